Source: an optimization exercise on an open RTL-to-GDS flow (aim: small area and a short achievable clock period). Production flows keep margins and buffers that such runs may drop. At most, simulation tests tie the RTL to the original design; equivalence was not proved. Runs are listed by start time; runs that overlapped did not see each other's results, and the first one shown may already differ from the original design. The series may have gaps, and a smaller design here may also do less where the tests do not look. Only the layout flow was run in runs 5 to 12, 21, 22, 27, 31, 38 to 41, 43, 44, 47 and 48; the RTL was not checked for function there.

==> flow/design.v <==
module shifter #(
  parameter int AMOUNT = 1
) (
  input  logic [15:0] shift_in,
  output logic [15:0] shift_out
);
  assign shift_out = (shift_in << AMOUNT) | (shift_in >> (16 - AMOUNT));
endmodule
module round (
  input  logic [15:0] x_in, y_in, key_in,
  output logic [15:0] x_out, y_out
);
  logic [15:0] s1, s2, s8;
  shifter #(1) S1 (x_in, s1);
  shifter #(8) S8 (x_in, s8);
  shifter #(2) S2 (x_in, s2);
  assign x_out = (s1 & s8) ^ s2 ^ (y_in ^ key_in);
  assign y_out = x_in;
endmodule
module key_gen (
  input  logic [63:0] key_in,
  input  logic        z,
  output logic [63:0] key_out
);
  logic [15:0] k0, k1, k3, t, t1, k3r;
  assign k0 = key_in[15:0];
  assign k1 = key_in[31:16];
  assign k3 = key_in[63:48];
  shifter #(13) R3 (k3, k3r);    
  assign t = k3r ^ k1;
  shifter #(15) R1 (t, t1);      
  assign key_out = {k0 ^ t ^ t1 ^ {14'h3fff, 1'b0, z}, key_in[63:16]};
endmodule
module simon32_64 (
	input  logic clk, reset,
	input  logic in_valid,
	output logic in_ready,
	input  logic [31:0] plaintext,
	input  logic [63:0] key,
	output logic out_valid,
	output logic [31:0] ciphertext
);
	localparam logic [31:0] Z = 32'hFA2561CD;
	logic        idle, done;
	logic [2:0]  cnt;
	logic [15:0] x, y;
	logic [63:0] k;
	logic [15:0] xr [0:4];
	logic [15:0] yr [0:4];
	logic [63:0] kr [0:4];
	logic [3:0]  zc;
	always_comb begin
		for (int j = 0; j < 4; j++)
			zc[j] = Z[31 - ((4 * cnt + j) & 31)];
	end
	assign xr[0] = x;
	assign yr[0] = y;
	assign kr[0] = k;
	generate
		genvar i;
		for (i = 0; i < 4; i++) begin : rounds
			round   r (xr[i], yr[i], kr[i][15:0], xr[i+1], yr[i+1]);
			key_gen g (kr[i], zc[i], kr[i+1]);
		end
	endgenerate
	always_ff @(posedge clk) begin
		if (idle) begin
			x   <= plaintext[31:16];
			y   <= plaintext[15:0];
			k   <= key;
			cnt <= 3'd0;
		end else begin
			x   <= xr[4];
			y   <= yr[4];
			k   <= kr[4];
			cnt <= cnt + 3'd1;
		end
	end
	always_ff @(posedge clk) begin
		if (reset) begin
			idle      <= 1'b1;
			out_valid <= 1'b0;
		end else begin
			idle      <= idle ? !in_valid : (cnt == 3'd7);
			out_valid <= !idle && (cnt == 3'd7);
		end
	end
	assign in_ready   = idle;
	assign ciphertext = {x, y};
endmodule
==> flow/run.sh <==
#!/bin/bash
# synth_recipe.tcl (not shown) runs the flow's synth.tcl, then flattens the netlist and writes it again
# the make line also repeats each setting of config.mk as NAME=value (left out here)
make -C /OpenROAD-flow-scripts/flow DESIGN_CONFIG=/design/flow/config.mk WORK_HOME=/design/flow/orfs CLKGATE_MAP_FILE= SYNTH_SCRIPT=/design/flow/synth_recipe.tcl finish
==> flow/config.mk <==
export PLATFORM = sky130hd
export DESIGN_NAME = simon32_64
export DESIGN_NICKNAME = simon32_64
export VERILOG_FILES = /design/flow/design.v
export SDC_FILE = /design/flow/constraint.sdc
export NUM_CORES = 4
export LEC_CHECK = 0
export CAP_MARGIN = 20
export CORE_MARGIN = 2
export CORE_UTILIZATION = 40
export SLEW_MARGIN = 20
==> flow/constraint.sdc <==
create_clock -name core_clock -period 2.5 [get_ports {clk}]
set_input_delay 0.5000 -clock core_clock [delete_from_list [all_inputs] [get_ports {clk}]]
set_output_delay 0.5000 -clock core_clock [all_outputs]
set_load 0.01 [all_outputs]
==> impl_summary.txt, run 1 <==
----------------------------------------------------
[STA]
  Number of hold violations in the final report ... 0
  Final number of max-transition violations ... 0
  Maximum clock skew at final layout ... 0.00923 ns
  Final setup vio count ... 33
  Timing-limited maximum frequency ... 357 MHz
  Setup repair after global routing missed its margin ... true
  Share of the clock period used by the worst path ... 1.12
  Time the final worst path needs with I/O delays and setup ... 2.80 ns
  Relative slew slack ... 0.498
  Post-layout worst setup margin ... -0.303 ns
  Fin Setup TNS ... -5.09 ns
  Worst slew pin tran ... 0.752 ns

[Setup path]
  Cell breakdown of the critical path ... xor2_2 > xnor3_2 > buf_6 > buf_6 > buf_6 > xor2_2 > xnor3_2 > buf_6 > buf_6 > a21oi_4 > nor4_4 > xnor3_1 > a21oi_1
  Critical path's most frequent cell ... buf_6
  Worst R2R Path Depth ... 13
  Critical path buffer and inverter count ... 5
  Critical path endpoint ... x[5]$_DFF_P_
  Required time at the endpoint of the critical path ... 2.74 ns
  Critical Path Source ... y[4]$_DFF_P_
  Reg-to-reg critical path startpoint ... y[4]$_DFF_P_
  Capture point of the worst reg-to-reg path ... x[5]$_DFF_P_
  Crit-path leading delay family ... XOR/XNOR gates
  Type of origin of the critical path ... flip-flop
  Number of stages on the worst setup path ... 13
  Standard cell with the maximum stage delay on the critical path ... xnor3_2
  Largest stage delay on the critical path ... 0.42 ns
  Maximum net fanout on the critical path ... 3
  Worst reg2reg setup slack ... -0.30 ns
  Data arrival at the endpoint of the critical path ... 3.04 ns
  CP endpoint kind ... flip-flop
  Class of the most critical setup path ... reg2reg

[Clock tree]
  Level count of the clock H-tree ... 3
  Maximum buffer depth of the clock tree ... 2
  Root buf cell ... clkbuf_16
  Clock-pin slew on the worst setup and hold paths ... 0.08 ns
  Number of clock buffers inserted by TritonCTS ... 9
  Hold buffer count at CTS ... 0
  Sinks on the clock net ... 101
  TritonCTS clock tree ... yes
  Clock latency on the worst-skew pair ... 0.37 ns

[Placement]
  Cell area after placement ... 12500 µm²
  Port Buffer Count ... 132
  Final estimated routing congestion in global placement ... 0.973
  Dpl hpwl ... 27600 µm

[Final layout]
  Layout cell share with drive strength beyond 1 ... 0.546
  Relative area change from synthesis to final layout ... 81.5%
  Summed area of non-filler cells in the final layout ... 15200 µm²
  Final core utilization ... 0.745
  Count of nets after finishing ... 1412
  Count of antenna diodes in the layout ... 0

[Run status]
  Failing layout criteria ..... setup timing
  Outcome ... finished with violations

[Drt]
  Via density per instance ... 4.90
  Number of detailed-routing iterations run before antenna repair ... 5
  Total via count after detailed routing ... 7767
  Remaining DRCs ... 0
  Remaining antenna violation count ... 0
  Starting DRC count in detailed routing ... 390
  Avg WL per Cell ... 22.0 µm
  Routed Wire Length ... 34800 µm

[Synthesis]
  Count of distinct cell types in the synthesized netlist ... 43
  Async set-reset flop share out of synthesis ... 0
  Sequential element share of the synthesized area ... 0.241
  Cell area after synthesis ... 8390 µm²
  Top FF cell, synth ... dfxtp_1
  EDFF count, synth ... 0
  Register bit total from synthesis ... 101
  Area leader, netlist ... dfxtp_1
  Post-synth net total ... 933
  Area share of the largest cell type after synthesis ... 0.241
  Cell types occupying the most area after synthesis ... dfxtp_1, xnor2_1, xnor3_1, xor2_1, nand2_1
  Cells after Synth ... 830
  Mean instance size in the synthesized netlist ... 10.1 µm²
  Count of synthesis-stage warnings from yosys ... 7

[Global route]
  Total GRT Usage ... 0.312
  Wire length of the first global-routing pass ... 49200 µm
  Vias in the first global route ... 7977
  Largest net degree at the start of global routing ... 75
  Total global routing overflow ... 0
  Number of antenna violations at the first check in global routing ... 0

[Floorplan]
  Core area ... 20400 µm²
  Effective utilization at floorplan ... 0.411
  Top-Level Pins ... 133
  Die outline height ... 149 µm
  Area enclosed by the die boundary ... 22100 µm²
  Width of the die ... 149 µm
  Row Count ... 52

[Job]
  Number of max-cap violations ... 0

[Min path]
  Type of the tightest min-delay check ... reg2reg

----------------------------------------------------
[placed cells by master, fill, tap and decap left out, types with 9 or more instances in the layout]
cell type        count
buf_4              321
xnor2_1            143
clkdlybuf4s50_1    132
nand2_1             88
xnor2_2             61
xor2_1              58
buf_6               53
dfxtp_2             38
dfxtp_1             38
xnor3_2             36
xor2_2              31
xnor3_1             30
mux2_2              29
xnor2_4             27
dfxtp_4             25
o21ai_0             23
o21ai_1             18
and3_4              13
nor4_4              13
nor2_1              12
o31ai_1             12
clkbuf_16            9
[sequential cells by signal, summed over array words and instances, names as in the netlist]
register	cells
idle	1
y	16
out_valid	1
x	16
cnt	3
k	64
[cells by family after synthesis]
kind of cell / synth area share
buffers and inverters: 0.0225
muxes: 0.0458
xor gates and xnor gates: 0.544
AOI/OAI and AO/OA: 0.0567
and+or+nand+nor: 0.0841
DFF: 0.241
adders and majority gates: 0.00597
[area by class of cell]
cell class	count	area [µm²]
clock buffers	10	229
clock inverters	6	55.1
fillers	1420	5200
inverters	4	15.0
multi-input cells	680	7960
flip-flops and latches	101	2160
well taps	270	338
repair buffers	513	4470
[tightest hold or removal path, delay by kind of cell, from the launching register on]
kind                   cells  cell delay [ns]
buffers and inverters      1             0.11
AND/OR/NAND/NOR            1             0.03
flip-flops                 1             0.36
[worst min-delay path by stage]
stage               slack (ns)                end               from  depth (start not counted)
detailed placement        0.55  cnt[0]$_SDFF_PP0_  cnt[0]$_SDFF_PP0_                          2
global placement          0.55  cnt[0]$_SDFF_PP0_  cnt[0]$_SDFF_PP0_                          2
floorplan                 0.43  cnt[0]$_SDFF_PP0_  cnt[0]$_SDFF_PP0_                          1
CTS                       0.57  cnt[0]$_SDFF_PP0_  cnt[0]$_SDFF_PP0_                          2
finish                    0.52  cnt[0]$_SDFF_PP0_  cnt[0]$_SDFF_PP0_                          2
global route              0.55  cnt[0]$_SDFF_PP0_  cnt[0]$_SDFF_PP0_                          2
[cells in the mapped netlist (12+ instances only)]
cell / count
xnor3_1: 64
nor2_1: 12
nor4_1: 14
nand2_1: 101
mux2_2: 31
clkbuf_1: 41
xnor2_1: 227
o21ai_0: 40
and3_1: 14
o31ai_1: 13
a21oi_1: 21
xor2_1: 94
dfxtp_1: 101
[per-layer routing]
layer / up-vias / wire (µm) / track usage
li1: 3672 / - / -
met1: 3734 / 14200 / 0.382
met2: 268 / 16900 / 0.538
met3: 93 / 1540 / 0.0419
met4: 0 / 2200 / 0.159
met5: - / 0 / 0
[timing repair]
item	in CTS	in global routing
setup buffers	40	38
endpoints found under the setup margin	53	50
pin swaps	95	69
gates resized for setup	266	134
[through the flow]
step	worst slack (ns)	hold WS (ns)	cells
2_1_floorplan	-0.106	0.429	830
3_3_place_gp	-0.666	0.548	1500
3_5_place_dp	-0.696	0.553	1500
4_1_cts	-0.265	0.570	1551
5_1_grt	-0.375	0.547	1584
6_report	-0.303	0.516	1584
Power of run 1 is not shown: default switching activity piles up to over one toggle a cycle in this logic, so the estimate is an artifact.
==> inputs of run 2 (changes only) <==
--- a/flow/design.v
+++ b/flow/design.v
@@ -42,49 +42,59 @@
 );
 	localparam logic [31:0] Z = 32'hFA2561CD;
-	logic        idle, done;
-	logic [2:0]  cnt;
-	logic [15:0] x, y;
-	logic [63:0] k;
-	logic [15:0] xr [0:4];
-	logic [15:0] yr [0:4];
-	logic [63:0] kr [0:4];
-	logic [3:0]  zc;
+	logic [15:0] xa, ya, xb, yb;
+	logic [63:0] ka, kb;
+	logic [2:0]  ma, mb;
+	logic        va, free_b;
+	logic        ld;
+	logic [15:0] xab [0:2], yab [0:2], xba [0:2], yba [0:2];
+	logic [63:0] kab [0:2], kba [0:2];
+	logic [1:0]  zab, zba;
 	always_comb begin
-		for (int j = 0; j < 4; j++)
-			zc[j] = Z[31 - ((4 * cnt + j) & 31)];
+		for (int j = 0; j < 2; j++) begin
+			zab[j] = Z[31 - (4 * ma + j)];
+			zba[j] = Z[31 - (4 * mb + 2 + j)];
+		end
 	end
-	assign xr[0] = x;
-	assign yr[0] = y;
-	assign kr[0] = k;
+	assign xab[0] = xa;  assign yab[0] = ya;  assign kab[0] = ka;
+	assign xba[0] = xb;  assign yba[0] = yb;  assign kba[0] = kb;
 	generate
 		genvar i;
-		for (i = 0; i < 4; i++) begin : rounds
-			round   r (xr[i], yr[i], kr[i][15:0], xr[i+1], yr[i+1]);
-			key_gen g (kr[i], zc[i], kr[i+1]);
+		for (i = 0; i < 2; i++) begin : rounds
+			round   rab (xab[i], yab[i], kab[i][15:0], xab[i+1], yab[i+1]);
+			key_gen gab (kab[i], zab[i], kab[i+1]);
+			round   rba (xba[i], yba[i], kba[i][15:0], xba[i+1], yba[i+1]);
+			key_gen gba (kba[i], zba[i], kba[i+1]);
 		end
 	endgenerate
+	assign ld = in_valid && free_b;
 	always_ff @(posedge clk) begin
-		if (idle) begin
-			x   <= plaintext[31:16];
-			y   <= plaintext[15:0];
-			k   <= key;
-			cnt <= 3'd0;
+		xb <= xab[2];
+		yb <= yab[2];
+		kb <= kab[2];
+		mb <= ma;
+		if (ld) begin
+			xa <= plaintext[31:16];
+			ya <= plaintext[15:0];
+			ka <= key;
+			ma <= 3'd0;
 		end else begin
-			x   <= xr[4];
-			y   <= yr[4];
-			k   <= kr[4];
-			cnt <= cnt + 3'd1;
+			xa <= xba[2];
+			ya <= yba[2];
+			ka <= kba[2];
+			ma <= mb + 3'd1;
 		end
 	end
 	always_ff @(posedge clk) begin
 		if (reset) begin
-			idle      <= 1'b1;
+			va        <= 1'b0;
+			free_b    <= 1'b1;
 			out_valid <= 1'b0;
 		end else begin
-			idle      <= idle ? !in_valid : (cnt == 3'd7);
-			out_valid <= !idle && (cnt == 3'd7);
+			va        <= ld || (!free_b && mb != 3'd7);
+			free_b    <= !va;
+			out_valid <= !free_b && mb == 3'd7;
 		end
 	end
-	assign in_ready   = idle;
-	assign ciphertext = {x, y};
+	assign in_ready   = free_b;
+	assign ciphertext = {xa, ya};
 endmodule
==> run 2 against run 1 <==
Effect of this change: the run now finishes clean; critical path depth decreased by 12; synthesized cell count increased by 16%; flip-flop and latch count is 100 higher; count of clock-buffer cells in the layout up 23; cell count is 11% lower; non-clock buffer count decreased by 364; worst hold slack got worse by 0.16 ns; wire length shrank 20%; first-iteration DRC count shrank 8.7%; sequential share of layout area increased by 20 points; die area increased by 9.8%.
==> impl_summary.txt, run 2 <==
----------------------------------------------------
[Clock tree]
  Maximum buffer depth of the clock tree ... 3
  Hold buffer count at CTS ... 0
  TritonCTS clock tree ... yes
  Number of clock buffers inserted by TritonCTS ... 23
  Clock-pin slew on the worst setup and hold paths ... 0.05 ns
  Post-cts gate resize count ... 0
  Root buf cell ... clkbuf_16

[Setup path]
  Required time at the endpoint of the critical path ... 2.00 ns
  Maximum net fanout on the critical path ... 5
  Reg-to-reg critical path startpoint ... mb[0]$_DFF_P_
  Critical path buffer and inverter count ... 1
  Class of the most critical setup path ... reg2out
  Critical Path Source ... xa[10]$_DFF_P_
  Standard cell with the maximum stage delay on the critical path ... clkdlybuf4s50_1
  Critical path endpoint ... ciphertext[26]
  Type of origin of the critical path ... flip-flop
  Worst reg2reg setup slack ... 0.46 ns
  Number of stages on the worst setup path ... 1
  Data arrival at the endpoint of the critical path ... 1.72 ns

[Global route]
  Gr busiest metal ... met2
  Met2 Track Usage GR ... 0.378
  Met3 capacity usage during global routing ... 0.0311
  Number of antenna violations at the first check in global routing ... 0
  Total global routing overflow ... 0
  Total GRT Usage ... 0.230

[STA]
  Fin Setup TNS ... 0 ns
  Timing-limited maximum frequency ... 450 MHz
  Time the final worst path needs with I/O delays and setup ... 2.22 ns
  Share of the clock period used by the worst path ... 0.889
  Final setup vio count ... 0
  Worst slew pin tran ... 0.608 ns

[Final layout]
  Count of antenna diodes in the layout ... 0
  Most used cells in the layout excluding fill and tap cells ... xnor2_1, dfxtp_1, nand2_1
  Fill cells ... 2117
  Relative area change from synthesis to final layout ... 26.4%
  Most common cell after layout, fill and taps aside ... xnor2_1
  Area of the multi-input gates ... 5110 µm²
  Count of nets after finishing ... 1218
  Biggest registers after layout ... ka x64, kb x64
  Final non-filler cell total ... 1411

[Floorplan]
  Die outline height ... 156 µm
  Effective utilization at floorplan ... 0.408
  Width of the die ... 156 µm
  Top-Level Pins ... 133
  Area enclosed by the die boundary ... 24300 µm²
  Core area ... 22600 µm²
  Row Count ... 55

[Synthesis]
  Area leader, netlist ... dfxtp_1
  Most frequent cells after synthesis ... xnor2_1, dfxtp_1, nand2_1
  Area share of the largest cell type after synthesis ... 0.436
  Sequential element share of the synthesized area ... 0.436
  Count of distinct cell types in the synthesized netlist ... 22
  EDFF count, synth ... 0
  Cell types occupying the most area after synthesis ... dfxtp_1, xnor2_1, nand2_1, xor2_1, nor2_1
  Mean instance size in the synthesized netlist ... 9.61 µm²
  Async set-reset flop share out of synthesis ... 0
  Top FF cell, synth ... dfxtp_1
  Count of synthesis-stage warnings from yosys ... 13
  Register bit total from synthesis ... 201
  Post-synth net total ... 1066
  Cell area after synthesis ... 9230 µm²
  Library cell with the highest instance count after synthesis ... xnor2_1

[Drt]
  Routed Wire Length ... 27700 µm
  Starting DRC count in detailed routing ... 356
  Total via count after detailed routing ... 6506

[Job]
  Number of max-cap violations ... 0

[Placement]
  Final estimated routing congestion in global placement ... 0.913
  Inst Count DP ... 1373
  Dpl hpwl ... 22600 µm

[Min path]
  Type of the tightest min-delay check ... reg2reg

[Run status]
  Outcome ... timing/DRC/antenna clean

----------------------------------------------------
[run 2: layer usage]
layer / share of wire / wire, µm
met1: 0.46 / 12900
met2: 0.46 / 12700
met3: 0.050 / 1390
met4: 0.029 / 799
met5: 0 / 0
[run 2: cells by family after synthesis]
| group | after synthesis | synth area share |
|---|---|---|
| xor+xnor | 396 | 0.400 |
| simple gates | 285 | 0.118 |
| flops | 201 | 0.436 |
| compound gates | 46 | 0.0257 |
| buf+inv | 26 | 0.0110 |
| fa+ha+maj | 6 | 0.00813 |
| mux | 1 | 0.00108 |
[run 2: layout make-up]
type                    count  share of cell area
inverters                   4             0.00129
well taps                 285              0.0306
clock buffers              33              0.0560
repair buffers            149               0.127
flip-flops and latches    201               0.345
clock inverters             5             0.00214
multi-input cells         734               0.438
[run 2: metrics by stage]
stage	utilization	instance area, µm²	hold slack [ns]	setup slack, ns
final	0.516	11700	0.361	0.277
after global routing	0.516	11700	0.370	0.224
after CTS	0.516	11700	0.361	0.244
after detailed placement	0.486	11000	0.354	0.458
after global placement	0.486	11000	0.352	0.505
after floorplan	-	9230	0.337	0.717
[run 2: worst min-delay path by stage]
| stage | from | endpoint | slack, ns | depth (start not counted) |
|---|---|---|---|---|
| floorplan | ma[0]$_SDFF_PP0_ | mb[0]$_DFF_P_ | 0.34 | 0 |
| global placement | ka[37]$_DFF_P_ | kb[5]$_DFF_P_ | 0.35 | 0 |
| detailed placement | ka[47]$_DFF_P_ | kb[15]$_DFF_P_ | 0.35 | 0 |
| CTS | ka[40]$_DFF_P_ | kb[8]$_DFF_P_ | 0.36 | 0 |
| global route | ka[37]$_DFF_P_ | kb[5]$_DFF_P_ | 0.37 | 0 |
| finish | ka[40]$_DFF_P_ | kb[8]$_DFF_P_ | 0.36 | 0 |
Power of run 2 is left out for the same reason.
==> inputs of run 3 (changes only) <==
--- a/flow/config.mk
+++ b/flow/config.mk
@@ -8,4 +8,6 @@
 export CAP_MARGIN = 20
 export CORE_MARGIN = 2
-export CORE_UTILIZATION = 40
+export CORE_UTILIZATION = 60
+export CTS_BUF_LIST = sky130_fd_sc_hd__clkbuf_4 sky130_fd_sc_hd__clkbuf_8
+export SETUP_SLACK_MARGIN = 1.0
 export SLEW_MARGIN = 20
==> run 3 against run 2 <==
Effect of this change: the run now fails in global routing; synthesized area stayed put; synthesized cell count unchanged.
==> impl_summary.txt, run 3 <==
----------------------------------------------------
[Placement]
  Cell area after placement ... 11000 µm²
  Final estimated routing congestion in global placement ... 1.00
  Dpl hpwl ... 21000 µm
  Port Buffer Count ... 132

[Synthesis]
  Library cell with the highest instance count after synthesis ... xnor2_1
  Count of synthesis-stage warnings from yosys ... 13
  Mean instance size in the synthesized netlist ... 9.61 µm²
  Count of distinct cell types in the synthesized netlist ... 22
  Cells after Synth ... 961
  Area leader, netlist ... dfxtp_1
  Top FF cell, synth ... dfxtp_1
  Async set-reset flop share out of synthesis ... 0
  EDFF count, synth ... 0
  Cell area after synthesis ... 9230 µm²
  Post-synth net total ... 1066
  Cell types occupying the most area after synthesis ... dfxtp_1, xnor2_1, nand2_1, xor2_1, nor2_1
  Most frequent cells after synthesis ... xnor2_1, dfxtp_1, nand2_1
  Area share of the largest cell type after synthesis ... 0.436
  Sequential element share of the synthesized area ... 0.436
  Register bit total from synthesis ... 201

[Clock tree]
  Hold buffer count at CTS ... 0
  Sinks on the clock net ... 201
  Root buf cell ... clkbuf_8
  Maximum buffer depth of the clock tree ... 3
  Number of clock buffers inserted by TritonCTS ... 34
  Level count of the clock H-tree ... 2

[Floorplan]
  Row Count ... 45
  Top-Level Pins ... 133
  Effective utilization at floorplan ... 0.610
  Die outline height ... 128 µm
  Width of the die ... 128 µm

[Run status]
  Error msg ... [ERROR DPL-0038] Utilization greater than 100%, impossible to legalize
  Outcome ... stopped before the end
  Halt Stage ... global routing

[STA]
  Critical endpoint after global-route timing repair ... ka[62]$_DFF_P_/D
  Worst-path end type ... register data pin

[Global route]
  Largest net degree at the start of global routing ... 82

----------------------------------------------------
==> run 3: cell counts after synthesis <==
No cell type changed its count.
==> run 3: how the worst min path moves through the flow <==
stage | depth (start not counted) | to
2_1_floorplan | 0 | mb[0]$_DFF_P_
3_3_place_gp | 0 | mb[0]$_DFF_P_
3_5_place_dp | 0 | kb[4]$_DFF_P_
4_1_cts | 0 | kb[6]$_DFF_P_
==> run 3: cells by family after synthesis <==
group | after synthesis | synth area share
mux | 1 | 0.00108
compound gates | 46 | 0.0257
simple gates | 285 | 0.118
fa+ha+maj | 6 | 0.00813
buf+inv | 26 | 0.0110
xor+xnor | 396 | 0.400
flops | 201 | 0.436
==> run 3: what timing repair did <==
action | in CTS
cloned | 0
resized for setup | 462
setup buffers | 72
pin swaps | 112
endpoints found under the setup margin | 106
==> run 3: per-stage QoR <==
stage | worst slack [ns] | utilization | cells
after floorplan | 0.861 | - | 961
after global placement | 0.430 | 0.724 | 1267
after detailed placement | 0.403 | 0.724 | 1267
after CTS | 0.744 | 0.902 | 1400
==> inputs of run 4 (changes only) <==
--- a/flow/config.mk
+++ b/flow/config.mk
@@ -8,6 +8,5 @@
 export CAP_MARGIN = 20
 export CORE_MARGIN = 2
-export CORE_UTILIZATION = 60
-export CTS_BUF_LIST = sky130_fd_sc_hd__clkbuf_4 sky130_fd_sc_hd__clkbuf_8
+export CORE_UTILIZATION = 40
 export SETUP_SLACK_MARGIN = 1.0
 export SLEW_MARGIN = 20
==> run 4 against run 3 <==
Effect of this change: synthesized area unchanged; synthesized cell count stayed put; now clean on timing, DRC and antenna.
==> impl_summary.txt, run 4 <==
----------------------------------------------------
[Final layout]
  Biggest registers after layout ... ka x64, kb x64
  Most common cell after layout, fill and taps aside ... nand2_1
  Fill cells ... 1693
  Layout cell share with drive strength beyond 1 ... 0.461
  Relative area change from synthesis to final layout ... 64.2%
  Count of antenna diodes in the layout ... 0
  Most used cells in the layout excluding fill and tap cells ... nand2_1, xnor2_1, xnor2_2
  Count of nets after finishing ... 1337

[Clock tree]
  TritonCTS clock tree ... yes
  Clock latency on the worst-skew pair ... 0.51 ns
  Level count of the clock H-tree ... 1
  Hold buffer count at CTS ... 0
  Maximum buffer depth of the clock tree ... 3
  Number of clock buffers inserted by TritonCTS ... 22
  Clock-pin slew on the worst setup and hold paths ... 0.06 ns
  Root buf cell ... clkbuf_16
  Sinks on the clock net ... 201

[STA]
  Worst slew pin tran ... 0.543 ns
  Share of the clock period used by the worst path ... 0.709
  Final number of max-transition violations ... 0
  Time the final worst path needs with I/O delays and setup ... 1.77 ns
  Final setup vio count ... 0
  Setup repair after global routing missed its margin ... true
  Post-layout worst setup margin ... 0.728 ns
  Fin Setup TNS ... 0 ns
  Number of hold violations in the final report ... 0
  Maximum clock skew at final layout ... 0.0104 ns
  Timing-limited maximum frequency ... 564 MHz
  Relative slew slack ... 0.637

[Floorplan]
  Area enclosed by the die boundary ... 24300 µm²
  Die outline height ... 156 µm
  Top-Level Pins ... 133
  Row Count ... 55
  Effective utilization at floorplan ... 0.408
  Core area ... 22600 µm²
  Width of the die ... 156 µm

[Synthesis]
  Post-synth net total ... 1066
  Mean instance size in the synthesized netlist ... 9.61 µm²
  Count of synthesis-stage warnings from yosys ... 13
  Area leader, netlist ... dfxtp_1
  Async set-reset flop share out of synthesis ... 0
  Cells after Synth ... 961
  Cell area after synthesis ... 9230 µm²
  EDFF count, synth ... 0
  Top FF cell, synth ... dfxtp_1
  Count of distinct cell types in the synthesized netlist ... 22
  Library cell with the highest instance count after synthesis ... xnor2_1
  Cell types occupying the most area after synthesis ... dfxtp_1, xnor2_1, nand2_1, xor2_1, nor2_1
  Area share of the largest cell type after synthesis ... 0.436
  Most frequent cells after synthesis ... xnor2_1, dfxtp_1, nand2_1
  Register bit total from synthesis ... 201
  Sequential element share of the synthesized area ... 0.436

[Setup path]
  CP endpoint kind ... flip-flop
  Worst reg2reg setup slack ... 0.73 ns
  Maximum net fanout on the critical path ... 2
  Largest stage delay on the critical path ... 0.40 ns
  Type of origin of the critical path ... flip-flop
  Data arrival at the endpoint of the critical path ... 2.16 ns
  Cell breakdown of the critical path ... xnor2_4 > xnor3_2 > xnor2_2 > xor2_1 > xnor2_1 > o21ai_1
  Class of the most critical setup path ... reg2reg
  Required time at the endpoint of the critical path ... 2.89 ns
  Standard cell with the maximum stage delay on the critical path ... xnor3_2

[Placement]
  Setup slack after placement ... 0.504 ns
  Port Buffer Count ... 132
  Final estimated routing congestion in global placement ... 0.951
  Dpl hpwl ... 22600 µm

[Drt]
  Remaining DRCs ... 0
  Total via count after detailed routing ... 7181
  Routed Wire Length ... 31600 µm
  Number of detailed-routing iterations run before antenna repair ... 5
  Via density per instance ... 4.69
  Starting DRC count in detailed routing ... 380
  Remaining antenna violation count ... 0
  Avg WL per Cell ... 20.6 µm

[Global route]
  Wire length of the first global-routing pass ... 44100 µm
  Total global routing overflow ... 0
  Total GRT Usage ... 0.251
  Number of antenna violations at the first check in global routing ... 0
  Largest net degree at the start of global routing ... 45
  Vias in the first global route ... 7125

[Min path]
  Type of the tightest min-delay check ... reg2reg

[Run status]
  Outcome ... timing/DRC/antenna clean

[Job]
  Number of max-cap violations ... 0

----------------------------------------------------
## run 4: metrics by stage
step / util / area [µm²] / instances / hold slack (ns)
3_5_place_dp: 0.492 / 11100 / 1370 / 0.343
4_1_cts: 0.611 / 13800 / 1493 / 0.353
5_1_grt: 0.670 / 15200 / 1531 / 0.363
3_3_place_gp: 0.492 / 11100 / 1370 / 0.342
2_1_floorplan: - / 9400 / 961 / 0.335
6_report: 0.670 / 15200 / 1531 / 0.350
## run 4: worst paths after layout
kind                                  startpoint  cells after the start              to
worst max register to register    kb[52]$_DFF_P_                      6  ka[61]$_DFF_P_
worst min register to register  ma[0]$_SDFF_PP0_                      0   mb[0]$_DFF_P_
worst min-delay path            ma[0]$_SDFF_PP0_                      0   mb[0]$_DFF_P_
worst max-delay path              kb[52]$_DFF_P_                      6  ka[61]$_DFF_P_
## run 4: timing repair
action,4_1_cts,5_1_grt
gates resized for setup,451,203
pin swaps,108,145
endpoints found under the setup margin,107,87
setup buffers,85,38
## run 4: final cells by class
class,count,area [µm²],share of cell area
Sequential cell,201,4390,0.290
Timing Repair Buffer,269,2460,0.163
Clock buffer,35,671,0.0442
Tap cell,285,357,0.0235
Multi-Input combinational cell,734,7240,0.478
Clock inverter,3,15.0,0.000990
Inverter,4,15.0,0.000990
## run 4: layer usage
metal  vias to the layer above  wire length (µm)  global-route usage
li1                       3500                 -                   -
met1                      3399             13400               0.332
met2                       229             15200               0.405
met3                        53              1900              0.0492
met4                         0              1110              0.0957
met5                         -                 0                   0
## run 4: cells by family after synthesis
kind of cell / after synthesis / synth area share
buf+inv: 26 / 0.0110
mux: 1 / 0.00108
compound gates: 46 / 0.0257
xor+xnor: 396 / 0.400
simple gates: 285 / 0.118
flops: 201 / 0.436
fa+ha+maj: 6 / 0.00813
## run 4: worst max-delay path: cells and delay by family, from the launching register on
kind / cells / cell delay, ns
xor gates and xnor gates: 5 / 1.23
AOI/OAI and AO/OA: 1 / 0.07
DFF: 1 / 0.35
Power of run 4 is left out for the same reason.
==> inputs of run 5 (changes only) <==
==> flow/design.v (replaced) <==
module shifter #(
  parameter int AMOUNT = 1
) (
  input  logic [15:0] shift_in,
  output logic [15:0] shift_out
);
  assign shift_out = (shift_in << AMOUNT) | (shift_in >> (16 - AMOUNT));
endmodule
module round (
  input  logic [15:0] x_in, w_in, k1, k2,
  output logic [15:0] x_out, w_out
);
  logic [15:0] a1, a2, a8, x1, b1, b2, b8;
  shifter #(1) A1 (x_in, a1);
  shifter #(8) A8 (x_in, a8);
  shifter #(2) A2 (x_in, a2);
  assign x1 = (a1 & a8) ^ (a2 ^ w_in);
  shifter #(1) B1 (x1, b1);
  shifter #(8) B8 (x1, b8);
  shifter #(2) B2 (x1, b2);
  assign x_out = (b1 & b8) ^ (b2 ^ (x_in ^ k1));
  assign w_out = x1 ^ k2;
endmodule
module key_gen (
  input  logic [63:0] key_in,
  input  logic        z0, z1,
  output logic [63:0] key_out
);
  logic [15:0] k0, k1, k2, k3, k4, k5, p, q, p3, p4, k1r, k2r, k3r3, k3r4, k3r6, k3r8;
  assign k0 = key_in[15:0];
  assign k1 = key_in[31:16];
  assign k2 = key_in[47:32];
  assign k3 = key_in[63:48];
  shifter #(15) R1a (k1, k1r);       
  shifter #(15) R1b (k2, k2r);       
  shifter #(13) R3  (k3, k3r3);      
  shifter #(12) R4  (k3, k3r4);      
  shifter #(10) R6  (k3, k3r6);      
  shifter #(8)  R8  (k3, k3r8);      
  assign p  = k0 ^ k1 ^ k1r ^ {14'h3fff, 1'b0, z0};
  assign q  = k3r3 ^ k3r4;
  assign k4 = p ^ q;
  shifter #(13) P3 (p, p3);          
  shifter #(12) P4 (p, p4);          
  assign k5 = (p3 ^ p4) ^ ((k1 ^ k2 ^ k2r ^ {14'h3fff, 1'b0, z1}) ^ (k3r6 ^ k3r8));
  assign key_out = {k5, k4, k3, k2};
endmodule
module simon32_64 (
	input  logic clk, reset,
	input  logic in_valid,
	output logic in_ready,
	input  logic [31:0] plaintext,
	input  logic [63:0] key,
	output logic out_valid,
	output logic [31:0] ciphertext
);
	localparam logic [2:0] FIRST = 3'b110;
	localparam logic [2:0] LAST  = 3'b101;
	logic [15:0] xa, wa, xb, wb;
	logic [63:0] ka, kb;
	logic [2:0]  ca, cb, cb_next;
	logic [1:0]  zb;
	logic        va, free_b, ld, last_b;
	logic [15:0] xab, wab, xba, wba;
	logic [63:0] kab, kba;
	always_comb begin
		case (cb)
			3'b110:  begin zb = 2'b11; cb_next = 3'b100; end
			3'b100:  begin zb = 2'b10; cb_next = 3'b000; end
			3'b000:  begin zb = 2'b10; cb_next = 3'b010; end
			3'b010:  begin zb = 2'b01; cb_next = 3'b011; end
			3'b011:  begin zb = 2'b10; cb_next = 3'b001; end
			3'b001:  begin zb = 2'b01; cb_next = 3'b111; end
			3'b111:  begin zb = 2'b00; cb_next = 3'b101; end
			default: begin zb = 2'b01; cb_next = 3'b110; end
		endcase
	end
	assign last_b = (cb == LAST);
	round   rab (xa, wa, ka[31:16], ka[47:32], xab, wab);
	key_gen gab (ka, ca[2], ca[1], kab);
	round   rba (xb, wb, kb[31:16], kb[47:32] & {16{!last_b}}, xba, wba);
	key_gen gba (kb, zb[1], zb[0], kba);
	assign ld = in_valid && free_b;
	always_ff @(posedge clk) begin
		xb <= xab;
		wb <= wab;
		kb <= kab;
		cb <= ca;
		if (ld) begin
			xa <= plaintext[31:16];
			wa <= plaintext[15:0] ^ key[15:0];
			ka <= key;
			ca <= FIRST;
		end else begin
			xa <= xba;
			wa <= wba;
			ka <= kba;
			ca <= cb_next;
		end
	end
	always_ff @(posedge clk) begin
		if (reset) begin
			va        <= 1'b0;
			free_b    <= 1'b1;
			out_valid <= 1'b0;
		end else begin
			va        <= ld || (!free_b && !last_b);
			free_b    <= !va;
			out_valid <= !free_b && last_b;
		end
	end
	assign in_ready   = free_b;
	assign ciphertext = {xa, wa};
endmodule
--- a/flow/config.mk
+++ b/flow/config.mk
@@ -9,4 +9,4 @@
 export CORE_MARGIN = 2
 export CORE_UTILIZATION = 40
-export SETUP_SLACK_MARGIN = 1.0
+export SETUP_SLACK_MARGIN = 0.5
 export SLEW_MARGIN = 20
==> run 5 against run 4 <==
Effect of this change: still clean on timing, DRC and antenna; global-route usage decreased by 1.5 points; die area increased by 8.1%; synthesized area increased by 8.3%; critical path depth decreased by 5; first-iteration DRC count increased by 49%; sequential share of layout area increased by 3.6 points; critical path type is now reg2out; largest cell class unchanged.
==> impl_summary.txt, run 5 <==
----------------------------------------------------
[Run status]
  Outcome ... timing/DRC/antenna clean

[Clock tree]
  Hold buffer count at CTS ... 0
  Setup repair bufs after CTS ... 0
  Number of clock buffers inserted by TritonCTS ... 23
  Root buf cell ... clkbuf_16
  Clock latency on the worst-skew pair ... 0.52 ns
  Maximum buffer depth of the clock tree ... 3
  Clock-pin slew on the worst setup and hold paths ... 0.06 ns
  Sinks on the clock net ... 201
  TritonCTS clock tree ... yes
  Level count of the clock H-tree ... 1

[Setup path]
  Required time at the endpoint of the critical path ... 2.00 ns
  Class of the most critical setup path ... reg2out
  Largest stage delay on the critical path ... 0.56 ns
  Maximum net fanout on the critical path ... 5
  Critical Path Source ... xa[0]$_DFF_P_
  Number of stages on the worst setup path ... 1
  Type of origin of the critical path ... flip-flop
  Data arrival at the endpoint of the critical path ... 1.49 ns
  Standard cell with the maximum stage delay on the critical path ... clkdlybuf4s50_1
  Crit-path leading delay family ... buffers and inverters
  Critical path buffer and inverter count ... 1
  Capture point of the worst reg-to-reg path ... ka[32]$_DFF_P_
  Critical path endpoint ... ciphertext[16]
  Worst R2R Path Depth ... 7
  Worst reg2reg setup slack ... 0.61 ns
  CP endpoint kind ... primary output
  Reg-to-reg critical path startpoint ... cb[1]$_DFF_P_
  Cell breakdown of the critical path ... clkdlybuf4s50_1

[Synthesis]
  Count of distinct cell types in the synthesized netlist ... 24
  Area share of the largest cell type after synthesis ... 0.403
  Cell area after synthesis ... 10000 µm²
  Mean instance size in the synthesized netlist ... 9.39 µm²
  Top FF cell, synth ... dfxtp_1
  Sequential element share of the synthesized area ... 0.403
  Cell types occupying the most area after synthesis ... dfxtp_1, xnor2_1, xor2_1, nand2_1, nor2_1
  Library cell with the highest instance count after synthesis ... xnor2_1
  EDFF count, synth ... 0
  Register bit total from synthesis ... 201
  Area leader, netlist ... dfxtp_1
  Async set-reset flop share out of synthesis ... 0
  Most frequent cells after synthesis ... xnor2_1, dfxtp_1, nand2_1
  Post-synth net total ... 1168
  Cells after Synth ... 1065
  Count of synthesis-stage warnings from yosys ... 1

[STA]
  Maximum clock skew at final layout ... 0.0132 ns
  Setup repair after global routing missed its margin ... true
  Relative slew slack ... 0.496
  Timing-limited maximum frequency ... 503 MHz
  Final setup vio count ... 0
  Worst slew pin tran ... 0.751 ns
  Final number of max-transition violations ... 0
  Number of hold violations in the final report ... 0
  Fin Setup TNS ... 0 ns
  Time the final worst path needs with I/O delays and setup ... 1.99 ns
  Worst hold margin ... 0.327 ns
  Share of the clock period used by the worst path ... 0.795

[Floorplan]
  Top-Level Pins ... 133
  Core area ... 24500 µm²
  Die outline height ... 162 µm
  Area enclosed by the die boundary ... 26300 µm²
  Row Count ... 57
  Width of the die ... 162 µm
  Effective utilization at floorplan ... 0.409

[Min path]
  Startpoint of the lowest-slack hold path ... ca[0]$_SDFF_PP0_
  Terminating pin of the worst hold path ... cb[0]$_DFF_P_
  Hold path depth ... 0
  Type of the tightest min-delay check ... reg2reg

[Job]
  Number of max-cap violations ... 0

[Final layout]
  Layout cell share with drive strength beyond 1 ... 0.0637
  Count of nets after finishing ... 1294
  Most used cells in the layout excluding fill and tap cells ... xnor2_1, dfxtp_1, nand2_1
  Relative area change from synthesis to final layout ... 25.2%
  Fill cells ... 2327
  Final core utilization ... 0.511
  Most common cell after layout, fill and taps aside ... xnor2_1
  Biggest registers after layout ... ka x64, kb x64

[Drt]
  Remaining DRCs ... 0
  Avg WL per Cell ... 20.1 µm
  Routed Wire Length ... 30800 µm
  Remaining antenna violation count ... 0
  Starting DRC count in detailed routing ... 566
  Via density per instance ... 4.64
  Total via count after detailed routing ... 7106
  Number of detailed-routing iterations run before antenna repair ... 5

[Global route]
  Largest net degree at the start of global routing ... 59
  Total GRT Usage ... 0.236
  Vias in the first global route ... 7104
  Number of antenna violations at the first check in global routing ... 0
  Total global routing overflow ... 0
  Wire length of the first global-routing pass ... 45500 µm

[Placement]
  Final estimated routing congestion in global placement ... 0.866
  Port Buffer Count ... 132
  Dpl hpwl ... 24500 µm

----------------------------------------------------
## run 5: cell count changes in the layout (fill, tap and decap cells not counted), sizes merged, moves of 7 or more
cell	before	now
dlymetal6s2s	0	7
xor2	61	85
nor2	83	74
a21oi	13	42
clkdlybuf4s50	98	124
nand2	193	172
xnor2	328	407
buf	171	9
o21ai	31	24
## run 5: repair_timing
action / in CTS / in global routing
cloned: 0 / 0
setup endpoints to repair: 21 / 9
resized for setup: 30 / 9
## run 5: area by class of cell
class                           instances  area, µm²  share of cell area
Multi-Input combinational cell        820       5830               0.466
Sequential cell                       201       4070               0.326
Timing Repair Buffer                  141       1430               0.114
Clock buffer                           34        667              0.0533
Tap cell                              324        405              0.0324
Clock inverter                          8       93.8             0.00750
Inverter                                4       15.0             0.00120
Antenna cell                            1       2.50            0.000200
## run 5: cell families after synthesis
| logic type | count (synthesis) | synth area share |
|---|---|---|
| and+or+nand+nor | 251 | 0.0955 |
| buffers and inverters | 44 | 0.0166 |
| AOI/OAI and AO/OA | 69 | 0.0360 |
| xor gates and xnor gates | 495 | 0.443 |
| DFF | 201 | 0.403 |
| muxes | 1 | 0.00113 |
| adders and majority gates | 4 | 0.00501 |
## run 5: per-stage QoR
stage	cell area, µm²	std cells	worst slack (ns)
final	12500	1533	0.512
after global routing	12500	1532	0.482
after detailed placement	11700	1490	0.588
after global placement	11700	1490	0.642
after floorplan	10000	1065	0.730
after CTS	12500	1532	0.407
## run 5: routing by layer
layer	part of all wire	global-route usage	vias up
li1	-	-	3532
met1	0.46	0.327	3332
met2	0.46	0.386	196
met3	0.048	0.0294	46
met4	0.029	0.0672	0
met5	0	0	-
Power of run 5 is left out for the same reason.
==> inputs of run 6 (changes only) <==
--- a/flow/config.mk
+++ b/flow/config.mk
@@ -9,4 +9,3 @@
 export CORE_MARGIN = 2
 export CORE_UTILIZATION = 40
-export SETUP_SLACK_MARGIN = 0.5
 export SLEW_MARGIN = 20
==> run 6 against run 5 <==
Effect of this change: via count grew 0.37%; cell area fell by 0.61%; count of clock-buffer cells in the layout unchanged; synthesized area is the same; die area unchanged; worst hold slack barely moved; setup slack worse by 0.24 ns; global-route usage is the same; critical path type unchanged; flip-flop and latch count is the same; still clean on timing, DRC and antenna; critical endpoint is now ciphertext[22]; utilization is 0.31 points lower.
==> impl_summary.txt, run 6 <==
----------------------------------------------------
[Run status]
  Outcome ... timing/DRC/antenna clean

[Synthesis]
  Count of synthesis-stage warnings from yosys ... 1
  Cell area after synthesis ... 10000 µm²
  Cells after Synth ... 1065
  Most frequent cells after synthesis ... xnor2_1, dfxtp_1, nand2_1
  Top FF cell, synth ... dfxtp_1
  Async set-reset flop share out of synthesis ... 0
  Post-synth net total ... 1168
  Count of distinct cell types in the synthesized netlist ... 24
  Library cell with the highest instance count after synthesis ... xnor2_1
  Sequential element share of the synthesized area ... 0.403
  EDFF count, synth ... 0
  Cell types occupying the most area after synthesis ... dfxtp_1, xnor2_1, xor2_1, nand2_1, nor2_1
  Area leader, netlist ... dfxtp_1
  Area share of the largest cell type after synthesis ... 0.403
  Mean instance size in the synthesized netlist ... 9.39 µm²
  Register bit total from synthesis ... 201

[Clock tree]
  TritonCTS clock tree ... yes
  Setup repair bufs after CTS ... 0
  Maximum buffer depth of the clock tree ... 3
  Number of clock buffers inserted by TritonCTS ... 23
  Sinks on the clock net ... 201
  Post-cts gate resize count ... 0
  Root buf cell ... clkbuf_16
  Level count of the clock H-tree ... 1
  Hold buffer count at CTS ... 0
  Clock latency on the worst-skew pair ... 0.52 ns
  Clock-pin slew on the worst setup and hold paths ... 0.06 ns

[Global route]
  Global-route track usage on met1 ... 0.327
  Vias in the first global route ... 7101
  Largest net degree at the start of global routing ... 59
  Gr busiest metal ... met2
  Number of antenna violations at the first check in global routing ... 0
  Met2 Track Usage GR ... 0.386
  Met3 capacity usage during global routing ... 0.0294
  Total global routing overflow ... 0
  Wire length of the first global-routing pass ... 45500 µm
  Total GRT Usage ... 0.236

[Setup path]
  CP endpoint kind ... primary output
  Type of origin of the critical path ... flip-flop
  Class of the most critical setup path ... reg2out
  Data arrival at the endpoint of the critical path ... 1.73 ns
  Required time at the endpoint of the critical path ... 2.00 ns
  Crit-path leading delay family ... buffers and inverters
  Maximum net fanout on the critical path ... 5
  Critical path buffer and inverter count ... 1
  Worst R2R Path Depth ... 7
  Cell breakdown of the critical path ... clkdlybuf4s50_1
  Standard cell with the maximum stage delay on the critical path ... clkdlybuf4s50_1
  Number of stages on the worst setup path ... 1
  Largest stage delay on the critical path ... 0.62 ns

[Placement]
  Final estimated routing congestion in global placement ... 0.866
  Dpl hpwl ... 24500 µm
  Port Buffer Count ... 132

[STA]
  Timing-limited maximum frequency ... 449 MHz
  Time the final worst path needs with I/O delays and setup ... 2.23 ns
  Number of hold violations in the final report ... 0
  Share of the clock period used by the worst path ... 0.890
  Worst slew pin tran ... 0.753 ns
  Relative slew slack ... 0.495
  Final setup vio count ... 0
  Maximum clock skew at final layout ... 0.0121 ns
  Final number of max-transition violations ... 0
  Fin Setup TNS ... 0 ns
  Setup repair after global routing missed its margin ... false

[Drt]
  Remaining antenna violation count ... 0
  Via density per instance ... 4.65
  Remaining DRCs ... 0
  Routed Wire Length ... 30800 µm
  Avg WL per Cell ... 20.1 µm
  Starting DRC count in detailed routing ... 578
  Total via count after detailed routing ... 7132
  Number of detailed-routing iterations run before antenna repair ... 5

[Floorplan]
  Core area ... 24500 µm²
  Area enclosed by the die boundary ... 26300 µm²
  Effective utilization at floorplan ... 0.409
  Top-Level Pins ... 133
  Row Count ... 57
  Die outline height ... 162 µm
  Width of the die ... 162 µm

[Job]
  Number of max-cap violations ... 0

[Min path]
  Type of the tightest min-delay check ... reg2reg
  Hold path depth ... 0

[Final layout]
  Count of nets after finishing ... 1294
  Layout cell share with drive strength beyond 1 ... 0.0464
  Final core utilization ... 0.508
  Most common cell after layout, fill and taps aside ... xnor2_1
  Relative area change from synthesis to final layout ... 24.4%
  Biggest registers after layout ... ka x64, kb x64
  Most used cells in the layout excluding fill and tap cells ... xnor2_1, dfxtp_1, nand2_1

----------------------------------------------------
## run 6: logic make-up (layout without fill, tap and decap cells)
family | count (synthesis) | count (layout) | share of synthesized area
other | 0 | 1 | 0
AOI/OAI and AO/OA | 69 | 69 | 0.0360
buffers and inverters | 44 | 187 | 0.0166
DFF | 201 | 201 | 0.403
and+or+nand+nor | 251 | 251 | 0.0955
muxes | 1 | 1 | 0.00113
adders and majority gates | 4 | 4 | 0.00501
xor gates and xnor gates | 495 | 495 | 0.443
## run 6: metal layers
layer | routed length, µm | up-vias
met1 | 14500 | 3360
met2 | 14100 | 196
met3 | 1430 | 46
met4 | 901 | 0
li1 | - | 3530
met5 | 0 | -
## run 6: metrics by stage
| step | setup WS, ns | instance area (µm²) | hold slack [ns] | std cells |
|---|---|---|---|---|
| after global routing | 0.235 | 12400 | 0.344 | 1532 |
| after CTS | 0.234 | 12400 | 0.329 | 1532 |
| after detailed placement | 0.588 | 11700 | 0.314 | 1490 |
| final | 0.275 | 12400 | 0.327 | 1533 |
| after floorplan | 0.730 | 10000 | 0.310 | 1065 |
| after global placement | 0.642 | 11700 | 0.312 | 1490 |
## run 6: cell type report
cell class              instances  area, µm²
clock inverters                 8       93.8
flip-flops and latches        201       4020
fillers                      2339      12000
well taps                     324        405
repair buffers                141       1410
multi-input cells             820       5810
diodes                          1       2.50
inverters                       4       15.0
clock buffers                  34        667
## run 6: worst reg2reg max path, cell delays in order (launching register included)
cell,delay [ns]
dfxtp_1,0.42
inv_1,0.10
ha_1,0.32
inv_1,0.06
a221oi_2,0.33
xnor3_1,0.46
nor2_1,0.09
nor2_1,0.04
## run 6: final timing paths
check / startpoint / end / slack (ns)
worst min-delay path: ca[0]$_SDFF_PP0_ / cb[0]$_DFF_P_ / 0.33
worst max-delay path: xa[6]$_DFF_P_ / ciphertext[22] / 0.27
worst max register to register: cb[1]$_DFF_P_ / ka[32]$_DFF_P_ / 0.58
worst min register to register: ca[0]$_SDFF_PP0_ / cb[0]$_DFF_P_ / 0.33
Power of run 6 is left out for the same reason.
==> inputs of run 7 (changes only) <==
==> flow/flow/run.sh (new file) <==
#!/bin/bash
# Standard layout, with the port buffers made from plain buffers instead of
# the delay cells buffer_ports picks by default.
set -euo pipefail
export BUFFER_PORTS_ARGS="-buffer_cell sky130_fd_sc_hd__buf_2"
bash standard.sh finish > standard_finish.log 2>&1
==> flow/standard.sh (new file) <==
#!/bin/bash
# synth_recipe.tcl (not shown) runs the flow's synth.tcl, then flattens the netlist and writes it again
# the make line also repeats each setting of config.mk as NAME=value (left out here)
make -C /OpenROAD-flow-scripts/flow DESIGN_CONFIG=/design/flow/config.mk WORK_HOME=/design/flow/orfs CLKGATE_MAP_FILE= SYNTH_SCRIPT=/design/flow/synth_recipe.tcl "${@:-finish}"
--- a/flow/config.mk
+++ b/flow/config.mk
@@ -9,3 +9,4 @@
 export CORE_MARGIN = 2
 export CORE_UTILIZATION = 40
+export SETUP_SLACK_MARGIN = 0.5
 export SLEW_MARGIN = 20
removed: flow/run.sh
==> run 7 against run 6 <==
Effect of this change: still clean on timing, DRC and antenna; cell area decreased by 5.8%; synthesized cell count unchanged; cell count shrank 0.52%; critical path depth grew 6; non-clock buffer count shrank 2; flip-flop and latch count unchanged; via count shrank 0.72%; clock skew shrank 0.0011 ns; sequential share of layout area is 2.0 points higher; wire length fell by 2.5%; utilization fell by 3.0 points.
==> impl_summary.txt, run 7 <==
----------------------------------------------------
[Synthesis]
  Library cell with the highest instance count after synthesis ... xnor2_1
  Most frequent cells after synthesis ... xnor2_1, dfxtp_1, nand2_1
  Multiplexer fraction of the synthesized cell area ... 0.00113
  Compound-Gate Fraction of Synth Area ... 0.0360
  EDFF count, synth ... 0
  Register bit total from synthesis ... 201
  Count of distinct cell types in the synthesized netlist ... 24
  Cell area after synthesis ... 10000 µm²
  Area leader, netlist ... dfxtp_1
  Cell types occupying the most area after synthesis ... dfxtp_1, xnor2_1, xor2_1, nand2_1, nor2_1
  Parity-gate share of the synthesized area counting xor and xnor cells ... 0.443
  Sequential element share of the synthesized area ... 0.403
  Mean instance size in the synthesized netlist ... 9.39 µm²
  Top FF cell, synth ... dfxtp_1
  Fraction of the mapped netlist area in simple logic gates ... 0.0955
  Post-synth net total ... 1168
  Async set-reset flop share out of synthesis ... 0

[Clock tree]
  Maximum buffer depth of the clock tree ... 3
  Clock latency on the worst-skew pair ... 0.51 ns
  TritonCTS clock tree ... yes
  Level count of the clock H-tree ... 1
  Setup repair bufs after CTS ... 0
  Sinks on the clock net ... 201
  Number of clock buffers inserted by TritonCTS ... 22
  Root buf cell ... clkbuf_16
  Clock-pin slew on the worst setup and hold paths ... 0.06 ns

[Final layout]
  Relative area change from synthesis to final layout ... 17.1%
  Layout cell share with drive strength beyond 1 ... 0.151
  Combined flip-flop and latch cell area ... 4020 µm²
  Most common cell after layout, fill and taps aside ... xnor2_1
  Count of nets after finishing ... 1291
  Area of the multi-input gates ... 5830 µm²
  Biggest registers after layout ... ka x64, kb x64

[Setup path]
  Class of the most critical setup path ... reg2reg
  Reg-to-reg critical path startpoint ... cb[0]$_DFF_P_
  Capture point of the worst reg-to-reg path ... ka[61]$_DFF_P_
  CP endpoint kind ... flip-flop
  Type of origin of the critical path ... flip-flop
  Data arrival at the endpoint of the critical path ... 2.28 ns

[Min path]
  Hold path depth ... 3
  Type of the tightest min-delay check ... in2reg
  Startpoint of the lowest-slack hold path ... key[24]

[Drt]
  Remaining DRCs ... 0
  Total via count after detailed routing ... 7081
  Avg WL per Cell ... 19.7 µm
  Via density per instance ... 4.64
  Remaining antenna violation count ... 0
  Starting DRC count in detailed routing ... 425
  Routed Wire Length ... 30100 µm
  Number of detailed-routing iterations run before antenna repair ... 5

[STA]
  Worst slew pin tran ... 0.845 ns
  Timing-limited maximum frequency ... 527 MHz
  Relative slew slack ... 0.433
  Time the final worst path needs with I/O delays and setup ... 1.90 ns
  Number of hold violations in the final report ... 0
  Fin Setup TNS ... 0 ns

[Floorplan]
  Area enclosed by the die boundary ... 26300 µm²
  Top-Level Pins ... 133
  Effective utilization at floorplan ... 0.409
  Die outline height ... 162 µm
  Width of the die ... 162 µm

[Job]
  Number of max-cap violations ... 0

[Global route]
  Wire length of the first global-routing pass ... 44600 µm
  Number of antenna violations at the first check in global routing ... 0
  Total GRT Usage ... 0.231
  Total global routing overflow ... 0
  Largest net degree at the start of global routing ... 59

[Placement]
  Final estimated routing congestion in global placement ... 0.905
  Dpl hpwl ... 24100 µm
  Port Buffer Count ... 132

[Run status]
  Outcome ... timing/DRC/antenna clean

----------------------------------------------------
==> run 7: cell counts after synthesis <==
No cell type changed its count.
==> run 7: how the worst max path moves through the flow <==
stage | start | end | slack (ns)
6_report | cb[0]$_DFF_P_ | ka[61]$_DFF_P_ | 0.60
5_1_grt | cb[0]$_DFF_P_ | ka[61]$_DFF_P_ | 0.46
4_1_cts | cb[1]$_DFF_P_ | wa[9]$_DFF_P_ | 0.61
3_5_place_dp | cb[1]$_DFF_P_ | wa[9]$_DFF_P_ | 0.61
3_3_place_gp | cb[1]$_DFF_P_ | wa[9]$_DFF_P_ | 0.64
2_1_floorplan | cb[1]$_DFF_P_ | ka[32]$_DFF_P_ | 0.73
==> run 7: layer usage <==
layer	wire length (µm)	global-route usage	vias to the layer above
li1	-	-	3519
met1	14200	0.322	3341
met2	13800	0.381	184
met3	1570	0.0327	37
met4	560	0.0487	0
met5	0	0	-
==> run 7: final cells by class <==
type,instances,area share
tap,324,0.0346
multi-input combinational,820,0.497
clock inverter,5,0.00427
sequential,201,0.344
inverter,4,0.00128
clock buffer,32,0.0546
timing repair buffer,139,0.0641
==> run 7: what timing repair did <==
action | 4_1_cts | 5_1_grt
gates resized for setup | 0 | 1
hold endpoints to repair | 0 | 0
setup endpoints to repair | 0 | 1
==> run 7: metrics by stage <==
step	hold slack, ns	worst slack [ns]	cell area (µm²)	cells	util
global route	0.186	0.461	11700	1525	0.479
floorplan	0.310	0.730	10000	1065	-
CTS	0.174	0.606	11700	1525	0.478
global placement	0.313	0.640	11000	1488	0.450
finish	0.185	0.603	11700	1525	0.479
detailed placement	0.312	0.610	11000	1488	0.450
==> run 7: cell families after synthesis <==
logic type | Yosys count
adders and majority gates | 4
DFF | 201
buffers and inverters | 44
xor gates and xnor gates | 495
muxes | 1
and+or+nand+nor | 251
AOI/OAI and AO/OA | 69
==> run 7: critical path, stage by stage (launching register included) <==
cell      delay (ns)
dfxtp_1         0.39
inv_1           0.10
ha_1            0.33
nor3b_1         0.36
a221oi_4        0.08
xnor2_2         0.28
xnor2_1         0.16
a21oi_1         0.09
Power of run 7 is left out for the same reason.
==> inputs of run 8 (changes only) <==
--- a/flow/config.mk
+++ b/flow/config.mk
@@ -9,4 +9,3 @@
 export CORE_MARGIN = 2
 export CORE_UTILIZATION = 40
-export SETUP_SLACK_MARGIN = 0.5
 export SLEW_MARGIN = 20
==> run 8 against run 7 <==
Effect of this change: critical path depth stayed put; synthesized area stayed put; utilization about the same; critical endpoint is now ka[32]$_DFF_P_; count of clock-buffer cells in the layout stayed put; sequential share of layout area barely moved; highest routed layer unchanged; synthesized cell count unchanged.
==> impl_summary.txt, run 8 <==
----------------------------------------------------
[Global route]
  Vias in the first global route ... 7190
  Total global routing overflow ... 0
  Number of antenna violations at the first check in global routing ... 0
  Global-route track usage on met1 ... 0.322
  Largest net degree at the start of global routing ... 59
  Met3 capacity usage during global routing ... 0.0327
  Gr busiest metal ... met2
  Met2 Track Usage GR ... 0.381
  Wire length of the first global-routing pass ... 44600 µm
  Total GRT Usage ... 0.231

[Drt]
  Routed Wire Length ... 30000 µm
  Remaining antenna violation count ... 0
  Avg WL per Cell ... 19.7 µm
  Number of detailed-routing iterations run before antenna repair ... 4
  Starting DRC count in detailed routing ... 427
  Total via count after detailed routing ... 7074
  Via density per instance ... 4.64
  Remaining DRCs ... 0

[Synthesis]
  Area leader, netlist ... dfxtp_1
  Most frequent cells after synthesis ... xnor2_1, dfxtp_1, nand2_1
  Cell area after synthesis ... 10000 µm²
  Cells after Synth ... 1065
  Count of synthesis-stage warnings from yosys ... 1
  Count of distinct cell types in the synthesized netlist ... 24
  Top FF cell, synth ... dfxtp_1
  EDFF count, synth ... 0
  Library cell with the highest instance count after synthesis ... xnor2_1
  Area share of the largest cell type after synthesis ... 0.403
  Cell types occupying the most area after synthesis ... dfxtp_1, xnor2_1, xor2_1, nand2_1, nor2_1
  Async set-reset flop share out of synthesis ... 0
  Register bit total from synthesis ... 201
  Mean instance size in the synthesized netlist ... 9.39 µm²
  Sequential element share of the synthesized area ... 0.403
  Post-synth net total ... 1168

[STA]
  Number of hold violations in the final report ... 0
  Timing-limited maximum frequency ... 529 MHz
  Final number of max-transition violations ... 0
  Setup repair after global routing missed its margin ... false
  Worst slew pin tran ... 0.840 ns
  Relative slew slack ... 0.436
  Share of the clock period used by the worst path ... 0.756
  Final setup vio count ... 0
  Worst hold margin ... 0.186 ns
  Maximum clock skew at final layout ... 0.0101 ns
  Time the final worst path needs with I/O delays and setup ... 1.89 ns
  Fin Setup TNS ... 0 ns

[Setup path]
  Type of origin of the critical path ... flip-flop
  Cell breakdown of the critical path ... inv_1 > ha_1 > inv_1 > a221oi_2 > xnor3_1 > nor2_1 > nor2_1
  Critical path buffer and inverter count ... 2
  CP endpoint kind ... flip-flop
  Standard cell with the maximum stage delay on the critical path ... xnor3_1
  Data arrival at the endpoint of the critical path ... 2.29 ns
  Required time at the endpoint of the critical path ... 2.90 ns
  Class of the most critical setup path ... reg2reg
  Crit-path leading delay family ... XOR/XNOR gates
  Maximum net fanout on the critical path ... 4
  Largest stage delay on the critical path ... 0.45 ns

[Placement]
  Dpl hpwl ... 24100 µm
  Cell area after placement ... 11000 µm²
  Port Buffer Count ... 132
  Final estimated routing congestion in global placement ... 0.905

[Clock tree]
  Maximum buffer depth of the clock tree ... 3
  Clock latency on the worst-skew pair ... 0.51 ns
  Number of clock buffers inserted by TritonCTS ... 22
  Setup repair bufs after CTS ... 0
  Level count of the clock H-tree ... 1
  Post-cts gate resize count ... 0
  Hold buffer count at CTS ... 0
  Root buf cell ... clkbuf_16
  Clock-pin slew on the worst setup and hold paths ... 0.06 ns
  Sinks on the clock net ... 201
  TritonCTS clock tree ... yes

[Floorplan]
  Row Count ... 57
  Top-Level Pins ... 133
  Area enclosed by the die boundary ... 26300 µm²
  Core area ... 24500 µm²
  Die outline height ... 162 µm
  Effective utilization at floorplan ... 0.409
  Width of the die ... 162 µm

[Run status]
  Outcome ... timing/DRC/antenna clean

[Job]
  Number of max-cap violations ... 0

[Final layout]
  Count of nets after finishing ... 1291
  Final core utilization ... 0.478
  Fill cells ... 2376
  Summed area of non-filler cells in the final layout ... 11700 µm²
  Area of the multi-input gates ... 5810 µm²
  Combined flip-flop and latch cell area ... 4020 µm²
  Most common cell after layout, fill and taps aside ... xnor2_1
  Biggest registers after layout ... ka x64, kb x64
  Relative area change from synthesis to final layout ... 17.0%
  Count of antenna diodes in the layout ... 0
  Layout cell share with drive strength beyond 1 ... 0.151
  Most used cells in the layout excluding fill and tap cells ... xnor2_1, dfxtp_1, nand2_1

[Min path]
  Type of the tightest min-delay check ... in2reg

----------------------------------------------------
[run 8: final cells by class]
| type | count | area share |
|---|---|---|
| clock inverter | 5 | 0.00428 |
| timing repair buffer | 139 | 0.0642 |
| clock buffer | 32 | 0.0547 |
| inverter | 4 | 0.00128 |
| tap | 324 | 0.0347 |
| multi-input combinational | 820 | 0.497 |
| sequential | 201 | 0.344 |
[run 8: cell families (layout without fill, tap and decap cells)]
group,count (synthesis),count (layout),share of synthesized area
AO/OA/AOI/OAI,69,69,0.0360
XOR/XNOR,495,495,0.443
adder cells (fa/ha/maj),4,4,0.00501
buffers and inverters,44,180,0.0166
flip-flops,201,201,0.403
multiplexers,1,1,0.00113
AND/OR/NAND/NOR,251,251,0.0955
[run 8: per-stage QoR]
stage | worst slack, ns | instances
final | 0.609 | 1525
after floorplan | 0.730 | 1065
after detailed placement | 0.610 | 1488
after global placement | 0.640 | 1488
after CTS | 0.606 | 1525
after global routing | 0.489 | 1525
[run 8: path summary, 6_finish.rpt]
| kind | start | slack, ns | endpoint | depth (start not counted) |
|---|---|---|---|---|
| worst max-delay path | cb[0]$_DFF_P_ | 0.61 | ka[32]$_DFF_P_ | 7 |
| worst max register to register | cb[0]$_DFF_P_ | 0.61 | ka[32]$_DFF_P_ | 7 |
| worst min register to register | ca[0]$_SDFF_PP0_ | 0.33 | cb[0]$_DFF_P_ | 0 |
| worst min-delay path | reset | 0.19 | va$_SDFF_PP0_ | 2 |
[run 8: per-layer routing]
layer	wire [µm]	part of all wire	up-vias
met4	573	0.019	0
met5	0	0	-
met2	13800	0.46	176
li1	-	-	3518
met1	14200	0.47	3341
met3	1450	0.048	39
Power of run 8 is left out for the same reason.
==> inputs of run 9 (changes only) <==
--- a/flow/design.v
+++ b/flow/design.v
@@ -55,46 +55,54 @@
 	output logic [31:0] ciphertext
 );
-	localparam logic [2:0] FIRST = 3'b110;
-	localparam logic [2:0] LAST  = 3'b101;
+	localparam logic [2:0] A_FIRST = 3'b110;
+	localparam logic [3:0] B_LAST  = 4'b1101;
 	logic [15:0] xa, wa, xb, wb;
 	logic [63:0] ka, kb;
-	logic [2:0]  ca, cb, cb_next;
-	logic [1:0]  zb;
-	logic        va, free_b, ld, last_b;
+	logic [2:0]  ca, ca_next;
+	logic [3:0]  cb, cb_next;
+	logic        va, free_b, last_b;
 	logic [15:0] xab, wab, xba, wba;
 	logic [63:0] kab, kba;
 	always_comb begin
+		case (ca)
+			3'b110:  cb_next = 4'b1100;
+			3'b100:  cb_next = 4'b1000;
+			3'b000:  cb_next = 4'b1001;
+			3'b010:  cb_next = 4'b0100;
+			3'b011:  cb_next = 4'b1010;
+			3'b001:  cb_next = 4'b0101;
+			3'b111:  cb_next = 4'b0000;
+			default: cb_next = 4'b1101;
+		endcase
 		case (cb)
-			3'b110:  begin zb = 2'b11; cb_next = 3'b100; end
-			3'b100:  begin zb = 2'b10; cb_next = 3'b000; end
-			3'b000:  begin zb = 2'b10; cb_next = 3'b010; end
-			3'b010:  begin zb = 2'b01; cb_next = 3'b011; end
-			3'b011:  begin zb = 2'b10; cb_next = 3'b001; end
-			3'b001:  begin zb = 2'b01; cb_next = 3'b111; end
-			3'b111:  begin zb = 2'b00; cb_next = 3'b101; end
-			default: begin zb = 2'b01; cb_next = 3'b110; end
+			4'b1100: ca_next = 3'b100;
+			4'b1000: ca_next = 3'b000;
+			4'b1001: ca_next = 3'b010;
+			4'b0100: ca_next = 3'b011;
+			4'b1010: ca_next = 3'b001;
+			4'b0101: ca_next = 3'b111;
+			default: ca_next = 3'b101;
 		endcase
 	end
-	assign last_b = (cb == LAST);
+	assign last_b = (cb == B_LAST);
 	round   rab (xa, wa, ka[31:16], ka[47:32], xab, wab);
 	key_gen gab (ka, ca[2], ca[1], kab);
 	round   rba (xb, wb, kb[31:16], kb[47:32] & {16{!last_b}}, xba, wba);
-	key_gen gba (kb, zb[1], zb[0], kba);
-	assign ld = in_valid && free_b;
+	key_gen gba (kb, cb[3], cb[2], kba);
 	always_ff @(posedge clk) begin
 		xb <= xab;
 		wb <= wab;
 		kb <= kab;
-		cb <= ca;
-		if (ld) begin
+		cb <= cb_next;
+		if (free_b) begin
 			xa <= plaintext[31:16];
 			wa <= plaintext[15:0] ^ key[15:0];
 			ka <= key;
-			ca <= FIRST;
+			ca <= A_FIRST;
 		end else begin
 			xa <= xba;
 			wa <= wba;
 			ka <= kba;
-			ca <= cb_next;
+			ca <= ca_next;
 		end
 	end
@@ -105,5 +113,5 @@
 			out_valid <= 1'b0;
 		end else begin
-			va        <= ld || (!free_b && !last_b);
+			va        <= free_b ? in_valid : !last_b;
 			free_b    <= !va;
 			out_valid <= !free_b && last_b;
==> run 9 against run 8 <==
Effect of this change: global-route usage barely moved; cell area up 5.0%; cell count down 3.4%; utilization fell by 0.68 points; critical path depth decreased by 3; still clean; die area increased by 5.8%; non-clock buffer count grew 2.
==> impl_summary.txt, run 9 <==
----------------------------------------------------
[Clock tree]
  Clock latency on the worst-skew pair ... 0.51 ns
  Setup repair bufs after CTS ... 0
  Maximum buffer depth of the clock tree ... 3
  Sinks on the clock net ... 202
  Level count of the clock H-tree ... 1
  Clock-pin slew on the worst setup and hold paths ... 0.06 ns
  Hold buffer count at CTS ... 0
  Post-cts gate resize count ... 0
  Root buf cell ... clkbuf_16
  TritonCTS clock tree ... yes
  Number of clock buffers inserted by TritonCTS ... 23

[STA]
  Final setup vio count ... 0
  Worst slew pin tran ... 0.703 ns
  Share of the clock period used by the worst path ... 0.811
  Post-layout worst setup margin ... 0.473 ns
  Setup repair after global routing missed its margin ... false
  Time the final worst path needs with I/O delays and setup ... 2.03 ns
  Number of hold violations in the final report ... 0
  Final number of max-transition violations ... 0
  Timing-limited maximum frequency ... 493 MHz
  Maximum clock skew at final layout ... 0.00924 ns
  Worst hold margin ... 0.181 ns
  Relative slew slack ... 0.528
  Fin Setup TNS ... 0 ns

[Floorplan]
  Top-Level Pins ... 133
  Area enclosed by the die boundary ... 27800 µm²
  Core area ... 26100 µm²
  Row Count ... 59
  Effective utilization at floorplan ... 0.406
  Width of the die ... 167 µm
  Die outline height ... 167 µm

[Setup path]
  Worst reg2reg setup slack ... 0.47 ns
  Reg-to-reg critical path startpoint ... kb[16]$_DFF_P_
  Capture point of the worst reg-to-reg path ... ka[61]$_DFF_P_
  Type of origin of the critical path ... flip-flop
  Required time at the endpoint of the critical path ... 2.94 ns
  Maximum net fanout on the critical path ... 5
  Critical path endpoint ... ka[61]$_DFF_P_
  Class of the most critical setup path ... reg2reg
  Data arrival at the endpoint of the critical path ... 2.46 ns
  Worst R2R Path Depth ... 4
  CP endpoint kind ... flip-flop
  Critical Path Source ... kb[16]$_DFF_P_

[Min path]
  Type of the tightest min-delay check ... in2reg

[Run status]
  Outcome ... timing/DRC/antenna clean

[Synthesis]
  Mean instance size in the synthesized netlist ... 10.6 µm²
  Most frequent cells after synthesis ... xnor2_1, dfxtp_1, nand2_1
  Sequential element share of the synthesized area ... 0.382
  Post-synth net total ... 1101
  Library cell with the highest instance count after synthesis ... xnor2_1
  Area leader, netlist ... dfxtp_1
  Area share of the largest cell type after synthesis ... 0.382
  Cell types occupying the most area after synthesis ... dfxtp_1, xnor2_1, xnor3_1, xor2_1, mux2_2
  Async set-reset flop share out of synthesis ... 0
  Cells after Synth ... 997
  Cell area after synthesis ... 10600 µm²
  EDFF count, synth ... 0
  Register bit total from synthesis ... 202
  Top FF cell, synth ... dfxtp_1
  Count of distinct cell types in the synthesized netlist ... 28
  Count of synthesis-stage warnings from yosys ... 1

[Final layout]
  Count of antenna diodes in the layout ... 0
  Final non-filler cell total ... 1473
  Relative area change from synthesis to final layout ... 16.0%
  Final core utilization ... 0.471
  Biggest registers after layout ... ka x64, kb x64
  Fill cells ... 2545
  Most used cells in the layout excluding fill and tap cells ... xnor2_1, dfxtp_1, buf_2
  Layout cell share with drive strength beyond 1 ... 0.203
  Most common cell after layout, fill and taps aside ... xnor2_1
  Summed area of non-filler cells in the final layout ... 12300 µm²
  Count of nets after finishing ... 1227

[Global route]
  Total global routing overflow ... 0
  Total GRT Usage ... 0.231
  Vias in the first global route ... 7179
  Number of antenna violations at the first check in global routing ... 1
  Largest net degree at the start of global routing ... 35
  Wire length of the first global-routing pass ... 46900 µm

[Drt]
  Total via count after detailed routing ... 7089
  Starting DRC count in detailed routing ... 548
  Remaining DRCs ... 0
  Number of detailed-routing iterations run before antenna repair ... 4
  Remaining antenna violation count ... 0
  Avg WL per Cell ... 22.0 µm
  Routed Wire Length ... 32300 µm
  Via density per instance ... 4.81

[Placement]
  Cell area after placement ... 11500 µm²
  Dpl hpwl ... 26000 µm
  Port Buffer Count ... 132
  Final estimated routing congestion in global placement ... 0.868
  Inst Count DP ... 1433
  Setup slack after placement ... 0.490 ns

[Job]
  Number of max-cap violations ... 0

----------------------------------------------------
run 9: cell types whose count changed after synthesis, sizes merged, moves of 14 or more:
cell,before,now
nand2,172,81
mux2,1,48
a21oi,42,7
nor2,74,40
xnor2,407,375
xnor3,3,35
o21ai,24,46
a31oi,0,17
or3,0,16
xor2,85,71
run 9: worst min-delay path by stage:
stage / end / slack, ns / cells past startpoint / start
CTS: va$_SDFF_PP0_ / 0.17 / 2 / reset
finish: va$_SDFF_PP0_ / 0.18 / 2 / reset
detailed placement: kb[17]$_DFF_P_ / 0.36 / 0 / ka[49]$_DFF_P_
floorplan: kb[17]$_DFF_P_ / 0.35 / 0 / ka[49]$_DFF_P_
global placement: kb[17]$_DFF_P_ / 0.36 / 0 / ka[49]$_DFF_P_
global route: va$_SDFF_PP0_ / 0.18 / 2 / reset
run 9: critical path: stages, from the launching register on:
cell and delay [ns]:
dfxtp_1 0.69, xnor3_1 0.47, xnor2_2 0.24, xnor3_1 0.43, o21ai_1 0.13
run 9: cells by family (layout without fill, tap and decap cells):
group,Yosys count,after routing,synth area share
fa+ha+maj,5,5,0.00591
mux,48,48,0.0510
simple gates,145,145,0.0571
xor+xnor,481,481,0.447
compound gates,72,72,0.0366
buf+inv,44,185,0.0206
flops,202,202,0.382
run 9: per-layer routing:
layer | vias up | part of all wire | global-route usage
met3 | 51 | 0.064 | 0.0475
met1 | 3365 | 0.45 | 0.316
li1 | 3427 | - | -
met2 | 246 | 0.45 | 0.368
met5 | - | 0 | 0
met4 | 0 | 0.033 | 0.0701
run 9: cell type report:
type / instances / area, µm² / share of cell area
clock buffers: 33 / 663 / 0.0540
clock inverters: 7 / 85.1 / 0.00693
inverters: 4 / 15.0 / 0.00122
multi-input cells: 751 / 6330 / 0.515
flip-flops and latches: 202 / 4050 / 0.329
well taps: 335 / 419 / 0.0341
repair buffers: 141 / 728 / 0.0593
Power of run 9 is not shown: the default activity estimate is doubtful for this run.
==> inputs of run 10 (changes only) <==
--- a/flow/config.mk
+++ b/flow/config.mk
@@ -9,3 +9,5 @@
 export CORE_MARGIN = 2
 export CORE_UTILIZATION = 40
+export CTS_BUF_LIST = sky130_fd_sc_hd__clkbuf_4 sky130_fd_sc_hd__clkbuf_8
+export SETUP_SLACK_MARGIN = 0.3
 export SLEW_MARGIN = 20
==> run 10 against run 9 <==
Effect of this change: wire length grew 1.4%; still clean; count of clock-buffer cells in the layout grew 26; first-iteration DRC count shrank 19%; critical endpoint unchanged.
==> impl_summary.txt, run 10 <==
----------------------------------------------------
[Run status]
  Outcome ... timing/DRC/antenna clean

[STA]
  Final setup vio count ... 0
  Maximum clock skew at final layout ... 0.0112 ns
  Setup repair after global routing missed its margin ... false
  Post-layout worst setup margin ... 0.447 ns
  Timing-limited maximum frequency ... 487 MHz
  Time the final worst path needs with I/O delays and setup ... 2.05 ns
  Number of hold violations in the final report ... 0
  Final number of max-transition violations ... 0
  Fin Setup TNS ... 0 ns

[Synthesis]
  Cells after Synth ... 997
  Share of synthesized cell area in full adder, half adder and majority cells ... 0.00591
  Library cell with the highest instance count after synthesis ... xnor2_1
  Multiplexer fraction of the synthesized cell area ... 0.0510
  Cell area after synthesis ... 10600 µm²
  EDFF count, synth ... 0
  Count of distinct cell types in the synthesized netlist ... 28
  Sequential element share of the synthesized area ... 0.382
  Most frequent cells after synthesis ... xnor2_1, dfxtp_1, nand2_1
  Area share of the largest cell type after synthesis ... 0.382
  Parity-gate share of the synthesized area counting xor and xnor cells ... 0.447
  Top FF cell, synth ... dfxtp_1
  Main combinational cell family by area after synthesis ... XOR/XNOR gates
  Area leader, netlist ... dfxtp_1

[Global route]
  Total GRT Usage ... 0.235
  Wire length of the first global-routing pass ... 47300 µm
  Largest net degree at the start of global routing ... 35
  Vias in the first global route ... 7309
  Total global routing overflow ... 0
  Number of antenna violations at the first check in global routing ... 1

[Setup path]
  Critical path's most frequent cell ... xnor3_1
  CP endpoint kind ... flip-flop
  Largest stage delay on the critical path ... 0.70 ns
  Crit-path leading delay family ... XOR/XNOR gates
  Standard cell with the maximum stage delay on the critical path ... dfxtp_1
  Data arrival at the endpoint of the critical path ... 2.51 ns
  Class of the most critical setup path ... reg2reg
  Worst R2R Path Depth ... 4
  Critical path buffer and inverter count ... 0
  Number of stages on the worst setup path ... 4
  Maximum net fanout on the critical path ... 5
  Worst reg2reg setup slack ... 0.45 ns

[Floorplan]
  Width of the die ... 167 µm
  Area enclosed by the die boundary ... 27800 µm²
  Effective utilization at floorplan ... 0.406
  Core area ... 26100 µm²
  Row Count ... 59
  Die outline height ... 167 µm

[Min path]
  Type of the tightest min-delay check ... in2reg
  Startpoint of the lowest-slack hold path ... reset

[Clock tree]
  TritonCTS clock tree ... yes
  Clock latency on the worst-skew pair ... 0.53 ns
  Post-cts gate resize count ... 0
  Number of clock buffers inserted by TritonCTS ... 36
  Root buf cell ... clkbuf_8
  Sinks on the clock net ... 202
  Maximum buffer depth of the clock tree ... 3

[Drt]
  Starting DRC count in detailed routing ... 443
  Via density per instance ... 4.84
  Avg WL per Cell ... 21.9 µm
  Number of detailed-routing iterations run before antenna repair ... 5
  Total via count after detailed routing ... 7229
  Remaining DRCs ... 0

[Final layout]
  Count of nets after finishing ... 1240
  Most used cells in the layout excluding fill and tap cells ... xnor2_1, dfxtp_1, buf_2
  Layout cell share with drive strength beyond 1 ... 0.222
  Fill cells ... 2542
  Relative area change from synthesis to final layout ... 16.3%

[Placement]
  Dpl hpwl ... 26000 µm
  Port Buffer Count ... 132

[Job]
  Number of max-cap violations ... 0

----------------------------------------------------
run 10: logic make-up after synthesis:
logic type	after synthesis
DFF	202
muxes	48
xor gates and xnor gates	481
adders and majority gates	5
buffers and inverters	44
and+or+nand+nor	145
AOI/OAI and AO/OA	72
run 10: worst max path at each step:
stage | from | end | slack [ns]
finish | kb[16]$_DFF_P_ | ka[61]$_DFF_P_ | 0.45
global route | kb[16]$_DFF_P_ | ka[61]$_DFF_P_ | 0.43
CTS | kb[16]$_DFF_P_ | ka[61]$_DFF_P_ | 0.47
detailed placement | kb[16]$_DFF_P_ | ka[61]$_DFF_P_ | 0.49
global placement | kb[16]$_DFF_P_ | ka[61]$_DFF_P_ | 0.52
floorplan | kb[31]$_DFF_P_ | ka[59]$_DFF_P_ | 0.93
run 10: stage by stage:
| step | area [µm²] | util | hold slack [ns] | instances |
|---|---|---|---|---|
| after floorplan | 10600 | - | 0.349 | 997 |
| after global placement | 11500 | 0.443 | 0.361 | 1433 |
| after detailed placement | 11500 | 0.443 | 0.358 | 1433 |
| after CTS | 12300 | 0.473 | 0.137 | 1495 |
| after global routing | 12300 | 0.473 | 0.151 | 1495 |
| final | 12300 | 0.473 | 0.161 | 1495 |
run 10: per-layer routing:
layer | GRT usage | wire length [µm]
met5 | 0 | 0
met2 | 0.369 | 14700
met1 | 0.316 | 14700
met3 | 0.0513 | 2320
met4 | 0.0907 | 1090
run 10: final cells by class:
| class | instances | area [µm²] | area share |
|---|---|---|---|
| multi-input cells | 751 | 6330 | 0.514 |
| flip-flops and latches | 202 | 4050 | 0.329 |
| repair buffers | 141 | 728 | 0.0591 |
| clock buffers | 59 | 712 | 0.0578 |
| well taps | 335 | 419 | 0.0340 |
| clock inverters | 3 | 65.1 | 0.00528 |
| inverters | 4 | 15.0 | 0.00122 |
run 10: worst reg2reg max path, cell delays in order, from the launching register on:
cell     delay, ns
dfxtp_1       0.70
xnor3_1       0.48
xnor2_2       0.25
xnor3_1       0.43
o21ai_1       0.13
Power of run 10 is not shown: the default activity estimate is doubtful for this run.
==> inputs of run 11 (changes only) <==
--- a/flow/config.mk
+++ b/flow/config.mk
@@ -6,8 +6,7 @@
 export NUM_CORES = 4
 export LEC_CHECK = 0
+export ABC_CLOCK_PERIOD_IN_PS = 1200
 export CAP_MARGIN = 20
 export CORE_MARGIN = 2
 export CORE_UTILIZATION = 40
-export CTS_BUF_LIST = sky130_fd_sc_hd__clkbuf_4 sky130_fd_sc_hd__clkbuf_8
-export SETUP_SLACK_MARGIN = 0.3
 export SLEW_MARGIN = 20
==> run 11 against run 10 <==
Effect of this change: still clean on timing, DRC and antenna; sequential share of layout area up 0.077 points; synthesized cell count is the same; setup slack better by 0.026 ns; flip-flop and latch count did not move; synthesized area unchanged; clock skew shrank 0.0019 ns; critical path depth did not move; utilization decreased by 0.11 points; cell area shrank 0.23%; global-route usage down 0.39 points; highest routed layer unchanged.
==> impl_summary.txt, run 11 <==
----------------------------------------------------
[Setup path]
  Data arrival at the endpoint of the critical path ... 2.46 ns
  Maximum net fanout on the critical path ... 5
  Crit-path leading delay family ... XOR/XNOR gates
  Critical path buffer and inverter count ... 0
  Capture point of the worst reg-to-reg path ... ka[61]$_DFF_P_
  Cell breakdown of the critical path ... xnor3_1 > xnor2_2 > xnor3_1 > o21ai_1
  Standard cell with the maximum stage delay on the critical path ... dfxtp_1
  Worst R2R Path Depth ... 4
  Type of origin of the critical path ... flip-flop
  Reg-to-reg critical path startpoint ... kb[16]$_DFF_P_
  Critical path endpoint ... ka[61]$_DFF_P_
  Number of stages on the worst setup path ... 4
  Class of the most critical setup path ... reg2reg
  Worst reg2reg setup slack ... 0.47 ns

[Final layout]
  Most used cells in the layout excluding fill and tap cells ... xnor2_1, dfxtp_1, buf_2
  Count of antenna diodes in the layout ... 0
  Layout cell share with drive strength beyond 1 ... 0.203
  Biggest registers after layout ... ka x64, kb x64

[Synthesis]
  Fraction of the mapped netlist area in simple logic gates ... 0.0571
  Parity-gate share of the synthesized area counting xor and xnor cells ... 0.447
  Cells after Synth ... 997
  Top FF cell, synth ... dfxtp_1
  Register bit total from synthesis ... 202
  Async set-reset flop share out of synthesis ... 0
  Share of synthesized cell area in full adder, half adder and majority cells ... 0.00591
  Mean instance size in the synthesized netlist ... 10.6 µm²
  Area leader, netlist ... dfxtp_1
  Compound-Gate Fraction of Synth Area ... 0.0366
  Post-synth net total ... 1101
  Cell area after synthesis ... 10600 µm²

[Global route]
  Wire length of the first global-routing pass ... 46900 µm
  Number of antenna violations at the first check in global routing ... 1
  Vias in the first global route ... 7179
  Total global routing overflow ... 0

[Clock tree]
  Root buf cell ... clkbuf_16
  TritonCTS clock tree ... yes
  Setup repair bufs after CTS ... 0
  Maximum buffer depth of the clock tree ... 3
  Hold buffer count at CTS ... 0
  Sinks on the clock net ... 202
  Post-cts gate resize count ... 0
  Clock-pin slew on the worst setup and hold paths ... 0.06 ns
  Level count of the clock H-tree ... 1

[Drt]
  Routed Wire Length ... 32300 µm
  Starting DRC count in detailed routing ... 548
  Avg WL per Cell ... 22.0 µm
  Total via count after detailed routing ... 7089
  Via density per instance ... 4.81
  Remaining antenna violation count ... 0
  Remaining DRCs ... 0
  Number of detailed-routing iterations run before antenna repair ... 4

[STA]
  Timing-limited maximum frequency ... 493 MHz
  Fin Setup TNS ... 0 ns
  Time the final worst path needs with I/O delays and setup ... 2.03 ns
  Relative slew slack ... 0.528
  Number of hold violations in the final report ... 0
  Setup repair after global routing missed its margin ... false
  Final number of max-transition violations ... 0
  Worst slew pin tran ... 0.703 ns
  Final setup vio count ... 0

[Floorplan]
  Top-Level Pins ... 133
  Core area ... 26100 µm²
  Width of the die ... 167 µm
  Effective utilization at floorplan ... 0.406
  Area enclosed by the die boundary ... 27800 µm²
  Die outline height ... 167 µm

[Placement]
  Dpl hpwl ... 26000 µm
  Port Buffer Count ... 132

[Job]
  Number of max-cap violations ... 0

[Run status]
  Outcome ... timing/DRC/antenna clean

[Min path]
  Type of the tightest min-delay check ... in2reg

----------------------------------------------------
==> run 11: worst reg2reg max path: stages (launching register included) <==
cell	delay, ns
dfxtp_1	0.69
xnor3_1	0.47
xnor2_2	0.24
xnor3_1	0.43
o21ai_1	0.13
==> run 11: how the worst min path moves through the flow <==
stage	startpoint	end	slack, ns	depth (start not counted)
floorplan	ka[49]$_DFF_P_	kb[17]$_DFF_P_	0.35	0
global placement	ka[49]$_DFF_P_	kb[17]$_DFF_P_	0.36	0
detailed placement	ka[49]$_DFF_P_	kb[17]$_DFF_P_	0.36	0
CTS	reset	va$_SDFF_PP0_	0.17	2
global route	reset	va$_SDFF_PP0_	0.18	2
finish	reset	va$_SDFF_PP0_	0.18	2
==> run 11: stage by stage <==
| step | util | instance area (µm²) | worst slack, ns | hold slack [ns] | instances |
|---|---|---|---|---|---|
| 6_report | 0.471 | 12300 | 0.473 | 0.181 | 1473 |
| 5_1_grt | 0.471 | 12300 | 0.440 | 0.185 | 1473 |
| 4_1_cts | 0.471 | 12300 | 0.484 | 0.168 | 1473 |
| 3_5_place_dp | 0.443 | 11500 | 0.490 | 0.358 | 1433 |
| 3_3_place_gp | 0.443 | 11500 | 0.523 | 0.361 | 1433 |
| 2_1_floorplan | - | 10600 | 0.927 | 0.349 | 997 |
==> run 11: area by class of cell <==
cell class	instances	area, µm²
flip-flops and latches	202	4050
repair buffers	141	728
multi-input cells	751	6330
clock inverters	7	85.1
well taps	335	419
fillers	2545	13800
inverters	4	15.0
clock buffers	33	663
==> run 11: cells by family (layout without fill, tap and decap cells) <==
family	count (synthesis)	in the layout
xor gates and xnor gates	481	481
DFF	202	202
and+or+nand+nor	145	145
AOI/OAI and AO/OA	72	72
muxes	48	48
buffers and inverters	44	185
adders and majority gates	5	5
==> run 11: layer usage <==
layer  share of wire  vias to the layer above  global-route usage
met5               0                        -                   0
met4           0.033                        0              0.0701
met3           0.064                       51              0.0475
met2            0.45                      246               0.368
met1            0.45                     3365               0.316
li1                -                     3427                   -
Power of run 11 is not shown: the default activity estimate is doubtful for this run.
==> inputs of run 12 (changes only) <==
--- a/flow/config.mk
+++ b/flow/config.mk
@@ -10,3 +10,4 @@
 export CORE_MARGIN = 2
 export CORE_UTILIZATION = 40
+export SETUP_SLACK_MARGIN = 0.8
 export SLEW_MARGIN = 20
==> run 12 against run 11 <==
Effect of this change: clock skew is 0.0019 ns lower; worst hold slack worse by 0.0012 ns; first-iteration DRC count decreased by 16%; non-clock buffer count rose by 6; cell count increased by 0.41%; global-route usage grew 0.25 points; critical path depth did not move; critical endpoint unchanged; sequential share of layout area decreased by 0.12 points; die area is the same; synthesized cell count is the same; synthesized area stayed put.
==> impl_summary.txt, run 12 <==
----------------------------------------------------
[Run status]
  Outcome ... timing/DRC/antenna clean

[Synthesis]
  Cells after Synth ... 997
  Async set-reset flop share out of synthesis ... 0
  Mean instance size in the synthesized netlist ... 10.6 µm²
  Top FF cell, synth ... dfxtp_1
  Count of synthesis-stage warnings from yosys ... 1
  Area share of the largest cell type after synthesis ... 0.382
  EDFF count, synth ... 0
  Register bit total from synthesis ... 202
  Area leader, netlist ... dfxtp_1
  Most frequent cells after synthesis ... xnor2_1, dfxtp_1, nand2_1
  Post-synth net total ... 1101
  Cell types occupying the most area after synthesis ... dfxtp_1, xnor2_1, xnor3_1, xor2_1, mux2_2
  Count of distinct cell types in the synthesized netlist ... 28
  Sequential element share of the synthesized area ... 0.382
  Library cell with the highest instance count after synthesis ... xnor2_1
  Cell area after synthesis ... 10600 µm²

[Final layout]
  Summed area of non-filler cells in the final layout ... 12500 µm²
  Relative area change from synthesis to final layout ... 18.5%
  Biggest registers after layout ... ka x64, kb x64
  Layout cell share with drive strength beyond 1 ... 0.259
  Final non-filler cell total ... 1479
  Count of antenna diodes in the layout ... 0
  Combined flip-flop and latch cell area ... 4120 µm²
  Fill cells ... 2525
  Most used cells in the layout excluding fill and tap cells ... xnor2_1, dfxtp_1, buf_2
  Count of nets after finishing ... 1233
  Area of the multi-input gates ... 6470 µm²
  Most common cell after layout, fill and taps aside ... xnor2_1

[Clock tree]
  Root buf cell ... clkbuf_16
  Post-cts gate resize count ... 35
  Setup repair bufs after CTS ... 3
  TritonCTS clock tree ... yes
  Clock latency on the worst-skew pair ... 0.51 ns
  Level count of the clock H-tree ... 1
  Number of clock buffers inserted by TritonCTS ... 23
  Hold buffer count at CTS ... 0
  Sinks on the clock net ... 202
  Maximum buffer depth of the clock tree ... 3
  Clock-pin slew on the worst setup and hold paths ... 0.06 ns

[Floorplan]
  Area enclosed by the die boundary ... 27800 µm²
  Die outline height ... 167 µm
  Row Count ... 59
  Effective utilization at floorplan ... 0.406
  Top-Level Pins ... 133
  Core area ... 26100 µm²
  Width of the die ... 167 µm

[Min path]
  Type of the tightest min-delay check ... in2reg

[Global route]
  Vias in the first global route ... 7265
  Largest net degree at the start of global routing ... 35
  Number of antenna violations at the first check in global routing ... 1
  Total global routing overflow ... 0
  Wire length of the first global-routing pass ... 47400 µm
  Total GRT Usage ... 0.233

[Setup path]
  Cell breakdown of the critical path ... xnor3_1 > xnor2_2 > xnor3_1 > o21ai_1
  Largest stage delay on the critical path ... 0.46 ns
  Class of the most critical setup path ... reg2reg
  CP endpoint kind ... flip-flop
  Data arrival at the endpoint of the critical path ... 2.12 ns
  Standard cell with the maximum stage delay on the critical path ... xnor3_1
  Maximum net fanout on the critical path ... 4
  Type of origin of the critical path ... flip-flop
  Critical path's most frequent cell ... xnor3_1
  Required time at the endpoint of the critical path ... 2.94 ns

[Drt]
  Remaining antenna violation count ... 0
  Total via count after detailed routing ... 7149
  Avg WL per Cell ... 22.1 µm
  Remaining DRCs ... 0
  Via density per instance ... 4.83
  Routed Wire Length ... 32700 µm
  Starting DRC count in detailed routing ... 460
  Number of detailed-routing iterations run before antenna repair ... 4

[STA]
  Relative slew slack ... 0.539
  Number of hold violations in the final report ... 0
  Share of the clock period used by the worst path ... 0.674
  Time the final worst path needs with I/O delays and setup ... 1.68 ns
  Maximum clock skew at final layout ... 0.00737 ns
  Setup repair after global routing missed its margin ... true
  Fin Setup TNS ... 0 ns
  Final number of max-transition violations ... 0
  Worst slew pin tran ... 0.687 ns
  Timing-limited maximum frequency ... 594 MHz
  Final setup vio count ... 0

[Job]
  Number of max-cap violations ... 0

[Placement]
  Final estimated routing congestion in global placement ... 0.868
  Dpl hpwl ... 26000 µm
  Port Buffer Count ... 132
  Cell area after placement ... 11500 µm²
  Inst Count DP ... 1433

----------------------------------------------------
## run 12: changes by cell type in the layout (fill, tap and decap cells not counted), moves of 2 or more
cell / delta
dfxtp_4: +8
dfxtp_2: +33
xnor2_1: -15
buf_4: +5
xnor2_2: +15
xor2_1: -2
dfxtp_1: -41
## run 12: final timing paths
path / slack [ns] / endpoint / startpoint / cells after the start
worst min register to register: 0.36 / kb[17]$_DFF_P_ / ka[49]$_DFF_P_ / 0
worst max register to register: 0.82 / ka[61]$_DFF_P_ / kb[51]$_DFF_P_ / 4
worst max-delay path: 0.82 / ka[61]$_DFF_P_ / kb[51]$_DFF_P_ / 4
worst min-delay path: 0.18 / va$_SDFF_PP0_ / reset / 2
## run 12: layer usage
metal  global-route usage  part of all wire  wire length (µm)
met1                0.318              0.44             14400
met2                0.370              0.45             14800
met3               0.0513             0.072              2370
met4               0.0723             0.034              1110
met5                    0                 0                 0
## run 12: layout make-up
cell class / count / area share
Timing Repair Buffer: 147 / 0.0619
Multi-Input combinational cell: 751 / 0.516
Inverter: 4 / 0.00120
Clock inverter: 7 / 0.00678
Tap cell: 335 / 0.0334
Sequential cell: 202 / 0.328
Clock buffer: 33 / 0.0529
## run 12: worst max-delay path: cells and delay by family (launching register included)
kind | cells | cell delay (ns)
DFF | 1 | 0.39
xor gates and xnor gates | 3 | 1.09
AOI/OAI and AO/OA | 1 | 0.13
## run 12: cell families after synthesis
group | synth area share
multiplexers | 0.0510
XOR/XNOR | 0.447
AO/OA/AOI/OAI | 0.0366
flip-flops | 0.382
buffers and inverters | 0.0206
adder cells (fa/ha/maj) | 0.00591
AND/OR/NAND/NOR | 0.0571
## run 12: metrics by stage
step	hold WS (ns)	worst slack, ns	utilization
after floorplan	0.349	0.927	-
after global placement	0.361	0.523	0.443
after detailed placement	0.358	0.490	0.443
after CTS	0.168	0.735	0.475
after global routing	0.191	0.768	0.481
final	0.180	0.815	0.481
Power of run 12 is not shown: the default activity estimate is doubtful for this run.
==> inputs of run 13 (changes only) <==
--- a/flow/design.v
+++ b/flow/design.v
@@ -27,22 +27,27 @@
   output logic [63:0] key_out
 );
-  logic [15:0] k0, k1, k2, k3, k4, k5, p, q, p3, p4, k1r, k2r, k3r3, k3r4, k3r6, k3r8;
-  assign k0 = key_in[15:0];
+  logic [15:0] p, k1, k2, k3, k4, k5, pn, c0, c1, bc0;
+  logic [15:0] k2r1, k3r1, k3r3, k3r4, k3r6, k3r8, pr3, pr4, c0r3, c0r4;
+  assign p  = key_in[15:0];
   assign k1 = key_in[31:16];
   assign k2 = key_in[47:32];
   assign k3 = key_in[63:48];
-  shifter #(15) R1a (k1, k1r);       
-  shifter #(15) R1b (k2, k2r);       
-  shifter #(13) R3  (k3, k3r3);      
-  shifter #(12) R4  (k3, k3r4);      
-  shifter #(10) R6  (k3, k3r6);      
-  shifter #(8)  R8  (k3, k3r8);      
-  assign p  = k0 ^ k1 ^ k1r ^ {14'h3fff, 1'b0, z0};
-  assign q  = k3r3 ^ k3r4;
-  assign k4 = p ^ q;
-  shifter #(13) P3 (p, p3);          
-  shifter #(12) P4 (p, p4);          
-  assign k5 = (p3 ^ p4) ^ ((k1 ^ k2 ^ k2r ^ {14'h3fff, 1'b0, z1}) ^ (k3r6 ^ k3r8));
-  assign key_out = {k5, k4, k3, k2};
+  assign c0 = {14'h3fff, 1'b0, z0};
+  assign c1 = {14'h3fff, 1'b0, z1};
+  shifter #(15) R2a (k2, k2r1);      
+  shifter #(15) R3a (k3, k3r1);      
+  shifter #(13) R3b (k3, k3r3);      
+  shifter #(12) R3c (k3, k3r4);      
+  shifter #(10) R3d (k3, k3r6);      
+  shifter #(8)  R3e (k3, k3r8);      
+  shifter #(13) RPa (p, pr3);        
+  shifter #(12) RPb (p, pr4);        
+  shifter #(13) RCa (c0, c0r3);      
+  shifter #(12) RCb (c0, c0r4);      
+  assign bc0 = c0r3 ^ c0r4;
+  assign k4 = p ^ (k3r3 ^ k3r4) ^ c0;
+  assign k5 = (k1 ^ (k2 ^ k2r1)) ^ ((pr3 ^ pr4) ^ (k3r6 ^ k3r8)) ^ bc0 ^ c1;
+  assign pn = k2 ^ k3 ^ k3r1;
+  assign key_out = {k5, k4, k3, pn};
 endmodule
 module simon32_64 (
@@ -98,5 +103,5 @@
 			xa <= plaintext[31:16];
 			wa <= plaintext[15:0] ^ key[15:0];
-			ka <= key;
+			ka <= {key[63:16], key[15:0] ^ key[31:16] ^ {key[16], key[31:17]}};
 			ca <= A_FIRST;
 		end else begin
==> flow/flow/run.sh (replaced) <==
#!/bin/bash
# Standard layout, with the port buffers made from plain buffers instead of
# the delay cells buffer_ports picks by default, and without the slow
# three-input XOR cells.
set -euo pipefail
export BUFFER_PORTS_ARGS="-buffer_cell sky130_fd_sc_hd__buf_2"
export DONT_USE_CELLS="sky130_fd_sc_hd__xor3_1 sky130_fd_sc_hd__xor3_2 sky130_fd_sc_hd__xor3_4 sky130_fd_sc_hd__xnor3_1 sky130_fd_sc_hd__xnor3_2 sky130_fd_sc_hd__xnor3_4"
bash standard.sh finish > standard_finish.log 2>&1
--- a/flow/config.mk
+++ b/flow/config.mk
@@ -6,5 +6,4 @@
 export NUM_CORES = 4
 export LEC_CHECK = 0
-export ABC_CLOCK_PERIOD_IN_PS = 1200
 export CAP_MARGIN = 20
 export CORE_MARGIN = 2
==> run 13 against run 12 <==
Effect of this change: worst hold slack lost 0.027 ns; synthesized cell count grew 2.6%; first-iteration DRC count grew 31%; die area shrank 1.4%; register-to-register slack is essentially flat; flip-flop and latch count is the same; setup slack lost 0.019 ns; critical endpoint is now in_ready; utilization grew 0.064 points; largest cell class unchanged.
==> impl_summary.txt, run 13 <==
----------------------------------------------------
[Setup path]
  Largest stage delay on the critical path ... 0.49 ns
  Data arrival at the endpoint of the critical path ... 1.20 ns
  Critical path buffer and inverter count ... 1
  Maximum net fanout on the critical path ... 13
  Critical Path Source ... free_b$_SDFF_PP1_
  Reg-to-reg critical path startpoint ... xb[2]$_DFF_P_
  Type of origin of the critical path ... flip-flop
  Cell breakdown of the critical path ... buf_2
  Capture point of the worst reg-to-reg path ... xa[6]$_DFF_P_
  Required time at the endpoint of the critical path ... 2.00 ns
  Worst R2R Path Depth ... 4
  Class of the most critical setup path ... reg2out
  CP endpoint kind ... primary output
  Standard cell with the maximum stage delay on the critical path ... dfxtp_4
  Worst reg2reg setup slack ... 0.82 ns
  Crit-path leading delay family ... flip-flops

[Clock tree]
  Clock-pin slew on the worst setup and hold paths ... 0.06 ns
  Number of clock buffers inserted by TritonCTS ... 24
  Root buf cell ... clkbuf_16
  TritonCTS clock tree ... yes
  Sinks on the clock net ... 202
  Clock latency on the worst-skew pair ... 0.54 ns
  Level count of the clock H-tree ... 1
  Hold buffer count at CTS ... 0
  Maximum buffer depth of the clock tree ... 3

[Global route]
  Largest net degree at the start of global routing ... 79
  Vias in the first global route ... 7279
  Number of antenna violations at the first check in global routing ... 0
  Total global routing overflow ... 0
  Total GRT Usage ... 0.248
  Wire length of the first global-routing pass ... 48000 µm

[STA]
  Worst slew pin tran ... 0.793 ns
  Relative slew slack ... 0.468
  Number of hold violations in the final report ... 0
  Share of the clock period used by the worst path ... 0.682
  Timing-limited maximum frequency ... 587 MHz
  Maximum clock skew at final layout ... 0.0176 ns
  Setup repair after global routing missed its margin ... true
  Fin Setup TNS ... 0 ns
  Time the final worst path needs with I/O delays and setup ... 1.70 ns
  Final setup vio count ... 0
  Post-layout worst setup margin ... 0.796 ns
  Final number of max-transition violations ... 0

[Final layout]
  Count of antenna diodes in the layout ... 0
  Biggest registers after layout ... ka x64, kb x64
  Most used cells in the layout excluding fill and tap cells ... xnor2_1, dfxtp_1, buf_2
  Layout cell share with drive strength beyond 1 ... 0.226
  Relative area change from synthesis to final layout ... 19.4%
  Most common cell after layout, fill and taps aside ... xnor2_1
  Count of nets after finishing ... 1263
  Fill cells ... 2478

[Synthesis]
  Mean instance size in the synthesized netlist ... 10.2 µm²
  Count of distinct cell types in the synthesized netlist ... 26
  Area share of the largest cell type after synthesis ... 0.388
  Register bit total from synthesis ... 202
  Cell types occupying the most area after synthesis ... dfxtp_1, xnor2_1, xor2_1, xnor3_1, nand2_1
  Top FF cell, synth ... dfxtp_1
  Sequential element share of the synthesized area ... 0.388
  Most frequent cells after synthesis ... xnor2_1, dfxtp_1, nand2_1
  Async set-reset flop share out of synthesis ... 0
  Post-synth net total ... 1127
  Library cell with the highest instance count after synthesis ... xnor2_1
  Cells after Synth ... 1023
  Cell area after synthesis ... 10400 µm²
  EDFF count, synth ... 0
  Count of synthesis-stage warnings from yosys ... 1
  Area leader, netlist ... dfxtp_1

[Min path]
  Startpoint of the lowest-slack hold path ... key[34]
  Terminating pin of the worst hold path ... ka[34]$_DFF_P_
  Hold path depth ... 3
  Type of the tightest min-delay check ... in2reg

[Drt]
  Via density per instance ... 4.90
  Starting DRC count in detailed routing ... 601
  Number of detailed-routing iterations run before antenna repair ... 5
  Total via count after detailed routing ... 7409
  Routed Wire Length ... 33700 µm
  Remaining antenna violation count ... 0
  Remaining DRCs ... 0
  Avg WL per Cell ... 22.3 µm

[Floorplan]
  Die outline height ... 166 µm
  Row Count ... 59
  Top-Level Pins ... 133
  Area enclosed by the die boundary ... 27400 µm²
  Effective utilization at floorplan ... 0.404
  Core area ... 25800 µm²
  Width of the die ... 166 µm

[Placement]
  Final estimated routing congestion in global placement ... 0.904
  Setup slack after placement ... 0.737 ns
  Port Buffer Count ... 132
  Dpl hpwl ... 26700 µm

[Job]
  Number of max-cap violations ... 0

[Run status]
  Outcome ... timing/DRC/antenna clean

----------------------------------------------------
==> run 13: cell families after synthesis <==
kind of cell    share of synthesized area
flops                               0.388
mux                                0.0313
simple gates                       0.0743
xor+xnor                            0.444
fa+ha+maj                         0.00600
buf+inv                            0.0162
compound gates                     0.0405
==> run 13: worst max-delay path by stage <==
stage	endpoint	slack, ns	cells past startpoint
final	in_ready	0.80	1
after global routing	in_ready	0.77	1
after CTS	in_ready	0.72	1
after detailed placement	xa[6]$_DFF_P_	0.74	4
after global placement	xa[12]$_DFF_P_	0.73	4
after floorplan	ka[17]$_DFF_P_	0.90	4
==> run 13: routing by layer <==
metal,track usage,wire [µm],vias up
met5,0,0,-
met3,0.0357,2180,65
met1,0.331,14600,3526
met4,0.0944,1400,0
li1,-,-,3544
met2,0.407,15500,274
==> run 13: through the flow <==
stage               utilization  cell area, µm²  std cells  hold slack, ns
floorplan                     -           10400       1023           0.329
CTS                       0.480           12400       1508           0.146
detailed placement        0.445           11500       1464           0.362
finish                    0.482           12500       1511           0.153
global placement          0.445           11500       1464           0.358
global route              0.482           12500       1511           0.159
==> run 13: cell type report <==
class,count,area [µm²],area share
Tap cell,335,419,0.0337
Sequential cell,202,4090,0.328
Timing Repair Buffer,149,821,0.0659
Inverter,4,15.0,0.00121
Multi-Input combinational cell,778,6260,0.502
Clock buffer,35,732,0.0588
Clock inverter,8,121,0.00974
==> run 13: tightest hold or removal path: cells and delay by family <==
kind / cells / cell delay (ns)
buf+inv: 1 / 0.07
compound gates: 1 / 0.05
simple gates: 1 / 0.04
==> run 13: repair_timing <==
| action | CTS | global route |
|---|---|---|
| resized for setup | 19 | 18 |
| pin swaps | 0 | 2 |
| buffers inserted | 1 | 3 |
| endpoints found under the setup margin | 19 | 24 |
Power of run 13 is not shown: the default activity estimate is doubtful for this run.
==> inputs of run 14 (changes only) <==
==> flow/flow/run.sh (replaced) <==
#!/bin/bash
# Standard layout, with the port buffers made from plain buffers instead of
# the delay cells buffer_ports picks by default.
set -euo pipefail
export BUFFER_PORTS_ARGS="-buffer_cell sky130_fd_sc_hd__buf_2"
bash standard.sh finish > standard_finish.log 2>&1
--- a/flow/config.mk
+++ b/flow/config.mk
@@ -9,4 +9,4 @@
 export CORE_MARGIN = 2
 export CORE_UTILIZATION = 40
-export SETUP_SLACK_MARGIN = 0.8
+export SETUP_SLACK_MARGIN = 1.0
 export SLEW_MARGIN = 20
==> run 14 against run 13 <==
Effect of this change: still clean on timing, DRC and antenna; flip-flop and latch count stayed put; utilization is 4.0 points higher; global-route usage is 0.52 points higher; worst hold slack better by 0.017 ns; die area stayed put; clock skew is 0.0044 ns lower; critical path depth is 3 higher; setup slack better by 0.089 ns; synthesized area stayed put; non-clock buffer count is 54 higher; largest cell class unchanged.
==> impl_summary.txt, run 14 <==
----------------------------------------------------
[Floorplan]
  Core area ... 25800 µm²
  Top-Level Pins ... 133
  Width of the die ... 166 µm
  Die outline height ... 166 µm
  Effective utilization at floorplan ... 0.404
  Area enclosed by the die boundary ... 27400 µm²
  Row Count ... 59

[STA]
  Timing-limited maximum frequency ... 619 MHz
  Number of hold violations in the final report ... 0
  Worst hold margin ... 0.170 ns
  Worst slew pin tran ... 0.637 ns
  Post-layout worst setup margin ... 0.885 ns
  Final setup vio count ... 0
  Maximum clock skew at final layout ... 0.0132 ns
  Fin Setup TNS ... 0 ns
  Final number of max-transition violations ... 0
  Time the final worst path needs with I/O delays and setup ... 1.62 ns
  Relative slew slack ... 0.572
  Setup repair after global routing missed its margin ... true
  Share of the clock period used by the worst path ... 0.646

[Global route]
  Vias in the first global route ... 7582
  Total GRT Usage ... 0.253
  Largest net degree at the start of global routing ... 41
  Number of antenna violations at the first check in global routing ... 0
  Total global routing overflow ... 0
  Wire length of the first global-routing pass ... 49000 µm

[Drt]
  Highest Signal Layer ... met4
  Number of detailed-routing iterations run before antenna repair ... 5
  Routed met3 length ... 2830 µm
  DR WL met2 ... 15800 µm
  Remaining DRCs ... 0
  Avg WL per Cell ... 22.3 µm
  Met1 layer wirelength in the final routing ... 14500 µm
  Remaining antenna violation count ... 0
  Routed Wire Length ... 34700 µm
  Total via count after detailed routing ... 7748
  Starting DRC count in detailed routing ... 615
  Via density per instance ... 4.97

[Placement]
  Dpl hpwl ... 26500 µm
  Port Buffer Count ... 132
  Setup slack after placement ... 0.821 ns
  Inst Count DP ... 1467
  Cell area after placement ... 11500 µm²
  Final estimated routing congestion in global placement ... 0.947

[Final layout]
  Relative area change from synthesis to final layout ... 29.2%
  Count of antenna diodes in the layout ... 0
  Count of nets after finishing ... 1316
  Final core utilization ... 0.522
  Fill cells ... 2308
  Summed area of non-filler cells in the final layout ... 13500 µm²
  Most used cells in the layout excluding fill and tap cells ... xnor2_1, dfxtp_1, nand2_1
  Layout cell share with drive strength beyond 1 ... 0.333
  Biggest registers after layout ... ka x64, kb x64
  Most common cell after layout, fill and taps aside ... xnor2_1
  Final non-filler cell total ... 1559

[Setup path]
  Cell breakdown of the critical path ... xnor2_2 > xnor3_1 > or4_1 > nand3_1
  Maximum net fanout on the critical path ... 4
  CP endpoint kind ... flip-flop
  Largest stage delay on the critical path ... 0.49 ns
  Data arrival at the endpoint of the critical path ... 2.06 ns
  Required time at the endpoint of the critical path ... 2.95 ns
  Class of the most critical setup path ... reg2reg
  Standard cell with the maximum stage delay on the critical path ... or4_1
  Type of origin of the critical path ... flip-flop

[Clock tree]
  Clock-pin slew on the worst setup and hold paths ... 0.06 ns
  Hold buffer count at CTS ... 0
  TritonCTS clock tree ... yes
  Maximum buffer depth of the clock tree ... 3
  Sinks on the clock net ... 202
  Clock latency on the worst-skew pair ... 0.53 ns
  Number of clock buffers inserted by TritonCTS ... 23
  Root buf cell ... clkbuf_16
  Level count of the clock H-tree ... 1

[Synthesis]
  Count of synthesis-stage warnings from yosys ... 1
  Library cell with the highest instance count after synthesis ... xnor2_1
  Post-synth net total ... 1127
  Cell area after synthesis ... 10400 µm²
  Top FF cell, synth ... dfxtp_1
  Sequential element share of the synthesized area ... 0.388
  Cell types occupying the most area after synthesis ... dfxtp_1, xnor2_1, xor2_1, xnor3_1, nand2_1
  Most frequent cells after synthesis ... xnor2_1, dfxtp_1, nand2_1
  Async set-reset flop share out of synthesis ... 0
  Area leader, netlist ... dfxtp_1
  Count of distinct cell types in the synthesized netlist ... 26
  Mean instance size in the synthesized netlist ... 10.2 µm²
  Cells after Synth ... 1023
  Register bit total from synthesis ... 202
  EDFF count, synth ... 0
  Area share of the largest cell type after synthesis ... 0.388

[Min path]
  Type of the tightest min-delay check ... in2reg

[Job]
  Number of max-cap violations ... 0

[Run status]
  Outcome ... timing/DRC/antenna clean

----------------------------------------------------
==> run 14: cell counts after synthesis <==
No cell type changed its count.
==> run 14: routing by layer <==
layer,track usage,up-vias
met5,0,-
met4,0.107,0
met3,0.0519,78
met2,0.406,337
met1,0.332,3677
li1,-,3656
==> run 14: final timing paths <==
check / start / to / slack, ns / depth (start not counted)
setup / recovery: xb[12]$_DFF_P_ / xa[12]$_DFF_P_ / 0.88 / 4
setup reg to reg: xb[12]$_DFF_P_ / xa[12]$_DFF_P_ / 0.88 / 4
hold / removal: key[35] / ka[35]$_DFF_P_ / 0.17 / 3
hold reg to reg: va$_SDFF_PP0_ / free_b$_SDFF_PP1_ / 0.38 / 1
==> run 14: worst max-delay path: cells and delay by family (launching register included) <==
kind,cells,cell delay [ns]
flops,1,0.37
simple gates,2,0.58
xor+xnor,2,0.59
==> run 14: logic make-up (layout without fill, tap and decap cells) <==
| family | Yosys count | count (layout) | synth area share |
|---|---|---|---|
| AOI/OAI and AO/OA | 75 | 75 | 0.0405 |
| xor gates and xnor gates | 489 | 489 | 0.444 |
| adders and majority gates | 5 | 5 | 0.00600 |
| buffers and inverters | 43 | 244 | 0.0162 |
| DFF | 202 | 202 | 0.388 |
| muxes | 29 | 29 | 0.0313 |
| and+or+nand+nor | 180 | 180 | 0.0743 |
==> run 14: cell type report <==
cell class | instances | area, µm² | area share
Clock inverter | 7 | 88.8 | 0.00659
Inverter | 4 | 15.0 | 0.00111
Timing Repair Buffer | 203 | 1420 | 0.105
Sequential cell | 202 | 4250 | 0.315
Multi-Input combinational cell | 778 | 6670 | 0.495
Clock buffer | 30 | 622 | 0.0461
Tap cell | 335 | 419 | 0.0311
==> run 14: what timing repair did <==
action,CTS,global route
pin swaps,26,14
endpoints found under the setup margin,103,67
resized for setup,150,56
setup buffers,44,11
Power of run 14 is not shown: the default activity estimate is doubtful for this run.
==> inputs of run 15 (changes only) <==
--- a/flow/config.mk
+++ b/flow/config.mk
@@ -9,4 +9,4 @@
 export CORE_MARGIN = 2
 export CORE_UTILIZATION = 40
-export SETUP_SLACK_MARGIN = 1.0
+export SETUP_SLACK_MARGIN = 1.2
 export SLEW_MARGIN = 20
==> run 15 against run 14 <==
Effect of this change: synthesized cell count unchanged; utilization increased by 8.9 points; via count increased by 7.2%; sequential share of layout area decreased by 4.1 points; die area unchanged; synthesized area unchanged; register-to-register slack got worse by 0.07 ns; worst hold slack got worse by 0.019 ns; cell area increased by 17%; critical path depth unchanged.
==> impl_summary.txt, run 15 <==
----------------------------------------------------
[Min path]
  Type of the tightest min-delay check ... in2reg

[STA]
  Fin Setup TNS ... 0 ns
  Maximum clock skew at final layout ... 0.0137 ns
  Final setup vio count ... 0
  Share of the clock period used by the worst path ... 0.674
  Worst slew pin tran ... 0.565 ns
  Final number of max-transition violations ... 0
  Setup repair after global routing missed its margin ... true
  Time the final worst path needs with I/O delays and setup ... 1.69 ns
  Timing-limited maximum frequency ... 593 MHz
  Relative slew slack ... 0.621
  Number of hold violations in the final report ... 0

[Setup path]
  Type of origin of the critical path ... flip-flop
  Required time at the endpoint of the critical path ... 2.96 ns
  Cell breakdown of the critical path ... xnor2_2 > xnor3_2 > or4_1 > nand3_1
  Data arrival at the endpoint of the critical path ... 2.15 ns
  CP endpoint kind ... flip-flop
  Class of the most critical setup path ... reg2reg
  Standard cell with the maximum stage delay on the critical path ... or4_1
  Largest stage delay on the critical path ... 0.50 ns
  Maximum net fanout on the critical path ... 4

[Clock tree]
  TritonCTS clock tree ... yes
  Hold buffer count at CTS ... 0
  Number of clock buffers inserted by TritonCTS ... 24
  Level count of the clock H-tree ... 1
  Clock-pin slew on the worst setup and hold paths ... 0.06 ns
  Maximum buffer depth of the clock tree ... 3
  Root buf cell ... clkbuf_16
  Sinks on the clock net ... 202
  Clock latency on the worst-skew pair ... 0.53 ns

[Synthesis]
  Area share of the largest cell type after synthesis ... 0.388
  Count of synthesis-stage warnings from yosys ... 1
  Top FF cell, synth ... dfxtp_1
  Library cell with the highest instance count after synthesis ... xnor2_1
  Cell types occupying the most area after synthesis ... dfxtp_1, xnor2_1, xor2_1, xnor3_1, nand2_1
  Count of distinct cell types in the synthesized netlist ... 26
  Cell area after synthesis ... 10400 µm²
  Register bit total from synthesis ... 202
  EDFF count, synth ... 0
  Post-synth net total ... 1127
  Area leader, netlist ... dfxtp_1
  Most frequent cells after synthesis ... xnor2_1, dfxtp_1, nand2_1
  Sequential element share of the synthesized area ... 0.388
  Mean instance size in the synthesized netlist ... 10.2 µm²
  Async set-reset flop share out of synthesis ... 0
  Cells after Synth ... 1023

[Drt]
  Via density per instance ... 5.11
  Remaining antenna violation count ... 0
  Remaining DRCs ... 0
  Starting DRC count in detailed routing ... 604
  Avg WL per Cell ... 24.2 µm
  Total via count after detailed routing ... 8309
  Number of detailed-routing iterations run before antenna repair ... 5
  Routed Wire Length ... 39400 µm

[Final layout]
  Count of antenna diodes in the layout ... 0
  Fill cells ... 2008
  Area of the multi-input gates ... 7970 µm²
  Combined flip-flop and latch cell area ... 4320 µm²
  Layout cell share with drive strength beyond 1 ... 0.481
  Relative area change from synthesis to final layout ... 51.2%
  Most common cell after layout, fill and taps aside ... xnor2_1
  Most used cells in the layout excluding fill and tap cells ... xnor2_1, buf_2, nand2_1, dfxtp_1, xor2_1
  Count of nets after finishing ... 1377
  Biggest registers after layout ... ka x64, kb x64

[Run status]
  Outcome ... timing/DRC/antenna clean

[Floorplan]
  Width of the die ... 166 µm
  Effective utilization at floorplan ... 0.404
  Die outline height ... 166 µm
  Area enclosed by the die boundary ... 27400 µm²
  Core area ... 25800 µm²
  Row Count ... 59
  Top-Level Pins ... 133

[Global route]
  Total global routing overflow ... 0
  Largest net degree at the start of global routing ... 41
  Number of antenna violations at the first check in global routing ... 0
  Vias in the first global route ... 7844
  Total GRT Usage ... 0.270
  Wire length of the first global-routing pass ... 51800 µm

[Placement]
  Final estimated routing congestion in global placement ... 0.929
  Dpl hpwl ... 27900 µm
  Port Buffer Count ... 132

[Job]
  Number of max-cap violations ... 0

----------------------------------------------------
## run 15: cell type report
type	count	area share
clock buffers	35	0.0465
multi-input cells	778	0.505
clock inverters	9	0.00539
repair buffers	263	0.141
inverters	4	0.00174
flip-flops and latches	202	0.274
well taps	335	0.0266
## run 15: metrics by stage
step	std cells	setup slack, ns	hold WS, ns	instance area, µm²	utilization
5_1_grt	1626	0.801	0.157	15800	0.611
6_report	1626	0.814	0.152	15800	0.611
2_1_floorplan	1023	1.01	0.329	10500	-
3_5_place_dp	1468	0.763	0.374	11600	0.447
4_1_cts	1563	0.806	0.147	14000	0.541
3_3_place_gp	1468	0.750	0.359	11600	0.447
## run 15: cell families (layout without fill, tap and decap cells)
kind of cell,after synthesis,count (layout),share of synthesized area
xor+xnor,489,489,0.444
flops,202,202,0.388
simple gates,180,180,0.0743
compound gates,75,75,0.0405
buf+inv,43,311,0.0162
mux,29,29,0.0313
fa+ha+maj,5,5,0.00600
## run 15: path summary, 6_finish.rpt
kind	start	cells past startpoint	end	slack, ns
min reg2reg	va$_SDFF_PP0_	1	free_b$_SDFF_PP1_	0.39
min	reset	2	va$_SDFF_PP0_	0.15
max reg2reg	xb[6]$_DFF_P_	4	xa[6]$_DFF_P_	0.81
max	xb[6]$_DFF_P_	4	xa[6]$_DFF_P_	0.81
## run 15: metal layers
layer / part of all wire / GRT usage / up-vias
met5: 0 / 0 / -
met4: 0.038 / 0.0960 / 0
met3: 0.072 / 0.0397 / 85
met2: 0.48 / 0.442 / 357
met1: 0.41 / 0.363 / 4078
li1: - / - / 3789
## run 15: repair_timing
action | CTS | global route
endpoints found under the setup margin | 138 | 119
gates resized for setup | 249 | 230
pin swaps | 38 | 112
cloned | 1 | 3
setup buffers | 50 | 60
## run 15: critical path, delay by kind of cell (launching register included)
family | cells | cell delay [ns]
DFF | 1 | 0.41
and+or+nand+nor | 2 | 0.59
xor gates and xnor gates | 2 | 0.60
Power of run 15 is not shown: the default activity estimate is doubtful for this run.
==> inputs of run 16 (changes only) <==
--- a/flow/config.mk
+++ b/flow/config.mk
@@ -9,4 +9,4 @@
 export CORE_MARGIN = 2
 export CORE_UTILIZATION = 40
-export SETUP_SLACK_MARGIN = 1.2
+export SETUP_SLACK_MARGIN = 0.8
 export SLEW_MARGIN = 20
==> run 16 against run 15 <==
Effect of this change: still clean on timing, DRC and antenna; clock skew increased by 0.0038 ns; count of clock-buffer cells in the layout unchanged; non-clock buffer count decreased by 114; flip-flop and latch count unchanged; worst hold slack improved by 0.0016 ns; global-route usage decreased by 2.1 points; fmax decreased by 1.0%; cell count decreased by 7.1%; via count decreased by 11%; critical path depth decreased by 3; synthesized cell count unchanged; cell area decreased by 21%.
==> impl_summary.txt, run 16 <==
----------------------------------------------------
[Clock tree]
  Clock-pin slew on the worst setup and hold paths ... 0.06 ns
  Number of clock buffers inserted by TritonCTS ... 24
  Root buf cell ... clkbuf_16
  TritonCTS clock tree ... yes
  Hold buffer count at CTS ... 0
  Level count of the clock H-tree ... 1
  Sinks on the clock net ... 202

[Final layout]
  Count of nets after finishing ... 1263
  Biggest registers after layout ... ka x64, kb x64
  Most common cell after layout, fill and taps aside ... xnor2_1
  Area of the multi-input gates ... 6260 µm²
  Fill cells ... 2478
  Summed area of non-filler cells in the final layout ... 12500 µm²
  Relative area change from synthesis to final layout ... 19.4%
  Combined flip-flop and latch cell area ... 4090 µm²
  Count of antenna diodes in the layout ... 0

[STA]
  Worst hold margin ... 0.153 ns
  Timing-limited maximum frequency ... 587 MHz
  Maximum clock skew at final layout ... 0.0176 ns
  Time the final worst path needs with I/O delays and setup ... 1.70 ns
  Setup repair after global routing missed its margin ... true
  Share of the clock period used by the worst path ... 0.682
  Relative slew slack ... 0.468

[Global route]
  Vias in the first global route ... 7279
  Total global routing overflow ... 0
  Total GRT Usage ... 0.248
  Number of antenna violations at the first check in global routing ... 0
  Wire length of the first global-routing pass ... 48000 µm

[Synthesis]
  EDFF count, synth ... 0
  Area leader, netlist ... dfxtp_1
  Mean instance size in the synthesized netlist ... 10.2 µm²
  Most frequent cells after synthesis ... xnor2_1, dfxtp_1, nand2_1
  Count of synthesis-stage warnings from yosys ... 1
  Cells after Synth ... 1023
  Count of distinct cell types in the synthesized netlist ... 26
  Top FF cell, synth ... dfxtp_1
  Async set-reset flop share out of synthesis ... 0
  Sequential element share of the synthesized area ... 0.388
  Post-synth net total ... 1127
  Cell area after synthesis ... 10400 µm²

[Floorplan]
  Effective utilization at floorplan ... 0.404
  Row Count ... 59
  Area enclosed by the die boundary ... 27400 µm²
  Die outline height ... 166 µm
  Top-Level Pins ... 133

[Placement]
  Dpl hpwl ... 26700 µm
  Final estimated routing congestion in global placement ... 0.904

[Job]
  Number of max-cap violations ... 0

[Drt]
  Avg WL per Cell ... 22.3 µm
  Remaining DRCs ... 0
  Via density per instance ... 4.90
  Starting DRC count in detailed routing ... 601
  Remaining antenna violation count ... 0
  Number of detailed-routing iterations run before antenna repair ... 5

[Setup path]
  Crit-path leading delay family ... flip-flops
  Standard cell with the maximum stage delay on the critical path ... dfxtp_4
  Required time at the endpoint of the critical path ... 2.00 ns
  Worst R2R Path Depth ... 4
  Largest stage delay on the critical path ... 0.49 ns
  Data arrival at the endpoint of the critical path ... 1.20 ns
  Class of the most critical setup path ... reg2out
  Maximum net fanout on the critical path ... 13
  Reg-to-reg critical path startpoint ... xb[2]$_DFF_P_
  Worst reg2reg setup slack ... 0.82 ns
  Type of origin of the critical path ... flip-flop
  CP endpoint kind ... primary output

[Min path]
  Startpoint of the lowest-slack hold path ... key[34]
  Hold path depth ... 3
  Terminating pin of the worst hold path ... ka[34]$_DFF_P_
  Type of the tightest min-delay check ... in2reg

[Run status]
  Outcome ... timing/DRC/antenna clean

----------------------------------------------------
## run 16: changes by cell type in the layout (fill, tap and decap cells not counted), moves of 9 or more
cell,before,now
dfxtp_1,88,170
xnor2_2,69,13
nor2_1,19,28
buf_6,71,0
xnor2_4,57,1
xnor2_1,255,367
dfxtp_4,55,3
dfxtp_2,59,29
buf_4,77,14
nand2_2,16,0
buf_2,99,132
nand2_1,88,112
## run 16: kinds of logic after synthesis
kind of cell	share of synthesized area
flops	0.388
buf+inv	0.0162
compound gates	0.0405
fa+ha+maj	0.00600
simple gates	0.0743
mux	0.0313
xor+xnor	0.444
## run 16: area by class of cell
type,instances,share of cell area
tap,335,0.0337
clock inverter,8,0.00974
inverter,4,0.00121
sequential,202,0.328
clock buffer,35,0.0588
timing repair buffer,149,0.0659
multi-input combinational,778,0.502
## run 16: how the worst max path moves through the flow
stage / start / to / slack, ns
after floorplan: free_b$_SDFF_PP1_ / ka[17]$_DFF_P_ / 0.90
after global placement: xb[8]$_DFF_P_ / xa[12]$_DFF_P_ / 0.73
after detailed placement: xb[2]$_DFF_P_ / xa[6]$_DFF_P_ / 0.74
after CTS: free_b$_SDFF_PP1_ / in_ready / 0.72
after global routing: free_b$_SDFF_PP1_ / in_ready / 0.77
final: free_b$_SDFF_PP1_ / in_ready / 0.80
## run 16: per-stage QoR
| stage | setup WS (ns) | util | std cells |
|---|---|---|---|
| floorplan | 0.901 | - | 1023 |
| global placement | 0.732 | 0.445 | 1464 |
| detailed placement | 0.737 | 0.445 | 1464 |
| CTS | 0.719 | 0.480 | 1508 |
| global route | 0.768 | 0.482 | 1511 |
| finish | 0.796 | 0.482 | 1511 |
## run 16: routing by layer
metal  vias up  routed length [µm]  track usage
met5         -                   0            0
met4         0                1400       0.0944
met3        65                2180       0.0357
met2       274               15500        0.407
met1      3526               14600        0.331
li1       3544                   -            -
## run 16: what timing repair did
| item | in CTS | in global routing |
|---|---|---|
| setup buffers | 1 | 3 |
| resized for setup | 19 | 18 |
| pin swaps | 0 | 2 |
| setup endpoints to repair | 19 | 24 |
Power of run 16 is not shown: the default activity estimate is doubtful for this run.
==> inputs of run 17 (changes only) <==
--- a/flow/config.mk
+++ b/flow/config.mk
@@ -9,4 +9,6 @@
 export CORE_MARGIN = 2
 export CORE_UTILIZATION = 40
+export CTS_CLUSTER_DIAMETER = 100
+export CTS_CLUSTER_SIZE = 25
 export SETUP_SLACK_MARGIN = 0.8
 export SLEW_MARGIN = 20
==> run 17 against run 16 <==
Effect of this change: critical path type unchanged; highest routed layer unchanged; largest cell class unchanged; wire length decreased by 1.3%; setup slack improved by 0.017 ns; cell count decreased by 1.8%; critical path depth unchanged; utilization down 1.9 points.
==> impl_summary.txt, run 17 <==
----------------------------------------------------
[Run status]
  Outcome ... timing/DRC/antenna clean

[Floorplan]
  Effective utilization at floorplan ... 0.404
  Core area ... 25800 µm²
  Top-Level Pins ... 133
  Die outline height ... 166 µm
  Row Count ... 59
  Width of the die ... 166 µm
  Area enclosed by the die boundary ... 27400 µm²

[Placement]
  Dpl hpwl ... 26700 µm
  Final estimated routing congestion in global placement ... 0.904
  Port Buffer Count ... 132

[Clock tree]
  Maximum buffer depth of the clock tree ... 3
  Sinks on the clock net ... 202
  Root buf cell ... clkbuf_16
  Hold buffer count at CTS ... 0
  Clock latency on the worst-skew pair ... 0.49 ns
  Clock-pin slew on the worst setup and hold paths ... 0.11 ns
  TritonCTS clock tree ... yes
  Number of clock buffers inserted by TritonCTS ... 12
  Level count of the clock H-tree ... 1

[STA]
  Final setup vio count ... 0
  Fin Setup TNS ... 0 ns
  Setup repair after global routing missed its margin ... true
  Share of the clock period used by the worst path ... 0.675
  Number of hold violations in the final report ... 0
  Worst hold margin ... 0.198 ns
  Timing-limited maximum frequency ... 593 MHz
  Maximum clock skew at final layout ... 0.0320 ns
  Final number of max-transition violations ... 0
  Worst slew pin tran ... 0.785 ns
  Time the final worst path needs with I/O delays and setup ... 1.69 ns
  Relative slew slack ... 0.473

[Global route]
  Global-route track usage on met1 ... 0.331
  Met2 Track Usage GR ... 0.405
  Largest net degree at the start of global routing ... 79
  Met3 capacity usage during global routing ... 0.0340
  Total global routing overflow ... 0
  Wire length of the first global-routing pass ... 47300 µm
  Gr busiest metal ... met2
  Number of antenna violations at the first check in global routing ... 0
  Total GRT Usage ... 0.244
  Vias in the first global route ... 7141

[Synthesis]
  EDFF count, synth ... 0
  Count of distinct cell types in the synthesized netlist ... 26
  Cells after Synth ... 1023
  Post-synth net total ... 1127
  Cell types occupying the most area after synthesis ... dfxtp_1, xnor2_1, xor2_1, xnor3_1, nand2_1
  Cell area after synthesis ... 10400 µm²
  Library cell with the highest instance count after synthesis ... xnor2_1
  Sequential element share of the synthesized area ... 0.388
  Area share of the largest cell type after synthesis ... 0.388
  Most frequent cells after synthesis ... xnor2_1, dfxtp_1, nand2_1
  Count of synthesis-stage warnings from yosys ... 1
  Top FF cell, synth ... dfxtp_1
  Register bit total from synthesis ... 202
  Async set-reset flop share out of synthesis ... 0
  Area leader, netlist ... dfxtp_1
  Mean instance size in the synthesized netlist ... 10.2 µm²

[Final layout]
  Final core utilization ... 0.463
  Count of antenna diodes in the layout ... 0
  Most used cells in the layout excluding fill and tap cells ... xnor2_1, dfxtp_1, buf_2
  Layout cell share with drive strength beyond 1 ... 0.208
  Biggest registers after layout ... ka x64, kb x64
  Count of nets after finishing ... 1251
  Most common cell after layout, fill and taps aside ... xnor2_1
  Relative area change from synthesis to final layout ... 14.7%

[Min path]
  Type of the tightest min-delay check ... in2reg

[Drt]
  Starting DRC count in detailed routing ... 578
  Routed Wire Length ... 33300 µm
  Avg WL per Cell ... 22.4 µm
  Remaining DRCs ... 0
  Number of detailed-routing iterations run before antenna repair ... 5
  Total via count after detailed routing ... 7272
  Remaining antenna violation count ... 0
  Via density per instance ... 4.90

[Setup path]
  CP endpoint kind ... primary output
  Critical path buffer and inverter count ... 1
  Class of the most critical setup path ... reg2out
  Largest stage delay on the critical path ... 0.51 ns
  Data arrival at the endpoint of the critical path ... 1.19 ns
  Cell breakdown of the critical path ... buf_2
  Maximum net fanout on the critical path ... 13
  Standard cell with the maximum stage delay on the critical path ... dfxtp_4
  Crit-path leading delay family ... flip-flops
  Type of origin of the critical path ... flip-flop
  Required time at the endpoint of the critical path ... 2.00 ns

[Job]
  Number of max-cap violations ... 0

----------------------------------------------------
run 17: cell counts after synthesis:
No cell type changed its count.
run 17: layout make-up:
| type | instances | area, µm² |
|---|---|---|
| repair buffers | 149 | 827 |
| clock inverters | 2 | 28.8 |
| well taps | 335 | 419 |
| clock buffers | 14 | 329 |
| inverters | 4 | 15.0 |
| multi-input cells | 778 | 6260 |
| fillers | 2533 | 13900 |
| flip-flops and latches | 202 | 4090 |
run 17: worst paths after layout:
check	start	to	slack, ns	depth (start not counted)
worst max-delay path	free_b$_SDFF_PP1_	in_ready	0.81	1
worst min-delay path	reset	va$_SDFF_PP0_	0.20	2
worst max register to register	xb[9]$_DFF_P_	xa[9]$_DFF_P_	0.82	4
worst min register to register	va$_SDFF_PP0_	free_b$_SDFF_PP1_	0.38	1
run 17: per-layer routing:
layer / vias up / part of all wire
li1: 3496 / -
met1: 3492 / 0.45
met2: 246 / 0.46
met3: 38 / 0.058
met4: 0 / 0.030
met5: - / 0
run 17: logic make-up after synthesis:
| kind of cell | Yosys count | synth area share |
|---|---|---|
| AOI/OAI and AO/OA | 75 | 0.0405 |
| xor gates and xnor gates | 489 | 0.444 |
| adders and majority gates | 5 | 0.00600 |
| buffers and inverters | 43 | 0.0162 |
| DFF | 202 | 0.388 |
| muxes | 29 | 0.0313 |
| and+or+nand+nor | 180 | 0.0743 |
run 17: what timing repair did:
action                     CTS  global route
setup endpoints to repair   20            19
resized for setup           18            19
pin swaps                    0             2
buffers inserted             1             3
run 17: worst reg2reg max path, stage by stage, from the launching register on:
cell     delay [ns]
dfxtp_2        0.43
xnor2_1        0.15
xnor3_1        0.48
or4_1          0.49
nand3_1        0.07
run 17: metrics by stage:
stage          worst slack, ns  cell area (µm²)  cells
2_1_floorplan            0.901            10400   1023
3_3_place_gp             0.732            11500   1464
3_5_place_dp             0.737            11500   1464
4_1_cts                  0.748            11900   1481
5_1_grt                  0.761            12000   1484
6_report                 0.813            12000   1484
Power of run 17 is not shown: the default activity estimate is doubtful for this run.
==> inputs of run 18 (changes only) <==
--- a/flow/config.mk
+++ b/flow/config.mk
@@ -11,4 +11,4 @@
 export CTS_CLUSTER_DIAMETER = 100
 export CTS_CLUSTER_SIZE = 25
-export SETUP_SLACK_MARGIN = 0.8
+export SETUP_SLACK_MARGIN = 0.9
 export SLEW_MARGIN = 20
==> run 18 against run 17 <==
Effect of this change: critical endpoint is now xa[8]$_DFF_P_; cell count rose by 0.88%; via count rose by 1.5%; setup slack improved by 0.051 ns; synthesized cell count did not move; utilization rose by 1.6 points; global-route usage rose by 0.29 points; fmax rose by 3.1%; critical path type is now reg2reg; worst hold slack improved by 0.0058 ns.
==> impl_summary.txt, run 18 <==
----------------------------------------------------
[Run status]
  Outcome ... timing/DRC/antenna clean

[Setup path]
  Data arrival at the endpoint of the critical path ... 2.04 ns
  Worst reg2reg setup slack ... 0.86 ns
  Capture point of the worst reg-to-reg path ... xa[8]$_DFF_P_
  Worst R2R Path Depth ... 4
  Class of the most critical setup path ... reg2reg
  CP endpoint kind ... flip-flop
  Required time at the endpoint of the critical path ... 2.90 ns
  Maximum net fanout on the critical path ... 4
  Reg-to-reg critical path startpoint ... xb[4]$_DFF_P_
  Type of origin of the critical path ... flip-flop

[Floorplan]
  Width of the die ... 166 µm
  Row Count ... 59
  Core area ... 25800 µm²
  Die outline height ... 166 µm
  Top-Level Pins ... 133
  Effective utilization at floorplan ... 0.404
  Area enclosed by the die boundary ... 27400 µm²

[Final layout]
  Count of nets after finishing ... 1264
  Final non-filler cell total ... 1497
  Biggest registers after layout ... ka x64, kb x64
  Count of antenna diodes in the layout ... 0
  Most common cell after layout, fill and taps aside ... xnor2_1
  Relative area change from synthesis to final layout ... 18.6%
  Final core utilization ... 0.479
  Summed area of non-filler cells in the final layout ... 12400 µm²
  Layout cell share with drive strength beyond 1 ... 0.257
  Most used cells in the layout excluding fill and tap cells ... xnor2_1, dfxtp_1, buf_2

[Synthesis]
  Count of distinct cell types in the synthesized netlist ... 26
  Register bit total from synthesis ... 202
  Area leader, netlist ... dfxtp_1
  Library cell with the highest instance count after synthesis ... xnor2_1
  Cell types occupying the most area after synthesis ... dfxtp_1, xnor2_1, xor2_1, xnor3_1, nand2_1
  Mean instance size in the synthesized netlist ... 10.2 µm²
  Async set-reset flop share out of synthesis ... 0
  Post-synth net total ... 1127
  Cells after Synth ... 1023
  Count of synthesis-stage warnings from yosys ... 1
  Most frequent cells after synthesis ... xnor2_1, dfxtp_1, nand2_1
  EDFF count, synth ... 0
  Cell area after synthesis ... 10400 µm²
  Area share of the largest cell type after synthesis ... 0.388
  Top FF cell, synth ... dfxtp_1
  Sequential element share of the synthesized area ... 0.388

[Placement]
  Dpl hpwl ... 26700 µm
  Final estimated routing congestion in global placement ... 0.904
  Port Buffer Count ... 132
  Cell area after placement ... 11500 µm²
  Setup slack after placement ... 0.737 ns
  Inst Count DP ... 1464

[STA]
  Timing-limited maximum frequency ... 611 MHz
  Worst hold margin ... 0.203 ns
  Maximum clock skew at final layout ... 0.0300 ns
  Setup repair after global routing missed its margin ... true
  Final setup vio count ... 0
  Post-layout worst setup margin ... 0.865 ns
  Final number of max-transition violations ... 0
  Time the final worst path needs with I/O delays and setup ... 1.64 ns
  Worst slew pin tran ... 0.772 ns
  Number of hold violations in the final report ... 0
  Share of the clock period used by the worst path ... 0.654
  Relative slew slack ... 0.482
  Fin Setup TNS ... 0 ns

[Clock tree]
  Maximum buffer depth of the clock tree ... 3
  Hold buffer count at CTS ... 0
  Number of clock buffers inserted by TritonCTS ... 12
  Root buf cell ... clkbuf_16
  Sinks on the clock net ... 202
  Level count of the clock H-tree ... 1
  Clock-pin slew on the worst setup and hold paths ... 0.11 ns
  TritonCTS clock tree ... yes
  Clock latency on the worst-skew pair ... 0.49 ns

[Drt]
  Remaining DRCs ... 0
  Total via count after detailed routing ... 7380
  Routed Wire Length ... 33600 µm
  Via density per instance ... 4.93
  Remaining antenna violation count ... 0
  Avg WL per Cell ... 22.4 µm
  Number of detailed-routing iterations run before antenna repair ... 7
  Starting DRC count in detailed routing ... 599

[Global route]
  Total global routing overflow ... 0
  Vias in the first global route ... 7211
  Total GRT Usage ... 0.247
  Number of antenna violations at the first check in global routing ... 0
  Largest net degree at the start of global routing ... 79
  Wire length of the first global-routing pass ... 47800 µm

[Min path]
  Type of the tightest min-delay check ... in2reg
  Terminating pin of the worst hold path ... ka[34]$_DFF_P_
  Startpoint of the lowest-slack hold path ... key[34]
  Hold path depth ... 3

[Job]
  Number of max-cap violations ... 0

----------------------------------------------------
==> run 18: changes by cell type in the layout (fill, tap and decap cells not counted), sizes merged <==
cell | previous run | this run
clkbuf | 15 | 14
buf | 148 | 162
==> run 18: worst max-delay path by stage <==
stage / slack [ns] / to / start
floorplan: 0.90 / ka[17]$_DFF_P_ / free_b$_SDFF_PP1_
global route: 0.80 / xa[14]$_DFF_P_ / xb[4]$_DFF_P_
global placement: 0.73 / xa[12]$_DFF_P_ / xb[8]$_DFF_P_
detailed placement: 0.74 / xa[6]$_DFF_P_ / xb[2]$_DFF_P_
finish: 0.86 / xa[8]$_DFF_P_ / xb[4]$_DFF_P_
CTS: 0.82 / ciphertext[19] / xa[3]$_DFF_P_
==> run 18: kinds of logic after synthesis <==
logic type / count (synthesis) / share of synthesized area
AND/OR/NAND/NOR: 180 / 0.0743
AO/OA/AOI/OAI: 75 / 0.0405
flip-flops: 202 / 0.388
XOR/XNOR: 489 / 0.444
buffers and inverters: 43 / 0.0162
adder cells (fa/ha/maj): 5 / 0.00600
multiplexers: 29 / 0.0313
==> run 18: layout make-up <==
type	count	area, µm²
multi-input combinational	778	6480
timing repair buffer	162	926
sequential	202	4180
fill	2505	13500
clock inverter	2	28.8
tap	335	419
inverter	4	15.0
clock buffer	14	329
==> run 18: repair_timing <==
action | in CTS | in global routing
setup endpoints to repair | 47 | 35
gates resized for setup | 73 | 40
pin swaps | 13 | 11
setup buffers | 6 | 11
==> run 18: critical path, cell delays in order, from the launching register on <==
cell	delay [ns]
dfxtp_4	0.42
xnor2_4	0.13
xnor3_1	0.44
or4_1	0.47
nand3_1	0.09
==> run 18: metal layers <==
metal | global-route usage | vias to the layer above | wire length, µm
li1 | - | 3531 | -
met1 | 0.332 | 3545 | 14600
met2 | 0.410 | 260 | 15700
met3 | 0.0345 | 44 | 2170
met4 | 0.0792 | 0 | 1080
met5 | 0 | - | 0
Power of run 18 is not shown: the default activity estimate is doubtful for this run.
==> inputs of run 19 (changes only) <==
==> flow/flow/run.sh (replaced) <==
#!/bin/bash
# Standard layout (standard.sh) with two changes:
#  - the port buffers are plain buffers instead of the delay cells that
#    buffer_ports picks by default;
#  - the slow cells listed in flow/dont_use.txt are added to the platform's
#    don't-use list, so that synthesis maps the XOR-heavy logic onto faster
#    two-input gates.
set -euo pipefail
export BUFFER_PORTS_ARGS="-buffer_cell sky130_fd_sc_hd__buf_2"
plat=$(make -s -C "$FLOW_HOME" DESIGN_CONFIG="$PWD/config.mk" WORK_HOME="$PWD/orfs" \
  print-DONT_USE_CELLS 2> print_dont_use.log | sed -n 's/^DONT_USE_CELLS: //p')
extra=$(grep -v '^#' flow/dont_use.txt | tr '\n' ' ')
echo "platform: $plat" > dont_use.log
echo "added: $extra" >> dont_use.log
bash standard.sh "DONT_USE_CELLS=$plat $extra" finish > standard_finish.log 2>&1
==> flow/flow/dont_use.txt (new file) <==
# slow cells kept out of synthesis and repair
sky130_fd_sc_hd__xor3_1
sky130_fd_sc_hd__xor3_2
sky130_fd_sc_hd__xor3_4
sky130_fd_sc_hd__xnor3_1
sky130_fd_sc_hd__xnor3_2
sky130_fd_sc_hd__xnor3_4
--- a/flow/config.mk
+++ b/flow/config.mk
@@ -11,4 +11,4 @@
 export CTS_CLUSTER_DIAMETER = 100
 export CTS_CLUSTER_SIZE = 25
-export SETUP_SLACK_MARGIN = 0.9
+export SETUP_SLACK_MARGIN = 0.8
 export SLEW_MARGIN = 20
==> run 19 against run 18 <==
Effect of this change: still clean; clock skew is 0.0083 ns higher; utilization fell by 1.3 points; non-clock buffer count is 2 lower; synthesized area is 1.1% higher; synthesized cell count rose by 0.39%; critical endpoint is now ciphertext[29]; highest routed layer unchanged.
==> impl_summary.txt, run 19 <==
----------------------------------------------------
[Setup path]
  Cell breakdown of the critical path ... buf_2
  Worst R2R Path Depth ... 4
  Class of the most critical setup path ... reg2out
  Largest stage delay on the critical path ... 0.47 ns
  Type of origin of the critical path ... flip-flop
  Worst reg2reg setup slack ... 0.83 ns
  Required time at the endpoint of the critical path ... 2.00 ns
  Standard cell with the maximum stage delay on the critical path ... dfxtp_1
  Critical path endpoint ... ciphertext[29]
  Capture point of the worst reg-to-reg path ... wa[6]$_DFF_P_
  CP endpoint kind ... primary output
  Maximum net fanout on the critical path ... 5
  Critical Path Source ... xa[13]$_DFF_P_

[STA]
  Number of hold violations in the final report ... 0
  Setup repair after global routing missed its margin ... true
  Maximum clock skew at final layout ... 0.0383 ns
  Fin Setup TNS ... 0 ns
  Timing-limited maximum frequency ... 596 MHz
  Time the final worst path needs with I/O delays and setup ... 1.68 ns
  Final number of max-transition violations ... 0
  Relative slew slack ... 0.567
  Worst slew pin tran ... 0.645 ns
  Share of the clock period used by the worst path ... 0.671

[Global route]
  Number of antenna violations at the first check in global routing ... 0
  Largest net degree at the start of global routing ... 53
  Vias in the first global route ... 7074

[Synthesis]
  Count of synthesis-stage warnings from yosys ... 1
  Post-synth net total ... 1131
  Multiplexer fraction of the synthesized cell area ... 0.0317
  Share of synthesized cell area in full adder, half adder and majority cells ... 0.00593
  Cell area after synthesis ... 10600 µm²
  Area share of the largest cell type after synthesis ... 0.383
  EDFF count, synth ... 0
  Sequential element share of the synthesized area ... 0.383
  Area leader, netlist ... dfxtp_1
  Most frequent cells after synthesis ... xnor2_1, dfxtp_1, nand2_1
  Async set-reset flop share out of synthesis ... 0
  Fraction of the mapped netlist area in simple logic gates ... 0.0691
  Register bit total from synthesis ... 202
  Library cell with the highest instance count after synthesis ... xnor2_1
  Mean instance size in the synthesized netlist ... 10.3 µm²

[Drt]
  Remaining antenna violation count ... 0
  Avg WL per Cell ... 21.5 µm
  Remaining DRCs ... 0
  Number of detailed-routing iterations run before antenna repair ... 5
  Routed Wire Length ... 32200 µm
  Via density per instance ... 4.82

[Clock tree]
  Clock latency on the worst-skew pair ... 0.50 ns
  Clock-pin slew on the worst setup and hold paths ... 0.11 ns
  TritonCTS clock tree ... yes
  Root buf cell ... clkbuf_16
  Level count of the clock H-tree ... 1
  Number of clock buffers inserted by TritonCTS ... 12
  Sinks on the clock net ... 202

[Floorplan]
  Core area ... 26000 µm²
  Width of the die ... 166 µm
  Effective utilization at floorplan ... 0.406
  Area enclosed by the die boundary ... 27700 µm²
  Row Count ... 59
  Top-Level Pins ... 133

[Placement]
  Final estimated routing congestion in global placement ... 0.940
  Dpl hpwl ... 26300 µm
  Port Buffer Count ... 132

[Final layout]
  Biggest registers after layout ... ka x64, kb x64
  Count of nets after finishing ... 1265
  Relative area change from synthesis to final layout ... 14.8%
  Layout cell share with drive strength beyond 1 ... 0.218
  Most common cell after layout, fill and taps aside ... xnor2_1
  Count of antenna diodes in the layout ... 0

[Run status]
  Outcome ... timing/DRC/antenna clean

[Job]
  Number of max-cap violations ... 0

----------------------------------------------------
[run 19: stage by stage]
| step | std cells | area (µm²) | util | worst slack (ns) | hold WS (ns) |
|---|---|---|---|---|---|
| after global routing | 1498 | 12100 | 0.466 | 0.785 | 0.215 |
| final | 1498 | 12100 | 0.466 | 0.823 | 0.211 |
| after global placement | 1471 | 11600 | 0.448 | 0.759 | 0.357 |
| after detailed placement | 1471 | 11600 | 0.448 | 0.741 | 0.362 |
| after CTS | 1491 | 12000 | 0.463 | 0.722 | 0.206 |
| after floorplan | 1027 | 10600 | - | 1.03 | 0.326 |
[run 19: cells by family after synthesis]
| group | after synthesis |
|---|---|
| xor+xnor | 492 |
| flops | 202 |
| mux | 30 |
| compound gates | 74 |
| simple gates | 179 |
| fa+ha+maj | 5 |
| buf+inv | 45 |
[run 19: worst min path at each step]
stage	end	slack, ns	cells past startpoint
finish	ka[40]$_DFF_P_	0.21	3
global route	va$_SDFF_PP0_	0.22	2
CTS	va$_SDFF_PP0_	0.21	2
detailed placement	free_b$_SDFF_PP1_	0.36	1
global placement	free_b$_SDFF_PP1_	0.36	1
floorplan	kb[21]$_DFF_P_	0.33	0
[run 19: final cells by class]
| cell class | instances | area, µm² |
|---|---|---|
| Clock inverter | 3 | 30.0 |
| Fill cell | 2550 | 13900 |
| Multi-Input combinational cell | 780 | 6320 |
| Tap cell | 335 | 419 |
| Clock buffer | 13 | 325 |
| Sequential cell | 202 | 4070 |
| Inverter | 5 | 18.8 |
| Timing Repair Buffer | 160 | 935 |
[run 19: routing by layer]
layer | global-route usage | up-vias | routed length [µm]
met5 | 0 | - | 0
met4 | 0.0750 | 0 | 1110
met3 | 0.0290 | 53 | 1750
met2 | 0.374 | 230 | 14800
met1 | 0.308 | 3423 | 14600
li1 | - | 3521 | -
[run 19: what timing repair did]
action / CTS / global route
setup endpoints to repair: 13 / 12
endpoints found under the hold margin: 0 / 0
resized for setup: 10 / 7
pin swaps: 1 / 3
setup buffers: 4 / 7
Power of run 19 is not shown: the default activity estimate is doubtful for this run.
==> inputs of run 20 (changes only) <==
--- a/flow/flow/dont_use.txt
+++ b/flow/flow/dont_use.txt
@@ -6,2 +6,21 @@
 sky130_fd_sc_hd__xnor3_2
 sky130_fd_sc_hd__xnor3_4
+sky130_fd_sc_hd__or4_1
+sky130_fd_sc_hd__or4_2
+sky130_fd_sc_hd__or4_4
+sky130_fd_sc_hd__nor4_1
+sky130_fd_sc_hd__nor4_2
+sky130_fd_sc_hd__nor4_4
+sky130_fd_sc_hd__and4_1
+sky130_fd_sc_hd__and4_2
+sky130_fd_sc_hd__and4_4
+sky130_fd_sc_hd__nand4_1
+sky130_fd_sc_hd__nand4_2
+sky130_fd_sc_hd__nand4_4
+sky130_fd_sc_hd__or4b_1
+sky130_fd_sc_hd__or4bb_1
+sky130_fd_sc_hd__nor4b_1
+sky130_fd_sc_hd__nor4bb_1
+sky130_fd_sc_hd__or3_1
+sky130_fd_sc_hd__or3b_1
+sky130_fd_sc_hd__nor3_1
==> run 20 against run 19 <==
Effect of this change: largest cell class unchanged; register-to-register slack improved by 0.07 ns; fmax fell by 0.58%; global-route usage rose by 0.82 points; first-iteration DRC count fell by 15%; wire length fell by 1.6%; count of clock-buffer cells in the layout rose by 1; worst hold slack got worse by 0.015 ns; synthesized area fell by 1.8%; utilization rose by 0.49 points.
==> impl_summary.txt, run 20 <==
----------------------------------------------------
[Clock tree]
  Maximum buffer depth of the clock tree ... 3
  Root buf cell ... clkbuf_16
  Level count of the clock H-tree ... 1
  Clock latency on the worst-skew pair ... 0.49 ns
  TritonCTS clock tree ... yes
  Clock-pin slew on the worst setup and hold paths ... 0.11 ns
  Sinks on the clock net ... 202

[STA]
  Final setup vio count ... 0
  Worst hold margin ... 0.196 ns
  Setup repair after global routing missed its margin ... false
  Final number of max-transition violations ... 0
  Relative slew slack ... 0.555
  Share of the clock period used by the worst path ... 0.675
  Fin Setup TNS ... 0 ns
  Number of hold violations in the final report ... 0
  Time the final worst path needs with I/O delays and setup ... 1.69 ns
  Worst slew pin tran ... 0.662 ns

[Synthesis]
  Sequential element share of the synthesized area ... 0.390
  Multiplexer fraction of the synthesized cell area ... 0.0496
  Area leader, netlist ... dfxtp_1
  Cell area after synthesis ... 10400 µm²
  Register bit total from synthesis ... 202
  Library cell with the highest instance count after synthesis ... xnor2_1
  Main combinational cell family by area after synthesis ... XOR/XNOR gates
  Cell types occupying the most area after synthesis ... dfxtp_1, xnor2_1, xor2_1, xnor2_2, mux2_2
  Most frequent cells after synthesis ... xnor2_1, dfxtp_1, nand2_1
  Parity-gate share of the synthesized area counting xor and xnor cells ... 0.452
  Cells after Synth ... 1009
  Async set-reset flop share out of synthesis ... 0
  Mean instance size in the synthesized netlist ... 10.3 µm²
  Compound-Gate Fraction of Synth Area ... 0.0295
  Fraction of the mapped netlist area in simple logic gates ... 0.0553
  Top FF cell, synth ... dfxtp_1
  Post-synth net total ... 1113
  Count of distinct cell types in the synthesized netlist ... 22
  Count of synthesis-stage warnings from yosys ... 1

[Global route]
  Total GRT Usage ... 0.235
  Number of antenna violations at the first check in global routing ... 1
  Vias in the first global route ... 6855
  Wire length of the first global-routing pass ... 45200 µm
  Total global routing overflow ... 0

[Min path]
  Type of the tightest min-delay check ... in2reg
  Terminating pin of the worst hold path ... va$_SDFF_PP0_
  Hold path depth ... 2
  Startpoint of the lowest-slack hold path ... reset

[Floorplan]
  Core area ... 25300 µm²
  Effective utilization at floorplan ... 0.409
  Die outline height ... 165 µm
  Width of the die ... 165 µm
  Area enclosed by the die boundary ... 27200 µm²

[Run status]
  Outcome ... timing/DRC/antenna clean

[Final layout]
  Biggest registers after layout ... ka x64, kb x64
  Most used cells in the layout excluding fill and tap cells ... xnor2_1, dfxtp_1, buf_2
  Most common cell after layout, fill and taps aside ... xnor2_1
  Count of nets after finishing ... 1236
  Layout cell share with drive strength beyond 1 ... 0.228
  Fill cells ... 2363

[Setup path]
  Type of origin of the critical path ... flip-flop
  Critical Path Source ... xa[13]$_DFF_P_
  CP endpoint kind ... primary output
  Standard cell with the maximum stage delay on the critical path ... dfxtp_2
  Cell breakdown of the critical path ... buf_2
  Class of the most critical setup path ... reg2out
  Largest stage delay on the critical path ... 0.50 ns
  Critical path buffer and inverter count ... 1

[Drt]
  Via density per instance ... 4.71
  Routed Wire Length ... 31700 µm
  Remaining antenna violation count ... 0
  Avg WL per Cell ... 21.7 µm
  Remaining DRCs ... 0

[Placement]
  Port Buffer Count ... 132

----------------------------------------------------
[run 20: per-layer routing]
layer	part of all wire	GRT usage	vias to the layer above
li1	-	-	3375
met1	0.46	0.319	3284
met2	0.46	0.384	200
met3	0.056	0.0357	41
met4	0.030	0.0739	0
met5	0	0	-
[run 20: worst max-delay path by stage]
| stage | to | cells past startpoint |
|---|---|---|
| after detailed placement | xb[1]$_DFF_P_ | 4 |
| after CTS | in_ready | 1 |
| after floorplan | xa[10]$_DFF_P_ | 4 |
| after global routing | xa[7]$_DFF_P_ | 5 |
| final | ciphertext[29] | 1 |
| after global placement | xb[1]$_DFF_P_ | 4 |
[run 20: kinds of logic after synthesis]
logic type | after synthesis
mux | 46
simple gates | 147
xor+xnor | 508
buf+inv | 42
compound gates | 59
flops | 202
fa+ha+maj | 5
[run 20: through the flow]
| stage | cells | cell area, µm² | util | setup WS, ns |
|---|---|---|---|---|
| detailed placement | 1442 | 11400 | 0.449 | 0.634 |
| floorplan | 1009 | 10400 | - | 0.965 |
| global route | 1464 | 11900 | 0.471 | 0.798 |
| finish | 1464 | 11900 | 0.471 | 0.814 |
| global placement | 1442 | 11400 | 0.449 | 0.591 |
| CTS | 1460 | 11900 | 0.468 | 0.699 |
[run 20: repair_timing]
action                     in CTS  in global routing
pin swaps                       0                  1
setup buffers                   2                  4
gates resized for setup        13                 11
setup endpoints to repair      19                 25
[run 20: layout make-up]
type	instances	area [µm²]	share of cell area
multi-input combinational	765	6230	0.523
sequential	202	4060	0.341
timing repair buffer	146	835	0.0699
tap	330	413	0.0346
clock buffer	14	339	0.0284
clock inverter	2	27.5	0.00231
inverter	5	18.8	0.00157
Power of run 20 is not shown: the default activity estimate is doubtful for this run.
==> inputs of run 21 (changes only) <==
--- a/flow/design.v
+++ b/flow/design.v
@@ -27,27 +27,22 @@
   output logic [63:0] key_out
 );
-  logic [15:0] p, k1, k2, k3, k4, k5, pn, c0, c1, bc0;
-  logic [15:0] k2r1, k3r1, k3r3, k3r4, k3r6, k3r8, pr3, pr4, c0r3, c0r4;
-  assign p  = key_in[15:0];
+  logic [15:0] k0, k1, k2, k3, k4, k5, p, q, p3, p4, k1r, k2r, k3r3, k3r4, k3r6, k3r8;
+  assign k0 = key_in[15:0];
   assign k1 = key_in[31:16];
   assign k2 = key_in[47:32];
   assign k3 = key_in[63:48];
-  assign c0 = {14'h3fff, 1'b0, z0};
-  assign c1 = {14'h3fff, 1'b0, z1};
-  shifter #(15) R2a (k2, k2r1);      
-  shifter #(15) R3a (k3, k3r1);      
-  shifter #(13) R3b (k3, k3r3);      
-  shifter #(12) R3c (k3, k3r4);      
-  shifter #(10) R3d (k3, k3r6);      
-  shifter #(8)  R3e (k3, k3r8);      
-  shifter #(13) RPa (p, pr3);        
-  shifter #(12) RPb (p, pr4);        
-  shifter #(13) RCa (c0, c0r3);      
-  shifter #(12) RCb (c0, c0r4);      
-  assign bc0 = c0r3 ^ c0r4;
-  assign k4 = p ^ (k3r3 ^ k3r4) ^ c0;
-  assign k5 = (k1 ^ (k2 ^ k2r1)) ^ ((pr3 ^ pr4) ^ (k3r6 ^ k3r8)) ^ bc0 ^ c1;
-  assign pn = k2 ^ k3 ^ k3r1;
-  assign key_out = {k5, k4, k3, pn};
+  shifter #(15) R1a (k1, k1r);       
+  shifter #(15) R1b (k2, k2r);       
+  shifter #(13) R3  (k3, k3r3);      
+  shifter #(12) R4  (k3, k3r4);      
+  shifter #(10) R6  (k3, k3r6);      
+  shifter #(8)  R8  (k3, k3r8);      
+  assign p  = k0 ^ k1 ^ k1r ^ {14'h3fff, 1'b0, z0};
+  assign q  = k3r3 ^ k3r4;
+  assign k4 = p ^ q;
+  shifter #(13) P3 (p, p3);          
+  shifter #(12) P4 (p, p4);          
+  assign k5 = (p3 ^ p4) ^ ((k1 ^ k2 ^ k2r ^ {14'h3fff, 1'b0, z1}) ^ (k3r6 ^ k3r8));
+  assign key_out = {k5, k4, k3, k2};
 endmodule
 module simon32_64 (
@@ -103,5 +98,5 @@
 			xa <= plaintext[31:16];
 			wa <= plaintext[15:0] ^ key[15:0];
-			ka <= {key[63:16], key[15:0] ^ key[31:16] ^ {key[16], key[31:17]}};
+			ka <= key;
 			ca <= A_FIRST;
 		end else begin
==> run 21 against run 20 <==
Effect of this change: global-route usage grew 0.35 points; register-to-register slack lost 0.04 ns; synthesized cell count shrank 1.6%; cell area grew 1.2%; utilization grew 0.71 points; count of clock-buffer cells in the layout grew 3; wire length grew 0.53%; cell count shrank 0.61%; critical path depth is the same.
==> impl_summary.txt, run 21 <==
----------------------------------------------------
[Drt]
  Avg WL per Cell ... 21.9 µm
  Number of detailed-routing iterations run before antenna repair ... 5
  Routed Wire Length ... 31900 µm
  Total via count after detailed routing ... 6885
  Remaining DRCs ... 0
  Remaining antenna violation count ... 0
  Via density per instance ... 4.73
  Starting DRC count in detailed routing ... 438

[Clock tree]
  Clock-pin slew on the worst setup and hold paths ... 0.10 ns
  Root buf cell ... clkbuf_16
  Level count of the clock H-tree ... 1
  Maximum buffer depth of the clock tree ... 3
  Clock latency on the worst-skew pair ... 0.48 ns
  TritonCTS clock tree ... yes
  Hold buffer count at CTS ... 0
  Number of clock buffers inserted by TritonCTS ... 12
  Sinks on the clock net ... 202

[Setup path]
  Critical path endpoint ... ciphertext[22]
  Class of the most critical setup path ... reg2out
  Number of stages on the worst setup path ... 1
  Critical Path Source ... xa[6]$_DFF_P_
  Type of origin of the critical path ... flip-flop
  Reg-to-reg critical path startpoint ... kb[19]$_DFF_P_
  Standard cell with the maximum stage delay on the critical path ... dfxtp_1
  Worst R2R Path Depth ... 4
  CP endpoint kind ... primary output
  Required time at the endpoint of the critical path ... 2.00 ns
  Crit-path leading delay family ... flip-flops
  Data arrival at the endpoint of the critical path ... 1.18 ns
  Worst reg2reg setup slack ... 0.86 ns
  Cell breakdown of the critical path ... buf_2
  Critical path buffer and inverter count ... 1
  Largest stage delay on the critical path ... 0.51 ns
  Maximum net fanout on the critical path ... 5
  Capture point of the worst reg-to-reg path ... ka[48]$_DFF_P_

[Global route]
  Total GRT Usage ... 0.238
  Vias in the first global route ... 6989
  Wire length of the first global-routing pass ... 45900 µm
  Number of antenna violations at the first check in global routing ... 0
  Largest net degree at the start of global routing ... 60
  Total global routing overflow ... 0

[Synthesis]
  Library cell with the highest instance count after synthesis ... xnor2_1
  Cell types occupying the most area after synthesis ... dfxtp_1, xnor2_1, mux2_2, xor2_1, nand2_1
  Cell area after synthesis ... 10300 µm²
  Post-synth net total ... 1097
  EDFF count, synth ... 0
  Async set-reset flop share out of synthesis ... 0
  Mean instance size in the synthesized netlist ... 10.4 µm²
  Sequential element share of the synthesized area ... 0.392
  Count of distinct cell types in the synthesized netlist ... 24
  Count of synthesis-stage warnings from yosys ... 1
  Area leader, netlist ... dfxtp_1
  Most frequent cells after synthesis ... xnor2_1, dfxtp_1, nand2_1
  Register bit total from synthesis ... 202
  Cells after Synth ... 993
  Area share of the largest cell type after synthesis ... 0.392
  Top FF cell, synth ... dfxtp_1

[Min path]
  Startpoint of the lowest-slack hold path ... reset
  Type of the tightest min-delay check ... in2reg
  Terminating pin of the worst hold path ... va$_SDFF_PP0_
  Hold path depth ... 2

[Final layout]
  Biggest registers after layout ... ka x64, kb x64
  Relative area change from synthesis to final layout ... 17.0%
  Final non-filler cell total ... 1455
  Count of nets after finishing ... 1225
  Count of antenna diodes in the layout ... 0
  Most used cells in the layout excluding fill and tap cells ... xnor2_1, dfxtp_1, buf_2
  Final core utilization ... 0.478
  Layout cell share with drive strength beyond 1 ... 0.260
  Most common cell after layout, fill and taps aside ... xnor2_1

[Floorplan]
  Row Count ... 58
  Top-Level Pins ... 133
  Width of the die ... 165 µm
  Die outline height ... 165 µm
  Core area ... 25300 µm²
  Effective utilization at floorplan ... 0.409
  Area enclosed by the die boundary ... 27100 µm²

[Job]
  Number of max-cap violations ... 0

[Placement]
  Dpl hpwl ... 25300 µm
  Inst Count DP ... 1431
  Port Buffer Count ... 132
  Setup slack after placement ... 0.578 ns
  Final estimated routing congestion in global placement ... 0.921

[STA]
  Final setup vio count ... 0
  Post-layout worst setup margin ... 0.821 ns
  Final number of max-transition violations ... 0
  Worst slew pin tran ... 0.676 ns
  Share of the clock period used by the worst path ... 0.672
  Time the final worst path needs with I/O delays and setup ... 1.68 ns
  Timing-limited maximum frequency ... 596 MHz
  Maximum clock skew at final layout ... 0.0245 ns
  Number of hold violations in the final report ... 0
  Relative slew slack ... 0.546
  Setup repair after global routing missed its margin ... true
  Fin Setup TNS ... 0 ns

[Run status]
  Outcome ... timing/DRC/antenna clean

----------------------------------------------------
## run 21: cell types whose count changed after synthesis, moves of 2 or more
cell and change:
xnor2_1 +72, xor2_1 -35, xnor2_2 -30, nand2_1 -27, o21ai_0 -27, mux2_2 +25, buf_2 +6, clkbuf_1 -5
buf_1 -3, buf_6 +2, inv_1 +2, mux2i_1 +2
## run 21: layout make-up
cell class                      count  area (µm²)
Tap cell                          330         413
Inverter                            7        26.3
Multi-Input combinational cell    746        6290
Clock inverter                      1        20.0
Clock buffer                       17         360
Fill cell                        2455       13200
Sequential cell                   202        4080
Timing Repair Buffer              152         893
## run 21: kinds of logic (layout without fill, tap and decap cells)
group	count (synthesis)	after routing	synth area share
AOI/OAI and AO/OA	32	32	0.0165
xor gates and xnor gates	516	516	0.440
adders and majority gates	5	5	0.00606
buffers and inverters	45	177	0.0209
DFF	202	202	0.392
muxes	73	73	0.0790
and+or+nand+nor	120	120	0.0457
## run 21: worst reg2reg max path: cells and delay by family, from the launching register on
kind                      cells  cell delay, ns
xor gates and xnor gates      3            0.72
muxes                         1            0.27
DFF                           1            0.55
## run 21: timing repair
item,CTS,global route
buffers inserted,1,3
pin swaps,0,2
gates resized for setup,28,26
setup endpoints to repair,38,33
gates cloned,2,0
## run 21: metal layers
layer / vias up / GRT usage / routed length [µm]
li1: 3328 / - / -
met1: 3296 / 0.331 / 14400
met2: 219 / 0.394 / 14900
met3: 42 / 0.0296 / 1910
met4: 0 / 0.0593 / 649
met5: - / 0 / 0
## run 21: stage by stage
stage / hold WS [ns] / area (µm²)
after detailed placement: 0.362 / 11300
after floorplan: 0.349 / 10300
after global routing: 0.178 / 12100
after global placement: 0.354 / 11300
after CTS: 0.181 / 11900
final: 0.182 / 12100
Power of run 21 is not shown: default switching activity piles up to over one toggle a cycle in this logic, so the estimate is an artifact.
==> inputs of run 22 (changes only) <==
--- a/flow/design.v
+++ b/flow/design.v
@@ -27,22 +27,22 @@
   output logic [63:0] key_out
 );
-  logic [15:0] k0, k1, k2, k3, k4, k5, p, q, p3, p4, k1r, k2r, k3r3, k3r4, k3r6, k3r8;
-  assign k0 = key_in[15:0];
+  logic [15:0] p, k1, k2, k3, k4, k5, pn, c0, c1;
+  logic [15:0] k2r1, k3r1, k3r3, k3r4, k4r3, k4r4;
+  assign p  = key_in[15:0];
   assign k1 = key_in[31:16];
   assign k2 = key_in[47:32];
   assign k3 = key_in[63:48];
-  shifter #(15) R1a (k1, k1r);       
-  shifter #(15) R1b (k2, k2r);       
-  shifter #(13) R3  (k3, k3r3);      
-  shifter #(12) R4  (k3, k3r4);      
-  shifter #(10) R6  (k3, k3r6);      
-  shifter #(8)  R8  (k3, k3r8);      
-  assign p  = k0 ^ k1 ^ k1r ^ {14'h3fff, 1'b0, z0};
-  assign q  = k3r3 ^ k3r4;
-  assign k4 = p ^ q;
-  shifter #(13) P3 (p, p3);          
-  shifter #(12) P4 (p, p4);          
-  assign k5 = (p3 ^ p4) ^ ((k1 ^ k2 ^ k2r ^ {14'h3fff, 1'b0, z1}) ^ (k3r6 ^ k3r8));
-  assign key_out = {k5, k4, k3, k2};
+  assign c0 = {14'h3fff, 1'b0, z0};
+  assign c1 = {14'h3fff, 1'b0, z1};
+  shifter #(15) R2a (k2, k2r1);      
+  shifter #(15) R3a (k3, k3r1);      
+  shifter #(13) R3b (k3, k3r3);      
+  shifter #(12) R3c (k3, k3r4);      
+  shifter #(13) R4a (k4, k4r3);      
+  shifter #(12) R4b (k4, k4r4);      
+  assign k4 = p ^ (k3r3 ^ k3r4) ^ c0;
+  assign k5 = (k1 ^ (k2 ^ k2r1) ^ c1) ^ (k4r3 ^ k4r4);
+  assign pn = k2 ^ k3 ^ k3r1;
+  assign key_out = {k5, k4, k3, pn};
 endmodule
 module simon32_64 (
@@ -98,5 +98,5 @@
 			xa <= plaintext[31:16];
 			wa <= plaintext[15:0] ^ key[15:0];
-			ka <= key;
+			ka <= {key[63:16], key[15:0] ^ key[31:16] ^ {key[16], key[31:17]}};
 			ca <= A_FIRST;
 		end else begin
==> run 22 against run 21 <==
Effect of this change: still clean on timing, DRC and antenna; first-iteration DRC count shrank 15%; critical path depth is the same; register-to-register slack lost 0.02 ns; cell count shrank 3.2%.
==> impl_summary.txt, run 22 <==
----------------------------------------------------
[Setup path]
  Type of origin of the critical path ... flip-flop
  Worst R2R Path Depth ... 5
  Data arrival at the endpoint of the critical path ... 1.17 ns
  Largest stage delay on the critical path ... 0.49 ns
  Critical path buffer and inverter count ... 1
  Standard cell with the maximum stage delay on the critical path ... dfxtp_1
  Cell breakdown of the critical path ... buf_2
  Required time at the endpoint of the critical path ... 2.00 ns
  Class of the most critical setup path ... reg2out
  Crit-path leading delay family ... flip-flops
  CP endpoint kind ... primary output
  Maximum net fanout on the critical path ... 5

[Min path]
  Type of the tightest min-delay check ... in2reg
  Terminating pin of the worst hold path ... va$_SDFF_PP0_

[Final layout]
  Most common cell after layout, fill and taps aside ... xnor2_1
  Layout cell share with drive strength beyond 1 ... 0.280
  Biggest registers after layout ... ka x64, kb x64
  Combined flip-flop and latch cell area ... 4070 µm²
  Final non-filler cell total ... 1409
  Summed area of non-filler cells in the final layout ... 11800 µm²
  Area of the multi-input gates ... 6170 µm²
  Count of nets after finishing ... 1182

[Synthesis]
  Top FF cell, synth ... dfxtp_1
  Most frequent cells after synthesis ... xnor2_1, dfxtp_1, nand2_1
  Area share of the largest cell type after synthesis ... 0.402
  Async set-reset flop share out of synthesis ... 0
  Library cell with the highest instance count after synthesis ... xnor2_1
  Cell types occupying the most area after synthesis ... dfxtp_1, xnor2_1, xnor2_2, xor2_1, mux2_2
  Count of distinct cell types in the synthesized netlist ... 25
  Cell area after synthesis ... 10100 µm²
  Cells after Synth ... 939
  Mean instance size in the synthesized netlist ... 10.7 µm²
  Sequential element share of the synthesized area ... 0.402

[Job]
  Number of max-cap violations ... 0

[Drt]
  Avg WL per Cell ... 21.1 µm
  Number of detailed-routing iterations run before antenna repair ... 5
  Remaining antenna violation count ... 0
  Highest Signal Layer ... met4
  Met1 layer wirelength in the final routing ... 13700 µm
  Total via count after detailed routing ... 6474
  Starting DRC count in detailed routing ... 373

[Clock tree]
  Number of clock buffers inserted by TritonCTS ... 12
  TritonCTS clock tree ... yes
  Root buf cell ... clkbuf_16
  Clock-pin slew on the worst setup and hold paths ... 0.11 ns
  Maximum buffer depth of the clock tree ... 3
  Level count of the clock H-tree ... 1
  Hold buffer count at CTS ... 0
  Post-cts gate resize count ... 16

[Placement]
  Dpl hpwl ... 24500 µm
  Port Buffer Count ... 132
  Cell area after placement ... 11200 µm²
  Final estimated routing congestion in global placement ... 0.880

[Global route]
  Total global routing overflow ... 0
  Met2 Track Usage GR ... 0.379
  Gr busiest metal ... met2
  Total GRT Usage ... 0.226
  Largest net degree at the start of global routing ... 61
  Vias in the first global route ... 6441

[Floorplan]
  Top-Level Pins ... 133
  Width of the die ... 163 µm
  Row Count ... 58
  Die outline height ... 163 µm
  Area enclosed by the die boundary ... 26400 µm²

[STA]
  Maximum clock skew at final layout ... 0.0346 ns
  Timing-limited maximum frequency ... 600 MHz
  Number of hold violations in the final report ... 0
  Final number of max-transition violations ... 0
  Share of the clock period used by the worst path ... 0.667
  Final setup vio count ... 0

[Run status]
  Outcome ... timing/DRC/antenna clean

----------------------------------------------------
## run 22: cells by family (layout without fill, tap and decap cells)
logic type / count (synthesis) / count (layout) / synth area share
adder cells (fa/ha/maj): 5 / 5 / 0.00622
AO/OA/AOI/OAI: 54 / 54 / 0.0278
AND/OR/NAND/NOR: 142 / 142 / 0.0551
buffers and inverters: 27 / 167 / 0.0102
flip-flops: 202 / 202 / 0.402
multiplexers: 51 / 51 / 0.0563
XOR/XNOR: 458 / 458 / 0.443
## run 22: worst max path at each step
stage | startpoint | endpoint | slack [ns] | depth (start not counted)
global placement | xa[15]$_DFF_P_ | xb[9]$_DFF_P_ | 0.63 | 4
floorplan | free_b$_SDFF_PP1_ | ka[31]$_DFF_P_ | 1.01 | 3
detailed placement | xa[15]$_DFF_P_ | xb[9]$_DFF_P_ | 0.65 | 4
global route | ka[59]$_DFF_P_ | kb[52]$_DFF_P_ | 0.76 | 5
CTS | ka[59]$_DFF_P_ | kb[52]$_DFF_P_ | 0.80 | 5
finish | xa[11]$_DFF_P_ | ciphertext[27] | 0.83 | 1
## run 22: layout make-up
| type | count | area share |
|---|---|---|
| Multi-Input combinational cell | 710 | 0.522 |
| Sequential cell | 202 | 0.345 |
| Timing Repair Buffer | 144 | 0.0657 |
| Tap cell | 330 | 0.0350 |
| Clock buffer | 13 | 0.0275 |
| Inverter | 8 | 0.00254 |
| Clock inverter | 2 | 0.00244 |
## run 22: metrics by stage
stage / utilization / hold slack (ns) / setup WS (ns)
2_1_floorplan: - / 0.329 / 1.01
3_3_place_gp: 0.447 / 0.358 / 0.635
3_5_place_dp: 0.447 / 0.365 / 0.651
4_1_cts: 0.465 / 0.179 / 0.802
5_1_grt: 0.473 / 0.184 / 0.765
6_report: 0.473 / 0.191 / 0.832
## run 22: worst register-to-register path, cell delays in order, from the launching register on
cell and delay, ns:
dfxtp_1 0.38, xnor2_2 0.40, xnor2_2 0.18, xnor2_1 0.16, xnor2_1 0.14, mux2_2 0.26
Power of run 22 is left out for the same reason.
==> inputs of run 23 (changes only) <==
--- a/flow/design.v
+++ b/flow/design.v
@@ -27,6 +27,6 @@
   output logic [63:0] key_out
 );
-  logic [15:0] p, k1, k2, k3, k4, k5, pn, c0, c1;
-  logic [15:0] k2r1, k3r1, k3r3, k3r4, k4r3, k4r4;
+  logic [15:0] p, k1, k2, k3, k4, k5, pn, c0, c1, bc0;
+  logic [15:0] k2r1, k3r1, k3r3, k3r4, k3r6, k3r8, pr3, pr4, c0r3, c0r4;
   assign p  = key_in[15:0];
   assign k1 = key_in[31:16];
@@ -39,8 +39,13 @@
   shifter #(13) R3b (k3, k3r3);      
   shifter #(12) R3c (k3, k3r4);      
-  shifter #(13) R4a (k4, k4r3);      
-  shifter #(12) R4b (k4, k4r4);      
+  shifter #(10) R3d (k3, k3r6);      
+  shifter #(8)  R3e (k3, k3r8);      
+  shifter #(13) RPa (p, pr3);        
+  shifter #(12) RPb (p, pr4);        
+  shifter #(13) RCa (c0, c0r3);      
+  shifter #(12) RCb (c0, c0r4);      
+  assign bc0 = c0r3 ^ c0r4;
   assign k4 = p ^ (k3r3 ^ k3r4) ^ c0;
-  assign k5 = (k1 ^ (k2 ^ k2r1) ^ c1) ^ (k4r3 ^ k4r4);
+  assign k5 = (k1 ^ (k2 ^ k2r1)) ^ ((pr3 ^ pr4) ^ (k3r6 ^ k3r8)) ^ bc0 ^ c1;
   assign pn = k2 ^ k3 ^ k3r1;
   assign key_out = {k5, k4, k3, pn};
--- a/flow/flow/dont_use.txt
+++ b/flow/flow/dont_use.txt
@@ -25,2 +25,6 @@
 sky130_fd_sc_hd__or3b_1
 sky130_fd_sc_hd__nor3_1
+sky130_fd_sc_hd__mux2_1
+sky130_fd_sc_hd__mux2_2
+sky130_fd_sc_hd__mux2_4
+sky130_fd_sc_hd__mux2_8
==> run 23 against run 22 <==
Effect of this change: wire length grew 8.0%; flip-flop and latch count unchanged; synthesized cell count rose by 17%; synthesized area rose by 4.3%; critical endpoint is now ciphertext[31]; worst hold slack better by 0.013 ns; non-clock buffer count shrank 2; via count is 15% higher; utilization fell by 1.1 points.
==> impl_summary.txt, run 23 <==
----------------------------------------------------
[Run status]
  Outcome ... timing/DRC/antenna clean

[Final layout]
  Layout cell share with drive strength beyond 1 ... 0.171
  Relative area change from synthesis to final layout ... 14.0%
  Biggest registers after layout ... ka x64, kb x64
  Most used cells in the layout excluding fill and tap cells ... xnor2_1, dfxtp_1, buf_2
  Count of antenna diodes in the layout ... 0
  Count of nets after finishing ... 1315
  Most common cell after layout, fill and taps aside ... xnor2_1

[Setup path]
  Standard cell with the maximum stage delay on the critical path ... dfxtp_1
  Critical path buffer and inverter count ... 1
  Largest stage delay on the critical path ... 0.50 ns
  Crit-path leading delay family ... flip-flops
  Class of the most critical setup path ... reg2out
  CP endpoint kind ... primary output
  Type of origin of the critical path ... flip-flop
  Cell breakdown of the critical path ... buf_2
  Maximum net fanout on the critical path ... 5
  Data arrival at the endpoint of the critical path ... 1.16 ns
  Required time at the endpoint of the critical path ... 2.00 ns

[Synthesis]
  Cell area after synthesis ... 10500 µm²
  Count of synthesis-stage warnings from yosys ... 1
  Sequential element share of the synthesized area ... 0.385
  Cells after Synth ... 1098
  Post-synth net total ... 1202
  Cell types occupying the most area after synthesis ... dfxtp_1, xnor2_1, xor2_1, nand2_1, xor2_2
  Top FF cell, synth ... dfxtp_1
  Mean instance size in the synthesized netlist ... 9.56 µm²
  EDFF count, synth ... 0
  Most frequent cells after synthesis ... xnor2_1, dfxtp_1, nand2_1
  Async set-reset flop share out of synthesis ... 0
  Area share of the largest cell type after synthesis ... 0.385
  Count of distinct cell types in the synthesized netlist ... 25
  Area leader, netlist ... dfxtp_1
  Register bit total from synthesis ... 202
  Library cell with the highest instance count after synthesis ... xnor2_1

[STA]
  Number of hold violations in the final report ... 0
  Final setup vio count ... 0
  Final number of max-transition violations ... 0
  Maximum clock skew at final layout ... 0.0278 ns
  Fin Setup TNS ... 0 ns
  Setup repair after global routing missed its margin ... true
  Time the final worst path needs with I/O delays and setup ... 1.66 ns
  Timing-limited maximum frequency ... 601 MHz
  Worst slew pin tran ... 0.713 ns
  Relative slew slack ... 0.521
  Share of the clock period used by the worst path ... 0.666

[Clock tree]
  Post-cts gate resize count ... 10
  Hold buffer count at CTS ... 0
  Setup repair bufs after CTS ... 1
  Clock-pin slew on the worst setup and hold paths ... 0.09 ns
  Root buf cell ... clkbuf_16
  Number of clock buffers inserted by TritonCTS ... 12
  Level count of the clock H-tree ... 1
  Maximum buffer depth of the clock tree ... 3
  Sinks on the clock net ... 202
  TritonCTS clock tree ... yes
  Clock latency on the worst-skew pair ... 0.48 ns

[Drt]
  Routed Wire Length ... 32100 µm
  Total via count after detailed routing ... 7413
  Remaining antenna violation count ... 0
  Via density per instance ... 4.79
  Remaining DRCs ... 0
  Avg WL per Cell ... 20.8 µm
  Starting DRC count in detailed routing ... 494
  Number of detailed-routing iterations run before antenna repair ... 5

[Placement]
  Final estimated routing congestion in global placement ... 0.958
  Port Buffer Count ... 132
  Dpl hpwl ... 26700 µm

[Floorplan]
  Area enclosed by the die boundary ... 27600 µm²
  Row Count ... 59
  Width of the die ... 166 µm
  Core area ... 25900 µm²
  Die outline height ... 166 µm
  Effective utilization at floorplan ... 0.405
  Top-Level Pins ... 133

[Min path]
  Type of the tightest min-delay check ... in2reg

[Global route]
  Total global routing overflow ... 0
  Wire length of the first global-routing pass ... 46900 µm
  Vias in the first global route ... 7269
  Global-route track usage on met1 ... 0.322
  Largest net degree at the start of global routing ... 60
  Met2 Track Usage GR ... 0.380
  Gr busiest metal ... met2
  Number of antenna violations at the first check in global routing ... 1
  Total GRT Usage ... 0.230
  Met3 capacity usage during global routing ... 0.0224

[Job]
  Number of max-cap violations ... 0

----------------------------------------------------
run 23: worst register-to-register path, stage by stage, from the launching register on:
cell     delay [ns]
dfxtp_1        0.53
xor2_2         0.29
xnor2_2        0.21
nand2_1        0.11
nor3b_1        0.15
a221o_1        0.26
run 23: worst paths after layout:
| check | depth (start not counted) | slack [ns] | start | endpoint |
|---|---|---|---|---|
| setup / recovery | 1 | 0.84 | xa[15]$_DFF_P_ | ciphertext[31] |
| hold / removal | 2 | 0.20 | reset | va$_SDFF_PP0_ |
| setup reg to reg | 5 | 0.84 | xb[8]$_DFF_P_ | xa[2]$_DFF_P_ |
| hold reg to reg | 1 | 0.39 | va$_SDFF_PP0_ | free_b$_SDFF_PP1_ |
run 23: cells by family (layout without fill, tap and decap cells):
family                   after synthesis  in the layout  share of synthesized area
flip-flops                           202            202                      0.385
AO/OA/AOI/OAI                         99             99                     0.0548
adder cells (fa/ha/maj)                5              5                    0.00596
XOR/XNOR                             508            508                      0.441
AND/OR/NAND/NOR                      201            201                     0.0789
buffers and inverters                 77            192                     0.0286
multiplexers                           6              6                    0.00572
run 23: metal layers:
layer | part of all wire | wire length (µm) | vias to the layer above
met1 | 0.45 | 14600 | 3509
met2 | 0.46 | 14700 | 252
met3 | 0.058 | 1870 | 46
li1 | - | - | 3606
met5 | 0 | 0 | -
met4 | 0.031 | 984 | 0
run 23: area by class of cell:
class	count	area, µm²
Sequential cell	202	4070
Clock inverter	2	21.3
Timing Repair Buffer	142	777
Tap cell	335	419
Clock buffer	14	350
Multi-Input combinational cell	819	6210
Fill cell	2526	13900
Inverter	34	128
run 23: metrics by stage:
step | instance area (µm²) | hold slack (ns) | cells | utilization | setup WS [ns]
floorplan | 10500 | 0.329 | 1098 | - | 1.02
global placement | 11500 | 0.355 | 1528 | 0.444 | 0.709
detailed placement | 11500 | 0.366 | 1528 | 0.444 | 0.721
CTS | 11900 | 0.188 | 1545 | 0.459 | 0.793
global route | 12000 | 0.201 | 1548 | 0.462 | 0.781
finish | 12000 | 0.204 | 1548 | 0.462 | 0.835
Power of run 23 is not shown: the default activity estimate is doubtful for this run.
==> inputs of run 24 (changes only) <==
--- a/flow/flow/dont_use.txt
+++ b/flow/flow/dont_use.txt
@@ -25,6 +25,2 @@
 sky130_fd_sc_hd__or3b_1
 sky130_fd_sc_hd__nor3_1
-sky130_fd_sc_hd__mux2_1
-sky130_fd_sc_hd__mux2_2
-sky130_fd_sc_hd__mux2_4
-sky130_fd_sc_hd__mux2_8
--- a/flow/config.mk
+++ b/flow/config.mk
@@ -11,4 +11,4 @@
 export CTS_CLUSTER_DIAMETER = 100
 export CTS_CLUSTER_SIZE = 25
-export SETUP_SLACK_MARGIN = 0.8
+export SETUP_SLACK_MARGIN = 1.1
 export SLEW_MARGIN = 20
==> run 24 against run 23 <==
Effect of this change: critical path depth unchanged; clock skew fell by 0.0082 ns; highest routed layer unchanged; still clean on timing, DRC and antenna; wire length grew 9.7%.
==> impl_summary.txt, run 24 <==
----------------------------------------------------
[Clock tree]
  Clock latency on the worst-skew pair ... 0.49 ns
  Number of clock buffers inserted by TritonCTS ... 12
  Sinks on the clock net ... 202
  Level count of the clock H-tree ... 1
  TritonCTS clock tree ... yes
  Clock-pin slew on the worst setup and hold paths ... 0.10 ns

[Synthesis]
  Cell types occupying the most area after synthesis ... dfxtp_1, xnor2_1, xor2_1, xnor2_2, mux2_2
  Area share of the largest cell type after synthesis ... 0.390
  EDFF count, synth ... 0
  Area leader, netlist ... dfxtp_1
  Register bit total from synthesis ... 202
  Multiplexer fraction of the synthesized cell area ... 0.0496
  Main combinational cell family by area after synthesis ... XOR/XNOR gates
  Parity-gate share of the synthesized area counting xor and xnor cells ... 0.452
  Most frequent cells after synthesis ... xnor2_1, dfxtp_1, nand2_1
  Top FF cell, synth ... dfxtp_1
  Fraction of the mapped netlist area in simple logic gates ... 0.0553
  Cell area after synthesis ... 10400 µm²
  Compound-Gate Fraction of Synth Area ... 0.0295
  Cells after Synth ... 1009
  Async set-reset flop share out of synthesis ... 0
  Mean instance size in the synthesized netlist ... 10.3 µm²
  Sequential element share of the synthesized area ... 0.390
  Count of synthesis-stage warnings from yosys ... 1

[Global route]
  Total global routing overflow ... 0
  Largest net degree at the start of global routing ... 81
  Wire length of the first global-routing pass ... 47200 µm
  Met2 Track Usage GR ... 0.408
  Number of antenna violations at the first check in global routing ... 0
  Met3 capacity usage during global routing ... 0.0281
  Global-route track usage on met1 ... 0.331
  Gr busiest metal ... met2
  Vias in the first global route ... 7368

[Setup path]
  Type of origin of the critical path ... flip-flop
  Required time at the endpoint of the critical path ... 2.00 ns
  Cell breakdown of the critical path ... buf_6
  Maximum net fanout on the critical path ... 3
  Largest stage delay on the critical path ... 0.42 ns
  Critical path buffer and inverter count ... 1
  Standard cell with the maximum stage delay on the critical path ... dfxtp_4
  Crit-path leading delay family ... flip-flops

[STA]
  Worst slew pin tran ... 0.596 ns
  Fin Setup TNS ... 0 ns
  Maximum clock skew at final layout ... 0.0196 ns
  Time the final worst path needs with I/O delays and setup ... 1.53 ns
  Timing-limited maximum frequency ... 655 MHz
  Share of the clock period used by the worst path ... 0.611
  Relative slew slack ... 0.599

[Drt]
  Avg WL per Cell ... 22.7 µm
  Remaining DRCs ... 0
  Remaining antenna violation count ... 0
  Number of detailed-routing iterations run before antenna repair ... 7
  Starting DRC count in detailed routing ... 496
  Routed Wire Length ... 35300 µm

[Floorplan]
  Core area ... 25300 µm²
  Effective utilization at floorplan ... 0.409
  Row Count ... 58
  Die outline height ... 165 µm
  Top-Level Pins ... 133
  Width of the die ... 165 µm

[Job]
  Number of max-cap violations ... 0

[Placement]
  Port Buffer Count ... 132
  Final estimated routing congestion in global placement ... 0.912

[Run status]
  Outcome ... timing/DRC/antenna clean

[Min path]
  Type of the tightest min-delay check ... in2reg

[Final layout]
  Layout cell share with drive strength beyond 1 ... 0.434
  Biggest registers after layout ... ka x64, kb x64
  Fill cells ... 2159
  Final core utilization ... 0.555
  Relative area change from synthesis to final layout ... 35.7%
  Area of the multi-input gates ... 7260 µm²

----------------------------------------------------
==> run 24: changes by cell type in the layout (fill, tap and decap cells not counted), sizes merged, moves of 16 or more <==
cell / change
buf: +90
o21ai: -16
xor2: -27
inv: -27
nand2: -29
xnor2: +27
mux2: +43
==> run 24: cell families (layout without fill, tap and decap cells) <==
kind of cell	count (synthesis)	in the layout
AO/OA/AOI/OAI	59	59
XOR/XNOR	508	508
adder cells (fa/ha/maj)	5	5
buffers and inverters	42	255
flip-flops	202	202
multiplexers	46	46
AND/OR/NAND/NOR	147	147
==> run 24: path summary, 6_finish.rpt <==
| kind | from | slack, ns | depth (start not counted) | endpoint |
|---|---|---|---|---|
| setup / recovery | xa[12]$_DFF_P_ | 0.97 | 1 | ciphertext[28] |
| hold / removal | reset | 0.20 | 2 | va$_SDFF_PP0_ |
| setup reg to reg | xb[2]$_DFF_P_ | 0.98 | 5 | xa[5]$_DFF_P_ |
| hold reg to reg | va$_SDFF_PP0_ | 0.38 | 1 | free_b$_SDFF_PP1_ |
==> run 24: metal layers <==
layer	vias to the layer above	wire length [µm]
li1	3558	-
met1	3667	15100
met2	244	17000
met3	54	2030
met4	0	1080
met5	-	0
==> run 24: metrics by stage <==
| stage | setup WS, ns | instances | cell area, µm² |
|---|---|---|---|
| 2_1_floorplan | 1.10 | 1009 | 10400 |
| 3_3_place_gp | 0.699 | 1439 | 11300 |
| 3_5_place_dp | 0.681 | 1439 | 11300 |
| 4_1_cts | 0.975 | 1520 | 13200 |
| 5_1_grt | 0.939 | 1552 | 14100 |
| 6_report | 0.973 | 1552 | 14100 |
==> run 24: timing repair <==
action	CTS	global route
gates cloned	0	3
setup endpoints to repair	110	105
gates resized for setup	222	121
buffers inserted	65	29
pin swaps	43	51
==> run 24: layout make-up <==
class	count	area share
clock buffers	13	0.0231
clock inverters	3	0.00205
inverters	5	0.00133
multi-input cells	765	0.516
flip-flops and latches	202	0.303
well taps	330	0.0294
repair buffers	234	0.125
Power of run 24 is not shown: the default activity estimate is doubtful for this run.
==> inputs of run 25 (changes only) <==
--- a/flow/config.mk
+++ b/flow/config.mk
@@ -11,4 +11,4 @@
 export CTS_CLUSTER_DIAMETER = 100
 export CTS_CLUSTER_SIZE = 25
-export SETUP_SLACK_MARGIN = 1.1
+export SETUP_SLACK_MARGIN = 1.0
 export SLEW_MARGIN = 20
==> run 25 against run 24 <==
Effect of this change: register-to-register slack about the same; global-route usage down 0.49 points; cell count down 3.0%; wire length down 7.3%; flip-flop and latch count unchanged; fmax down 1.3%; worst hold slack better by 0.0033 ns; utilization down 4.7 points; die area unchanged; via count down 4.5%; cell area down 8.5%; critical path type unchanged.
==> impl_summary.txt, run 25 <==
----------------------------------------------------
[Drt]
  Remaining antenna violation count ... 0
  Remaining DRCs ... 0
  Number of detailed-routing iterations run before antenna repair ... 5
  Total via count after detailed routing ... 7183
  Starting DRC count in detailed routing ... 398
  Routed Wire Length ... 32700 µm
  Avg WL per Cell ... 21.7 µm
  Via density per instance ... 4.77

[STA]
  Number of hold violations in the final report ... 0
  Final number of max-transition violations ... 0
  Setup repair after global routing missed its margin ... true
  Fin Setup TNS ... 0 ns
  Maximum clock skew at final layout ... 0.0150 ns
  Timing-limited maximum frequency ... 646 MHz
  Worst hold margin ... 0.205 ns
  Relative slew slack ... 0.605
  Worst slew pin tran ... 0.589 ns
  Final setup vio count ... 0
  Share of the clock period used by the worst path ... 0.619
  Time the final worst path needs with I/O delays and setup ... 1.55 ns

[Placement]
  Final estimated routing congestion in global placement ... 0.912
  Port Buffer Count ... 132
  Cell area after placement ... 11300 µm²
  Dpl hpwl ... 25700 µm

[Synthesis]
  Area share of the largest cell type after synthesis ... 0.390
  Register bit total from synthesis ... 202
  Parity-gate share of the synthesized area counting xor and xnor cells ... 0.452
  Async set-reset flop share out of synthesis ... 0
  Fraction of the mapped netlist area in simple logic gates ... 0.0553
  Sequential element share of the synthesized area ... 0.390
  Compound-Gate Fraction of Synth Area ... 0.0295
  Count of distinct cell types in the synthesized netlist ... 22
  Main combinational cell family by area after synthesis ... XOR/XNOR gates
  Cells after Synth ... 1009
  Multiplexer fraction of the synthesized cell area ... 0.0496
  Top FF cell, synth ... dfxtp_1
  Cell area after synthesis ... 10400 µm²
  EDFF count, synth ... 0
  Post-synth net total ... 1113
  Mean instance size in the synthesized netlist ... 10.3 µm²
  Count of synthesis-stage warnings from yosys ... 1
  Cell types occupying the most area after synthesis ... dfxtp_1, xnor2_1, xor2_1, xnor2_2, mux2_2
  Share of synthesized cell area in full adder, half adder and majority cells ... 0.00604
  Library cell with the highest instance count after synthesis ... xnor2_1
  Most frequent cells after synthesis ... xnor2_1, dfxtp_1, nand2_1
  Area leader, netlist ... dfxtp_1

[Setup path]
  Required time at the endpoint of the critical path ... 2.00 ns
  CP endpoint kind ... primary output
  Critical path buffer and inverter count ... 1
  Type of origin of the critical path ... flip-flop
  Class of the most critical setup path ... reg2out
  Cell breakdown of the critical path ... buf_2
  Crit-path leading delay family ... flip-flops
  Standard cell with the maximum stage delay on the critical path ... dfxtp_4
  Data arrival at the endpoint of the critical path ... 1.05 ns
  Largest stage delay on the critical path ... 0.42 ns
  Maximum net fanout on the critical path ... 5

[Final layout]
  Most used cells in the layout excluding fill and tap cells ... xnor2_1, dfxtp_1, buf_2
  Relative area change from synthesis to final layout ... 24.2%
  Area of the multi-input gates ... 6690 µm²
  Summed area of non-filler cells in the final layout ... 12900 µm²
  Most common cell after layout, fill and taps aside ... xnor2_1
  Biggest registers after layout ... ka x64, kb x64
  Count of antenna diodes in the layout ... 0
  Combined flip-flop and latch cell area ... 4190 µm²
  Layout cell share with drive strength beyond 1 ... 0.319
  Count of nets after finishing ... 1277
  Fill cells ... 2329

[Clock tree]
  Root buf cell ... clkbuf_16
  TritonCTS clock tree ... yes
  Clock-pin slew on the worst setup and hold paths ... 0.11 ns
  Level count of the clock H-tree ... 1
  Number of clock buffers inserted by TritonCTS ... 12
  Sinks on the clock net ... 202
  Clock latency on the worst-skew pair ... 0.48 ns
  Maximum buffer depth of the clock tree ... 3

[Global route]
  Number of antenna violations at the first check in global routing ... 0
  Total GRT Usage ... 0.239
  Wire length of the first global-routing pass ... 46100 µm
  Total global routing overflow ... 0
  Largest net degree at the start of global routing ... 81
  Vias in the first global route ... 7120

[Floorplan]
  Effective utilization at floorplan ... 0.409
  Top-Level Pins ... 133
  Row Count ... 58
  Area enclosed by the die boundary ... 27200 µm²
  Die outline height ... 165 µm
  Core area ... 25300 µm²
  Width of the die ... 165 µm

[Min path]
  Type of the tightest min-delay check ... in2reg

[Job]
  Number of max-cap violations ... 0

[Run status]
  Outcome ... timing/DRC/antenna clean

----------------------------------------------------
==> run 25: cell counts after synthesis <==
No cell type changed its count.
==> run 25: cell families (layout without fill, tap and decap cells) <==
logic type,count (synthesis),count (layout)
xor+xnor,508,508
flops,202,202
simple gates,147,147
compound gates,59,59
mux,46,46
buf+inv,42,208
fa+ha+maj,5,5
==> run 25: layer usage <==
layer | track usage | vias to the layer above | part of all wire
met5 | 0 | - | 0
met4 | 0.0581 | 0 | 0.024
met3 | 0.0261 | 42 | 0.047
met2 | 0.397 | 211 | 0.47
met1 | 0.330 | 3471 | 0.46
li1 | - | 3459 | -
==> run 25: through the flow <==
stage	cells	utilization	setup WS [ns]
after floorplan	1009	-	1.10
after global placement	1439	0.448	0.699
after detailed placement	1439	0.448	0.681
after CTS	1485	0.486	0.899
after global routing	1505	0.508	0.930
final	1505	0.508	0.953
==> run 25: final timing paths <==
check                                    from                 to  slack (ns)  cells after the start
worst max-delay path            xa[0]$_DFF_P_     ciphertext[16]        0.95                      1
worst min register to register  va$_SDFF_PP0_  free_b$_SDFF_PP1_        0.38                      1
worst max register to register  xb[2]$_DFF_P_      xa[6]$_DFF_P_        0.99                      5
worst min-delay path                    reset      va$_SDFF_PP0_        0.20                      2
==> run 25: cell type report <==
| class | count | share of cell area |
|---|---|---|
| multi-input combinational | 765 | 0.520 |
| sequential | 202 | 0.326 |
| timing repair buffer | 187 | 0.0936 |
| tap | 330 | 0.0321 |
| clock buffer | 13 | 0.0253 |
| clock inverter | 3 | 0.00224 |
| inverter | 5 | 0.00146 |
==> run 25: timing repair <==
item / CTS / global route
endpoints found under the setup margin: 81 / 77
hold buffers: 0 / 0
resized for setup: 94 / 73
pin swaps: 9 / 18
buffers inserted: 30 / 20
Power of run 25 is not shown: the default activity estimate is doubtful for this run.
==> inputs of run 26 (changes only) <==
--- a/flow/flow/run.sh
+++ b/flow/flow/run.sh
@@ -7,5 +7,5 @@
 #    two-input gates.
 set -euo pipefail
-export BUFFER_PORTS_ARGS="-buffer_cell sky130_fd_sc_hd__buf_2"
+export BUFFER_PORTS_ARGS="-buffer_cell sky130_fd_sc_hd__buf_1"
 plat=$(make -s -C "$FLOW_HOME" DESIGN_CONFIG="$PWD/config.mk" WORK_HOME="$PWD/orfs" \
   print-DONT_USE_CELLS 2> print_dont_use.log | sed -n 's/^DONT_USE_CELLS: //p')
--- a/flow/config.mk
+++ b/flow/config.mk
@@ -11,4 +11,4 @@
 export CTS_CLUSTER_DIAMETER = 100
 export CTS_CLUSTER_SIZE = 25
-export SETUP_SLACK_MARGIN = 1.0
+export SETUP_SLACK_MARGIN = 0.9
 export SLEW_MARGIN = 20
==> run 26 against run 25 <==
Effect of this change: still clean on timing, DRC and antenna; fmax decreased by 4.2%; cell count decreased by 2.6%; sequential share of layout area increased by 2.0 points; flip-flop and latch count unchanged.
==> impl_summary.txt, run 26 <==
----------------------------------------------------
[Run status]
  Outcome ... timing/DRC/antenna clean

[Global route]
  Met3 capacity usage during global routing ... 0.0324
  Met2 Track Usage GR ... 0.379
  Total GRT Usage ... 0.233
  Largest net degree at the start of global routing ... 57
  Vias in the first global route ... 6841
  Number of antenna violations at the first check in global routing ... 1
  Total global routing overflow ... 0
  Gr busiest metal ... met2
  Global-route track usage on met1 ... 0.327

[Clock tree]
  Root buf cell ... clkbuf_16
  Sinks on the clock net ... 202
  Hold buffer count at CTS ... 0
  Clock latency on the worst-skew pair ... 0.48 ns
  Maximum buffer depth of the clock tree ... 3
  TritonCTS clock tree ... yes
  Clock-pin slew on the worst setup and hold paths ... 0.10 ns

[Floorplan]
  Effective utilization at floorplan ... 0.409
  Row Count ... 58
  Die outline height ... 165 µm
  Width of the die ... 165 µm
  Core area ... 25300 µm²

[Synthesis]
  Share of synthesized cell area in full adder, half adder and majority cells ... 0.00604
  Fraction of the mapped netlist area in simple logic gates ... 0.0553
  Library cell with the highest instance count after synthesis ... xnor2_1
  Async set-reset flop share out of synthesis ... 0
  Cell types occupying the most area after synthesis ... dfxtp_1, xnor2_1, xor2_1, xnor2_2, mux2_2
  Register bit total from synthesis ... 202
  Sequential element share of the synthesized area ... 0.390
  EDFF count, synth ... 0
  Count of distinct cell types in the synthesized netlist ... 22
  Compound-Gate Fraction of Synth Area ... 0.0295
  Mean instance size in the synthesized netlist ... 10.3 µm²
  Area share of the largest cell type after synthesis ... 0.390
  Top FF cell, synth ... dfxtp_1
  Post-synth net total ... 1113

[Final layout]
  Most common cell after layout, fill and taps aside ... xnor2_1
  Layout cell share with drive strength beyond 1 ... 0.134
  Final core utilization ... 0.469
  Count of antenna diodes in the layout ... 0
  Combined flip-flop and latch cell area ... 4110 µm²
  Biggest registers after layout ... ka x64, kb x64
  Most used cells in the layout excluding fill and tap cells ... xnor2_1, dfxtp_1, buf_1
  Area of the multi-input gates ... 6330 µm²
  Fill cells ... 2392

[Setup path]
  Maximum net fanout on the critical path ... 2
  Crit-path leading delay family ... flip-flops
  Largest stage delay on the critical path ... 0.45 ns
  Standard cell with the maximum stage delay on the critical path ... dfxtp_1
  Type of origin of the critical path ... flip-flop
  Data arrival at the endpoint of the critical path ... 1.12 ns
  Critical path buffer and inverter count ... 1
  Cell breakdown of the critical path ... buf_1

[STA]
  Number of hold violations in the final report ... 0
  Time the final worst path needs with I/O delays and setup ... 1.62 ns
  Worst slew pin tran ... 0.621 ns
  Setup repair after global routing missed its margin ... false
  Maximum clock skew at final layout ... 0.0206 ns
  Timing-limited maximum frequency ... 619 MHz
  Relative slew slack ... 0.583

[Drt]
  Starting DRC count in detailed routing ... 394
  Via density per instance ... 4.72
  Total via count after detailed routing ... 6919
  Number of detailed-routing iterations run before antenna repair ... 5
  Avg WL per Cell ... 21.4 µm
  Remaining DRCs ... 0
  Remaining antenna violation count ... 0

[Placement]
  Port Buffer Count ... 132
  Final estimated routing congestion in global placement ... 0.901
  Dpl hpwl ... 25500 µm

[Min path]
  Type of the tightest min-delay check ... in2reg

----------------------------------------------------
## run 26: changes by cell type in the layout (fill, tap and decap cells not counted), moves of 6 or more
cell     delta
buf_1     +126
buf_2     -118
buf_4      -40
dfxtp_1    +27
dfxtp_4    -21
xnor2_1    +19
xnor2_4    -15
buf_6      -10
dfxtp_2     -6
## run 26: final cells by class
cell class | instances | share of cell area
timing repair buffer | 147 | 0.0550
tap | 330 | 0.0347
sequential | 202 | 0.345
clock inverter | 2 | 0.00210
clock buffer | 15 | 0.0288
inverter | 5 | 0.00158
multi-input combinational | 765 | 0.532
## run 26: what timing repair did
item,4_1_cts,5_1_grt
gates cloned,0,0
pin swaps,1,3
buffers inserted,3,4
setup endpoints to repair,41,32
gates resized for setup,38,27
## run 26: kinds of logic after synthesis
logic type                 count (synthesis)
xor gates and xnor gates                 508
DFF                                      202
and+or+nand+nor                          147
AOI/OAI and AO/OA                         59
muxes                                     46
buffers and inverters                     42
adders and majority gates                  5
## run 26: metal layers
metal | up-vias | share of wire
met5 | - | 0
met2 | 201 | 0.47
met1 | 3311 | 0.46
met3 | 33 | 0.056
met4 | 0 | 0.018
li1 | 3374 | -
## run 26: worst register-to-register path, cell delays in order (launching register included)
cell	delay [ns]
dfxtp_1	0.45
xnor2_1	0.12
xnor2_1	0.49
nor2_1	0.14
xnor2_1	0.28
## run 26: path summary, 6_finish.rpt
kind	from	endpoint	slack, ns	cells after the start
max	wa[10]$_DFF_P_	ciphertext[10]	0.88	1
min	key[37]	ka[37]$_DFF_P_	0.22	3
min reg2reg	va$_SDFF_PP0_	free_b$_SDFF_PP1_	0.39	1
max reg2reg	wa[10]$_DFF_P_	xb[11]$_DFF_P_	0.91	4
## run 26: per-stage QoR
stage / cells / area [µm²] / worst slack, ns / hold slack [ns]
floorplan: 1009 / 10400 / 0.965 / 0.326
finish: 1466 / 11900 / 0.884 / 0.223
global route: 1466 / 11900 / 0.886 / 0.226
detailed placement: 1442 / 11200 / 0.669 / 0.362
CTS: 1462 / 11700 / 0.903 / 0.210
global placement: 1442 / 11200 / 0.644 / 0.362
Power of run 26 is not shown: the default activity estimate is doubtful for this run.
==> inputs of run 27 (changes only) <==
--- a/flow/design.v
+++ b/flow/design.v
@@ -27,6 +27,6 @@
   output logic [63:0] key_out
 );
-  logic [15:0] p, k1, k2, k3, k4, k5, pn, c0, c1, bc0;
-  logic [15:0] k2r1, k3r1, k3r3, k3r4, k3r6, k3r8, pr3, pr4, c0r3, c0r4;
+  logic [15:0] p, k1, k2, k3, k4, k5, pn, c0, c1;
+  logic [15:0] k2r1, k3r1, k3r3, k3r4, k4r3, k4r4;
   assign p  = key_in[15:0];
   assign k1 = key_in[31:16];
@@ -39,13 +39,8 @@
   shifter #(13) R3b (k3, k3r3);      
   shifter #(12) R3c (k3, k3r4);      
-  shifter #(10) R3d (k3, k3r6);      
-  shifter #(8)  R3e (k3, k3r8);      
-  shifter #(13) RPa (p, pr3);        
-  shifter #(12) RPb (p, pr4);        
-  shifter #(13) RCa (c0, c0r3);      
-  shifter #(12) RCb (c0, c0r4);      
-  assign bc0 = c0r3 ^ c0r4;
+  shifter #(13) R4a (k4, k4r3);      
+  shifter #(12) R4b (k4, k4r4);      
   assign k4 = p ^ (k3r3 ^ k3r4) ^ c0;
-  assign k5 = (k1 ^ (k2 ^ k2r1)) ^ ((pr3 ^ pr4) ^ (k3r6 ^ k3r8)) ^ bc0 ^ c1;
+  assign k5 = (k1 ^ (k2 ^ k2r1) ^ c1) ^ (k4r3 ^ k4r4);
   assign pn = k2 ^ k3 ^ k3r1;
   assign key_out = {k5, k4, k3, pn};
--- a/flow/flow/run.sh
+++ b/flow/flow/run.sh
@@ -7,5 +7,5 @@
 #    two-input gates.
 set -euo pipefail
-export BUFFER_PORTS_ARGS="-buffer_cell sky130_fd_sc_hd__buf_1"
+export BUFFER_PORTS_ARGS="-buffer_cell sky130_fd_sc_hd__buf_2"
 plat=$(make -s -C "$FLOW_HOME" DESIGN_CONFIG="$PWD/config.mk" WORK_HOME="$PWD/orfs" \
   print-DONT_USE_CELLS 2> print_dont_use.log | sed -n 's/^DONT_USE_CELLS: //p')
==> run 27 against run 26 <==
Effect of this change: synthesized area down 2.9%; sequential share of layout area down 0.92 points; critical path depth up 4; first-iteration DRC count up 2.0%; still clean on timing, DRC and antenna; worst hold slack worse by 0.038 ns; utilization up 2.3 points; global-route usage down 0.52 points; clock skew up 0.013 ns; register-to-register slack worse by 0.03 ns.
==> impl_summary.txt, run 27 <==
----------------------------------------------------
[Setup path]
  Critical path's most frequent cell ... xor2_1
  Required time at the endpoint of the critical path ... 2.87 ns
  Maximum net fanout on the critical path ... 3
  Standard cell with the maximum stage delay on the critical path ... dfxtp_1
  Critical path buffer and inverter count ... 0
  Class of the most critical setup path ... reg2reg
  Crit-path leading delay family ... XOR/XNOR gates
  Data arrival at the endpoint of the critical path ... 1.99 ns
  CP endpoint kind ... flip-flop
  Cell breakdown of the critical path ... xor2_1 > xnor2_2 > xor2_1 > xnor2_1 > o21ai_1
  Type of origin of the critical path ... flip-flop
  Largest stage delay on the critical path ... 0.47 ns

[Final layout]
  Most used cells in the layout excluding fill and tap cells ... xnor2_1, dfxtp_1, buf_2
  Biggest registers after layout ... ka x64, kb x64
  Layout cell share with drive strength beyond 1 ... 0.334
  Count of nets after finishing ... 1202
  Most common cell after layout, fill and taps aside ... xnor2_1
  Relative area change from synthesis to final layout ... 22.2%
  Area of the multi-input gates ... 6440 µm²
  Combined flip-flop and latch cell area ... 4140 µm²
  Fill cells ... 2337
  Final core utilization ... 0.493
  Final non-filler cell total ... 1429
  Count of antenna diodes in the layout ... 0

[Clock tree]
  Sinks on the clock net ... 202
  TritonCTS clock tree ... yes
  Maximum buffer depth of the clock tree ... 3
  Hold buffer count at CTS ... 0
  Level count of the clock H-tree ... 1
  Clock latency on the worst-skew pair ... 0.49 ns
  Root buf cell ... clkbuf_16
  Number of clock buffers inserted by TritonCTS ... 12
  Clock-pin slew on the worst setup and hold paths ... 0.10 ns

[Placement]
  Final estimated routing congestion in global placement ... 0.880
  Port Buffer Count ... 132
  Inst Count DP ... 1392
  Dpl hpwl ... 24500 µm

[STA]
  Time the final worst path needs with I/O delays and setup ... 1.62 ns
  Share of the clock period used by the worst path ... 0.649
  Setup repair after global routing missed its margin ... true
  Relative slew slack ... 0.586
  Worst hold margin ... 0.185 ns
  Number of hold violations in the final report ... 0
  Fin Setup TNS ... 0 ns
  Timing-limited maximum frequency ... 617 MHz
  Worst slew pin tran ... 0.617 ns
  Maximum clock skew at final layout ... 0.0337 ns
  Final number of max-transition violations ... 0
  Final setup vio count ... 0

[Synthesis]
  EDFF count, synth ... 0
  Area share of the largest cell type after synthesis ... 0.402
  Async set-reset flop share out of synthesis ... 0
  Library cell with the highest instance count after synthesis ... xnor2_1
  Mean instance size in the synthesized netlist ... 10.7 µm²
  Count of distinct cell types in the synthesized netlist ... 25
  Most frequent cells after synthesis ... xnor2_1, dfxtp_1, nand2_1
  Area leader, netlist ... dfxtp_1
  Register bit total from synthesis ... 202
  Cell types occupying the most area after synthesis ... dfxtp_1, xnor2_1, xnor2_2, xor2_1, mux2_2
  Cell area after synthesis ... 10100 µm²
  Count of synthesis-stage warnings from yosys ... 1
  Cells after Synth ... 939
  Top FF cell, synth ... dfxtp_1
  Sequential element share of the synthesized area ... 0.402
  Post-synth net total ... 1043

[Floorplan]
  Top-Level Pins ... 133
  Effective utilization at floorplan ... 0.403
  Core area ... 25000 µm²
  Row Count ... 58
  Die outline height ... 163 µm
  Area enclosed by the die boundary ... 26400 µm²
  Width of the die ... 163 µm

[Drt]
  Via density per instance ... 4.66
  Avg WL per Cell ... 21.2 µm
  Met1 layer wirelength in the final routing ... 13400 µm
  Starting DRC count in detailed routing ... 402
  Highest Signal Layer ... met4
  Total via count after detailed routing ... 6659
  Number of detailed-routing iterations run before antenna repair ... 4
  Remaining DRCs ... 0
  DR WL met2 ... 14500 µm
  Routed Wire Length ... 30300 µm
  Remaining antenna violation count ... 0
  Routed met3 length ... 1680 µm

[Global route]
  Vias in the first global route ... 6545
  Largest net degree at the start of global routing ... 61
  Number of antenna violations at the first check in global routing ... 0
  Total global routing overflow ... 0
  Total GRT Usage ... 0.228
  Wire length of the first global-routing pass ... 42900 µm

[Job]
  Number of max-cap violations ... 0

[Run status]
  Outcome ... timing/DRC/antenna clean

[Min path]
  Type of the tightest min-delay check ... in2reg

----------------------------------------------------
## run 27: cell count changes after synthesis, sizes merged, moves of 5 or more
cell	change
xnor2	-36
buf	-17
xor2	-14
nand2	-5
o21ai	-5
## run 27: final cells by class
cell class,instances,area share
multi-input cells,710,0.524
flip-flops and latches,202,0.336
repair buffers,164,0.0753
well taps,330,0.0336
clock buffers,13,0.0264
inverters,8,0.00244
clock inverters,2,0.00234
## run 27: cells by family after synthesis
| family | after synthesis | synth area share |
|---|---|---|
| xor+xnor | 458 | 0.443 |
| flops | 202 | 0.402 |
| simple gates | 142 | 0.0551 |
| buf+inv | 27 | 0.0102 |
| fa+ha+maj | 5 | 0.00622 |
| compound gates | 54 | 0.0278 |
| mux | 51 | 0.0563 |
## run 27: metrics by stage
stage	area, µm²	worst slack, ns
after global routing	12300	0.841
after floorplan	10100	1.01
final	12300	0.878
after CTS	11900	0.873
after global placement	11200	0.635
after detailed placement	11200	0.651
## run 27: repair_timing
item	4_1_cts	5_1_grt
pin swaps	17	18
hold endpoints to repair	0	0
setup buffers	14	8
gates resized for setup	64	54
endpoints found under the setup margin	61	35
## run 27: path summary, 6_finish.rpt
check                               startpoint           endpoint  slack, ns  depth (start not counted)
worst max-delay path            kb[51]$_DFF_P_     ka[60]$_DFF_P_       0.88                          5
worst min-delay path                     reset      va$_SDFF_PP0_       0.18                          2
worst min register to register   va$_SDFF_PP0_  free_b$_SDFF_PP1_       0.40                          1
worst max register to register  kb[51]$_DFF_P_     ka[60]$_DFF_P_       0.88                          5
## run 27: layer usage
metal  GRT usage  vias up
li1            -     3244
met1       0.313     3186
met2       0.383      193
met3      0.0242       36
met4      0.0611        0
met5           0        -
Power of run 27 is left out: the tool's default activity adds up to more than one toggle a clock period on the data nets, which glitch-free logic cannot reach.
==> inputs of run 28 (changes only) <==
--- a/flow/design.v
+++ b/flow/design.v
@@ -27,6 +27,6 @@
   output logic [63:0] key_out
 );
-  logic [15:0] p, k1, k2, k3, k4, k5, pn, c0, c1;
-  logic [15:0] k2r1, k3r1, k3r3, k3r4, k4r3, k4r4;
+  logic [15:0] p, k1, k2, k3, k4, k5, pn, c0, c1, bc0;
+  logic [15:0] k2r1, k3r1, k3r3, k3r4, k3r6, k3r8, pr3, pr4, c0r3, c0r4;
   assign p  = key_in[15:0];
   assign k1 = key_in[31:16];
@@ -39,8 +39,13 @@
   shifter #(13) R3b (k3, k3r3);      
   shifter #(12) R3c (k3, k3r4);      
-  shifter #(13) R4a (k4, k4r3);      
-  shifter #(12) R4b (k4, k4r4);      
+  shifter #(10) R3d (k3, k3r6);      
+  shifter #(8)  R3e (k3, k3r8);      
+  shifter #(13) RPa (p, pr3);        
+  shifter #(12) RPb (p, pr4);        
+  shifter #(13) RCa (c0, c0r3);      
+  shifter #(12) RCb (c0, c0r4);      
+  assign bc0 = c0r3 ^ c0r4;
   assign k4 = p ^ (k3r3 ^ k3r4) ^ c0;
-  assign k5 = (k1 ^ (k2 ^ k2r1) ^ c1) ^ (k4r3 ^ k4r4);
+  assign k5 = (k1 ^ (k2 ^ k2r1)) ^ ((pr3 ^ pr4) ^ (k3r6 ^ k3r8)) ^ bc0 ^ c1;
   assign pn = k2 ^ k3 ^ k3r1;
   assign key_out = {k5, k4, k3, pn};
==> run 28 against run 27 <==
Effect of this change: global-route usage increased by 0.80 points; cell count rose by 2.7%; worst hold slack better by 0.011 ns; flip-flop and latch count stayed put; critical path depth shrank 4; first-iteration DRC count rose by 31%; critical endpoint is now ciphertext[24].
==> impl_summary.txt, run 28 <==
----------------------------------------------------
[Run status]
  Outcome ... timing/DRC/antenna clean

[Floorplan]
  Die outline height ... 165 µm
  Top-Level Pins ... 133
  Area enclosed by the die boundary ... 27200 µm²
  Core area ... 25300 µm²
  Effective utilization at floorplan ... 0.409
  Row Count ... 58

[Final layout]
  Area of the multi-input gates ... 6330 µm²
  Most common cell after layout, fill and taps aside ... xnor2_1
  Layout cell share with drive strength beyond 1 ... 0.248
  Relative area change from synthesis to final layout ... 16.8%
  Fill cells ... 2353
  Combined flip-flop and latch cell area ... 4110 µm²

[Min path]
  Type of the tightest min-delay check ... in2reg

[Synthesis]
  Mean instance size in the synthesized netlist ... 10.3 µm²
  Area share of the largest cell type after synthesis ... 0.390
  Async set-reset flop share out of synthesis ... 0
  Sequential element share of the synthesized area ... 0.390
  Most frequent cells after synthesis ... xnor2_1, dfxtp_1, nand2_1
  Cells after Synth ... 1009
  Cell types occupying the most area after synthesis ... dfxtp_1, xnor2_1, xor2_1, xnor2_2, mux2_2
  Post-synth net total ... 1113
  Top FF cell, synth ... dfxtp_1
  EDFF count, synth ... 0
  Area leader, netlist ... dfxtp_1
  Register bit total from synthesis ... 202
  Count of distinct cell types in the synthesized netlist ... 22

[Drt]
  Number of detailed-routing iterations run before antenna repair ... 5
  Via density per instance ... 4.72
  Avg WL per Cell ... 21.7 µm
  Remaining DRCs ... 0
  Met1 layer wirelength in the final routing ... 14400 µm
  Remaining antenna violation count ... 0
  Highest Signal Layer ... met4
  DR WL met2 ... 14700 µm
  Routed met3 length ... 1880 µm

[STA]
  Fin Setup TNS ... 0 ns
  Final number of max-transition violations ... 0
  Maximum clock skew at final layout ... 0.0247 ns
  Time the final worst path needs with I/O delays and setup ... 1.57 ns
  Worst slew pin tran ... 0.665 ns
  Timing-limited maximum frequency ... 636 MHz
  Number of hold violations in the final report ... 0
  Share of the clock period used by the worst path ... 0.629
  Setup repair after global routing missed its margin ... true

[Clock tree]
  TritonCTS clock tree ... yes
  Sinks on the clock net ... 202
  Maximum buffer depth of the clock tree ... 3
  Root buf cell ... clkbuf_16
  Number of clock buffers inserted by TritonCTS ... 12

[Setup path]
  Maximum net fanout on the critical path ... 5
  Worst reg2reg setup slack ... 0.95 ns
  Class of the most critical setup path ... reg2out
  Capture point of the worst reg-to-reg path ... xa[2]$_DFF_P_
  Worst R2R Path Depth ... 5
  Reg-to-reg critical path startpoint ... xb[8]$_DFF_P_
  CP endpoint kind ... primary output
  Crit-path leading delay family ... flip-flops
  Critical path buffer and inverter count ... 1
  Number of stages on the worst setup path ... 1
  Data arrival at the endpoint of the critical path ... 1.07 ns
  Type of origin of the critical path ... flip-flop
  Critical path endpoint ... ciphertext[24]
  Cell breakdown of the critical path ... buf_2

[Global route]
  Largest net degree at the start of global routing ... 39
  Vias in the first global route ... 6890
  Number of antenna violations at the first check in global routing ... 1
  Wire length of the first global-routing pass ... 45400 µm
  Total global routing overflow ... 0

[Job]
  Number of max-cap violations ... 0

[Placement]
  Dpl hpwl ... 25800 µm

----------------------------------------------------
-- run 28: layout make-up --
| type | count | area share |
|---|---|---|
| clock inverter | 2 | 0.00227 |
| inverter | 5 | 0.00155 |
| multi-input combinational | 765 | 0.523 |
| sequential | 202 | 0.339 |
| tap | 330 | 0.0341 |
| clock buffer | 14 | 0.0280 |
| timing repair buffer | 150 | 0.0720 |
-- run 28: worst min-delay path by stage --
| stage | startpoint | end | cells past startpoint |
|---|---|---|---|
| 2_1_floorplan | ka[53]$_DFF_P_ | kb[21]$_DFF_P_ | 0 |
| 3_3_place_gp | va$_SDFF_PP0_ | free_b$_SDFF_PP1_ | 1 |
| 3_5_place_dp | va$_SDFF_PP0_ | free_b$_SDFF_PP1_ | 1 |
| 4_1_cts | reset | va$_SDFF_PP0_ | 2 |
| 5_1_grt | reset | va$_SDFF_PP0_ | 2 |
| 6_report | reset | va$_SDFF_PP0_ | 2 |
-- run 28: logic make-up after synthesis --
logic type	count (synthesis)	share of synthesized area
AO/OA/AOI/OAI	59	0.0295
XOR/XNOR	508	0.452
adder cells (fa/ha/maj)	5	0.00604
buffers and inverters	42	0.0171
flip-flops	202	0.390
multiplexers	46	0.0496
AND/OR/NAND/NOR	147	0.0553
-- run 28: per-stage QoR --
step	cell area, µm²	cells	util	hold slack, ns	worst slack, ns
after floorplan	10400	1009	-	0.326	0.965
after global placement	11400	1442	0.449	0.362	0.591
after detailed placement	11400	1442	0.449	0.370	0.634
after CTS	12000	1464	0.473	0.187	0.901
after global routing	12100	1468	0.478	0.195	0.878
final	12100	1468	0.478	0.196	0.928
-- run 28: routing by layer --
metal	track usage	up-vias
li1	-	3385
met1	0.320	3281
met2	0.386	217
met3	0.0354	41
met4	0.0739	0
met5	0	-
-- run 28: what timing repair did --
action | in CTS | in global routing
setup buffers | 6 | 4
endpoints found under the setup margin | 51 | 22
pin swaps | 0 | 4
resized for setup | 37 | 22
Power of run 28 is not shown: the default activity estimate is doubtful for this run.
==> inputs of run 29 (changes only) <==
--- a/flow/config.mk
+++ b/flow/config.mk
@@ -8,5 +8,5 @@
 export CAP_MARGIN = 20
 export CORE_MARGIN = 2
-export CORE_UTILIZATION = 40
+export CORE_UTILIZATION = 30
 export CTS_CLUSTER_DIAMETER = 100
 export CTS_CLUSTER_SIZE = 25
==> run 29 against run 28 <==
Effect of this change: sequential share of layout area down 0.33 points; non-clock buffer count down 2; first-iteration DRC count up 11%; flip-flop and latch count unchanged; cell area up 1.3%; wire length up 3.8%; register-to-register slack worse by 0.03 ns.
==> impl_summary.txt, run 29 <==
----------------------------------------------------
[Job]
  Number of max-cap violations ... 0

[Setup path]
  Crit-path leading delay family ... flip-flops
  CP endpoint kind ... primary output
  Type of origin of the critical path ... flip-flop
  Capture point of the worst reg-to-reg path ... xa[4]$_DFF_P_
  Data arrival at the endpoint of the critical path ... 1.10 ns
  Required time at the endpoint of the critical path ... 2.00 ns
  Maximum net fanout on the critical path ... 2
  Standard cell with the maximum stage delay on the critical path ... dfxtp_1
  Critical path buffer and inverter count ... 1
  Largest stage delay on the critical path ... 0.44 ns
  Reg-to-reg critical path startpoint ... xb[10]$_DFF_P_
  Worst R2R Path Depth ... 5
  Class of the most critical setup path ... reg2out
  Cell breakdown of the critical path ... buf_2
  Worst reg2reg setup slack ... 0.92 ns

[Drt]
  Routed Wire Length ... 33100 µm
  Total via count after detailed routing ... 6988
  Starting DRC count in detailed routing ... 584
  Avg WL per Cell ... 20.8 µm
  Number of detailed-routing iterations run before antenna repair ... 5
  Remaining antenna violation count ... 0
  Via density per instance ... 4.39
  Remaining DRCs ... 0

[Clock tree]
  Maximum buffer depth of the clock tree ... 3
  Sinks on the clock net ... 202
  Clock latency on the worst-skew pair ... 0.49 ns
  Level count of the clock H-tree ... 1
  Clock-pin slew on the worst setup and hold paths ... 0.10 ns
  TritonCTS clock tree ... yes
  Number of clock buffers inserted by TritonCTS ... 12
  Root buf cell ... clkbuf_16

[STA]
  Time the final worst path needs with I/O delays and setup ... 1.60 ns
  Final setup vio count ... 0
  Share of the clock period used by the worst path ... 0.640
  Timing-limited maximum frequency ... 625 MHz
  Setup repair after global routing missed its margin ... true
  Final number of max-transition violations ... 0
  Maximum clock skew at final layout ... 0.0205 ns
  Relative slew slack ... 0.527
  Worst slew pin tran ... 0.705 ns
  Fin Setup TNS ... 0 ns
  Number of hold violations in the final report ... 0

[Synthesis]
  Mean instance size in the synthesized netlist ... 10.3 µm²
  Count of distinct cell types in the synthesized netlist ... 22
  Most frequent cells after synthesis ... xnor2_1, dfxtp_1, nand2_1
  Library cell with the highest instance count after synthesis ... xnor2_1
  Post-synth net total ... 1113
  Register bit total from synthesis ... 202
  EDFF count, synth ... 0
  Cells after Synth ... 1009
  Area share of the largest cell type after synthesis ... 0.390
  Top FF cell, synth ... dfxtp_1
  Cell area after synthesis ... 10400 µm²
  Count of synthesis-stage warnings from yosys ... 1
  Sequential element share of the synthesized area ... 0.390
  Async set-reset flop share out of synthesis ... 0
  Cell types occupying the most area after synthesis ... dfxtp_1, xnor2_1, xor2_1, xnor2_2, mux2_2
  Area leader, netlist ... dfxtp_1

[Min path]
  Startpoint of the lowest-slack hold path ... reset
  Hold path depth ... 2
  Terminating pin of the worst hold path ... va$_SDFF_PP0_
  Type of the tightest min-delay check ... in2reg

[Global route]
  Total GRT Usage ... 0.183
  Wire length of the first global-routing pass ... 47600 µm
  Number of antenna violations at the first check in global routing ... 1
  Vias in the first global route ... 7109
  Largest net degree at the start of global routing ... 61
  Total global routing overflow ... 0

[Placement]
  Dpl hpwl ... 27000 µm
  Final estimated routing congestion in global placement ... 0.917
  Inst Count DP ... 1562
  Port Buffer Count ... 132

[Final layout]
  Relative area change from synthesis to final layout ... 18.3%
  Count of antenna diodes in the layout ... 0
  Area of the multi-input gates ... 6360 µm²
  Fill cells ... 3456
  Final non-filler cell total ... 1592
  Layout cell share with drive strength beyond 1 ... 0.254
  Most used cells in the layout excluding fill and tap cells ... xnor2_1, dfxtp_1, buf_2
  Count of nets after finishing ... 1238
  Most common cell after layout, fill and taps aside ... xnor2_1
  Combined flip-flop and latch cell area ... 4120 µm²
  Biggest registers after layout ... ka x64, kb x64

[Floorplan]
  Area enclosed by the die boundary ... 36100 µm²
  Row Count ... 68
  Top-Level Pins ... 133
  Die outline height ... 190 µm
  Core area ... 34300 µm²
  Width of the die ... 190 µm
  Effective utilization at floorplan ... 0.302

[Run status]
  Outcome ... timing/DRC/antenna clean

----------------------------------------------------
## run 29: worst max-delay path by stage
stage / startpoint / endpoint / slack (ns) / cells past startpoint
final: wa[7]$_DFF_P_ / ciphertext[7] / 0.90 / 1
after CTS: xa[12]$_DFF_P_ / ciphertext[28] / 0.86 / 1
after detailed placement: cb[2]$_DFF_P_ / wa[6]$_DFF_P_ / 0.51 / 5
after floorplan: free_b$_SDFF_PP1_ / xa[10]$_DFF_P_ / 0.97 / 4
after global placement: cb[2]$_DFF_P_ / wa[5]$_DFF_P_ / 0.50 / 5
after global routing: wa[7]$_DFF_P_ / ciphertext[7] / 0.90 / 1
## run 29: final cells by class
type,instances,area share
clock inverter,2,0.00204
clock buffer,15,0.0288
timing repair buffer,148,0.0668
tap,455,0.0464
inverter,5,0.00153
sequential,202,0.336
multi-input combinational,765,0.519
## run 29: per-layer routing
layer,vias to the layer above,part of all wire,global-route usage
met3,39,0.051,0.0280
met5,-,0,0
met2,187,0.46,0.298
met1,3379,0.46,0.252
met4,0,0.026,0.0468
li1,3383,-,-
## run 29: through the flow
| step | hold slack [ns] | worst slack, ns | area [µm²] | utilization |
|---|---|---|---|---|
| after global placement | 0.359 | 0.500 | 11500 | 0.335 |
| after detailed placement | 0.365 | 0.507 | 11500 | 0.335 |
| after floorplan | 0.326 | 0.965 | 10400 | - |
| after CTS | 0.171 | 0.865 | 12200 | 0.354 |
| after global routing | 0.199 | 0.896 | 12300 | 0.358 |
| final | 0.183 | 0.899 | 12300 | 0.358 |
## run 29: timing repair
item                                    4_1_cts  5_1_grt
endpoints found under the setup margin       62       29
hold buffers                                  0        0
pin swaps                                     3        4
setup buffers                                12        1
resized for setup                            47       25
## run 29: cells by family (layout without fill, tap and decap cells)
logic type,Yosys count,in the layout,synth area share
flops,202,202,0.390
fa+ha+maj,5,5,0.00604
xor+xnor,508,508,0.452
buf+inv,42,170,0.0171
compound gates,59,59,0.0295
simple gates,147,147,0.0553
mux,46,46,0.0496
Power of run 29 is not shown: the default activity estimate is doubtful for this run.
==> inputs of run 30 (changes only) <==
--- a/flow/config.mk
+++ b/flow/config.mk
@@ -8,5 +8,5 @@
 export CAP_MARGIN = 20
 export CORE_MARGIN = 2
-export CORE_UTILIZATION = 30
+export CORE_UTILIZATION = 55
 export CTS_CLUSTER_DIAMETER = 100
 export CTS_CLUSTER_SIZE = 25
==> run 30 against run 29 <==
Effect of this change: fmax grew 1.6%; first-iteration DRC count is 14% lower; cell area is 3.0% lower; global-route usage rose by 13 points; setup slack gained 0.025 ns; worst hold slack got worse by 0.010 ns; non-clock buffer count fell by 2.
==> impl_summary.txt, run 30 <==
----------------------------------------------------
[Setup path]
  CP endpoint kind ... primary output
  Reg-to-reg critical path startpoint ... xb[1]$_DFF_P_
  Cell breakdown of the critical path ... buf_2
  Critical path buffer and inverter count ... 1
  Crit-path leading delay family ... flip-flops
  Type of origin of the critical path ... flip-flop
  Data arrival at the endpoint of the critical path ... 1.08 ns
  Standard cell with the maximum stage delay on the critical path ... dfxtp_1
  Class of the most critical setup path ... reg2out
  Maximum net fanout on the critical path ... 2
  Required time at the endpoint of the critical path ... 2.00 ns
  Critical Path Source ... wa[14]$_DFF_P_
  Largest stage delay on the critical path ... 0.42 ns

[Synthesis]
  Fraction of the mapped netlist area in simple logic gates ... 0.0553
  Top FF cell, synth ... dfxtp_1
  Register bit total from synthesis ... 202
  EDFF count, synth ... 0
  Library cell with the highest instance count after synthesis ... xnor2_1
  Area share of the largest cell type after synthesis ... 0.390
  Main combinational cell family by area after synthesis ... XOR/XNOR gates
  Parity-gate share of the synthesized area counting xor and xnor cells ... 0.452
  Compound-Gate Fraction of Synth Area ... 0.0295
  Most frequent cells after synthesis ... xnor2_1, dfxtp_1, nand2_1
  Count of synthesis-stage warnings from yosys ... 1
  Multiplexer fraction of the synthesized cell area ... 0.0496
  Area leader, netlist ... dfxtp_1
  Cell types occupying the most area after synthesis ... dfxtp_1, xnor2_1, xor2_1, xnor2_2, mux2_2
  Sequential element share of the synthesized area ... 0.390
  Async set-reset flop share out of synthesis ... 0
  Count of distinct cell types in the synthesized netlist ... 22
  Cell area after synthesis ... 10400 µm²
  Post-synth net total ... 1113
  Cells after Synth ... 1009
  Mean instance size in the synthesized netlist ... 10.3 µm²
  Share of synthesized cell area in full adder, half adder and majority cells ... 0.00604

[Floorplan]
  Row Count ... 50
  Die outline height ... 141 µm
  Area enclosed by the die boundary ... 20000 µm²
  Core area ... 18600 µm²
  Width of the die ... 141 µm
  Top-Level Pins ... 133
  Effective utilization at floorplan ... 0.558

[Final layout]
  Most used cells in the layout excluding fill and tap cells ... xnor2_1, dfxtp_1, buf_2
  Relative area change from synthesis to final layout ... 14.8%
  Biggest registers after layout ... ka x64, kb x64
  Layout cell share with drive strength beyond 1 ... 0.244
  Most common cell after layout, fill and taps aside ... xnor2_1
  Count of antenna diodes in the layout ... 0
  Count of nets after finishing ... 1236
  Final core utilization ... 0.640

[Clock tree]
  Clock latency on the worst-skew pair ... 0.49 ns
  Level count of the clock H-tree ... 1
  Maximum buffer depth of the clock tree ... 3
  Hold buffer count at CTS ... 0
  Number of clock buffers inserted by TritonCTS ... 12
  Sinks on the clock net ... 202
  TritonCTS clock tree ... yes
  Root buf cell ... clkbuf_16
  Clock-pin slew on the worst setup and hold paths ... 0.10 ns

[STA]
  Post-layout worst setup margin ... 0.925 ns
  Final setup vio count ... 0
  Number of hold violations in the final report ... 0
  Time the final worst path needs with I/O delays and setup ... 1.58 ns
  Fin Setup TNS ... 0 ns
  Share of the clock period used by the worst path ... 0.630
  Maximum clock skew at final layout ... 0.0324 ns
  Timing-limited maximum frequency ... 635 MHz
  Final number of max-transition violations ... 0
  Setup repair after global routing missed its margin ... true
  Worst hold margin ... 0.173 ns
  Worst slew pin tran ... 0.693 ns
  Relative slew slack ... 0.535

[Global route]
  Number of antenna violations at the first check in global routing ... 0
  Wire length of the first global-routing pass ... 44700 µm
  Largest net degree at the start of global routing ... 84
  Total global routing overflow ... 0
  Vias in the first global route ... 6945
  Total GRT Usage ... 0.310

[Placement]
  Setup slack after placement ... 0.776 ns
  Dpl hpwl ... 24600 µm
  Final estimated routing congestion in global placement ... 0.895
  Port Buffer Count ... 132

[Drt]
  Avg WL per Cell ... 22.4 µm
  Routed Wire Length ... 30600 µm
  Remaining DRCs ... 0
  Remaining antenna violation count ... 0
  Via density per instance ... 5.11
  Starting DRC count in detailed routing ... 505
  Total via count after detailed routing ... 6986
  Number of detailed-routing iterations run before antenna repair ... 5

[Min path]
  Type of the tightest min-delay check ... in2reg
  Startpoint of the lowest-slack hold path ... reset

[Run status]
  Outcome ... timing/DRC/antenna clean

[Job]
  Number of max-cap violations ... 0

----------------------------------------------------
run 30: changes by cell type in the layout (fill, tap and decap cells not counted), sizes merged:
cell	change
bufinv	+1
buf	-2
clkbuf	-2
run 30: final cells by class:
class	instances	area, µm²
fill	1582	6680
timing repair buffer	146	778
inverter	5	18.8
clock buffer	13	304
clock inverter	3	66.3
sequential	202	4100
multi-input combinational	765	6340
tap	234	293
run 30: repair_timing:
action                     in CTS  in global routing
setup endpoints to repair      45                 22
buffers inserted                2                  5
pin swaps                       2                  7
resized for setup              37                 21
run 30: kinds of logic (layout without fill, tap and decap cells):
| logic type | Yosys count | in the layout |
|---|---|---|
| buf+inv | 42 | 167 |
| xor+xnor | 508 | 508 |
| fa+ha+maj | 5 | 5 |
| simple gates | 147 | 147 |
| mux | 46 | 46 |
| flops | 202 | 202 |
| compound gates | 59 | 59 |
run 30: worst paths after layout:
check | cells after the start | slack (ns) | end
setup / recovery | 1 | 0.92 | ciphertext[14]
hold / removal | 2 | 0.17 | va$_SDFF_PP0_
setup reg to reg | 5 | 0.93 | xa[11]$_DFF_P_
hold reg to reg | 1 | 0.39 | free_b$_SDFF_PP1_
run 30: layer usage:
| layer | vias to the layer above | GRT usage | wire (µm) |
|---|---|---|---|
| li1 | 3372 | - | - |
| met5 | - | 0 | 0 |
| met4 | 0 | 0.107 | 1120 |
| met2 | 251 | 0.495 | 13800 |
| met3 | 51 | 0.0503 | 1950 |
| met1 | 3312 | 0.426 | 13800 |
run 30: through the flow:
step / area (µm²) / cells
after floorplan: 10400 / 1009
after global placement: 11200 / 1345
after detailed placement: 11200 / 1345
after CTS: 11800 / 1363
after global routing: 11900 / 1368
final: 11900 / 1368
Power of run 30 is not shown: the default activity estimate is doubtful for this run.
==> inputs of run 31 (changes only) <==
--- a/flow/design.v
+++ b/flow/design.v
@@ -22,5 +22,7 @@
   assign w_out = x1 ^ k2;
 endmodule
-module key_gen (
+module key_gen #(
+  parameter bit CHAIN = 0
+) (
   input  logic [63:0] key_in,
   input  logic        z0, z1,
@@ -28,5 +30,5 @@
 );
   logic [15:0] p, k1, k2, k3, k4, k5, pn, c0, c1, bc0;
-  logic [15:0] k2r1, k3r1, k3r3, k3r4, k3r6, k3r8, pr3, pr4, c0r3, c0r4;
+  logic [15:0] k2r1, k3r1, k3r3, k3r4, k3r6, k3r8, pr3, pr4, c0r3, c0r4, k4r3, k4r4;
   assign p  = key_in[15:0];
   assign k1 = key_in[31:16];
@@ -47,5 +49,13 @@
   assign bc0 = c0r3 ^ c0r4;
   assign k4 = p ^ (k3r3 ^ k3r4) ^ c0;
-  assign k5 = (k1 ^ (k2 ^ k2r1)) ^ ((pr3 ^ pr4) ^ (k3r6 ^ k3r8)) ^ bc0 ^ c1;
+  shifter #(13) R4a (k4, k4r3);      
+  shifter #(12) R4b (k4, k4r4);      
+  generate
+    if (CHAIN) begin : chained
+      assign k5 = (k1 ^ (k2 ^ k2r1) ^ c1) ^ (k4r3 ^ k4r4);
+    end else begin : flat
+      assign k5 = (k1 ^ (k2 ^ k2r1)) ^ ((pr3 ^ pr4) ^ (k3r6 ^ k3r8)) ^ bc0 ^ c1;
+    end
+  endgenerate
   assign pn = k2 ^ k3 ^ k3r1;
   assign key_out = {k5, k4, k3, pn};
@@ -92,5 +102,5 @@
 	assign last_b = (cb == B_LAST);
 	round   rab (xa, wa, ka[31:16], ka[47:32], xab, wab);
-	key_gen gab (ka, ca[2], ca[1], kab);
+	key_gen #(1) gab (ka, ca[2], ca[1], kab);
 	round   rba (xb, wb, kb[31:16], kb[47:32] & {16{!last_b}}, xba, wba);
 	key_gen gba (kb, cb[3], cb[2], kba);
--- a/flow/config.mk
+++ b/flow/config.mk
@@ -8,5 +8,5 @@
 export CAP_MARGIN = 20
 export CORE_MARGIN = 2
-export CORE_UTILIZATION = 55
+export CORE_UTILIZATION = 40
 export CTS_CLUSTER_DIAMETER = 100
 export CTS_CLUSTER_SIZE = 25
==> run 31 against run 30 <==
Effect of this change: still clean on timing, DRC and antenna; global-route usage shrank 7.5 points; count of clock-buffer cells in the layout grew 2; non-clock buffer count increased by 3; first-iteration DRC count up 1.4%; cell count rose by 4.4%; via count fell by 4.3%; wire length up 2.6%; worst hold slack better by 0.0074 ns; synthesized area fell by 1.4%; utilization shrank 16 points; clock skew decreased by 0.013 ns; cell area is 2.2% higher; highest routed layer unchanged.
==> impl_summary.txt, run 31 <==
----------------------------------------------------
[Setup path]
  Required time at the endpoint of the critical path ... 2.90 ns
  Type of origin of the critical path ... flip-flop
  Largest stage delay on the critical path ... 0.39 ns
  Number of stages on the worst setup path ... 5
  Critical path buffer and inverter count ... 0
  Capture point of the worst reg-to-reg path ... kb[51]$_DFF_P_
  Reg-to-reg critical path startpoint ... ka[59]$_DFF_P_
  Standard cell with the maximum stage delay on the critical path ... dfxtp_4
  Critical path's most frequent cell ... xor2_2
  Maximum net fanout on the critical path ... 3
  Worst reg2reg setup slack ... 0.91 ns
  Critical path endpoint ... kb[51]$_DFF_P_
  Crit-path leading delay family ... XOR/XNOR gates
  Critical Path Source ... ka[59]$_DFF_P_
  Data arrival at the endpoint of the critical path ... 1.99 ns

[Floorplan]
  Die outline height ... 164 µm
  Tap cell count ... 330
  Effective utilization at floorplan ... 0.407
  Row Count ... 58
  Width of the die ... 164 µm
  Area enclosed by the die boundary ... 26800 µm²

[Clock tree]
  Root buf cell ... clkbuf_16
  Level count of the clock H-tree ... 1
  Clock latency on the worst-skew pair ... 0.48 ns
  TritonCTS clock tree ... yes
  Sinks on the clock net ... 202

[Final layout]
  Biggest registers after layout ... ka x64, kb x64
  Fraction of area in registers ... 0.340
  Final clock-cell share ... 0.0296
  Area of the multi-input gates ... 6430 µm²
  Count of nets after finishing ... 1199
  Relative area change from synthesis to final layout ... 19.0%
  #MultiIn Comb ... 725
  Inverter count of the layout excluding clock inverters ... 5
  Most common cell after layout, fill and taps aside ... xnor2_1
  Fill cells ... 2430
  Most used cells in the layout excluding fill and tap cells ... xnor2_1, dfxtp_1, buf_2
  Count of antenna diodes in the layout ... 0
  Summed area of non-filler cells in the final layout ... 12200 µm²
  Combined flip-flop and latch cell area ... 4130 µm²
  Area-dominant class ... multi-input gates

[Synthesis]
  Async set-reset flop share out of synthesis ... 0
  Library cell with the highest instance count after synthesis ... xnor2_1
  Register bit total from synthesis ... 202
  Cell area after synthesis ... 10200 µm²
  Mean instance size in the synthesized netlist ... 10.6 µm²
  Sequential element share of the synthesized area ... 0.396
  Most frequent cells after synthesis ... xnor2_1, dfxtp_1, nand2_1
  Post-synth net total ... 1070
  EDFF count, synth ... 0

[Global route]
  Total global routing overflow ... 0
  Largest net degree at the start of global routing ... 111
  Wire length of the first global-routing pass ... 44800 µm
  Vias in the first global route ... 6814

[Drt]
  Remaining antenna violation count ... 0
  Remaining DRCs ... 0
  Routed Wire Length ... 31400 µm
  Starting DRC count in detailed routing ... 512
  Via density per instance ... 4.68

[Placement]
  Port Buffer Count ... 132
  Setup slack after placement ... 0.639 ns

[Run status]
  Outcome ... timing/DRC/antenna clean

[STA]
  Maximum clock skew at final layout ... 0.0199 ns
  Post-layout worst setup margin ... 0.912 ns
  Number of hold violations in the final report ... 0
  Worst slew pin tran ... 0.606 ns
  Time the final worst path needs with I/O delays and setup ... 1.59 ns
  Fin Setup TNS ... 0 ns

[Min path]
  Hold path depth ... 2
  Type of the tightest min-delay check ... in2reg

[Job]
  Number of max-cap violations ... 0

----------------------------------------------------
[run 31: worst reg2reg max path, stage by stage, from the launching register on]
cell and delay (ns):
dfxtp_4 0.39, xnor2_4 0.28, xor2_2 0.22, xor2_2 0.27, xor2_1 0.21, xnor2_1 0.14
[run 31: repair_timing]
item / 4_1_cts / 5_1_grt
resized for setup: 57 / 45
pin swaps: 14 / 14
setup endpoints to repair: 59 / 40
buffers inserted: 6 / 6
hold buffers: 0 / 0
[run 31: worst min-delay path by stage]
stage | start | slack (ns) | end
floorplan | va$_SDFF_PP0_ | 0.36 | free_b$_SDFF_PP1_
global placement | va$_SDFF_PP0_ | 0.36 | free_b$_SDFF_PP1_
detailed placement | va$_SDFF_PP0_ | 0.37 | free_b$_SDFF_PP1_
CTS | reset | 0.18 | va$_SDFF_PP0_
global route | reset | 0.20 | va$_SDFF_PP0_
finish | reset | 0.18 | va$_SDFF_PP0_
[run 31: cell families (layout without fill, tap and decap cells)]
family / count (synthesis) / after routing / share of synthesized area
AOI/OAI and AO/OA: 59 / 59 / 0.0299
adders and majority gates: 5 / 5 / 0.00612
and+or+nand+nor: 147 / 147 / 0.0561
DFF: 202 / 202 / 0.396
xor gates and xnor gates: 468 / 468 / 0.447
buffers and inverters: 39 / 171 / 0.0147
muxes: 46 / 46 / 0.0503
[run 31: per-layer routing]
metal | routed length [µm] | track usage
met2 | 14500 | 0.386
met5 | 0 | 0
met4 | 854 | 0.0702
met3 | 1660 | 0.0316
met1 | 14400 | 0.321
[run 31: per-stage QoR]
stage / util / std cells / hold slack (ns)
4_1_cts: 0.474 / 1422 / 0.177
2_1_floorplan: - / 966 / 0.355
5_1_grt: 0.484 / 1428 / 0.198
6_report: 0.484 / 1428 / 0.181
3_3_place_gp: 0.447 / 1399 / 0.358
3_5_place_dp: 0.447 / 1399 / 0.368
Power of run 31 is not shown: the default activity estimate is doubtful for this run.
==> inputs of run 32 (changes only) <==
--- a/flow/design.v
+++ b/flow/design.v
@@ -22,7 +22,5 @@
   assign w_out = x1 ^ k2;
 endmodule
-module key_gen #(
-  parameter bit CHAIN = 0
-) (
+module key_gen (
   input  logic [63:0] key_in,
   input  logic        z0, z1,
@@ -30,5 +28,5 @@
 );
   logic [15:0] p, k1, k2, k3, k4, k5, pn, c0, c1, bc0;
-  logic [15:0] k2r1, k3r1, k3r3, k3r4, k3r6, k3r8, pr3, pr4, c0r3, c0r4, k4r3, k4r4;
+  logic [15:0] k2r1, k3r1, k3r3, k3r4, k3r6, k3r8, pr3, pr4, c0r3, c0r4;
   assign p  = key_in[15:0];
   assign k1 = key_in[31:16];
@@ -49,13 +47,5 @@
   assign bc0 = c0r3 ^ c0r4;
   assign k4 = p ^ (k3r3 ^ k3r4) ^ c0;
-  shifter #(13) R4a (k4, k4r3);      
-  shifter #(12) R4b (k4, k4r4);      
-  generate
-    if (CHAIN) begin : chained
-      assign k5 = (k1 ^ (k2 ^ k2r1) ^ c1) ^ (k4r3 ^ k4r4);
-    end else begin : flat
-      assign k5 = (k1 ^ (k2 ^ k2r1)) ^ ((pr3 ^ pr4) ^ (k3r6 ^ k3r8)) ^ bc0 ^ c1;
-    end
-  endgenerate
+  assign k5 = (k1 ^ (k2 ^ k2r1)) ^ ((pr3 ^ pr4) ^ (k3r6 ^ k3r8)) ^ bc0 ^ c1;
   assign pn = k2 ^ k3 ^ k3r1;
   assign key_out = {k5, k4, k3, pn};
@@ -102,5 +92,5 @@
 	assign last_b = (cb == B_LAST);
 	round   rab (xa, wa, ka[31:16], ka[47:32], xab, wab);
-	key_gen #(1) gab (ka, ca[2], ca[1], kab);
+	key_gen gab (ka, ca[2], ca[1], kab);
 	round   rba (xb, wb, kb[31:16], kb[47:32] & {16{!last_b}}, xba, wba);
 	key_gen gba (kb, cb[3], cb[2], kba);
--- a/flow/flow/run.sh
+++ b/flow/flow/run.sh
@@ -8,4 +8,5 @@
 set -euo pipefail
 export BUFFER_PORTS_ARGS="-buffer_cell sky130_fd_sc_hd__buf_2"
+export CTS_ARGS="-repair_clock_nets"
 plat=$(make -s -C "$FLOW_HOME" DESIGN_CONFIG="$PWD/config.mk" WORK_HOME="$PWD/orfs" \
   print-DONT_USE_CELLS 2> print_dont_use.log | sed -n 's/^DONT_USE_CELLS: //p')
==> run 32 against run 31 <==
Effect of this change: still clean; cell area is 1.2% higher; clock skew is 0.0087 ns lower; non-clock buffer count is 1 lower; wire length is 1.3% higher; synthesized area is 1.4% higher; worst hold slack better by 0.061 ns; critical path depth is 4 lower; setup slack better by 0.026 ns; fmax is 1.7% higher; utilization is 0.15 points higher; flip-flop and latch count stayed put; register-to-register slack better by 0.05 ns; critical endpoint is now ciphertext[28].
==> impl_summary.txt, run 32 <==
----------------------------------------------------
[Run status]
  Outcome ... timing/DRC/antenna clean

[Final layout]
  Count of nets after finishing ... 1243
  Most used cells in the layout excluding fill and tap cells ... xnor2_1, dfxtp_1, buf_2
  Count of antenna diodes in the layout ... 0
  Layout cell share with drive strength beyond 1 ... 0.255
  Relative area change from synthesis to final layout ... 18.7%
  Summed area of non-filler cells in the final layout ... 12300 µm²
  Most common cell after layout, fill and taps aside ... xnor2_1
  Final non-filler cell total ... 1482

[Drt]
  Number of detailed-routing iterations run before antenna repair ... 5
  Routed Wire Length ... 31800 µm
  Remaining antenna violation count ... 0
  Total via count after detailed routing ... 6967
  Via density per instance ... 4.70
  Starting DRC count in detailed routing ... 505

[Setup path]
  Maximum net fanout on the critical path ... 5
  Worst reg2reg setup slack ... 0.96 ns
  Cell breakdown of the critical path ... buf_2
  Required time at the endpoint of the critical path ... 2.00 ns
  Class of the most critical setup path ... reg2out
  Capture point of the worst reg-to-reg path ... xa[4]$_DFF_P_
  Worst R2R Path Depth ... 5
  Reg-to-reg critical path startpoint ... xb[10]$_DFF_P_
  Type of origin of the critical path ... flip-flop
  CP endpoint kind ... primary output
  Data arrival at the endpoint of the critical path ... 1.06 ns

[Global route]
  Number of antenna violations at the first check in global routing ... 2
  Total GRT Usage ... 0.240
  Largest net degree at the start of global routing ... 39
  Total global routing overflow ... 0
  Vias in the first global route ... 6941

[Placement]
  Port Buffer Count ... 132
  Final estimated routing congestion in global placement ... 0.926
  Cell area after placement ... 11400 µm²
  Setup slack after placement ... 0.634 ns

[STA]
  Relative slew slack ... 0.558
  Post-layout worst setup margin ... 0.938 ns
  Share of the clock period used by the worst path ... 0.625
  Setup repair after global routing missed its margin ... true
  Maximum clock skew at final layout ... 0.0112 ns
  Final setup vio count ... 0
  Worst slew pin tran ... 0.659 ns
  Number of hold violations in the final report ... 0

[Synthesis]
  Area leader, netlist ... dfxtp_1
  Count of synthesis-stage warnings from yosys ... 1
  Top FF cell, synth ... dfxtp_1
  Cell area after synthesis ... 10400 µm²
  Register bit total from synthesis ... 202
  Mean instance size in the synthesized netlist ... 10.3 µm²
  Post-synth net total ... 1113
  Area share of the largest cell type after synthesis ... 0.390
  Sequential element share of the synthesized area ... 0.390
  Most frequent cells after synthesis ... xnor2_1, dfxtp_1, nand2_1
  Cell types occupying the most area after synthesis ... dfxtp_1, xnor2_1, xor2_1, xnor2_2, mux2_2
  Library cell with the highest instance count after synthesis ... xnor2_1

[Min path]
  Startpoint of the lowest-slack hold path ... reset
  Terminating pin of the worst hold path ... va$_SDFF_PP0_
  Hold path depth ... 2
  Type of the tightest min-delay check ... in2reg

[Clock tree]
  Clock-pin slew on the worst setup and hold paths ... 0.07 ns
  Root buf cell ... clkbuf_16
  TritonCTS clock tree ... yes
  Maximum buffer depth of the clock tree ... 2
  Number of clock buffers inserted by TritonCTS ... 17
  Level count of the clock H-tree ... 4
  Clock latency on the worst-skew pair ... 0.44 ns

[Floorplan]
  Area enclosed by the die boundary ... 27200 µm²
  Die outline height ... 165 µm
  Width of the die ... 165 µm
  Core area ... 25300 µm²
  Effective utilization at floorplan ... 0.409

----------------------------------------------------
run 32: cell count changes after synthesis, sizes merged:
| cell | before | now |
|---|---|---|
| buf | 4 | 19 |
| xor2 | 93 | 97 |
| xnor2 | 375 | 411 |
| clkbuf | 30 | 18 |
run 32: worst max path at each step:
stage | slack, ns | startpoint | depth (start not counted) | to
2_1_floorplan | 0.97 | free_b$_SDFF_PP1_ | 4 | xa[10]$_DFF_P_
3_3_place_gp | 0.59 | xa[13]$_DFF_P_ | 4 | xb[1]$_DFF_P_
3_5_place_dp | 0.63 | xa[13]$_DFF_P_ | 4 | xb[1]$_DFF_P_
4_1_cts | 0.75 | free_b$_SDFF_PP1_ | 1 | in_ready
5_1_grt | 0.89 | xb[10]$_DFF_P_ | 5 | xa[4]$_DFF_P_
6_report | 0.94 | xa[12]$_DFF_P_ | 1 | ciphertext[28]
run 32: through the flow:
step	hold slack [ns]	util
final	0.242	0.486
after global routing	0.240	0.486
after CTS	0.227	0.480
after detailed placement	0.370	0.449
after global placement	0.362	0.449
after floorplan	0.326	-
run 32: final cells by class:
type | count | area, µm²
flip-flops and latches | 202 | 4080
repair buffers | 148 | 850
clock buffers | 18 | 429
clock inverters | 14 | 158
multi-input cells | 765 | 6350
inverters | 5 | 18.8
well taps | 330 | 413
fillers | 2332 | 13000
run 32: routing by layer:
layer	wire (µm)	track usage
met2	14800	0.393
met1	14300	0.320
met4	887	0.0810
met3	1810	0.0409
met5	0	0
run 32: kinds of logic (layout without fill, tap and decap cells):
family	after synthesis	after routing	share of synthesized area
AO/OA/AOI/OAI	59	59	0.0295
XOR/XNOR	508	508	0.452
adder cells (fa/ha/maj)	5	5	0.00604
buffers and inverters	42	185	0.0171
flip-flops	202	202	0.390
multiplexers	46	46	0.0496
AND/OR/NAND/NOR	147	147	0.0553
run 32: what timing repair did:
action                     4_1_cts  5_1_grt
buffers inserted                 3        5
setup endpoints to repair       48       22
hold buffers                     0        0
pin swaps                        0        4
resized for setup               29       22
Power of run 32 is not shown: the default activity estimate is doubtful for this run.
==> inputs of run 33 (changes only) <==
--- a/flow/flow/run.sh
+++ b/flow/flow/run.sh
@@ -8,5 +8,5 @@
 set -euo pipefail
 export BUFFER_PORTS_ARGS="-buffer_cell sky130_fd_sc_hd__buf_2"
-export CTS_ARGS="-repair_clock_nets"
+export CTS_ARGS="-repair_clock_nets -buf_list sky130_fd_sc_hd__clkbuf_8 -root_buf sky130_fd_sc_hd__clkbuf_16"
 plat=$(make -s -C "$FLOW_HOME" DESIGN_CONFIG="$PWD/config.mk" WORK_HOME="$PWD/orfs" \
   print-DONT_USE_CELLS 2> print_dont_use.log | sed -n 's/^DONT_USE_CELLS: //p')
==> run 33 against run 32 <==
Effect of this change: utilization down 0.70 points; setup slack better by 0.0092 ns; sequential share of layout area up 0.48 points; critical path type unchanged; critical endpoint is now ciphertext[27].
==> impl_summary.txt, run 33 <==
----------------------------------------------------
[STA]
  Relative slew slack ... 0.588
  Time the final worst path needs with I/O delays and setup ... 1.55 ns
  Worst slew pin tran ... 0.614 ns
  Fin Setup TNS ... 0 ns
  Maximum clock skew at final layout ... 0.0177 ns
  Setup repair after global routing missed its margin ... true
  Number of hold violations in the final report ... 0
  Share of the clock period used by the worst path ... 0.621
  Timing-limited maximum frequency ... 644 MHz
  Final number of max-transition violations ... 0
  Final setup vio count ... 0

[Clock tree]
  Clock-pin slew on the worst setup and hold paths ... 0.11 ns
  Number of clock buffers inserted by TritonCTS ... 17
  TritonCTS clock tree ... yes
  Hold buffer count at CTS ... 0
  Maximum buffer depth of the clock tree ... 2
  Clock latency on the worst-skew pair ... 0.41 ns
  Level count of the clock H-tree ... 4
  Root buf cell ... clkbuf_16
  Sinks on the clock net ... 202

[Synthesis]
  Most frequent cells after synthesis ... xnor2_1, dfxtp_1, nand2_1
  Cells after Synth ... 1009
  Cell types occupying the most area after synthesis ... dfxtp_1, xnor2_1, xor2_1, xnor2_2, mux2_2
  Post-synth net total ... 1113
  Count of synthesis-stage warnings from yosys ... 1
  Top FF cell, synth ... dfxtp_1
  EDFF count, synth ... 0
  Async set-reset flop share out of synthesis ... 0
  Register bit total from synthesis ... 202
  Area share of the largest cell type after synthesis ... 0.390
  Sequential element share of the synthesized area ... 0.390
  Mean instance size in the synthesized netlist ... 10.3 µm²
  Cell area after synthesis ... 10400 µm²
  Library cell with the highest instance count after synthesis ... xnor2_1
  Area leader, netlist ... dfxtp_1
  Count of distinct cell types in the synthesized netlist ... 22

[Setup path]
  Standard cell with the maximum stage delay on the critical path ... dfxtp_1
  Worst R2R Path Depth ... 5
  Largest stage delay on the critical path ... 0.36 ns
  Critical path buffer and inverter count ... 2
  Data arrival at the endpoint of the critical path ... 1.05 ns
  CP endpoint kind ... primary output
  Class of the most critical setup path ... reg2out
  Number of stages on the worst setup path ... 2
  Required time at the endpoint of the critical path ... 2.00 ns
  Type of origin of the critical path ... flip-flop
  Crit-path leading delay family ... flip-flops
  Cell breakdown of the critical path ... buf_6 > buf_2
  Maximum net fanout on the critical path ... 4

[Final layout]
  Biggest registers after layout ... ka x64, kb x64
  Count of nets after finishing ... 1243
  Count of antenna diodes in the layout ... 0
  Fill cells ... 2357
  Most used cells in the layout excluding fill and tap cells ... xnor2_1, dfxtp_1, buf_2
  Layout cell share with drive strength beyond 1 ... 0.256
  Relative area change from synthesis to final layout ... 17.0%
  Most common cell after layout, fill and taps aside ... xnor2_1

[Placement]
  Port Buffer Count ... 132
  Dpl hpwl ... 25800 µm
  Final estimated routing congestion in global placement ... 0.926

[Floorplan]
  Effective utilization at floorplan ... 0.409
  Width of the die ... 165 µm
  Die outline height ... 165 µm
  Top-Level Pins ... 133
  Area enclosed by the die boundary ... 27200 µm²
  Core area ... 25300 µm²
  Row Count ... 58

[Min path]
  Hold path depth ... 2
  Type of the tightest min-delay check ... in2reg

[Global route]
  Vias in the first global route ... 6929
  Wire length of the first global-routing pass ... 45400 µm
  Largest net degree at the start of global routing ... 39
  Number of antenna violations at the first check in global routing ... 1
  Total global routing overflow ... 0
  Total GRT Usage ... 0.239

[Drt]
  Remaining DRCs ... 0
  Remaining antenna violation count ... 0
  Via density per instance ... 4.69
  Routed Wire Length ... 31700 µm
  Starting DRC count in detailed routing ... 531
  Avg WL per Cell ... 21.4 µm
  Total via count after detailed routing ... 6954
  Number of detailed-routing iterations run before antenna repair ... 5

[Job]
  Number of max-cap violations ... 0

[Run status]
  Outcome ... timing/DRC/antenna clean

----------------------------------------------------
## run 33: cell counts after synthesis
No cell type changed its count.
## run 33: metrics by stage
stage | std cells | worst slack (ns) | utilization | hold WS [ns] | area (µm²)
global placement | 1442 | 0.591 | 0.449 | 0.362 | 11400
floorplan | 1009 | 0.965 | - | 0.326 | 10400
CTS | 1477 | 0.777 | 0.472 | 0.259 | 11900
detailed placement | 1442 | 0.634 | 0.449 | 0.370 | 11400
global route | 1482 | 0.883 | 0.479 | 0.266 | 12100
finish | 1482 | 0.947 | 0.479 | 0.274 | 12100
## run 33: final timing paths
| path | slack [ns] | to | start |
|---|---|---|---|
| max | 0.95 | ciphertext[27] | xa[11]$_DFF_P_ |
| max reg2reg | 0.96 | xa[4]$_DFF_P_ | xb[10]$_DFF_P_ |
| min | 0.27 | va$_SDFF_PP0_ | reset |
| min reg2reg | 0.39 | free_b$_SDFF_PP1_ | va$_SDFF_PP0_ |
## run 33: cell families (layout without fill, tap and decap cells)
kind of cell	after synthesis	count (layout)	synth area share
AO/OA/AOI/OAI	59	59	0.0295
XOR/XNOR	508	508	0.452
adder cells (fa/ha/maj)	5	5	0.00604
buffers and inverters	42	185	0.0171
flip-flops	202	202	0.390
multiplexers	46	46	0.0496
AND/OR/NAND/NOR	147	147	0.0553
## run 33: layer usage
metal	up-vias	GRT usage	share of wire
li1	3403	-	-
met1	3303	0.317	0.45
met2	209	0.388	0.46
met3	39	0.0482	0.057
met4	0	0.0822	0.029
met5	-	0	0
## run 33: what timing repair did
action / in CTS / in global routing
pin swaps: 0 / 6
endpoints found under the setup margin: 44 / 30
gates resized for setup: 23 / 28
buffers inserted: 3 / 5
## run 33: layout make-up
type / count / area, µm² / share of cell area
clock inverter: 15 / 161 / 0.0133
timing repair buffer: 148 / 850 / 0.0701
multi-input combinational: 765 / 6360 / 0.524
clock buffer: 17 / 245 / 0.0202
sequential: 202 / 4080 / 0.337
inverter: 5 / 18.8 / 0.00155
tap: 330 / 413 / 0.0340
Power of run 33 is not shown: the default activity estimate is doubtful for this run.
==> inputs of run 34 (changes only) <==
--- a/flow/design.v
+++ b/flow/design.v
@@ -66,5 +66,5 @@
 	logic [2:0]  ca, ca_next;
 	logic [3:0]  cb, cb_next;
-	logic        va, free_b, last_b;
+	logic        va, free_b, busy_b, last_b;
 	logic [15:0] xab, wab, xba, wba;
 	logic [63:0] kab, kba;
@@ -100,5 +100,5 @@
 		kb <= kab;
 		cb <= cb_next;
-		if (free_b) begin
+		if (!busy_b) begin
 			xa <= plaintext[31:16];
 			wa <= plaintext[15:0] ^ key[15:0];
@@ -116,8 +116,10 @@
 			va        <= 1'b0;
 			free_b    <= 1'b1;
+			busy_b    <= 1'b0;
 			out_valid <= 1'b0;
 		end else begin
 			va        <= free_b ? in_valid : !last_b;
 			free_b    <= !va;
+			busy_b    <= va;
 			out_valid <= !free_b && last_b;
 		end
--- a/flow/config.mk
+++ b/flow/config.mk
@@ -11,4 +11,4 @@
 export CTS_CLUSTER_DIAMETER = 100
 export CTS_CLUSTER_SIZE = 25
-export SETUP_SLACK_MARGIN = 0.9
+export SETUP_SLACK_MARGIN = 1.0
 export SLEW_MARGIN = 20
==> run 34 against run 33 <==
Effect of this change: cell count grew 2.5%; non-clock buffer count grew 10; synthesized area shrank 2.7%; worst hold slack lost 0.00070 ns; utilization grew 1.1 points; wire length grew 2.4%; flip-flop and latch count grew 1; synthesized cell count grew 2.8%; critical path type is now reg2reg.
==> impl_summary.txt, run 34 <==
----------------------------------------------------
[Final layout]
  Layout cell share with drive strength beyond 1 ... 0.251
  Most used cells in the layout excluding fill and tap cells ... xnor2_1, dfxtp_1, xor2_1
  Biggest registers after layout ... ka x64, kb x64
  Summed area of non-filler cells in the final layout ... 12200 µm²
  Final core utilization ... 0.490
  Count of nets after finishing ... 1279
  Most common cell after layout, fill and taps aside ... xnor2_1

[Setup path]
  Critical Path Source ... xb[2]$_DFF_P_
  Critical path endpoint ... xa[6]$_DFF_P_
  Critical path's most frequent cell ... xnor2_1
  Class of the most critical setup path ... reg2reg
  Reg-to-reg critical path startpoint ... xb[2]$_DFF_P_
  Worst reg2reg setup slack ... 1.01 ns
  Standard cell with the maximum stage delay on the critical path ... dfxtp_2
  Type of origin of the critical path ... flip-flop
  CP endpoint kind ... flip-flop
  Maximum net fanout on the critical path ... 4

[Synthesis]
  EDFF count, synth ... 0
  Area share of the largest cell type after synthesis ... 0.403
  Library cell with the highest instance count after synthesis ... xnor2_1
  Cell area after synthesis ... 10100 µm²
  Cells after Synth ... 1037
  Top FF cell, synth ... dfxtp_1
  Sequential element share of the synthesized area ... 0.403
  Mean instance size in the synthesized netlist ... 9.72 µm²
  Cell types occupying the most area after synthesis ... dfxtp_1, xnor2_1, xor2_1, nand2_1, a21oi_1
  Register bit total from synthesis ... 203

[Global route]
  Largest net degree at the start of global routing ... 77
  Global-route track usage on met1 ... 0.337
  Vias in the first global route ... 7259
  Number of antenna violations at the first check in global routing ... 0
  Total GRT Usage ... 0.250
  Met2 Track Usage GR ... 0.398
  Gr busiest metal ... met2
  Wire length of the first global-routing pass ... 47000 µm
  Total global routing overflow ... 0

[Drt]
  Starting DRC count in detailed routing ... 514
  Number of detailed-routing iterations run before antenna repair ... 5
  Remaining DRCs ... 0
  DR WL met2 ... 15100 µm
  Via density per instance ... 4.79
  Highest Signal Layer ... met4
  Remaining antenna violation count ... 0
  Routed Wire Length ... 32500 µm
  Met1 layer wirelength in the final routing ... 14200 µm

[STA]
  Relative slew slack ... 0.501
  Worst hold margin ... 0.273 ns
  Fin Setup TNS ... 0 ns
  Share of the clock period used by the worst path ... 0.595
  Maximum clock skew at final layout ... 0.0134 ns
  Final setup vio count ... 0
  Final number of max-transition violations ... 0

[Floorplan]
  Die outline height ... 163 µm
  Width of the die ... 163 µm
  Core area ... 25000 µm²
  Top-Level Pins ... 133
  Row Count ... 58
  Effective utilization at floorplan ... 0.404

[Clock tree]
  TritonCTS clock tree ... yes
  Maximum buffer depth of the clock tree ... 2
  Root buf cell ... clkbuf_16
  Clock latency on the worst-skew pair ... 0.41 ns
  Level count of the clock H-tree ... 4
  Post-cts gate resize count ... 78
  Number of clock buffers inserted by TritonCTS ... 17
  Hold buffer count at CTS ... 0

[Placement]
  Inst Count DP ... 1468
  Final estimated routing congestion in global placement ... 0.951
  Port Buffer Count ... 132

[Run status]
  Outcome ... timing/DRC/antenna clean

[Job]
  Number of max-cap violations ... 0

----------------------------------------------------
[run 34: cell count changes in the layout (fill, tap and decap cells not counted), moves of 11 or more]
cell / previous run / this run
mux2_2: 43 / 20
xnor2_2: 34 / 23
dfxtp_4: 2 / 17
buf_4: 10 / 21
xnor2_1: 367 / 328
o21ai_0: 53 / 20
xor2_1: 96 / 135
dfxtp_1: 176 / 162
nor2_1: 37 / 81
a21oi_1: 2 / 61
nand2_1: 101 / 83
[run 34: logic make-up (layout without fill, tap and decap cells)]
| logic type | Yosys count | after routing | share of synthesized area |
|---|---|---|---|
| AO/OA/AOI/OAI | 84 | 84 | 0.0422 |
| XOR/XNOR | 508 | 508 | 0.441 |
| adder cells (fa/ha/maj) | 5 | 5 | 0.00620 |
| buffers and inverters | 44 | 195 | 0.0179 |
| flip-flops | 203 | 203 | 0.403 |
| multiplexers | 21 | 21 | 0.0233 |
| other | 0 | 1 | 0 |
| AND/OR/NAND/NOR | 172 | 172 | 0.0661 |
[run 34: layout make-up]
| type | instances | area (µm²) |
|---|---|---|
| Inverter | 5 | 18.8 |
| Sequential cell | 203 | 4160 |
| Clock inverter | 14 | 174 |
| Multi-Input combinational cell | 790 | 6300 |
| Antenna cell | 1 | 2.50 |
| Clock buffer | 18 | 259 |
| Timing Repair Buffer | 158 | 910 |
| Fill cell | 2392 | 12700 |
| Tap cell | 330 | 413 |
[run 34: worst min-delay path by stage]
stage                         startpoint                end  slack [ns]  cells past startpoint
final                              reset  busy_b$_SDFF_PP0_        0.27                      2
after global placement     va$_SDFF_PP0_  busy_b$_SDFF_PP0_        0.44                      1
after floorplan           ka[53]$_DFF_P_     kb[21]$_DFF_P_        0.33                      0
after CTS                          reset  busy_b$_SDFF_PP0_        0.26                      2
after detailed placement  ka[62]$_DFF_P_     kb[30]$_DFF_P_        0.44                      0
after global routing               reset      va$_SDFF_PP0_        0.26                      2
[run 34: critical path: cells and delay by family (launching register included)]
| family | cells | cell delay (ns) |
|---|---|---|
| compound gates | 1 | 0.08 |
| flops | 1 | 0.41 |
| xor+xnor | 4 | 0.88 |
Power of run 34 is not shown: the default activity estimate is doubtful for this run.
==> inputs of run 35 (changes only) <==
--- a/flow/config.mk
+++ b/flow/config.mk
@@ -11,4 +11,4 @@
 export CTS_CLUSTER_DIAMETER = 100
 export CTS_CLUSTER_SIZE = 25
-export SETUP_SLACK_MARGIN = 1.0
+export SETUP_SLACK_MARGIN = 0.9
 export SLEW_MARGIN = 20
==> run 35 against run 34 <==
Effect of this change: critical path depth unchanged; register-to-register slack worse by 0.13 ns; utilization down 1.5 points; via count down 0.66%; cell area down 3.0%; critical path type unchanged.
==> impl_summary.txt, run 35 <==
----------------------------------------------------
[STA]
  Worst slew pin tran ... 0.730 ns
  Worst hold margin ... 0.270 ns
  Final number of max-transition violations ... 0
  Post-layout worst setup margin ... 0.883 ns
  Number of hold violations in the final report ... 0
  Final setup vio count ... 0
  Fin Setup TNS ... 0 ns
  Setup repair after global routing missed its margin ... true
  Timing-limited maximum frequency ... 618 MHz
  Share of the clock period used by the worst path ... 0.647
  Time the final worst path needs with I/O delays and setup ... 1.62 ns
  Maximum clock skew at final layout ... 0.0125 ns
  Relative slew slack ... 0.510

[Placement]
  Setup slack after placement ... 0.612 ns
  Final estimated routing congestion in global placement ... 0.951
  Dpl hpwl ... 26400 µm
  Port Buffer Count ... 132
  Cell area after placement ... 11100 µm²

[Run status]
  Outcome ... timing/DRC/antenna clean

[Drt]
  Remaining DRCs ... 0
  Routed Wire Length ... 32400 µm
  Remaining antenna violation count ... 0
  Number of detailed-routing iterations run before antenna repair ... 5
  Total via count after detailed routing ... 7222
  Via density per instance ... 4.80
  Starting DRC count in detailed routing ... 491
  Avg WL per Cell ... 21.5 µm

[Final layout]
  Layout cell share with drive strength beyond 1 ... 0.211
  Biggest registers after layout ... ka x64, kb x64
  Most common cell after layout, fill and taps aside ... xnor2_1
  Fill cells ... 2433
  Count of nets after finishing ... 1264
  Combined flip-flop and latch cell area ... 4100 µm²
  Area of the multi-input gates ... 6140 µm²
  Most used cells in the layout excluding fill and tap cells ... xnor2_1, dfxtp_1, xor2_1
  Relative area change from synthesis to final layout ... 17.7%
  Summed area of non-filler cells in the final layout ... 11900 µm²

[Synthesis]
  Most frequent cells after synthesis ... xnor2_1, dfxtp_1, xor2_1
  Mean instance size in the synthesized netlist ... 9.72 µm²
  Count of synthesis-stage warnings from yosys ... 1
  Sequential element share of the synthesized area ... 0.403
  Fraction of the mapped netlist area in simple logic gates ... 0.0661
  Parity-gate share of the synthesized area counting xor and xnor cells ... 0.441
  Cell area after synthesis ... 10100 µm²
  Async set-reset flop share out of synthesis ... 0
  EDFF count, synth ... 0
  Cell types occupying the most area after synthesis ... dfxtp_1, xnor2_1, xor2_1, nand2_1, a21oi_1
  Register bit total from synthesis ... 203
  Multiplexer fraction of the synthesized cell area ... 0.0233
  Compound-Gate Fraction of Synth Area ... 0.0422
  Area share of the largest cell type after synthesis ... 0.403
  Post-synth net total ... 1141
  Share of synthesized cell area in full adder, half adder and majority cells ... 0.00620
  Top FF cell, synth ... dfxtp_1
  Cells after Synth ... 1037
  Area leader, netlist ... dfxtp_1
  Main combinational cell family by area after synthesis ... XOR/XNOR gates
  Count of distinct cell types in the synthesized netlist ... 20
  Library cell with the highest instance count after synthesis ... xnor2_1

[Global route]
  Largest net degree at the start of global routing ... 77
  Wire length of the first global-routing pass ... 46900 µm
  Vias in the first global route ... 7187
  Total global routing overflow ... 0
  Number of antenna violations at the first check in global routing ... 0
  Total GRT Usage ... 0.250

[Floorplan]
  Core area ... 25000 µm²
  Row Count ... 58
  Area enclosed by the die boundary ... 26500 µm²
  Effective utilization at floorplan ... 0.404
  Die outline height ... 163 µm
  Width of the die ... 163 µm
  Top-Level Pins ... 133

[Clock tree]
  Root buf cell ... clkbuf_16
  TritonCTS clock tree ... yes
  Clock latency on the worst-skew pair ... 0.41 ns
  Clock-pin slew on the worst setup and hold paths ... 0.11 ns
  Number of clock buffers inserted by TritonCTS ... 17
  Hold buffer count at CTS ... 0
  Level count of the clock H-tree ... 4
  Maximum buffer depth of the clock tree ... 2
  Sinks on the clock net ... 203

[Setup path]
  Maximum net fanout on the critical path ... 4
  Data arrival at the endpoint of the critical path ... 1.89 ns
  Type of origin of the critical path ... flip-flop
  Required time at the endpoint of the critical path ... 2.77 ns
  CP endpoint kind ... flip-flop
  Class of the most critical setup path ... reg2reg

[Min path]
  Type of the tightest min-delay check ... in2reg

[Job]
  Number of max-cap violations ... 0

----------------------------------------------------
-- run 35: layout make-up --
cell class / count / share of cell area
flip-flops and latches: 203 / 0.345
clock inverters: 14 / 0.0147
repair buffers: 143 / 0.0647
diodes: 1 / 0.000211
well taps: 330 / 0.0348
inverters: 5 / 0.00158
clock buffers: 18 / 0.0218
multi-input cells: 790 / 0.517
-- run 35: logic make-up after synthesis --
logic type	Yosys count
compound gates	84
xor+xnor	508
fa+ha+maj	5
buf+inv	44
flops	203
mux	21
simple gates	172
-- run 35: stage by stage --
| stage | std cells | util |
|---|---|---|
| floorplan | 1037 | - |
| global placement | 1468 | 0.444 |
| global route | 1503 | 0.475 |
| detailed placement | 1468 | 0.444 |
| finish | 1504 | 0.475 |
| CTS | 1502 | 0.469 |
-- run 35: worst paths after layout --
check                 start           endpoint  slack (ns)  cells past startpoint
max           xb[8]$_DFF_P_     wa[10]$_DFF_P_        0.88                      5
min                   reset  busy_b$_SDFF_PP0_        0.27                      2
min reg2reg  ka[62]$_DFF_P_     kb[30]$_DFF_P_        0.47                      0
max reg2reg   xb[8]$_DFF_P_     wa[10]$_DFF_P_        0.88                      5
-- run 35: repair_timing --
item | 4_1_cts | 5_1_grt
pin swaps | 4 | 2
gates resized for setup | 31 | 26
setup buffers | 2 | 1
endpoints found under the setup margin | 47 | 26
-- run 35: routing by layer --
layer / track usage / part of all wire
met5: 0 / 0
met4: 0.101 / 0.037
met3: 0.0430 / 0.056
met2: 0.398 / 0.46
met1: 0.335 / 0.45
-- run 35: worst max-delay path: stages (launching register included) --
cell     delay [ns]
dfxtp_1        0.48
xor2_1         0.21
xnor2_1        0.10
buf_4          0.17
xor2_1         0.16
a21oi_1        0.36
Power of run 35 is not shown: the default activity estimate is doubtful for this run.
==> inputs of run 36 (changes only) <==
--- a/flow/config.mk
+++ b/flow/config.mk
@@ -11,4 +11,4 @@
 export CTS_CLUSTER_DIAMETER = 100
 export CTS_CLUSTER_SIZE = 25
-export SETUP_SLACK_MARGIN = 0.9
+export SETUP_SLACK_MARGIN = 0.95
 export SLEW_MARGIN = 20
==> run 36 against run 35 <==
Effect of this change: die area stayed put; cell area is 0.89% higher; first-iteration DRC count is 2.0% higher; synthesized area stayed put; wire length hardly changed; fmax is 4.6% higher; non-clock buffer count is 3 higher; worst hold slack better by 0.0054 ns; flip-flop and latch count stayed put; sequential share of layout area is 0.073 points lower; global-route usage hardly changed; setup slack better by 0.071 ns; highest routed layer unchanged.
==> impl_summary.txt, run 36 <==
----------------------------------------------------
[Clock tree]
  Root buf cell ... clkbuf_16
  Clock latency on the worst-skew pair ... 0.41 ns
  TritonCTS clock tree ... yes
  Sinks on the clock net ... 203
  Number of clock buffers inserted by TritonCTS ... 17
  Level count of the clock H-tree ... 4
  Clock-pin slew on the worst setup and hold paths ... 0.11 ns

[Synthesis]
  Post-synth net total ... 1141
  Most frequent cells after synthesis ... xnor2_1, dfxtp_1, xor2_1
  EDFF count, synth ... 0
  Library cell with the highest instance count after synthesis ... xnor2_1
  Count of synthesis-stage warnings from yosys ... 1
  Cell area after synthesis ... 10100 µm²
  Async set-reset flop share out of synthesis ... 0
  Sequential element share of the synthesized area ... 0.403
  Mean instance size in the synthesized netlist ... 9.72 µm²
  Register bit total from synthesis ... 203
  Area leader, netlist ... dfxtp_1
  Count of distinct cell types in the synthesized netlist ... 20
  Top FF cell, synth ... dfxtp_1

[Final layout]
  Biggest registers after layout ... ka x64, kb x64
  Count of nets after finishing ... 1267
  Most used cells in the layout excluding fill and tap cells ... xnor2_1, dfxtp_1, xor2_1
  Relative area change from synthesis to final layout ... 18.7%
  Layout cell share with drive strength beyond 1 ... 0.227
  Count of antenna diodes in the layout ... 0

[STA]
  Worst slew pin tran ... 0.729 ns
  Time the final worst path needs with I/O delays and setup ... 1.55 ns
  Final setup vio count ... 0
  Share of the clock period used by the worst path ... 0.618
  Timing-limited maximum frequency ... 647 MHz
  Maximum clock skew at final layout ... 0.0150 ns
  Fin Setup TNS ... 0 ns
  Relative slew slack ... 0.510

[Floorplan]
  Row Count ... 58
  Core area ... 25000 µm²
  Width of the die ... 163 µm
  Area enclosed by the die boundary ... 26500 µm²

[Placement]
  Final estimated routing congestion in global placement ... 0.951
  Port Buffer Count ... 132
  Dpl hpwl ... 26400 µm

[Global route]
  Largest net degree at the start of global routing ... 77
  Number of antenna violations at the first check in global routing ... 0
  Total global routing overflow ... 0
  Vias in the first global route ... 7220
  Wire length of the first global-routing pass ... 46900 µm

[Min path]
  Startpoint of the lowest-slack hold path ... reset
  Terminating pin of the worst hold path ... busy_b$_SDFF_PP0_
  Hold path depth ... 2

[Drt]
  Number of detailed-routing iterations run before antenna repair ... 8
  Via density per instance ... 4.81
  Remaining DRCs ... 0
  Avg WL per Cell ... 21.5 µm
  Total via count after detailed routing ... 7247
  Remaining antenna violation count ... 0
  Routed Wire Length ... 32400 µm

[Setup path]
  Worst R2R Path Depth ... 4
  CP endpoint kind ... flip-flop
  Capture point of the worst reg-to-reg path ... ka[59]$_DFF_P_
  Largest stage delay on the critical path ... 0.47 ns
  Reg-to-reg critical path startpoint ... kb[51]$_DFF_P_
  Data arrival at the endpoint of the critical path ... 1.83 ns
  Required time at the endpoint of the critical path ... 2.78 ns
  Worst reg2reg setup slack ... 0.95 ns
  Class of the most critical setup path ... reg2reg
  Type of origin of the critical path ... flip-flop
  Maximum net fanout on the critical path ... 5
  Cell breakdown of the critical path ... xnor2_1 > xor2_1 > xnor2_1 > a21oi_1
  Critical path's most frequent cell ... xnor2_1

[Run status]
  Outcome ... timing/DRC/antenna clean

[Job]
  Number of max-cap violations ... 0

----------------------------------------------------
[run 36: through the flow]
step,worst slack (ns),std cells,hold slack [ns],instance area (µm²),util
after floorplan,1.17,1037,0.326,10100,-
after global placement,0.537,1468,0.442,11100,0.444
after detailed placement,0.612,1468,0.442,11100,0.444
after CTS,0.884,1504,0.259,11800,0.473
after global routing,0.905,1506,0.259,12000,0.480
final,0.954,1506,0.276,12000,0.480
[run 36: critical path: cells and delay by family (launching register included)]
kind / cells / cell delay, ns
DFF: 1 / 0.40
AOI/OAI and AO/OA: 1 / 0.12
xor gates and xnor gates: 3 / 0.91
[run 36: worst max path at each step]
stage	startpoint	to	slack (ns)
2_1_floorplan	cb[2]$_DFF_P_	wa[12]$_DFF_P_	1.17
3_3_place_gp	xb[6]$_DFF_P_	xa[15]$_DFF_P_	0.54
3_5_place_dp	xb[6]$_DFF_P_	xa[15]$_DFF_P_	0.61
4_1_cts	xb[12]$_DFF_P_	xa[15]$_DFF_P_	0.88
5_1_grt	xb[11]$_DFF_P_	xa[15]$_DFF_P_	0.90
6_report	kb[51]$_DFF_P_	ka[59]$_DFF_P_	0.95
[run 36: what timing repair did]
item,4_1_cts,5_1_grt
hold buffers,0,0
buffers inserted,4,2
endpoints found under the setup margin,61,29
pin swaps,3,4
resized for setup,51,29
[run 36: per-layer routing]
metal	routed length, µm	part of all wire	up-vias	track usage
met4	1200	0.037	0	0.101
met2	14900	0.46	256	0.398
li1	-	-	3453	-
met5	0	0	-	0
met1	14400	0.45	3473	0.337
met3	1890	0.058	65	0.0413
[run 36: kinds of logic after synthesis]
group,Yosys count,synth area share
xor gates and xnor gates,508,0.441
muxes,21,0.0233
and+or+nand+nor,172,0.0661
AOI/OAI and AO/OA,84,0.0422
buffers and inverters,44,0.0179
adders and majority gates,5,0.00620
DFF,203,0.403
[run 36: final cells by class]
class | instances | area, µm²
clock buffers | 18 | 259
clock inverters | 14 | 174
fillers | 2419 | 13000
inverters | 5 | 18.8
multi-input cells | 790 | 6180
flip-flops and latches | 203 | 4120
well taps | 330 | 413
repair buffers | 146 | 803
Power of run 36 is not shown: the default activity estimate is doubtful for this run.
==> inputs of run 37 (changes only) <==
--- a/flow/config.mk
+++ b/flow/config.mk
@@ -11,4 +11,4 @@
 export CTS_CLUSTER_DIAMETER = 100
 export CTS_CLUSTER_SIZE = 25
-export SETUP_SLACK_MARGIN = 0.95
+export SETUP_SLACK_MARGIN = 1.05
 export SLEW_MARGIN = 20
==> run 37 against run 36 <==
Effect of this change: count of clock-buffer cells in the layout did not move; flip-flop and latch count is the same; die area unchanged.
==> impl_summary.txt, run 37 <==
----------------------------------------------------
[STA]
  Final setup vio count ... 0
  Fin Setup TNS ... 0 ns
  Number of hold violations in the final report ... 0
  Final number of max-transition violations ... 0
  Worst slew pin tran ... 0.795 ns
  Setup repair after global routing missed its margin ... true
  Time the final worst path needs with I/O delays and setup ... 1.47 ns
  Timing-limited maximum frequency ... 681 MHz
  Relative slew slack ... 0.466
  Maximum clock skew at final layout ... 0.0125 ns
  Share of the clock period used by the worst path ... 0.588

[Drt]
  Number of detailed-routing iterations run before antenna repair ... 5
  Remaining DRCs ... 0
  Total via count after detailed routing ... 7371
  Via density per instance ... 4.80
  Avg WL per Cell ... 21.5 µm
  Remaining antenna violation count ... 0
  Routed Wire Length ... 33000 µm
  Starting DRC count in detailed routing ... 538

[Clock tree]
  Sinks on the clock net ... 203
  Post-cts gate resize count ... 115
  Clock-pin slew on the worst setup and hold paths ... 0.11 ns
  Clock latency on the worst-skew pair ... 0.41 ns
  Setup repair bufs after CTS ... 24
  Level count of the clock H-tree ... 4
  Number of clock buffers inserted by TritonCTS ... 17
  Maximum buffer depth of the clock tree ... 2
  Hold buffer count at CTS ... 0
  TritonCTS clock tree ... yes
  Root buf cell ... clkbuf_16

[Final layout]
  Final core utilization ... 0.511
  Final non-filler cell total ... 1536
  Relative area change from synthesis to final layout ... 26.4%
  Summed area of non-filler cells in the final layout ... 12700 µm²
  Most common cell after layout, fill and taps aside ... xnor2_1
  Most used cells in the layout excluding fill and tap cells ... xnor2_1, dfxtp_1, xor2_1
  Count of nets after finishing ... 1297
  Count of antenna diodes in the layout ... 0
  Layout cell share with drive strength beyond 1 ... 0.293
  Biggest registers after layout ... ka x64, kb x64

[Global route]
  Vias in the first global route ... 7343
  Wire length of the first global-routing pass ... 47300 µm
  Number of antenna violations at the first check in global routing ... 0
  Total GRT Usage ... 0.251
  Total global routing overflow ... 0
  Largest net degree at the start of global routing ... 77

[Synthesis]
  Register bit total from synthesis ... 203
  Area leader, netlist ... dfxtp_1
  Most frequent cells after synthesis ... xnor2_1, dfxtp_1, xor2_1
  Top FF cell, synth ... dfxtp_1
  EDFF count, synth ... 0
  Cell area after synthesis ... 10100 µm²
  Count of distinct cell types in the synthesized netlist ... 20
  Post-synth net total ... 1141
  Async set-reset flop share out of synthesis ... 0
  Count of synthesis-stage warnings from yosys ... 1
  Mean instance size in the synthesized netlist ... 9.72 µm²
  Area share of the largest cell type after synthesis ... 0.403
  Library cell with the highest instance count after synthesis ... xnor2_1
  Cell types occupying the most area after synthesis ... dfxtp_1, xnor2_1, xor2_1, nand2_1, a21oi_1
  Sequential element share of the synthesized area ... 0.403
  Cells after Synth ... 1037

[Floorplan]
  Effective utilization at floorplan ... 0.404
  Core area ... 25000 µm²
  Die outline height ... 163 µm
  Row Count ... 58
  Top-Level Pins ... 133
  Width of the die ... 163 µm
  Area enclosed by the die boundary ... 26500 µm²

[Setup path]
  Data arrival at the endpoint of the critical path ... 1.80 ns
  Required time at the endpoint of the critical path ... 2.83 ns
  CP endpoint kind ... flip-flop
  Reg-to-reg critical path startpoint ... xa[2]$_DFF_P_
  Worst R2R Path Depth ... 5
  Capture point of the worst reg-to-reg path ... xb[6]$_DFF_P_
  Class of the most critical setup path ... reg2reg
  Worst reg2reg setup slack ... 1.03 ns
  Maximum net fanout on the critical path ... 5
  Type of origin of the critical path ... flip-flop

[Min path]
  Hold path depth ... 2
  Startpoint of the lowest-slack hold path ... reset
  Type of the tightest min-delay check ... in2reg
  Terminating pin of the worst hold path ... busy_b$_SDFF_PP0_

[Job]
  Number of max-cap violations ... 0

[Placement]
  Port Buffer Count ... 132
  Cell area after placement ... 11100 µm²
  Dpl hpwl ... 26400 µm
  Inst Count DP ... 1468
  Final estimated routing congestion in global placement ... 0.951

[Run status]
  Outcome ... timing/DRC/antenna clean

----------------------------------------------------
## run 37: cell types whose count changed in the layout (fill, tap and decap cells not counted), sizes merged
cell and change:
buf +29, clkbuf +1
## run 37: worst max path at each step
stage	startpoint	endpoint	slack [ns]	cells after the start
2_1_floorplan	cb[2]$_DFF_P_	wa[12]$_DFF_P_	1.17	6
3_3_place_gp	xb[6]$_DFF_P_	xa[15]$_DFF_P_	0.54	5
3_5_place_dp	xb[6]$_DFF_P_	xa[15]$_DFF_P_	0.61	5
4_1_cts	xb[11]$_DFF_P_	xa[15]$_DFF_P_	0.99	6
5_1_grt	xa[2]$_DFF_P_	xb[6]$_DFF_P_	1.0	5
6_report	xa[2]$_DFF_P_	xb[6]$_DFF_P_	1.03	5
## run 37: layout make-up
class | count | area, µm²
Multi-Input combinational cell | 790 | 6530
Tap cell | 330 | 413
Timing Repair Buffer | 176 | 1150
Sequential cell | 203 | 4200
Fill cell | 2335 | 12200
Clock buffer | 18 | 259
Inverter | 5 | 18.8
Clock inverter | 14 | 174
## run 37: cells by family after synthesis
group	count (synthesis)	share of synthesized area
buf+inv	44	0.0179
fa+ha+maj	5	0.00620
compound gates	84	0.0422
xor+xnor	508	0.441
simple gates	172	0.0661
flops	203	0.403
mux	21	0.0233
## run 37: critical path, cell delays in order, from the launching register on
cell	delay, ns
dfxtp_4	0.38
xnor2_1	0.37
xnor2_2	0.14
buf_4	0.18
xnor2_1	0.19
xnor2_1	0.13
## run 37: per-stage QoR
stage / hold WS (ns) / setup slack (ns)
final: 0.273 / 1.03
after global routing: 0.259 / 0.997
after CTS: 0.259 / 0.990
after detailed placement: 0.442 / 0.612
after global placement: 0.442 / 0.537
after floorplan: 0.326 / 1.17
## run 37: routing by layer
metal | GRT usage | wire [µm]
met2 | 0.400 | 15200
met4 | 0.110 | 1370
met5 | 0 | 0
met1 | 0.335 | 14600
met3 | 0.0443 | 1850
Power of run 37 is not shown: the default activity estimate is doubtful for this run.
==> inputs of run 38 (changes only) <==
--- a/flow/design.v
+++ b/flow/design.v
@@ -61,4 +61,5 @@
 );
 	localparam logic [2:0] A_FIRST = 3'b110;
+	localparam logic [2:0] A_LAST  = 3'b101;
 	localparam logic [3:0] B_LAST  = 4'b1101;
 	logic [15:0] xa, wa, xb, wb;
@@ -66,7 +67,7 @@
 	logic [2:0]  ca, ca_next;
 	logic [3:0]  cb, cb_next;
-	logic        va, free_b, busy_b, last_b;
+	logic        va, free_b, busy_b, last_a, last_b;
 	logic [15:0] xab, wab, xba, wba;
-	logic [63:0] kab, kba;
+	logic [63:0] kab, kab_raw, kba;
 	always_comb begin
 		case (ca)
@@ -91,7 +92,9 @@
 	end
 	assign last_b = (cb == B_LAST);
+	assign last_a = (ca == A_LAST);
+	assign kab = {kab_raw[63:48], kab_raw[47:32] & {16{!last_a}}, kab_raw[31:0]};
 	round   rab (xa, wa, ka[31:16], ka[47:32], xab, wab);
-	key_gen gab (ka, ca[2], ca[1], kab);
-	round   rba (xb, wb, kb[31:16], kb[47:32] & {16{!last_b}}, xba, wba);
+	key_gen gab (ka, ca[2], ca[1], kab_raw);
+	round   rba (xb, wb, kb[31:16], kb[47:32], xba, wba);
 	key_gen gba (kb, cb[3], cb[2], kba);
 	always_ff @(posedge clk) begin
--- a/flow/config.mk
+++ b/flow/config.mk
@@ -11,4 +11,4 @@
 export CTS_CLUSTER_DIAMETER = 100
 export CTS_CLUSTER_SIZE = 25
-export SETUP_SLACK_MARGIN = 1.05
+export SETUP_SLACK_MARGIN = 1.0
 export SLEW_MARGIN = 20
==> run 38 against run 37 <==
Effect of this change: die area up 2.9%; still clean; worst hold slack better by 0.0048 ns; synthesized cell count up 0.77%; count of clock-buffer cells in the layout unchanged; via count down 2.2%; wire length down 1.6%; register-to-register slack worse by 0.04 ns; cell area down 3.7%; highest routed layer unchanged; clock skew up 0.0071 ns; flip-flop and latch count unchanged.
==> impl_summary.txt, run 38 <==
----------------------------------------------------
[Run status]
  Outcome ... timing/DRC/antenna clean

[Setup path]
  Class of the most critical setup path ... reg2reg
  Capture point of the worst reg-to-reg path ... xa[13]$_DFF_P_
  Maximum net fanout on the critical path ... 4
  Type of origin of the critical path ... flip-flop
  Required time at the endpoint of the critical path ... 2.79 ns
  Worst reg2reg setup slack ... 0.99 ns
  Critical Path Source ... xb[10]$_DFF_P_
  CP endpoint kind ... flip-flop
  Reg-to-reg critical path startpoint ... xb[10]$_DFF_P_

[STA]
  Post-layout worst setup margin ... 0.989 ns
  Final number of max-transition violations ... 0
  Worst hold margin ... 0.278 ns
  Time the final worst path needs with I/O delays and setup ... 1.51 ns
  Worst slew pin tran ... 0.556 ns
  Fin Setup TNS ... 0 ns
  Relative slew slack ... 0.628
  Share of the clock period used by the worst path ... 0.604
  Final setup vio count ... 0
  Maximum clock skew at final layout ... 0.0196 ns

[Clock tree]
  Sinks on the clock net ... 203
  Maximum buffer depth of the clock tree ... 2
  Number of clock buffers inserted by TritonCTS ... 17
  TritonCTS clock tree ... yes
  Root buf cell ... clkbuf_16
  Clock-pin slew on the worst setup and hold paths ... 0.10 ns
  Clock latency on the worst-skew pair ... 0.41 ns

[Floorplan]
  Width of the die ... 165 µm
  Effective utilization at floorplan ... 0.410
  Die outline height ... 165 µm
  Top-Level Pins ... 133
  Area enclosed by the die boundary ... 27300 µm²
  Row Count ... 58

[Global route]
  Number of antenna violations at the first check in global routing ... 0
  Largest net degree at the start of global routing ... 53
  Total GRT Usage ... 0.244
  Total global routing overflow ... 0
  Vias in the first global route ... 7296

[Drt]
  Via density per instance ... 4.79
  Remaining DRCs ... 0
  Number of detailed-routing iterations run before antenna repair ... 5
  Remaining antenna violation count ... 0
  Total via count after detailed routing ... 7210
  Avg WL per Cell ... 21.6 µm
  Starting DRC count in detailed routing ... 420
  Routed Wire Length ... 32500 µm

[Synthesis]
  Area share of the largest cell type after synthesis ... 0.391
  EDFF count, synth ... 0
  Post-synth net total ... 1149
  Most frequent cells after synthesis ... xnor2_1, dfxtp_1, xor2_1
  Area leader, netlist ... dfxtp_1
  Mean instance size in the synthesized netlist ... 9.94 µm²
  Count of synthesis-stage warnings from yosys ... 1
  Register bit total from synthesis ... 203
  Cell types occupying the most area after synthesis ... dfxtp_1, xnor2_1, xor2_1, xnor2_2, nor2_1
  Cells after Synth ... 1045
  Count of distinct cell types in the synthesized netlist ... 25
  Library cell with the highest instance count after synthesis ... xnor2_1
  Async set-reset flop share out of synthesis ... 0

[Placement]
  Inst Count DP ... 1469
  Cell area after placement ... 11400 µm²
  Setup slack after placement ... 0.614 ns
  Dpl hpwl ... 26500 µm
  Final estimated routing congestion in global placement ... 0.975

[Final layout]
  Final non-filler cell total ... 1506
  Relative area change from synthesis to final layout ... 18.2%
  Summed area of non-filler cells in the final layout ... 12300 µm²
  Biggest registers after layout ... ka x64, kb x64
  Count of antenna diodes in the layout ... 0
  Final core utilization ... 0.485

[Min path]
  Type of the tightest min-delay check ... in2reg

----------------------------------------------------
## run 38: changes by cell type after synthesis, moves of 5 or more
| cell | delta |
|---|---|
| xor2_1 | -57 |
| buf_2 | -7 |
| o211ai_1 | +6 |
| nand3_1 | +6 |
| nor2_1 | +9 |
| a21oi_1 | -5 |
| o221ai_1 | +6 |
| xor2_2 | +10 |
| xnor2_2 | +22 |
| xnor2_1 | +21 |
| clkbuf_1 | +12 |
| nand2_1 | -23 |
## run 38: critical path, stage by stage, from the launching register on
cell     delay, ns
dfxtp_2       0.44
nand2_1       0.17
xnor2_4       0.20
xnor2_2       0.29
xor2_2        0.20
a21oi_1       0.08
## run 38: final cells by class
cell class	count	area, µm²
clock inverters	12	78.8
fillers	2376	13100
repair buffers	145	810
well taps	330	413
flip-flops and latches	203	4160
inverters	9	33.8
clock buffers	18	259
multi-input cells	789	6530
## run 38: metal layers
layer | vias up | wire length [µm] | global-route usage
li1 | 3491 | - | -
met1 | 3452 | 14100 | 0.316
met2 | 219 | 15600 | 0.415
met3 | 48 | 1900 | 0.0440
met4 | 0 | 949 | 0.0759
met5 | - | 0 | 0
## run 38: cells by family after synthesis
logic type,Yosys count,share of synthesized area
simple gates,168,0.0646
buf+inv,53,0.0198
compound gates,92,0.0485
xor+xnor,504,0.448
flops,203,0.391
mux,20,0.0217
fa+ha+maj,5,0.00602
## run 38: how the worst min path moves through the flow
stage          slack, ns  depth (start not counted)           endpoint      startpoint
3_3_place_gp        0.44                          1  busy_b$_SDFF_PP0_   va$_SDFF_PP0_
3_5_place_dp        0.44                          1  busy_b$_SDFF_PP0_   va$_SDFF_PP0_
4_1_cts             0.27                          2      va$_SDFF_PP0_           reset
6_report            0.28                          2      va$_SDFF_PP0_           reset
2_1_floorplan       0.33                          0     kb[17]$_DFF_P_  ka[49]$_DFF_P_
5_1_grt             0.28                          2  busy_b$_SDFF_PP0_           reset
## run 38: timing repair
action                                  CTS  global route
pin swaps                                 6             9
setup buffers                             5             2
resized for setup                        70            35
endpoints found under the setup margin   61            26
Power of run 38 is not shown: the default activity estimate is doubtful for this run.
==> inputs of run 39 (changes only) <==
--- a/flow/config.mk
+++ b/flow/config.mk
@@ -11,4 +11,4 @@
 export CTS_CLUSTER_DIAMETER = 100
 export CTS_CLUSTER_SIZE = 25
-export SETUP_SLACK_MARGIN = 1.0
+export SETUP_SLACK_MARGIN = 0.95
 export SLEW_MARGIN = 20
==> run 39 against run 38 <==
Effect of this change: cell area shrank 2.2%; global-route usage down 0.24 points; synthesized area did not move; clock skew down 0.0031 ns; utilization decreased by 1.0 points; worst hold slack improved by 0.0032 ns; register-to-register slack barely moved; critical path type unchanged; critical endpoint is now xa[12]$_DFF_P_; largest cell class unchanged.
==> impl_summary.txt, run 39 <==
----------------------------------------------------
[Final layout]
  Layout cell share with drive strength beyond 1 ... 0.234
  Most common cell after layout, fill and taps aside ... xnor2_1
  Count of antenna diodes in the layout ... 0
  Count of nets after finishing ... 1267
  Fill cells ... 2403
  Most used cells in the layout excluding fill and tap cells ... xnor2_1, dfxtp_1, buf_2
  Summed area of non-filler cells in the final layout ... 12000 µm²
  Relative area change from synthesis to final layout ... 15.7%
  Biggest registers after layout ... ka x64, kb x64

[STA]
  Time the final worst path needs with I/O delays and setup ... 1.52 ns
  Share of the clock period used by the worst path ... 0.608
  Fin Setup TNS ... 0 ns
  Worst slew pin tran ... 0.560 ns
  Final setup vio count ... 0
  Timing-limited maximum frequency ... 658 MHz
  Relative slew slack ... 0.625
  Number of hold violations in the final report ... 0
  Final number of max-transition violations ... 0
  Maximum clock skew at final layout ... 0.0165 ns
  Setup repair after global routing missed its margin ... true

[Drt]
  Remaining DRCs ... 0
  Via density per instance ... 4.80
  Remaining antenna violation count ... 0
  Routed Wire Length ... 32500 µm
  Avg WL per Cell ... 21.6 µm
  Total via count after detailed routing ... 7212
  Number of detailed-routing iterations run before antenna repair ... 4
  Starting DRC count in detailed routing ... 490

[Global route]
  Vias in the first global route ... 7261
  Total global routing overflow ... 0
  Wire length of the first global-routing pass ... 46200 µm
  Largest net degree at the start of global routing ... 53
  Total GRT Usage ... 0.242
  Number of antenna violations at the first check in global routing ... 0

[Floorplan]
  Effective utilization at floorplan ... 0.410
  Die outline height ... 165 µm
  Area enclosed by the die boundary ... 27300 µm²
  Top-Level Pins ... 133
  Width of the die ... 165 µm
  Row Count ... 58
  Core area ... 25300 µm²

[Synthesis]
  Count of distinct cell types in the synthesized netlist ... 25
  Count of synthesis-stage warnings from yosys ... 1
  Main combinational cell family by area after synthesis ... XOR/XNOR gates
  Share of synthesized cell area in full adder, half adder and majority cells ... 0.00602
  Fraction of the mapped netlist area in simple logic gates ... 0.0646
  Parity-gate share of the synthesized area counting xor and xnor cells ... 0.448
  Area share of the largest cell type after synthesis ... 0.391
  EDFF count, synth ... 0
  Cell area after synthesis ... 10400 µm²
  Most frequent cells after synthesis ... xnor2_1, dfxtp_1, xor2_1
  Post-synth net total ... 1149
  Compound-Gate Fraction of Synth Area ... 0.0485
  Register bit total from synthesis ... 203
  Cells after Synth ... 1045
  Mean instance size in the synthesized netlist ... 9.94 µm²
  Sequential element share of the synthesized area ... 0.391
  Top FF cell, synth ... dfxtp_1
  Area leader, netlist ... dfxtp_1
  Async set-reset flop share out of synthesis ... 0
  Cell types occupying the most area after synthesis ... dfxtp_1, xnor2_1, xor2_1, xnor2_2, nor2_1
  Multiplexer fraction of the synthesized cell area ... 0.0217
  Library cell with the highest instance count after synthesis ... xnor2_1

[Setup path]
  Cell breakdown of the critical path ... xor2_2 > xor2_2 > xnor2_1 > xnor2_1 > a21oi_1
  Required time at the endpoint of the critical path ... 2.80 ns
  Type of origin of the critical path ... flip-flop
  Class of the most critical setup path ... reg2reg
  Data arrival at the endpoint of the critical path ... 1.82 ns
  Standard cell with the maximum stage delay on the critical path ... dfxtp_1
  Largest stage delay on the critical path ... 0.48 ns
  Maximum net fanout on the critical path ... 4
  CP endpoint kind ... flip-flop

[Placement]
  Dpl hpwl ... 26500 µm
  Cell area after placement ... 11400 µm²
  Final estimated routing congestion in global placement ... 0.975
  Port Buffer Count ... 132

[Clock tree]
  Number of clock buffers inserted by TritonCTS ... 17
  Clock-pin slew on the worst setup and hold paths ... 0.11 ns
  Clock latency on the worst-skew pair ... 0.40 ns
  Sinks on the clock net ... 203
  Maximum buffer depth of the clock tree ... 2
  TritonCTS clock tree ... yes
  Level count of the clock H-tree ... 4
  Root buf cell ... clkbuf_16
  Hold buffer count at CTS ... 0

[Run status]
  Outcome ... timing/DRC/antenna clean

[Job]
  Number of max-cap violations ... 0

[Min path]
  Type of the tightest min-delay check ... in2reg

----------------------------------------------------
==> run 39: cell counts after synthesis <==
Identical to the previous run, type by type.
==> run 39: path summary, 6_finish.rpt <==
kind | start | cells after the start | slack (ns) | end
worst max-delay path | xb[8]$_DFF_P_ | 5 | 0.98 | xa[12]$_DFF_P_
worst min-delay path | reset | 2 | 0.28 | va$_SDFF_PP0_
worst max register to register | xb[8]$_DFF_P_ | 5 | 0.98 | xa[12]$_DFF_P_
worst min register to register | ka[57]$_DFF_P_ | 0 | 0.45 | kb[25]$_DFF_P_
==> run 39: area by class of cell <==
class / count / area [µm²] / share of cell area
Multi-Input combinational cell: 789 / 6330 / 0.527
Inverter: 9 / 33.8 / 0.00281
Sequential cell: 203 / 4110 / 0.342
Clock buffer: 18 / 259 / 0.0216
Tap cell: 330 / 413 / 0.0344
Timing Repair Buffer: 143 / 781 / 0.0650
Clock inverter: 12 / 78.8 / 0.00656
==> run 39: critical path, delay by kind of cell, from the launching register on <==
family         cells  cell delay (ns)
XOR/XNOR           4             0.87
AO/OA/AOI/OAI      1             0.08
flip-flops         1             0.48
==> run 39: timing repair <==
item / 4_1_cts / 5_1_grt
gates resized for setup: 46 / 14
setup endpoints to repair: 48 / 23
setup buffers: 2 / 3
hold endpoints to repair: 0 / 0
pin swaps: 5 / 3
==> run 39: per-layer routing <==
metal,global-route usage,vias up,part of all wire
met5,0,-,0
met1,0.314,3468,0.44
met4,0.0739,0,0.024
met2,0.409,219,0.48
met3,0.0437,37,0.058
li1,-,3488,-
==> run 39: through the flow <==
stage	worst slack, ns	hold slack [ns]	std cells	utilization
after global routing	0.906	0.276	1504	0.474
after global placement	0.632	0.443	1469	0.449
after detailed placement	0.614	0.443	1469	0.449
after CTS	0.925	0.265	1501	0.470
after floorplan	1.14	0.329	1045	-
final	0.980	0.281	1504	0.474
Power of run 39 is not shown: the default activity estimate is doubtful for this run.
==> inputs of run 40 (changes only) <==
--- a/flow/config.mk
+++ b/flow/config.mk
@@ -6,4 +6,5 @@
 export NUM_CORES = 4
 export LEC_CHECK = 0
+export ABC_AREA = 1
 export CAP_MARGIN = 20
 export CORE_MARGIN = 2
==> run 40 against run 39 <==
Effect of this change: highest routed layer unchanged; setup slack got worse by 0.012 ns; cell area rose by 16%; cell count up 42%; critical endpoint is now ciphertext[5]; clock skew up 0.0019 ns.
==> impl_summary.txt, run 40 <==
----------------------------------------------------
[Run status]
  Outcome ... timing/DRC/antenna clean

[Setup path]
  Type of origin of the critical path ... flip-flop
  Class of the most critical setup path ... reg2out
  Largest stage delay on the critical path ... 0.45 ns
  Required time at the endpoint of the critical path ... 2.00 ns
  Maximum net fanout on the critical path ... 2
  Critical path endpoint ... ciphertext[5]
  Critical path buffer and inverter count ... 1
  Data arrival at the endpoint of the critical path ... 1.03 ns
  Worst R2R Path Depth ... 9
  Standard cell with the maximum stage delay on the critical path ... dfxtp_2
  Cell breakdown of the critical path ... buf_2
  Number of stages on the worst setup path ... 1
  Worst reg2reg setup slack ... 1.00 ns
  Critical Path Source ... wa[5]$_DFF_P_

[Synthesis]
  Count of distinct cell types in the synthesized netlist ... 28
  Top FF cell, synth ... dfxtp_1
  Most frequent cells after synthesis ... nand2_1, xnor2_1, dfxtp_1
  Area share of the largest cell type after synthesis ... 0.330
  Async set-reset flop share out of synthesis ... 0
  Sequential element share of the synthesized area ... 0.330
  Cell area after synthesis ... 12300 µm²
  Cell types occupying the most area after synthesis ... dfxtp_1, xnor2_1, nand2_1, xor2_1, nand3_1
  Cells after Synth ... 1610
  Count of synthesis-stage warnings from yosys ... 1
  Register bit total from synthesis ... 203
  EDFF count, synth ... 0
  Mean instance size in the synthesized netlist ... 7.65 µm²

[Clock tree]
  Level count of the clock H-tree ... 4
  Maximum buffer depth of the clock tree ... 2
  Sinks on the clock net ... 203
  Root buf cell ... clkbuf_16
  Clock latency on the worst-skew pair ... 0.42 ns
  Number of clock buffers inserted by TritonCTS ... 17
  Clock-pin slew on the worst setup and hold paths ... 0.12 ns
  TritonCTS clock tree ... yes

[STA]
  Time the final worst path needs with I/O delays and setup ... 1.53 ns
  Worst slew pin tran ... 0.592 ns
  Number of hold violations in the final report ... 0
  Setup repair after global routing missed its margin ... false
  Worst hold margin ... 0.246 ns

[Placement]
  Setup slack after placement ... 0.751 ns
  Port Buffer Count ... 132
  Inst Count DP ... 2103
  Dpl hpwl ... 33900 µm

[Global route]
  Wire length of the first global-routing pass ... 61400 µm
  Global-route track usage on met1 ... 0.339
  Vias in the first global route ... 9978
  Total GRT Usage ... 0.255
  Number of antenna violations at the first check in global routing ... 0
  Largest net degree at the start of global routing ... 84
  Met3 capacity usage during global routing ... 0.0399

[Final layout]
  Summed area of non-filler cells in the final layout ... 14000 µm²
  Biggest registers after layout ... ka x64, kb x64
  Final core utilization ... 0.459
  Final non-filler cell total ... 2137
  Layout cell share with drive strength beyond 1 ... 0.149
  Count of nets after finishing ... 1832
  Count of antenna diodes in the layout ... 0
  Most used cells in the layout excluding fill and tap cells ... nand2_1, xnor2_1, inv_1

[Floorplan]
  Core area ... 30400 µm²
  Area enclosed by the die boundary ... 32200 µm²
  Die outline height ... 179 µm

[Min path]
  Type of the tightest min-delay check ... in2reg

[Drt]
  Via density per instance ... 4.98
  Met1 layer wirelength in the final routing ... 18200 µm
  Remaining DRCs ... 0
  DR WL met2 ... 19600 µm
  Number of detailed-routing iterations run before antenna repair ... 6
  Total via count after detailed routing ... 10600
  Routed Wire Length ... 41600 µm

----------------------------------------------------
[run 40: changes by cell type in the layout (fill, tap and decap cells not counted), moves of 11 or more]
cell     previous run  this run
xnor2_1           371       234
nand3_1             6       137
mux2i_1             0        14
inv_1              11       164
nand2_1            59       493
o21ai_0            21        54
nor2_1             90        31
xor2_1             80       146
a21oi_1            57        19
dfxtp_1           174       163
o22ai_1             0        13
mux2_2             20         0
dfxtp_4             5        18
[run 40: final cells by class]
| cell class | count | area, µm² | share of cell area |
|---|---|---|---|
| Inverter | 164 | 618 | 0.0443 |
| Timing Repair Buffer | 138 | 749 | 0.0537 |
| Multi-Input combinational cell | 1204 | 7510 | 0.538 |
| Tap cell | 396 | 495 | 0.0355 |
| Clock inverter | 14 | 174 | 0.0125 |
| Sequential cell | 203 | 4160 | 0.298 |
| Clock buffer | 18 | 259 | 0.0185 |
[run 40: worst min-delay path by stage]
stage / start / end / depth (start not counted)
floorplan: ka[52]$_DFF_P_ / kb[20]$_DFF_P_ / 0
global placement: va$_SDFF_PP0_ / busy_b$_SDFF_PP0_ / 2
detailed placement: va$_SDFF_PP0_ / busy_b$_SDFF_PP0_ / 2
CTS: reset / out_valid$_SDFF_PP0_ / 2
global route: reset / out_valid$_SDFF_PP0_ / 2
finish: reset / out_valid$_SDFF_PP0_ / 2
[run 40: repair_timing]
| item | in CTS | in global routing |
|---|---|---|
| gates cloned | 0 | 0 |
| pin swaps | 0 | 1 |
| buffers inserted | 0 | 2 |
| gates resized for setup | 46 | 25 |
| setup endpoints to repair | 70 | 40 |
| hold buffers | 0 | 0 |
[run 40: cells by family (layout without fill, tap and decap cells)]
| kind of cell | after synthesis | in the layout | synth area share |
|---|---|---|---|
| DFF | 203 | 203 | 0.330 |
| buffers and inverters | 203 | 334 | 0.0668 |
| xor gates and xnor gates | 423 | 423 | 0.327 |
| and+or+nand+nor | 668 | 668 | 0.218 |
| adders and majority gates | 5 | 5 | 0.00508 |
| muxes | 14 | 14 | 0.0114 |
| AOI/OAI and AO/OA | 94 | 94 | 0.0411 |
Power of run 40 is not shown: the default activity estimate is doubtful for this run.
==> inputs of run 41 (changes only) <==
--- a/flow/config.mk
+++ b/flow/config.mk
@@ -12,4 +12,4 @@
 export CTS_CLUSTER_DIAMETER = 100
 export CTS_CLUSTER_SIZE = 25
-export SETUP_SLACK_MARGIN = 0.95
+export SETUP_SLACK_MARGIN = 1.0
 export SLEW_MARGIN = 20
==> run 41 against run 40 <==
Effect of this change: critical path type unchanged; global-route usage rose by 0.16 points; sequential share of layout area shrank 0.42 points; via count is 0.52% higher; highest routed layer unchanged; setup slack improved by 0.024 ns; critical endpoint is now ciphertext[2]; still clean on timing, DRC and antenna; worst hold slack worse by 0.00054 ns; count of clock-buffer cells in the layout is the same.
==> impl_summary.txt, run 41 <==
----------------------------------------------------
[Run status]
  Outcome ... timing/DRC/antenna clean

[Setup path]
  Type of origin of the critical path ... flip-flop
  Data arrival at the endpoint of the critical path ... 1.01 ns
  Standard cell with the maximum stage delay on the critical path ... dfxtp_2
  CP endpoint kind ... primary output
  Worst R2R Path Depth ... 5
  Maximum net fanout on the critical path ... 2
  Crit-path leading delay family ... flip-flops
  Worst reg2reg setup slack ... 1.05 ns
  Class of the most critical setup path ... reg2out
  Required time at the endpoint of the critical path ... 2.00 ns
  Reg-to-reg critical path startpoint ... xa[5]$_DFF_P_
  Capture point of the worst reg-to-reg path ... xb[15]$_DFF_P_
  Critical Path Source ... wa[2]$_DFF_P_
  Largest stage delay on the critical path ... 0.44 ns
  Cell breakdown of the critical path ... buf_2
  Critical path buffer and inverter count ... 1

[Min path]
  Hold path depth ... 2
  Type of the tightest min-delay check ... in2reg
  Terminating pin of the worst hold path ... out_valid$_SDFF_PP0_
  Startpoint of the lowest-slack hold path ... reset

[STA]
  Setup repair after global routing missed its margin ... true
  Final setup vio count ... 0
  Timing-limited maximum frequency ... 663 MHz
  Relative slew slack ... 0.626
  Worst hold margin ... 0.245 ns
  Share of the clock period used by the worst path ... 0.603
  Fin Setup TNS ... 0 ns
  Maximum clock skew at final layout ... 0.0194 ns
  Worst slew pin tran ... 0.560 ns
  Final number of max-transition violations ... 0
  Number of hold violations in the final report ... 0
  Time the final worst path needs with I/O delays and setup ... 1.51 ns

[Synthesis]
  Library cell with the highest instance count after synthesis ... nand2_1
  Top FF cell, synth ... dfxtp_1
  Cells after Synth ... 1610
  Mean instance size in the synthesized netlist ... 7.65 µm²
  Area leader, netlist ... dfxtp_1
  Post-synth net total ... 1714
  EDFF count, synth ... 0
  Most frequent cells after synthesis ... nand2_1, xnor2_1, dfxtp_1
  Register bit total from synthesis ... 203
  Count of distinct cell types in the synthesized netlist ... 28
  Count of synthesis-stage warnings from yosys ... 1
  Cell types occupying the most area after synthesis ... dfxtp_1, xnor2_1, nand2_1, xor2_1, nand3_1
  Cell area after synthesis ... 12300 µm²
  Area share of the largest cell type after synthesis ... 0.330
  Async set-reset flop share out of synthesis ... 0
  Sequential element share of the synthesized area ... 0.330

[Global route]
  Total global routing overflow ... 0
  Wire length of the first global-routing pass ... 61700 µm
  Vias in the first global route ... 10000
  Number of antenna violations at the first check in global routing ... 0
  Largest net degree at the start of global routing ... 84
  Total GRT Usage ... 0.257

[Final layout]
  Combined flip-flop and latch cell area ... 4190 µm²
  Most common cell after layout, fill and taps aside ... nand2_1
  Layout cell share with drive strength beyond 1 ... 0.166
  Biggest registers after layout ... ka x64, kb x64
  Final non-filler cell total ... 2156
  Area of the multi-input gates ... 7590 µm²
  Count of antenna diodes in the layout ... 0
  Count of nets after finishing ... 1851
  Relative area change from synthesis to final layout ... 16.0%
  Fill cells ... 3089
  Final core utilization ... 0.469
  Most used cells in the layout excluding fill and tap cells ... nand2_1, xnor2_1, inv_1

[Drt]
  Via density per instance ... 4.96
  Remaining antenna violation count ... 0
  Number of detailed-routing iterations run before antenna repair ... 6
  Total via count after detailed routing ... 10700
  Remaining DRCs ... 0
  Avg WL per Cell ... 19.4 µm
  Starting DRC count in detailed routing ... 916
  Routed Wire Length ... 41900 µm

[Floorplan]
  Row Count ... 64
  Effective utilization at floorplan ... 0.405
  Core area ... 30400 µm²
  Width of the die ... 179 µm
  Die outline height ... 179 µm
  Area enclosed by the die boundary ... 32200 µm²
  Top-Level Pins ... 133

[Job]
  Number of max-cap violations ... 0

[Clock tree]
  Maximum buffer depth of the clock tree ... 2
  Sinks on the clock net ... 203
  Root buf cell ... clkbuf_16
  Number of clock buffers inserted by TritonCTS ... 17
  Level count of the clock H-tree ... 4
  TritonCTS clock tree ... yes
  Clock latency on the worst-skew pair ... 0.42 ns
  Clock-pin slew on the worst setup and hold paths ... 0.12 ns

[Placement]
  Final estimated routing congestion in global placement ... 0.922
  Inst Count DP ... 2103
  Dpl hpwl ... 33900 µm
  Port Buffer Count ... 132

----------------------------------------------------
## run 41: changes by cell type in the layout (fill, tap and decap cells not counted), sizes merged
cell,before,now
buf,138,157
clkinv,5,6
inv,172,171
## run 41: layer usage
| metal | GRT usage | routed length [µm] |
|---|---|---|
| met1 | 0.339 | 18400 |
| met2 | 0.431 | 19800 |
| met3 | 0.0393 | 2620 |
| met4 | 0.0787 | 1110 |
| met5 | 0 | 0 |
## run 41: worst max path at each step
stage,to,cells past startpoint
2_1_floorplan,cb[3]$_DFF_P_,4
3_3_place_gp,xb[6]$_DFF_P_,5
3_5_place_dp,xb[5]$_DFF_P_,5
4_1_cts,ciphertext[27],1
5_1_grt,ciphertext[21],1
6_report,ciphertext[2],1
## run 41: stage by stage
step                      area, µm²  setup WS (ns)
after global placement        13300          0.700
after global routing          14300          0.976
after CTS                     14100          0.918
final                         14300          0.992
after floorplan               12300           1.22
after detailed placement      13300          0.751
## run 41: logic make-up after synthesis
logic type / share of synthesized area
xor gates and xnor gates: 0.327
adders and majority gates: 0.00508
muxes: 0.0114
and+or+nand+nor: 0.218
DFF: 0.330
AOI/OAI and AO/OA: 0.0411
buffers and inverters: 0.0668
## run 41: repair_timing
item / 4_1_cts / 5_1_grt
endpoints found under the setup margin: 86 / 51
pin swaps: 1 / 4
hold buffers: 0 / 0
setup buffers: 12 / 9
resized for setup: 72 / 33
## run 41: worst register-to-register path: stages, from the launching register on
cell and delay, ns:
dfxtp_4 0.42, xnor2_2 0.34, xor2_4 0.32, nand2_1 0.12, nand3_1 0.09, nand2_1 0.07
## run 41: final cells by class
type,instances,share of cell area
clock buffer,18,0.0181
clock inverter,14,0.0122
inverter,164,0.0435
multi-input combinational,1204,0.532
sequential,203,0.294
tap,396,0.0347
timing repair buffer,157,0.0661
Power of run 41 is not shown: the default activity estimate is doubtful for this run.
==> inputs of run 42 (changes only) <==
--- a/flow/design.v
+++ b/flow/design.v
@@ -61,5 +61,4 @@
 );
 	localparam logic [2:0] A_FIRST = 3'b110;
-	localparam logic [2:0] A_LAST  = 3'b101;
 	localparam logic [3:0] B_LAST  = 4'b1101;
 	logic [15:0] xa, wa, xb, wb;
@@ -67,7 +66,7 @@
 	logic [2:0]  ca, ca_next;
 	logic [3:0]  cb, cb_next;
-	logic        va, free_b, busy_b, last_a, last_b;
+	logic        va, free_b, busy_b, last_b;
 	logic [15:0] xab, wab, xba, wba;
-	logic [63:0] kab, kab_raw, kba;
+	logic [63:0] kab, kba;
 	always_comb begin
 		case (ca)
@@ -92,9 +91,7 @@
 	end
 	assign last_b = (cb == B_LAST);
-	assign last_a = (ca == A_LAST);
-	assign kab = {kab_raw[63:48], kab_raw[47:32] & {16{!last_a}}, kab_raw[31:0]};
 	round   rab (xa, wa, ka[31:16], ka[47:32], xab, wab);
-	key_gen gab (ka, ca[2], ca[1], kab_raw);
-	round   rba (xb, wb, kb[31:16], kb[47:32], xba, wba);
+	key_gen gab (ka, ca[2], ca[1], kab);
+	round   rba (xb, wb, kb[31:16], kb[47:32] & {16{!last_b}}, xba, wba);
 	key_gen gba (kb, cb[3], cb[2], kba);
 	always_ff @(posedge clk) begin
--- a/flow/config.mk
+++ b/flow/config.mk
@@ -6,10 +6,7 @@
 export NUM_CORES = 4
 export LEC_CHECK = 0
-export ABC_AREA = 1
 export CAP_MARGIN = 20
 export CORE_MARGIN = 2
 export CORE_UTILIZATION = 40
-export CTS_CLUSTER_DIAMETER = 100
-export CTS_CLUSTER_SIZE = 25
-export SETUP_SLACK_MARGIN = 1.0
+export SETUP_SLACK_MARGIN = 0.95
 export SLEW_MARGIN = 20
==> run 42 against run 41 <==
Effect of this change: still clean; register-to-register slack worse by 0.096 ns; wire length is 23% lower; via count fell by 32%; worst hold slack improved by 0.030 ns; die area is 18% lower; first-iteration DRC count decreased by 45%; synthesized area decreased by 18%; critical path depth grew 3; count of clock-buffer cells in the layout unchanged; global-route usage fell by 0.69 points; critical path type is now reg2reg.
==> impl_summary.txt, run 42 <==
----------------------------------------------------
[STA]
  Share of the clock period used by the worst path ... 0.618
  Maximum clock skew at final layout ... 0.0150 ns
  Time the final worst path needs with I/O delays and setup ... 1.55 ns
  Final setup vio count ... 0
  Relative slew slack ... 0.510
  Timing-limited maximum frequency ... 647 MHz
  Setup repair after global routing missed its margin ... true
  Number of hold violations in the final report ... 0
  Final number of max-transition violations ... 0
  Worst hold margin ... 0.276 ns
  Fin Setup TNS ... 0 ns
  Worst slew pin tran ... 0.729 ns

[Drt]
  Number of detailed-routing iterations run before antenna repair ... 8
  Total via count after detailed routing ... 7247
  Via density per instance ... 4.81
  Remaining antenna violation count ... 0
  Avg WL per Cell ... 21.5 µm
  Starting DRC count in detailed routing ... 501
  Routed Wire Length ... 32400 µm
  Remaining DRCs ... 0

[Placement]
  Dpl hpwl ... 26400 µm
  Cell area after placement ... 11100 µm²
  Inst Count DP ... 1468
  Final estimated routing congestion in global placement ... 0.951
  Port Buffer Count ... 132

[Global route]
  Wire length of the first global-routing pass ... 46900 µm
  Total GRT Usage ... 0.250
  Number of antenna violations at the first check in global routing ... 0
  Vias in the first global route ... 7220
  Total global routing overflow ... 0
  Largest net degree at the start of global routing ... 77

[Synthesis]
  Post-synth net total ... 1141
  Sequential element share of the synthesized area ... 0.403
  Count of distinct cell types in the synthesized netlist ... 20
  Async set-reset flop share out of synthesis ... 0
  Cell area after synthesis ... 10100 µm²
  Area share of the largest cell type after synthesis ... 0.403
  Mean instance size in the synthesized netlist ... 9.72 µm²
  Top FF cell, synth ... dfxtp_1
  EDFF count, synth ... 0
  Most frequent cells after synthesis ... xnor2_1, dfxtp_1, xor2_1
  Cell types occupying the most area after synthesis ... dfxtp_1, xnor2_1, xor2_1, nand2_1, a21oi_1
  Area leader, netlist ... dfxtp_1
  Library cell with the highest instance count after synthesis ... xnor2_1
  Count of synthesis-stage warnings from yosys ... 1
  Register bit total from synthesis ... 203
  Cells after Synth ... 1037

[Clock tree]
  Sinks on the clock net ... 203
  Maximum buffer depth of the clock tree ... 2
  Clock-pin slew on the worst setup and hold paths ... 0.11 ns
  Root buf cell ... clkbuf_16
  Number of clock buffers inserted by TritonCTS ... 17
  TritonCTS clock tree ... yes
  Clock latency on the worst-skew pair ... 0.41 ns
  Level count of the clock H-tree ... 4

[Setup path]
  Class of the most critical setup path ... reg2reg
  Required time at the endpoint of the critical path ... 2.78 ns
  Maximum net fanout on the critical path ... 5
  Data arrival at the endpoint of the critical path ... 1.83 ns
  Worst R2R Path Depth ... 4
  Worst reg2reg setup slack ... 0.95 ns
  Type of origin of the critical path ... flip-flop
  CP endpoint kind ... flip-flop

[Final layout]
  Biggest registers after layout ... ka x64, kb x64
  Layout cell share with drive strength beyond 1 ... 0.227
  Final non-filler cell total ... 1506
  Relative area change from synthesis to final layout ... 18.7%
  Most common cell after layout, fill and taps aside ... xnor2_1
  Fill cells ... 2419
  Most used cells in the layout excluding fill and tap cells ... xnor2_1, dfxtp_1, xor2_1
  Count of nets after finishing ... 1267
  Summed area of non-filler cells in the final layout ... 12000 µm²
  Count of antenna diodes in the layout ... 0

[Run status]
  Outcome ... timing/DRC/antenna clean

[Min path]
  Hold path depth ... 2
  Type of the tightest min-delay check ... in2reg

[Job]
  Number of max-cap violations ... 0

[Floorplan]
  Top-Level Pins ... 133
  Core area ... 25000 µm²
  Die outline height ... 163 µm
  Area enclosed by the die boundary ... 26500 µm²
  Effective utilization at floorplan ... 0.404
  Row Count ... 58
  Width of the die ... 163 µm

----------------------------------------------------
==> run 42: metrics by stage <==
stage	utilization	setup WS, ns
3_5_place_dp	0.444	0.612
4_1_cts	0.473	0.884
6_report	0.480	0.954
3_3_place_gp	0.444	0.537
5_1_grt	0.480	0.905
2_1_floorplan	-	1.17
==> run 42: per-layer routing <==
layer / track usage / part of all wire
met5: 0 / 0
met2: 0.398 / 0.46
met3: 0.0413 / 0.058
met1: 0.337 / 0.45
met4: 0.101 / 0.037
==> run 42: layout make-up <==
class / count / area, µm² / area share
clock buffer: 18 / 259 / 0.0216
tap: 330 / 413 / 0.0345
multi-input combinational: 790 / 6180 / 0.516
inverter: 5 / 18.8 / 0.00157
sequential: 203 / 4120 / 0.344
timing repair buffer: 146 / 803 / 0.0671
clock inverter: 14 / 174 / 0.0145
==> run 42: repair_timing <==
item                                    CTS  global route
cloned                                    0             0
endpoints found under the setup margin   61            29
hold buffers                              0             0
buffers inserted                          4             2
resized for setup                        51            29
pin swaps                                 3             4
==> run 42: kinds of logic after synthesis <==
kind of cell | count (synthesis) | share of synthesized area
mux | 21 | 0.0233
simple gates | 172 | 0.0661
flops | 203 | 0.403
xor+xnor | 508 | 0.441
buf+inv | 44 | 0.0179
fa+ha+maj | 5 | 0.00620
compound gates | 84 | 0.0422
==> run 42: worst paths after layout <==
| kind | startpoint | end |
|---|---|---|
| setup / recovery | kb[51]$_DFF_P_ | ka[59]$_DFF_P_ |
| hold / removal | reset | busy_b$_SDFF_PP0_ |
| setup reg to reg | kb[51]$_DFF_P_ | ka[59]$_DFF_P_ |
| hold reg to reg | ka[62]$_DFF_P_ | kb[30]$_DFF_P_ |
==> run 42: worst max-delay path, cell delays in order, from the launching register on <==
cell	delay, ns
dfxtp_2	0.40
xnor2_1	0.47
xor2_1	0.15
xnor2_1	0.29
a21oi_1	0.12
Power of run 42 is not shown: the default activity estimate is doubtful for this run.
==> inputs of run 43 (changes only) <==
--- a/flow/design.v
+++ b/flow/design.v
@@ -61,4 +61,5 @@
 );
 	localparam logic [2:0] A_FIRST = 3'b110;
+	localparam logic [2:0] A_LAST  = 3'b101;
 	localparam logic [3:0] B_LAST  = 4'b1101;
 	logic [15:0] xa, wa, xb, wb;
@@ -66,7 +67,7 @@
 	logic [2:0]  ca, ca_next;
 	logic [3:0]  cb, cb_next;
-	logic        va, free_b, busy_b, last_b;
+	logic        va, free_b, busy_b, last_a, last_b;
 	logic [15:0] xab, wab, xba, wba;
-	logic [63:0] kab, kba;
+	logic [63:0] kab, kab_raw, kba;
 	always_comb begin
 		case (ca)
@@ -91,7 +92,9 @@
 	end
 	assign last_b = (cb == B_LAST);
+	assign last_a = (ca == A_LAST);
+	assign kab = {kab_raw[63:48], kab_raw[47:32] & {16{!last_a}}, kab_raw[31:0]};
 	round   rab (xa, wa, ka[31:16], ka[47:32], xab, wab);
-	key_gen gab (ka, ca[2], ca[1], kab);
-	round   rba (xb, wb, kb[31:16], kb[47:32] & {16{!last_b}}, xba, wba);
+	key_gen gab (ka, ca[2], ca[1], kab_raw);
+	round   rba (xb, wb, kb[31:16], kb[47:32], xba, wba);
 	key_gen gba (kb, cb[3], cb[2], kba);
 	always_ff @(posedge clk) begin
--- a/flow/config.mk
+++ b/flow/config.mk
@@ -8,5 +8,7 @@
 export CAP_MARGIN = 20
 export CORE_MARGIN = 2
-export CORE_UTILIZATION = 40
+export CORE_UTILIZATION = 50
+export CTS_CLUSTER_DIAMETER = 100
+export CTS_CLUSTER_SIZE = 25
 export SETUP_SLACK_MARGIN = 0.95
 export SLEW_MARGIN = 20
==> run 43 against run 42 <==
Effect of this change: wire length shrank 2.2%; first-iteration DRC count down 25%; utilization increased by 11 points; via count is 2.5% lower.
==> impl_summary.txt, run 43 <==
----------------------------------------------------
[Final layout]
  Inverter count of the layout excluding clock inverters ... 9
  Combined flip-flop and latch cell area ... 4120 µm²
  #MultiIn Comb ... 789
  Area of the multi-input gates ... 6380 µm²
  Final clock-cell share ... 0.0352
  Fill cells ... 1865
  Area-dominant class ... multi-input gates
  Layout cell share with drive strength beyond 1 ... 0.233
  Relative area change from synthesis to final layout ... 16.0%
  Most common cell after layout, fill and taps aside ... xnor2_1
  Layout clock buffer count ... 19
  Biggest registers after layout ... ka x64, kb x64
  Number of signal-net buffers in the layout ... 140

[Floorplan]
  Effective utilization at floorplan ... 0.512
  Core area ... 20300 µm²
  Die outline height ... 148 µm
  Tap cell count ... 270
  Row Count ... 52

[Synthesis]
  Cells after Synth ... 1045
  Async set-reset flop share out of synthesis ... 0
  Count of synthesis-stage warnings from yosys ... 1
  Mean instance size in the synthesized netlist ... 9.94 µm²
  Sequential element share of the synthesized area ... 0.391
  Post-synth net total ... 1149
  EDFF count, synth ... 0
  Cell types occupying the most area after synthesis ... dfxtp_1, xnor2_1, xor2_1, xnor2_2, nor2_1
  Top FF cell, synth ... dfxtp_1
  Area share of the largest cell type after synthesis ... 0.391
  Library cell with the highest instance count after synthesis ... xnor2_1
  Most frequent cells after synthesis ... xnor2_1, dfxtp_1, xor2_1
  Register bit total from synthesis ... 203

[Min path]
  Type of the tightest min-delay check ... in2reg
  Terminating pin of the worst hold path ... out_valid$_SDFF_PP0_
  Startpoint of the lowest-slack hold path ... reset

[Setup path]
  Maximum net fanout on the critical path ... 2
  Data arrival at the endpoint of the critical path ... 1.04 ns
  Worst reg2reg setup slack ... 0.97 ns
  Largest stage delay on the critical path ... 0.47 ns
  Class of the most critical setup path ... reg2out
  CP endpoint kind ... primary output
  Crit-path leading delay family ... flip-flops
  Cell breakdown of the critical path ... buf_2
  Required time at the endpoint of the critical path ... 2.00 ns
  Worst R2R Path Depth ... 5
  Capture point of the worst reg-to-reg path ... xa[3]$_DFF_P_

[Drt]
  Avg WL per Cell ... 22.0 µm
  Via density per instance ... 4.90
  Routed Wire Length ... 31700 µm
  Total via count after detailed routing ... 7067
  Remaining antenna violation count ... 0
  Number of detailed-routing iterations run before antenna repair ... 4

[Run status]
  Outcome ... timing/DRC/antenna clean

[Clock tree]
  Clock latency on the worst-skew pair ... 0.40 ns
  Hold buffer count at CTS ... 0
  Sinks on the clock net ... 203
  Root buf cell ... clkbuf_16
  Number of clock buffers inserted by TritonCTS ... 17
  Clock-pin slew on the worst setup and hold paths ... 0.11 ns
  TritonCTS clock tree ... yes

[STA]
  Time the final worst path needs with I/O delays and setup ... 1.54 ns
  Number of hold violations in the final report ... 0
  Timing-limited maximum frequency ... 650 MHz
  Setup repair after global routing missed its margin ... true
  Share of the clock period used by the worst path ... 0.615
  Fin Setup TNS ... 0 ns

[Global route]
  Total global routing overflow ... 0
  Largest net degree at the start of global routing ... 57
  Vias in the first global route ... 7228

[Job]
  Number of max-cap violations ... 0

[Placement]
  Port Buffer Count ... 132
  Dpl hpwl ... 26300 µm

----------------------------------------------------
[run 43: metal layers]
layer	vias up	track usage	wire [µm]
met5	-	0	0
met4	0	0.110	1040
met3	43	0.0359	1180
met2	189	0.502	15200
met1	3343	0.395	14300
li1	3492	-	-
[run 43: cells by family (layout without fill, tap and decap cells)]
group / Yosys count / after routing / share of synthesized area
XOR/XNOR: 504 / 504 / 0.448
flip-flops: 203 / 203 / 0.391
buffers and inverters: 53 / 181 / 0.0198
adder cells (fa/ha/maj): 5 / 5 / 0.00602
multiplexers: 20 / 20 / 0.0217
AND/OR/NAND/NOR: 168 / 168 / 0.0646
AO/OA/AOI/OAI: 92 / 92 / 0.0485
[run 43: timing repair]
item                       4_1_cts  5_1_grt
pin swaps                        2        4
buffers inserted                 1        1
setup endpoints to repair       55       23
resized for setup               40       27
[run 43: worst max-delay path by stage]
stage,depth (start not counted),slack [ns],startpoint,endpoint
detailed placement,5,0.69,xb[5]$_DFF_P_,xa[14]$_DFF_P_
global route,5,0.94,wb[13]$_DFF_P_,xa[15]$_DFF_P_
floorplan,6,1.14,ca[1]$_SDFF_PN1_,kb[37]$_DFF_P_
CTS,1,0.88,xa[10]$_DFF_P_,ciphertext[26]
finish,1,0.96,wa[15]$_DFF_P_,ciphertext[15]
global placement,5,0.64,xb[5]$_DFF_P_,xa[5]$_DFF_P_
[run 43: stage by stage]
stage / hold WS (ns) / instances / worst slack [ns] / cell area [µm²] / util
after floorplan: 0.329 / 1045 / 1.14 / 10400 / -
after global placement: 0.448 / 1409 / 0.638 / 11300 / 0.556
after detailed placement: 0.449 / 1409 / 0.686 / 11300 / 0.556
after CTS: 0.261 / 1442 / 0.877 / 11900 / 0.586
after global routing: 0.267 / 1443 / 0.942 / 12000 / 0.594
final: 0.281 / 1443 / 0.962 / 12000 / 0.594
[run 43: worst reg2reg max path: cells and delay by family (launching register included)]
| family | cells | cell delay, ns |
|---|---|---|
| xor+xnor | 4 | 0.88 |
| flops | 1 | 0.47 |
| compound gates | 1 | 0.08 |
Power of run 43 is not shown: the default activity estimate is doubtful for this run.
==> inputs of run 44 (changes only) <==
--- a/flow/flow/run.sh
+++ b/flow/flow/run.sh
@@ -7,5 +7,5 @@
 #    two-input gates.
 set -euo pipefail
-export BUFFER_PORTS_ARGS="-buffer_cell sky130_fd_sc_hd__buf_2"
+export BUFFER_PORTS_ARGS="-buffer_cell sky130_fd_sc_hd__buf_1"
 export CTS_ARGS="-repair_clock_nets -buf_list sky130_fd_sc_hd__clkbuf_8 -root_buf sky130_fd_sc_hd__clkbuf_16"
 plat=$(make -s -C "$FLOW_HOME" DESIGN_CONFIG="$PWD/config.mk" WORK_HOME="$PWD/orfs" \
--- a/flow/config.mk
+++ b/flow/config.mk
@@ -8,5 +8,5 @@
 export CAP_MARGIN = 20
 export CORE_MARGIN = 2
-export CORE_UTILIZATION = 50
+export CORE_UTILIZATION = 40
 export CTS_CLUSTER_DIAMETER = 100
 export CTS_CLUSTER_SIZE = 25
==> run 44 against run 43 <==
Effect of this change: critical path type unchanged; still clean on timing, DRC and antenna; worst hold slack improved by 0.038 ns; fmax increased by 0.55%; flip-flop and latch count unchanged.
==> impl_summary.txt, run 44 <==
----------------------------------------------------
[Final layout]
  Summed area of non-filler cells in the final layout ... 11900 µm²
  Count of antenna diodes in the layout ... 0
  Most used cells in the layout excluding fill and tap cells ... xnor2_1, dfxtp_1, buf_1
  Biggest registers after layout ... ka x64, kb x64
  Layout cell share with drive strength beyond 1 ... 0.123
  Count of nets after finishing ... 1267
  Relative area change from synthesis to final layout ... 15.0%
  Most common cell after layout, fill and taps aside ... xnor2_1
  Final non-filler cell total ... 1505

[Synthesis]
  Mean instance size in the synthesized netlist ... 9.94 µm²
  Area share of the largest cell type after synthesis ... 0.391
  Cell area after synthesis ... 10400 µm²
  EDFF count, synth ... 0
  Register bit total from synthesis ... 203
  Post-synth net total ... 1149
  Async set-reset flop share out of synthesis ... 0
  Cells after Synth ... 1045
  Count of synthesis-stage warnings from yosys ... 1
  Area leader, netlist ... dfxtp_1
  Library cell with the highest instance count after synthesis ... xnor2_1
  Most frequent cells after synthesis ... xnor2_1, dfxtp_1, xor2_1
  Count of distinct cell types in the synthesized netlist ... 25
  Sequential element share of the synthesized area ... 0.391
  Top FF cell, synth ... dfxtp_1
  Cell types occupying the most area after synthesis ... dfxtp_1, xnor2_1, xor2_1, xnor2_2, nor2_1

[Placement]
  Inst Count DP ... 1471
  Cell area after placement ... 11200 µm²
  Final estimated routing congestion in global placement ... 0.927
  Port Buffer Count ... 132
  Dpl hpwl ... 26300 µm

[Clock tree]
  Sinks on the clock net ... 203
  TritonCTS clock tree ... yes
  Hold buffer count at CTS ... 0
  Number of clock buffers inserted by TritonCTS ... 17
  Level count of the clock H-tree ... 4
  Clock-pin slew on the worst setup and hold paths ... 0.10 ns
  Clock latency on the worst-skew pair ... 0.41 ns
  Maximum buffer depth of the clock tree ... 2
  Root buf cell ... clkbuf_16

[Drt]
  Total via count after detailed routing ... 7157
  Via density per instance ... 4.76
  Remaining antenna violation count ... 0
  Number of detailed-routing iterations run before antenna repair ... 4
  Starting DRC count in detailed routing ... 391
  Avg WL per Cell ... 21.3 µm
  Remaining DRCs ... 0
  Routed Wire Length ... 32100 µm

[Floorplan]
  Top-Level Pins ... 133
  Effective utilization at floorplan ... 0.410
  Width of the die ... 165 µm
  Core area ... 25300 µm²
  Area enclosed by the die boundary ... 27300 µm²
  Row Count ... 58
  Die outline height ... 165 µm

[STA]
  Setup repair after global routing missed its margin ... true
  Timing-limited maximum frequency ... 654 MHz
  Time the final worst path needs with I/O delays and setup ... 1.53 ns
  Maximum clock skew at final layout ... 0.0161 ns
  Worst slew pin tran ... 0.542 ns
  Share of the clock period used by the worst path ... 0.612
  Relative slew slack ... 0.636
  Final number of max-transition violations ... 0
  Final setup vio count ... 0
  Fin Setup TNS ... 0 ns
  Number of hold violations in the final report ... 0
  Worst hold margin ... 0.319 ns

[Global route]
  Total GRT Usage ... 0.240
  Wire length of the first global-routing pass ... 45600 µm
  Number of antenna violations at the first check in global routing ... 0
  Total global routing overflow ... 0
  Vias in the first global route ... 7057
  Largest net degree at the start of global routing ... 51

[Setup path]
  Largest stage delay on the critical path ... 0.46 ns
  Required time at the endpoint of the critical path ... 2.00 ns
  Reg-to-reg critical path startpoint ... xb[0]$_DFF_P_
  Worst R2R Path Depth ... 4
  Class of the most critical setup path ... reg2out
  Cell breakdown of the critical path ... buf_1
  Crit-path leading delay family ... flip-flops
  Standard cell with the maximum stage delay on the critical path ... dfxtp_2
  Data arrival at the endpoint of the critical path ... 1.03 ns
  Capture point of the worst reg-to-reg path ... xa[0]$_DFF_P_
  Worst reg2reg setup slack ... 0.97 ns
  CP endpoint kind ... primary output
  Critical path buffer and inverter count ... 1
  Maximum net fanout on the critical path ... 5
  Type of origin of the critical path ... flip-flop

[Min path]
  Type of the tightest min-delay check ... in2reg
  Hold path depth ... 2
  Terminating pin of the worst hold path ... ka[62]$_DFF_P_
  Startpoint of the lowest-slack hold path ... key[62]

[Job]
  Number of max-cap violations ... 0

[Run status]
  Outcome ... timing/DRC/antenna clean

----------------------------------------------------
## run 44: routing by layer
layer  up-vias  track usage  part of all wire
met3        46       0.0480             0.057
li1       3491            -                 -
met5         -            0                 0
met1      3396        0.308              0.44
met2       224        0.402              0.48
met4         0       0.0798             0.028
## run 44: timing repair
action / in CTS / in global routing
buffers inserted: 1 / 2
pin swaps: 2 / 3
endpoints found under the setup margin: 39 / 40
gates resized for setup: 40 / 28
## run 44: cell families after synthesis
kind of cell | after synthesis | share of synthesized area
adders and majority gates | 5 | 0.00602
xor gates and xnor gates | 504 | 0.448
DFF | 203 | 0.391
buffers and inverters | 53 | 0.0198
AOI/OAI and AO/OA | 92 | 0.0485
and+or+nand+nor | 168 | 0.0646
muxes | 20 | 0.0217
## run 44: per-stage QoR
stage	utilization	setup slack (ns)
6_report	0.472	0.971
4_1_cts	0.466	0.927
3_3_place_gp	0.443	0.604
2_1_floorplan	-	1.14
3_5_place_dp	0.443	0.586
5_1_grt	0.472	0.926
## run 44: worst max path at each step
stage / slack, ns / from / endpoint / cells past startpoint
3_3_place_gp: 0.60 / xb[14]$_DFF_P_ / xa[2]$_DFF_P_ / 5
5_1_grt: 0.93 / xb[7]$_DFF_P_ / xa[0]$_DFF_P_ / 4
2_1_floorplan: 1.14 / ca[1]$_SDFF_PN1_ / kb[37]$_DFF_P_ / 6
4_1_cts: 0.93 / xb[14]$_DFF_P_ / xa[2]$_DFF_P_ / 5
6_report: 0.97 / xa[8]$_DFF_P_ / ciphertext[24] / 1
3_5_place_dp: 0.59 / xb[14]$_DFF_P_ / xa[2]$_DFF_P_ / 5
## run 44: layout make-up
cell class | count | area (µm²)
clock buffer | 17 | 245
multi-input combinational | 789 | 6360
sequential | 203 | 4130
inverter | 9 | 33.8
clock inverter | 14 | 139
timing repair buffer | 143 | 624
tap | 330 | 413
fill | 2460 | 13400
Power of run 44 is not shown: the default activity estimate is doubtful for this run.
==> inputs of run 45 (changes only) <==
--- a/flow/design.v
+++ b/flow/design.v
@@ -8,6 +8,6 @@
 endmodule
 module round (
-  input  logic [15:0] x_in, w_in, k1, k2,
-  output logic [15:0] x_out, w_out
+  input  logic [15:0] x_in, w_in, k1,
+  output logic [15:0] x_out, y_out
 );
   logic [15:0] a1, a2, a8, x1, b1, b2, b8;
@@ -20,5 +20,5 @@
   shifter #(2) B2 (x1, b2);
   assign x_out = (b1 & b8) ^ (b2 ^ (x_in ^ k1));
-  assign w_out = x1 ^ k2;
+  assign y_out = x1;
 endmodule
 module key_gen (
@@ -68,5 +68,6 @@
 	logic [3:0]  cb, cb_next;
 	logic        va, free_b, busy_b, last_a, last_b;
-	logic [15:0] xab, wab, xba, wba;
+	logic [15:0] xab, wab, yab, xba, yba;
+	logic [15:0] m_x, m_y, m_k0, m_k1, m_k2, m_k3;
 	logic [63:0] kab, kab_raw, kba;
 	always_comb begin
@@ -94,8 +95,15 @@
 	assign last_a = (ca == A_LAST);
 	assign kab = {kab_raw[63:48], kab_raw[47:32] & {16{!last_a}}, kab_raw[31:0]};
-	round   rab (xa, wa, ka[31:16], ka[47:32], xab, wab);
+	round   rab (xa, wa, ka[31:16], xab, yab);
 	key_gen gab (ka, ca[2], ca[1], kab_raw);
-	round   rba (xb, wb, kb[31:16], kb[47:32], xba, wba);
+	round   rba (xb, wb, kb[31:16], xba, yba);
 	key_gen gba (kb, cb[3], cb[2], kba);
+	assign wab = yab ^ ka[47:32];
+	assign m_x  = busy_b ? xba        : plaintext[31:16];
+	assign m_y  = busy_b ? yba        : plaintext[15:0];
+	assign m_k0 = busy_b ? kb[47:32]  : key[15:0];
+	assign m_k1 = busy_b ? kb[63:48]  : key[31:16];
+	assign m_k2 = busy_b ? kba[47:32] : key[47:32];
+	assign m_k3 = busy_b ? kba[63:48] : key[63:48];
 	always_ff @(posedge clk) begin
 		xb <= xab;
@@ -103,15 +111,8 @@
 		kb <= kab;
 		cb <= cb_next;
-		if (!busy_b) begin
-			xa <= plaintext[31:16];
-			wa <= plaintext[15:0] ^ key[15:0];
-			ka <= {key[63:16], key[15:0] ^ key[31:16] ^ {key[16], key[31:17]}};
-			ca <= A_FIRST;
-		end else begin
-			xa <= xba;
-			wa <= wba;
-			ka <= kba;
-			ca <= ca_next;
-		end
+		xa <= m_x;
+		wa <= m_y ^ m_k0;
+		ka <= {m_k3, m_k2, m_k1, m_k0 ^ m_k1 ^ {m_k1[0], m_k1[15:1]}};
+		ca <= busy_b ? ca_next : A_FIRST;
 	end
 	always_ff @(posedge clk) begin
--- a/flow/config.mk
+++ b/flow/config.mk
@@ -9,6 +9,4 @@
 export CORE_MARGIN = 2
 export CORE_UTILIZATION = 40
-export CTS_CLUSTER_DIAMETER = 100
-export CTS_CLUSTER_SIZE = 25
 export SETUP_SLACK_MARGIN = 0.95
 export SLEW_MARGIN = 20
==> run 45 against run 44 <==
Effect of this change: first-iteration DRC count rose by 13%; synthesized cell count is 2.5% lower; largest cell class unchanged; synthesized area shrank 1.6%.
==> impl_summary.txt, run 45 <==
----------------------------------------------------
[Drt]
  DR WL met2 ... 14700 µm
  Starting DRC count in detailed routing ... 440
  Remaining antenna violation count ... 0
  Avg WL per Cell ... 20.6 µm
  Routed met3 length ... 1600 µm
  Highest Signal Layer ... met4
  Total via count after detailed routing ... 7014
  Remaining DRCs ... 0
  Via density per instance ... 4.69
  Number of detailed-routing iterations run before antenna repair ... 5
  Met1 layer wirelength in the final routing ... 13800 µm
  Routed Wire Length ... 30800 µm

[Synthesis]
  Sequential element share of the synthesized area ... 0.398
  Async set-reset flop share out of synthesis ... 0
  Area share of the largest cell type after synthesis ... 0.398
  Top FF cell, synth ... dfxtp_1
  Library cell with the highest instance count after synthesis ... xnor2_1
  Area leader, netlist ... dfxtp_1
  Register bit total from synthesis ... 203
  Count of distinct cell types in the synthesized netlist ... 26
  Cell area after synthesis ... 10200 µm²
  Mean instance size in the synthesized netlist ... 10.0 µm²
  EDFF count, synth ... 0
  Cells after Synth ... 1019
  Most frequent cells after synthesis ... xnor2_1, dfxtp_1, nor2_1
  Cell types occupying the most area after synthesis ... dfxtp_1, xnor2_1, xor2_1, nor2_1, mux2i_1
  Post-synth net total ... 1123
  Count of synthesis-stage warnings from yosys ... 1

[Setup path]
  Maximum net fanout on the critical path ... 3
  Standard cell with the maximum stage delay on the critical path ... dfxtp_1
  Critical path's most frequent cell ... xnor2_1
  Data arrival at the endpoint of the critical path ... 1.84 ns
  CP endpoint kind ... flip-flop
  Class of the most critical setup path ... reg2reg
  Cell breakdown of the critical path ... xnor2_1 > xnor2_1 > xnor2_1 > xnor2_1
  Type of origin of the critical path ... flip-flop
  Largest stage delay on the critical path ... 0.54 ns
  Required time at the endpoint of the critical path ... 2.79 ns

[Placement]
  Setup slack after placement ... 0.791 ns
  Dpl hpwl ... 25100 µm
  Inst Count DP ... 1457
  Final estimated routing congestion in global placement ... 0.900
  Port Buffer Count ... 132

[Final layout]
  Fill cells ... 2485
  Most common cell after layout, fill and taps aside ... xnor2_1
  Area of the multi-input gates ... 6160 µm²
  Count of nets after finishing ... 1257
  Relative area change from synthesis to final layout ... 15.2%
  Biggest registers after layout ... ka x64, kb x64
  Combined flip-flop and latch cell area ... 4120 µm²
  Final non-filler cell total ... 1496
  Count of antenna diodes in the layout ... 0
  Most used cells in the layout excluding fill and tap cells ... xnor2_1, dfxtp_1, buf_1
  Layout cell share with drive strength beyond 1 ... 0.103

[Clock tree]
  Clock latency on the worst-skew pair ... 0.41 ns
  Clock-pin slew on the worst setup and hold paths ... 0.10 ns
  Maximum buffer depth of the clock tree ... 2
  Number of clock buffers inserted by TritonCTS ... 17
  Hold buffer count at CTS ... 0
  Sinks on the clock net ... 203
  Level count of the clock H-tree ... 4
  Root buf cell ... clkbuf_16
  TritonCTS clock tree ... yes

[STA]
  Timing-limited maximum frequency ... 648 MHz
  Final setup vio count ... 0
  Post-layout worst setup margin ... 0.956 ns
  Fin Setup TNS ... 0 ns
  Maximum clock skew at final layout ... 0.0155 ns
  Share of the clock period used by the worst path ... 0.618
  Worst slew pin tran ... 0.525 ns
  Worst hold margin ... 0.311 ns
  Setup repair after global routing missed its margin ... true
  Number of hold violations in the final report ... 0
  Relative slew slack ... 0.640
  Time the final worst path needs with I/O delays and setup ... 1.54 ns
  Final number of max-transition violations ... 0

[Floorplan]
  Die outline height ... 164 µm
  Top-Level Pins ... 133
  Effective utilization at floorplan ... 0.407
  Row Count ... 58
  Area enclosed by the die boundary ... 26800 µm²
  Core area ... 25100 µm²
  Width of the die ... 164 µm

[Job]
  Number of max-cap violations ... 0

[Global route]
  Largest net degree at the start of global routing ... 44
  Wire length of the first global-routing pass ... 44200 µm
  Number of antenna violations at the first check in global routing ... 0
  Total global routing overflow ... 0
  Vias in the first global route ... 7028
  Total GRT Usage ... 0.234

[Min path]
  Type of the tightest min-delay check ... in2reg

[Run status]
  Outcome ... timing/DRC/antenna clean

----------------------------------------------------
run 45: final cells by class:
cell class,instances,share of cell area
tap,330,0.0351
inverter,20,0.00638
clock buffer,19,0.0232
timing repair buffer,144,0.0519
multi-input combinational,767,0.523
clock inverter,13,0.00999
sequential,203,0.350
run 45: stage by stage:
stage | instance area (µm²) | utilization
after detailed placement | 11000 | 0.440
after global routing | 11800 | 0.469
after global placement | 11000 | 0.440
after CTS | 11500 | 0.459
final | 11800 | 0.469
after floorplan | 10200 | -
run 45: cells by family after synthesis:
group / count (synthesis) / synth area share
multiplexers: 36 / 0.0358
AO/OA/AOI/OAI: 71 / 0.0360
XOR/XNOR: 498 / 0.442
buffers and inverters: 49 / 0.0211
adder cells (fa/ha/maj): 5 / 0.00612
AND/OR/NAND/NOR: 157 / 0.0610
flip-flops: 203 / 0.398
run 45: worst max-delay path, delay by kind of cell, from the launching register on:
| kind | cells | cell delay [ns] |
|---|---|---|
| flops | 1 | 0.54 |
| xor+xnor | 4 | 0.89 |
run 45: final timing paths:
path | start | to | slack [ns] | cells after the start
worst max-delay path | ka[45]$_DFF_P_ | kb[61]$_DFF_P_ | 0.96 | 4
worst min-delay path | key[49] | ka[49]$_DFF_P_ | 0.31 | 2
worst max register to register | ka[45]$_DFF_P_ | kb[61]$_DFF_P_ | 0.96 | 4
worst min register to register | free_b$_SDFF_PP1_ | out_valid$_SDFF_PP0_ | 0.46 | 1
run 45: layer usage:
metal  vias up  global-route usage
met4         0              0.0658
met3        39              0.0379
li1       3424                   -
met1      3338               0.310
met5         -                   0
met2       213               0.393
run 45: repair_timing:
| action | in CTS | in global routing |
|---|---|---|
| setup endpoints to repair | 53 | 48 |
| pin swaps | 0 | 3 |
| resized for setup | 30 | 36 |
| setup buffers | 1 | 6 |
Power of run 45 is not shown: the default activity estimate is doubtful for this run.
==> inputs of run 46 (changes only) <==
--- a/flow/config.mk
+++ b/flow/config.mk
@@ -9,4 +9,4 @@
 export CORE_MARGIN = 2
 export CORE_UTILIZATION = 40
-export SETUP_SLACK_MARGIN = 0.95
+export SETUP_SLACK_MARGIN = 1.0
 export SLEW_MARGIN = 20
==> run 46 against run 45 <==
Effect of this change: sequential share of layout area decreased by 0.61 points; non-clock buffer count increased by 16; cell count increased by 1.1%; flip-flop and latch count unchanged; worst hold slack about the same; global-route usage increased by 0.28 points; cell area increased by 2.4%; utilization increased by 1.1 points; setup slack improved by 0.048 ns.
==> impl_summary.txt, run 46 <==
----------------------------------------------------
[Run status]
  Outcome ... timing/DRC/antenna clean

[Setup path]
  Maximum net fanout on the critical path ... 5
  Data arrival at the endpoint of the critical path ... 1.00 ns
  Capture point of the worst reg-to-reg path ... xa[9]$_DFF_P_
  Reg-to-reg critical path startpoint ... xb[5]$_DFF_P_
  Standard cell with the maximum stage delay on the critical path ... dfxtp_2
  Class of the most critical setup path ... reg2out
  Crit-path leading delay family ... flip-flops
  Largest stage delay on the critical path ... 0.43 ns
  Worst reg2reg setup slack ... 1.02 ns
  Cell breakdown of the critical path ... buf_1
  Type of origin of the critical path ... flip-flop

[Global route]
  Met2 Track Usage GR ... 0.397
  Largest net degree at the start of global routing ... 44
  Vias in the first global route ... 7082
  Met3 capacity usage during global routing ... 0.0369
  Total global routing overflow ... 0
  Global-route track usage on met1 ... 0.316

[Final layout]
  Relative area change from synthesis to final layout ... 17.9%
  Most used cells in the layout excluding fill and tap cells ... xnor2_1, dfxtp_1, buf_1
  Most common cell after layout, fill and taps aside ... xnor2_1
  Layout cell share with drive strength beyond 1 ... 0.141
  Biggest registers after layout ... ka x64, kb x64

[STA]
  Share of the clock period used by the worst path ... 0.599
  Setup repair after global routing missed its margin ... true
  Final setup vio count ... 0
  Number of hold violations in the final report ... 0
  Maximum clock skew at final layout ... 0.0160 ns
  Time the final worst path needs with I/O delays and setup ... 1.50 ns
  Worst slew pin tran ... 0.543 ns
  Timing-limited maximum frequency ... 668 MHz
  Post-layout worst setup margin ... 1.00 ns
  Relative slew slack ... 0.628
  Fin Setup TNS ... 0 ns

[Floorplan]
  Core area ... 25100 µm²
  Width of the die ... 164 µm
  Effective utilization at floorplan ... 0.407
  Die outline height ... 164 µm
  Top-Level Pins ... 133

[Clock tree]
  Maximum buffer depth of the clock tree ... 2
  Hold buffer count at CTS ... 0
  Clock-pin slew on the worst setup and hold paths ... 0.10 ns
  Level count of the clock H-tree ... 4
  TritonCTS clock tree ... yes
  Sinks on the clock net ... 203
  Post-cts gate resize count ... 59

[Synthesis]
  Library cell with the highest instance count after synthesis ... xnor2_1
  Sequential element share of the synthesized area ... 0.398
  Mean instance size in the synthesized netlist ... 10.0 µm²
  Count of distinct cell types in the synthesized netlist ... 26
  Cell types occupying the most area after synthesis ... dfxtp_1, xnor2_1, xor2_1, nor2_1, mux2i_1
  Post-synth net total ... 1123
  Area leader, netlist ... dfxtp_1
  Area share of the largest cell type after synthesis ... 0.398
  EDFF count, synth ... 0

[Placement]
  Port Buffer Count ... 132
  Final estimated routing congestion in global placement ... 0.900
  Dpl hpwl ... 25100 µm

[Drt]
  Remaining DRCs ... 0
  Routed Wire Length ... 31300 µm
  Total via count after detailed routing ... 7110
  Avg WL per Cell ... 20.7 µm
  Met1 layer wirelength in the final routing ... 14100 µm
  Starting DRC count in detailed routing ... 474
  Routed met3 length ... 1460 µm
  DR WL met2 ... 15100 µm

[Min path]
  Hold path depth ... 2
  Type of the tightest min-delay check ... in2reg
  Terminating pin of the worst hold path ... ka[49]$_DFF_P_
  Startpoint of the lowest-slack hold path ... key[49]

[Job]
  Number of max-cap violations ... 0

----------------------------------------------------
## run 46: cell types whose count changed in the layout (fill, tap and decap cells not counted), moves of 3 or more
cell      change
mux2i_1       -3
dfxtp_4       +5
dfxtp_1       -9
buf_4        +15
mux2i_2       +3
clkbuf_2      +9
xor2_1        -4
buf_1        -11
dfxtp_2       +4
## run 46: worst max path at each step
stage,cells past startpoint,startpoint,slack (ns),endpoint
after floorplan,6,ca[1]$_SDFF_PN1_,1.14,kb[37]$_DFF_P_
after global placement,5,xb[8]$_DFF_P_,0.78,xa[8]$_DFF_P_
after detailed placement,5,xb[8]$_DFF_P_,0.79,xa[8]$_DFF_P_
after CTS,1,xa[0]$_DFF_P_,0.92,ciphertext[16]
after global routing,5,xb[10]$_DFF_P_,0.96,xa[4]$_DFF_P_
final,1,xa[7]$_DFF_P_,1.00,ciphertext[23]
## run 46: final cells by class
cell class / count / area (µm²)
repair buffers: 160 / 757
fillers: 2445 / 13100
clock buffers: 19 / 273
inverters: 20 / 75.1
multi-input cells: 767 / 6260
well taps: 330 / 413
flip-flops and latches: 203 / 4150
clock inverters: 13 / 118
## run 46: cells by family after synthesis
family / after synthesis / synth area share
mux: 36 / 0.0358
compound gates: 71 / 0.0360
simple gates: 157 / 0.0610
xor+xnor: 498 / 0.442
fa+ha+maj: 5 / 0.00612
buf+inv: 49 / 0.0211
flops: 203 / 0.398
## run 46: worst register-to-register path, delay by kind of cell (launching register included)
kind	cells	cell delay, ns
xor+xnor	4	0.82
flops	1	0.47
compound gates	1	0.08
## run 46: through the flow
| step | cells | hold WS (ns) | area (µm²) | utilization |
|---|---|---|---|---|
| after floorplan | 1019 | 0.329 | 10200 | - |
| after global placement | 1457 | 0.457 | 11000 | 0.440 |
| after detailed placement | 1457 | 0.451 | 11000 | 0.440 |
| after CTS | 1506 | 0.298 | 11800 | 0.470 |
| after global routing | 1512 | 0.314 | 12000 | 0.480 |
| final | 1512 | 0.310 | 12000 | 0.480 |
Power of run 46 is not shown: the default activity estimate is doubtful for this run.
==> inputs of run 47 (changes only) <==
--- a/flow/design.v
+++ b/flow/design.v
@@ -22,5 +22,7 @@
   assign y_out = x1;
 endmodule
-module key_gen (
+module key_gen #(
+  parameter bit CHAIN = 0
+) (
   input  logic [63:0] key_in,
   input  logic        z0, z1,
@@ -28,5 +30,5 @@
 );
   logic [15:0] p, k1, k2, k3, k4, k5, pn, c0, c1, bc0;
-  logic [15:0] k2r1, k3r1, k3r3, k3r4, k3r6, k3r8, pr3, pr4, c0r3, c0r4;
+  logic [15:0] k2r1, k3r1, k3r3, k3r4, k3r6, k3r8, pr3, pr4, c0r3, c0r4, k4r3, k4r4;
   assign p  = key_in[15:0];
   assign k1 = key_in[31:16];
@@ -47,5 +49,13 @@
   assign bc0 = c0r3 ^ c0r4;
   assign k4 = p ^ (k3r3 ^ k3r4) ^ c0;
-  assign k5 = (k1 ^ (k2 ^ k2r1)) ^ ((pr3 ^ pr4) ^ (k3r6 ^ k3r8)) ^ bc0 ^ c1;
+  shifter #(13) R4a (k4, k4r3);      
+  shifter #(12) R4b (k4, k4r4);      
+  generate
+    if (CHAIN) begin : chained
+      assign k5 = (k1 ^ (k2 ^ k2r1) ^ c1) ^ (k4r3 ^ k4r4);
+    end else begin : flat
+      assign k5 = (k1 ^ (k2 ^ k2r1)) ^ ((pr3 ^ pr4) ^ (k3r6 ^ k3r8)) ^ bc0 ^ c1;
+    end
+  endgenerate
   assign pn = k2 ^ k3 ^ k3r1;
   assign key_out = {k5, k4, k3, pn};
@@ -96,5 +106,5 @@
 	assign kab = {kab_raw[63:48], kab_raw[47:32] & {16{!last_a}}, kab_raw[31:0]};
 	round   rab (xa, wa, ka[31:16], xab, yab);
-	key_gen gab (ka, ca[2], ca[1], kab_raw);
+	key_gen #(1) gab (ka, ca[2], ca[1], kab_raw);
 	round   rba (xb, wb, kb[31:16], xba, yba);
 	key_gen gba (kb, cb[3], cb[2], kba);
--- a/flow/flow/run.sh
+++ b/flow/flow/run.sh
@@ -1,6 +1,9 @@
 #!/bin/bash
-# Standard layout (standard.sh) with two changes:
+# Standard layout (standard.sh) with three changes:
 #  - the port buffers are plain buffers instead of the delay cells that
-#    buffer_ports picks by default;
+#    buffer_ports picks by default (repair resizes them where timing needs);
+#  - the clock tree is a root buffer driving one level of leaf buffers, with
+#    no sink clustering, which gives less insertion delay than the default
+#    H-tree with clustered leaves;
 #  - the slow cells listed in flow/dont_use.txt are added to the platform's
 #    don't-use list, so that synthesis maps the XOR-heavy logic onto faster
--- a/flow/config.mk
+++ b/flow/config.mk
@@ -9,4 +9,4 @@
 export CORE_MARGIN = 2
 export CORE_UTILIZATION = 40
-export SETUP_SLACK_MARGIN = 1.0
+export SETUP_SLACK_MARGIN = 0.95
 export SLEW_MARGIN = 20
==> run 47 against run 46 <==
Effect of this change: still clean on timing, DRC and antenna; synthesized cell count decreased by 3.1%; sequential share of layout area increased by 0.095 points; cell area decreased by 0.43%; non-clock buffer count decreased by 8; flip-flop and latch count unchanged; worst hold slack got worse by 0.0034 ns; register-to-register slack got worse by 0.06 ns; clock skew increased by 0.0031 ns; count of clock-buffer cells in the layout decreased by 1.
==> impl_summary.txt, run 47 <==
----------------------------------------------------
[Run status]
  Outcome ... timing/DRC/antenna clean

[Min path]
  Hold path depth ... 2
  Type of the tightest min-delay check ... in2reg

[Synthesis]
  Cell types occupying the most area after synthesis ... dfxtp_1, xnor2_1, xor2_1, nor2_1, mux2i_1
  Sequential element share of the synthesized area ... 0.414
  Area leader, netlist ... dfxtp_1
  Main combinational cell family by area after synthesis ... XOR/XNOR gates
  Share of synthesized cell area in full adder, half adder and majority cells ... 0.00637
  Top FF cell, synth ... dfxtp_1
  Parity-gate share of the synthesized area counting xor and xnor cells ... 0.422
  Async set-reset flop share out of synthesis ... 0
  Count of distinct cell types in the synthesized netlist ... 24
  Most frequent cells after synthesis ... xnor2_1, dfxtp_1, nor2_1
  Count of synthesis-stage warnings from yosys ... 1
  Multiplexer fraction of the synthesized cell area ... 0.0382
  Cell area after synthesis ... 9810 µm²

[Drt]
  Total via count after detailed routing ... 7038
  Number of detailed-routing iterations run before antenna repair ... 5
  Remaining DRCs ... 0
  Avg WL per Cell ... 20.8 µm
  Remaining antenna violation count ... 0
  Starting DRC count in detailed routing ... 485

[Setup path]
  Standard cell with the maximum stage delay on the critical path ... dfxtp_4
  Largest stage delay on the critical path ... 0.41 ns
  Type of origin of the critical path ... flip-flop
  Capture point of the worst reg-to-reg path ... ka[6]$_DFF_P_
  Maximum net fanout on the critical path ... 58
  Worst R2R Path Depth ... 4
  Cell breakdown of the critical path ... buf_16 > mux2i_1 > xnor2_1 > xnor2_1
  Data arrival at the endpoint of the critical path ... 1.85 ns
  Required time at the endpoint of the critical path ... 2.82 ns
  Critical path buffer and inverter count ... 1
  CP endpoint kind ... flip-flop

[Global route]
  Wire length of the first global-routing pass ... 44300 µm
  Met2 Track Usage GR ... 0.385
  Total GRT Usage ... 0.239
  Met3 capacity usage during global routing ... 0.0447
  Number of antenna violations at the first check in global routing ... 0
  Gr busiest metal ... met2
  Total global routing overflow ... 0

[Floorplan]
  Core area ... 24200 µm²
  Row Count ... 57
  Effective utilization at floorplan ... 0.406
  Die outline height ... 161 µm

[Placement]
  Dpl hpwl ... 24300 µm
  Cell area after placement ... 10700 µm²
  Port Buffer Count ... 132
  Final estimated routing congestion in global placement ... 0.905
  Setup slack after placement ... 0.648 ns

[STA]
  Time the final worst path needs with I/O delays and setup ... 1.54 ns
  Maximum clock skew at final layout ... 0.0191 ns
  Worst slew pin tran ... 0.553 ns
  Share of the clock period used by the worst path ... 0.615
  Final setup vio count ... 0
  Worst hold margin ... 0.307 ns
  Final number of max-transition violations ... 0
  Number of hold violations in the final report ... 0
  Fin Setup TNS ... 0 ns
  Post-layout worst setup margin ... 0.963 ns
  Relative slew slack ... 0.629

[Final layout]
  Final core utilization ... 0.496
  Biggest registers after layout ... ka x64, kb x64
  Combined flip-flop and latch cell area ... 4140 µm²
  Count of nets after finishing ... 1237
  Most common cell after layout, fill and taps aside ... xnor2_1
  Final non-filler cell total ... 1470
  Fill cells ... 2291
  Count of antenna diodes in the layout ... 0

[Clock tree]
  Hold buffer count at CTS ... 0
  Clock latency on the worst-skew pair ... 0.41 ns
  Number of clock buffers inserted by TritonCTS ... 17

----------------------------------------------------
## run 47: changes by cell type after synthesis, sizes merged
cell | before | now
mux2i | 32 | 33
xor2 | 90 | 89
o21ai | 5 | 4
clkbuf | 10 | 7
xnor2 | 408 | 381
nand2b | 3 | 4
nand3b | 1 | 0
buf | 19 | 18
## run 47: how the worst max path moves through the flow
stage,depth (start not counted),endpoint,startpoint,slack [ns]
after floorplan,5,ka[32]$_DFF_P_,busy_b$_SDFF_PP0_,1.10
after global placement,4,ka[4]$_DFF_P_,busy_b$_SDFF_PP0_,0.64
after detailed placement,5,kb[54]$_DFF_P_,ka[61]$_DFF_P_,0.65
after CTS,5,kb[54]$_DFF_P_,ka[62]$_DFF_P_,0.86
after global routing,5,kb[51]$_DFF_P_,ka[59]$_DFF_P_,0.90
final,4,ka[6]$_DFF_P_,busy_b$_SDFF_PP0_,0.96
## run 47: cell families (layout without fill, tap and decap cells)
logic type | Yosys count | count (layout)
XOR/XNOR | 470 | 470
flip-flops | 203 | 203
AND/OR/NAND/NOR | 157 | 157
AO/OA/AOI/OAI | 70 | 70
buffers and inverters | 45 | 204
multiplexers | 37 | 37
adder cells (fa/ha/maj) | 5 | 5
## run 47: layer usage
metal  up-vias  share of wire  wire, µm
met4         0          0.027       829
met1      3406           0.45     13700
met2       243           0.47     14300
met3        43          0.060      1830
li1       3346              -         -
met5         -              0         0
## run 47: timing repair
| item | 4_1_cts | 5_1_grt |
|---|---|---|
| hold endpoints to repair | 0 | 0 |
| gates resized for setup | 79 | 62 |
| setup buffers | 6 | 4 |
| setup endpoints to repair | 96 | 42 |
| pin swaps | 8 | 13 |
## run 47: cell type report
type                    instances  area share
well taps                     324      0.0338
multi-input cells             739       0.520
clock buffers                  18      0.0216
inverters                      20     0.00626
clock inverters                14      0.0134
flip-flops and latches        203       0.345
repair buffers                152      0.0594
## run 47: worst reg2reg max path: cells and delay by family (launching register included)
family | cells | cell delay (ns)
XOR/XNOR | 2 | 0.43
flip-flops | 1 | 0.41
multiplexers | 1 | 0.35
buffers and inverters | 1 | 0.27
Power of run 47 is not shown: the default activity estimate is doubtful for this run.
==> inputs of run 48 (changes only) <==
--- a/flow/config.mk
+++ b/flow/config.mk
@@ -9,4 +9,4 @@
 export CORE_MARGIN = 2
 export CORE_UTILIZATION = 40
-export SETUP_SLACK_MARGIN = 0.95
+export SETUP_SLACK_MARGIN = 1.0
 export SLEW_MARGIN = 20
==> run 48 against run 47 <==
Effect of this change: fmax grew 0.50%; flip-flop and latch count unchanged; first-iteration DRC count rose by 16%; utilization up 1.7 points; non-clock buffer count grew 12; cell count is 0.82% higher.
==> impl_summary.txt, run 48 <==
----------------------------------------------------
[Run status]
  Outcome ... timing/DRC/antenna clean

[Drt]
  Starting DRC count in detailed routing ... 561
  Total via count after detailed routing ... 7094
  Routed Wire Length ... 31300 µm
  Number of detailed-routing iterations run before antenna repair ... 5
  Remaining DRCs ... 0
  Avg WL per Cell ... 21.1 µm
  Remaining antenna violation count ... 0

[Placement]
  Port Buffer Count ... 132
  Inst Count DP ... 1428
  Final estimated routing congestion in global placement ... 0.905

[STA]
  Final setup vio count ... 0
  Worst hold margin ... 0.302 ns
  Timing-limited maximum frequency ... 654 MHz
  Post-layout worst setup margin ... 0.971 ns
  Fin Setup TNS ... 0 ns
  Setup repair after global routing missed its margin ... true
  Time the final worst path needs with I/O delays and setup ... 1.53 ns
  Share of the clock period used by the worst path ... 0.612

[Global route]
  Total global routing overflow ... 0
  Met2 Track Usage GR ... 0.388
  Global-route track usage on met1 ... 0.331
  Met3 capacity usage during global routing ... 0.0436
  Largest net degree at the start of global routing ... 30
  Wire length of the first global-routing pass ... 45100 µm
  Gr busiest metal ... met2
  Vias in the first global route ... 7118
  Total GRT Usage ... 0.244

[Synthesis]
  Share of synthesized cell area in full adder, half adder and majority cells ... 0.00637
  Cells after Synth ... 987
  Main combinational cell family by area after synthesis ... XOR/XNOR gates
  Cell types occupying the most area after synthesis ... dfxtp_1, xnor2_1, xor2_1, nor2_1, mux2i_1
  Count of synthesis-stage warnings from yosys ... 1
  Fraction of the mapped netlist area in simple logic gates ... 0.0634
  Compound-Gate Fraction of Synth Area ... 0.0370
  Sequential element share of the synthesized area ... 0.414
  Count of distinct cell types in the synthesized netlist ... 24
  EDFF count, synth ... 0
  Library cell with the highest instance count after synthesis ... xnor2_1
  Multiplexer fraction of the synthesized cell area ... 0.0382
  Post-synth net total ... 1091
  Cell area after synthesis ... 9810 µm²
  Parity-gate share of the synthesized area counting xor and xnor cells ... 0.422
  Register bit total from synthesis ... 203
  Top FF cell, synth ... dfxtp_1
  Most frequent cells after synthesis ... xnor2_1, dfxtp_1, nor2_1
  Area share of the largest cell type after synthesis ... 0.414

[Clock tree]
  Clock latency on the worst-skew pair ... 0.41 ns
  Clock-pin slew on the worst setup and hold paths ... 0.11 ns
  Level count of the clock H-tree ... 4
  Maximum buffer depth of the clock tree ... 2
  Root buf cell ... clkbuf_16

[Final layout]
  Count of nets after finishing ... 1249
  Biggest registers after layout ... ka x64, kb x64
  Fill cells ... 2236
  Most common cell after layout, fill and taps aside ... xnor2_1
  Relative area change from synthesis to final layout ... 26.4%
  Layout cell share with drive strength beyond 1 ... 0.200
  Count of antenna diodes in the layout ... 0
  Area of the multi-input gates ... 6430 µm²

[Setup path]
  Maximum net fanout on the critical path ... 3
  Required time at the endpoint of the critical path ... 2.79 ns
  Reg-to-reg critical path startpoint ... ka[59]$_DFF_P_
  CP endpoint kind ... flip-flop

[Min path]
  Startpoint of the lowest-slack hold path ... reset
  Type of the tightest min-delay check ... in2reg

[Floorplan]
  Effective utilization at floorplan ... 0.406
  Row Count ... 57
  Area enclosed by the die boundary ... 25800 µm²
  Die outline height ... 161 µm
  Top-Level Pins ... 133

----------------------------------------------------
==> run 48: per-stage QoR <==
| step | utilization | cell area, µm² |
|---|---|---|
| 2_1_floorplan | - | 9810 |
| 3_3_place_gp | 0.443 | 10700 |
| 3_5_place_dp | 0.443 | 10700 |
| 4_1_cts | 0.493 | 11900 |
| 5_1_grt | 0.513 | 12400 |
| 6_report | 0.513 | 12400 |
==> run 48: layout make-up <==
class,instances,share of cell area
flip-flops and latches,203,0.338
well taps,324,0.0327
clock buffers,18,0.0209
clock inverters,14,0.0129
repair buffers,164,0.0718
multi-input cells,739,0.518
inverters,20,0.00605
==> run 48: routing by layer <==
metal | up-vias | wire length [µm]
met5 | - | 0
met4 | 0 | 1200
met3 | 62 | 1980
met2 | 267 | 14500
met1 | 3389 | 13600
li1 | 3376 | -
==> run 48: logic make-up after synthesis <==
| kind of cell | after synthesis |
|---|---|
| xor gates and xnor gates | 470 |
| muxes | 37 |
| buffers and inverters | 45 |
| adders and majority gates | 5 |
| DFF | 203 |
| AOI/OAI and AO/OA | 70 |
| and+or+nand+nor | 157 |
==> run 48: worst paths after layout <==
path                         end  depth (start not counted)  slack [ns]
setup / recovery  kb[52]$_DFF_P_                          6        0.97
hold / removal     va$_SDFF_PP0_                          2        0.30
setup reg to reg  kb[52]$_DFF_P_                          6        0.97
hold reg to reg   kb[22]$_DFF_P_                          0        0.41
==> run 48: timing repair <==
item	4_1_cts	5_1_grt
setup buffers	12	8
resized for setup	124	83
pin swaps	13	15
gates cloned	2	0
endpoints found under the setup margin	113	62
==> run 48: worst max-delay path, stage by stage (launching register included) <==
cell and delay, ns:
dfxtp_4 0.40, xnor2_4 0.17, xnor2_2 0.25, xnor2_2 0.13
buf_4 0.17, xor2_2 0.17, xnor2_1 0.13
Power of run 48 is not shown: the default activity estimate is doubtful for this run.
==> inputs of run 49 (changes only) <==
--- a/flow/design.v
+++ b/flow/design.v
@@ -22,7 +22,5 @@
   assign y_out = x1;
 endmodule
-module key_gen #(
-  parameter bit CHAIN = 0
-) (
+module key_gen (
   input  logic [63:0] key_in,
   input  logic        z0, z1,
@@ -30,5 +28,5 @@
 );
   logic [15:0] p, k1, k2, k3, k4, k5, pn, c0, c1, bc0;
-  logic [15:0] k2r1, k3r1, k3r3, k3r4, k3r6, k3r8, pr3, pr4, c0r3, c0r4, k4r3, k4r4;
+  logic [15:0] k2r1, k3r1, k3r3, k3r4, k3r6, k3r8, pr3, pr4, c0r3, c0r4;
   assign p  = key_in[15:0];
   assign k1 = key_in[31:16];
@@ -49,13 +47,5 @@
   assign bc0 = c0r3 ^ c0r4;
   assign k4 = p ^ (k3r3 ^ k3r4) ^ c0;
-  shifter #(13) R4a (k4, k4r3);      
-  shifter #(12) R4b (k4, k4r4);      
-  generate
-    if (CHAIN) begin : chained
-      assign k5 = (k1 ^ (k2 ^ k2r1) ^ c1) ^ (k4r3 ^ k4r4);
-    end else begin : flat
-      assign k5 = (k1 ^ (k2 ^ k2r1)) ^ ((pr3 ^ pr4) ^ (k3r6 ^ k3r8)) ^ bc0 ^ c1;
-    end
-  endgenerate
+  assign k5 = (k1 ^ (k2 ^ k2r1)) ^ ((pr3 ^ pr4) ^ (k3r6 ^ k3r8)) ^ bc0 ^ c1;
   assign pn = k2 ^ k3 ^ k3r1;
   assign key_out = {k5, k4, k3, pn};
@@ -106,5 +96,5 @@
 	assign kab = {kab_raw[63:48], kab_raw[47:32] & {16{!last_a}}, kab_raw[31:0]};
 	round   rab (xa, wa, ka[31:16], xab, yab);
-	key_gen #(1) gab (ka, ca[2], ca[1], kab_raw);
+	key_gen gab (ka, ca[2], ca[1], kab_raw);
 	round   rba (xb, wb, kb[31:16], xba, yba);
 	key_gen gba (kb, cb[3], cb[2], kba);
--- a/flow/config.mk
+++ b/flow/config.mk
@@ -9,4 +9,4 @@
 export CORE_MARGIN = 2
 export CORE_UTILIZATION = 40
-export SETUP_SLACK_MARGIN = 1.0
+export SETUP_SLACK_MARGIN = 0.95
 export SLEW_MARGIN = 20
==> run 49 against run 48 <==
Effect of this change: still clean; cell area down 5.2%; count of clock-buffer cells in the layout up 1; fmax shrank 0.99%; synthesized area rose by 4.1%; global-route usage down 0.98 points; critical path depth shrank 2; synthesized cell count grew 3.2%; setup slack got worse by 0.015 ns; wire length decreased by 1.5%; critical path type unchanged; critical endpoint is now kb[61]$_DFF_P_; highest routed layer unchanged.
==> impl_summary.txt, run 49 <==
----------------------------------------------------
[Floorplan]
  Top-Level Pins ... 133
  Area enclosed by the die boundary ... 26800 µm²
  Die outline height ... 164 µm
  Row Count ... 58
  Width of the die ... 164 µm
  Effective utilization at floorplan ... 0.407

[Setup path]
  Data arrival at the endpoint of the critical path ... 1.84 ns
  Capture point of the worst reg-to-reg path ... kb[61]$_DFF_P_
  Number of stages on the worst setup path ... 4
  Reg-to-reg critical path startpoint ... ka[45]$_DFF_P_
  Worst reg2reg setup slack ... 0.96 ns
  Maximum net fanout on the critical path ... 3
  Type of origin of the critical path ... flip-flop
  Critical path buffer and inverter count ... 0
  Class of the most critical setup path ... reg2reg
  Crit-path leading delay family ... XOR/XNOR gates
  Critical path's most frequent cell ... xnor2_1
  Largest stage delay on the critical path ... 0.54 ns

[Placement]
  Port Buffer Count ... 132
  Dpl hpwl ... 25100 µm
  Cell area after placement ... 11000 µm²
  Final estimated routing congestion in global placement ... 0.900

[Min path]
  Terminating pin of the worst hold path ... ka[49]$_DFF_P_
  Startpoint of the lowest-slack hold path ... key[49]
  Hold path depth ... 2
  Type of the tightest min-delay check ... in2reg

[Clock tree]
  Level count of the clock H-tree ... 4
  Clock latency on the worst-skew pair ... 0.41 ns
  Number of clock buffers inserted by TritonCTS ... 17
  Maximum buffer depth of the clock tree ... 2
  Sinks on the clock net ... 203
  Clock-pin slew on the worst setup and hold paths ... 0.10 ns
  TritonCTS clock tree ... yes

[Synthesis]
  Cell area after synthesis ... 10200 µm²
  Mean instance size in the synthesized netlist ... 10.0 µm²
  Library cell with the highest instance count after synthesis ... xnor2_1
  Cell types occupying the most area after synthesis ... dfxtp_1, xnor2_1, xor2_1, nor2_1, mux2i_1
  Area leader, netlist ... dfxtp_1
  Area share of the largest cell type after synthesis ... 0.398
  Register bit total from synthesis ... 203
  Cells after Synth ... 1019
  Top FF cell, synth ... dfxtp_1
  Post-synth net total ... 1123
  Most frequent cells after synthesis ... xnor2_1, dfxtp_1, nor2_1
  Count of distinct cell types in the synthesized netlist ... 26

[STA]
  Final setup vio count ... 0
  Fin Setup TNS ... 0 ns
  Final number of max-transition violations ... 0
  Maximum clock skew at final layout ... 0.0155 ns
  Timing-limited maximum frequency ... 648 MHz
  Share of the clock period used by the worst path ... 0.618
  Relative slew slack ... 0.640
  Number of hold violations in the final report ... 0

[Drt]
  Met1 layer wirelength in the final routing ... 13800 µm
  Via density per instance ... 4.69
  Remaining antenna violation count ... 0
  Routed met3 length ... 1600 µm
  Starting DRC count in detailed routing ... 440
  Routed Wire Length ... 30800 µm
  Number of detailed-routing iterations run before antenna repair ... 5
  DR WL met2 ... 14700 µm
  Remaining DRCs ... 0

[Global route]
  Vias in the first global route ... 7028
  Largest net degree at the start of global routing ... 44
  Total GRT Usage ... 0.234

[Final layout]
  Final core utilization ... 0.469
  Layout cell share with drive strength beyond 1 ... 0.103
  Count of antenna diodes in the layout ... 0
  Summed area of non-filler cells in the final layout ... 11800 µm²

[Job]
  Number of max-cap violations ... 0

[Run status]
  Outcome ... timing/DRC/antenna clean

----------------------------------------------------
## run 49: cell types whose count changed in the layout (fill, tap and decap cells not counted), sizes merged, moves of 2 or more
cell / delta
buf: -10
bufbuf: -2
clkbuf: -7
clkinv: +3
inv: -2
xnor2: +27
## run 49: kinds of logic (layout without fill, tap and decap cells)
family	count (synthesis)	in the layout	synth area share
buf+inv	49	196	0.0211
fa+ha+maj	5	5	0.00612
compound gates	71	71	0.0360
simple gates	157	157	0.0610
xor+xnor	498	498	0.442
mux	36	36	0.0358
flops	203	203	0.398
## run 49: routing by layer
layer	global-route usage	up-vias
met5	0	-
met4	0.0658	0
met3	0.0379	39
met2	0.393	213
met1	0.310	3338
li1	-	3424
## run 49: cell type report
class	count	area, µm²	area share
flip-flops and latches	203	4120	0.350
well taps	330	413	0.0351
repair buffers	144	611	0.0519
clock buffers	19	273	0.0232
clock inverters	13	118	0.00999
inverters	20	75.1	0.00638
multi-input cells	767	6160	0.523
## run 49: through the flow
step / cells / setup WS, ns / hold slack (ns)
2_1_floorplan: 1019 / 1.14 / 0.329
3_3_place_gp: 1457 / 0.780 / 0.457
3_5_place_dp: 1457 / 0.791 / 0.451
4_1_cts: 1490 / 0.872 / 0.298
5_1_grt: 1496 / 0.946 / 0.314
6_report: 1496 / 0.956 / 0.311
## run 49: worst max-delay path by stage
stage	from	endpoint	slack [ns]
after global routing	busy_b$_SDFF_PP0_	ka[1]$_DFF_P_	0.95
final	ka[45]$_DFF_P_	kb[61]$_DFF_P_	0.96
after floorplan	ca[1]$_SDFF_PN1_	kb[37]$_DFF_P_	1.14
after detailed placement	xb[8]$_DFF_P_	xa[8]$_DFF_P_	0.79
after CTS	xb[12]$_DFF_P_	xa[5]$_DFF_P_	0.87
after global placement	xb[8]$_DFF_P_	xa[8]$_DFF_P_	0.78
## run 49: repair_timing
action | CTS | global route
resized for setup | 30 | 36
hold buffers | 0 | 0
buffers inserted | 1 | 6
pin swaps | 0 | 3
endpoints found under the setup margin | 53 | 48
Power of run 49 is not shown: the default activity estimate is doubtful for this run.
==> inputs of run 50 (changes only) <==
--- a/flow/config.mk
+++ b/flow/config.mk
@@ -8,5 +8,5 @@
 export CAP_MARGIN = 20
 export CORE_MARGIN = 2
-export CORE_UTILIZATION = 40
+export CORE_UTILIZATION = 30
 export SETUP_SLACK_MARGIN = 0.95
 export SLEW_MARGIN = 20
==> run 50 against run 49 <==
Effect of this change: still clean; count of clock-buffer cells in the layout down 2; fmax up 0.18%; critical path depth up 1; global-route usage down 4.5 points; largest cell class unchanged.
==> impl_summary.txt, run 50 <==
----------------------------------------------------
[Final layout]
  Most used cells in the layout excluding fill and tap cells ... xnor2_1, dfxtp_1, buf_1
  Count of antenna diodes in the layout ... 0
  Most common cell after layout, fill and taps aside ... xnor2_1
  Relative area change from synthesis to final layout ... 17.6%
  Biggest registers after layout ... ka x64, kb x64
  Layout cell share with drive strength beyond 1 ... 0.113
  Count of nets after finishing ... 1257

[Clock tree]
  Sinks on the clock net ... 203
  TritonCTS clock tree ... yes
  Clock latency on the worst-skew pair ... 0.42 ns
  Level count of the clock H-tree ... 4
  Clock-pin slew on the worst setup and hold paths ... 0.12 ns
  Root buf cell ... clkbuf_16
  Maximum buffer depth of the clock tree ... 2
  Hold buffer count at CTS ... 0
  Number of clock buffers inserted by TritonCTS ... 17

[Synthesis]
  Fraction of the mapped netlist area in simple logic gates ... 0.0610
  Cells after Synth ... 1019
  Async set-reset flop share out of synthesis ... 0
  Post-synth net total ... 1123
  EDFF count, synth ... 0
  Library cell with the highest instance count after synthesis ... xnor2_1
  Count of synthesis-stage warnings from yosys ... 1
  Mean instance size in the synthesized netlist ... 10.0 µm²
  Count of distinct cell types in the synthesized netlist ... 26
  Compound-Gate Fraction of Synth Area ... 0.0360
  Most frequent cells after synthesis ... xnor2_1, dfxtp_1, nor2_1
  Main combinational cell family by area after synthesis ... XOR/XNOR gates
  Area leader, netlist ... dfxtp_1
  Area share of the largest cell type after synthesis ... 0.398
  Top FF cell, synth ... dfxtp_1
  Multiplexer fraction of the synthesized cell area ... 0.0358
  Register bit total from synthesis ... 203
  Cell area after synthesis ... 10200 µm²
  Parity-gate share of the synthesized area counting xor and xnor cells ... 0.442
  Sequential element share of the synthesized area ... 0.398
  Cell types occupying the most area after synthesis ... dfxtp_1, xnor2_1, xor2_1, nor2_1, mux2i_1
  Share of synthesized cell area in full adder, half adder and majority cells ... 0.00612

[STA]
  Post-layout worst setup margin ... 0.958 ns
  Maximum clock skew at final layout ... 0.0247 ns
  Worst slew pin tran ... 0.511 ns
  Share of the clock period used by the worst path ... 0.617
  Final setup vio count ... 0
  Time the final worst path needs with I/O delays and setup ... 1.54 ns
  Relative slew slack ... 0.657
  Fin Setup TNS ... 0 ns
  Setup repair after global routing missed its margin ... true
  Final number of max-transition violations ... 0
  Number of hold violations in the final report ... 0
  Timing-limited maximum frequency ... 649 MHz

[Drt]
  Remaining antenna violation count ... 0
  Number of detailed-routing iterations run before antenna repair ... 7
  Total via count after detailed routing ... 7151
  Via density per instance ... 4.43
  Remaining DRCs ... 0
  Avg WL per Cell ... 20.7 µm
  Routed Wire Length ... 33400 µm
  Starting DRC count in detailed routing ... 584

[Job]
  Number of max-cap violations ... 0

[Setup path]
  Critical path buffer and inverter count ... 0
  Crit-path leading delay family ... XOR/XNOR gates
  Standard cell with the maximum stage delay on the critical path ... dfxtp_1
  Largest stage delay on the critical path ... 0.46 ns
  CP endpoint kind ... flip-flop
  Maximum net fanout on the critical path ... 4
  Type of origin of the critical path ... flip-flop
  Cell breakdown of the critical path ... nand2_1 > xnor2_2 > nand2_1 > xnor2_1 > a21oi_1
  Critical path's most frequent cell ... nand2_1
  Required time at the endpoint of the critical path ... 2.80 ns
  Data arrival at the endpoint of the critical path ... 1.84 ns
  Class of the most critical setup path ... reg2reg

[Global route]
  Total GRT Usage ... 0.189
  Largest net degree at the start of global routing ... 35
  Total global routing overflow ... 0
  Number of antenna violations at the first check in global routing ... 0
  Wire length of the first global-routing pass ... 47800 µm
  Vias in the first global route ... 7455

[Floorplan]
  Width of the die ... 189 µm
  Core area ... 33500 µm²
  Die outline height ... 189 µm
  Effective utilization at floorplan ... 0.305
  Area enclosed by the die boundary ... 35500 µm²
  Top-Level Pins ... 133
  Row Count ... 67

[Placement]
  Setup slack after placement ... 0.700 ns
  Final estimated routing congestion in global placement ... 0.951
  Port Buffer Count ... 132
  Dpl hpwl ... 27100 µm

[Min path]
  Type of the tightest min-delay check ... in2reg

[Run status]
  Outcome ... timing/DRC/antenna clean

----------------------------------------------------
-- run 50: kinds of logic after synthesis --
family | Yosys count
xor+xnor | 498
mux | 36
fa+ha+maj | 5
buf+inv | 49
flops | 203
simple gates | 157
compound gates | 71
-- run 50: metrics by stage --
step | std cells | instance area (µm²) | utilization | hold WS, ns
3_5_place_dp | 1576 | 11200 | 0.334 | 0.455
2_1_floorplan | 1019 | 10200 | - | 0.329
6_report | 1614 | 12000 | 0.358 | 0.290
5_1_grt | 1614 | 12000 | 0.358 | 0.296
4_1_cts | 1610 | 11800 | 0.352 | 0.285
3_3_place_gp | 1576 | 11200 | 0.334 | 0.455
-- run 50: cell type report --
cell class                      count  area, µm²
Clock inverter                     15        178
Multi-Input combinational cell    767       6190
Clock buffer                       17        245
Sequential cell                   203       4130
Tap cell                          448        561
Inverter                           20       75.1
Timing Repair Buffer              144        639
Fill cell                        3392      21500
-- run 50: worst register-to-register path: stages, from the launching register on --
cell and delay [ns]:
dfxtp_1 0.46, nand2_1 0.17, xnor2_2 0.35, nand2_1 0.12
xnor2_1 0.24, a21oi_1 0.09
-- run 50: metal layers --
layer / wire (µm) / part of all wire / global-route usage
met3: 2270 / 0.068 / 0.0441
met5: 0 / 0 / 0
met2: 15800 / 0.47 / 0.311
met4: 1070 / 0.032 / 0.0730
met1: 14200 / 0.43 / 0.241
-- run 50: final timing paths --
kind                      start           endpoint  slack (ns)  cells after the start
setup / recovery  xb[3]$_DFF_P_      xa[5]$_DFF_P_        0.96                      5
hold / removal          key[33]     ka[33]$_DFF_P_        0.29                      2
setup reg to reg  xb[3]$_DFF_P_      xa[5]$_DFF_P_        0.96                      5
hold reg to reg   va$_SDFF_PP0_  busy_b$_SDFF_PP0_        0.47                      1
-- run 50: what timing repair did --
action                     CTS  global route
gates resized for setup     45            34
gates cloned                 1             0
setup endpoints to repair   65            32
setup buffers                1             4
pin swaps                    0             4
Power of run 50 is not shown: the default activity estimate is doubtful for this run.
==> inputs of run 51 (changes only) <==
--- a/flow/config.mk
+++ b/flow/config.mk
@@ -8,5 +8,5 @@
 export CAP_MARGIN = 20
 export CORE_MARGIN = 2
-export CORE_UTILIZATION = 30
+export CORE_UTILIZATION = 55
 export SETUP_SLACK_MARGIN = 0.95
 export SLEW_MARGIN = 20
==> run 51 against run 50 <==
Effect of this change: worst hold slack improved by 0.015 ns; non-clock buffer count shrank 4; synthesized cell count unchanged; global-route usage grew 12 points; critical path type is now reg2out; largest cell class unchanged.
==> impl_summary.txt, run 51 <==
----------------------------------------------------
[Run status]
  Outcome ... timing/DRC/antenna clean

[Setup path]
  Critical path buffer and inverter count ... 1
  Worst R2R Path Depth ... 5
  Standard cell with the maximum stage delay on the critical path ... dfxtp_4
  Capture point of the worst reg-to-reg path ... xa[5]$_DFF_P_
  Data arrival at the endpoint of the critical path ... 1.03 ns
  Crit-path leading delay family ... flip-flops
  Reg-to-reg critical path startpoint ... xb[1]$_DFF_P_
  Maximum net fanout on the critical path ... 5
  Type of origin of the critical path ... flip-flop
  Cell breakdown of the critical path ... buf_1
  Largest stage delay on the critical path ... 0.45 ns
  CP endpoint kind ... primary output
  Worst reg2reg setup slack ... 0.98 ns

[Floorplan]
  Top-Level Pins ... 133
  Width of the die ... 140 µm
  Area enclosed by the die boundary ... 19700 µm²
  Row Count ... 49
  Die outline height ... 140 µm
  Effective utilization at floorplan ... 0.565

[STA]
  Number of hold violations in the final report ... 0
  Setup repair after global routing missed its margin ... true
  Final setup vio count ... 0
  Post-layout worst setup margin ... 0.973 ns
  Share of the clock period used by the worst path ... 0.611
  Fin Setup TNS ... 0 ns
  Time the final worst path needs with I/O delays and setup ... 1.53 ns
  Timing-limited maximum frequency ... 655 MHz

[Drt]
  Routed Wire Length ... 30000 µm
  Avg WL per Cell ... 21.6 µm
  Remaining DRCs ... 0
  Number of detailed-routing iterations run before antenna repair ... 5
  Remaining antenna violation count ... 0

[Global route]
  Largest net degree at the start of global routing ... 46
  Total global routing overflow ... 0
  Vias in the first global route ... 6933
  Wire length of the first global-routing pass ... 43600 µm
  Number of antenna violations at the first check in global routing ... 0
  Gr busiest metal ... met2
  Total GRT Usage ... 0.311
  Global-route track usage on met1 ... 0.417
  Met3 capacity usage during global routing ... 0.0424

[Synthesis]
  Async set-reset flop share out of synthesis ... 0
  Count of distinct cell types in the synthesized netlist ... 26
  Sequential element share of the synthesized area ... 0.398
  Cell types occupying the most area after synthesis ... dfxtp_1, xnor2_1, xor2_1, nor2_1, mux2i_1
  Count of synthesis-stage warnings from yosys ... 1
  Most frequent cells after synthesis ... xnor2_1, dfxtp_1, nor2_1
  Post-synth net total ... 1123
  Top FF cell, synth ... dfxtp_1
  Library cell with the highest instance count after synthesis ... xnor2_1

[Clock tree]
  Maximum buffer depth of the clock tree ... 2
  Level count of the clock H-tree ... 4
  TritonCTS clock tree ... yes
  Root buf cell ... clkbuf_16

[Final layout]
  Final core utilization ... 0.647
  Relative area change from synthesis to final layout ... 14.6%
  Final non-filler cell total ... 1391
  Most common cell after layout, fill and taps aside ... xnor2_1
  Count of nets after finishing ... 1253
  Biggest registers after layout ... ka x64, kb x64
  Summed area of non-filler cells in the final layout ... 11700 µm²
  Count of antenna diodes in the layout ... 0

[Min path]
  Hold path depth ... 2
  Startpoint of the lowest-slack hold path ... key[61]
  Type of the tightest min-delay check ... in2reg
  Terminating pin of the worst hold path ... ka[61]$_DFF_P_

[Placement]
  Inst Count DP ... 1355
  Port Buffer Count ... 132
  Dpl hpwl ... 24000 µm

[Job]
  Number of max-cap violations ... 0

----------------------------------------------------
[run 51: changes by cell type in the layout (fill, tap and decap cells not counted), sizes merged]
cell and change:
clkinv -4, buf -4, inv +5, clkinvlp -1
[run 51: worst max-delay path by stage]
stage	start	end	slack (ns)	cells past startpoint
finish	xa[14]$_DFF_P_	ciphertext[30]	0.97	1
global placement	xa[0]$_DFF_P_	xb[4]$_DFF_P_	0.86	4
global route	busy_b$_SDFF_PP0_	ka[12]$_DFF_P_	0.92	4
CTS	xa[15]$_DFF_P_	ciphertext[31]	0.91	1
detailed placement	busy_b$_SDFF_PP0_	ka[12]$_DFF_P_	0.86	4
floorplan	ca[1]$_SDFF_PN1_	kb[37]$_DFF_P_	1.14	6
[run 51: cell families (layout without fill, tap and decap cells)]
family	Yosys count	count (layout)	share of synthesized area
AO/OA/AOI/OAI	71	71	0.0360
XOR/XNOR	498	498	0.442
adder cells (fa/ha/maj)	5	5	0.00612
buffers and inverters	49	192	0.0211
flip-flops	203	203	0.398
multiplexers	36	36	0.0358
AND/OR/NAND/NOR	157	157	0.0610
[run 51: worst reg2reg max path: stages (launching register included)]
cell     delay, ns
dfxtp_1       0.46
xor2_2        0.25
xor2_1        0.30
xnor2_1       0.19
xnor2_1       0.14
a21oi_1       0.08
[run 51: area by class of cell]
class | instances | area (µm²)
Clock inverter | 15 | 168
Timing Repair Buffer | 140 | 607
Clock buffer | 17 | 245
Sequential cell | 203 | 4130
Inverter | 20 | 75.1
Multi-Input combinational cell | 767 | 6200
Fill cell | 1574 | 6380
Tap cell | 229 | 287
[run 51: what timing repair did]
action                                  CTS  global route
cloned                                    1             0
gates resized for setup                  29            43
buffers inserted                          1             2
endpoints found under the setup margin   43            35
pin swaps                                 2             3
[run 51: layer usage]
metal	vias up	share of wire	routed length, µm
met4	0	0.025	753
met5	-	0	0
met1	3321	0.45	13600
met3	34	0.044	1320
li1	3417	-	-
met2	217	0.48	14400
Power of run 51 is not shown: the default activity estimate is doubtful for this run.
==> inputs of run 52 (changes only) <==
--- a/flow/config.mk
+++ b/flow/config.mk
@@ -8,5 +8,6 @@
 export CAP_MARGIN = 20
 export CORE_MARGIN = 2
-export CORE_UTILIZATION = 55
+export CORE_UTILIZATION = 40
+export GPL_TIMING_DRIVEN = 0
 export SETUP_SLACK_MARGIN = 0.95
 export SLEW_MARGIN = 20
==> run 52 against run 51 <==
Effect of this change: still clean; critical path depth increased by 4; sequential share of layout area decreased by 0.92 points; clock skew rose by 0.0084 ns; register-to-register slack is essentially flat.
==> impl_summary.txt, run 52 <==
----------------------------------------------------
[STA]
  Fin Setup TNS ... 0 ns
  Worst slew pin tran ... 0.557 ns
  Final number of max-transition violations ... 0
  Time the final worst path needs with I/O delays and setup ... 1.52 ns
  Timing-limited maximum frequency ... 659 MHz
  Setup repair after global routing missed its margin ... true
  Maximum clock skew at final layout ... 0.0212 ns
  Final setup vio count ... 0
  Relative slew slack ... 0.626
  Share of the clock period used by the worst path ... 0.607
  Number of hold violations in the final report ... 0

[Setup path]
  Class of the most critical setup path ... reg2reg
  Data arrival at the endpoint of the critical path ... 1.79 ns
  CP endpoint kind ... flip-flop
  Worst R2R Path Depth ... 5
  Maximum net fanout on the critical path ... 4
  Required time at the endpoint of the critical path ... 2.78 ns
  Type of origin of the critical path ... flip-flop

[Min path]
  Type of the tightest min-delay check ... in2reg
  Hold path depth ... 2

[Drt]
  Met1 layer wirelength in the final routing ... 14400 µm
  Remaining DRCs ... 0
  Via density per instance ... 4.73
  Total via count after detailed routing ... 7157
  Routed met3 length ... 1520 µm
  Remaining antenna violation count ... 0
  Routed Wire Length ... 32600 µm
  DR WL met2 ... 16100 µm
  Highest Signal Layer ... met4
  Avg WL per Cell ... 21.5 µm
  Starting DRC count in detailed routing ... 546
  Number of detailed-routing iterations run before antenna repair ... 5

[Synthesis]
  Top FF cell, synth ... dfxtp_1
  Area leader, netlist ... dfxtp_1
  Compound-Gate Fraction of Synth Area ... 0.0360
  Sequential element share of the synthesized area ... 0.398
  Cell area after synthesis ... 10200 µm²
  Parity-gate share of the synthesized area counting xor and xnor cells ... 0.442
  Cells after Synth ... 1019
  Count of synthesis-stage warnings from yosys ... 1
  Main combinational cell family by area after synthesis ... XOR/XNOR gates
  EDFF count, synth ... 0
  Fraction of the mapped netlist area in simple logic gates ... 0.0610
  Mean instance size in the synthesized netlist ... 10.0 µm²
  Area share of the largest cell type after synthesis ... 0.398
  Library cell with the highest instance count after synthesis ... xnor2_1
  Multiplexer fraction of the synthesized cell area ... 0.0358
  Async set-reset flop share out of synthesis ... 0
  Post-synth net total ... 1123
  Count of distinct cell types in the synthesized netlist ... 26
  Register bit total from synthesis ... 203
  Share of synthesized cell area in full adder, half adder and majority cells ... 0.00612
  Most frequent cells after synthesis ... xnor2_1, dfxtp_1, nor2_1
  Cell types occupying the most area after synthesis ... dfxtp_1, xnor2_1, xor2_1, nor2_1, mux2i_1

[Global route]
  Number of antenna violations at the first check in global routing ... 0
  Largest net degree at the start of global routing ... 19
  Total global routing overflow ... 0
  Wire length of the first global-routing pass ... 46400 µm
  Vias in the first global route ... 7133
  Total GRT Usage ... 0.248

[Clock tree]
  Root buf cell ... clkbuf_16
  Maximum buffer depth of the clock tree ... 2
  Clock latency on the worst-skew pair ... 0.42 ns
  TritonCTS clock tree ... yes
  Number of clock buffers inserted by TritonCTS ... 17
  Clock-pin slew on the worst setup and hold paths ... 0.11 ns
  Sinks on the clock net ... 203
  Level count of the clock H-tree ... 4

[Final layout]
  Most used cells in the layout excluding fill and tap cells ... xnor2_1, dfxtp_1, buf_1
  Most common cell after layout, fill and taps aside ... xnor2_1
  Layout cell share with drive strength beyond 1 ... 0.124
  Count of nets after finishing ... 1275
  Count of antenna diodes in the layout ... 0
  Relative area change from synthesis to final layout ... 17.8%
  Biggest registers after layout ... ka x64, kb x64

[Placement]
  Port Buffer Count ... 132
  Dpl hpwl ... 26400 µm
  Final estimated routing congestion in global placement ... 0.932

[Floorplan]
  Row Count ... 58
  Core area ... 25100 µm²
  Effective utilization at floorplan ... 0.407
  Top-Level Pins ... 133
  Die outline height ... 164 µm
  Area enclosed by the die boundary ... 26800 µm²
  Width of the die ... 164 µm

[Job]
  Number of max-cap violations ... 0

[Run status]
  Outcome ... timing/DRC/antenna clean

----------------------------------------------------
## run 52: cell counts after synthesis
Identical to the previous run, type by type.
## run 52: cell type report
class                           instances  area (µm²)
Tap cell                              330         413
Clock inverter                         15         139
Buffer                                 29         211
Inverter                               20        75.1
Timing Repair Buffer                  133         504
Fill cell                            2425       13100
Clock buffer                           17         245
Sequential cell                       203        4130
Multi-Input combinational cell        767        6310
## run 52: layer usage
metal | global-route usage | vias to the layer above
met5 | 0 | -
met2 | 0.425 | 214
met1 | 0.331 | 3438
met4 | 0.0622 | 0
li1 | - | 3473
met3 | 0.0311 | 32
## run 52: worst max-delay path, stage by stage (launching register included)
cell and delay [ns]:
dfxtp_1 0.48, xor2_2 0.27, xnor2_4 0.21, xnor2_1 0.16, o211ai_1 0.12, o221ai_1 0.14
## run 52: worst paths after layout
path | startpoint | end | slack (ns)
min reg2reg | ka[54]$_DFF_P_ | kb[22]$_DFF_P_ | 0.35
min | key[49] | ka[49]$_DFF_P_ | 0.30
max reg2reg | xb[13]$_DFF_P_ | xa[1]$_DFF_P_ | 0.98
max | xb[13]$_DFF_P_ | xa[1]$_DFF_P_ | 0.98
## run 52: logic make-up (layout without fill, tap and decap cells)
group | after synthesis | count (layout)
flip-flops | 203 | 203
XOR/XNOR | 498 | 498
adder cells (fa/ha/maj) | 5 | 5
AO/OA/AOI/OAI | 71 | 71
multiplexers | 36 | 36
AND/OR/NAND/NOR | 157 | 157
buffers and inverters | 49 | 214
## run 52: metrics by stage
stage	hold slack [ns]	std cells	setup WS, ns	util	cell area (µm²)
2_1_floorplan	0.329	1019	1.14	-	10200
3_3_place_gp	0.333	1481	0.458	0.443	11100
3_5_place_dp	0.336	1481	0.474	0.443	11100
4_1_cts	0.297	1513	0.880	0.468	11800
5_1_grt	0.308	1514	0.920	0.479	12000
6_report	0.304	1514	0.983	0.479	12000
## run 52: what timing repair did
action	in CTS	in global routing
gates resized for setup	66	52
hold buffers	0	0
setup endpoints to repair	101	69
pin swaps	1	6
cloned	0	0
buffers inserted	0	1
Power of run 52 is not shown: the default activity estimate is doubtful for this run.
==> inputs of run 53 (changes only) <==
--- a/flow/config.mk
+++ b/flow/config.mk
@@ -9,5 +9,5 @@
 export CORE_MARGIN = 2
 export CORE_UTILIZATION = 40
-export GPL_TIMING_DRIVEN = 0
+export GPL_ROUTABILITY_DRIVEN = 0
 export SETUP_SLACK_MARGIN = 0.95
 export SLEW_MARGIN = 20
==> run 53 against run 52 <==
Effect of this change: still clean; clock skew fell by 0.0058 ns; setup slack got worse by 0.028 ns; count of clock-buffer cells in the layout rose by 2; global-route usage fell by 1.4 points; utilization fell by 1.1 points; critical path depth fell by 1.
==> impl_summary.txt, run 53 <==
----------------------------------------------------
[Run status]
  Outcome ... timing/DRC/antenna clean

[Floorplan]
  Width of the die ... 164 µm
  Row Count ... 58
  Top-Level Pins ... 133
  Die outline height ... 164 µm
  Area enclosed by the die boundary ... 26800 µm²
  Core area ... 25100 µm²
  Effective utilization at floorplan ... 0.407

[Clock tree]
  Clock latency on the worst-skew pair ... 0.41 ns
  Number of clock buffers inserted by TritonCTS ... 17
  Hold buffer count at CTS ... 0
  Maximum buffer depth of the clock tree ... 2
  Root buf cell ... clkbuf_16
  Sinks on the clock net ... 203
  Clock-pin slew on the worst setup and hold paths ... 0.10 ns
  Level count of the clock H-tree ... 4
  TritonCTS clock tree ... yes

[Global route]
  Vias in the first global route ... 7028
  Wire length of the first global-routing pass ... 44200 µm
  Largest net degree at the start of global routing ... 44
  Total global routing overflow ... 0
  Total GRT Usage ... 0.234
  Number of antenna violations at the first check in global routing ... 0

[Placement]
  Port Buffer Count ... 132
  Setup slack after placement ... 0.791 ns
  Dpl hpwl ... 25100 µm

[STA]
  Worst hold margin ... 0.311 ns
  Number of hold violations in the final report ... 0
  Share of the clock period used by the worst path ... 0.618
  Post-layout worst setup margin ... 0.956 ns
  Relative slew slack ... 0.640
  Timing-limited maximum frequency ... 648 MHz
  Time the final worst path needs with I/O delays and setup ... 1.54 ns
  Final number of max-transition violations ... 0
  Setup repair after global routing missed its margin ... true
  Final setup vio count ... 0
  Maximum clock skew at final layout ... 0.0155 ns
  Worst slew pin tran ... 0.525 ns
  Fin Setup TNS ... 0 ns

[Synthesis]
  Count of distinct cell types in the synthesized netlist ... 26
  Sequential element share of the synthesized area ... 0.398
  Post-synth net total ... 1123
  Async set-reset flop share out of synthesis ... 0
  Register bit total from synthesis ... 203
  Cell types occupying the most area after synthesis ... dfxtp_1, xnor2_1, xor2_1, nor2_1, mux2i_1
  Most frequent cells after synthesis ... xnor2_1, dfxtp_1, nor2_1
  Area share of the largest cell type after synthesis ... 0.398
  EDFF count, synth ... 0
  Area leader, netlist ... dfxtp_1
  Cell area after synthesis ... 10200 µm²
  Library cell with the highest instance count after synthesis ... xnor2_1
  Top FF cell, synth ... dfxtp_1
  Count of synthesis-stage warnings from yosys ... 1
  Cells after Synth ... 1019
  Mean instance size in the synthesized netlist ... 10.0 µm²

[Final layout]
  Count of antenna diodes in the layout ... 0
  Layout cell share with drive strength beyond 1 ... 0.103
  Biggest registers after layout ... ka x64, kb x64
  Most common cell after layout, fill and taps aside ... xnor2_1
  Most used cells in the layout excluding fill and tap cells ... xnor2_1, dfxtp_1, buf_1
  Count of nets after finishing ... 1257
  Relative area change from synthesis to final layout ... 15.2%
  Fill cells ... 2485

[Drt]
  Total via count after detailed routing ... 7014
  Via density per instance ... 4.69
  Number of detailed-routing iterations run before antenna repair ... 5
  Remaining antenna violation count ... 0
  Starting DRC count in detailed routing ... 440
  Routed Wire Length ... 30800 µm
  Remaining DRCs ... 0
  Avg WL per Cell ... 20.6 µm

[Setup path]
  Worst reg2reg setup slack ... 0.96 ns
  Required time at the endpoint of the critical path ... 2.79 ns
  Reg-to-reg critical path startpoint ... ka[45]$_DFF_P_
  Class of the most critical setup path ... reg2reg
  Data arrival at the endpoint of the critical path ... 1.84 ns
  Worst R2R Path Depth ... 4
  CP endpoint kind ... flip-flop
  Maximum net fanout on the critical path ... 3
  Capture point of the worst reg-to-reg path ... kb[61]$_DFF_P_
  Type of origin of the critical path ... flip-flop

[Min path]
  Terminating pin of the worst hold path ... ka[49]$_DFF_P_
  Type of the tightest min-delay check ... in2reg
  Hold path depth ... 2
  Startpoint of the lowest-slack hold path ... key[49]

[Job]
  Number of max-cap violations ... 0

----------------------------------------------------
-- run 53: cell counts after synthesis --
No cell type changed its count.
-- run 53: layout make-up --
class                      count  area (µm²)  share of cell area
tap                          330         413              0.0351
clock buffer                  19         273              0.0232
clock inverter                13         118             0.00999
multi-input combinational    767        6160               0.523
sequential                   203        4120               0.350
inverter                      20        75.1             0.00638
timing repair buffer         144         611              0.0519
-- run 53: metrics by stage --
step	area, µm²	util	std cells
floorplan	10200	-	1019
finish	11800	0.469	1496
detailed placement	11000	0.440	1457
global route	11800	0.469	1496
global placement	11000	0.440	1457
CTS	11500	0.459	1490
-- run 53: layer usage --
layer / vias to the layer above / wire, µm / track usage
met1: 3338 / 13800 / 0.310
met5: - / 0 / 0
li1: 3424 / - / -
met4: 0 / 770 / 0.0658
met2: 213 / 14700 / 0.393
met3: 39 / 1600 / 0.0379
-- run 53: timing repair --
item | CTS | global route
setup buffers | 1 | 6
setup endpoints to repair | 53 | 48
gates resized for setup | 30 | 36
pin swaps | 0 | 3
-- run 53: worst max-delay path by stage --
stage                                 start        endpoint  slack [ns]  cells after the start
after global placement        xb[8]$_DFF_P_   xa[8]$_DFF_P_        0.78                      5
after floorplan            ca[1]$_SDFF_PN1_  kb[37]$_DFF_P_        1.14                      6
after global routing      busy_b$_SDFF_PP0_   ka[1]$_DFF_P_        0.95                      4
final                        ka[45]$_DFF_P_  kb[61]$_DFF_P_        0.96                      4
after detailed placement      xb[8]$_DFF_P_   xa[8]$_DFF_P_        0.79                      5
after CTS                    xb[12]$_DFF_P_   xa[5]$_DFF_P_        0.87                      5
-- run 53: kinds of logic after synthesis --
family          share of synthesized area
compound gates                     0.0360
xor+xnor                            0.442
fa+ha+maj                         0.00612
buf+inv                            0.0211
flops                               0.398
mux                                0.0358
simple gates                       0.0610
-- run 53: worst max-delay path: stages, from the launching register on --
cell     delay (ns)
dfxtp_1        0.54
xnor2_1        0.14
xnor2_1        0.41
xnor2_1        0.19
xnor2_1        0.15
Power of run 53 is not shown: the default activity estimate is doubtful for this run.
==> inputs of run 54 (changes only) <==
--- a/flow/config.mk
+++ b/flow/config.mk
@@ -9,5 +9,5 @@
 export CORE_MARGIN = 2
 export CORE_UTILIZATION = 40
-export GPL_ROUTABILITY_DRIVEN = 0
+export PLACE_DENSITY = 0.7
 export SETUP_SLACK_MARGIN = 0.95
 export SLEW_MARGIN = 20
==> run 54 against run 53 <==
Effect of this change: worst hold slack got worse by 0.0097 ns; synthesized cell count unchanged; sequential share of layout area decreased by 0.31 points; wire length increased by 0.65%; critical path type unchanged.
==> impl_summary.txt, run 54 <==
----------------------------------------------------
[Synthesis]
  Top FF cell, synth ... dfxtp_1
  Most frequent cells after synthesis ... xnor2_1, dfxtp_1, nor2_1
  Library cell with the highest instance count after synthesis ... xnor2_1
  EDFF count, synth ... 0
  Count of synthesis-stage warnings from yosys ... 1
  Post-synth net total ... 1123
  Cell types occupying the most area after synthesis ... dfxtp_1, xnor2_1, xor2_1, nor2_1, mux2i_1
  Async set-reset flop share out of synthesis ... 0
  Main combinational cell family by area after synthesis ... XOR/XNOR gates
  Area leader, netlist ... dfxtp_1
  Count of distinct cell types in the synthesized netlist ... 26
  Area share of the largest cell type after synthesis ... 0.398
  Multiplexer fraction of the synthesized cell area ... 0.0358
  Parity-gate share of the synthesized area counting xor and xnor cells ... 0.442
  Register bit total from synthesis ... 203
  Share of synthesized cell area in full adder, half adder and majority cells ... 0.00612
  Compound-Gate Fraction of Synth Area ... 0.0360
  Fraction of the mapped netlist area in simple logic gates ... 0.0610
  Sequential element share of the synthesized area ... 0.398
  Cells after Synth ... 1019
  Mean instance size in the synthesized netlist ... 10.0 µm²
  Cell area after synthesis ... 10200 µm²

[Clock tree]
  Hold buffer count at CTS ... 0
  Level count of the clock H-tree ... 4
  Number of clock buffers inserted by TritonCTS ... 17
  Clock latency on the worst-skew pair ... 0.41 ns
  Maximum buffer depth of the clock tree ... 2
  Root buf cell ... clkbuf_16
  Clock-pin slew on the worst setup and hold paths ... 0.11 ns
  Sinks on the clock net ... 203
  TritonCTS clock tree ... yes

[Run status]
  Outcome ... timing/DRC/antenna clean

[Setup path]
  Class of the most critical setup path ... reg2reg
  Maximum net fanout on the critical path ... 4
  Type of origin of the critical path ... flip-flop
  CP endpoint kind ... flip-flop
  Required time at the endpoint of the critical path ... 2.80 ns
  Data arrival at the endpoint of the critical path ... 1.83 ns

[Final layout]
  Fill cells ... 2458
  Layout cell share with drive strength beyond 1 ... 0.109
  Most used cells in the layout excluding fill and tap cells ... xnor2_1, dfxtp_1, buf_1
  Biggest registers after layout ... ka x64, kb x64
  Count of antenna diodes in the layout ... 0
  Relative area change from synthesis to final layout ... 16.1%
  Count of nets after finishing ... 1262
  Most common cell after layout, fill and taps aside ... xnor2_1
  Final non-filler cell total ... 1501

[STA]
  Final setup vio count ... 0
  Fin Setup TNS ... 0 ns
  Worst slew pin tran ... 0.605 ns
  Relative slew slack ... 0.594
  Maximum clock skew at final layout ... 0.0154 ns
  Final number of max-transition violations ... 0
  Number of hold violations in the final report ... 0
  Setup repair after global routing missed its margin ... true
  Timing-limited maximum frequency ... 650 MHz
  Time the final worst path needs with I/O delays and setup ... 1.54 ns
  Share of the clock period used by the worst path ... 0.615

[Global route]
  Number of antenna violations at the first check in global routing ... 0
  Gr busiest metal ... met2
  Vias in the first global route ... 7217
  Wire length of the first global-routing pass ... 44500 µm
  Total GRT Usage ... 0.232
  Largest net degree at the start of global routing ... 34
  Met3 capacity usage during global routing ... 0.0429
  Total global routing overflow ... 0
  Global-route track usage on met1 ... 0.304
  Met2 Track Usage GR ... 0.386

[Floorplan]
  Width of the die ... 164 µm
  Die outline height ... 164 µm
  Core area ... 25100 µm²
  Area enclosed by the die boundary ... 26800 µm²
  Top-Level Pins ... 133
  Row Count ... 58
  Effective utilization at floorplan ... 0.407

[Drt]
  Avg WL per Cell ... 20.7 µm
  Total via count after detailed routing ... 7198
  Routed met3 length ... 1890 µm
  Starting DRC count in detailed routing ... 538
  Via density per instance ... 4.80
  Remaining antenna violation count ... 0
  DR WL met2 ... 14700 µm
  Highest Signal Layer ... met4
  Routed Wire Length ... 31000 µm
  Met1 layer wirelength in the final routing ... 13500 µm
  Number of detailed-routing iterations run before antenna repair ... 5
  Remaining DRCs ... 0

[Placement]
  Inst Count DP ... 1460
  Dpl hpwl ... 24900 µm
  Port Buffer Count ... 132
  Final estimated routing congestion in global placement ... 0.939

[Job]
  Number of max-cap violations ... 0

[Min path]
  Type of the tightest min-delay check ... in2reg

----------------------------------------------------
==> run 54: cell counts after synthesis <==
No cell type changed its count.
==> run 54: kinds of logic (layout without fill, tap and decap cells) <==
family | Yosys count | after routing
AND/OR/NAND/NOR | 157 | 157
XOR/XNOR | 498 | 498
multiplexers | 36 | 36
AO/OA/AOI/OAI | 71 | 71
buffers and inverters | 49 | 201
flip-flops | 203 | 203
adder cells (fa/ha/maj) | 5 | 5
==> run 54: through the flow <==
step | utilization | worst slack, ns | hold WS, ns | instance area, µm²
after floorplan | - | 1.14 | 0.329 | 10200
final | 0.472 | 0.962 | 0.301 | 11900
after CTS | 0.461 | 0.890 | 0.296 | 11600
after detailed placement | 0.441 | 0.743 | 0.461 | 11100
after global routing | 0.472 | 0.904 | 0.290 | 11900
after global placement | 0.441 | 0.753 | 0.455 | 11100
==> run 54: layout make-up <==
class / count / area [µm²] / area share
clock buffer: 17 / 245 / 0.0207
clock inverter: 15 / 165 / 0.0139
inverter: 20 / 75.1 / 0.00633
multi-input combinational: 767 / 6200 / 0.523
sequential: 203 / 4120 / 0.347
tap: 330 / 413 / 0.0348
timing repair buffer: 149 / 642 / 0.0541
==> run 54: worst max-delay path: stages, from the launching register on <==
cell	delay, ns
dfxtp_2	0.44
nand2_1	0.17
xnor2_4	0.30
buf_4	0.18
xnor2_1	0.06
a21oi_1	0.27
==> run 54: path summary, 6_finish.rpt <==
check	startpoint	endpoint	slack, ns	cells after the start
worst min register to register	ka[51]$_DFF_P_	kb[19]$_DFF_P_	0.47	0
worst max-delay path	xb[14]$_DFF_P_	wa[15]$_DFF_P_	0.96	5
worst min-delay path	key[62]	ka[62]$_DFF_P_	0.30	2
worst max register to register	xb[14]$_DFF_P_	wa[15]$_DFF_P_	0.96	5
==> run 54: what timing repair did <==
| action | in CTS | in global routing |
|---|---|---|
| resized for setup | 27 | 40 |
| setup buffers | 1 | 8 |
| pin swaps | 1 | 4 |
| setup endpoints to repair | 67 | 29 |
Power of run 54 is not shown: the default activity estimate is doubtful for this run.
==> inputs of run 55 (changes only) <==
--- a/flow/config.mk
+++ b/flow/config.mk
@@ -9,5 +9,4 @@
 export CORE_MARGIN = 2
 export CORE_UTILIZATION = 40
-export PLACE_DENSITY = 0.7
-export SETUP_SLACK_MARGIN = 0.95
+export SETUP_SLACK_MARGIN = 0.97
 export SLEW_MARGIN = 20
==> run 55 against run 54 <==
Effect of this change: still clean on timing, DRC and antenna; non-clock buffer count rose by 3; first-iteration DRC count decreased by 16%; clock skew down 0.00090 ns; global-route usage grew 0.16 points; cell area up 0.46%; critical path type is now reg2out; largest cell class unchanged.
==> impl_summary.txt, run 55 <==
----------------------------------------------------
[Run status]
  Outcome ... timing/DRC/antenna clean

[Drt]
  Starting DRC count in detailed routing ... 451
  Routed Wire Length ... 30900 µm
  Remaining DRCs ... 0
  Number of detailed-routing iterations run before antenna repair ... 4
  Remaining antenna violation count ... 0
  Via density per instance ... 4.67

[Synthesis]
  Async set-reset flop share out of synthesis ... 0
  EDFF count, synth ... 0
  Register bit total from synthesis ... 203
  Top FF cell, synth ... dfxtp_1
  Cells after Synth ... 1019
  Most frequent cells after synthesis ... xnor2_1, dfxtp_1, nor2_1
  Count of distinct cell types in the synthesized netlist ... 26
  Cell area after synthesis ... 10200 µm²
  Cell types occupying the most area after synthesis ... dfxtp_1, xnor2_1, xor2_1, nor2_1, mux2i_1
  Area leader, netlist ... dfxtp_1
  Count of synthesis-stage warnings from yosys ... 1
  Library cell with the highest instance count after synthesis ... xnor2_1
  Mean instance size in the synthesized netlist ... 10.0 µm²

[Final layout]
  Layout cell share with drive strength beyond 1 ... 0.118
  Relative area change from synthesis to final layout ... 16.6%
  Combined flip-flop and latch cell area ... 4130 µm²
  Most used cells in the layout excluding fill and tap cells ... xnor2_1, dfxtp_1, buf_1
  Fill cells ... 2470
  Count of nets after finishing ... 1265

[Floorplan]
  Top-Level Pins ... 133
  Effective utilization at floorplan ... 0.407
  Die outline height ... 164 µm
  Area enclosed by the die boundary ... 26800 µm²
  Width of the die ... 164 µm
  Core area ... 25100 µm²

[Setup path]
  Worst R2R Path Depth ... 5
  Number of stages on the worst setup path ... 1
  Cell breakdown of the critical path ... buf_1
  CP endpoint kind ... primary output
  Critical Path Source ... xa[1]$_DFF_P_
  Standard cell with the maximum stage delay on the critical path ... dfxtp_2
  Data arrival at the endpoint of the critical path ... 1.01 ns
  Reg-to-reg critical path startpoint ... xb[10]$_DFF_P_
  Largest stage delay on the critical path ... 0.44 ns
  Critical path endpoint ... ciphertext[17]
  Crit-path leading delay family ... flip-flops
  Class of the most critical setup path ... reg2out
  Worst reg2reg setup slack ... 1.02 ns
  Capture point of the worst reg-to-reg path ... xa[14]$_DFF_P_

[STA]
  Number of hold violations in the final report ... 0
  Share of the clock period used by the worst path ... 0.603
  Time the final worst path needs with I/O delays and setup ... 1.51 ns
  Setup repair after global routing missed its margin ... true
  Final setup vio count ... 0
  Final number of max-transition violations ... 0
  Timing-limited maximum frequency ... 664 MHz
  Maximum clock skew at final layout ... 0.0145 ns

[Global route]
  Number of antenna violations at the first check in global routing ... 0
  Total GRT Usage ... 0.234
  Total global routing overflow ... 0
  Wire length of the first global-routing pass ... 44200 µm
  Vias in the first global route ... 7033

[Min path]
  Type of the tightest min-delay check ... in2reg
  Startpoint of the lowest-slack hold path ... key[49]

[Clock tree]
  Number of clock buffers inserted by TritonCTS ... 17
  Level count of the clock H-tree ... 4
  Root buf cell ... clkbuf_16
  Sinks on the clock net ... 203
  Setup repair bufs after CTS ... 2
  Clock latency on the worst-skew pair ... 0.41 ns
  TritonCTS clock tree ... yes

[Placement]
  Port Buffer Count ... 132
  Dpl hpwl ... 25100 µm

[Job]
  Number of max-cap violations ... 0

----------------------------------------------------
run 55: cell counts after synthesis:
No cell type changed its count.
run 55: area by class of cell:
cell class / count / area share
Tap cell: 330 / 0.0347
Multi-Input combinational cell: 767 / 0.521
Timing Repair Buffer: 152 / 0.0582
Clock buffer: 19 / 0.0229
Inverter: 20 / 0.00630
Sequential cell: 203 / 0.347
Clock inverter: 13 / 0.00987
run 55: worst min-delay path by stage:
stage                                       to  slack, ns  cells after the start
final                           ka[49]$_DFF_P_       0.31                      2
after global routing      out_valid$_SDFF_PP0_       0.31                      2
after CTS                       ka[49]$_DFF_P_       0.30                      2
after detailed placement        kb[31]$_DFF_P_       0.45                      0
after global placement       busy_b$_SDFF_PP0_       0.46                      1
after floorplan                 kb[17]$_DFF_P_       0.33                      0
run 55: logic make-up (layout without fill, tap and decap cells):
family / count (synthesis) / count (layout) / synth area share
xor gates and xnor gates: 498 / 498 / 0.442
muxes: 36 / 36 / 0.0358
and+or+nand+nor: 157 / 157 / 0.0610
adders and majority gates: 5 / 5 / 0.00612
DFF: 203 / 203 / 0.398
buffers and inverters: 49 / 204 / 0.0211
AOI/OAI and AO/OA: 71 / 71 / 0.0360
run 55: stage by stage:
| stage | hold WS (ns) | worst slack [ns] | std cells | area, µm² | util |
|---|---|---|---|---|---|
| finish | 0.311 | 0.994 | 1504 | 11900 | 0.474 |
| CTS | 0.298 | 0.898 | 1491 | 11600 | 0.462 |
| global placement | 0.457 | 0.780 | 1457 | 11000 | 0.440 |
| detailed placement | 0.451 | 0.791 | 1457 | 11000 | 0.440 |
| global route | 0.314 | 0.914 | 1504 | 11900 | 0.474 |
| floorplan | 0.329 | 1.14 | 1019 | 10200 | - |
run 55: per-layer routing:
metal / share of wire / wire [µm] / vias to the layer above / GRT usage
met5: 0 / 0 / - / 0
met4: 0.022 / 691 / 0 / 0.0682
met3: 0.047 / 1460 / 36 / 0.0386
met2: 0.48 / 14800 / 192 / 0.392
met1: 0.45 / 14000 / 3362 / 0.311
li1: - / - / 3439 / -
Power of run 55 is not shown: the default activity estimate is doubtful for this run.
==> inputs of run 56 (changes only) <==
==> flow/flow/dont_use.txt (replaced) <==
# slow cells kept out of synthesis and repair
sky130_fd_sc_hd__xor3_1
sky130_fd_sc_hd__xor3_2
sky130_fd_sc_hd__xor3_4
sky130_fd_sc_hd__xnor3_1
sky130_fd_sc_hd__xnor3_2
sky130_fd_sc_hd__xnor3_4
--- a/flow/config.mk
+++ b/flow/config.mk
@@ -9,4 +9,4 @@
 export CORE_MARGIN = 2
 export CORE_UTILIZATION = 40
-export SETUP_SLACK_MARGIN = 0.97
+export SETUP_SLACK_MARGIN = 0.95
 export SLEW_MARGIN = 20
==> run 56 against run 55 <==
Effect of this change: die area hardly changed; largest cell class unchanged; clock skew is 0.0020 ns higher; count of clock-buffer cells in the layout is 1 lower; cell area is 0.34% lower; worst hold slack worse by 0.022 ns; register-to-register slack worse by 0.08 ns; still clean on timing, DRC and antenna; critical endpoint is now xa[8]$_DFF_P_; utilization is 0.16 points lower; non-clock buffer count is 5 lower.
==> impl_summary.txt, run 56 <==
----------------------------------------------------
[Run status]
  Outcome ... timing/DRC/antenna clean

[Global route]
  Total global routing overflow ... 0
  Total GRT Usage ... 0.238
  Number of antenna violations at the first check in global routing ... 0
  Largest net degree at the start of global routing ... 46
  Wire length of the first global-routing pass ... 45000 µm
  Vias in the first global route ... 6993

[STA]
  Time the final worst path needs with I/O delays and setup ... 1.56 ns
  Timing-limited maximum frequency ... 642 MHz
  Worst hold margin ... 0.289 ns
  Setup repair after global routing missed its margin ... true
  Post-layout worst setup margin ... 0.942 ns
  Share of the clock period used by the worst path ... 0.623
  Final setup vio count ... 0
  Fin Setup TNS ... 0 ns
  Worst slew pin tran ... 0.596 ns
  Final number of max-transition violations ... 0
  Number of hold violations in the final report ... 0
  Maximum clock skew at final layout ... 0.0165 ns
  Relative slew slack ... 0.600

[Final layout]
  Count of antenna diodes in the layout ... 0
  Final non-filler cell total ... 1498
  Relative area change from synthesis to final layout ... 16.3%
  Layout cell share with drive strength beyond 1 ... 0.112
  Final core utilization ... 0.473
  Biggest registers after layout ... ka x64, kb x64
  Summed area of non-filler cells in the final layout ... 11900 µm²
  Most common cell after layout, fill and taps aside ... xnor2_1
  Count of nets after finishing ... 1259
  Most used cells in the layout excluding fill and tap cells ... xnor2_1, dfxtp_1, buf_1

[Synthesis]
  Cells after Synth ... 1018
  Top FF cell, synth ... dfxtp_1
  Count of distinct cell types in the synthesized netlist ... 27
  Mean instance size in the synthesized netlist ... 10.0 µm²
  EDFF count, synth ... 0
  Async set-reset flop share out of synthesis ... 0
  Area leader, netlist ... dfxtp_1
  Parity-gate share of the synthesized area counting xor and xnor cells ... 0.443
  Cell types occupying the most area after synthesis ... dfxtp_1, xnor2_1, xor2_1, nor2_1, mux2i_1
  Compound-Gate Fraction of Synth Area ... 0.0353
  Most frequent cells after synthesis ... xnor2_1, dfxtp_1, nor2_1
  Count of synthesis-stage warnings from yosys ... 1
  Register bit total from synthesis ... 203
  Cell area after synthesis ... 10200 µm²
  Library cell with the highest instance count after synthesis ... xnor2_1
  Sequential element share of the synthesized area ... 0.398
  Main combinational cell family by area after synthesis ... XOR/XNOR gates
  Share of synthesized cell area in full adder, half adder and majority cells ... 0.00613
  Area share of the largest cell type after synthesis ... 0.398
  Fraction of the mapped netlist area in simple logic gates ... 0.0605
  Multiplexer fraction of the synthesized cell area ... 0.0368
  Post-synth net total ... 1122

[Placement]
  Inst Count DP ... 1455
  Setup slack after placement ... 0.771 ns
  Port Buffer Count ... 132
  Final estimated routing congestion in global placement ... 0.929
  Dpl hpwl ... 25500 µm
  Cell area after placement ... 11000 µm²

[Setup path]
  CP endpoint kind ... flip-flop
  Data arrival at the endpoint of the critical path ... 1.83 ns
  Type of origin of the critical path ... flip-flop
  Reg-to-reg critical path startpoint ... xb[4]$_DFF_P_
  Maximum net fanout on the critical path ... 4
  Critical Path Source ... xb[4]$_DFF_P_
  Class of the most critical setup path ... reg2reg
  Required time at the endpoint of the critical path ... 2.77 ns

[Clock tree]
  Clock-pin slew on the worst setup and hold paths ... 0.12 ns
  Maximum buffer depth of the clock tree ... 2
  TritonCTS clock tree ... yes
  Number of clock buffers inserted by TritonCTS ... 17
  Level count of the clock H-tree ... 4
  Clock latency on the worst-skew pair ... 0.42 ns
  Root buf cell ... clkbuf_16
  Hold buffer count at CTS ... 0
  Sinks on the clock net ... 203

[Drt]
  Remaining antenna violation count ... 0
  Remaining DRCs ... 0
  Via density per instance ... 4.71
  Number of detailed-routing iterations run before antenna repair ... 4
  Total via count after detailed routing ... 7059
  Starting DRC count in detailed routing ... 401
  Avg WL per Cell ... 21.0 µm
  Routed Wire Length ... 31500 µm

[Floorplan]
  Effective utilization at floorplan ... 0.407
  Die outline height ... 164 µm
  Width of the die ... 164 µm
  Area enclosed by the die boundary ... 26800 µm²
  Core area ... 25100 µm²
  Top-Level Pins ... 133
  Row Count ... 58

[Job]
  Number of max-cap violations ... 0

[Min path]
  Type of the tightest min-delay check ... in2reg
  Startpoint of the lowest-slack hold path ... reset

----------------------------------------------------
run 56: cell types whose count changed in the layout (fill, tap and decap cells not counted), sizes merged, moves of 2 or more:
| cell | previous run | this run |
|---|---|---|
| o21ai | 5 | 3 |
| clkinvlp | 0 | 2 |
| clkbuf | 22 | 20 |
| buf | 149 | 145 |
| nor3 | 0 | 2 |
run 56: what timing repair did:
item / 4_1_cts / 5_1_grt
cloned: 0 / 0
gates resized for setup: 38 / 37
endpoints found under the setup margin: 70 / 26
buffers inserted: 3 / 8
pin swaps: 2 / 4
run 56: final cells by class:
class / instances / area, µm²
clock buffers: 18 / 259
clock inverters: 14 / 153
fillers: 2505 / 13200
inverters: 20 / 75.1
multi-input cells: 766 / 6200
flip-flops and latches: 203 / 4130
well taps: 330 / 413
repair buffers: 147 / 639
run 56: logic make-up after synthesis:
group / count (synthesis)
adders and majority gates: 5
buffers and inverters: 49
xor gates and xnor gates: 498
muxes: 37
AOI/OAI and AO/OA: 69
DFF: 203
and+or+nand+nor: 157
run 56: per-layer routing:
metal  up-vias  wire, µm  global-route usage
li1       3434         -                   -
met5         -         0                   0
met2       189     15200               0.400
met1      3389     14100               0.314
met4         0       782              0.0678
met3        47      1430              0.0404
run 56: path summary, 6_finish.rpt:
kind / end / slack, ns / cells after the start
max: xa[8]$_DFF_P_ / 0.94 / 5
min reg2reg: busy_b$_SDFF_PP0_ / 0.47 / 1
max reg2reg: xa[8]$_DFF_P_ / 0.94 / 5
min: va$_SDFF_PP0_ / 0.29 / 2
run 56: critical path, cell delays in order, from the launching register on:
cell	delay, ns
dfxtp_1	0.44
xor2_1	0.35
xor2_1	0.24
xnor2_1	0.15
xnor2_1	0.14
a21oi_1	0.10
Power of run 56 is not shown: the default activity estimate is doubtful for this run.
==> inputs of run 57 (changes only) <==
--- a/flow/flow/dont_use.txt
+++ b/flow/flow/dont_use.txt
@@ -6,2 +6,28 @@
 sky130_fd_sc_hd__xnor3_2
 sky130_fd_sc_hd__xnor3_4
+sky130_fd_sc_hd__or4_1
+sky130_fd_sc_hd__or4_2
+sky130_fd_sc_hd__or4_4
+sky130_fd_sc_hd__nor4_1
+sky130_fd_sc_hd__nor4_2
+sky130_fd_sc_hd__nor4_4
+sky130_fd_sc_hd__and4_1
+sky130_fd_sc_hd__and4_2
+sky130_fd_sc_hd__and4_4
+sky130_fd_sc_hd__nand4_1
+sky130_fd_sc_hd__nand4_2
+sky130_fd_sc_hd__nand4_4
+sky130_fd_sc_hd__or4b_1
+sky130_fd_sc_hd__or4bb_1
+sky130_fd_sc_hd__nor4b_1
+sky130_fd_sc_hd__nor4bb_1
+sky130_fd_sc_hd__or3_1
+sky130_fd_sc_hd__or3b_1
+sky130_fd_sc_hd__nor3_1
+sky130_fd_sc_hd__mux2_1
+sky130_fd_sc_hd__mux2_2
+sky130_fd_sc_hd__mux2_4
+sky130_fd_sc_hd__mux2_8
+sky130_fd_sc_hd__ha_1
+sky130_fd_sc_hd__ha_2
+sky130_fd_sc_hd__ha_4
==> run 57 against run 56 <==
Effect of this change: register-to-register slack better by 0.08 ns; setup slack improved by 0.044 ns; wire length fell by 1.4%; critical endpoint is now ciphertext[26]; critical path type is now reg2out; synthesized cell count increased by 0.20%; highest routed layer is now met5; die area down 0.43%; largest cell class unchanged; fmax up 2.9%; flip-flop and latch count unchanged; utilization shrank 0.71 points; critical path depth fell by 4; count of clock-buffer cells in the layout decreased by 1.
==> impl_summary.txt, run 57 <==
----------------------------------------------------
[Setup path]
  Required time at the endpoint of the critical path ... 2.00 ns
  Reg-to-reg critical path startpoint ... xb[6]$_DFF_P_
  Data arrival at the endpoint of the critical path ... 1.01 ns
  Class of the most critical setup path ... reg2out
  Cell breakdown of the critical path ... buf_1
  CP endpoint kind ... primary output
  Capture point of the worst reg-to-reg path ... xa[10]$_DFF_P_
  Critical path buffer and inverter count ... 1
  Crit-path leading delay family ... flip-flops
  Largest stage delay on the critical path ... 0.44 ns
  Worst reg2reg setup slack ... 1.02 ns
  Type of origin of the critical path ... flip-flop
  Standard cell with the maximum stage delay on the critical path ... dfxtp_2
  Maximum net fanout on the critical path ... 5
  Number of stages on the worst setup path ... 1

[Min path]
  Hold path depth ... 3
  Terminating pin of the worst hold path ... ka[49]$_DFF_P_
  Type of the tightest min-delay check ... in2reg

[STA]
  Time the final worst path needs with I/O delays and setup ... 1.51 ns
  Number of hold violations in the final report ... 0
  Post-layout worst setup margin ... 0.986 ns
  Final number of max-transition violations ... 0
  Setup repair after global routing missed its margin ... true
  Final setup vio count ... 0

[Clock tree]
  Level count of the clock H-tree ... 4
  Root buf cell ... clkbuf_16
  Number of clock buffers inserted by TritonCTS ... 17
  Hold buffer count at CTS ... 0
  Clock latency on the worst-skew pair ... 0.40 ns
  Setup repair bufs after CTS ... 3
  Clock-pin slew on the worst setup and hold paths ... 0.10 ns
  Sinks on the clock net ... 203
  Maximum buffer depth of the clock tree ... 2
  TritonCTS clock tree ... yes

[Synthesis]
  Count of distinct cell types in the synthesized netlist ... 22
  Cell types occupying the most area after synthesis ... dfxtp_1, xnor2_1, xor2_1, nor2_1, mux2i_1
  Register bit total from synthesis ... 203
  Async set-reset flop share out of synthesis ... 0
  Sequential element share of the synthesized area ... 0.400
  Mean instance size in the synthesized netlist ... 9.97 µm²
  Area leader, netlist ... dfxtp_1
  Cell area after synthesis ... 10200 µm²
  Post-synth net total ... 1119
  Count of synthesis-stage warnings from yosys ... 1
  Library cell with the highest instance count after synthesis ... xnor2_1
  Area share of the largest cell type after synthesis ... 0.400
  Cells after Synth ... 1020
  Top FF cell, synth ... dfxtp_1

[Drt]
  Number of detailed-routing iterations run before antenna repair ... 7
  Routed Wire Length ... 31000 µm
  Via density per instance ... 4.68
  Remaining DRCs ... 0

[Floorplan]
  Die outline height ... 163 µm
  Width of the die ... 163 µm
  Top-Level Pins ... 133
  Core area ... 25000 µm²
  Row Count ... 58
  Effective utilization at floorplan ... 0.406

[Placement]
  Dpl hpwl ... 25500 µm
  Final estimated routing congestion in global placement ... 0.918
  Port Buffer Count ... 132
  Setup slack after placement ... 0.695 ns

[Final layout]
  Layout cell share with drive strength beyond 1 ... 0.0946
  Relative area change from synthesis to final layout ... 14.7%
  Count of antenna diodes in the layout ... 0
  Fill cells ... 2465

[Run status]
  Outcome ... timing/DRC/antenna clean

[Global route]
  Total GRT Usage ... 0.237
  Largest net degree at the start of global routing ... 43
  Number of antenna violations at the first check in global routing ... 0

[Job]
  Number of max-cap violations ... 0

----------------------------------------------------
[run 57: cell count changes after synthesis, sizes merged, moves of 4 or more]
cell	change
xor2	+7
ha	-5
xnor2	-5
mux2	-4
nor3b	+4
[run 57: worst max-delay path by stage]
stage	slack, ns	start	end
floorplan	1.23	busy_b$_SDFF_PP0_	wa[0]$_DFF_P_
global placement	0.71	busy_b$_SDFF_PP0_	ka[8]$_DFF_P_
detailed placement	0.70	busy_b$_SDFF_PP0_	ka[8]$_DFF_P_
CTS	0.90	xb[11]$_DFF_P_	xa[13]$_DFF_P_
global route	0.92	xb[13]$_DFF_P_	xa[13]$_DFF_P_
finish	0.99	xa[10]$_DFF_P_	ciphertext[26]
[run 57: cell families (layout without fill, tap and decap cells)]
| group | count (synthesis) | in the layout | synth area share |
|---|---|---|---|
| mux | 34 | 34 | 0.0335 |
| xor+xnor | 500 | 500 | 0.445 |
| buf+inv | 54 | 197 | 0.0231 |
| compound gates | 73 | 73 | 0.0368 |
| simple gates | 156 | 156 | 0.0614 |
| flops | 203 | 203 | 0.400 |
[run 57: metal layers]
metal  vias up  global-route usage  wire [µm]  share of wire
met5         -              0.0152         52         0.0017
met4         2              0.0772        754          0.024
met3        34              0.0391       1750          0.056
met2       200               0.403      15100           0.48
met1      3336               0.304      13400           0.43
li1       3414                   -          -              -
[run 57: stage by stage]
| step | hold WS [ns] | cells | area, µm² | util |
|---|---|---|---|---|
| after floorplan | 0.329 | 1020 | 10200 | - |
| after detailed placement | 0.447 | 1459 | 11000 | 0.439 |
| after global placement | 0.448 | 1459 | 11000 | 0.439 |
| final | 0.307 | 1493 | 11700 | 0.466 |
| after CTS | 0.304 | 1493 | 11500 | 0.460 |
| after global routing | 0.324 | 1493 | 11700 | 0.466 |
[run 57: cell type report]
type                    instances  area [µm²]  area share
clock buffers                  17         245      0.0210
well taps                     330         413      0.0354
repair buffers                143         596      0.0511
clock inverters                14         155      0.0133
flip-flops and latches        203        4120       0.353
multi-input cells             763        6050       0.519
inverters                      23        86.3     0.00740
Power of run 57 is not shown: the default activity estimate is doubtful for this run.
==> inputs of run 58 (changes only) <==
--- a/flow/config.mk
+++ b/flow/config.mk
@@ -9,4 +9,4 @@
 export CORE_MARGIN = 2
 export CORE_UTILIZATION = 40
-export SETUP_SLACK_MARGIN = 0.95
+export SETUP_SLACK_MARGIN = 1.0
 export SLEW_MARGIN = 20
==> run 58 against run 57 <==
Effect of this change: still clean; count of clock-buffer cells in the layout unchanged; setup slack gained 0.024 ns; critical path depth unchanged; global-route usage up 0.15 points; synthesized area did not move; wire length is 1.2% higher; first-iteration DRC count up 10%; synthesized cell count did not move; flip-flop and latch count did not move; non-clock buffer count rose by 11.
==> impl_summary.txt, run 58 <==
----------------------------------------------------
[Run status]
  Outcome ... timing/DRC/antenna clean

[Final layout]
  Count of nets after finishing ... 1261
  Layout cell share with drive strength beyond 1 ... 0.131
  Area of the multi-input gates ... 6140 µm²
  Fill cells ... 2434
  Combined flip-flop and latch cell area ... 4150 µm²
  Most common cell after layout, fill and taps aside ... xnor2_1
  Relative area change from synthesis to final layout ... 16.9%
  Biggest registers after layout ... ka x64, kb x64
  Count of antenna diodes in the layout ... 0
  Most used cells in the layout excluding fill and tap cells ... xnor2_1, dfxtp_1, buf_1

[Clock tree]
  TritonCTS clock tree ... yes
  Clock latency on the worst-skew pair ... 0.40 ns
  Post-cts gate resize count ... 56
  Level count of the clock H-tree ... 4
  Number of clock buffers inserted by TritonCTS ... 17
  Hold buffer count at CTS ... 0
  Clock-pin slew on the worst setup and hold paths ... 0.10 ns
  Sinks on the clock net ... 203
  Maximum buffer depth of the clock tree ... 2
  Root buf cell ... clkbuf_16
  Setup repair bufs after CTS ... 7

[Setup path]
  Cell breakdown of the critical path ... buf_2
  Required time at the endpoint of the critical path ... 2.00 ns
  Type of origin of the critical path ... flip-flop
  Class of the most critical setup path ... reg2out
  Maximum net fanout on the critical path ... 5
  Critical path buffer and inverter count ... 1
  Standard cell with the maximum stage delay on the critical path ... dfxtp_4
  Data arrival at the endpoint of the critical path ... 0.99 ns
  Crit-path leading delay family ... flip-flops
  CP endpoint kind ... primary output
  Largest stage delay on the critical path ... 0.43 ns

[Synthesis]
  Async set-reset flop share out of synthesis ... 0
  Cell area after synthesis ... 10200 µm²
  Register bit total from synthesis ... 203
  Mean instance size in the synthesized netlist ... 9.97 µm²
  Cells after Synth ... 1020
  Cell types occupying the most area after synthesis ... dfxtp_1, xnor2_1, xor2_1, nor2_1, mux2i_1
  Area leader, netlist ... dfxtp_1
  Count of distinct cell types in the synthesized netlist ... 22
  Library cell with the highest instance count after synthesis ... xnor2_1
  Area share of the largest cell type after synthesis ... 0.400
  Sequential element share of the synthesized area ... 0.400
  Top FF cell, synth ... dfxtp_1
  Count of synthesis-stage warnings from yosys ... 1
  Post-synth net total ... 1119
  Most frequent cells after synthesis ... xnor2_1, dfxtp_1, xor2_1
  EDFF count, synth ... 0

[Global route]
  Vias in the first global route ... 7041
  Wire length of the first global-routing pass ... 45000 µm
  Number of antenna violations at the first check in global routing ... 0
  Largest net degree at the start of global routing ... 43
  Total global routing overflow ... 0
  Total GRT Usage ... 0.238

[Drt]
  Number of detailed-routing iterations run before antenna repair ... 8
  Via density per instance ... 4.70
  Remaining antenna violation count ... 0
  Avg WL per Cell ... 20.9 µm
  Remaining DRCs ... 0
  Total via count after detailed routing ... 7076
  Starting DRC count in detailed routing ... 538
  Routed Wire Length ... 31400 µm

[Floorplan]
  Die outline height ... 163 µm
  Area enclosed by the die boundary ... 26700 µm²
  Core area ... 25000 µm²
  Row Count ... 58
  Top-Level Pins ... 133
  Effective utilization at floorplan ... 0.406
  Width of the die ... 163 µm

[STA]
  Final setup vio count ... 0
  Maximum clock skew at final layout ... 0.0122 ns
  Final number of max-transition violations ... 0
  Post-layout worst setup margin ... 1.01 ns
  Worst slew pin tran ... 0.453 ns
  Setup repair after global routing missed its margin ... true
  Relative slew slack ... 0.696
  Number of hold violations in the final report ... 0
  Worst hold margin ... 0.304 ns
  Time the final worst path needs with I/O delays and setup ... 1.49 ns
  Fin Setup TNS ... 0 ns
  Share of the clock period used by the worst path ... 0.596
  Timing-limited maximum frequency ... 671 MHz

[Placement]
  Dpl hpwl ... 25500 µm
  Setup slack after placement ... 0.695 ns
  Port Buffer Count ... 132
  Final estimated routing congestion in global placement ... 0.918

[Min path]
  Type of the tightest min-delay check ... in2reg

[Job]
  Number of max-cap violations ... 0

----------------------------------------------------
==> run 58: cell counts after synthesis <==
Identical to the previous run, type by type.
==> run 58: logic make-up (layout without fill, tap and decap cells) <==
| logic type | after synthesis | count (layout) | synth area share |
|---|---|---|---|
| compound gates | 73 | 73 | 0.0368 |
| xor+xnor | 500 | 500 | 0.445 |
| buf+inv | 54 | 208 | 0.0231 |
| flops | 203 | 203 | 0.400 |
| mux | 34 | 34 | 0.0335 |
| simple gates | 156 | 156 | 0.0614 |
==> run 58: routing by layer <==
layer / up-vias / share of wire / wire (µm) / track usage
li1: 3426 / - / - / -
met1: 3375 / 0.43 / 13400 / 0.305
met2: 225 / 0.48 / 15100 / 0.406
met3: 48 / 0.061 / 1910 / 0.0396
met4: 2 / 0.029 / 924 / 0.0796
met5: - / 0.0017 / 52 / 0.0152
==> run 58: area by class of cell <==
| class | count | share of cell area |
|---|---|---|
| Clock buffer | 17 | 0.0206 |
| Sequential cell | 203 | 0.349 |
| Multi-Input combinational cell | 763 | 0.517 |
| Timing Repair Buffer | 154 | 0.0587 |
| Inverter | 23 | 0.00726 |
| Tap cell | 330 | 0.0347 |
| Clock inverter | 14 | 0.0130 |
==> run 58: path summary, 6_finish.rpt <==
path                                     start                end  slack (ns)  cells after the start
worst max-delay path            xa[12]$_DFF_P_     ciphertext[28]        1.01                      1
worst min-delay path                   key[49]     ka[49]$_DFF_P_        0.30                      3
worst max register to register   xb[6]$_DFF_P_      xa[9]$_DFF_P_        1.02                      5
worst min register to register   va$_SDFF_PP0_  busy_b$_SDFF_PP0_        0.46                      1
==> run 58: through the flow <==
stage | instances | area, µm² | util
after floorplan | 1020 | 10200 | -
after global placement | 1459 | 11000 | 0.439
after detailed placement | 1459 | 11000 | 0.439
after CTS | 1497 | 11700 | 0.466
after global routing | 1504 | 11900 | 0.475
final | 1504 | 11900 | 0.475
Power of run 58 is not shown: the default activity estimate is doubtful for this run.
==> inputs of run 59 (changes only) <==
--- a/flow/config.mk
+++ b/flow/config.mk
@@ -9,4 +9,4 @@
 export CORE_MARGIN = 2
 export CORE_UTILIZATION = 40
-export SETUP_SLACK_MARGIN = 1.0
+export SETUP_SLACK_MARGIN = 0.9
 export SLEW_MARGIN = 20
==> run 59 against run 58 <==
Effect of this change: still clean; die area is the same; fmax shrank 8.2%; register-to-register slack lost 0.14 ns; via count shrank 0.24%; wire length shrank 1.4%; count of clock-buffer cells in the layout is the same; global-route usage shrank 0.17 points; largest cell class unchanged.
==> impl_summary.txt, run 59 <==
----------------------------------------------------
[Drt]
  Routed Wire Length ... 31000 µm
  Starting DRC count in detailed routing ... 477
  Number of detailed-routing iterations run before antenna repair ... 5
  Remaining antenna violation count ... 0
  Via density per instance ... 4.73
  Avg WL per Cell ... 20.8 µm
  Remaining DRCs ... 0
  Total via count after detailed routing ... 7059

[Floorplan]
  Width of the die ... 163 µm
  Top-Level Pins ... 133
  Die outline height ... 163 µm
  Row Count ... 58
  Core area ... 25000 µm²
  Effective utilization at floorplan ... 0.406
  Area enclosed by the die boundary ... 26700 µm²

[Setup path]
  Number of stages on the worst setup path ... 5
  Data arrival at the endpoint of the critical path ... 1.91 ns
  Cell breakdown of the critical path ... xor2_1 > xor2_1 > xnor2_1 > xnor2_1 > a21oi_1
  Critical path buffer and inverter count ... 0
  Crit-path leading delay family ... XOR/XNOR gates
  Type of origin of the critical path ... flip-flop
  Worst R2R Path Depth ... 5
  Standard cell with the maximum stage delay on the critical path ... dfxtp_1
  CP endpoint kind ... flip-flop
  Class of the most critical setup path ... reg2reg
  Maximum net fanout on the critical path ... 4
  Largest stage delay on the critical path ... 0.50 ns
  Required time at the endpoint of the critical path ... 2.78 ns

[Placement]
  Port Buffer Count ... 132
  Final estimated routing congestion in global placement ... 0.918
  Dpl hpwl ... 25500 µm

[Final layout]
  Relative area change from synthesis to final layout ... 13.7%
  Fill cells ... 2465
  Most common cell after layout, fill and taps aside ... xnor2_1
  Count of nets after finishing ... 1250
  Most used cells in the layout excluding fill and tap cells ... xnor2_1, dfxtp_1, buf_1
  Count of antenna diodes in the layout ... 0
  Layout cell share with drive strength beyond 1 ... 0.0791
  Biggest registers after layout ... ka x64, kb x64

[Global route]
  Total GRT Usage ... 0.237
  Vias in the first global route ... 7025
  Largest net degree at the start of global routing ... 43
  Total global routing overflow ... 0
  Wire length of the first global-routing pass ... 44600 µm
  Number of antenna violations at the first check in global routing ... 0

[Clock tree]
  Number of clock buffers inserted by TritonCTS ... 17
  Clock-pin slew on the worst setup and hold paths ... 0.10 ns
  Maximum buffer depth of the clock tree ... 2
  Root buf cell ... clkbuf_16
  Hold buffer count at CTS ... 0
  Sinks on the clock net ... 203
  Level count of the clock H-tree ... 4
  Clock latency on the worst-skew pair ... 0.40 ns
  TritonCTS clock tree ... yes

[Synthesis]
  EDFF count, synth ... 0
  Area share of the largest cell type after synthesis ... 0.400
  Cell types occupying the most area after synthesis ... dfxtp_1, xnor2_1, xor2_1, nor2_1, mux2i_1
  Top FF cell, synth ... dfxtp_1
  Register bit total from synthesis ... 203
  Most frequent cells after synthesis ... xnor2_1, dfxtp_1, xor2_1
  Cell area after synthesis ... 10200 µm²
  Count of synthesis-stage warnings from yosys ... 1
  Cells after Synth ... 1020
  Count of distinct cell types in the synthesized netlist ... 22
  Area leader, netlist ... dfxtp_1
  Library cell with the highest instance count after synthesis ... xnor2_1
  Sequential element share of the synthesized area ... 0.400
  Post-synth net total ... 1119
  Mean instance size in the synthesized netlist ... 9.97 µm²
  Async set-reset flop share out of synthesis ... 0

[STA]
  Final setup vio count ... 0
  Fin Setup TNS ... 0 ns
  Timing-limited maximum frequency ... 616 MHz
  Setup repair after global routing missed its margin ... true
  Relative slew slack ... 0.696
  Time the final worst path needs with I/O delays and setup ... 1.62 ns
  Number of hold violations in the final report ... 0
  Worst slew pin tran ... 0.444 ns
  Final number of max-transition violations ... 0
  Share of the clock period used by the worst path ... 0.649
  Maximum clock skew at final layout ... 0.00947 ns

[Min path]
  Type of the tightest min-delay check ... in2reg
  Hold path depth ... 3

[Job]
  Number of max-cap violations ... 0

[Run status]
  Outcome ... timing/DRC/antenna clean

----------------------------------------------------
==> run 59: cell counts after synthesis <==
No cell type changed its count.
==> run 59: cells by family after synthesis <==
kind of cell	after synthesis	synth area share
multiplexers	34	0.0335
buffers and inverters	54	0.0231
AND/OR/NAND/NOR	156	0.0614
AO/OA/AOI/OAI	73	0.0368
flip-flops	203	0.400
XOR/XNOR	500	0.445
==> run 59: through the flow <==
step                      worst slack, ns   util  instance area [µm²]  instances  hold WS, ns
after floorplan                      1.23      -                10200       1020        0.329
after CTS                           0.893  0.458                11500       1493        0.304
after global placement              0.714  0.439                11000       1459        0.448
after detailed placement            0.695  0.439                11000       1459        0.447
after global routing                0.835  0.462                11600       1493        0.324
final                               0.877  0.462                11600       1493        0.311
==> run 59: per-layer routing <==
| layer | track usage | vias up | wire (µm) |
|---|---|---|---|
| met1 | 0.306 | 3397 | 13700 |
| met2 | 0.396 | 202 | 14800 |
| met4 | 0.0929 | 2 | 941 |
| li1 | - | 3415 | - |
| met3 | 0.0350 | 43 | 1490 |
| met5 | 0.0152 | - | 52 |
==> run 59: final cells by class <==
cell class                 count  area, µm²  share of cell area
sequential                   203       4090               0.353
timing repair buffer         143        594              0.0514
inverter                      23       86.3             0.00747
clock buffer                  17        245              0.0212
multi-input combinational    763       5980               0.517
clock inverter                14        155              0.0134
tap                          330        413              0.0357
==> run 59: final timing paths <==
| check | startpoint | to | slack, ns |
|---|---|---|---|
| setup / recovery | xb[15]$_DFF_P_ | xa[3]$_DFF_P_ | 0.88 |
| hold / removal | key[49] | ka[49]$_DFF_P_ | 0.31 |
| setup reg to reg | xb[15]$_DFF_P_ | xa[3]$_DFF_P_ | 0.88 |
| hold reg to reg | va$_SDFF_PP0_ | busy_b$_SDFF_PP0_ | 0.46 |
==> run 59: repair_timing <==
action | in CTS | in global routing
resized for setup | 15 | 16
pin swaps | 0 | 2
endpoints found under the setup margin | 29 | 16
buffers inserted | 3 | 0
Power of run 59 is not shown: the default activity estimate is doubtful for this run.
==> inputs of run 60 (changes only) <==
--- a/flow/config.mk
+++ b/flow/config.mk
@@ -6,7 +6,7 @@
 export NUM_CORES = 4
 export LEC_CHECK = 0
-export CAP_MARGIN = 20
+export CAP_MARGIN = 5
 export CORE_MARGIN = 2
 export CORE_UTILIZATION = 40
-export SETUP_SLACK_MARGIN = 0.9
-export SLEW_MARGIN = 20
+export SETUP_SLACK_MARGIN = 0.95
+export SLEW_MARGIN = 5
==> run 60 against run 59 <==
Effect of this change: clock skew about the same; global-route usage about the same; count of clock-buffer cells in the layout unchanged; cell area increased by 0.83%; still clean on timing, DRC and antenna; flip-flop and latch count unchanged; non-clock buffer count unchanged.
==> impl_summary.txt, run 60 <==
----------------------------------------------------
[Setup path]
  Standard cell with the maximum stage delay on the critical path ... dfxtp_2
  Largest stage delay on the critical path ... 0.44 ns
  Class of the most critical setup path ... reg2out
  Cell breakdown of the critical path ... buf_1
  Required time at the endpoint of the critical path ... 2.00 ns
  Maximum net fanout on the critical path ... 5
  Worst reg2reg setup slack ... 1.02 ns
  CP endpoint kind ... primary output
  Data arrival at the endpoint of the critical path ... 1.01 ns
  Critical path buffer and inverter count ... 1
  Type of origin of the critical path ... flip-flop
  Crit-path leading delay family ... flip-flops

[Global route]
  Largest net degree at the start of global routing ... 43
  Total global routing overflow ... 0
  Total GRT Usage ... 0.237
  Vias in the first global route ... 7014
  Number of antenna violations at the first check in global routing ... 0
  Wire length of the first global-routing pass ... 44700 µm

[Clock tree]
  Number of clock buffers inserted by TritonCTS ... 17
  TritonCTS clock tree ... yes
  Level count of the clock H-tree ... 4
  Maximum buffer depth of the clock tree ... 2
  Hold buffer count at CTS ... 0
  Root buf cell ... clkbuf_16
  Clock-pin slew on the worst setup and hold paths ... 0.10 ns
  Sinks on the clock net ... 203
  Clock latency on the worst-skew pair ... 0.40 ns

[Placement]
  Final estimated routing congestion in global placement ... 0.918
  Dpl hpwl ... 25500 µm
  Inst Count DP ... 1459
  Port Buffer Count ... 132

[Floorplan]
  Die outline height ... 163 µm
  Effective utilization at floorplan ... 0.406
  Core area ... 25000 µm²
  Area enclosed by the die boundary ... 26700 µm²
  Top-Level Pins ... 133
  Width of the die ... 163 µm
  Row Count ... 58

[Drt]
  Total via count after detailed routing ... 6986
  Remaining DRCs ... 0
  Via density per instance ... 4.68
  Remaining antenna violation count ... 0
  Avg WL per Cell ... 20.8 µm
  Routed Wire Length ... 31000 µm
  Starting DRC count in detailed routing ... 488
  Number of detailed-routing iterations run before antenna repair ... 7

[Final layout]
  Relative area change from synthesis to final layout ... 14.7%
  Most common cell after layout, fill and taps aside ... xnor2_1
  Final core utilization ... 0.466
  Layout cell share with drive strength beyond 1 ... 0.0946
  Count of nets after finishing ... 1250
  Final non-filler cell total ... 1493
  Most used cells in the layout excluding fill and tap cells ... xnor2_1, dfxtp_1, buf_1
  Count of antenna diodes in the layout ... 0
  Biggest registers after layout ... ka x64, kb x64

[STA]
  Relative slew slack ... 0.689
  Final number of max-transition violations ... 0
  Final setup vio count ... 0
  Worst slew pin tran ... 0.464 ns
  Number of hold violations in the final report ... 0
  Time the final worst path needs with I/O delays and setup ... 1.51 ns
  Fin Setup TNS ... 0 ns
  Setup repair after global routing missed its margin ... true
  Maximum clock skew at final layout ... 0.00972 ns
  Share of the clock period used by the worst path ... 0.606
  Timing-limited maximum frequency ... 660 MHz

[Synthesis]
  Area leader, netlist ... dfxtp_1
  Register bit total from synthesis ... 203
  Library cell with the highest instance count after synthesis ... xnor2_1
  Count of synthesis-stage warnings from yosys ... 1
  Post-synth net total ... 1119
  Most frequent cells after synthesis ... xnor2_1, dfxtp_1, xor2_1
  Count of distinct cell types in the synthesized netlist ... 22
  Sequential element share of the synthesized area ... 0.400
  Cells after Synth ... 1020
  Area share of the largest cell type after synthesis ... 0.400
  EDFF count, synth ... 0
  Mean instance size in the synthesized netlist ... 9.97 µm²
  Cell types occupying the most area after synthesis ... dfxtp_1, xnor2_1, xor2_1, nor2_1, mux2i_1
  Top FF cell, synth ... dfxtp_1
  Cell area after synthesis ... 10200 µm²
  Async set-reset flop share out of synthesis ... 0

[Job]
  Number of max-cap violations ... 0

[Run status]
  Outcome ... timing/DRC/antenna clean

[Min path]
  Type of the tightest min-delay check ... in2reg

----------------------------------------------------
-- run 60: cell counts after synthesis --
No cell type changed its count.
-- run 60: final timing paths --
check,startpoint,end,cells after the start
setup / recovery,xa[10]$_DFF_P_,ciphertext[26],1
hold / removal,key[49],ka[49]$_DFF_P_,3
setup reg to reg,xb[6]$_DFF_P_,xa[10]$_DFF_P_,5
hold reg to reg,va$_SDFF_PP0_,busy_b$_SDFF_PP0_,1
-- run 60: area by class of cell --
cell class | instances | area, µm²
Sequential cell | 203 | 4120
Clock inverter | 14 | 155
Fill cell | 2465 | 13400
Timing Repair Buffer | 143 | 596
Multi-Input combinational cell | 763 | 6050
Tap cell | 330 | 413
Inverter | 23 | 86.3
Clock buffer | 17 | 245
-- run 60: timing repair --
item	4_1_cts	5_1_grt
cloned	0	0
endpoints found under the setup margin	43	23
pin swaps	1	3
setup buffers	3	0
gates resized for setup	29	29
hold endpoints to repair	0	0
-- run 60: cells by family after synthesis --
group / synth area share
AOI/OAI and AO/OA: 0.0368
xor gates and xnor gates: 0.445
muxes: 0.0335
DFF: 0.400
buffers and inverters: 0.0231
and+or+nand+nor: 0.0614
-- run 60: through the flow --
| step | instance area (µm²) | hold slack, ns | worst slack [ns] |
|---|---|---|---|
| 2_1_floorplan | 10200 | 0.329 | 1.23 |
| 3_3_place_gp | 11000 | 0.448 | 0.714 |
| 3_5_place_dp | 11000 | 0.447 | 0.695 |
| 4_1_cts | 11500 | 0.304 | 0.895 |
| 5_1_grt | 11700 | 0.324 | 0.921 |
| 6_report | 11700 | 0.307 | 0.986 |
-- run 60: per-layer routing --
metal  routed length, µm  GRT usage
met1               13400      0.304
met2               15100      0.403
met3                1750     0.0391
met4                 754     0.0772
met5                  52     0.0152
Power of run 60 is not shown: the default activity estimate is doubtful for this run.
==> inputs of run 61 (changes only) <==
--- a/flow/flow/dont_use.txt
+++ b/flow/flow/dont_use.txt
@@ -1,3 +1,5 @@
-# slow cells kept out of synthesis and repair
+# cells kept out of synthesis and repair: slow three-input XORs, slow wide
+# OR/NOR/AND/NAND gates, the two-input multiplexer (the load multiplexer maps
+# faster onto inverting mux and AOI gates) and the half adder
 sky130_fd_sc_hd__xor3_1
 sky130_fd_sc_hd__xor3_2
--- a/flow/config.mk
+++ b/flow/config.mk
@@ -6,7 +6,7 @@
 export NUM_CORES = 4
 export LEC_CHECK = 0
-export CAP_MARGIN = 5
+export CAP_MARGIN = 20
 export CORE_MARGIN = 2
 export CORE_UTILIZATION = 40
 export SETUP_SLACK_MARGIN = 0.95
-export SLEW_MARGIN = 5
+export SLEW_MARGIN = 20
==> run 61 against run 60 <==
Effect of this change: via count stayed put; count of clock-buffer cells in the layout unchanged; critical path type unchanged; setup slack stayed put; still clean on timing, DRC and antenna; wire length did not move; worst hold slack did not move.
==> impl_summary.txt, run 61 <==
----------------------------------------------------
[Placement]
  Dpl hpwl ... 25500 µm
  Final estimated routing congestion in global placement ... 0.918
  Setup slack after placement ... 0.695 ns
  Cell area after placement ... 11000 µm²
  Port Buffer Count ... 132

[Clock tree]
  Root buf cell ... clkbuf_16
  Clock latency on the worst-skew pair ... 0.40 ns
  Number of clock buffers inserted by TritonCTS ... 17
  Level count of the clock H-tree ... 4
  TritonCTS clock tree ... yes
  Clock-pin slew on the worst setup and hold paths ... 0.10 ns
  Maximum buffer depth of the clock tree ... 2
  Sinks on the clock net ... 203

[Setup path]
  Required time at the endpoint of the critical path ... 2.00 ns
  Maximum net fanout on the critical path ... 5
  Worst R2R Path Depth ... 5
  Critical Path Source ... xa[10]$_DFF_P_
  CP endpoint kind ... primary output
  Largest stage delay on the critical path ... 0.44 ns
  Class of the most critical setup path ... reg2out
  Crit-path leading delay family ... flip-flops
  Worst reg2reg setup slack ... 1.02 ns
  Critical path buffer and inverter count ... 1
  Data arrival at the endpoint of the critical path ... 1.01 ns
  Reg-to-reg critical path startpoint ... xb[6]$_DFF_P_
  Standard cell with the maximum stage delay on the critical path ... dfxtp_2
  Cell breakdown of the critical path ... buf_1
  Capture point of the worst reg-to-reg path ... xa[10]$_DFF_P_
  Type of origin of the critical path ... flip-flop

[Drt]
  Total via count after detailed routing ... 6986
  Starting DRC count in detailed routing ... 488
  Via density per instance ... 4.68
  Avg WL per Cell ... 20.8 µm
  Number of detailed-routing iterations run before antenna repair ... 7
  Remaining DRCs ... 0
  Routed Wire Length ... 31000 µm
  Remaining antenna violation count ... 0

[Job]
  Number of max-cap violations ... 0

[STA]
  Maximum clock skew at final layout ... 0.00972 ns
  Fin Setup TNS ... 0 ns
  Final number of max-transition violations ... 0
  Post-layout worst setup margin ... 0.986 ns
  Number of hold violations in the final report ... 0
  Worst slew pin tran ... 0.464 ns
  Time the final worst path needs with I/O delays and setup ... 1.51 ns
  Setup repair after global routing missed its margin ... true
  Timing-limited maximum frequency ... 660 MHz
  Share of the clock period used by the worst path ... 0.606
  Final setup vio count ... 0
  Relative slew slack ... 0.689

[Synthesis]
  Cell types occupying the most area after synthesis ... dfxtp_1, xnor2_1, xor2_1, nor2_1, mux2i_1
  Sequential element share of the synthesized area ... 0.400
  Top FF cell, synth ... dfxtp_1
  Register bit total from synthesis ... 203
  Count of synthesis-stage warnings from yosys ... 1
  Cells after Synth ... 1020
  Area share of the largest cell type after synthesis ... 0.400
  Post-synth net total ... 1119
  Library cell with the highest instance count after synthesis ... xnor2_1
  Async set-reset flop share out of synthesis ... 0
  Count of distinct cell types in the synthesized netlist ... 22
  Cell area after synthesis ... 10200 µm²
  Mean instance size in the synthesized netlist ... 9.97 µm²
  Area leader, netlist ... dfxtp_1
  Most frequent cells after synthesis ... xnor2_1, dfxtp_1, xor2_1
  EDFF count, synth ... 0

[Global route]
  Wire length of the first global-routing pass ... 44700 µm
  Number of antenna violations at the first check in global routing ... 0
  Total global routing overflow ... 0
  Total GRT Usage ... 0.237
  Vias in the first global route ... 7014
  Largest net degree at the start of global routing ... 43

[Floorplan]
  Area enclosed by the die boundary ... 26700 µm²
  Effective utilization at floorplan ... 0.406
  Core area ... 25000 µm²
  Width of the die ... 163 µm
  Top-Level Pins ... 133
  Die outline height ... 163 µm
  Row Count ... 58

[Final layout]
  Biggest registers after layout ... ka x64, kb x64
  Most common cell after layout, fill and taps aside ... xnor2_1
  Most used cells in the layout excluding fill and tap cells ... xnor2_1, dfxtp_1, buf_1
  Layout cell share with drive strength beyond 1 ... 0.0946
  Relative area change from synthesis to final layout ... 14.7%
  Count of antenna diodes in the layout ... 0
  Count of nets after finishing ... 1250
  Fill cells ... 2465
  Summed area of non-filler cells in the final layout ... 11700 µm²

[Run status]
  Outcome ... timing/DRC/antenna clean

[Min path]
  Type of the tightest min-delay check ... in2reg
  Terminating pin of the worst hold path ... ka[49]$_DFF_P_
  Hold path depth ... 3
  Startpoint of the lowest-slack hold path ... key[49]

----------------------------------------------------
==> run 61: cell counts after synthesis <==
No cell type changed its count.
==> run 61: kinds of logic (layout without fill, tap and decap cells) <==
logic type / Yosys count / in the layout / synth area share
XOR/XNOR: 500 / 500 / 0.445
flip-flops: 203 / 203 / 0.400
AND/OR/NAND/NOR: 156 / 156 / 0.0614
AO/OA/AOI/OAI: 73 / 73 / 0.0368
buffers and inverters: 54 / 197 / 0.0231
multiplexers: 34 / 34 / 0.0335
==> run 61: worst max-delay path by stage <==
stage | end | depth (start not counted)
6_report | ciphertext[26] | 1
5_1_grt | xa[13]$_DFF_P_ | 5
4_1_cts | xa[13]$_DFF_P_ | 5
3_5_place_dp | ka[8]$_DFF_P_ | 4
3_3_place_gp | ka[8]$_DFF_P_ | 4
2_1_floorplan | wa[0]$_DFF_P_ | 6
==> run 61: cell type report <==
class	instances	area, µm²	share of cell area
clock buffer	17	245	0.0210
clock inverter	14	155	0.0133
inverter	23	86.3	0.00740
multi-input combinational	763	6050	0.519
sequential	203	4120	0.353
tap	330	413	0.0354
timing repair buffer	143	596	0.0511
==> run 61: metal layers <==
layer,part of all wire,vias up,track usage
li1,-,3414,-
met1,0.43,3336,0.304
met2,0.48,200,0.403
met3,0.056,34,0.0391
met4,0.024,2,0.0772
met5,0.0017,-,0.0152
==> run 61: stage by stage <==
step                       util  hold WS [ns]  instances
after floorplan               -         0.329       1020
after global placement    0.439         0.448       1459
after detailed placement  0.439         0.447       1459
after CTS                 0.460         0.304       1493
after global routing      0.466         0.324       1493
final                     0.466         0.307       1493
==> run 61: what timing repair did <==
action	in CTS	in global routing
endpoints found under the setup margin	43	23
hold buffers	0	0
gates resized for setup	29	29
buffers inserted	3	0
pin swaps	1	3
Power of run 61 is not shown: the default activity estimate is doubtful for this run.

re-timing with driven ports:
The results above use ideal ports. As a check the final layouts listed here were re-extracted and re-timed, cells and wires unchanged. Step 1, drivers: a clkbuf_16 drives clk and a buf_2 each remaining input, both assumed. Step 2 also shifts input and output timing later by t, the mid clock arrival at the registers, as if the neighbouring blocks saw the same clock. Three values: no drivers, after step 1, after step 2; two values: the first two.
| run | shift t [ns] | slack for setup (ns) | worst setup path after step 2 |
|---|---|---|---|
| run 1 | 0.410 | -0.303 / -0.303 / -0.303 | register to register |
| run 2 | 0.548 | 0.277 / 0.230 / 0.458 | register to register |
| run 4 | 0.552 | 0.728 / 0.728 / 0.488 | input to register |
| run 5 | 0.558 | 0.512 / 0.466 / 0.609 | register to register |
| run 6 | 0.556 | 0.275 / 0.229 / 0.578 | register to register |
| run 7 | 0.548 | 0.603 / 0.603 / 0.603 | register to register |
| run 8 | 0.548 | 0.609 / 0.609 / 0.609 | register to register |
| run 9 | 0.548 | 0.473 / 0.473 / 0.473 | register to register |
| run 10 | 0.567 | 0.447 / 0.447 / 0.447 | register to register |
| run 11 | 0.548 | 0.473 / 0.473 / 0.473 | register to register |
| run 12 | 0.548 | 0.815 / 0.807 / 0.815 | register to register |
| run 13 | 0.586 | 0.796 / 0.744 / 0.825 | register to register |
| run 14 | 0.565 | 0.885 / 0.863 / 0.885 | register to register |
| run 15 | 0.573 | 0.814 / 0.814 / 0.814 | register to register |
| run 16 | 0.586 | 0.796 / 0.744 / 0.825 | register to register |
| run 17 | 0.522 | 0.813 / 0.765 / 0.818 | register to register |
| run 18 | 0.522 | 0.865 / 0.865 / 0.865 | register to register |
| run 19 | 0.526 | 0.823 / 0.776 / 0.829 | register to register |
| run 20 | 0.526 | 0.814 / 0.765 / 0.897 | register to register |
| run 21 | 0.520 | 0.821 / 0.773 / 0.861 | register to register |
| run 22 | 0.520 | 0.832 / 0.781 / 0.844 | register to register |
| run 23 | 0.513 | 0.835 / 0.788 / 0.838 | register to register |
| run 24 | 0.523 | 0.973 / 0.927 / 0.984 | register to register |
| run 25 | 0.522 | 0.953 / 0.906 / 0.986 | register to register |
| run 26 | 0.514 | 0.884 / 0.836 / 0.914 | register to register |
| run 27 | 0.526 | 0.878 / 0.867 / 0.878 | register to register |
| run 28 | 0.524 | 0.928 / 0.879 / 0.948 | register to register |
| run 29 | 0.527 | 0.899 / 0.851 / 0.920 | register to register |
| run 30 | 0.524 | 0.925 / 0.879 / 0.927 | register to register |
| run 31 | 0.516 | 0.912 / 0.882 / 0.912 | register to register |
| run 32 | 0.485 | 0.938 / 0.890 / 0.959 | register to register |
| run 33 | 0.446 | 0.947 / 0.899 / 0.959 | register to register |
| run 34 | 0.443 | 1.012 / 0.983 / 1.012 | register to register |
| run 35 | 0.448 | 0.883 / 0.883 / 0.883 | register to register |
| run 36 | 0.444 | 0.954 / 0.947 / 0.954 | register to register |
| run 37 | 0.445 | 1.031 / 1.018 / 1.031 | register to register |
| run 38 | 0.442 | 0.989 / 0.982 / 0.969 | input to register |
| run 39 | 0.440 | 0.980 / 0.934 / 0.970 | input to register |
| run 40 | 0.459 | 0.968 / 0.918 / 0.999 | register to register |
| run 41 | 0.458 | 0.992 / 0.943 / 1.050 | register to register |
| run 42 | 0.444 | 0.954 / 0.947 / 0.954 | register to register |
| run 43 | 0.440 | 0.962 / 0.916 / 0.969 | register to register |
| run 44 | 0.445 | 0.971 / 0.923 / 0.972 | input to register |
| run 45 | 0.447 | 0.956 / 0.943 / 0.956 | register to register |
| run 46 | 0.446 | 1.004 / 0.956 / 1.021 | register to register |
| run 47 | 0.439 | 0.963 / 0.936 / 0.963 | register to register |
| run 48 | 0.442 | 0.971 / 0.971 / 0.971 | register to register |
| run 49 | 0.447 | 0.956 / 0.943 / 0.956 | register to register |
| run 50 | 0.463 | 0.958 / 0.927 / 0.958 | register to register |
| run 51 | 0.450 | 0.973 / 0.924 / 0.977 | register to register |
| run 52 | 0.453 | 0.983 / 0.944 / 0.983 | register to register |
| run 53 | 0.447 | 0.956 / 0.943 / 0.956 | register to register |
| run 54 | 0.450 | 0.962 / 0.938 / 0.962 | register to register |
| run 55 | 0.446 | 0.994 / 0.946 / 1.021 | register to register |
| run 56 | 0.453 | 0.942 / 0.942 / 0.942 | register to register |
| run 57 | 0.439 | 0.986 / 0.939 / 1.016 | register to register |
| run 58 | 0.443 | 1.010 / 0.963 / 1.015 | register to register |
| run 59 | 0.438 | 0.877 / 0.871 / 0.877 | register to register |
| run 60 | 0.439 | 0.986 / 0.939 / 1.016 | register to register |
| run 61 | 0.439 | 0.986 / 0.939 / 1.016 | register to register |
For run 4, which loses most, drivers alone change the setup slack by 0.000 ns; drivers and shift together by -0.240 ns.
